Source: an optimization exercise on an open RTL-to-GDS flow (aim: small area). Production flows keep margins and buffers that such runs may drop. RTL that was checked went through simulation tests only; none was proved equivalent to the original. Order is by start time. A run may have started before the one above it ended, and the first run may already hold edits. Not every run is shown, and edits may drop behaviour that the tests do not exercise. The RTL of run 7 was laid out without a check of its function.

## run.sh

```bash
#!/bin/bash
# synth_recipe.tcl (not shown) runs the flow's synth.tcl, then flattens the netlist and writes it again
# the make line also repeats each setting of config.mk as NAME=value (left out here)
make -C /OpenROAD-flow-scripts/flow DESIGN_CONFIG=/design/flow/config.mk WORK_HOME=/design/flow/orfs CLKGATE_MAP_FILE= SYNTH_SCRIPT=/design/flow/synth_recipe.tcl finish
```

## config.mk

```make
export PLATFORM = sky130hd
export DESIGN_NAME = MazeRunner
export DESIGN_NICKNAME = MazeRunner
export VERILOG_FILES = /design/flow/design.v
export SDC_FILE = /design/flow/constraint.sdc
export NUM_CORES = 4
export LEC_CHECK = 0
export CAP_MARGIN = 20
export CORE_MARGIN = 2
export CORE_UTILIZATION = 40
export PLACE_DENSITY = 0.6
export SLEW_MARGIN = 20
```

## constraint.sdc

```tcl
create_clock -name core_clock -period 10.0 [get_ports {clk}]
set_input_delay 2.0000 -clock core_clock [delete_from_list [all_inputs] [get_ports {clk}]]
set_output_delay 2.0000 -clock core_clock [all_outputs]
set_load 0.01 [all_outputs]
```

## design.v

```verilog
module rst_synch(clk, rst_n, RST_n);
  input RST_n, clk;
  output rst_n;
  reg ff1, ff2;
  always_ff @(negedge clk, negedge RST_n)
    if (!RST_n) begin
      ff1 <= 1'b0;
      ff2 <= 1'b0;
    end else begin
      ff1 <= 1'b1;
      ff2 <= ff1;
    end
  assign rst_n = ff2;
endmodule
module PWM11(clk, rst_n, duty, PWM_sig);
  input clk, rst_n;
  input[10:0] duty;
  output reg PWM_sig;
  reg[10:0] cnt;
  always_ff @(posedge clk, negedge rst_n)
    if (!rst_n) begin
      cnt <= 1'b0;
      PWM_sig <= 1'b0;
    end else begin
      cnt <= cnt + 1;
      PWM_sig <= cnt < duty;
    end
endmodule
module mtr_drv(clk, rst_n, lft_duty, rght_duty, DIRL, DIRR, PWML, PWMR);
  input clk, rst_n;
  input[11:0] lft_duty, rght_duty;
  output PWML, PWMR, DIRL, DIRR;
  wire[10:0] abs_rght_duty, abs_lft_duty;
  assign DIRR = rght_duty[11];
  assign abs_rght_duty = DIRR ? (~rght_duty[10:0]) : rght_duty[10:0];
  assign DIRL = lft_duty[11];
  assign abs_lft_duty = DIRL ? (~lft_duty[10:0]) : lft_duty[10:0];
  PWM11 rght_PWM(.clk(clk), .rst_n(rst_n), .duty(abs_rght_duty), .PWM_sig(PWMR));
  PWM11 lft_PWM(.clk(clk), .rst_n(rst_n), .duty(abs_lft_duty), .PWM_sig(PWML));
endmodule
module err_compute_DP(clk,en_accum,clr_accum,sub,sel,IR_R0,IR_R1,IR_R2,IR_R3,
                    IR_L0,IR_L1,IR_L2,IR_L3,error);
  input clk;							 
  input en_accum,clr_accum;				 
  input sub;							 
  input [2:0] sel;						 
  input [11:0] IR_R0,IR_R1,IR_R2,IR_R3;  
  input [11:0] IR_L0,IR_L1,IR_L2,IR_L3;  
  output reg signed [15:0] error;	 
	wire [15:0] selected_IR; 
	assign selected_IR = (sel==3'b000) ? {4'h0, IR_R0} :
						(sel==3'b001) ? {4'h0, IR_L0} :
						(sel==3'b010) ? {3'h0, IR_R1, 1'b0} :
						(sel==3'b011) ? {3'h0, IR_L1, 1'b0} :
						(sel==3'b100) ? {2'h0, IR_R2, 2'h0} :
						(sel==3'b101) ? {2'h0, IR_L2, 2'h0} :
						(sel==3'b110) ? {1'b0, IR_R3, 3'h0} :
						{1'b0, IR_L3, 3'h0};
	wire [15:0] selected_IR_comp;
	assign selected_IR_comp = sub ? (~selected_IR + 1'b1) : selected_IR;
	wire [15:0] next_error;
	assign next_error = error + selected_IR_comp;
  always_ff @(posedge clk)
    if (clr_accum)
	  error <= 16'h0000;
	else if (en_accum)
	  error <= next_error;  
endmodule
module err_compute_SM(sel, err_vld, IR_vld, clr_accum, en_accum, clk, rst_n);
	typedef enum reg [1:0] {IDLE, ERR, ACCUM} state_t;
		state_t state, nxt_state;
	input IR_vld, clk, rst_n;
	output logic err_vld, clr_accum, en_accum;
	output logic [2:0] sel;
	logic inc_sel, clr_sel;  
	always_ff @(posedge clk, negedge rst_n)
		if(!rst_n)
			state <= IDLE;
		else
			state <= nxt_state;
	always_ff @(posedge clk, negedge rst_n)
		if(!rst_n)
			sel <= 3'h0;
		else if(clr_sel)
			sel <= 3'h0;
		else if(inc_sel)
			sel <= sel + 1;
	always_comb begin
		nxt_state = IDLE;
		err_vld = 0;
		clr_accum = 0;
		en_accum = 0;
		inc_sel = 0;
		clr_sel = 0;
		case(state)
			IDLE: if(IR_vld) begin  
					nxt_state = ERR;
					clr_accum = 1;  
				end
			ERR: begin
					nxt_state = ACCUM;
					en_accum = 1;  
				end
			ACCUM: if(sel == 3'h7) begin  
					nxt_state = IDLE;
					err_vld = 1;  
					clr_sel = 1;
				end else begin  
					nxt_state = ERR;
					inc_sel = 1;  
				end
			default: nxt_state = IDLE;  
		endcase
	end
endmodule
module err_compute(error, err_vld, IR_vld, clk, rst_n, IR_R0,IR_R1,IR_R2,IR_R3,
                    IR_L0,IR_L1,IR_L2,IR_L3);
	input [11:0] IR_R0,IR_R1,IR_R2,IR_R3;
	input [11:0] IR_L0,IR_L1,IR_L2,IR_L3;
	input IR_vld, clk, rst_n;
	output reg signed [15:0] error;
	output logic err_vld;
	logic en_accum, clr_accum;
	wire [2:0] sel;	
	err_compute_SM sm(.sel(sel), .err_vld(err_vld), .IR_vld(IR_vld), .clr_accum(clr_accum), .en_accum(en_accum), .clk(clk), .rst_n(rst_n));			
	err_compute_DP datapath(.clk(clk),.en_accum(en_accum),.clr_accum(clr_accum),.sub(sel[0]),.sel(sel),.IR_R0(IR_R0),.IR_R1(IR_R1),.IR_R2(IR_R2),.IR_R3(IR_R3),
                    .IR_L0(IR_L0),.IR_L1(IR_L1),.IR_L2(IR_L2),.IR_L3(IR_L3),.error(error));
endmodule
module SPI_mstr16(clk,rst_n,SS_n,SCLK,MOSI,MISO,wrt,cmd,done,rd_data);
  input clk,rst_n;
  input wrt;
  input [15:0] cmd;
  input MISO;
  output reg done;		 
  output reg SS_n;		 
  output SCLK, MOSI;
  output [15:0] rd_data;
  typedef enum reg[1:0] {IDLE, FRNT_PRCH, MAIN, BCK_PRCH} state_t;
  state_t state, nxt_state;
  reg [15:0] shft_reg;
  reg [4:0] sclk_div;
  reg MISO_smpl;
  reg [3:0] bit_cnt;
  logic set_done,initialize,rst_sclk_div,shft,smpl;
  wire SCLK_rise_nxt, SCLK_fall_nxt;
  always @(posedge clk)
    if (initialize)
	  shft_reg <= cmd;
	else if (shft)
	  shft_reg <= {shft_reg[14:0],MISO_smpl};
  assign rd_data = shft_reg;
  assign MOSI = shft_reg[15];
  always @(posedge clk)
    if (smpl)
	  MISO_smpl <= MISO;
  always @(posedge clk)
    if (rst_sclk_div)
	  sclk_div <= 5'b10111;
	else
	  sclk_div <= sclk_div + 1;
  assign SCLK = sclk_div[4];
  assign SCLK_fall_nxt = &sclk_div;
  assign SCLK_rise_nxt = ~sclk_div[4] & &sclk_div[3:0];
  always @(posedge clk)
    if (initialize)
	  bit_cnt <= 4'b0000;
	else if (shft)
	  bit_cnt <= bit_cnt + 1;
  always @(posedge clk,negedge rst_n)
    if (!rst_n)
	  done <= 1'b0;			 
	else if (set_done)
	  done <= 1'b1;
	else if (initialize)
	  done <= 1'b0;
  always @(posedge clk,negedge rst_n)
    if (!rst_n)
	  SS_n <= 1'b1;			 
	else if (set_done)
	  SS_n <= 1'b1;
	else if (initialize)
	  SS_n <= 1'b0;
  always @(posedge clk, negedge	rst_n)
    if (!rst_n)
	  state <= IDLE;
	else
	  state <= nxt_state;
  always_comb begin
    nxt_state = IDLE;
	initialize = 0;
	rst_sclk_div = 0;
	set_done = 0;
	shft = 0;
	smpl = 0;
	case (state)
	  IDLE : begin
	    if (wrt) begin
		  initialize = 1;
		  nxt_state = FRNT_PRCH;
		end	 
        rst_sclk_div = 1;			 
	  end
	  FRNT_PRCH : begin
	    if (SCLK_rise_nxt) begin
		  smpl = 1;
		  nxt_state = MAIN;
		end else
		  nxt_state = FRNT_PRCH;
	  end
	  MAIN : begin
	    smpl = SCLK_rise_nxt;
		shft = SCLK_fall_nxt;
		if (&bit_cnt & SCLK_rise_nxt)
		  nxt_state = BCK_PRCH;
		else
		  nxt_state = MAIN;
	  end
	  BCK_PRCH : begin
	    if (SCLK_fall_nxt) begin
		  rst_sclk_div = 1;			 
		  set_done = 1;
		  shft = 1;
		  nxt_state = IDLE;
		end else
		  nxt_state = BCK_PRCH;  
	  end
	endcase
  end
endmodule
module A2D_intf(res, cnv_cmplt, strt_cnv, chnnl, SS_n, SCLK, MOSI, MISO, clk, rst_n);
typedef enum reg [1:0] {IDLE, CMD1, WAIT, CMD2} state_t;
	state_t state, nxt_state;
input strt_cnv, clk, rst_n;
input [2:0] chnnl;
output logic cnv_cmplt;
output [11:0] res;
input MISO;
output SS_n, SCLK, MOSI;
logic wrt, cmplt;
wire done;
wire [15:0] rd_data;
assign res[11:0] = ~rd_data[11:0];  
SPI_mstr16 spi(.cmd({2'b00, chnnl, 11'h000}), .wrt(wrt), .done(done), .rd_data(rd_data),
				.SS_n(SS_n), .SCLK(SCLK), .MOSI(MOSI), .MISO(MISO), .clk(clk), .rst_n(rst_n));
always_ff @(posedge clk, negedge rst_n)
	if(!rst_n)
		state <= IDLE;
	else
		state <= nxt_state;
always_comb begin
	nxt_state = IDLE;
	wrt = 0;
	cmplt = 0;
	case(state)
		IDLE: if(strt_cnv) begin   
				nxt_state = CMD1;
				wrt = 1;           
			end
		CMD1: if(done)             
				nxt_state = WAIT;
			   else
				nxt_state = CMD1;
		WAIT: begin
				nxt_state = CMD2;  
				wrt = 1;           
			end
		CMD2: if(done) begin       
				nxt_state = IDLE;
				cmplt = 1;         
			end else begin
				nxt_state = CMD2;
			end
		default: nxt_state = IDLE;
	endcase
end
always_ff @(posedge clk, negedge rst_n)
	if(!rst_n) begin
		cnv_cmplt <= 0;
	end else if(strt_cnv) begin  
		cnv_cmplt <= 0;
	end else if(cmplt) begin  
		cnv_cmplt <= 1;
	end
endmodule
module IR_intf(clk, rst_n, IR_R0, IR_R1, IR_R2, IR_R3, IR_L0, IR_L1, IR_L2, IR_L3, IR_en, IR_vld, line_present, SS_n, SCLK, MOSI, MISO);
  localparam LINE_THRES = 12'h040;
  parameter FAST_SIM = 0;
  input MISO, clk, rst_n;
  output reg [11:0] IR_R0, IR_R1, IR_R2, IR_R3, IR_L0, IR_L1, IR_L2, IR_L3;
  output logic IR_en, IR_vld, line_present;
  output SS_n, SCLK, MOSI;
  reg [17:0] tmr;
  reg [11:0] IR_max;
  logic rst_tmr, strt_cnv, clr, EN_R0, EN_R1, EN_R2, EN_R3, EN_L0, EN_L1, EN_L2, EN_L3, inc_chnnl, clr_chnnl;
  logic [2:0] chnnl;
  wire nxt_round, settled, cnv_cmplt;
  wire [11:0] res;
  typedef enum reg [2:0] { IDLE, WAIT_TMR, IR_SETTLE, START_CNV, WAIT_CNV } state_t;
  state_t state, next_state;
  A2D_intf a2d(.clk(clk), .rst_n(rst_n), .chnnl(chnnl), .strt_cnv(strt_cnv), .SS_n(SS_n), .SCLK(SCLK), .MOSI(MOSI), .MISO(MISO), .cnv_cmplt(cnv_cmplt), .res(res));
  always_ff @(posedge clk)
    if (EN_R0)
      IR_R0 <= res;
  always_ff @(posedge clk)
    if (EN_R1)
      IR_R1 <= res;
  always_ff @(posedge clk)
    if (EN_R2)
      IR_R2 <= res;
  always_ff @(posedge clk)
    if (EN_R3)
      IR_R3 <= res;
  always_ff @(posedge clk)
    if (EN_L0)
      IR_L0 <= res;
  always_ff @(posedge clk)
    if (EN_L1)
      IR_L1 <= res;
  always_ff @(posedge clk)
    if (EN_L2)
      IR_L2 <= res;
  always_ff @(posedge clk)
    if (EN_L3)
      IR_L3 <= res;
  always_ff @(posedge clk, negedge rst_n)
	if(!rst_n)
	  chnnl <= 3'b000;
    else if (clr_chnnl)
      chnnl <= 3'b000;
    else if (inc_chnnl)
      chnnl <= chnnl + 1;
  always_ff @(posedge clk, negedge rst_n)
  	if(!rst_n)
	  tmr <= 18'h00000;
    else if (rst_tmr)
      tmr <= 18'h00000;
    else
      tmr <= tmr + 1;
  always_ff @(posedge clk, negedge rst_n)
    if (!rst_n)
      state <= IDLE;
    else
      state <= next_state;
  always_ff @(posedge clk, negedge rst_n)
    if (!rst_n)
      line_present <= 1'b0;
    else if (IR_vld) begin
      if (IR_max > LINE_THRES)
        line_present <= 1'b1;
      else
        line_present <= 1'b0;
    end
  always_ff @(posedge clk,negedge rst_n)
    if(!rst_n)
      IR_max <= 12'h000;
    else if (clr)
      IR_max <= 12'h000;
    else if (cnv_cmplt && res > IR_max)
      IR_max <= res;
  always_comb begin
	next_state = IDLE;
    clr = 0;
    IR_en = 0;
    IR_vld = 0;
    rst_tmr = 0;
    strt_cnv = 0;
    inc_chnnl = 0;
    clr_chnnl = 0;
    EN_R0 = 0;
    EN_R1 = 0;
    EN_R2 = 0;
    EN_R3 = 0;
    EN_L0 = 0;
    EN_L1 = 0;
    EN_L2 = 0;
    EN_L3 = 0;
    case(state)
      default : begin
        clr = 1;
        rst_tmr = 1;
        next_state = WAIT_TMR;
      end
      WAIT_TMR : if (nxt_round) begin
        rst_tmr = 1;
        next_state = IR_SETTLE;
        clr = 1;
      end else begin
        clr = 1;
        next_state = WAIT_TMR;
      end
      IR_SETTLE : if (settled) begin
        IR_en = 1;
        clr_chnnl = 1;
        next_state = START_CNV;
      end else begin
        IR_en = 1;
        next_state = IR_SETTLE;
      end
      START_CNV : begin
        IR_en = 1;
        strt_cnv = 1;
        next_state = WAIT_CNV;
      end
      WAIT_CNV : if (cnv_cmplt) begin
        case (chnnl)
          3'b001 : EN_R1 = 1;
          3'b010 : EN_R2 = 1;
          3'b011 : EN_R3 = 1;
          3'b100 : EN_L0 = 1;
          3'b101 : EN_L1 = 1;
          3'b110 : EN_L2 = 1;
          3'b111 : EN_L3 = 1;
          default : EN_R0 = 1;
        endcase
        inc_chnnl = 1;
        if (chnnl == 3'b111) begin
		      rst_tmr = 1;
          IR_vld = 1;
          next_state = IDLE;
        end else begin
          IR_en = 1;
          next_state = START_CNV;
        end
      end else begin
        IR_en = 1;
        next_state = WAIT_CNV;
      end
    endcase
  end
  generate 
    if (FAST_SIM) begin
      assign nxt_round = &tmr[13:0];
      assign settled = &tmr[10:0];
    end else begin
      assign nxt_round = &tmr;
      assign settled = &tmr[11:0];
    end 
  endgenerate
endmodule
module PID(lft_speed, rght_speed, moving, error, err_vld, go, line_present, clk, rst_n);
	parameter FAST_SIM = 0;       
	localparam P_coeff = 7'h06;   
	localparam I_coeff = 7'h01;   
	localparam D_coeff = 7'h38;   
	output [11:0] lft_speed;      
	output [11:0] rght_speed;     
	output wire moving;           
	input [15:0] error;
	input err_vld, go, line_present;
	input clk, rst_n;
	reg [10:0] FRWRD;             
	reg signed [14:0] P_term;
	reg signed [9:0] I_term;
	reg signed [14:0] D_term;
	reg signed [14:0] P_term_flopped;
	reg signed [9:0] I_term_flopped;
	reg signed [14:0] D_term_flopped;
	wire signed [14:0] PID;
	wire [11:0] FRWRD_sum;
	wire [11:0] FRWRD_diff;
	wire incr_en;
	assign PID = go ? (P_term_flopped + {{5{I_term_flopped[9]}},I_term_flopped} + D_term_flopped) : 15'h0000;
	assign moving = (FRWRD > 11'h080) ? 1'b1 : 1'b0;  
	assign lft_speed = moving ? FRWRD_sum : {1'b0, FRWRD};  
	assign rght_speed = moving ? FRWRD_diff : {1'b0, FRWRD};  
	assign FRWRD_sum = {1'b0, FRWRD} + PID[14:3];  
	assign FRWRD_diff = {1'b0, FRWRD} - PID[14:3];
	assign incr_en = err_vld && ~&FRWRD[9:8];  
	always_ff @(posedge clk) begin
		P_term_flopped <= P_term;
		I_term_flopped <= I_term;  
		D_term_flopped <= D_term;
	end
	generate
		if(FAST_SIM) begin
			always_ff @(posedge clk, negedge rst_n)
				if(!rst_n)
					FRWRD <= 11'h000;
				else if(!go)
					FRWRD <= 11'h000;
				else if(incr_en)
					FRWRD <= FRWRD + 6'h20;
		end else begin
			always_ff @(posedge clk, negedge rst_n)
				if(!rst_n)
					FRWRD <= 11'h000;
				else if(!go)
					FRWRD <= 11'h000;
				else if(incr_en)
					FRWRD <= FRWRD + 6'h04;
		end
	endgenerate
	wire signed [10:0] err_sat;
	assign err_sat = (!error[15] && |error[14:10]) ? 11'h3ff :
						(error[15] && ~&error[14:10]) ? 11'h400 :
						error[10:0];
	assign P_term = $signed(P_coeff)*err_sat;  
	logic [10:0] err_sat_flopped, prev_err;
	wire [10:0] D_diff;
	wire signed [7:0] D_diff_sat;
	always_ff @(posedge clk, negedge rst_n)
		if(!rst_n) begin
			err_sat_flopped <= 11'h000;
			prev_err <= 11'h000;
		end else if(err_vld) begin
			err_sat_flopped <= err_sat;
			prev_err <= err_sat_flopped;
		end
	assign D_diff = err_sat - prev_err;
	assign D_diff_sat = (!D_diff[10] && |D_diff[9:7]) ? 8'h7f :
						(D_diff[10] && ~&D_diff[9:7]) ? 8'h80 :
						D_diff[7:0];
	assign D_term = $signed(D_coeff)*D_diff_sat;
	logic signed [15:0] integrator;
    logic [15:0] ext_err_sat;  
    logic [15:0] temp_sum;  
    logic [15:0] res_sum;  
    logic overflow_sel;  
    logic res_sel;  
    assign ext_err_sat = { {5{err_sat[10]}}, err_sat[10:0] };
    assign temp_sum = integrator + ext_err_sat;  
    assign res_sum = (~overflow_sel && err_vld) ? temp_sum : integrator;  
	assign I_term = $signed(I_coeff)*integrator[15:6];
    always_ff @(posedge clk, negedge rst_n)
        if (!rst_n)
            integrator <= 0;
        else if (res_sel)
            integrator <= 0;
        else
            integrator <= res_sum;
    always_comb begin
        overflow_sel = 0;
        if (ext_err_sat[15] == integrator[15] && ext_err_sat[15] != temp_sum[15]) begin
            overflow_sel = 1;
        end
    end
    logic prev_line;  
    always_ff @(posedge clk, negedge rst_n)
        if (!rst_n) 
            prev_line <= 0;
        else
            prev_line <= line_present;
    logic pos_edge;  
    assign pos_edge = (prev_line == 0) && (line_present == 1);
    assign res_sel = pos_edge | (~go) | (~moving);
endmodule
module UART_rcv(rdy, rx_data, clr_rdy, RX, clk, rst_n);
typedef enum reg [1:0] {IDLE, START, RXS} state_t;
	state_t state, nxt_state;
input clk, rst_n;
input clr_rdy;
output [7:0] rx_data;
input RX;
output reg rdy;
reg [12:0] baud_cnt;
reg [3:0] bit_cnt;
reg [8:0] rx_shft_reg;
reg RX_metastable, RX_stable, RX_previous;
reg start, shift, receiving, set_rdy;  
always_ff @(posedge clk)
	if(start)
		bit_cnt <= 4'h0;
	else if(shift)
		bit_cnt <= bit_cnt+1;
always_ff @(posedge clk)
	if(start)
		baud_cnt <= 13'h0000;
	else if(shift)
		baud_cnt <= 13'h0000;
	else if(receiving)
		baud_cnt <= baud_cnt+1;
assign shift = (baud_cnt == 13'h1458);  
always_ff @(posedge clk)
	RX_metastable <= RX;
always_ff @(posedge clk) begin
	RX_stable <= RX_metastable;
	RX_previous <= RX_stable;  
end
always_ff @(posedge clk)
	if(shift)
		rx_shft_reg <= {RX_stable, rx_shft_reg} >> 1;  
assign rx_data = rx_shft_reg;
always_ff @(posedge clk, negedge rst_n)
	if(!rst_n)
		rdy <= 1'b0;
	else if(clr_rdy || start)
		rdy <= 1'b0;
	else if(set_rdy)
		rdy <= 1'b1;
always_ff @(posedge clk, negedge rst_n)
	if(!rst_n)
		state <= IDLE;
	else
		state <= nxt_state;
always_comb begin
	nxt_state = IDLE;
	start = 0;
	receiving = 0;
	set_rdy = 0;
	case(state)
		IDLE: if(!RX_stable && RX_previous) begin  
				nxt_state = START;
				start = 1;
			end
		START: begin
			nxt_state = RXS;
			receiving = 1;
			end
		RXS: if(bit_cnt == 4'h9) begin  
				nxt_state = IDLE;
				set_rdy = 1;
			end else begin
				nxt_state = RXS;
				receiving = 1;
			end
		default: nxt_state = IDLE;  
	endcase
end
endmodule
module UART_wrapper(cmd_rdy, clr_cmd_rdy, cmd, RX, clk, rst_n);
typedef enum reg [1:0] {BYTE1, BYTE2} state_t;
	state_t state, nxt_state;
input clr_cmd_rdy, RX, clk, rst_n;
output logic [15:0] cmd;
output logic cmd_rdy;
wire rx_rdy;
wire [7:0] rx_data;
logic clr_rx_rdy, set_cmd_rdy, shft_byte;
UART_rcv UART_rx(.clk(clk),.rst_n(rst_n),.RX(RX),.rdy(rx_rdy),.rx_data(rx_data),.clr_rdy(clr_rx_rdy));
always_ff @(posedge clk)
	if(shft_byte)
		cmd <= {cmd[7:0],rx_data[7:0]};  
always_ff @(posedge clk, negedge rst_n)
	if(!rst_n)
		state <= BYTE1;
	else
		state <= nxt_state;
always_comb begin
	nxt_state = BYTE1;
	clr_rx_rdy = 0;
	shft_byte = 0;
	set_cmd_rdy = 0;
	case(state)
		BYTE1: if(rx_rdy) begin  
			shft_byte = 1;  
			clr_rx_rdy = 1;  
			nxt_state = BYTE2;
		end
		BYTE2: if(rx_rdy) begin  
			shft_byte = 1;  
			clr_rx_rdy = 1;  
			set_cmd_rdy = 1;  
			nxt_state = BYTE1;
		end else
			nxt_state = BYTE2;
		default: nxt_state = BYTE1;
	endcase
end
always_ff @(posedge clk, negedge rst_n)
	if(!rst_n)
		cmd_rdy <= 0;
	else if(clr_cmd_rdy)
		cmd_rdy <= 0;
	else if(set_cmd_rdy)
		cmd_rdy <= 1;
endmodule
module cmd_proc(clk,rst_n,BMPL_n,BMPR_n,go,err_opn_lp,line_present,buzz,RX);
input clk,rst_n,BMPL_n,BMPR_n,RX,line_present;
output logic go;
output logic buzz;
output reg [15:0] err_opn_lp;
logic last_veer_right, nxt_cmd, cmd_rdy, cap_cmd, rst_tmr;
logic [15:0] cmd;
logic [1:0] cmd_reg;
logic [15:0] cmd_shft_reg;
logic [25:0] tmr;
logic REV_tmr1, REV_tmr2, BMP_DBNC_tmr;
logic shft;
logic en_buzz;
logic [14:0] buzz_cntr;
parameter FAST_SIM = 0;
UART_wrapper UART(.cmd(cmd), .cmd_rdy(cmd_rdy), .clr_cmd_rdy(cap_cmd), .RX(RX), .clk(clk), .rst_n(rst_n));
always_ff @(posedge clk, negedge rst_n)begin 
	if(!rst_n)
		cmd_shft_reg[15:0] <= 16'h0000;
	else if(cap_cmd) begin 
		cmd_shft_reg[15:0] <= cmd[15:0];
	end else if(shft) begin 
		cmd_shft_reg[15:0] <= {2'b0 , cmd_shft_reg[15:2]}; 
	end 
end 
assign cmd_reg[1:0] = cmd_shft_reg[1:0];
always_ff@(posedge clk, negedge rst_n) begin 
	if(!rst_n)
		buzz_cntr <= 15'b000000000000000;
	else if(en_buzz)
		buzz_cntr <= buzz_cntr + 1;
end 
assign buzz = buzz_cntr[14];
always_ff @(posedge clk, negedge rst_n) begin 
	if(!rst_n)
		last_veer_right <= 0;
	else if(nxt_cmd)
		last_veer_right <= cmd_reg[0];
end 
always_ff @(posedge clk, negedge rst_n) begin
	if(!rst_n)
		tmr <= 0;
	else if(rst_tmr)
		tmr <= 0;
	else
		tmr <= tmr + 1;
end 
typedef enum reg [3:0] { IDLE, READY, CLR_GO, ASSERT_ERR_OPN_LP_1,ASSERT_ERR_OPN_LP_2, RST_ERR_OPN_LP, ASSERT_LFT_RGHT_ERR,BUZZ_100MS, BUZZ, REGULAR_VEER} state_t;
state_t state, next_state;
  always_ff @(posedge clk, negedge rst_n)
    if (!rst_n)
      state <= IDLE;
    else
      state <= next_state;
assign shft = nxt_cmd;
always_comb begin 
	next_state = IDLE;
	nxt_cmd = 0;
	cap_cmd = 0;
	err_opn_lp = 0;
	go = 0;
	rst_tmr = 0;
	en_buzz = 0;
	case (state) 
	IDLE : begin 
		if(cmd_rdy && line_present) begin 
			next_state = READY;
			cap_cmd = 1;
			go = 1;
		end else
			next_state = IDLE;
	end 
	READY : begin
		cap_cmd = 0;
		if(line_present) begin 
			if(!BMPL_n || !BMPR_n) begin 
				go = 0;
				rst_tmr = 1;
				en_buzz = 1;
				next_state = BUZZ_100MS;
				if(BMPL_n && BMPR_n)
					next_state = READY;
				else
					next_state = BUZZ;
			end else begin
				go = 1;
				next_state = READY;
			end
		end else if(cmd_shft_reg[1:0] == 2'b11) begin 
			go = 0;
			rst_tmr = 1;
			next_state = ASSERT_ERR_OPN_LP_1;
		end else if(|cmd_shft_reg[1:0]) begin
			go = 1;
			rst_tmr = 1;
			next_state = REGULAR_VEER;
		end else begin 
			go = 0;
			rst_tmr = 1;
			next_state = IDLE;
		end 
	end
	REGULAR_VEER : begin
		go = 1;
		if(cmd_shft_reg[0]) begin
			err_opn_lp = 16'h340;
			next_state = REGULAR_VEER;
		end else begin
			err_opn_lp = -16'h340;
			next_state = REGULAR_VEER;
		end 
		if(line_present) begin 
			nxt_cmd = 1;
			next_state = READY;
		end else
			next_state = REGULAR_VEER;
	end
	ASSERT_ERR_OPN_LP_1 : begin 
		go = 1;
		if(!last_veer_right) begin 
			if(!REV_tmr1) begin 
				err_opn_lp = -16'h1E0;
				next_state = ASSERT_ERR_OPN_LP_1;
			end else begin 
				go = 0;
				rst_tmr = 1;
				next_state = ASSERT_ERR_OPN_LP_2;
			end 
		end else begin 
			if(!REV_tmr1) begin 
				err_opn_lp = 16'h1E0;
				next_state = ASSERT_ERR_OPN_LP_1;
			end else begin 
				go = 0;
				rst_tmr = 1;
				next_state = ASSERT_ERR_OPN_LP_2;
			end 
		end
	end 
	ASSERT_ERR_OPN_LP_2 : begin 
		go = 1;
		if(!last_veer_right) begin 
			if(!REV_tmr2) begin 
				err_opn_lp = 16'h380;
				next_state = ASSERT_ERR_OPN_LP_2;
			end else begin 
				rst_tmr = 1;
				next_state = RST_ERR_OPN_LP;
			end 
		end else begin 
			if(!REV_tmr2) begin 
				err_opn_lp = -16'h380;
				next_state = ASSERT_ERR_OPN_LP_2;
			end else begin 
				rst_tmr = 1;
				next_state = RST_ERR_OPN_LP;
			end 
		end
	end 
	RST_ERR_OPN_LP : begin
		go = 1; 
		err_opn_lp = 0;
		if(line_present) begin
			nxt_cmd = 1;
			next_state = READY;
		end	else
			next_state = RST_ERR_OPN_LP;
	end 
	BUZZ_100MS : begin
		en_buzz = 1;
		if(BMP_DBNC_tmr) begin 
			if(BMPL_n && BMPR_n) begin 
				en_buzz = 0;
				next_state = READY;
			end else begin 
				next_state = BUZZ;
			end
		end else
			next_state = BUZZ_100MS;
	end 
	BUZZ : begin
		en_buzz = 1;
		if(BMPL_n && BMPR_n) begin 
			en_buzz = 0;
			next_state = READY;
		end else begin 
			next_state = BUZZ;
		end
	end 
	endcase
end 
 generate 
    if (FAST_SIM) begin
      assign REV_tmr1 = tmr[20:16] == 5'h0A ? 1'b1 : 1'b0;
      assign REV_tmr2 = tmr[20:16] == 5'h10 ? 1'b1 : 1'b0;
	  assign BMP_DBNC_tmr = &tmr[16:0];
    end else begin
      assign REV_tmr1 = tmr[20:16] == 5'h16 ? 1'b1 : 1'b0;
      assign REV_tmr2 = tmr[25:21] == 5'h1F ? 1'b1 : 1'b0;
	  assign BMP_DBNC_tmr = &tmr[21:0];
    end 
  endgenerate
endmodule 
module MazeRunner(clk,RST_n,SS_n,MOSI,MISO,SCLK,PWMR,PWML,
                  DIRR,DIRL,IR_EN,BMPL_n,BMPR_n,buzz,
				  buzz_n,RX,LED);
  input clk;		 
  input RST_n;		 
  output SS_n;		 
  output MOSI;		 
  output SCLK;		 
  input MISO;		 
  output PWMR;		 
  output PWML;		 
  output DIRR;		 
  output DIRL;		 
  output IR_EN;		 
  input BMPL_n;		 
  input BMPR_n;		 
  output buzz;		 
  output buzz_n;
  input RX;			 
  output [7:0] LED;	 
  wire rst_n;		 
  wire send_resp;	 
  wire cmd_rdy;		 
  wire [15:0] cmd;	 
  wire clr_cmd_rdy;	 
  wire [11:0] IR_R0,IR_R1,IR_R2,IR_R3;
  wire [11:0] IR_L0,IR_L1,IR_L2,IR_L3;
  wire moving;
  wire IR_vld;					 
  wire line_present;		 
  wire err_vld;				 
  wire go;
  wire [15:0] err_raw;		 
  wire [15:0] err_opn_lp;	 
  wire [15:0] error;		 
  wire signed [11:0] lft_spd,rght_spd;
  wire bmp_raw;				 
  localparam FAST_SIM = 1;		 
  rst_synch iRST(.clk(clk),.RST_n(RST_n),.rst_n(rst_n));
  mtr_drv iDRV(.clk(clk), .rst_n(rst_n), .lft_duty(lft_spd), .rght_duty(rght_spd), .DIRL(DIRL), .DIRR(DIRR), .PWML(PWML), .PWMR(PWMR));
  IR_intf #(.FAST_SIM(FAST_SIM)) iINTF(.clk(clk), .rst_n(rst_n), .IR_R0(IR_R0), .IR_R1(IR_R1), .IR_R2(IR_R2), .IR_R3(IR_R3), .IR_L0(IR_L0), .IR_L1(IR_L1), .IR_L2(IR_L2), .IR_L3(IR_L3), .IR_en(IR_EN), .IR_vld(IR_vld), .line_present(line_present), .SS_n(SS_n), .SCLK(SCLK), .MOSI(MOSI), .MISO(MISO));
  err_compute iERR(.error(err_raw), .err_vld(err_vld), .IR_R0(IR_R0), .IR_L0(IR_L0), .IR_R1(IR_R1), .IR_L1(IR_L1), .IR_R2(IR_R2), .IR_L2(IR_L2), .IR_R3(IR_R3), .IR_L3(IR_L3), .IR_vld(IR_vld), .clk(clk), .rst_n(rst_n));
  cmd_proc #(FAST_SIM) iCMDPROC(.clk(clk), .rst_n(rst_n), .BMPL_n(BMPL_n), .BMPR_n(BMPR_n), .go(go), .err_opn_lp(err_opn_lp), .line_present(line_present), .buzz(buzz), .RX(RX));
  assign buzz_n = ~buzz;
  assign error = (line_present) ? err_raw : err_opn_lp;	 
  PID #(.FAST_SIM(FAST_SIM)) iPID(.clk(clk), .rst_n(rst_n), .lft_speed(lft_spd), .rght_speed(rght_spd), .moving(moving), .error(error), .err_vld(err_vld), .go(go), .line_present(line_present));
  assign LED = 0;  
endmodule
```

==> impl_metrics.csv, run 1 <==
group,metric,value,unit
die,placementRows,85,
clock_network,clkSlewWorstSetupHoldPaths,0.04,ns
job,maxCapViolations,0,
finish,diodes,0,
synth,synth_top_area_cell,"dfrtp_1",
die,io_pins,24,
synth,ys_seq_area_frac,0.4584,
clock_network,clk_latency,0.58,ns
synth,synth_cells,2181,
finish,regMostFlops,"iCMDPROC.tmr",
routing,drtPass1Iterations,5,
place,place.gp.congestion,0.8254,
timing,fmax,123.2,MHz
timing,finClkSkew,0.02064,ns
global_routing,grt_max_degree,135,
synth,synth.area.top_cells,"dfrtp_1, edfxtp_1, ha_1",
place,dpl.hpwl,31970,um
global_routing,antenna_found_initial,1,
timing,fin_setup_tns,0,ns
finish,syn_to_final_growth,11.77,%
timing,setup_viol,0,
clock_network,hold_buffers,0,
routing,viasPerCell,5.233,
place,place.port_buffers,15,
die,die-area,56820,um2
timing,drv_slew,0,
hold_path,hp-class,"reg -> reg",
run_status,outcome,"complete, no violations",
finish,largest_reg_flops,21,
hold_path,worstHoldStart,"iRST.ff1$_DFF_NN0_",
finish,layout_common_cells,"nand2_1, nor2_1, dfrtp_1",
finish,final_common_cell,"nand2_1",
timing,final-hold-violation-count,0,
synth,avgSynthCellArea,10.07,um2
global_routing,grt_pass1_vias,15620,
global_routing,grt_usage,0.1637,
global_routing,gr-total-overflow,0,
synth,synth_cell_type_count,95,
clock_network,clock-sinks,396,
synth,synth_area,21970,um2
clock_network,htreeDepth,2,
place,placed_cells,2846,
clock_network,cts_buffer_depth,3,
critical_path,required,8.00,ns
clock_network,ctsResizeCount,0,
routing,ant_nets,0,
routing,drt_wl_total,44940,um
routing,num_vias,15340,
clock_network,clockRootBuffer,"clkbuf_16",
die,die_width,238.4,um
routing,wire_per_inst,15.33,um
finish,fin_area,24560,um2
finish,nets,2398,
critical_path,startpoint,"BMPR_n",
routing,drc,0,
synth,yosys.area.top_type_share,0.1993,
timing,max_slew_margin,0.3666,
die,core,54030,um2
clock_network,cts_tree,"built",
critical_path,critical_path_class,"in -> out",
global_routing,grt_pass1_wl,77020,um
critical_path,worstSetupStartpointType,"input pin",
timing,fin_crit_sh,0.8120,
die,initial_core_util,0.4066,
timing,post-route-min-period,8.120,ns
finish,fin_cells,2931,
finish,layout-drive-gt1-share,0.06174,
critical_path,crit_arrival,6.12,ns
synth,synthArstFlopShare,0.4495,
synth,synth_edf_count,125,
routing,drt_iter0_drc,821,
clock_network,cts_setup_buffers,0,
critical_path,crit_fanout,13,
critical_path,rr_startpoint,"iERR.datapath.error[11]$_SDFFE_PP0N_",
clock_network,numCtsBuffers,46,
die,fp.dieH,238.4,um
synth,ys_ff_latch,396,
timing,rsz0062_at_grt,"no",
synth,yosys_warnings,15,
synth,synth-main-ff-cell,"dfrtp_1",
timing,tightest_slew,0.9500,ns
critical_path,crit_path_end_kind,"primary output",
place,place_area,22870,um2
-- stage by stage --
| step | util | hold slack, ns | setup slack (ns) |
|---|---|---|---|
| after floorplan | - | 0.2917 | -0.4030 |
| after global placement | 0.4233 | 0.3005 | 1.989 |
| after detailed placement | 0.4233 | 0.2984 | 1.890 |
| after CTS | 0.4543 | 0.3002 | 1.863 |
| after global routing | 0.4545 | 0.3250 | 1.499 |
| final | 0.4545 | 0.2985 | 1.880 |
-- synth_stat cells, drive strengths merged, types with 9 or more instances --
master	number
a211oi	11
a21o	41
a21oi	130
a221oi	10
a22oi	15
a31oi	11
and2	14
and3	36
buf	28
clkbuf	51
dfrtp	175
dfxtp	93
edfxtp	125
fa	22
ha	172
inv	138
mux2i	44
nand2	210
nand2b	20
nand3	61
nand4	28
nor2	203
nor2b	32
nor3	26
o21a	14
o21ai	98
o21bai	18
o22ai	13
o31ai	11
or2	9
or3	9
xnor2	114
xor2	74
-- cell families after synthesis --
family,Yosys count,synth area share
AND/OR/NAND/NOR,689,0.1504
AO/OA/AOI/OAI,442,0.1318
flip-flops,396,0.4584
buffers and inverters,218,0.04078
adder cells (fa/ha/maj),194,0.1180
XOR/XNOR,189,0.07666
multiplexers,51,0.02363
other,2,0.0003418
-- layout make-up --
cell class | count | area, um2
clock buffers | 59 | 1251
clock inverters | 26 | 424.2
fillers | 5003 | 29470
inverters | 139 | 521.8
multi-input cells | 1575 | 11070
flip-flops and latches | 396 | 10070
well taps | 696 | 870.8
repair buffers | 40 | 350.3
-- worst paths after layout --
kind	endpoint	slack, ns	cells after the start
min in group asynchronous	iCMDPROC.UART.UART_rx.rdy$_DFFE_PN0P_	5.38	1
min	iRST.ff2$_DFF_NN0_	0.30	0
max	DIRR	1.88	14
min reg2reg	iRST.ff2$_DFF_NN0_	0.30	0
max in group asynchronous	iRST.ff2$_DFF_NN0_	3.37	1
max reg2reg	iPID.D_term_flopped[14]$_DFF_P_	3.01	27
-- routing by layer --
metal	global-route usage	up-vias	share of wire
li1	-	7686	-
met1	0.2018	7372	0.45
met2	0.2909	201	0.49
met3	0.02672	80	0.036
met4	0.05417	0	0.025
met5	0	-	0
-- worst max-delay path, cell delays in order --
cell and delay (ns):
clkdlybuf4s50_1 0.52, nand3_1 0.15, o21ai_0 0.17, a2111o_1 0.49
nand2_1 0.15, ha_1 0.48, a21o_1 0.21, nand2_1 0.07
o21ai_0 0.08, a311oi_1 0.08, o41a_1 0.47, xnor2_2 0.66
nor2_1 0.08, clkdlybuf4s50_1 0.50
Power of run 1 is not shown: the default activity estimate is doubtful for this run.
==> run 2: changes to the inputs <==
==> design.v (replaced) <==
module rst_synch(clk, rst_n, RST_n);
  input RST_n, clk;
  output rst_n;
  reg ff1, ff2;
  always_ff @(negedge clk, negedge RST_n)
    if (!RST_n) begin
      ff1 <= 1'b0;
      ff2 <= 1'b0;
    end else begin
      ff1 <= 1'b1;
      ff2 <= ff1;
    end
  assign rst_n = ff2;
endmodule
module mtr_drv(clk, rst_n, lft_duty, rght_duty, DIRL, DIRR, PWML, PWMR);
  input clk, rst_n;
  input [11:0] lft_duty, rght_duty;
  output PWML, PWMR, DIRL, DIRR;
  reg [10:0] cnt;
  reg PWML, PWMR;
  assign DIRR = rght_duty[11];
  assign DIRL = lft_duty[11];
  wire [10:0] abs_rght = DIRR ? ~rght_duty[10:0] : rght_duty[10:0];
  wire [10:0] abs_lft  = DIRL ? ~lft_duty[10:0]  : lft_duty[10:0];
  always_ff @(posedge clk, negedge rst_n)
    if (!rst_n) begin
      cnt  <= 11'h000;
      PWMR <= 1'b0;
      PWML <= 1'b0;
    end else begin
      cnt  <= cnt + 1'b1;
      PWMR <= cnt < abs_rght;
      PWML <= cnt < abs_lft;
    end
endmodule
module IR_intf(clk, rst_n, MISO, SS_n, SCLK, MOSI, IR_en, line_present, error, err_vld);
  input clk, rst_n, MISO;
  output SS_n, SCLK, MOSI, IR_en;
  output reg line_present;
  output reg [15:0] error;
  output err_vld;
  localparam [2:0] IDLE = 3'd0, WAIT_TMR = 3'd1, SETTLE = 3'd2, START = 3'd3, CONV = 3'd4;
  reg [2:0] state;
  reg [13:0] tmr;		 
  reg [2:0] chnnl;
  reg [11:0] sh;		 
  reg flag;			 
  reg acc;			 
  reg [11:0] r0, r1, r2, r3;	 
  reg [11:0] l0, l1, l2;	 
  wire s_idle   = (state == IDLE);
  wire s_wait   = (state == WAIT_TMR);
  wire s_settle = (state == SETTLE);
  wire s_start  = (state == START);
  wire s_conv   = (state == CONV);
  wire gap   = ~tmr[9] & ~tmr[8];
  wire xfer  = s_conv & ~gap;
  wire w2    = s_conv & gap & tmr[0] & ~tmr[11];	 
  wire cmplt = s_conv & gap & tmr[0] & tmr[11];	 
  wire last  = &chnnl;
  wire ir_vld = cmplt & last;
  wire smpl  = xfer & (tmr[4:0] == 5'b01111);
  assign SS_n = ~xfer;
  assign SCLK = ~xfer | tmr[4];
  assign MOSI = ((tmr[8:5] == 4'd2) & chnnl[2]) | ((tmr[8:5] == 4'd3) & chnnl[1]) | ((tmr[8:5] == 4'd4) & chnnl[0]);
  assign IR_en = s_settle | s_start | (s_conv & ~ir_vld);
  always_ff @(posedge clk, negedge rst_n)
    if (!rst_n)
      state <= IDLE;
    else case (state)
      IDLE:     state <= WAIT_TMR;
      WAIT_TMR: if (&tmr) state <= SETTLE;
      SETTLE:   if (&tmr[10:0]) state <= START;
      START:    state <= CONV;
      CONV:     if (cmplt) state <= last ? IDLE : START;
      default:  state <= IDLE;
    endcase
  always_ff @(posedge clk)
    if (s_idle)
      tmr <= 14'h0000;
    else if (s_start)
      tmr <= 14'h01F7;
    else if (w2)
      tmr <= 14'h05F7;
    else
      tmr <= tmr + 1'b1;
  always_ff @(posedge clk)
    if (s_settle)
      chnnl <= 3'b000;
    else if (cmplt)
      chnnl <= chnnl + 1'b1;
  always_ff @(posedge clk)
    if (smpl)
      sh <= {sh[10:0], ~MISO};
  wire gt = (sh > 12'h040);
  always_ff @(posedge clk, negedge rst_n)
    if (!rst_n)
      flag <= 1'b0;
    else if (cmplt)
      flag <= gt | (flag & ~last);
  always_ff @(posedge clk, negedge rst_n)
    if (!rst_n)
      line_present <= 1'b0;
    else if (ir_vld)
      line_present <= flag;
  wire [3:0] selp = tmr[3:0] + 1'b1;
  wire [2:0] sel = s_idle ? 3'd0 : selp[3:1];
  wire en = acc & (s_idle | (s_wait & tmr[0]));
  assign err_vld = acc & s_wait & (tmr[3:1] == 3'b111);
  wire sub = sel[0];
  always_ff @(posedge clk, negedge rst_n)
    if (!rst_n)
      acc <= 1'b0;
    else if (ir_vld)
      acc <= 1'b1;
    else if (err_vld)
      acc <= 1'b0;
  wire shift_r = (cmplt & ~chnnl[2]) | (en & ~sub);
  wire shift_l = (cmplt & chnnl[2] & ~last) | (en & sub);
  always_ff @(posedge clk)
    if (shift_r) begin
      r0 <= r1; r1 <= r2; r2 <= r3; r3 <= sh;
    end
  always_ff @(posedge clk)
    if (shift_l) begin
      l0 <= l1; l1 <= l2; l2 <= sh;
    end
  wire [11:0] x = sub ? l0 : r0;
  reg [14:0] xs;
  always_comb
    case (sel[2:1])
      2'd0: xs = {3'b000, x};
      2'd1: xs = {2'b00, x, 1'b0};
      2'd2: xs = {1'b0, x, 2'b00};
      default: xs = {x, 3'b000};
    endcase
  wire [15:0] op = {1'b0, xs} ^ {16{sub}};
  always_ff @(posedge clk)
    if (ir_vld)
      error <= 16'h0000;
    else if (en)
      error <= error + op + sub;
endmodule
module PID(lft_speed, rght_speed, moving, error, err_vld, go, line_present, clk, rst_n);
	output [11:0] lft_speed;
	output [11:0] rght_speed;
	output wire moving;
	input [15:0] error;
	input err_vld, go, line_present;
	input clk, rst_n;
	reg [4:0] frwrd;
	always_ff @(posedge clk, negedge rst_n)
		if (!rst_n)
			frwrd <= 5'h00;
		else if (!go)
			frwrd <= 5'h00;
		else if (err_vld && ~&frwrd[4:3])
			frwrd <= frwrd + 1'b1;
	assign moving = frwrd > 5'd4;
	wire [10:0] err_sat = (!error[15] && |error[14:10]) ? 11'h3ff :
	                      (error[15] && ~&error[14:10]) ? 11'h400 :
	                      error[10:0];
	reg [10:0] err_sat_flopped, prev_err;
	always_ff @(posedge clk)
		if (err_vld) begin
			err_sat_flopped <= err_sat;
			prev_err <= err_sat_flopped;
		end
	wire [10:0] D_diff = err_sat - prev_err;
	wire [7:0] D_diff_sat = (!D_diff[10] && |D_diff[9:7]) ? 8'h7f :
	                        (D_diff[10] && ~&D_diff[9:7]) ? 8'h80 :
	                        D_diff[7:0];
	reg [15:0] integrator;
	reg prev_line;
	wire [15:0] ext_err_sat = {{5{err_sat[10]}}, err_sat};
	wire [15:0] temp_sum = integrator + ext_err_sat;
	wire overflow = (ext_err_sat[15] == integrator[15]) && (ext_err_sat[15] != temp_sum[15]);
	wire res_sel = (~prev_line & line_present) | ~go | ~moving;
	always_ff @(posedge clk) begin
		prev_line <= line_present;
		if (res_sel)
			integrator <= 16'h0000;
		else if (err_vld && !overflow)
			integrator <= temp_sum;
	end
	wire [14:0] P_term = {{4{err_sat[10]}}, err_sat} * 15'd6;
	wire [14:0] D_term = {{7{D_diff_sat[7]}}, D_diff_sat} * 15'd56;
	wire [14:0] I_term = {{5{integrator[15]}}, integrator[15:6]};
	wire [14:0] PID_sum = P_term + I_term + D_term;
	reg [11:0] PID_q;
	always_ff @(posedge clk)
		PID_q <= PID_sum[14:3];
	wire [11:0] PID = go ? PID_q : 12'h000;
	wire [11:0] F = {2'b00, frwrd, 5'b00000};
	assign lft_speed  = moving ? F + PID : F;
	assign rght_speed = moving ? F - PID : F;
endmodule
module cmd_proc(clk,rst_n,BMPL_n,BMPR_n,go,err_opn_lp,line_present,buzz,RX);
input clk,rst_n,BMPL_n,BMPR_n,RX,line_present;
output logic go;
output logic buzz;
output logic [10:0] err_opn_lp;
reg [12:0] baud_cnt;
reg [3:0] bit_cnt;
reg [7:0] rx_data;
reg RX_meta, RX_stable, RX_prev;
reg rx_busy;
reg rx_rdy;
wire rx_start = ~rx_busy & ~RX_stable & RX_prev;
wire rx_shift = (baud_cnt == 13'h1458);
wire rx_done = rx_busy & (bit_cnt == 4'h9);
always_ff @(posedge clk) begin
	RX_meta <= RX;
	RX_stable <= RX_meta;
	RX_prev <= RX_stable;
end
always_ff @(posedge clk)
	if (rx_start | rx_shift)
		baud_cnt <= 13'h0000;
	else
		baud_cnt <= baud_cnt + 1'b1;
always_ff @(posedge clk)
	if (rx_start)
		bit_cnt <= 4'h0;
	else if (rx_shift)
		bit_cnt <= bit_cnt + 1'b1;
always_ff @(posedge clk)
	if (rx_shift & ~bit_cnt[3])
		rx_data <= {RX_stable, rx_data[7:1]};
always_ff @(posedge clk, negedge rst_n)
	if (!rst_n)
		rx_busy <= 1'b0;
	else if (rx_start)
		rx_busy <= 1'b1;
	else if (rx_done)
		rx_busy <= 1'b0;
always_ff @(posedge clk, negedge rst_n)
	if (!rst_n)
		rx_rdy <= 1'b0;
	else
		rx_rdy <= rx_done;
reg [15:0] cmd;
reg byte2;
reg cmd_rdy;
logic cap_cmd;
always_ff @(posedge clk)
	if (rx_rdy)
		cmd <= {cmd[7:0], rx_data};
always_ff @(posedge clk, negedge rst_n)
	if (!rst_n)
		byte2 <= 1'b0;
	else if (rx_rdy)
		byte2 <= ~byte2;
always_ff @(posedge clk, negedge rst_n)
	if (!rst_n)
		cmd_rdy <= 1'b0;
	else if (cap_cmd)
		cmd_rdy <= 1'b0;
	else if (rx_rdy & byte2)
		cmd_rdy <= 1'b1;
localparam [2:0] IDLE = 3'd0, READY = 3'd1, VEER = 3'd2, LP1 = 3'd3, LP2 = 3'd4, RST_LP = 3'd5, BUZZ = 3'd6;
reg [2:0] state;
reg [15:0] cmd_shft_reg;
reg last_veer_right;
reg [20:0] tmr;
reg [14:0] buzz_cntr;
logic nxt_cmd, en_buzz, rst_tmr;
logic [2:0] next_state;
wire bump = ~BMPL_n | ~BMPR_n;
wire REV_tmr1 = tmr[19] & tmr[17];	 
wire REV_tmr2 = tmr[20];		 
always_ff @(posedge clk)
	if (cap_cmd)
		cmd_shft_reg <= cmd;
	else if (nxt_cmd)
		cmd_shft_reg <= {2'b00, cmd_shft_reg[15:2]};
always_ff @(posedge clk, negedge rst_n)
	if (!rst_n)
		last_veer_right <= 1'b0;
	else if (nxt_cmd)
		last_veer_right <= cmd_shft_reg[0];
always_ff @(posedge clk)
	if (rst_tmr)
		tmr <= 21'h000000;
	else
		tmr <= tmr + 1'b1;
always_ff @(posedge clk, negedge rst_n)
	if (!rst_n)
		buzz_cntr <= 15'h0000;
	else if (en_buzz)
		buzz_cntr <= buzz_cntr + 1'b1;
assign buzz = buzz_cntr[14];
always_ff @(posedge clk, negedge rst_n)
	if (!rst_n)
		state <= IDLE;
	else
		state <= next_state;
always_comb begin
	next_state = state;
	nxt_cmd = 0;
	cap_cmd = 0;
	err_opn_lp = 11'h000;
	go = 0;
	rst_tmr = 0;
	en_buzz = 0;
	case (state)
	IDLE: if (cmd_rdy && line_present) begin
			next_state = READY;
			cap_cmd = 1;
			go = 1;
		end
	READY: begin
		rst_tmr = 1;
		if (line_present) begin
			if (bump) begin
				en_buzz = 1;
				next_state = BUZZ;
			end else
				go = 1;
		end else if (cmd_shft_reg[1:0] == 2'b11)
			next_state = LP1;
		else if (|cmd_shft_reg[1:0]) begin
			go = 1;
			next_state = VEER;
		end else
			next_state = IDLE;
	end
	VEER: begin
		go = 1;
		err_opn_lp = cmd_shft_reg[0] ? 11'h340 : 11'h4c0;
		if (line_present) begin
			nxt_cmd = 1;
			next_state = READY;
		end
	end
	LP1: if (!REV_tmr1) begin
			go = 1;
			err_opn_lp = last_veer_right ? 11'h1e0 : 11'h620;
		end else begin
			rst_tmr = 1;
			next_state = LP2;
		end
	LP2: begin
		go = 1;
		if (!REV_tmr2)
			err_opn_lp = last_veer_right ? 11'h480 : 11'h380;
		else
			next_state = RST_LP;
	end
	RST_LP: begin
		go = 1;
		if (line_present) begin
			nxt_cmd = 1;
			next_state = READY;
		end
	end
	BUZZ: if (bump)
			en_buzz = 1;
		else
			next_state = READY;
	default: next_state = IDLE;
	endcase
end
endmodule
module MazeRunner(clk,RST_n,SS_n,MOSI,MISO,SCLK,PWMR,PWML,
                  DIRR,DIRL,IR_EN,BMPL_n,BMPR_n,buzz,
				  buzz_n,RX,LED);
  input clk;		 
  input RST_n;		 
  output SS_n;		 
  output MOSI;		 
  output SCLK;		 
  input MISO;		 
  output PWMR;		 
  output PWML;		 
  output DIRR;		 
  output DIRL;		 
  output IR_EN;		 
  input BMPL_n;		 
  input BMPR_n;		 
  output buzz;		 
  output buzz_n;
  input RX;			 
  output [7:0] LED;	 
  wire rst_n;
  wire line_present, err_vld, go, moving;
  wire [15:0] err_raw;
  wire [10:0] err_opn_lp;
  wire [11:0] lft_spd, rght_spd;
  rst_synch iRST(.clk(clk), .RST_n(RST_n), .rst_n(rst_n));
  mtr_drv iDRV(.clk(clk), .rst_n(rst_n), .lft_duty(lft_spd), .rght_duty(rght_spd),
               .DIRL(DIRL), .DIRR(DIRR), .PWML(PWML), .PWMR(PWMR));
  IR_intf iINTF(.clk(clk), .rst_n(rst_n), .MISO(MISO), .SS_n(SS_n), .SCLK(SCLK), .MOSI(MOSI),
                .IR_en(IR_EN), .line_present(line_present), .error(err_raw), .err_vld(err_vld));
  cmd_proc iCMDPROC(.clk(clk), .rst_n(rst_n), .BMPL_n(BMPL_n), .BMPR_n(BMPR_n), .go(go),
                    .err_opn_lp(err_opn_lp), .line_present(line_present), .buzz(buzz), .RX(RX));
  assign buzz_n = ~buzz;
  wire [15:0] error = line_present ? err_raw : {{5{err_opn_lp[10]}}, err_opn_lp};
  PID iPID(.clk(clk), .rst_n(rst_n), .lft_speed(lft_spd), .rght_speed(rght_spd), .moving(moving),
           .error(error), .err_vld(err_vld), .go(go), .line_present(line_present));
  assign LED = 8'h00;
endmodule
==> run 2 against run 1 <==
- still clean
- via count is 25% lower
- area after synthesis shrank 23%
- die area is 23% lower
- critical path type is now reg -> reg
- largest cell class unchanged
==> impl_metrics.csv, run 2 <==
group,metric,value,unit
run_status,outcome,"complete, no violations",
job,maxCapViolations,0,
global_routing,grt_pass1_vias,11510,
global_routing,antenna_found_initial,1,
place,dpl.hpwl,24920,um
global_routing,grt_pass1_wl,57820,um
finish,layout-drive-gt1-share,0.05719,
timing,fmax,113.2,MHz
place,place.gp.congestion,0.8610,
clock_network,hold_buffers,0,
timing,final-hold-violation-count,0,
clock_network,cts_setup_buffers,0,
synth,synthArstFlopShare,0.1581,
place,place.port_buffers,15,
critical_path,slowest_stage,"a311oi_1",
synth,ys_ff_latch,310,
timing,fin_crit_sh,0.8832,
global_routing,gr-total-overflow,0,
clock_network,htreeDepth,2,
synth,synth.area.top_cells,"edfxtp_1, dfxtp_1, ha_1",
die,die-area,43930,um2
routing,ant_nets,0,
critical_path,worstSetupStartpointType,"flop",
clock_network,ctsResizeCount,0,
synth,synth_edf_count,158,
critical_path,crit_path_end_kind,"flop",
critical_path,critical_path_class,"reg -> reg",
routing,num_vias,11500,
clock_network,numCtsBuffers,35,
finish,fin_area,18830,um2
synth,avgSynthCellArea,10.24,um2
routing,drt_iter0_drc,661,
routing,viasPerCell,5.144,
clock_network,clkSlewWorstSetupHoldPaths,0.05,ns
finish,largest_reg_flops,21,
finish,final_common_cell,"nand2_1",
synth,synth_top_area_cell,"edfxtp_1",
clock_network,cts_tree,"built",
synth,synth_area,16910,um2
timing,fin_setup_tns,0,ns
synth,yosys.area.top_type_share,0.2806,
critical_path,crit_fanout,15,
clock_network,clockRootBuffer,"clkbuf_16",
synth,synth_cells,1651,
critical_path,crit_arrival,9.25,ns
routing,drtPass1Iterations,6,
routing,drt_wl_total,34120,um
synth,ys_seq_area_frac,0.4751,
timing,tightest_slew,0.9755,ns
synth,yosys_warnings,5,
clock_network,cts_buffer_depth,3,
finish,syn_to_final_growth,11.40,%
timing,max_slew_margin,0.3428,
die,core,41850,um2
critical_path,max_stage_delay,0.63,ns
timing,drv_slew,0,
timing,rsz0062_at_grt,"no",
timing,finClkSkew,0.02131,ns
routing,drc,0,
timing,post-route-min-period,8.832,ns
timing,setup_viol,0,
finish,regMostFlops,"iCMDPROC.tmr",
die,fp.dieH,209.6,um
die,initial_core_util,0.4039,
finish,nets,1815,
die,die_width,209.6,um
die,io_pins,24,
synth,synth_cell_type_count,73,
clock_network,clock-sinks,310,
critical_path,required,10.42,ns
clock_network,clk_latency,0.56,ns
synth,synth.top_cells.by_count,"nand2_1, edfxtp_1, nor2_1",
place,place_area,17630,um2
finish,layout_common_cells,"nand2_1, edfxtp_1, nor2_1",
synth,yosysMostFrequentCell,"nand2_1",
routing,wire_per_inst,15.26,um
die,placementRows,75,
global_routing,grt_max_degree,49,
hold_path,hp-class,"reg -> reg",
synth,synth-main-ff-cell,"edfxtp_1",
global_routing,grt_usage,0.1616,
-- run 2: path summary, 6_finish.rpt --
path | start | endpoint | slack, ns | depth (start not counted)
max | iINTF.line_present$_DFFE_PN0P_ | iPID.PID_q[11]$_DFF_P_ | 1.17 | 35
min | iRST.ff1$_DFF_NN0_ | iRST.ff2$_DFF_NN0_ | 0.30 | 0
max reg2reg | iINTF.line_present$_DFFE_PN0P_ | iPID.PID_q[11]$_DFF_P_ | 1.17 | 35
min reg2reg | iRST.ff1$_DFF_NN0_ | iRST.ff2$_DFF_NN0_ | 0.30 | 0
max in group asynchronous | RST_n | iRST.ff2$_DFF_NN0_ | 3.36 | 1
min in group asynchronous | iRST.ff2$_DFF_NN0_ | iINTF.state[0]$_DFFE_PN0P_ | 5.43 | 1
-- run 2: cells by family after synthesis --
logic type / count (synthesis) / share of synthesized area
simple gates: 512 / 0.1397
buf+inv: 159 / 0.03848
mux: 34 / 0.02035
other cells: 2 / 0.0004442
fa+ha+maj: 140 / 0.1134
compound gates: 324 / 0.1245
xor+xnor: 170 / 0.08807
flops: 310 / 0.4751
-- run 2: critical path: cells and delay by family (launching register included) --
family,cells,cell delay [ns]
AOI/OAI and AO/OA,13,3.41
adders and majority gates,7,2.54
and+or+nand+nor,7,0.97
buffers and inverters,5,0.69
DFF,1,0.62
xor gates and xnor gates,3,0.47
-- run 2: per-stage QoR --
step	worst slack, ns	hold WS [ns]	util	instances
global route	0.1159	0.3113	0.4499	2235
detailed placement	1.183	0.3009	0.4213	2170
global placement	1.425	0.2956	0.4213	2170
finish	1.168	0.2986	0.4500	2236
CTS	1.160	0.3008	0.4493	2234
floorplan	2.182	0.2917	-	1658
-- run 2: cell type report --
| cell class | count | area, um2 |
|---|---|---|
| Multi-Input combinational cell | 1189 | 8274 |
| Antenna cell | 1 | 2.502 |
| Sequential cell | 310 | 8033 |
| Timing Repair Buffer | 32 | 297.8 |
| Clock buffer | 43 | 945.9 |
| Tap cell | 539 | 674.4 |
| Inverter | 101 | 379.1 |
| Fill cell | 3927 | 23020 |
| Clock inverter | 21 | 226.5 |
-- run 2: layer usage --
metal | GRT usage | up-vias | share of wire
li1 | - | 5858 | -
met1 | 0.2094 | 5414 | 0.47
met2 | 0.2668 | 159 | 0.46
met3 | 0.02708 | 71 | 0.035
met4 | 0.07263 | 0 | 0.039
met5 | 0 | - | 0
Power of run 2 is not shown: the default activity estimate is doubtful for this run.
==> run 3: changes to the inputs <==
--- a/design.v
+++ b/design.v
@@ -46,8 +46,7 @@
   reg [11:0] sh;		 
   reg flag;			 
   reg acc;			 
-  reg [11:0] r0, r1, r2, r3;	 
-  reg [11:0] l0, l1, l2;	 
+  reg [11:0] ring [0:6];
   wire s_idle   = (state == IDLE);
   wire s_wait   = (state == WAIT_TMR);
   wire s_settle = (state == SETTLE);
@@ -115,17 +114,13 @@
       acc <= 1'b1;
     else if (err_vld)
       acc <= 1'b0;
-  wire shift_r = (cmplt & ~chnnl[2]) | (en & ~sub);
-  wire shift_l = (cmplt & chnnl[2] & ~last) | (en & sub);
-  always_ff @(posedge clk)
-    if (shift_r) begin
-      r0 <= r1; r1 <= r2; r2 <= r3; r3 <= sh;
-    end
-  always_ff @(posedge clk)
-    if (shift_l) begin
-      l0 <= l1; l1 <= l2; l2 <= sh;
-    end
-  wire [11:0] x = sub ? l0 : r0;
+  wire wr = s_start & (chnnl != 3'd0);
+  always_ff @(posedge clk) begin
+    ring[0] <= ring[1]; ring[1] <= ring[2]; ring[2] <= ring[3];
+    ring[3] <= ring[4]; ring[4] <= ring[5]; ring[5] <= ring[6];
+    ring[6] <= wr ? sh : ring[0];
+  end
+  wire [11:0] x = (sel == 3'd7) ? sh : ring[0];
   reg [14:0] xs;
   always_comb
     case (sel[2:1])
@@ -207,18 +202,19 @@
 reg rx_busy;
 reg rx_rdy;
 wire rx_start = ~rx_busy & ~RX_stable & RX_prev;
-wire rx_shift = (baud_cnt == 13'h1458);
+wire rx_shift = &baud_cnt;
 wire rx_done = rx_busy & (bit_cnt == 4'h9);
 always_ff @(posedge clk) begin
 	RX_meta <= RX;
 	RX_stable <= RX_meta;
 	RX_prev <= RX_stable;
 end
+localparam [12:0] BAUD_SEED = 13'h1475;
 always_ff @(posedge clk)
 	if (rx_start | rx_shift)
-		baud_cnt <= 13'h0000;
+		baud_cnt <= BAUD_SEED;
 	else
-		baud_cnt <= baud_cnt + 1'b1;
+		baud_cnt <= {baud_cnt[11:0], baud_cnt[12] ^ baud_cnt[11] ^ baud_cnt[10] ^ baud_cnt[7]};
 always_ff @(posedge clk)
 	if (rx_start)
 		bit_cnt <= 4'h0;
@@ -234,11 +230,8 @@
 		rx_busy <= 1'b1;
 	else if (rx_done)
 		rx_busy <= 1'b0;
-always_ff @(posedge clk, negedge rst_n)
-	if (!rst_n)
-		rx_rdy <= 1'b0;
-	else
-		rx_rdy <= rx_done;
+always_ff @(posedge clk)
+	rx_rdy <= rx_done;
 reg [15:0] cmd;
 reg byte2;
 reg cmd_rdy;
@@ -263,12 +256,16 @@
 reg [15:0] cmd_shft_reg;
 reg last_veer_right;
 reg [20:0] tmr;
-reg [14:0] buzz_cntr;
+reg [13:0] buzz_cntr;
+reg buzz_q;
 logic nxt_cmd, en_buzz, rst_tmr;
 logic [2:0] next_state;
 wire bump = ~BMPL_n | ~BMPR_n;
-wire REV_tmr1 = tmr[19] & tmr[17];	 
-wire REV_tmr2 = tmr[20];		 
+localparam [20:0] TMR_SEED1 = 21'h1530aa;
+localparam [20:0] TMR_SEED2 = 21'h155400;
+wire tmr_done = &tmr;
+wire REV_tmr1 = tmr_done;
+wire REV_tmr2 = tmr_done;
 always_ff @(posedge clk)
 	if (cap_cmd)
 		cmd_shft_reg <= cmd;
@@ -281,15 +278,20 @@
 		last_veer_right <= cmd_shft_reg[0];
 always_ff @(posedge clk)
 	if (rst_tmr)
-		tmr <= 21'h000000;
+		tmr <= (state == LP1) ? TMR_SEED2 : TMR_SEED1;
 	else
-		tmr <= tmr + 1'b1;
+		tmr <= {tmr[19:0], tmr[20] ^ tmr[18]};
+wire buzz_z = ~|buzz_cntr[12:0];
 always_ff @(posedge clk, negedge rst_n)
-	if (!rst_n)
-		buzz_cntr <= 15'h0000;
-	else if (en_buzz)
-		buzz_cntr <= buzz_cntr + 1'b1;
-assign buzz = buzz_cntr[14];
+	if (!rst_n) begin
+		buzz_cntr <= 14'h0000;
+		buzz_q <= 1'b0;
+	end else if (en_buzz) begin
+		buzz_cntr <= {buzz_cntr[12:0], buzz_cntr[13] ^ buzz_cntr[12] ^ buzz_cntr[11] ^ buzz_cntr[1] ^ buzz_z};
+		if (buzz_z & buzz_cntr[13])
+			buzz_q <= ~buzz_q;
+	end
+assign buzz = buzz_q;
 always_ff @(posedge clk, negedge rst_n)
 	if (!rst_n)
 		state <= IDLE;
==> run 3 against run 2 <==
- core utilization up 0.51 points
- worst hold slack improved by 0.0028 ns
- count of clock-buffer cells in the layout grew 1
==> impl_metrics.csv, run 3 <==
group,metric,value,unit
routing,drtPass1Iterations,5,
routing,drc,0,
synth,synth_edf_count,74,
timing,hold_slack,0.3015,ns
routing,drt_wl_total,31730,um
synth,yosysMostFrequentCell,"dfxtp_1",
run_status,outcome,"complete, no violations",
finish,layout_common_cells,"dfxtp_1, nand2_1, nor2_1",
hold_path,hp-class,"reg -> reg",
place,place.gp.congestion,0.8701,
die,io_pins,24,
synth,ys_ff_latch,310,
clock_network,clockRootBuffer,"clkbuf_16",
synth,yosys.area.top_type_share,0.2380,
timing,fmax,118.7,MHz
critical_path,crit_arrival,8.86,ns
finish,nets,1796,
timing,fin_setup_tns,0,ns
clock_network,cts_buffer_depth,3,
clock_network,clk_latency,0.53,ns
finish,syn_to_final_growth,11.76,%
critical_path,endpoint,"iPID.PID_q[10]$_DFF_P_",
clock_network,clkSlewWorstSetupHoldPaths,0.06,ns
critical_path,rr_worst_depth,32,
clock_network,cts_setup_buffers,0,
clock_network,cts_tree,"built",
place,place_area,16520,um2
finish,fin_area,17670,um2
timing,finClkSkew,0.02836,ns
global_routing,gr-total-overflow,0,
job,maxCapViolations,0,
finish,regMostFlops,"iINTF.ring",
clock_network,htreeDepth,2,
synth,synth_area,15810,um2
timing,rsz0062_at_grt,"no",
timing,fin_crit_sh,0.8424,
global_routing,top_usage_layer,"met2",
routing,drt_iter0_drc,637,
routing,num_vias,11200,
die,core,38830,um2
die,die_width,202.8,um
timing,setup_viol,0,
critical_path,reg2reg_to,"iPID.PID_q[10]$_DFF_P_",
clock_network,hold_buffers,0,
timing,final-hold-violation-count,0,
synth,avgSynthCellArea,9.682,um2
global_routing,grt_pass1_vias,10760,
die,placementRows,72,
routing,ant_nets,0,
clock_network,ctsResizeCount,0,
timing,drv_slew,0,
critical_path,crit_fanout,19,
timing,max_slew_margin,0.3044,
place,dpl.hpwl,22910,um
die,die-area,41130,um2
finish,fill_cells,3677,
global_routing,antenna_found_initial,0,
global_routing,grt_usage,0.1549,
critical_path,critical_path_class,"reg -> reg",
finish,largest_reg_flops,84,
die,initial_core_util,0.4072,
finish,diodes,0,
finish,final_common_cell,"dfxtp_1",
global_routing,grt_pass1_wl,52980,um
synth,synth_cell_type_count,77,
routing,viasPerCell,5.096,
critical_path,slowest_stage,"dfrtp_1",
critical_path,required,10.44,ns
finish,fin_cells,2197,
timing,post-route-min-period,8.424,ns
clock_network,clock-sinks,310,
synth,yosys_warnings,6,
global_routing,gr-usage-met3,0.02247,
critical_path,crit_path_end_kind,"flop",
timing,tightest_slew,1.042,ns
synth,synthArstFlopShare,0.1548,
finish,reg_top3,"iINTF.ring (84), iCMDPROC.tmr (21)",
synth,synth_top_area_cell,"dfxtp_1",
finish,layout-drive-gt1-share,0.07147,
synth,synth.top_cells.by_count,"dfxtp_1, nand2_1, nor2_1",
synth,synth_cells,1633,
synth,synth.area.top_cells,"dfxtp_1, edfxtp_1, ha_1",
critical_path,rr_startpoint,"iINTF.line_present$_DFFE_PN0P_",
global_routing,use_met1,0.2094,
synth,synth-main-ff-cell,"dfxtp_1",
critical_path,max_stage_delay,0.69,ns
global_routing,grt_max_degree,47,
routing,wire_per_inst,14.44,um
die,fp.dieH,202.8,um
synth,ys_seq_area_frac,0.4545,
place,place.port_buffers,15,
place,placed_cells,2136,
clock_network,numCtsBuffers,34,
critical_path,startpoint,"iINTF.line_present$_DFFE_PN0P_",
critical_path,worstSetupStartpointType,"flop",
critical_path,reg2reg_setup_slack,1.58,ns
global_routing,met2_usage,0.2587,
run 3: cell types whose count changed after synthesis, sizes merged, moves of 10 or more:
cell	before	now
mux2i	31	15
dfxtp	103	188
xor2	63	37
xnor2	107	89
a22o	12	1
mux2	3	24
nor2b	12	24
edfxtp	158	74
o21ai	59	77
nand3	42	32
a21oi	108	127
run 3: how the worst min path moves through the flow:
stage / from / to / slack (ns) / cells past startpoint
2_1_floorplan: iRST.ff1$_DFF_NN0_ / iRST.ff2$_DFF_NN0_ / 0.29 / 0
3_3_place_gp: iRST.ff1$_DFF_NN0_ / iRST.ff2$_DFF_NN0_ / 0.30 / 0
3_5_place_dp: iRST.ff1$_DFF_NN0_ / iRST.ff2$_DFF_NN0_ / 0.30 / 0
4_1_cts: iRST.ff1$_DFF_NN0_ / iRST.ff2$_DFF_NN0_ / 0.30 / 0
5_1_grt: iRST.ff1$_DFF_NN0_ / iRST.ff2$_DFF_NN0_ / 0.32 / 0
6_report: iRST.ff1$_DFF_NN0_ / iRST.ff2$_DFF_NN0_ / 0.30 / 0
run 3: final cells by class:
class | instances | area [um2] | area share
timing repair buffer | 31 | 270.3 | 0.01529
sequential | 310 | 7187 | 0.4067
multi-input combinational | 1179 | 8050 | 0.4556
clock inverter | 17 | 196.4 | 0.01112
clock buffer | 44 | 950.9 | 0.05381
tap | 518 | 648.1 | 0.03668
inverter | 98 | 367.9 | 0.02082
run 3: per-stage QoR:
step | utilization | setup WS, ns
global route | 0.4551 | 0.8578
floorplan | - | 2.588
finish | 0.4551 | 1.576
global placement | 0.4255 | 1.739
detailed placement | 0.4255 | 1.627
CTS | 0.4550 | 1.569
run 3: logic make-up (layout without fill, tap and decap cells):
logic type	count (synthesis)	in the layout	share of synthesized area
simple gates	496	496	0.1424
other cells	2	9	0.0004750
mux	39	39	0.02659
flops	310	310	0.4545
compound gates	373	373	0.1490
xor+xnor	126	126	0.06980
fa+ha+maj	136	136	0.1190
buf+inv	151	190	0.03814
run 3: worst max-delay path, delay by kind of cell, from the launching register on:
family,cells,cell delay (ns)
flops,1,0.69
compound gates,15,3.39
fa+ha+maj,6,2.28
buf+inv,3,0.46
simple gates,5,0.89
xor+xnor,3,0.62
run 3: routing by layer:
layer,up-vias,part of all wire
li1,5735,-
met1,5243,0.48
met2,173,0.47
met3,45,0.034
met4,0,0.020
met5,-,0
Power of run 3 is not shown: the default activity estimate is doubtful for this run.
==> run 4: changes to the inputs <==
--- a/config.mk
+++ b/config.mk
@@ -8,5 +8,8 @@
 export CAP_MARGIN = 20
 export CORE_MARGIN = 2
 export CORE_UTILIZATION = 40
+export CTS_BUF_LIST = sky130_fd_sc_hd__clkbuf_16
+export CTS_CLUSTER_DIAMETER = 100
+export CTS_CLUSTER_SIZE = 30
 export PLACE_DENSITY = 0.6
 export SLEW_MARGIN = 20
==> run 4 against run 3 <==
- area after synthesis unchanged
- wire length down 1.9%
- still clean
- critical path type unchanged
- global-route usage down 0.44 points
==> impl_metrics.csv, run 4 <==
group,metric,value,unit
synth,synth_edf_count,74,
critical_path,startpoint,"iINTF.line_present$_DFFE_PN0P_",
clock_network,cts_setup_buffers,0,
finish,largest_reg_flops,84,
routing,wire_per_inst,14.40,um
synth,yosysMostFrequentCell,"dfxtp_1",
finish,fin_cells,2161,
die,die-area,41130,um2
synth,synth.area.top_cells,"dfxtp_1, edfxtp_1, ha_1",
critical_path,worstSetupStartpointType,"flop",
place,place_area,16520,um2
critical_path,crit_arrival,8.89,ns
timing,fin_setup_tns,0,ns
place,placed_cells,2136,
global_routing,grt_pass1_wl,51920,um
routing,drc,0,
routing,num_vias,11040,
timing,tightest_slew,1.035,ns
synth,synth_area,15810,um2
routing,viasPerCell,5.110,
synth,yosys_warnings,6,
synth,ys_seq_area_frac,0.4545,
finish,regMostFlops,"iINTF.ring",
finish,fin_area,16980,um2
routing,drt_wl_total,31120,um
timing,max_slew_margin,0.3092,
critical_path,critPathTopFamily,"compound AO/OA/AOI/OAI gates",
global_routing,grt_usage,0.1505,
critical_path,max_stage_delay,0.72,ns
finish,seq_area,7187,um2
synth,avgSynthCellArea,9.682,um2
global_routing,gr-total-overflow,0,
routing,drt_iter0_drc,638,
synth,synthArstFlopShare,0.1548,
synth,synth_cells,1633,
critical_path,crit_fanout,19,
critical_path,slowest_stage,"dfrtp_1",
timing,setup_viol,0,
die,die_width,202.8,um
die,io_pins,24,
synth,ys_ff_latch,310,
clock_network,clkSlewWorstSetupHoldPaths,0.12,ns
place,dpl.hpwl,22910,um
finish,syn_to_final_growth,7.383,%
place,place.port_buffers,15,
critical_path,required,10.43,ns
timing,finClkSkew,0.03001,ns
finish,reg_top3,"iINTF.ring (84), iCMDPROC.tmr (21)",
clock_network,clk_latency,0.52,ns
timing,drv_slew,0,
synth,synth-main-ff-cell,"dfxtp_1",
job,maxCapViolations,0,
synth,synth.top_cells.by_count,"dfxtp_1, nand2_1, nor2_1",
critical_path,critical_path_class,"reg -> reg",
clock_network,cts_buffer_depth,3,
finish,diodes,0,
die,initial_core_util,0.4072,
clock_network,ctsResizeCount,0,
finish,multi_input_area,8050,um2
timing,rsz0062_at_grt,"no",
global_routing,grt_pass1_vias,10480,
clock_network,cts_tree,"built",
clock_network,clockRootBuffer,"clkbuf_16",
finish,nets,1777,
critical_path,crit_path_end_kind,"flop",
hold_path,worstHoldStart,"iRST.ff1$_DFF_NN0_",
routing,ant_nets,0,
synth,synth_cell_type_count,77,
timing,final-hold-violation-count,0,
finish,layout-drive-gt1-share,0.05234,
routing,drtPass1Iterations,5,
synth,synth_top_area_cell,"dfxtp_1",
hold_path,hp-class,"reg -> reg",
clock_network,htreeDepth,1,
clock_network,clock-sinks,310,
die,core,38830,um2
global_routing,grt_max_degree,47,
run_status,outcome,"complete, no violations",
clock_network,hold_buffers,0,
die,fp.dieH,202.8,um
timing,fin_crit_sh,0.8462,
critical_path,cp_num_buf_inv,3,
clock_network,numCtsBuffers,15,
place,place.gp.congestion,0.8701,
finish,layout_common_cells,"dfxtp_1, nand2_1, nor2_1",
die,placementRows,72,
synth,yosys.area.top_type_share,0.2380,
global_routing,antenna_found_initial,0,
timing,fmax,118.2,MHz
finish,final_common_cell,"dfxtp_1",
critical_path,rr_startpoint,"iINTF.line_present$_DFFE_PN0P_",
finish,fill_cells,3735,
timing,post-route-min-period,8.462,ns
-- run 4: stage by stage --
stage | worst slack, ns | utilization | hold slack [ns]
finish | 1.538 | 0.4373 | 0.3028
global placement | 1.739 | 0.4255 | 0.2966
global route | 0.8198 | 0.4373 | 0.3255
floorplan | 2.588 | - | 0.2917
CTS | 1.549 | 0.4372 | 0.3062
detailed placement | 1.627 | 0.4255 | 0.3047
-- run 4: final timing paths --
| kind | to | slack [ns] | depth (start not counted) |
|---|---|---|---|
| min in group asynchronous | iCMDPROC.state[2]$_DFFE_PN0P_ | 5.40 | 1 |
| min reg2reg | iRST.ff2$_DFF_NN0_ | 0.30 | 0 |
| max reg2reg | iPID.PID_q[10]$_DFF_P_ | 1.54 | 32 |
| min | iRST.ff2$_DFF_NN0_ | 0.30 | 0 |
| max in group asynchronous | iRST.ff2$_DFF_NN0_ | 3.33 | 1 |
| max | iPID.PID_q[10]$_DFF_P_ | 1.54 | 32 |
-- run 4: cells by family (layout without fill, tap and decap cells) --
family	count (synthesis)	count (layout)	synth area share
other	2	9	0.0004750
AO/OA/AOI/OAI	373	373	0.1490
XOR/XNOR	126	126	0.06980
buffers and inverters	151	154	0.03814
multiplexers	39	39	0.02659
adder cells (fa/ha/maj)	136	136	0.1190
AND/OR/NAND/NOR	496	496	0.1424
flip-flops	310	310	0.4545
-- run 4: per-layer routing --
metal  vias up  global-route usage  wire length, um
li1       5673                   -                -
met1      5181              0.2074            15040
met2       158              0.2583            14760
met3        31             0.01541              906
met4         0             0.02763              421
met5         -                   0                0
-- run 4: final cells by class --
| cell class | count | share of cell area |
|---|---|---|
| multi-input cells | 1179 | 0.4741 |
| inverters | 98 | 0.02167 |
| clock inverters | 10 | 0.004716 |
| repair buffers | 31 | 0.01592 |
| well taps | 518 | 0.03817 |
| clock buffers | 15 | 0.02211 |
| flip-flops and latches | 310 | 0.4233 |
-- run 4: worst register-to-register path: cells and delay by family (launching register included) --
| kind | cells | cell delay (ns) |
|---|---|---|
| compound gates | 15 | 3.40 |
| fa+ha+maj | 6 | 2.28 |
| simple gates | 5 | 0.89 |
| flops | 1 | 0.72 |
| xor+xnor | 3 | 0.62 |
| buf+inv | 3 | 0.47 |
Power of run 4 is not shown: the default activity estimate is doubtful for this run.
==> run 5: changes to the inputs <==
--- a/design.v
+++ b/design.v
@@ -22,17 +22,61 @@
   assign DIRL = lft_duty[11];
   wire [10:0] abs_rght = DIRR ? ~rght_duty[10:0] : rght_duty[10:0];
   wire [10:0] abs_lft  = DIRL ? ~lft_duty[10:0]  : lft_duty[10:0];
+  wire [10:0] cnt_inc;
+  wire lt_r, lt_l;
+  inc #(11) iCNT(.a(cnt), .s(cnt_inc));
+  ltu #(11) iLTR(.a(cnt), .b(abs_rght), .lt(lt_r));
+  ltu #(11) iLTL(.a(cnt), .b(abs_lft), .lt(lt_l));
   always_ff @(posedge clk, negedge rst_n)
     if (!rst_n) begin
       cnt  <= 11'h000;
       PWMR <= 1'b0;
       PWML <= 1'b0;
     end else begin
-      cnt  <= cnt + 1'b1;
-      PWMR <= cnt < abs_rght;
-      PWML <= cnt < abs_lft;
+      cnt  <= cnt_inc;
+      PWMR <= lt_r;
+      PWML <= lt_l;
     end
 endmodule
+module rca #(parameter W = 8) (input [W-1:0] a, input [W-1:0] b, input ci, output [W-1:0] s, output co);
+  wire [W:0] c;
+  assign c[0] = ci;
+  genvar i;
+  generate
+    for (i = 0; i < W; i = i + 1) begin : bit_
+      assign s[i] = a[i] ^ b[i] ^ c[i];
+      assign c[i+1] = (a[i] & b[i]) | (a[i] & c[i]) | (b[i] & c[i]);
+    end
+  endgenerate
+  assign co = c[W];
+endmodule
+module inc #(parameter W = 8) (input [W-1:0] a, output [W-1:0] s);
+  wire [W:0] c;
+  assign c[0] = 1'b1;
+  genvar i;
+  generate
+    for (i = 0; i < W; i = i + 1) begin : bit_
+      assign s[i] = a[i] ^ c[i];
+      assign c[i+1] = a[i] & c[i];
+    end
+  endgenerate
+endmodule
+module ltu #(parameter W = 8) (input [W-1:0] a, input [W-1:0] b, output lt);
+  wire [W:0] c;
+  assign c[0] = 1'b0;
+  genvar i;
+  generate
+    for (i = 0; i < W; i = i + 1) begin : bit_
+      assign c[i+1] = (~a[i] & b[i]) | (~a[i] & c[i]) | (b[i] & c[i]);
+    end
+  endgenerate
+  assign lt = c[W];
+endmodule
+module csa #(parameter W = 8) (input [W-1:0] a, input [W-1:0] b, input [W-1:0] c, output [W-1:0] s, output [W-1:0] cy);
+  assign s = a ^ b ^ c;
+  wire [W-1:0] m = (a & b) | (a & c) | (b & c);
+  assign cy = {m[W-2:0], 1'b0};
+endmodule
 module IR_intf(clk, rst_n, MISO, SS_n, SCLK, MOSI, IR_en, line_present, error, err_vld);
   input clk, rst_n, MISO;
   output SS_n, SCLK, MOSI, IR_en;
@@ -74,6 +118,8 @@
       CONV:     if (cmplt) state <= last ? IDLE : START;
       default:  state <= IDLE;
     endcase
+  wire [13:0] tmr_inc;
+  inc #(14) iTMR(.a(tmr), .s(tmr_inc));
   always_ff @(posedge clk)
     if (s_idle)
       tmr <= 14'h0000;
@@ -82,16 +128,16 @@
     else if (w2)
       tmr <= 14'h05F7;
     else
-      tmr <= tmr + 1'b1;
+      tmr <= tmr_inc;
   always_ff @(posedge clk)
     if (s_settle)
       chnnl <= 3'b000;
     else if (cmplt)
-      chnnl <= chnnl + 1'b1;
+      chnnl <= {chnnl[2] ^ (chnnl[1] & chnnl[0]), chnnl[1] ^ chnnl[0], ~chnnl[0]};
   always_ff @(posedge clk)
     if (smpl)
       sh <= {sh[10:0], ~MISO};
-  wire gt = (sh > 12'h040);
+  wire gt = (|sh[11:7]) | (sh[6] & (|sh[5:0]));
   always_ff @(posedge clk, negedge rst_n)
     if (!rst_n)
       flag <= 1'b0;
@@ -102,8 +148,8 @@
       line_present <= 1'b0;
     else if (ir_vld)
       line_present <= flag;
-  wire [3:0] selp = tmr[3:0] + 1'b1;
-  wire [2:0] sel = s_idle ? 3'd0 : selp[3:1];
+  wire [2:0] selp = {tmr[3] ^ (tmr[2] & tmr[1]), tmr[2] ^ tmr[1], ~tmr[1]};
+  wire [2:0] sel = s_idle ? 3'd0 : selp;
   wire en = acc & (s_idle | (s_wait & tmr[0]));
   assign err_vld = acc & s_wait & (tmr[3:1] == 3'b111);
   wire sub = sel[0];
@@ -130,11 +176,14 @@
       default: xs = {x, 3'b000};
     endcase
   wire [15:0] op = {1'b0, xs} ^ {16{sub}};
+  wire [15:0] err_nxt;
+  wire err_co;
+  rca #(16) iACC(.a(error), .b(op), .ci(sub), .s(err_nxt), .co(err_co));
   always_ff @(posedge clk)
     if (ir_vld)
       error <= 16'h0000;
     else if (en)
-      error <= error + op + sub;
+      error <= err_nxt;
 endmodule
 module PID(lft_speed, rght_speed, moving, error, err_vld, go, line_present, clk, rst_n);
 	output [11:0] lft_speed;
@@ -150,8 +199,10 @@
 		else if (!go)
 			frwrd <= 5'h00;
 		else if (err_vld && ~&frwrd[4:3])
-			frwrd <= frwrd + 1'b1;
-	assign moving = frwrd > 5'd4;
+			frwrd <= frwrd_inc;
+	wire [4:0] frwrd_inc;
+	inc #(5) iFRW(.a(frwrd), .s(frwrd_inc));
+	assign moving = frwrd[4] | frwrd[3] | (frwrd[2] & (frwrd[1] | frwrd[0]));
 	wire [10:0] err_sat = (!error[15] && |error[14:10]) ? 11'h3ff :
 	                      (error[15] && ~&error[14:10]) ? 11'h400 :
 	                      error[10:0];
@@ -161,14 +212,18 @@
 			err_sat_flopped <= err_sat;
 			prev_err <= err_sat_flopped;
 		end
-	wire [10:0] D_diff = err_sat - prev_err;
+	wire [10:0] D_diff;
+	wire d_co;
+	rca #(11) iDD(.a(err_sat), .b(~prev_err), .ci(1'b1), .s(D_diff), .co(d_co));
 	wire [7:0] D_diff_sat = (!D_diff[10] && |D_diff[9:7]) ? 8'h7f :
 	                        (D_diff[10] && ~&D_diff[9:7]) ? 8'h80 :
 	                        D_diff[7:0];
 	reg [15:0] integrator;
 	reg prev_line;
 	wire [15:0] ext_err_sat = {{5{err_sat[10]}}, err_sat};
-	wire [15:0] temp_sum = integrator + ext_err_sat;
+	wire [15:0] temp_sum;
+	wire i_co;
+	rca #(16) iINT(.a(integrator), .b(ext_err_sat), .ci(1'b0), .s(temp_sum), .co(i_co));
 	wire overflow = (ext_err_sat[15] == integrator[15]) && (ext_err_sat[15] != temp_sum[15]);
 	wire res_sel = (~prev_line & line_present) | ~go | ~moving;
 	always_ff @(posedge clk) begin
@@ -178,17 +233,26 @@
 		else if (err_vld && !overflow)
 			integrator <= temp_sum;
 	end
-	wire [14:0] P_term = {{4{err_sat[10]}}, err_sat} * 15'd6;
-	wire [14:0] D_term = {{7{D_diff_sat[7]}}, D_diff_sat} * 15'd56;
+	wire [14:0] e15 = {{4{err_sat[10]}}, err_sat};
 	wire [14:0] I_term = {{5{integrator[15]}}, integrator[15:6]};
-	wire [14:0] PID_sum = P_term + I_term + D_term;
+	wire [14:0] u_s, u_c, u;
+	wire u_co;
+	csa #(15) iU1(.a({e15[12:0], 2'b00}), .b({e15[13:0], 1'b0}), .c(I_term), .s(u_s), .cy(u_c));
+	rca #(15) iU2(.a(u_s), .b(u_c), .ci(1'b0), .s(u), .co(u_co));
+	wire [11:0] d12 = {{4{D_diff_sat[7]}}, D_diff_sat};
+	wire [11:0] v_s, v_c, PID_s;
+	wire v_co;
+	csa #(12) iV1(.a(u[14:3]), .b({d12[8:0], 3'b000}), .c(~d12), .s(v_s), .cy(v_c));
+	rca #(12) iV2(.a(v_s), .b(v_c), .ci(1'b1), .s(PID_s), .co(v_co));
 	reg [11:0] PID_q;
 	always_ff @(posedge clk)
-		PID_q <= PID_sum[14:3];
+		PID_q <= PID_s;
 	wire [11:0] PID = go ? PID_q : 12'h000;
 	wire [11:0] F = {2'b00, frwrd, 5'b00000};
-	assign lft_speed  = moving ? F + PID : F;
-	assign rght_speed = moving ? F - PID : F;
+	wire [11:0] PIDm = moving ? PID : 12'h000;
+	wire l_co, r_co;
+	rca #(12) iL(.a(F), .b(PIDm), .ci(1'b0), .s(lft_speed), .co(l_co));
+	rca #(12) iR(.a(F), .b(~PIDm), .ci(1'b1), .s(rght_speed), .co(r_co));
 endmodule
 module cmd_proc(clk,rst_n,BMPL_n,BMPR_n,go,err_opn_lp,line_present,buzz,RX);
 input clk,rst_n,BMPL_n,BMPR_n,RX,line_present;
@@ -219,7 +283,7 @@
 	if (rx_start)
 		bit_cnt <= 4'h0;
 	else if (rx_shift)
-		bit_cnt <= bit_cnt + 1'b1;
+		bit_cnt <= {bit_cnt[3] ^ (&bit_cnt[2:0]), bit_cnt[2] ^ (&bit_cnt[1:0]), bit_cnt[1] ^ bit_cnt[0], ~bit_cnt[0]};
 always_ff @(posedge clk)
 	if (rx_shift & ~bit_cnt[3])
 		rx_data <= {RX_stable, rx_data[7:1]};
--- a/config.mk
+++ b/config.mk
@@ -10,6 +10,6 @@
 export CORE_UTILIZATION = 40
 export CTS_BUF_LIST = sky130_fd_sc_hd__clkbuf_16
 export CTS_CLUSTER_DIAMETER = 100
-export CTS_CLUSTER_SIZE = 30
+export CTS_CLUSTER_SIZE = 25
 export PLACE_DENSITY = 0.6
 export SLEW_MARGIN = 20
==> run 5 against run 4 <==
- final area is 5.7% lower
- synthesized cell count is 20% lower
- register-to-register slack worse by 1.0 ns
- area after synthesis is 7.2% lower
- clock skew is 0.0090 ns lower
- critical path type is now in -> out
==> impl_metrics.csv, run 5 <==
group,metric,value,unit
run_status,outcome,"complete, no violations",
timing,max_slew_margin,0.3002,
routing,dr_wl_met2,12620,um
finish,final_common_cell,"dfxtp_1",
synth,synth.top_cells.by_count,"dfxtp_1, inv_1, nor2_1",
global_routing,grt_pass1_vias,9158,
finish,syn_to_final_growth,9.195,%
global_routing,grt_max_degree,47,
synth,ys_ff_latch,310,
global_routing,grt_pass1_wl,45210,um
routing,dr.max_layer_used,"met4",
routing,wl_met1,12530,um
place,place.port_buffers,15,
synth,ys_seq_area_frac,0.4899,
clock_network,hold_buffers,0,
synth,avgSynthCellArea,11.16,um2
critical_path,slowest_stage,"clkdlybuf4s50_1",
synth,synth.area.top_cells,"dfxtp_1, edfxtp_1, fa_1",
finish,diodes,0,
synth,yosysMostFrequentCell,"dfxtp_1",
timing,hold_slack,0.3019,ns
synth,synth_area,14670,um2
routing,drt_wl_total,26620,um
die,core,36350,um2
synth,synth-simple-area-share,0.09860,
finish,reg_top3,"iINTF.ring (84), iCMDPROC.tmr (21)",
synth,synth_cells,1314,
die,placementRows,70,
synth,synthArstFlopShare,0.1548,
place,dpl.hpwl,19360,um
finish,layout_common_cells,"dfxtp_1, inv_1, nor2_1",
synth,synth_fa_ha_area_frac,0.1573,
finish,regMostFlops,"iINTF.ring",
critical_path,crit_path_end_kind,"primary output",
routing,drtPass1Iterations,5,
timing,fin_crit_sh,0.9619,
timing,drv_slew,0,
timing,setup_viol,0,
synth,synth_cell_type_count,73,
clock_network,numCtsBuffers,17,
place,place.gp.congestion,0.8347,
synth,yosys.area.top_type_share,0.2566,
synth,synth-compound-area-share,0.1072,
critical_path,crit_path_frequent_cell,"fa_1",
critical_path,cp_num_buf_inv,6,
routing,drt_iter0_drc,487,
critical_path,critPathTopFamily,"adder cells",
routing,viasPerCell,4.950,
job,maxCapViolations,0,
global_routing,grt_usage,0.1435,
synth,synth_top_area_cell,"dfxtp_1",
synth,synthXorXnorAreaFrac,0.04700,
die,io_pins,24,
clock_network,cts_buffer_depth,3,
routing,num_vias,8970,
routing,wire_per_inst,14.69,um
finish,nets,1473,
finish,layout-drive-gt1-share,0.1057,
timing,post-route-min-period,9.619,ns
critical_path,crit_arrival,7.62,ns
timing,finClkSkew,0.02104,ns
hold_path,hp-class,"reg -> reg",
routing,ant_nets,0,
clock_network,clock-sinks,310,
critical_path,required,8.00,ns
timing,fin_setup_tns,0,ns
finish,fin_area,16020,um2
die,die-area,38220,um2
critical_path,critical_path_class,"in -> out",
clock_network,cts_tree,"built",
clock_network,htreeDepth,1,
finish,fill_cells,3386,
critical_path,path_cells,"clkdlybuf4s50_1, nand3_1, a21boi_1, o221a_4, a21oi_1, buf_4, nand2_1, ha_1, ha_1, ha_1, inv_1, fa_1, inv_1, fa_1, fa_1, fa_1, fa_1, ha_1, xnor2_1, clkinv_1, clkdlybuf4s50_1",
critical_path,max_stage_delay,0.54,ns
clock_network,clkSlewWorstSetupHoldPaths,0.06,ns
timing,final-hold-violation-count,0,
routing,wl_met3,945,um
place,place_area,15450,um2
timing,fmax,104.0,MHz
synth,synth_edf_count,74,
routing,drc,0,
clock_network,clk_latency,0.53,ns
synth,synth-main-ff-cell,"dfxtp_1",
finish,largest_reg_flops,84,
timing,tightest_slew,1.049,ns
synth,synthMuxAreaShare,0.04640,
global_routing,gr-total-overflow,0,
timing,rsz0062_at_grt,"no",
synth,yosys_warnings,6,
critical_path,worstSetupStartpointType,"input pin",
clock_network,clockRootBuffer,"clkbuf_16",
die,initial_core_util,0.4036,
die,die_width,195.5,um
die,fp.dieH,195.5,um
finish,fin_util,0.4407,
synth,synth_top_family_by_area,"adder cells",
critical_path,crit_fanout,13,
global_routing,antenna_found_initial,0,
-- run 5: per-layer routing --
layer	vias to the layer above	global-route usage
li1	4471	-
met1	4306	0.1946
met2	144	0.2439
met3	49	0.01969
met4	0	0.03449
met5	-	0
-- run 5: kinds of logic (layout without fill, tap and decap cells) --
group	Yosys count	after routing
buffers and inverters	198	221
XOR/XNOR	59	59
AND/OR/NAND/NOR	314	314
adder cells (fa/ha/maj)	134	134
multiplexers	62	62
other	2	9
AO/OA/AOI/OAI	235	235
flip-flops	310	310
-- run 5: metrics by stage --
stage	setup slack [ns]	cells
after floorplan	0.05437	1321
after global placement	-0.04074	1780
after detailed placement	-0.1910	1780
after CTS	0.0001394	1811
after global routing	0.008746	1812
final	0.3807	1812
-- run 5: final cells by class --
cell class	count	area (um2)	area share
multi-input cells	813	6793	0.4241
clock buffers	17	425.4	0.02656
repair buffers	50	412.9	0.02578
flip-flops and latches	310	7188	0.4488
inverters	141	529.3	0.03304
well taps	468	585.6	0.03656
clock inverters	13	83.83	0.005234
-- run 5: final timing paths --
kind	from	end	slack, ns	depth (start not counted)
min	iRST.ff1$_DFF_NN0_	iRST.ff2$_DFF_NN0_	0.30	0
max	BMPR_n	DIRR	0.38	21
max in group asynchronous	RST_n	iRST.ff2$_DFF_NN0_	3.34	1
min in group asynchronous	iRST.ff2$_DFF_NN0_	iCMDPROC.rx_busy$_DFFE_PN0P_	5.41	1
min reg2reg	iRST.ff1$_DFF_NN0_	iRST.ff2$_DFF_NN0_	0.30	0
max reg2reg	iINTF.error[11]$_SDFFE_PP0P_	iPID.PID_q[11]$_DFF_P_	0.52	34
-- run 5: timing repair --
item                                    in CTS  in global routing
setup buffers                                1                  0
pin swaps                                    1                  3
endpoints found under the setup margin       2                  2
gates resized for setup                      3                 14
Power of run 5 is not shown: the default activity estimate is doubtful for this run.
==> run 6: changes to the inputs <==
--- a/config.mk
+++ b/config.mk
@@ -7,9 +7,9 @@
 export LEC_CHECK = 0
 export CAP_MARGIN = 20
 export CORE_MARGIN = 2
-export CORE_UTILIZATION = 40
+export CORE_UTILIZATION = 70
 export CTS_BUF_LIST = sky130_fd_sc_hd__clkbuf_16
-export CTS_CLUSTER_DIAMETER = 100
-export CTS_CLUSTER_SIZE = 25
-export PLACE_DENSITY = 0.6
+export CTS_CLUSTER_DIAMETER = 60
+export CTS_CLUSTER_SIZE = 30
+export PLACE_DENSITY = 0.8
 export SLEW_MARGIN = 20
==> run 6 against run 5 <==
- critical path type unchanged
- core utilization up 34 points
- register-to-register slack worse by 0.11 ns
- die area down 42%
==> impl_metrics.csv, run 6 <==
group,metric,value,unit
run_status,outcome,"complete, no violations",
timing,rsz0062_at_grt,"no",
global_routing,grt_max_degree,47,
die,initial_core_util,0.7180,
synth,ys_ff_latch,310,
timing,finClkSkew,0.04076,ns
critical_path,crit_path_end_kind,"primary output",
timing,setup_slack,0.3044,ns
clock_network,numCtsBuffers,19,
finish,syn_to_final_growth,8.393,%
finish,nets,1474,
clock_network,clkSlewWorstSetupHoldPaths,0.07,ns
global_routing,grt_pass1_vias,9514,
finish,fill_cells,1341,
hold_path,hp-class,"reg -> reg",
die,placementRows,52,
synth,synth-main-ff-cell,"dfxtp_1",
clock_network,clockRootBuffer,"clkbuf_16",
finish,final_common_cell,"dfxtp_1",
critical_path,reg2reg_setup_slack,0.41,ns
die,core,20430,um2
place,dpl.hpwl,19260,um
synth,yosys_warnings,6,
synth,synth_cell_type_count,73,
finish,regMostFlops,"iINTF.ring",
clock_network,cts_buffer_depth,3,
finish,reg_top3,"iINTF.ring (84), iCMDPROC.tmr (21)",
timing,fmax,103.1,MHz
global_routing,grt_usage,0.2543,
routing,num_vias,9361,
critical_path,critical_path_class,"in -> out",
synth,ys_seq_area_frac,0.4899,
clock_network,clk_latency,0.53,ns
die,die_width,148.8,um
critical_path,crit_fanout,7,
global_routing,grt_pass1_wl,45370,um
synth,yosysMostFrequentCell,"dfxtp_1",
global_routing,gr-total-overflow,0,
synth,yosys.area.top_type_share,0.2566,
clock_network,hold_buffers,0,
synth,synth.top_cells.by_count,"dfxtp_1, inv_1, nor2_1",
critical_path,worstSetupStartpointType,"input pin",
synth,synth_cells,1314,
routing,drt_wl_total,27160,um
routing,drtPass1Iterations,5,
synth,synth_area,14670,um2
die,die-area,22130,um2
place,placed_cells,1579,
place,place.port_buffers,15,
finish,fin_cells,1616,
finish,layout_common_cells,"dfxtp_1, inv_1, nor2_1",
finish,diodes,0,
routing,ant_nets,0,
clock_network,cts_tree,"built",
synth,synth_edf_count,74,
synth,avgSynthCellArea,11.16,um2
synth,synth.area.top_cells,"dfxtp_1, edfxtp_1, fa_1",
timing,setup_viol,0,
routing,viasPerCell,5.793,
routing,drc,0,
synth,synth_top_area_cell,"dfxtp_1",
finish,layout-drive-gt1-share,0.1092,
die,fp.dieH,148.8,um
finish,largest_reg_flops,84,
timing,fin_crit_sh,0.9696,
job,maxCapViolations,0,
synth,synthArstFlopShare,0.1548,
timing,max_slew_margin,0.3079,
timing,drv_slew,0,
timing,tightest_slew,1.034,ns
routing,wire_per_inst,16.81,um
routing,drt_iter0_drc,614,
timing,final-hold-violation-count,0,
place,place.gp.congestion,0.9218,
critical_path,crit_arrival,7.70,ns
critical_path,required,8.00,ns
timing,post-route-min-period,9.696,ns
die,io_pins,24,
clock_network,clock-sinks,310,
clock_network,htreeDepth,1,
place,pre_cts_slack,-0.2895,ns
global_routing,antenna_found_initial,0,
run 6: routing by layer:
layer / global-route usage / routed length, um / share of wire / up-vias
met2: 0.4375 / 13450 / 0.50 / 267
met3: 0.03364 / 1197 / 0.044 / 50
met5: 0 / 0 / 0 / -
met1: 0.3392 / 11800 / 0.43 / 4564
li1: - / - / - / 4480
met4: 0.08286 / 706 / 0.026 / 0
run 6: final timing paths:
check | start | end | cells after the start
max reg2reg | iINTF.error[13]$_SDFFE_PP0P_ | iPID.PID_q[11]$_DFF_P_ | 36
min reg2reg | iRST.ff1$_DFF_NN0_ | iRST.ff2$_DFF_NN0_ | 0
min in group asynchronous | iRST.ff2$_DFF_NN0_ | iCMDPROC.buzz_cntr[3]$_DFFE_PN0P_ | 1
max in group asynchronous | RST_n | iRST.ff1$_DFF_NN0_ | 1
min | iRST.ff1$_DFF_NN0_ | iRST.ff2$_DFF_NN0_ | 0
max | BMPR_n | DIRR | 21
run 6: logic make-up after synthesis:
group / Yosys count / synth area share
xor gates and xnor gates: 59 / 0.04700
other: 2 / 0.0005120
buffers and inverters: 198 / 0.05305
DFF: 310 / 0.4899
and+or+nand+nor: 314 / 0.09860
muxes: 62 / 0.04640
AOI/OAI and AO/OA: 235 / 0.1072
adders and majority gates: 134 / 0.1573
run 6: critical path, stage by stage:
cell and delay (ns):
clkdlybuf4s50_1 0.56, nand3_1 0.12, a21boi_1 0.16, o221a_4 0.31, a21oi_1 0.34, nand2_1 0.15
ha_1 0.20, ha_1 0.18, ha_1 0.18, ha_1 0.17, inv_1 0.07, fa_1 0.17
inv_1 0.05, fa_1 0.41, fa_1 0.42, fa_1 0.42, fa_1 0.40, ha_1 0.22
xnor2_1 0.25, clkinv_1 0.33, clkdlybuf4s50_1 0.57
run 6: metrics by stage:
step / util / area [um2] / setup TNS [ns] / hold slack, ns
6_report: 0.7783 / 15900 / 0 / 0.2977
5_1_grt: 0.7783 / 15900 / 0 / 0.3121
4_1_cts: 0.7773 / 15880 / 0 / 0.3038
3_5_place_dp: 0.7425 / 15170 / -0.4503 / 0.3030
3_3_place_gp: 0.7422 / 15160 / 0 / 0.2952
2_1_floorplan: - / 14700 / 0 / 0.2917
run 6: area by class of cell:
type | instances | area (um2) | area share
Clock buffer | 19 | 475.5 | 0.02990
Inverter | 141 | 529.3 | 0.03329
Tap cell | 270 | 337.8 | 0.02125
Multi-Input combinational cell | 813 | 6782 | 0.4265
Timing Repair Buffer | 49 | 405.4 | 0.02550
Sequential cell | 310 | 7187 | 0.4520
Clock inverter | 14 | 183.9 | 0.01157
run 6: repair_timing:
| item | 4_1_cts | 5_1_grt |
|---|---|---|
| gates resized for setup | 5 | 11 |
| setup buffers | 4 | 0 |
| pin swaps | 1 | 2 |
| endpoints found under the setup margin | 2 | 2 |
Power of run 6 is not shown: the default activity estimate is doubtful for this run.
==> run 7: changes to the inputs <==
--- a/design.v
+++ b/design.v
@@ -161,12 +161,13 @@
     else if (err_vld)
       acc <= 1'b0;
   wire wr = s_start & (chnnl != 3'd0);
+  wire use_sh = wr | (acc & (sel == 3'd7));
+  wire [11:0] x = use_sh ? sh : ring[0];
   always_ff @(posedge clk) begin
     ring[0] <= ring[1]; ring[1] <= ring[2]; ring[2] <= ring[3];
     ring[3] <= ring[4]; ring[4] <= ring[5]; ring[5] <= ring[6];
-    ring[6] <= wr ? sh : ring[0];
+    ring[6] <= x;
   end
-  wire [11:0] x = (sel == 3'd7) ? sh : ring[0];
   reg [14:0] xs;
   always_comb
     case (sel[2:1])
@@ -193,10 +194,8 @@
 	input err_vld, go, line_present;
 	input clk, rst_n;
 	reg [4:0] frwrd;
-	always_ff @(posedge clk, negedge rst_n)
-		if (!rst_n)
-			frwrd <= 5'h00;
-		else if (!go)
+	always_ff @(posedge clk)
+		if (!go)
 			frwrd <= 5'h00;
 		else if (err_vld && ~&frwrd[4:3])
 			frwrd <= frwrd_inc;
--- a/config.mk
+++ b/config.mk
@@ -5,6 +5,7 @@
 export SDC_FILE = /design/flow/constraint.sdc
 export NUM_CORES = 4
 export LEC_CHECK = 0
+export ABC_AREA = 1
 export CAP_MARGIN = 20
 export CORE_MARGIN = 2
 export CORE_UTILIZATION = 70
==> run 7 against run 6 <==
- clock skew decreased by 0.013 ns
- core utilization decreased by 0.35 points
- critical path depth increased by 19
- wire length decreased by 10%
- count of clock-buffer cells in the layout increased by 2
- final area decreased by 2.4%
- global-route usage decreased by 1.5 points
- die area decreased by 3.3%
- via count decreased by 3.8%
- maximum frequency decreased by 0.37%
- register-to-register slack got worse by 0.14 ns
- synthesized cell count increased by 6.3%
- largest cell class unchanged
==> impl_metrics.csv, run 7 <==
group,metric,value,unit
synth,synth_cells,1397,
finish,layout-drive-gt1-share,0.1224,
clock_network,htreeDepth,1,
global_routing,grt_pass1_vias,9051,
timing,fmax,102.8,MHz
finish,layout_common_cells,"inv_1, nand2_1, dfxtp_1",
routing,num_vias,9004,
finish,largest_reg_flops,84,
timing,fin_crit_sh,0.9732,
synth,synth.area.top_cells,"dfxtp_1, edfxtp_1, fa_1",
critical_path,crit_fanout,5,
synth,avgSynthCellArea,10.14,um2
timing,finClkSkew,0.02817,ns
die,initial_core_util,0.7070,
place,dpl.hpwl,17290,um
synth,ys_seq_area_frac,0.5055,
critical_path,reg2reg_setup_slack,0.27,ns
finish,nets,1571,
finish,syn_to_final_growth,9.581,%
critical_path,crit_arrival,10.14,ns
routing,drtPass1Iterations,5,
clock_network,cts_buffer_depth,3,
critical_path,crit_path_frequent_cell,"fa_2",
clock_network,clk_latency,0.54,ns
place,place.port_buffers,15,
critical_path,required,10.41,ns
clock_network,numCtsBuffers,21,
timing,tightest_slew,1.036,ns
synth,yosysMostFrequentCell,"inv_1",
global_routing,gr-total-overflow,0,
timing,max_slew_margin,0.3066,
routing,viasPerCell,5.247,
synth,synthArstFlopShare,0.1387,
synth,synth_area,14170,um2
routing,drc,0,
synth,synth_top_area_cell,"dfxtp_1",
job,maxCapViolations,0,
critical_path,max_stage_delay,0.44,ns
finish,final_common_cell,"inv_1",
finish,multi_input_area,5911,um2
timing,final-hold-violation-count,0,
global_routing,grt_pass1_wl,42050,um
timing,drv_slew,0,
clock_network,clock-sinks,310,
place,placed_cells,1672,
die,die-area,21390,um2
routing,ant_nets,0,
clock_network,cts_tree,"built",
critical_path,critical_path_class,"reg -> reg",
routing,drt_wl_total,24360,um
clock_network,clockRootBuffer,"clkbuf_16",
timing,post-route-min-period,9.732,ns
critical_path,rr_worst_depth,40,
finish,diodes,0,
global_routing,grt_usage,0.2393,
finish,fill_cells,1303,
hold_path,hp-class,"reg -> reg",
finish,regMostFlops,"iINTF.ring",
finish,seq_area,7169,um2
synth,synth-main-ff-cell,"dfxtp_1",
critical_path,rr_startpoint,"iCMDPROC.state[1]$_DFFE_PN0P_",
timing,setup_viol,0,
finish,reg_top3,"iINTF.ring (84), iCMDPROC.tmr (21)",
die,core,20040,um2
die,die_width,146.3,um
routing,wire_per_inst,14.19,um
die,io_pins,24,
critical_path,worstSetupStartpointType,"flop",
synth,synth_edf_count,74,
synth,synth_cell_type_count,56,
hold_path,holdPathEnd,"iRST.ff2$_DFF_NN0_",
critical_path,crit_path_end_kind,"flop",
finish,fin_cells,1716,
critical_path,slowest_stage,"fa_1",
critical_path,reg2reg_to,"iPID.PID_q[11]$_DFF_P_",
synth,yosys.area.top_type_share,0.2727,
run_status,outcome,"complete, no violations",
global_routing,grt_max_degree,42,
place,place.gp.congestion,0.8777,
routing,drt_iter0_drc,530,
clock_network,hold_buffers,0,
hold_path,worstHoldPathCells,0,
clock_network,clkSlewWorstSetupHoldPaths,0.09,ns
global_routing,antenna_found_initial,0,
synth,ys_ff_latch,310,
hold_path,worstHoldStart,"iRST.ff1$_DFF_NN0_",
synth,yosys_warnings,6,
die,placementRows,52,
die,fp.dieH,146.3,um
synth,synth.top_cells.by_count,"inv_1, nand2_1, dfxtp_1",
run 7: cell types whose count changed after synthesis, moves of 14 or more:
cell,previous run,this run
nor2_1,116,81
inv_2,0,22
inv_1,140,259
nor2b_1,19,0
and2_1,16,0
mux2i_1,14,0
nand2_1,77,206
a211oi_1,31,2
o21ai_0,51,84
mux2_2,48,19
clkbuf_1,42,14
run 7: layer usage:
metal	vias up	share of wire	GRT usage
met5	-	0	0
met4	0	0.033	0.08010
met3	61	0.038	0.03031
met2	189	0.50	0.4163
met1	4319	0.43	0.3150
li1	4435	-	-
run 7: logic make-up after synthesis:
family	synth area share
other	0.0005300
adder cells (fa/ha/maj)	0.1628
buffers and inverters	0.08831
multiplexers	0.01510
XOR/XNOR	0.03223
flip-flops	0.5055
AND/OR/NAND/NOR	0.1164
AO/OA/AOI/OAI	0.07912
run 7: worst max-delay path by stage:
stage | start | to | slack [ns] | depth (start not counted)
after floorplan | iCMDPROC.tmr[8]$_SDFF_PP0_ | iPID.PID_q[11]$_DFF_P_ | 0.05 | 45
after global placement | iCMDPROC.state[1]$_DFFE_PN0P_ | iPID.PID_q[11]$_DFF_P_ | 0.12 | 40
after detailed placement | iCMDPROC.state[1]$_DFFE_PN0P_ | iPID.PID_q[11]$_DFF_P_ | -0.23 | 40
after CTS | iCMDPROC.tmr[10]$_DFF_P_ | iPID.PID_q[11]$_DFF_P_ | 0.02 | 45
after global routing | iCMDPROC.tmr[14]$_DFF_P_ | iPID.PID_q[11]$_DFF_P_ | -0.1 | 45
final | iCMDPROC.state[1]$_DFFE_PN0P_ | iPID.PID_q[11]$_DFF_P_ | 0.27 | 40
run 7: through the flow:
step           TNS, ns  hold slack, ns  cell area [um2]  utilization  worst slack [ns]
5_1_grt        -0.1091          0.3132            15530       0.7748          -0.09773
2_1_floorplan        0          0.2917            14220            -           0.04837
6_report             0          0.2965            15530       0.7748            0.2685
3_5_place_dp   -0.3237          0.2992            14650       0.7310           -0.2318
4_1_cts              0          0.2994            15440       0.7705           0.01519
3_3_place_gp         0          0.2929            14650       0.7310            0.1192
run 7: worst max-delay path, delay by kind of cell, from the launching register on:
| family | cells | cell delay [ns] |
|---|---|---|
| AOI/OAI and AO/OA | 5 | 0.72 |
| xor gates and xnor gates | 3 | 0.54 |
| adders and majority gates | 21 | 6.88 |
| buffers and inverters | 5 | 0.41 |
| DFF | 1 | 0.40 |
| and+or+nand+nor | 6 | 0.64 |
run 7: final cells by class:
type,count,area share
timing repair buffer,36,0.02007
tap,270,0.02176
clock inverter,17,0.01322
sequential,310,0.4618
clock buffer,21,0.03385
multi-input combinational,779,0.3807
inverter,283,0.06866
run 7: repair_timing:
item                       in CTS  in global routing
setup endpoints to repair       2                  2
pin swaps                       2                 15
hold endpoints to repair        0                  0
setup buffers                   3                  3
resized for setup              14                 16
cloned                          0                  0
Power of run 7 is not shown: the default activity estimate is doubtful for this run.
==> run 8: changes to the inputs <==
--- a/design.v
+++ b/design.v
@@ -186,11 +186,11 @@
     else if (en)
       error <= err_nxt;
 endmodule
-module PID(lft_speed, rght_speed, moving, error, err_vld, go, line_present, clk, rst_n);
+module PID(lft_speed, rght_speed, moving, err_sat, err_vld, go, line_present, clk, rst_n);
 	output [11:0] lft_speed;
 	output [11:0] rght_speed;
 	output wire moving;
-	input [15:0] error;
+	input [10:0] err_sat;	 
 	input err_vld, go, line_present;
 	input clk, rst_n;
 	reg [4:0] frwrd;
@@ -202,9 +202,6 @@
 	wire [4:0] frwrd_inc;
 	inc #(5) iFRW(.a(frwrd), .s(frwrd_inc));
 	assign moving = frwrd[4] | frwrd[3] | (frwrd[2] & (frwrd[1] | frwrd[0]));
-	wire [10:0] err_sat = (!error[15] && |error[14:10]) ? 11'h3ff :
-	                      (error[15] && ~&error[14:10]) ? 11'h400 :
-	                      error[10:0];
 	reg [10:0] err_sat_flopped, prev_err;
 	always_ff @(posedge clk)
 		if (err_vld) begin
@@ -319,8 +316,7 @@
 reg [15:0] cmd_shft_reg;
 reg last_veer_right;
 reg [20:0] tmr;
-reg [13:0] buzz_cntr;
-reg buzz_q;
+reg [14:0] buzz_cntr;
 logic nxt_cmd, en_buzz, rst_tmr;
 logic [2:0] next_state;
 wire bump = ~BMPL_n | ~BMPR_n;
@@ -344,17 +340,22 @@
 		tmr <= (state == LP1) ? TMR_SEED2 : TMR_SEED1;
 	else
 		tmr <= {tmr[19:0], tmr[20] ^ tmr[18]};
-wire buzz_z = ~|buzz_cntr[12:0];
-always_ff @(posedge clk, negedge rst_n)
-	if (!rst_n) begin
-		buzz_cntr <= 14'h0000;
-		buzz_q <= 1'b0;
-	end else if (en_buzz) begin
-		buzz_cntr <= {buzz_cntr[12:0], buzz_cntr[13] ^ buzz_cntr[12] ^ buzz_cntr[11] ^ buzz_cntr[1] ^ buzz_z};
-		if (buzz_z & buzz_cntr[13])
-			buzz_q <= ~buzz_q;
+wire [14:0] buzz_c, buzz_nxt;
+assign buzz_c[0] = en_buzz;
+assign buzz_nxt[0] = buzz_cntr[0] ^ en_buzz;
+genvar gi;
+generate
+	for (gi = 1; gi < 15; gi = gi + 1) begin : bz
+		assign buzz_c[gi] = buzz_c[gi-1] & buzz_cntr[gi-1];
+		assign buzz_nxt[gi] = buzz_cntr[gi] ^ buzz_c[gi];
 	end
-assign buzz = buzz_q;
+endgenerate
+always_ff @(posedge clk, negedge rst_n)
+	if (!rst_n)
+		buzz_cntr <= 15'h0000;
+	else
+		buzz_cntr <= buzz_nxt;
+assign buzz = buzz_cntr[14];
 always_ff @(posedge clk, negedge rst_n)
 	if (!rst_n)
 		state <= IDLE;
@@ -460,8 +461,11 @@
   cmd_proc iCMDPROC(.clk(clk), .rst_n(rst_n), .BMPL_n(BMPL_n), .BMPR_n(BMPR_n), .go(go),
                     .err_opn_lp(err_opn_lp), .line_present(line_present), .buzz(buzz), .RX(RX));
   assign buzz_n = ~buzz;
-  wire [15:0] error = line_present ? err_raw : {{5{err_opn_lp[10]}}, err_opn_lp};
+  wire [10:0] raw_sat = (!err_raw[15] && |err_raw[14:10]) ? 11'h3ff :
+                        (err_raw[15] && ~&err_raw[14:10]) ? 11'h400 :
+                        err_raw[10:0];
+  wire [10:0] err_sat = line_present ? raw_sat : err_opn_lp;
   PID iPID(.clk(clk), .rst_n(rst_n), .lft_speed(lft_spd), .rght_speed(rght_spd), .moving(moving),
-           .error(error), .err_vld(err_vld), .go(go), .line_present(line_present));
+           .err_sat(err_sat), .err_vld(err_vld), .go(go), .line_present(line_present));
   assign LED = 8'h00;
 endmodule
==> run 8 against run 7 <==
- still clean on timing, DRC and antenna
- final area shrank 2.4%
- global-route usage is 0.82 points lower
- wire length down 3.0%
- via count fell by 2.6%
- synthesized cell count shrank 4.2%
- first-iteration DRC count down 7.4%
- worst hold slack improved by 0.0052 ns
- register-to-register slack improved by 0.45 ns
- flip-flop and latch count did not move
- critical path depth shrank 13
- count of clock-buffer cells in the layout is 1 lower
- final cell count is 4.3% lower
- largest cell class unchanged
- highest routed layer unchanged
==> impl_metrics.csv, run 8 <==
group,metric,value,unit
run_status,outcome,"complete, no violations",
finish,layout-drive-gt1-share,0.09289,
critical_path,worstSetupStartpointType,"input pin",
die,placementRows,51,
routing,ant_nets,0,
routing,dr.max_layer_used,"met4",
clock_network,cts_setup_buffers,0,
clock_network,htreeDepth,1,
synth,synth_edf_count,74,
place,place.port_buffers,15,
routing,drtPass1Iterations,5,
clock_network,numCtsBuffers,20,
clock_network,cts_tree,"built",
synth,avgSynthCellArea,10.44,um2
synth,synth_top_area_cell,"dfxtp_1",
finish,reg_top3,"iINTF.ring (84), iCMDPROC.tmr (21)",
routing,drt_iter0_drc,491,
place,place.gp.congestion,0.8564,
hold_path,hp-class,"reg -> reg",
global_routing,grt_pass1_wl,40470,um
synth,ys_seq_area_frac,0.5124,
place,dpl.hpwl,17120,um
clock_network,ctsResizeCount,0,
timing,max_slew_margin,0.4294,
synth,yosys_warnings,6,
global_routing,grt_usage,0.2311,
job,maxCapViolations,0,
clock_network,clkSlewWorstSetupHoldPaths,0.07,ns
finish,nets,1515,
timing,hold_slack,0.3016,ns
finish,diodes,0,
synth,synth_cell_type_count,56,
timing,post-route-min-period,9.342,ns
finish,syn_to_final_growth,8.451,%
synth,ys_ff_latch,310,
timing,finClkSkew,0.01911,ns
routing,wire_per_inst,14.38,um
critical_path,required,8.00,ns
die,fp.dieH,145.3,um
global_routing,grt_max_degree,42,
synth,synth-main-ff-cell,"dfxtp_1",
clock_network,cts_buffer_depth,3,
timing,fin_crit_sh,0.9342,
synth,yosysMostFrequentCell,"inv_1",
synth,synth_area,13980,um2
finish,fin_util,0.7762,
routing,drc,0,
timing,fin_setup_tns,0,ns
clock_network,clockRootBuffer,"clkbuf_16",
routing,num_vias,8767,
die,die-area,21110,um2
critical_path,crit_path_end_kind,"primary output",
routing,drt_wl_total,23630,um
clock_network,clock-sinks,310,
finish,largest_reg_flops,84,
critical_path,critical_path_class,"in -> out",
global_routing,grt_pass1_vias,8799,
timing,drv_slew,0,
timing,setup_viol,0,
die,initial_core_util,0.7158,
timing,fmax,107.0,MHz
routing,dr_wl_met2,11430,um
finish,final_common_cell,"inv_1",
global_routing,gr-total-overflow,0,
die,core,19530,um2
clock_network,clk_latency,0.54,ns
synth,synth_cells,1339,
routing,viasPerCell,5.336,
timing,rsz0062_at_grt,"no",
synth,synth.top_cells.by_count,"inv_1, dfxtp_1, nand2_1",
finish,regMostFlops,"iINTF.ring",
die,io_pins,24,
die,die_width,145.3,um
timing,tightest_slew,0.8559,ns
critical_path,crit_arrival,7.34,ns
finish,layout_common_cells,"inv_1, dfxtp_1, nand2_1",
finish,fill_cells,1269,
critical_path,crit_fanout,12,
synth,yosys.area.top_type_share,0.2765,
routing,wl_met1,10390,um
clock_network,hold_buffers,0,
timing,final-hold-violation-count,0,
synth,synthArstFlopShare,0.1387,
global_routing,antenna_found_initial,0,
routing,wl_met3,1228,um
synth,synth.area.top_cells,"dfxtp_1, edfxtp_1, fa_1",
run 8: logic make-up after synthesis:
kind of cell | count (synthesis) | share of synthesized area
simple gates | 367 | 0.1179
flops | 310 | 0.5124
buf+inv | 275 | 0.07950
compound gates | 174 | 0.07064
fa+ha+maj | 145 | 0.1728
xor+xnor | 45 | 0.02928
mux | 21 | 0.01692
other cells | 2 | 0.0005374
run 8: through the flow:
| stage | instances | instance area, um2 | worst slack, ns |
|---|---|---|---|
| 3_3_place_gp | 1607 | 14370 | 0.7926 |
| 3_5_place_dp | 1607 | 14370 | 0.6474 |
| 6_report | 1643 | 15160 | 0.6581 |
| 4_1_cts | 1643 | 15140 | 0.5659 |
| 2_1_floorplan | 1346 | 14000 | 1.097 |
| 5_1_grt | 1643 | 15160 | 0.03653 |
run 8: cell type report:
class | instances | area (um2) | area share
multi-input combinational | 761 | 5751 | 0.3794
tap | 265 | 331.6 | 0.02188
timing repair buffer | 25 | 225.2 | 0.01486
clock inverter | 16 | 264.0 | 0.01742
sequential | 310 | 7162 | 0.4725
clock buffer | 20 | 500.5 | 0.03302
inverter | 246 | 923.4 | 0.06092
run 8: worst paths after layout:
kind                                         startpoint                          endpoint  slack (ns)  cells after the start
max                                              BMPR_n                              DIRR        0.66                     27
max in group asynchronous                         RST_n                iRST.ff1$_DFF_NN0_        3.34                      1
min in group asynchronous            iRST.ff2$_DFF_NN0_  iCMDPROC.buzz_cntr[14]$_DFF_PN0_        5.39                      1
max reg2reg                iINTF.error[13]$_SDFFE_PP0P_            iPID.PID_q[11]$_DFF_P_        0.72                     42
min                                  iRST.ff1$_DFF_NN0_                iRST.ff2$_DFF_NN0_        0.30                      0
min reg2reg                          iRST.ff1$_DFF_NN0_                iRST.ff2$_DFF_NN0_        0.30                      0
run 8: critical path, cell delays in order:
cell and delay [ns]:
clkdlybuf4s50_1 0.49, nand2_1 0.08, nand2_1 0.07, o21ai_0 0.10, nor2_2 0.14, nor2_4 0.06, nand2_4 0.10, nand2_4 0.06
inv_2 0.17, nand2_1 0.13, ha_1 0.23, ha_1 0.19, ha_1 0.18, ha_1 0.17, inv_1 0.07, fa_1 0.17
inv_1 0.05, fa_1 0.41, fa_1 0.43, fa_1 0.42, fa_1 0.40, ha_1 0.23, inv_1 0.08, nand3_2 0.13
nand2_4 0.22, inv_1 0.06, clkdlybuf4s50_1 0.47
run 8: metal layers:
metal / global-route usage / vias to the layer above
met5: 0 / -
met3: 0.03553 / 49
met1: 0.3132 / 4199
li1: - / 4299
met4: 0.06716 / 0
met2: 0.3915 / 220
Power of run 8 is not shown: the default activity estimate is doubtful for this run.
==> run 9: changes to the inputs <==
--- a/config.mk
+++ b/config.mk
@@ -8,9 +8,9 @@
 export ABC_AREA = 1
 export CAP_MARGIN = 20
 export CORE_MARGIN = 2
-export CORE_UTILIZATION = 70
+export CORE_UTILIZATION = 40
 export CTS_BUF_LIST = sky130_fd_sc_hd__clkbuf_16
-export CTS_CLUSTER_DIAMETER = 60
-export CTS_CLUSTER_SIZE = 30
-export PLACE_DENSITY = 0.8
+export CTS_CLUSTER_DIAMETER = 100
+export CTS_CLUSTER_SIZE = 25
+export PLACE_DENSITY = 0.6
 export SLEW_MARGIN = 20
==> run 9 against run 8 <==
- still clean
- maximum frequency is 0.58% higher
- final cell count is 11% higher
- via count is 4.4% lower
- wire length is 1.5% lower
- final area is 0.13% lower
- critical path depth stayed put
- core utilization is 34 points lower
==> impl_metrics.csv, run 9 <==
group,metric,value,unit
run_status,outcome,"complete, no violations",
synth,synth_cell_type_count,56,
timing,post-route-min-period,9.288,ns
synth,synth_cells,1339,
synth,synth.area.top_cells,"dfxtp_1, edfxtp_1, fa_1",
finish,fin_cells,1827,
routing,wire_per_inst,12.73,um
timing,setup_viol,0,
clock_network,hold_buffers,0,
routing,drc,0,
job,maxCapViolations,0,
synth,avgSynthCellArea,10.44,um2
place,placed_cells,1797,
die,core,34460,um2
finish,diodes,0,
timing,fin_setup_tns,0,ns
synth,synth_edf_count,74,
timing,hold_slack,0.2975,ns
routing,drt_wl_total,23270,um
synth,synth.top_cells.by_count,"inv_1, dfxtp_1, nand2_1",
finish,reg_top3,"iINTF.ring (84), iCMDPROC.tmr (21)",
synth,yosysMostFrequentCell,"inv_1",
clock_network,clk_latency,0.51,ns
timing,drv_slew,0,
clock_network,clock-sinks,310,
finish,layout_common_cells,"inv_1, dfxtp_1, nand2_1",
critical_path,worstSetupStartpointType,"input pin",
timing,fmax,107.7,MHz
die,fp.dieH,190.9,um
timing,rsz0062_at_grt,"no",
die,initial_core_util,0.4056,
critical_path,crit_fanout,12,
critical_path,max_stage_delay,0.49,ns
routing,num_vias,8380,
critical_path,cp.depth,27,
critical_path,slowest_stage,"clkdlybuf4s50_1",
clock_network,clockRootBuffer,"clkbuf_16",
global_routing,grt_pass1_wl,40350,um
global_routing,grt_max_degree,42,
finish,regMostFlops,"iINTF.ring",
timing,tightest_slew,1.037,ns
clock_network,clkSlewWorstSetupHoldPaths,0.06,ns
synth,yosys.area.top_type_share,0.2765,
routing,ant_nets,0,
critical_path,crit_arrival,7.29,ns
critical_path,reg2reg_to,"iPID.PID_q[11]$_DFF_P_",
hold_path,hp-class,"reg -> reg",
synth,ys_ff_latch,310,
place,place.gp.congestion,0.7990,
synth,synthArstFlopShare,0.1387,
critical_path,endpoint,"DIRR",
synth,yosys_warnings,6,
finish,fill_cells,3238,
critical_path,crit_path_end_kind,"primary output",
global_routing,antenna_found_initial,0,
clock_network,cts_tree,"built",
global_routing,grt_usage,0.1347,
global_routing,gr-total-overflow,0,
timing,max_slew_margin,0.3064,
critical_path,reg2reg_setup_slack,0.75,ns
critical_path,rr_worst_depth,42,
clock_network,numCtsBuffers,17,
die,placementRows,68,
routing,drt_iter0_drc,457,
routing,drtPass1Iterations,5,
finish,nets,1513,
synth,synth_top_area_cell,"dfxtp_1",
global_routing,grt_pass1_vias,8556,
finish,final_common_cell,"inv_1",
clock_network,htreeDepth,1,
hold_path,worstHoldStart,"iRST.ff1$_DFF_NN0_",
die,die_width,190.9,um
critical_path,startpoint,"BMPL_n",
synth,ys_seq_area_frac,0.5124,
clock_network,cts_buffer_depth,3,
finish,syn_to_final_growth,8.308,%
timing,finClkSkew,0.02440,ns
timing,fin_crit_sh,0.9288,
critical_path,rr_startpoint,"iINTF.error[12]$_SDFFE_PP0P_",
finish,largest_reg_flops,84,
synth,synth-main-ff-cell,"dfxtp_1",
synth,synth_area,13980,um2
place,place.port_buffers,15,
critical_path,critical_path_class,"in -> out",
hold_path,worstHoldPathCells,0,
routing,viasPerCell,4.587,
critical_path,cp_num_buf_inv,7,
die,die-area,36450,um2
die,io_pins,24,
finish,layout-drive-gt1-share,0.08163,
timing,final-hold-violation-count,0,
critical_path,required,8.00,ns
place,dpl.hpwl,17200,um
critical_path,critPathTopFamily,"adder cells",
[run 9: timing repair]
action	in CTS	in global routing
gates resized for setup	0	3
hold endpoints to repair	0	0
setup endpoints to repair	0	2
buffers inserted	0	1
[run 9: layout make-up]
type	count	area [um2]	area share
clock buffer	17	425.4	0.02810
clock inverter	12	76.32	0.005042
inverter	246	923.4	0.06100
multi-input combinational	761	5748	0.3797
sequential	310	7162	0.4731
tap	455	569.3	0.03761
timing repair buffer	26	232.7	0.01537
[run 9: worst min-delay path by stage]
stage	end	slack (ns)
4_1_cts	iINTF.ring[1][7]$_DFF_P_	0.30
3_5_place_dp	iRST.ff2$_DFF_NN0_	0.30
2_1_floorplan	iRST.ff2$_DFF_NN0_	0.29
3_3_place_gp	iRST.ff2$_DFF_NN0_	0.29
5_1_grt	iRST.ff2$_DFF_NN0_	0.30
6_report	iRST.ff2$_DFF_NN0_	0.30
[run 9: worst register-to-register path: cells and delay by family, from the launching register on]
kind	cells	cell delay (ns)
fa+ha+maj	20	6.27
xor+xnor	3	0.49
buf+inv	9	0.71
compound gates	4	0.61
flops	1	0.38
simple gates	6	0.75
[run 9: metal layers]
metal	up-vias	GRT usage	wire length, um
met5	-	0	0
met2	118	0.2245	10490
li1	4264	-	-
met1	3967	0.1877	11480
met4	0	0.02773	430
met3	31	0.01818	862
[run 9: cells by family (layout without fill, tap and decap cells)]
kind of cell	Yosys count	in the layout	share of synthesized area
AOI/OAI and AO/OA	174	174	0.07064
xor gates and xnor gates	45	45	0.02928
adders and majority gates	145	145	0.1728
buffers and inverters	275	301	0.07950
DFF	310	310	0.5124
muxes	21	21	0.01692
other	2	9	0.0005374
and+or+nand+nor	367	367	0.1179
[run 9: per-stage QoR]
stage / worst slack, ns / utilization / instance area [um2]
CTS: 0.5090 / 0.4386 / 15110
floorplan: 1.097 / - / 14000
finish: 0.7122 / 0.4393 / 15140
detailed placement: 0.5558 / 0.4240 / 14610
global route: 0.02296 / 0.4393 / 15140
global placement: 0.7421 / 0.4240 / 14610
Power of run 9 is not shown: the default activity estimate is doubtful for this run.
==> run 10: changes to the inputs <==
==> flow/run.sh (new file) <==
#!/bin/bash
# Layout flow: the standard ORFS flow, with three changes:
#  - synthesis maps the logic with an area-oriented ABC script (flow/abc_area.script);
#    everything before and after ABC (and so every register) is as in the standard flow
#  - ports are buffered with sky130_fd_sc_hd__buf_1
#  - clock tree synthesis inserts no dummy loads
set -euo pipefail
W=$(pwd)
rm -rf "$W/scripts_area"
cp -r "$FLOW_HOME/scripts" "$W/scripts_area"
cp "$W/flow/abc_area.script" "$W/scripts_area/abc_area.script"
bash standard.sh \
  SCRIPTS_DIR="$W/scripts_area" \
  "BUFFER_PORTS_ARGS=-buffer_cell sky130_fd_sc_hd__buf_1" \
  "CTS_ARGS=-sink_clustering_enable -repair_clock_nets -sink_clustering_size 25 -sink_clustering_max_diameter 100 -buf_list sky130_fd_sc_hd__clkbuf_16 -dont_use_dummy_load" \
  finish > flow_make.log 2>&1
==> flow/abc_area.script (new file) <==
strash
dch -f
amap
topo
stime -c
==> standard.sh (new file) <==
#!/bin/bash
# synth_recipe.tcl (not shown) runs the flow's synth.tcl, then flattens the netlist and writes it again
# the make line also repeats each setting of config.mk as NAME=value (left out here)
make -C /OpenROAD-flow-scripts/flow DESIGN_CONFIG=/design/flow/config.mk WORK_HOME=/design/flow/orfs CLKGATE_MAP_FILE= SYNTH_SCRIPT=/design/flow/synth_recipe.tcl "${@:-finish}"
removed: run.sh
==> run 10 against run 9 <==
- non-clock buffer count rose by 14
- synthesized cell count shrank 12%
- critical path depth increased by 16
- final cell count shrank 8.3%
- critical endpoint is now iPID.PID_q[11]$_DFF_P_
- critical path type is now reg -> reg
- sequential share of layout area increased by 2.1 points
- worst hold slack worse by 0.0014 ns
- largest cell class unchanged
- register-to-register slack got worse by 0.17 ns
- first-iteration DRC count down 22%
==> impl_metrics.csv, run 10 <==
group,metric,value,unit
finish,seq_area,7162,um2
finish,syn_to_final_growth,9.246,%
synth,yosys.area.top_type_share,0.2910,
timing,fin_crit_sh,0.9423,
die,die_width,186.2,um
clock_network,cts_tree,"built",
critical_path,required,10.42,ns
synth,synth_top_area_cell,"dfxtp_1",
global_routing,grt_usage,0.1395,
routing,ant_nets,0,
hold_path,hp-class,"reg -> reg",
place,placed_cells,1658,
clock_network,htreeDepth,1,
job,maxCapViolations,0,
timing,setup_viol,0,
routing,dr_wl_met2,10500,um
global_routing,grt_pass1_vias,7981,
die,core,32620,um2
clock_network,clkSlewWorstSetupHoldPaths,0.09,ns
routing,drtPass1Iterations,5,
routing,drt_iter0_drc,356,
synth,synthArstFlopShare,0.1387,
clock_network,numCtsBuffers,16,
critical_path,max_stage_delay,0.46,ns
critical_path,worstSetupStartpointType,"flop",
die,placementRows,66,
finish,nets,1386,
global_routing,antenna_found_initial,0,
finish,final_common_cell,"dfxtp_1",
global_routing,grt_pass1_wl,39290,um
synth,synth.area.top_cells,"dfxtp_1, edfxtp_1, fa_1",
synth,synth-main-ff-cell,"dfxtp_1",
die,die-area,34660,um2
clock_network,clockRootBuffer,"clkbuf_16",
place,place.port_buffers,15,
synth,synth_area,13280,um2
die,io_pins,24,
critical_path,critical_path_class,"reg -> reg",
finish,layout_common_cells,"dfxtp_1, clkinv_1, nor2_1",
clock_network,hold_buffers,0,
routing,dr.max_layer_used,"met4",
routing,wire_per_inst,13.76,um
finish,largest_reg_flops,84,
finish,regMostFlops,"iINTF.ring",
routing,viasPerCell,4.910,
finish,reg_top3,"iINTF.ring (84), iCMDPROC.tmr (21)",
synth,synth_cell_type_count,47,
timing,finClkSkew,0.06418,ns
timing,final-hold-violation-count,0,
die,initial_core_util,0.4070,
critical_path,crit_path_frequent_cell,"fa_1",
clock_network,clock-sinks,310,
critical_path,crit_fanout,6,
die,fp.dieH,186.2,um
timing,post-route-min-period,9.423,ns
clock_network,cts_buffer_depth,3,
place,place.gp.congestion,0.8176,
routing,num_vias,8225,
timing,max_slew_margin,0.3529,
place,dpl.hpwl,17110,um
critical_path,crit_arrival,9.84,ns
finish,layout-drive-gt1-share,0.04136,
global_routing,grt_max_degree,42,
run_status,outcome,"complete, no violations",
synth,ys_ff_latch,310,
finish,fill_cells,3046,
finish,fin_cells,1675,
synth,synth_edf_count,74,
synth,ys_seq_area_frac,0.5395,
timing,tightest_slew,0.9676,ns
timing,drv_slew,0,
routing,wl_met1,11280,um
synth,synth.top_cells.by_count,"dfxtp_1, clkinv_1, nor2_1",
synth,yosys_warnings,6,
synth,avgSynthCellArea,11.26,um2
synth,yosysMostFrequentCell,"dfxtp_1",
critical_path,slowest_stage,"fa_1",
routing,drc,0,
finish,multi_input_area,5487,um2
clock_network,clk_latency,0.52,ns
global_routing,gr-total-overflow,0,
routing,drt_wl_total,23050,um
routing,wl_met3,777,um
finish,diodes,0,
timing,fmax,106.1,MHz
critical_path,crit_path_end_kind,"flop",
synth,synth_cells,1179,
run 10: path summary, 6_finish.rpt:
kind | startpoint | end | slack (ns) | cells past startpoint
worst max-delay path | iINTF.error[13]$_SDFFE_PP0P_ | iPID.PID_q[11]$_DFF_P_ | 0.58 | 43
worst min-delay path | iRST.ff1$_DFF_NN0_ | iRST.ff2$_DFF_NN0_ | 0.30 | 0
worst max register to register | iINTF.error[13]$_SDFFE_PP0P_ | iPID.PID_q[11]$_DFF_P_ | 0.58 | 43
worst min register to register | iRST.ff1$_DFF_NN0_ | iRST.ff2$_DFF_NN0_ | 0.30 | 0
max in group asynchronous | RST_n | iRST.ff2$_DFF_NN0_ | 3.71 | 1
min in group asynchronous | iRST.ff2$_DFF_NN0_ | iCMDPROC.rx_busy$_DFFE_PN0P_ | 5.36 | 1
run 10: final cells by class:
| type | count | area share |
|---|---|---|
| repair buffers | 40 | 0.01682 |
| clock buffers | 16 | 0.02761 |
| flip-flops and latches | 310 | 0.4938 |
| multi-input cells | 692 | 0.3783 |
| inverters | 175 | 0.04529 |
| well taps | 442 | 0.03813 |
run 10: kinds of logic (layout without fill, tap and decap cells):
family / after synthesis / after routing / share of synthesized area
adder cells (fa/ha/maj): 145 / 145 / 0.1819
other: 2 / 9 / 0.0005657
buffers and inverters: 184 / 231 / 0.05429
AO/OA/AOI/OAI: 241 / 241 / 0.1213
AND/OR/NAND/NOR: 297 / 297 / 0.1025
flip-flops: 310 / 310 / 0.5395
run 10: worst max-delay path, delay by kind of cell (launching register included):
kind | cells | cell delay [ns]
adders and majority gates | 19 | 5.95
AOI/OAI and AO/OA | 10 | 1.32
buffers and inverters | 8 | 0.89
and+or+nand+nor | 6 | 0.81
DFF | 1 | 0.34
run 10: routing by layer:
metal / track usage / vias up
met2: 0.2275 / 125
met4: 0.03276 / 0
met1: 0.1999 / 3902
li1: - / 4172
met3: 0.01655 / 26
met5: 0 / -
run 10: repair_timing:
| action | in CTS | in global routing |
|---|---|---|
| hold endpoints to repair | 0 | 0 |
| endpoints found under the setup margin | 0 | 3 |
| setup buffers | 0 | 1 |
| resized for setup | 0 | 16 |
run 10: through the flow:
step	cell area, um2	setup slack (ns)	setup TNS, ns	util	hold slack, ns
CTS	14430	0.01289	0	0.4423	0.2984
floorplan	13300	0.1666	0	-	0.2917
global route	14500	-0.007042	-0.007042	0.4446	0.3123
global placement	14030	0.2949	0	0.4300	0.2941
detailed placement	14030	0.08203	0	0.4300	0.2978
finish	14500	0.5767	0	0.4446	0.2961
Power of run 10 is not shown: the default activity estimate is doubtful for this run.
==> run 11: changes to the inputs <==
--- a/flow/run.sh
+++ b/flow/run.sh
@@ -12,5 +12,5 @@
 bash standard.sh \
   SCRIPTS_DIR="$W/scripts_area" \
   "BUFFER_PORTS_ARGS=-buffer_cell sky130_fd_sc_hd__buf_1" \
-  "CTS_ARGS=-sink_clustering_enable -repair_clock_nets -sink_clustering_size 25 -sink_clustering_max_diameter 100 -buf_list sky130_fd_sc_hd__clkbuf_16 -dont_use_dummy_load" \
+  "CTS_ARGS=-sink_clustering_enable -repair_clock_nets -sink_clustering_size 30 -sink_clustering_max_diameter 100 -buf_list sky130_fd_sc_hd__clkbuf_16 -dont_use_dummy_load" \
   finish > flow_make.log 2>&1
==> flow/abc_area.script (replaced) <==
strash
dch -f
amap
strash
dch -f
amap
topo
stime -c
==> config.mk (replaced) <==
export PLATFORM = sky130hd
export DESIGN_NAME = MazeRunner
export DESIGN_NICKNAME = MazeRunner
export VERILOG_FILES = /design/flow/design.v
export SDC_FILE = /design/flow/constraint.sdc
export NUM_CORES = 4
export LEC_CHECK = 0
export ABC_AREA = 1
export CAP_MARGIN = 10
export CORE_MARGIN = 2
export CORE_UTILIZATION = 40
export PLACE_DENSITY = 0.6
export SLEW_MARGIN = 10
==> run 11 against run 10 <==
- still clean on timing, DRC and antenna
- area after synthesis down 0.86%
- clock skew is 0.032 ns lower
- setup slack gained 0.050 ns
- sequential share of layout area grew 0.77 points
- wire length decreased by 1.1%
- first-iteration DRC count increased by 20%
- die area decreased by 0.84%
- synthesized cell count down 0.17%
- critical path depth decreased by 1
- via count fell by 1.5%
- register-to-register slack better by 0.05 ns
==> impl_metrics.csv, run 11 <==
group,metric,value,unit
finish,largest_reg_flops,84,
finish,multi_input_area,5316,um2
timing,setup_viol,0,
critical_path,crit_path_end_kind,"flop",
job,maxCapViolations,0,
finish,layout-drive-gt1-share,0.03752,
clock_network,numCtsBuffers,14,
synth,synth_edf_count,74,
finish,diodes,0,
routing,viasPerCell,4.859,
critical_path,rr_startpoint,"iINTF.error[10]$_SDFFE_PP0P_",
routing,drtPass1Iterations,4,
critical_path,critPathTopFamily,"adder cells",
global_routing,grt_pass1_wl,39030,um
run_status,outcome,"complete, no violations",
critical_path,cp.depth,42,
timing,fin_crit_sh,0.9373,
synth,synth_top_area_cell,"dfxtp_1",
clock_network,clk_latency,0.49,ns
finish,fin_cells,1668,
place,dpl.hpwl,16830,um
clock_network,clkSlewWorstSetupHoldPaths,0.10,ns
die,die-area,34370,um2
routing,drc,0,
synth,avgSynthCellArea,11.18,um2
global_routing,grt_usage,0.1392,
global_routing,grt_pass1_vias,7950,
global_routing,gr-total-overflow,0,
routing,drt_wl_total,22780,um
die,core,32450,um2
timing,post-route-min-period,9.373,ns
critical_path,crit_arrival,9.77,ns
timing,tightest_slew,1.059,ns
synth,synth_cells,1177,
finish,layout_common_cells,"dfxtp_1, clkinv_1, nor2_1",
critical_path,worstSetupStartpointType,"flop",
global_routing,grt_max_degree,42,
die,io_pins,24,
finish,regMostFlops,"iINTF.ring",
synth,synth-main-ff-cell,"dfxtp_1",
finish,nets,1379,
clock_network,clock-sinks,310,
critical_path,slowest_stage,"fa_1",
timing,max_slew_margin,0.2914,
die,fp.dieH,185.4,um
finish,seq_area,7162,um2
critical_path,startpoint,"iINTF.error[10]$_SDFFE_PP0P_",
finish,fin_area,14280,um2
critical_path,crit_fanout,6,
place,placed_cells,1652,
critical_path,critical_path_class,"reg -> reg",
place,pre_cts_slack,0.1434,ns
synth,synth_area,13160,um2
synth,synth.top_cells.by_count,"dfxtp_1, clkinv_1, nor2_1",
critical_path,rr_worst_depth,42,
clock_network,hold_buffers,0,
die,initial_core_util,0.4055,
clock_network,htreeDepth,1,
clock_network,clockRootBuffer,"clkbuf_16",
place,place_area,13880,um2
place,place.gp.congestion,0.8447,
synth,synthArstFlopShare,0.1387,
critical_path,crit_path_frequent_cell,"fa_1",
synth,synth.area.top_cells,"dfxtp_1, edfxtp_1, fa_1",
synth,ys_ff_latch,310,
timing,drv_slew,0,
synth,ys_seq_area_frac,0.5442,
hold_path,hp-class,"reg -> reg",
timing,finClkSkew,0.03264,ns
finish,fill_cells,3033,
timing,final-hold-violation-count,0,
clock_network,cts_tree,"built",
critical_path,required,10.40,ns
timing,hold_slack,0.2977,ns
hold_path,worstHoldPathCells,0,
die,placementRows,66,
place,place.port_buffers,15,
routing,drt_iter0_drc,426,
finish,syn_to_final_growth,8.489,%
clock_network,cts_buffer_depth,3,
finish,final_common_cell,"dfxtp_1",
timing,setup_slack,0.6268,ns
synth,yosys_warnings,6,
finish,reg_top3,"iINTF.ring (84), iCMDPROC.tmr (21)",
routing,wire_per_inst,13.66,um
critical_path,cp_num_buf_inv,8,
timing,fmax,106.7,MHz
synth,synth_cell_type_count,48,
routing,num_vias,8104,
synth,yosysMostFrequentCell,"dfxtp_1",
die,die_width,185.4,um
critical_path,max_stage_delay,0.44,ns
routing,ant_nets,0,
synth,yosys.area.top_type_share,0.2936,
global_routing,antenna_found_initial,0,
hold_path,worstHoldStart,"iRST.ff1$_DFF_NN0_",
==> run 11: cells by family (layout without fill, tap and decap cells) <==
kind of cell               after synthesis  count (layout)  synth area share
adders and majority gates              145             145            0.1835
buffers and inverters                  189             231           0.05618
DFF                                    310             310            0.5442
AOI/OAI and AO/OA                      260             260            0.1260
and+or+nand+nor                        271             271           0.08965
other                                    2               9         0.0005706
==> run 11: routing by layer <==
metal	GRT usage	vias to the layer above	part of all wire
li1	-	4097	-
met1	0.1945	3882	0.49
met2	0.2307	98	0.46
met3	0.01809	27	0.029
met4	0.03238	0	0.020
met5	0	-	0
==> run 11: worst paths after layout <==
path                                          end  slack (ns)
max reg2reg                iPID.PID_q[11]$_DFF_P_        0.63
min in group asynchronous  iDRV.cnt[10]$_DFF_PN0_        5.41
min                            iRST.ff2$_DFF_NN0_        0.30
max                        iPID.PID_q[11]$_DFF_P_        0.63
max in group asynchronous      iRST.ff1$_DFF_NN0_        3.68
min reg2reg                    iRST.ff2$_DFF_NN0_        0.30
==> run 11: metrics by stage <==
step                setup TNS [ns]  utilization
global route              -0.02474       0.4400
global placement                 0       0.4278
floorplan                        0            -
detailed placement               0       0.4278
CTS                              0       0.4386
finish                           0       0.4400
==> run 11: area by class of cell <==
type	instances	area share
Tap cell	442	0.03873
Clock buffer	14	0.02454
Sequential cell	310	0.5016
Multi-Input combinational cell	685	0.3723
Inverter	180	0.04732
Timing Repair Buffer	37	0.01551
==> run 11: worst reg2reg max path: cells and delay by family (launching register included) <==
kind | cells | cell delay, ns
buffers and inverters | 8 | 0.77
and+or+nand+nor | 6 | 0.89
DFF | 1 | 0.34
AOI/OAI and AO/OA | 8 | 1.13
adders and majority gates | 20 | 6.17
==> run 11: what timing repair did <==
action | in CTS | in global routing
buffers inserted | 0 | 2
endpoints found under the setup margin | 0 | 3
resized for setup | 0 | 14
Power of run 11 is not shown: the default activity estimate is doubtful for this run.
==> run 12: changes to the inputs <==
--- a/config.mk
+++ b/config.mk
@@ -9,5 +9,6 @@
 export CAP_MARGIN = 10
 export CORE_MARGIN = 2
 export CORE_UTILIZATION = 40
+export GPL_TIMING_DRIVEN = 0
 export PLACE_DENSITY = 0.6
 export SLEW_MARGIN = 10
==> run 12 against run 11 <==
- area after synthesis did not move
- clock skew rose by 0.015 ns
- final area rose by 0.82%
- die area did not move
- wire length rose by 0.28%
- flip-flop and latch count did not move
- still clean
- non-clock buffer count rose by 1
- global-route usage fell by 0.26 points
- final cell count barely moved
==> impl_metrics.csv, run 12 <==
group,metric,value,unit
synth,ys_ff_latch,310,
timing,drv_slew,0,
global_routing,gr-total-overflow,0,
synth,yosysMostFrequentCell,"dfxtp_1",
global_routing,grt_max_degree,31,
timing,setup_viol,0,
clock_network,cts_buffer_depth,3,
finish,syn_to_final_growth,9.383,%
die,die_width,185.4,um
timing,max_slew_margin,0.1796,
critical_path,critPathTopFamily,"adder cells",
die,io_pins,24,
routing,drt_wl_total,22850,um
job,maxCapViolations,0,
timing,tightest_slew,1.227,ns
routing,wire_per_inst,13.69,um
synth,synth_cells,1177,
synth,synth-main-ff-cell,"dfxtp_1",
routing,num_vias,8067,
finish,layout_common_cells,"dfxtp_1, clkinv_1, nor2_1",
place,place.gp.congestion,0.8266,
clock_network,clkSlewWorstSetupHoldPaths,0.11,ns
finish,fin_util,0.4436,
global_routing,grt_pass1_vias,7885,
synth,synth_top_area_cell,"dfxtp_1",
place,dpl.hpwl,16850,um
synth,avgSynthCellArea,11.18,um2
synth,synth.top_cells.by_count,"dfxtp_1, clkinv_1, nor2_1",
routing,drtPass1Iterations,4,
timing,setup_slack,0.4430,ns
clock_network,cts_tree,"built",
run_status,outcome,"complete, no violations",
clock_network,hold_buffers,0,
synth,yosys_warnings,6,
global_routing,antenna_found_initial,0,
place,place.port_buffers,15,
critical_path,critical_path_class,"reg -> reg",
critical_path,required,10.39,ns
synth,synth_cell_type_count,48,
finish,reg_top3,"iINTF.ring (84), iCMDPROC.tmr (21)",
finish,nets,1380,
die,placementRows,66,
timing,finClkSkew,0.04779,ns
finish,diodes,0,
finish,final_common_cell,"dfxtp_1",
finish,largest_reg_flops,84,
timing,final-hold-violation-count,0,
clock_network,clockRootBuffer,"clkbuf_16",
critical_path,crit_path_frequent_cell,"fa_1",
die,fp.dieH,185.4,um
routing,drc,0,
critical_path,crit_path_end_kind,"flop",
critical_path,cp_num_buf_inv,8,
timing,rsz0062_at_grt,"yes",
synth,synth_edf_count,74,
clock_network,clock-sinks,310,
critical_path,crit_arrival,9.95,ns
synth,ys_seq_area_frac,0.5442,
critical_path,worstSetupStartpointType,"flop",
synth,synthArstFlopShare,0.1387,
clock_network,numCtsBuffers,14,
routing,viasPerCell,4.833,
routing,ant_nets,0,
die,core,32450,um2
hold_path,hp-class,"reg -> reg",
global_routing,grt_pass1_wl,38260,um
timing,post-route-min-period,9.557,ns
place,pre_cts_slack,-0.5828,ns
die,die-area,34370,um2
critical_path,slowest_stage,"dfrtp_1",
finish,layout-drive-gt1-share,0.05216,
clock_network,htreeDepth,1,
critical_path,max_stage_delay,0.56,ns
global_routing,grt_usage,0.1366,
routing,drt_iter0_drc,494,
clock_network,clk_latency,0.51,ns
die,initial_core_util,0.4055,
timing,fin_crit_sh,0.9557,
critical_path,crit_fanout,8,
synth,synth_area,13160,um2
synth,yosys.area.top_type_share,0.2936,
timing,fmax,104.6,MHz
finish,regMostFlops,"iINTF.ring",
synth,synth.area.top_cells,"dfxtp_1, edfxtp_1, fa_1",
-- run 12: cell counts after synthesis --
Identical to the previous run, type by type.
-- run 12: layout make-up --
type                            instances  area, um2
Tap cell                              442      553.0
Fill cell                            3042      18060
Timing Repair Buffer                   29      196.4
Buffer                                  9      63.81
Clock buffer                           14      350.3
Multi-Input combinational cell        685       5388
Inverter                              180      683.2
Sequential cell                       310       7162
-- run 12: metrics by stage --
stage | instance area [um2] | TNS [ns] | hold slack, ns | std cells
floorplan | 13190 | 0 | 0.2917 | 1184
global placement | 13800 | -6.215 | 0.2980 | 1641
detailed placement | 13870 | -1.781 | 0.3008 | 1647
CTS | 14260 | -0.1014 | 0.3016 | 1663
global route | 14400 | -0.1656 | 0.3049 | 1669
finish | 14400 | 0 | 0.2990 | 1669
-- run 12: final timing paths --
kind | startpoint | to | slack (ns) | depth (start not counted)
max | iINTF.line_present$_DFFE_PN0P_ | iPID.PID_q[11]$_DFF_P_ | 0.44 | 41
min | iRST.ff1$_DFF_NN0_ | iRST.ff2$_DFF_NN0_ | 0.30 | 0
max reg2reg | iINTF.line_present$_DFFE_PN0P_ | iPID.PID_q[11]$_DFF_P_ | 0.44 | 41
min reg2reg | iRST.ff1$_DFF_NN0_ | iRST.ff2$_DFF_NN0_ | 0.30 | 0
max in group asynchronous | RST_n | iRST.ff1$_DFF_NN0_ | 3.67 | 1
min in group asynchronous | iRST.ff2$_DFF_NN0_ | iDRV.cnt[2]$_DFF_PN0_ | 5.32 | 0
-- run 12: timing repair --
action	CTS	global route
pin swaps	1	3
gates cloned	0	0
setup endpoints to repair	6	6
buffers inserted	2	6
gates resized for setup	10	23
-- run 12: cell families (layout without fill, tap and decap cells) --
group / after synthesis / count (layout) / share of synthesized area
and+or+nand+nor: 271 / 271 / 0.08965
buffers and inverters: 189 / 232 / 0.05618
AOI/OAI and AO/OA: 260 / 260 / 0.1260
DFF: 310 / 310 / 0.5442
other: 2 / 9 / 0.0005706
adders and majority gates: 145 / 145 / 0.1835
-- run 12: routing by layer --
metal  part of all wire  vias to the layer above  track usage  wire (um)
li1                   -                     4085            -          -
met1               0.48                     3858       0.1869      11010
met2               0.47                       92       0.2282      10660
met3              0.027                       32      0.01789        627
met4              0.024                        0      0.03778        544
met5                  0                        -            0          0
Power of run 12 is not shown: the default activity estimate is doubtful for this run.
==> run 13: changes to the inputs <==
--- a/design.v
+++ b/design.v
@@ -236,10 +236,10 @@
 	csa #(15) iU1(.a({e15[12:0], 2'b00}), .b({e15[13:0], 1'b0}), .c(I_term), .s(u_s), .cy(u_c));
 	rca #(15) iU2(.a(u_s), .b(u_c), .ci(1'b0), .s(u), .co(u_co));
 	wire [11:0] d12 = {{4{D_diff_sat[7]}}, D_diff_sat};
-	wire [11:0] v_s, v_c, PID_s;
-	wire v_co;
-	csa #(12) iV1(.a(u[14:3]), .b({d12[8:0], 3'b000}), .c(~d12), .s(v_s), .cy(v_c));
-	rca #(12) iV2(.a(v_s), .b(v_c), .ci(1'b1), .s(PID_s), .co(v_co));
+	wire [11:0] d7, PID_s;
+	wire c1, c2;
+	rca #(12) iD7(.a({d12[8:0], 3'b000}), .b(~d12), .ci(1'b1), .s(d7), .co(c1));
+	rca #(12) iV2(.a(u[14:3]), .b(d7), .ci(1'b0), .s(PID_s), .co(c2));
 	reg [11:0] PID_q;
 	always_ff @(posedge clk)
 		PID_q <= PID_s;
==> flow/run.sh (replaced) <==
#!/bin/bash
# Layout flow: the standard ORFS flow, with these changes:
#  - synthesis: Yosys's synth skips its early "abc -fast" (-noabc), so the adders
#    written out in the RTL reach extract_fa intact, and the final ABC mapping uses
#    an area-oriented script (flow/abc_area.script). Registers are untouched by both.
#  - ports are buffered with sky130_fd_sc_hd__buf_1
#  - clock tree synthesis uses clusters of up to 30 sinks and inserts no dummy loads
set -euo pipefail
W=$(pwd)
rm -rf "$W/scripts_area"
cp -r "$FLOW_HOME/scripts" "$W/scripts_area"
cp "$W/flow/abc_area.script" "$W/scripts_area/abc_area.script"
sed 's/yosys synth -nofsm -noshare {\*}\$args/yosys synth -nofsm -noshare -noabc {*}$args/' \
  "$W/synth_recipe.tcl" > "$W/synth_recipe_noabc.tcl"
grep -q -- '-nofsm -noshare -noabc' "$W/synth_recipe_noabc.tcl"
bash standard.sh \
  SCRIPTS_DIR="$W/scripts_area" \
  SYNTH_SCRIPT="$W/synth_recipe_noabc.tcl" \
  "BUFFER_PORTS_ARGS=-buffer_cell sky130_fd_sc_hd__buf_1" \
  "CTS_ARGS=-sink_clustering_enable -repair_clock_nets -sink_clustering_size 30 -sink_clustering_max_diameter 100 -buf_list sky130_fd_sc_hd__clkbuf_16 -dont_use_dummy_load" \
  finish > flow_make.log 2>&1
--- a/config.mk
+++ b/config.mk
@@ -9,6 +9,5 @@
 export CAP_MARGIN = 10
 export CORE_MARGIN = 2
 export CORE_UTILIZATION = 40
-export GPL_TIMING_DRIVEN = 0
 export PLACE_DENSITY = 0.6
 export SLEW_MARGIN = 10
==> run 13 against run 12 <==
- count of clock-buffer cells in the layout did not move
- register-to-register slack got worse by 0.12 ns
- global-route usage is essentially flat
- die area down 1.3%
- largest cell class unchanged
- still clean
- maximum frequency is 1.2% lower
- critical endpoint unchanged
==> impl_metrics.csv, run 13 <==
group,metric,value,unit
critical_path,critical_path_class,"reg -> reg",
finish,fin_area,14300,um2
global_routing,grt_pass1_vias,7803,
synth,synth-simple-area-share,0.09475,
global_routing,gr-total-overflow,0,
die,die-area,33910,um2
synth,avgSynthCellArea,11.69,um2
routing,drtPass1Iterations,7,
synth,synthMuxAreaShare,0,
critical_path,critPathTopFamily,"adder cells",
synth,synth-compound-area-share,0.1154,
finish,layout_common_cells,"dfxtp_1, nor2_1, clkinv_1",
finish,fin_util,0.4508,
finish,nets,1340,
critical_path,slowest_stage,"fa_2",
synth,synth-main-ff-cell,"dfxtp_1",
run_status,outcome,"complete, no violations",
place,dpl.hpwl,16220,um
hold_path,hp-class,"reg -> reg",
die,fp.dieH,184.1,um
routing,drt_wl_total,22040,um
timing,fin_setup_tns,0,ns
synth,yosys_warnings,6,
routing,drt_iter0_drc,510,
critical_path,crit_path_frequent_cell,"fa_2",
clock_network,htreeDepth,1,
clock_network,clkSlewWorstSetupHoldPaths,0.11,ns
critical_path,worstSetupStartpointType,"flop",
critical_path,crit_arrival,10.07,ns
synth,synth.top_cells.by_count,"dfxtp_1, nor2_1, clkinv_1",
synth,yosys.area.top_type_share,0.2976,
timing,setup_viol,0,
timing,max_slew_margin,0.2948,
finish,diodes,0,
finish,fin_cells,1580,
timing,post-route-min-period,9.677,ns
synth,synth_cell_type_count,46,
timing,fin_crit_sh,0.9677,
finish,syn_to_final_growth,10.14,%
timing,drv_slew,0,
timing,final-hold-violation-count,0,
routing,drc,0,
finish,regMostFlops,"iINTF.ring",
synth,synth_area,12980,um2
critical_path,crit_fanout,4,
global_routing,grt_usage,0.1363,
global_routing,grt_max_degree,42,
finish,layout-drive-gt1-share,0.08829,
routing,viasPerCell,4.952,
timing,tightest_slew,1.054,ns
global_routing,grt_pass1_wl,38010,um
synth,synth_top_area_cell,"dfxtp_1",
synth,yosysMostFrequentCell,"dfxtp_1",
critical_path,cp_num_buf_inv,4,
die,initial_core_util,0.4093,
synth,synth_edf_count,74,
place,place_area,13870,um2
place,placed_cells,1562,
critical_path,required,10.39,ns
routing,ant_nets,0,
die,placementRows,65,
finish,largest_reg_flops,84,
synth,synthArstFlopShare,0.1387,
job,maxCapViolations,0,
critical_path,crit_path_end_kind,"flop",
timing,fmax,103.3,MHz
synth,synth_cells,1110,
synth,synth.area.top_cells,"dfxtp_1, edfxtp_1, fa_1",
clock_network,clock-sinks,310,
place,place.port_buffers,15,
routing,num_vias,7824,
critical_path,max_stage_delay,0.41,ns
synth,ys_seq_area_frac,0.5517,
clock_network,clk_latency,0.50,ns
die,core,31720,um2
synth,synthXorXnorAreaFrac,0.0006747,
timing,finClkSkew,0.06638,ns
synth,ys_ff_latch,310,
synth,synth_top_family_by_area,"adder cells",
die,io_pins,24,
critical_path,reg2reg_setup_slack,0.32,ns
finish,final_common_cell,"dfxtp_1",
finish,reg_top3,"iINTF.ring (84), iCMDPROC.tmr (21)",
global_routing,antenna_found_initial,0,
die,die_width,184.1,um
place,place.gp.congestion,0.8234,
clock_network,numCtsBuffers,14,
clock_network,cts_buffer_depth,3,
clock_network,cts_tree,"built",
synth,synth_fa_ha_area_frac,0.1976,
routing,wire_per_inst,13.95,um
clock_network,clockRootBuffer,"clkbuf_16",
-- run 13: worst reg2reg max path: cells and delay by family, from the launching register on --
family	cells	cell delay, ns
adder cells (fa/ha/maj)	21	7.67
AO/OA/AOI/OAI	6	0.65
AND/OR/NAND/NOR	5	0.46
buffers and inverters	4	0.45
flip-flops	1	0.35
-- run 13: cells by family (layout without fill, tap and decap cells) --
| logic type | after synthesis | in the layout |
|---|---|---|
| AND/OR/NAND/NOR | 277 | 277 |
| other | 2 | 9 |
| buffers and inverters | 128 | 189 |
| flip-flops | 310 | 310 |
| adder cells (fa/ha/maj) | 154 | 154 |
| AO/OA/AOI/OAI | 238 | 238 |
| XOR/XNOR | 1 | 1 |
-- run 13: stage by stage --
step / setup slack [ns] / hold WS (ns)
detailed placement: -0.06473 / 0.3112
global route: -0.008214 / 0.3275
global placement: 0.08237 / 0.3029
finish: 0.3233 / 0.3184
floorplan: -0.04495 / 0.2917
CTS: 0.02894 / 0.3149
-- run 13: path summary, 6_finish.rpt --
check | endpoint | cells after the start | from
worst max-delay path | iPID.PID_q[11]$_DFF_P_ | 36 | iINTF.error[12]$_SDFFE_PP0P_
worst min-delay path | iRST.ff2$_DFF_NN0_ | 0 | iRST.ff1$_DFF_NN0_
worst max register to register | iPID.PID_q[11]$_DFF_P_ | 36 | iINTF.error[12]$_SDFFE_PP0P_
worst min register to register | iRST.ff2$_DFF_NN0_ | 0 | iRST.ff1$_DFF_NN0_
max in group asynchronous | iRST.ff2$_DFF_NN0_ | 1 | RST_n
min in group asynchronous | iINTF.acc$_DFFE_PN0P_ | 1 | iRST.ff2$_DFF_NN0_
-- run 13: layout make-up --
type                       count  area [um2]
sequential                   310        7168
inverter                     120       455.4
timing repair buffer          55       360.3
multi-input combinational    679        5460
fill                        2965       17420
tap                          402       503.0
clock buffer                  14       350.3
-- run 13: layer usage --
layer  global-route usage  up-vias  wire length [um]
met4              0.03328        0               471
met2               0.2269      101             10320
met5                    0        -                 0
met1               0.1910     3726             10680
li1                     -     3973                 -
met3              0.01561       24               561
-- run 13: repair_timing --
action,CTS,global route
setup buffers,2,2
pin swaps,4,20
resized for setup,3,16
endpoints found under the setup margin,2,2
hold buffers,0,0
Power of run 13 is not shown: the default activity estimate is doubtful for this run.
==> run 14: changes to the inputs <==
==> flow/run.sh (replaced) <==
#!/bin/bash
# Layout flow: the standard ORFS flow, with these changes:
#  - synthesis: Yosys's synth skips its early "abc -fast" (-noabc), so the adders
#    written out in the RTL reach extract_fa intact, and the final ABC mapping uses
#    an area-oriented script (flow/abc_area.script). Registers are untouched by both.
#  - ports are buffered with sky130_fd_sc_hd__buf_1
#  - after synthesis, adder cells with an unused output are swapped for the smaller
#    cell of the same function on the used output (flow/shrink_adders.py)
#  - clock tree synthesis uses clusters of up to 30 sinks and inserts no dummy loads
set -euo pipefail
W=$(pwd)
rm -rf "$W/scripts_area"
cp -r "$FLOW_HOME/scripts" "$W/scripts_area"
cp "$W/flow/abc_area.script" "$W/scripts_area/abc_area.script"
sed 's/yosys synth -nofsm -noshare {\*}\$args/yosys synth -nofsm -noshare -noabc {*}$args/' \
  "$W/synth_recipe.tcl" > "$W/synth_recipe_noabc.tcl"
grep -q -- '-nofsm -noshare -noabc' "$W/synth_recipe_noabc.tcl"
RES="$W/orfs/results/sky130hd/MazeRunner/base"
ARGS=(
  SCRIPTS_DIR="$W/scripts_area"
  SYNTH_SCRIPT="$W/synth_recipe_noabc.tcl"
  "BUFFER_PORTS_ARGS=-buffer_cell sky130_fd_sc_hd__buf_1"
  "CTS_ARGS=-sink_clustering_enable -repair_clock_nets -sink_clustering_size 30 -sink_clustering_max_diameter 100 -buf_list sky130_fd_sc_hd__clkbuf_16 -dont_use_dummy_load"
)
bash standard.sh "${ARGS[@]}" "$RES/1_2_yosys.v" > synth_make.log 2>&1
cp "$RES/1_2_yosys.v" "$W/1_2_yosys_before_shrink.v.txt"
python3 "$W/flow/shrink_adders.py" "$RES/1_2_yosys.v" > shrink_adders.log 2>&1
bash standard.sh "${ARGS[@]}" finish > flow_make.log 2>&1
==> flow/shrink_adders.py (new file) <==
#!/usr/bin/env python3
"""Replace adder cells that have an unused output with a smaller cell of the
same function on the used output:
  fa_1 with SUM unused  -> maj3_1 (X = majority(A, B, CIN))
  ha_1 with COUT unused -> xor2_1 (X = A ^ B)
  ha_1 with SUM unused  -> and2_1 (X = A & B)
Usage: shrink_adders.py netlist.v  (rewrites the file in place)"""
import re, sys, collections

path = sys.argv[1]
text = open(path).read()
inst_re = re.compile(r'(sky130_fd_sc_hd__\w+)\s+(\\\S+\s|\S+)\s*\((.*?)\);', re.S)
pin_re = re.compile(r'\.(\w+)\(\s*(.*?)\s*\)(?=\s*[,)]|\s*$)', re.S)

def pins(body):
    return [(p, n.strip()) for p, n in pin_re.findall(body)]

OUTS = {'X', 'Y', 'Q', 'Q_N', 'SUM', 'COUT', 'HI', 'LO'}
uses = collections.Counter()
insts = list(inst_re.finditer(text))
for m in insts:
    for p, n in pins(m.group(3)):
        if p not in OUTS and n:
            uses[n] += 1
# nets read outside cell instances (assigns, ports)
rest = inst_re.sub('', text)
for stmt in re.findall(r'^\s*(?:assign|output)\b.*?;', rest, re.M | re.S):
    for tok in re.findall(r'(\\\S+|[A-Za-z_][\w$]*(?:\[\d+\])?)', stmt):
        uses[tok.strip()] += 1
    for tok in re.findall(r'output\s+(?:\[(\d+):(\d+)\]\s*)?(\w+)', stmt):
        hi, lo, nm = tok
        if hi:
            for i in range(int(lo), int(hi) + 1):
                uses['%s[%d]' % (nm, i)] += 1

def used(n):
    return bool(n) and uses[n] > 0

out = []
last = 0
counts = collections.Counter()
for m in insts:
    cell, name, body = m.group(1), m.group(2), m.group(3)
    pm = dict(pins(body))
    new = None
    if cell == 'sky130_fd_sc_hd__fa_1' and not used(pm.get('SUM', '')) and used(pm.get('COUT', '')):
        new = 'sky130_fd_sc_hd__maj3_1 %s (.A(%s), .B(%s), .C(%s), .X(%s));' % (name.strip(), pm['A'], pm['B'], pm['CIN'], pm['COUT'])
    elif cell == 'sky130_fd_sc_hd__ha_1' and not used(pm.get('COUT', '')) and used(pm.get('SUM', '')):
        new = 'sky130_fd_sc_hd__xor2_1 %s (.A(%s), .B(%s), .X(%s));' % (name.strip(), pm['A'], pm['B'], pm['SUM'])
    elif cell == 'sky130_fd_sc_hd__ha_1' and not used(pm.get('SUM', '')) and used(pm.get('COUT', '')):
        new = 'sky130_fd_sc_hd__and2_1 %s (.A(%s), .B(%s), .X(%s));' % (name.strip(), pm['A'], pm['B'], pm['COUT'])
    if new:
        # escaped identifiers need their terminating space
        new = re.sub(r'(\\\S+)(?=[),])', r'\1 ', new)
        out.append(text[last:m.start()]); out.append(new); last = m.end()
        counts[cell + ' -> ' + new.split()[0]] += 1
out.append(text[last:])
open(path, 'w').write(''.join(out))
for k, v in sorted(counts.items()):
    print('%4d  %s' % (v, k))
==> run 14 against run 13 <==
- the flow now stops in netlist read-in after synthesis (1_synth)
==> impl_metrics.csv, run 14 <==
group,metric,value,unit
run_status,outcome,"stopped before the end",
run_status,flow.stopped_at,"netlist read-in after synthesis (1_synth)",
run_status,tool.error,"[ERROR STA-0171] /design/flow/orfs/results/sky130hd/MazeRunner/base/1_2_yosys.v line 5407, syntax error",
synth,yosys_warnings,6,
==> run 15: changes to the inputs <==
--- a/flow/shrink_adders.py
+++ b/flow/shrink_adders.py
@@ -33,6 +33,10 @@
             for i in range(int(lo), int(hi) + 1):
                 uses['%s[%d]' % (nm, i)] += 1
 
+def fmt(n):
+    # escaped identifiers need a terminating space
+    return n + ' ' if n.startswith('\\') else n
+
 def used(n):
     return bool(n) and uses[n] > 0
 
@@ -44,14 +48,12 @@
     pm = dict(pins(body))
     new = None
     if cell == 'sky130_fd_sc_hd__fa_1' and not used(pm.get('SUM', '')) and used(pm.get('COUT', '')):
-        new = 'sky130_fd_sc_hd__maj3_1 %s (.A(%s), .B(%s), .C(%s), .X(%s));' % (name.strip(), pm['A'], pm['B'], pm['CIN'], pm['COUT'])
+        new = 'sky130_fd_sc_hd__maj3_1 %s (.A(%s), .B(%s), .C(%s), .X(%s));' % (fmt(name.strip()), fmt(pm['A']), fmt(pm['B']), fmt(pm['CIN']), fmt(pm['COUT']))
     elif cell == 'sky130_fd_sc_hd__ha_1' and not used(pm.get('COUT', '')) and used(pm.get('SUM', '')):
-        new = 'sky130_fd_sc_hd__xor2_1 %s (.A(%s), .B(%s), .X(%s));' % (name.strip(), pm['A'], pm['B'], pm['SUM'])
+        new = 'sky130_fd_sc_hd__xor2_1 %s (.A(%s), .B(%s), .X(%s));' % (fmt(name.strip()), fmt(pm['A']), fmt(pm['B']), fmt(pm['SUM']))
     elif cell == 'sky130_fd_sc_hd__ha_1' and not used(pm.get('SUM', '')) and used(pm.get('COUT', '')):
-        new = 'sky130_fd_sc_hd__and2_1 %s (.A(%s), .B(%s), .X(%s));' % (name.strip(), pm['A'], pm['B'], pm['COUT'])
+        new = 'sky130_fd_sc_hd__and2_1 %s (.A(%s), .B(%s), .X(%s));' % (fmt(name.strip()), fmt(pm['A']), fmt(pm['B']), fmt(pm['COUT']))
     if new:
-        # escaped identifiers need their terminating space
-        new = re.sub(r'(\\\S+)(?=[),])', r'\1 ', new)
         out.append(text[last:m.start()]); out.append(new); last = m.end()
         counts[cell + ' -> ' + new.split()[0]] += 1
 out.append(text[last:])
==> run 15 against run 14 <==
- now clean on timing, DRC and antenna
==> impl_metrics.csv, run 15 <==
group,metric,value,unit
critical_path,crit_path_frequent_cell,"fa_2",
finish,layout-drive-gt1-share,0.09145,
clock_network,htreeDepth,1,
clock_network,cts_buffer_depth,3,
synth,yosys_warnings,6,
die,placementRows,65,
die,core,31640,um2
timing,final-hold-violation-count,0,
die,fp.dieH,183.6,um
routing,viasPerCell,5.028,
timing,fin_crit_sh,0.9538,
place,pre_cts_slack,-0.07332,ns
synth,ys_area,12980,um2
timing,fmax,104.8,MHz
critical_path,crit_path_end_kind,"flop",
global_routing,antenna_found_initial,0,
timing,finClkSkew,0.05976,ns
routing,drt_iter0_drc,455,
routing,drt_wl_total,21980,um
global_routing,grt_max_degree,42,
synth,synth-main-ff-cell,"dfxtp_1",
synth,avgSynthCellArea,11.62,um2
hold_path,hp-class,"reg -> reg",
global_routing,grt_pass1_vias,7894,
critical_path,required,10.41,ns
synth,synth_edf_count,74,
synth,synth_area,12900,um2
routing,num_vias,7960,
finish,regMostFlops,"iINTF.ring",
finish,syn_to_final_growth,10.51,%
clock_network,numCtsBuffers,14,
run_status,outcome,"complete, no violations",
timing,post-route-min-period,9.538,ns
routing,drtPass1Iterations,7,
critical_path,worstSetupStartpointType,"flop",
finish,fill_cells,2961,
timing,rsz0062_at_grt,"no",
critical_path,max_stage_delay,0.57,ns
synth,yosysMostFrequentCell,"dfxtp_1",
global_routing,gr-total-overflow,0,
finish,reg_top3,"iINTF.ring (84), iCMDPROC.tmr (21)",
routing,wire_per_inst,13.89,um
synth,yosys.area.top_type_share,0.2976,
synth,ys_ff_latch,310,
clock_network,clk_latency,0.51,ns
synth,synth.area.top_cells,"dfxtp_1, edfxtp_1, fa_1",
die,die_width,183.6,um
place,dpl.hpwl,16070,um
clock_network,clock-sinks,310,
finish,diodes,0,
synth,synth.top_cells.by_count,"dfxtp_1, nor2_1, clkinv_1",
finish,fin_util,0.4507,
job,maxCapViolations,0,
synth,synth_cells,1110,
critical_path,crit_fanout,6,
timing,setup_slack,0.4617,ns
synth,synthArstFlopShare,0.1387,
timing,hold_slack,0.3092,ns
synth,synth_top_area_cell,"dfxtp_1",
critical_path,slowest_stage,"fa_2",
routing,ant_nets,0,
critical_path,critical_path_class,"reg -> reg",
global_routing,grt_pass1_wl,37910,um
synth,ys_seq_area_frac,0.5517,
timing,tightest_slew,1.035,ns
finish,layout_common_cells,"dfxtp_1, nor2_1, clkinv_1",
finish,final_common_cell,"dfxtp_1",
synth,synth_cell_type_count,46,
place,place.port_buffers,15,
finish,nets,1329,
clock_network,cts_tree,"built",
die,initial_core_util,0.4078,
finish,largest_reg_flops,84,
timing,drv_slew,0,
clock_network,clockRootBuffer,"clkbuf_16",
timing,max_slew_margin,0.3072,
place,place.gp.congestion,0.8265,
timing,setup_viol,0,
critical_path,crit_arrival,9.95,ns
die,io_pins,24,
clock_network,clkSlewWorstSetupHoldPaths,0.11,ns
die,die-area,33710,um2
global_routing,grt_usage,0.1359,
routing,drc,0,
run 15: routing by layer:
metal | vias up | part of all wire | GRT usage
met5 | - | 0 | 0
li1 | 3996 | - | -
met4 | 0 | 0.020 | 0.03392
met1 | 3826 | 0.49 | 0.1863
met3 | 33 | 0.029 | 0.01862
met2 | 105 | 0.46 | 0.2281
run 15: cell families (layout without fill, tap and decap cells):
| kind of cell | after synthesis | after routing | share of synthesized area |
|---|---|---|---|
| compound gates | 238 | 238 | 0.1154 |
| xor+xnor | 1 | 4 | 0.0006748 |
| fa+ha+maj | 154 | 140 | 0.1976 |
| buf+inv | 128 | 192 | 0.03933 |
| flops | 310 | 310 | 0.5517 |
| other cells | 2 | 9 | 0.0005785 |
| simple gates | 277 | 288 | 0.09475 |
run 15: cell type report:
class	count	area, um2	area share
flip-flops and latches	310	7168	0.5028
multi-input cells	679	5401	0.3789
well taps	402	503.0	0.03528
inverters	120	455.4	0.03194
repair buffers	58	379.1	0.02659
clock buffers	14	350.3	0.02457
run 15: what timing repair did:
item / in CTS / in global routing
pin swaps: 3 / 19
buffers inserted: 5 / 0
gates resized for setup: 4 / 14
endpoints found under the setup margin: 2 / 2
hold buffers: 0 / 0
run 15: worst max-delay path: cells and delay by family, from the launching register on:
| family | cells | cell delay (ns) |
|---|---|---|
| fa+ha+maj | 21 | 7.56 |
| compound gates | 5 | 0.64 |
| buf+inv | 6 | 0.55 |
| flops | 1 | 0.36 |
| simple gates | 4 | 0.36 |
run 15: final timing paths:
| path | from | endpoint | slack [ns] | cells after the start |
|---|---|---|---|---|
| worst min-delay path | iRST.ff1$_DFF_NN0_ | iRST.ff2$_DFF_NN0_ | 0.31 | 0 |
| worst min register to register | iRST.ff1$_DFF_NN0_ | iRST.ff2$_DFF_NN0_ | 0.31 | 0 |
| worst max register to register | iINTF.error[13]$_SDFFE_PP0P_ | iPID.PID_q[10]$_DFF_P_ | 0.46 | 36 |
| max in group asynchronous | RST_n | iRST.ff1$_DFF_NN0_ | 3.67 | 1 |
| min in group asynchronous | iRST.ff2$_DFF_NN0_ | iINTF.flag$_DFFE_PN0P_ | 5.36 | 1 |
| worst max-delay path | iINTF.error[13]$_SDFFE_PP0P_ | iPID.PID_q[10]$_DFF_P_ | 0.46 | 36 |
run 15: stage by stage:
stage               instance area (um2)  instances  TNS [ns]
finish                            14260       1583         0
global route                      14260       1583         0
CTS                               14210       1583         0
detailed placement                13810       1564  -0.07332
global placement                  13810       1564         0
floorplan                         13020       1117  -0.04837
Power of run 15 is not shown: the default activity estimate is doubtful for this run.
==> run 16: changes to the inputs <==
--- a/design.v
+++ b/design.v
@@ -236,10 +236,10 @@
 	csa #(15) iU1(.a({e15[12:0], 2'b00}), .b({e15[13:0], 1'b0}), .c(I_term), .s(u_s), .cy(u_c));
 	rca #(15) iU2(.a(u_s), .b(u_c), .ci(1'b0), .s(u), .co(u_co));
 	wire [11:0] d12 = {{4{D_diff_sat[7]}}, D_diff_sat};
-	wire [11:0] d7, PID_s;
-	wire c1, c2;
-	rca #(12) iD7(.a({d12[8:0], 3'b000}), .b(~d12), .ci(1'b1), .s(d7), .co(c1));
-	rca #(12) iV2(.a(u[14:3]), .b(d7), .ci(1'b0), .s(PID_s), .co(c2));
+	wire [11:0] v_s, v_c, PID_s;
+	wire v_co;
+	csa #(12) iV1(.a(u[14:3]), .b({d12[8:0], 3'b000}), .c(~d12), .s(v_s), .cy(v_c));
+	rca #(12) iV2(.a(v_s), .b(v_c), .ci(1'b1), .s(PID_s), .co(v_co));
 	reg [11:0] PID_q;
 	always_ff @(posedge clk)
 		PID_q <= PID_s;
==> run 16 against run 15 <==
- area after synthesis is 1.0% higher
- register-to-register slack worse by 0.15 ns
- critical path type unchanged
- critical path depth is 5 lower
==> impl_metrics.csv, run 16 <==
group,metric,value,unit
critical_path,crit_path_frequent_cell,"fa_2",
finish,layout_common_cells,"dfxtp_1, nor2_1, clkinv_1",
place,dpl.hpwl,16620,um
place,place.port_buffers,15,
critical_path,slowest_stage,"fa_2",
synth,avgSynthCellArea,11.49,um2
routing,ant_nets,0,
synth,synth_cell_type_count,47,
finish,syn_to_final_growth,10.57,%
critical_path,critPathTopFamily,"adder cells",
synth,ys_ff_latch,310,
timing,tightest_slew,1.010,ns
finish,regMostFlops,"iINTF.ring",
routing,num_vias,8051,
die,die_width,184.5,um
clock_network,htreeDepth,1,
critical_path,crit_path_end_kind,"flop",
clock_network,clockRootBuffer,"clkbuf_16",
routing,drc,0,
synth,synth.area.top_cells,"dfxtp_1, edfxtp_1, fa_1",
synth,ys_seq_area_frac,0.5458,
clock_network,clk_latency,0.52,ns
synth,yosys_warnings,6,
die,die-area,34050,um2
synth,synth.top_cells.by_count,"dfxtp_1, clkinv_1, nor2_1",
synth,ys_area,13120,um2
synth,synth_edf_count,74,
timing,setup_viol,0,
routing,wire_per_inst,13.78,um
finish,fin_util,0.4464,
finish,diodes,0,
hold_path,hp-class,"reg -> reg",
place,place.gp.congestion,0.8286,
die,initial_core_util,0.4037,
timing,finClkSkew,0.08147,ns
timing,max_slew_margin,0.3094,
critical_path,worstSetupStartpointType,"flop",
critical_path,max_stage_delay,0.52,ns
die,placementRows,66,
critical_path,crit_fanout,7,
finish,reg_top3,"iINTF.ring (84), iCMDPROC.tmr (21)",
place,pre_cts_slack,-0.04975,ns
die,core,32290,um2
routing,drt_wl_total,22620,um
run_status,outcome,"complete, no violations",
critical_path,required,10.37,ns
global_routing,antenna_found_initial,0,
timing,fin_crit_sh,0.9688,
routing,viasPerCell,4.906,
timing,hold_slack,0.3019,ns
synth,synthArstFlopShare,0.1387,
routing,drtPass1Iterations,6,
critical_path,crit_arrival,10.05,ns
job,maxCapViolations,0,
finish,nets,1348,
global_routing,grt_usage,0.1392,
synth,synth_area,13040,um2
finish,largest_reg_flops,84,
timing,final-hold-violation-count,0,
synth,synth_top_area_cell,"dfxtp_1",
die,fp.dieH,184.5,um
critical_path,critical_path_class,"reg -> reg",
timing,post-route-min-period,9.688,ns
global_routing,grt_pass1_wl,38850,um
routing,drt_iter0_drc,538,
finish,final_common_cell,"dfxtp_1",
clock_network,numCtsBuffers,14,
synth,synth_cells,1135,
clock_network,clock-sinks,310,
global_routing,grt_max_degree,42,
timing,setup_slack,0.3118,ns
clock_network,cts_tree,"built",
synth,synth-main-ff-cell,"dfxtp_1",
finish,fill_cells,3032,
timing,fmax,103.2,MHz
global_routing,gr-total-overflow,0,
timing,drv_slew,0,
die,io_pins,24,
synth,yosysMostFrequentCell,"dfxtp_1",
finish,layout-drive-gt1-share,0.07673,
critical_path,cp_num_buf_inv,1,
synth,yosys.area.top_type_share,0.2944,
clock_network,clkSlewWorstSetupHoldPaths,0.11,ns
clock_network,cts_buffer_depth,3,
global_routing,grt_pass1_vias,8048,
run 16: metal layers:
metal / wire length [um] / global-route usage / vias up
li1: - / - / 4044
met1: 10650 / 0.1843 / 3891
met2: 10890 / 0.2406 / 91
met3: 576 / 0.01778 / 25
met4: 499 / 0.03744 / 0
met5: 0 / 0 / -
run 16: path summary, 6_finish.rpt:
kind	from	to	slack, ns	depth (start not counted)
worst max-delay path	iINTF.error[14]$_SDFFE_PP0P_	iPID.PID_q[11]$_DFF_P_	0.31	31
min in group asynchronous	iRST.ff2$_DFF_NN0_	iINTF.flag$_DFFE_PN0P_	5.36	1
worst max register to register	iINTF.error[14]$_SDFFE_PP0P_	iPID.PID_q[11]$_DFF_P_	0.31	31
max in group asynchronous	RST_n	iRST.ff1$_DFF_NN0_	3.68	1
worst min-delay path	iRST.ff1$_DFF_NN0_	iRST.ff2$_DFF_NN0_	0.30	0
worst min register to register	iRST.ff1$_DFF_NN0_	iRST.ff2$_DFF_NN0_	0.30	0
run 16: area by class of cell:
class,instances,area (um2),share of cell area
Timing Repair Buffer,51,330.3,0.02292
Sequential cell,310,7172,0.4976
Inverter,127,483.0,0.03351
Clock buffer,14,350.3,0.02431
Multi-Input combinational cell,697,5525,0.3833
Tap cell,442,553.0,0.03837
run 16: logic make-up after synthesis:
family | Yosys count | synth area share
flip-flops | 310 | 0.5458
AND/OR/NAND/NOR | 297 | 0.1005
AO/OA/AOI/OAI | 234 | 0.1142
adder cells (fa/ha/maj) | 156 | 0.1974
buffers and inverters | 135 | 0.04090
other | 2 | 0.0005723
XOR/XNOR | 1 | 0.0006676
run 16: per-stage QoR:
stage               std cells   TNS, ns  instance area [um2]
global placement         1621         0                13980
finish                   1641         0                14410
CTS                      1635         0                14340
detailed placement       1621  -0.04975                13980
floorplan                1142  -0.03910                13200
global route             1641  -0.03704                14410
run 16: what timing repair did:
action                                  CTS  global route
gates resized for setup                   3            10
hold buffers                              0             0
buffers inserted                          0             6
pin swaps                                 1            17
endpoints found under the setup margin    1             2
Power of run 16 is not shown: the default activity estimate is doubtful for this run.
==> run 17: changes to the inputs <==
--- a/design.v
+++ b/design.v
@@ -236,10 +236,10 @@
 	csa #(15) iU1(.a({e15[12:0], 2'b00}), .b({e15[13:0], 1'b0}), .c(I_term), .s(u_s), .cy(u_c));
 	rca #(15) iU2(.a(u_s), .b(u_c), .ci(1'b0), .s(u), .co(u_co));
 	wire [11:0] d12 = {{4{D_diff_sat[7]}}, D_diff_sat};
-	wire [11:0] v_s, v_c, PID_s;
-	wire v_co;
-	csa #(12) iV1(.a(u[14:3]), .b({d12[8:0], 3'b000}), .c(~d12), .s(v_s), .cy(v_c));
-	rca #(12) iV2(.a(v_s), .b(v_c), .ci(1'b1), .s(PID_s), .co(v_co));
+	wire [11:0] d7, PID_s;
+	wire c1, c2;
+	rca #(12) iD7(.a({d12[8:0], 3'b000}), .b(~d12), .ci(1'b1), .s(d7), .co(c1));
+	rca #(12) iV2(.a(u[14:3]), .b(d7), .ci(1'b0), .s(PID_s), .co(c2));
 	reg [11:0] PID_q;
 	always_ff @(posedge clk)
 		PID_q <= PID_s;
@@ -325,11 +325,10 @@
 wire tmr_done = &tmr;
 wire REV_tmr1 = tmr_done;
 wire REV_tmr2 = tmr_done;
+wire csr_hold = ~cap_cmd & ~nxt_cmd;
+wire csr_shft = ~cap_cmd & nxt_cmd;
 always_ff @(posedge clk)
-	if (cap_cmd)
-		cmd_shft_reg <= cmd;
-	else if (nxt_cmd)
-		cmd_shft_reg <= {2'b00, cmd_shft_reg[15:2]};
+	cmd_shft_reg <= ({16{cap_cmd}} & cmd) | ({16{csr_shft}} & {2'b00, cmd_shft_reg[15:2]}) | ({16{csr_hold}} & cmd_shft_reg);
 always_ff @(posedge clk, negedge rst_n)
 	if (!rst_n)
 		last_veer_right <= 1'b0;
==> run 17 against run 16 <==
- still clean on timing, DRC and antenna
- worst hold slack lost 0.0061 ns
- clock skew is 0.018 ns lower
- register-to-register slack improved by 0.06 ns
- critical path depth up 3
- maximum frequency up 0.60%
- sequential share of layout area fell by 0.78 points
- count of clock-buffer cells in the layout is the same
- area after synthesis is 0.95% lower
- global-route usage down 0.52 points
- first-iteration DRC count fell by 26%
==> impl_metrics.csv, run 17 <==
group,metric,value,unit
run_status,outcome,"complete, no violations",
finish,final_common_cell,"dfxtp_1",
finish,layout_common_cells,"dfxtp_1, clkinv_1, nor2_1",
timing,tightest_slew,0.9604,ns
global_routing,grt_pass1_vias,7775,
synth,synthXorXnorAreaFrac,0,
clock_network,clk_latency,0.51,ns
synth,synth-main-ff-cell,"dfxtp_1",
critical_path,slowest_stage,"fa_1",
clock_network,cts_tree,"built",
timing,fmax,103.8,MHz
critical_path,crit_arrival,10.07,ns
critical_path,worstSetupStartpointType,"flop",
place,dpl.hpwl,16370,um
timing,finClkSkew,0.06301,ns
place,place_area,13870,um2
die,placementRows,65,
synth,synth_fa_ha_area_frac,0.1974,
clock_network,numCtsBuffers,14,
synth,avgSynthCellArea,11.21,um2
critical_path,crit_path_end_kind,"flop",
timing,max_slew_margin,0.3569,
finish,largest_reg_flops,84,
synth,ys_seq_area_frac,0.5389,
hold_path,worstHoldPathCells,0,
synth,synth_top_area_cell,"dfxtp_1",
synth,synth_cell_type_count,47,
synth,synth_area,12910,um2
timing,fin_crit_sh,0.9630,
global_routing,grt_max_degree,42,
routing,wire_per_inst,13.58,um
routing,num_vias,8055,
routing,viasPerCell,4.939,
place,placed_cells,1611,
clock_network,clockRootBuffer,"clkbuf_16",
place,place.port_buffers,15,
finish,reg_top3,"iINTF.ring (84), iCMDPROC.tmr (21)",
job,maxCapViolations,0,
routing,drtPass1Iterations,6,
synth,synth_edf_count,58,
global_routing,antenna_found_initial,0,
critical_path,required,10.44,ns
timing,final-hold-violation-count,0,
finish,fin_util,0.4523,
finish,fin_cells,1631,
clock_network,cts_buffer_depth,3,
clock_network,htreeDepth,1,
synth,yosys_warnings,6,
synth,yosys.area.top_type_share,0.3220,
die,die-area,33730,um2
finish,diodes,0,
synth,synthMuxAreaShare,0,
die,core,31640,um2
routing,drt_wl_total,22150,um
timing,setup_viol,0,
global_routing,grt_usage,0.1340,
hold_path,hp-class,"reg -> reg",
clock_network,clkSlewWorstSetupHoldPaths,0.12,ns
critical_path,crit_fanout,3,
synth,yosysMostFrequentCell,"dfxtp_1",
clock_network,clock-sinks,310,
critical_path,rr_worst_depth,34,
timing,rsz0062_at_grt,"no",
routing,ant_nets,0,
synth,synth-compound-area-share,0.1183,
synth,synth-simple-area-share,0.1012,
finish,fin_area,14310,um2
hold_path,worstHoldStart,"iRST.ff1$_DFF_NN0_",
finish,syn_to_final_growth,10.81,%
place,pre_cts_slack,-0.2476,ns
timing,post-route-min-period,9.630,ns
global_routing,gr-total-overflow,0,
synth,synth_top_family_by_area,"adder cells",
synth,ys_ff_latch,310,
die,die_width,183.7,um
synth,synth.top_cells.by_count,"dfxtp_1, clkinv_1, nor2_1",
critical_path,reg2reg_setup_slack,0.37,ns
synth,ys_area,12990,um2
synth,synth_cells,1152,
finish,nets,1377,
synth,synth.area.top_cells,"dfxtp_1, edfxtp_1, fa_1",
critical_path,rr_startpoint,"iINTF.error[10]$_SDFFE_PP0P_",
die,fp.dieH,183.7,um
routing,drc,0,
die,io_pins,24,
synth,synthArstFlopShare,0.1387,
critical_path,max_stage_delay,0.55,ns
timing,drv_slew,0,
critical_path,critical_path_class,"reg -> reg",
timing,setup_slack,0.3699,ns
global_routing,grt_pass1_wl,37540,um
finish,regMostFlops,"iINTF.ring",
finish,layout-drive-gt1-share,0.09439,
critical_path,crit_path_frequent_cell,"fa_2",
critical_path,reg2reg_to,"iPID.PID_q[10]$_DFF_P_",
hold_path,holdPathEnd,"iRST.ff2$_DFF_NN0_",
routing,drt_iter0_drc,399,
die,initial_core_util,0.4081,
place,place.gp.congestion,0.8379,
==> run 17: changes by cell type after synthesis, sizes merged, moves of 5 or more <==
cell,delta
o22ai,+7
a222oi,+10
a22o,-12
dfxtp,+16
nand2,+9
edfxtp,-16
or4,+5
nor3,+5
a21oi,+9
clkinv,+8
a22oi,-12
==> run 17: how the worst max path moves through the flow <==
stage / start / to / slack (ns) / depth (start not counted)
2_1_floorplan: iINTF.error[13]$_SDFFE_PP0P_ / iPID.PID_q[11]$_DFF_P_ / -0.07 / 35
3_3_place_gp: iINTF.error[13]$_SDFFE_PP0P_ / iPID.PID_q[11]$_DFF_P_ / -0.07 / 35
3_5_place_dp: iINTF.error[13]$_SDFFE_PP0P_ / iPID.PID_q[11]$_DFF_P_ / -0.25 / 35
4_1_cts: iINTF.error[10]$_SDFFE_PP0P_ / iPID.PID_q[11]$_DFF_P_ / 0.0007 / 37
5_1_grt: iINTF.error[10]$_SDFFE_PP0P_ / iPID.PID_q[11]$_DFF_P_ / 0.002 / 36
6_report: iINTF.error[10]$_SDFFE_PP0P_ / iPID.PID_q[10]$_DFF_P_ / 0.37 / 34
==> run 17: per-layer routing <==
| metal | up-vias | share of wire | global-route usage |
|---|---|---|---|
| met5 | - | 0 | 0 |
| met4 | 0 | 0.017 | 0.02880 |
| met3 | 26 | 0.036 | 0.01882 |
| met2 | 111 | 0.46 | 0.2246 |
| met1 | 3800 | 0.49 | 0.1855 |
| li1 | 4118 | - | - |
==> run 17: cells by family (layout without fill, tap and decap cells) <==
logic type / Yosys count / in the layout
other: 2 / 9
flip-flops: 310 / 310
adder cells (fa/ha/maj): 154 / 140
AO/OA/AOI/OAI: 241 / 241
AND/OR/NAND/NOR: 302 / 313
buffers and inverters: 143 / 213
XOR/XNOR: 0 / 3
==> run 17: cell type report <==
class / instances / area, um2
flip-flops and latches: 310 / 7008
repair buffers: 64 / 424.2
inverters: 135 / 511.7
well taps: 402 / 503.0
clock buffers: 14 / 350.3
multi-input cells: 706 / 5512
fillers: 2899 / 17330
==> run 17: critical path, delay by kind of cell, from the launching register on <==
family	cells	cell delay, ns
adders and majority gates	21	7.66
DFF	1	0.35
and+or+nand+nor	4	0.58
AOI/OAI and AO/OA	5	0.59
buffers and inverters	4	0.38
==> run 17: stage by stage <==
stage / hold WS [ns] / setup TNS [ns]
after global routing: 0.3012 / 0
final: 0.2958 / 0
after CTS: 0.2971 / 0
after floorplan: 0.2917 / -0.07004
after detailed placement: 0.2960 / -0.3937
after global placement: 0.2946 / -0.06938
==> run 17: repair_timing <==
action | in CTS | in global routing
hold endpoints to repair | 0 | 0
resized for setup | 3 | 15
pin swaps | 4 | 27
gates cloned | 0 | 0
setup endpoints to repair | 2 | 2
buffers inserted | 5 | 1
hold buffers | 0 | 0
Power of run 17 is not shown: the default activity estimate is doubtful for this run.
==> run 18: changes to the inputs <==
--- a/flow/run.sh
+++ b/flow/run.sh
@@ -18,7 +18,7 @@
 RES="$W/orfs/results/sky130hd/MazeRunner/base"
 ARGS=(
   SCRIPTS_DIR="$W/scripts_area"
-  SYNTH_SCRIPT="$W/synth_recipe_noabc.tcl"
+  SYNTH_SCRIPT="$W/synth_recipe.tcl"
   "BUFFER_PORTS_ARGS=-buffer_cell sky130_fd_sc_hd__buf_1"
   "CTS_ARGS=-sink_clustering_enable -repair_clock_nets -sink_clustering_size 30 -sink_clustering_max_diameter 100 -buf_list sky130_fd_sc_hd__clkbuf_16 -dont_use_dummy_load"
 )
==> run 18 against run 17 <==
- still clean on timing, DRC and antenna
- first-iteration DRC count is 4.0% lower
- register-to-register slack gained 0.09 ns
- core utilization decreased by 0.91 points
- area after synthesis up 1.0%
- global-route usage shrank 0.052 points
- flip-flop and latch count did not move
- via count unchanged
- count of clock-buffer cells in the layout unchanged
- critical endpoint is now iPID.PID_q[11]$_DFF_P_
- largest cell class unchanged
==> impl_metrics.csv, run 18 <==
group,metric,value,unit
run_status,outcome,"complete, no violations",
die,die-area,34070,um2
die,io_pins,24,
clock_network,cts_buffer_depth,3,
timing,tightest_slew,1.129,ns
routing,wire_per_inst,12.82,um
hold_path,worstHoldPathCells,0,
critical_path,reg2reg_setup_slack,0.46,ns
clock_network,clkSlewWorstSetupHoldPaths,0.11,ns
finish,syn_to_final_growth,9.708,%
timing,finClkSkew,0.06819,ns
synth,synth-main-ff-cell,"dfxtp_1",
timing,max_slew_margin,0.2449,
timing,drv_slew,0,
synth,synth_area,13040,um2
synth,yosys.area.top_type_share,0.3201,
synth,synth.top_cells.by_count,"dfxtp_1, clkinv_1, nor2_1",
timing,final-hold-violation-count,0,
timing,fin_setup_tns,0,ns
die,placementRows,66,
finish,regMostFlops,"iINTF.ring",
clock_network,clock-sinks,310,
critical_path,worstSetupStartpointType,"flop",
routing,drt_wl_total,21830,um
critical_path,crit_path_end_kind,"flop",
synth,ys_seq_area_frac,0.5357,
hold_path,holdPathEnd,"iRST.ff2$_DFF_NN0_",
clock_network,hold_buffers,0,
place,dpl.hpwl,16110,um
synth,synth_edf_count,58,
critical_path,crit_fanout,4,
global_routing,grt_max_degree,42,
hold_path,worstHoldStart,"iRST.ff1$_DFF_NN0_",
timing,post-route-min-period,9.539,ns
routing,ant_nets,0,
routing,drtPass1Iterations,5,
place,place.port_buffers,15,
global_routing,antenna_found_initial,0,
finish,diodes,0,
die,fp.dieH,184.6,um
synth,synth_top_area_cell,"dfxtp_1",
finish,reg_top3,"iINTF.ring (84), iCMDPROC.tmr (21)",
finish,layout_common_cells,"dfxtp_1, clkinv_1, nor2_1",
synth,synthArstFlopShare,0.1387,
timing,setup_viol,0,
clock_network,htreeDepth,1,
global_routing,gr-total-overflow,0,
finish,final_common_cell,"dfxtp_1",
clock_network,clk_latency,0.52,ns
critical_path,slowest_stage,"fa_1",
clock_network,clockRootBuffer,"clkbuf_16",
synth,yosysMostFrequentCell,"dfxtp_1",
synth,synth.area.top_cells,"dfxtp_1, edfxtp_1, fa_1",
critical_path,rr_startpoint,"iINTF.error[11]$_SDFFE_PP0P_",
synth,yosys_warnings,6,
die,core,32290,um2
finish,layout-drive-gt1-share,0.05317,
place,place.gp.congestion,0.8094,
critical_path,rr_worst_depth,38,
clock_network,cts_tree,"built",
synth,avgSynthCellArea,10.88,um2
critical_path,reg2reg_to,"iPID.PID_q[11]$_DFF_P_",
routing,drc,0,
routing,num_vias,8055,
synth,ys_area,13070,um2
job,maxCapViolations,0,
timing,fmax,104.8,MHz
global_routing,grt_usage,0.1335,
timing,fin_crit_sh,0.9539,
critical_path,crit_arrival,9.99,ns
hold_path,hp-class,"reg -> reg",
critical_path,max_stage_delay,0.43,ns
synth,ys_ff_latch,310,
synth,synth_cells,1199,
critical_path,critical_path_class,"reg -> reg",
die,initial_core_util,0.4039,
global_routing,grt_pass1_vias,7893,
finish,nets,1407,
die,die_width,184.6,um
synth,synth_cell_type_count,44,
clock_network,numCtsBuffers,14,
routing,viasPerCell,4.733,
critical_path,startpoint,"iINTF.error[11]$_SDFFE_PP0P_",
critical_path,required,10.45,ns
critical_path,crit_path_frequent_cell,"fa_1",
routing,drt_iter0_drc,383,
global_routing,grt_pass1_wl,37710,um
finish,largest_reg_flops,84,
-- run 18: layer usage --
layer	global-route usage	vias to the layer above	part of all wire
li1	-	4152	-
met4	0.03040	0	0.021
met1	0.1830	3788	0.49
met2	0.2253	87	0.46
met3	0.01759	28	0.026
met5	0	-	0
-- run 18: cell families (layout without fill, tap and decap cells) --
| logic type | after synthesis | in the layout | synth area share |
|---|---|---|---|
| AO/OA/AOI/OAI | 249 | 249 | 0.1225 |
| AND/OR/NAND/NOR | 300 | 304 | 0.09888 |
| adder cells (fa/ha/maj) | 144 | 139 | 0.1844 |
| flip-flops | 310 | 310 | 0.5357 |
| other | 2 | 9 | 0.0005745 |
| buffers and inverters | 194 | 248 | 0.05801 |
| XOR/XNOR | 0 | 1 | 0 |
-- run 18: stage by stage --
stage	hold WS [ns]	worst slack (ns)	utilization	cells	cell area (um2)
finish	0.3048	0.4612	0.4432	1702	14310
global route	0.3088	-0.006368	0.4432	1702	14310
CTS	0.3088	0.01488	0.4412	1700	14250
detailed placement	0.3086	-0.1741	0.4294	1686	13870
global placement	0.3029	0.04943	0.4294	1686	13870
floorplan	0.2917	0.02718	-	1206	13080
-- run 18: worst max path at each step --
stage                             endpoint  slack, ns  depth (start not counted)
CTS                 iPID.PID_q[11]$_DFF_P_       0.01                         38
finish              iPID.PID_q[11]$_DFF_P_       0.46                         38
global placement    iPID.PID_q[11]$_DFF_P_       0.05                         39
global route        iPID.PID_q[11]$_DFF_P_     -0.006                         38
detailed placement  iPID.PID_q[11]$_DFF_P_      -0.17                         39
floorplan           iPID.PID_q[11]$_DFF_P_       0.03                         39
-- run 18: cell type report --
cell class,instances,area [um2]
multi-input cells,702,5396
clock buffers,14,350.3
repair buffers,49,311.5
well taps,442,553.0
fillers,3035,17980
inverters,185,695.7
flip-flops and latches,310,7002
-- run 18: critical path: cells and delay by family, from the launching register on --
kind            cells  cell delay [ns]
buf+inv             4             0.37
fa+ha+maj          20             6.72
flops               1             0.35
compound gates      9             1.38
simple gates        5             0.65
-- run 18: timing repair --
item,4_1_cts,5_1_grt
buffers inserted,0,2
gates resized for setup,7,16
pin swaps,2,5
setup endpoints to repair,2,3
Power of run 18 is not shown: the default activity estimate is doubtful for this run.
==> run 19: changes to the inputs <==
--- a/config.mk
+++ b/config.mk
@@ -6,8 +6,8 @@
 export NUM_CORES = 4
 export LEC_CHECK = 0
 export ABC_AREA = 1
-export CAP_MARGIN = 10
+export CAP_MARGIN = 0
 export CORE_MARGIN = 2
 export CORE_UTILIZATION = 40
 export PLACE_DENSITY = 0.6
-export SLEW_MARGIN = 10
+export SLEW_MARGIN = 0
==> run 19 against run 18 <==
- clock skew did not move
- wire length unchanged
- synthesized cell count is the same
- maximum frequency unchanged
- die area is the same
- sequential share of layout area unchanged
- core utilization unchanged
- area after synthesis unchanged
- final area stayed put
- via count unchanged
- critical path type unchanged
- critical endpoint unchanged
==> impl_metrics.csv, run 19 <==
group,metric,value,unit
timing,finClkSkew,0.06819,ns
clock_network,cts_tree,"built",
finish,final_common_cell,"dfxtp_1",
critical_path,slowest_stage,"fa_1",
hold_path,hp-class,"reg -> reg",
finish,regMostFlops,"iINTF.ring",
critical_path,critPathTopFamily,"adder cells",
synth,synth_top_area_cell,"dfxtp_1",
synth,synth-simple-area-share,0.09888,
critical_path,max_stage_delay,0.43,ns
synth,ys_seq_area_frac,0.5357,
critical_path,reg2reg_setup_slack,0.46,ns
synth,synthMuxAreaShare,0,
critical_path,reg2reg_to,"iPID.PID_q[11]$_DFF_P_",
finish,diodes,0,
critical_path,critical_path_class,"reg -> reg",
synth,synth_top_family_by_area,"adder cells",
finish,fin_cells,1702,
timing,tightest_slew,1.129,ns
critical_path,worstSetupStartpointType,"flop",
die,core,32290,um2
synth,ys_ff_latch,310,
finish,nets,1407,
global_routing,grt_max_degree,42,
synth,synth_fa_ha_area_frac,0.1844,
critical_path,crit_path_frequent_cell,"fa_1",
routing,drt_iter0_drc,383,
routing,viasPerCell,4.733,
finish,syn_to_final_growth,9.708,%
die,placementRows,66,
timing,fin_crit_sh,0.9539,
place,place.gp.congestion,0.8094,
clock_network,clk_latency,0.52,ns
finish,layout_common_cells,"dfxtp_1, clkinv_1, nor2_1",
timing,drv_slew,0,
global_routing,gr-total-overflow,0,
synth,synth.top_cells.by_count,"dfxtp_1, clkinv_1, nor2_1",
critical_path,crit_path_end_kind,"flop",
critical_path,cp_num_buf_inv,4,
routing,drt_wl_total,21830,um
critical_path,cp.depth,38,
critical_path,startpoint,"iINTF.error[11]$_SDFFE_PP0P_",
routing,drtPass1Iterations,5,
global_routing,grt_usage,0.1335,
die,initial_core_util,0.4039,
place,placed_cells,1686,
synth,synth-compound-area-share,0.1225,
routing,num_vias,8055,
global_routing,grt_pass1_wl,37710,um
synth,avgSynthCellArea,10.88,um2
die,fp.dieH,184.6,um
clock_network,numCtsBuffers,14,
clock_network,cts_buffer_depth,3,
place,place.port_buffers,15,
critical_path,endpoint,"iPID.PID_q[11]$_DFF_P_",
critical_path,rr_worst_depth,38,
die,die-area,34070,um2
clock_network,htreeDepth,1,
job,maxCapViolations,0,
critical_path,crit_fanout,4,
timing,max_slew_margin,0.2449,
synth,ys_area,13070,um2
clock_network,clkSlewWorstSetupHoldPaths,0.11,ns
routing,drc,0,
critical_path,crit_arrival,9.99,ns
synth,synth_edf_count,58,
place,place_area,13870,um2
global_routing,antenna_found_initial,0,
finish,layout-drive-gt1-share,0.05317,
die,io_pins,24,
critical_path,required,10.45,ns
synth,synth_cell_type_count,44,
global_routing,grt_pass1_vias,7893,
synth,synth_cells,1199,
place,dpl.hpwl,16110,um
finish,largest_reg_flops,84,
timing,hold_slack,0.3048,ns
synth,synthXorXnorAreaFrac,0,
synth,synth-main-ff-cell,"dfxtp_1",
synth,synth.area.top_cells,"dfxtp_1, edfxtp_1, fa_1",
routing,ant_nets,0,
synth,synthArstFlopShare,0.1387,
clock_network,clock-sinks,310,
synth,yosys.area.top_type_share,0.3201,
die,die_width,184.6,um
finish,fin_area,14310,um2
synth,yosysMostFrequentCell,"dfxtp_1",
timing,post-route-min-period,9.539,ns
clock_network,hold_buffers,0,
synth,synth_area,13040,um2
finish,reg_top3,"iINTF.ring (84), iCMDPROC.tmr (21)",
synth,yosys_warnings,6,
timing,fmax,104.8,MHz
timing,final-hold-violation-count,0,
critical_path,rr_startpoint,"iINTF.error[11]$_SDFFE_PP0P_",
routing,wire_per_inst,12.82,um
clock_network,clockRootBuffer,"clkbuf_16",
timing,setup_viol,0,
run_status,outcome,"complete, no violations",
[run 19: cell counts in the layout (fill, tap and decap cells not counted)]
No cell type changed its count.
[run 19: area by class of cell]
class	count	area [um2]
Clock buffer	14	350.3
Fill cell	3035	17980
Inverter	185	695.7
Multi-Input combinational cell	702	5396
Sequential cell	310	7002
Tap cell	442	553.0
Timing Repair Buffer	49	311.5
[run 19: per-layer routing]
metal  routed length (um)  GRT usage  part of all wire
met2                10080     0.2253              0.46
met3                  560    0.01759             0.026
met5                    0          0                 0
met4                  452    0.03040             0.021
met1                10730     0.1830              0.49
[run 19: stage by stage]
step / worst slack, ns / TNS, ns / utilization
floorplan: 0.02718 / 0 / -
finish: 0.4612 / 0 / 0.4432
global route: -0.006368 / -0.006368 / 0.4432
global placement: 0.04943 / 0 / 0.4294
detailed placement: -0.1741 / -0.2599 / 0.4294
CTS: 0.01488 / 0 / 0.4412
[run 19: cells by family after synthesis]
logic type / Yosys count
adders and majority gates: 144
DFF: 310
AOI/OAI and AO/OA: 249
other: 2
buffers and inverters: 194
and+or+nand+nor: 300
[run 19: worst min path at each step]
stage	from	end	slack, ns	depth (start not counted)
after floorplan	iRST.ff1$_DFF_NN0_	iRST.ff2$_DFF_NN0_	0.29	0
after global placement	iRST.ff1$_DFF_NN0_	iRST.ff2$_DFF_NN0_	0.30	0
after detailed placement	iRST.ff1$_DFF_NN0_	iRST.ff2$_DFF_NN0_	0.31	0
after CTS	iRST.ff1$_DFF_NN0_	iRST.ff2$_DFF_NN0_	0.31	0
after global routing	iRST.ff1$_DFF_NN0_	iRST.ff2$_DFF_NN0_	0.31	0
final	iRST.ff1$_DFF_NN0_	iRST.ff2$_DFF_NN0_	0.30	0
[run 19: what timing repair did]
action	CTS	global route
buffers inserted	0	2
endpoints found under the setup margin	2	3
gates resized for setup	7	16
pin swaps	2	5
gates cloned	0	0
Power of run 19 is not shown: the default activity estimate is doubtful for this run.
==> run 20: changes to the inputs <==
--- a/flow/run.sh
+++ b/flow/run.sh
@@ -20,7 +20,7 @@
   SCRIPTS_DIR="$W/scripts_area"
   SYNTH_SCRIPT="$W/synth_recipe.tcl"
   "BUFFER_PORTS_ARGS=-buffer_cell sky130_fd_sc_hd__buf_1"
-  "CTS_ARGS=-sink_clustering_enable -repair_clock_nets -sink_clustering_size 30 -sink_clustering_max_diameter 100 -buf_list sky130_fd_sc_hd__clkbuf_16 -dont_use_dummy_load"
+  "CTS_ARGS=-sink_clustering_enable -repair_clock_nets -sink_clustering_size 16 -sink_clustering_max_diameter 60 -buf_list sky130_fd_sc_hd__clkbuf_8 -dont_use_dummy_load"
 )
 bash standard.sh "${ARGS[@]}" "$RES/1_2_yosys.v" > synth_make.log 2>&1
 cp "$RES/1_2_yosys.v" "$W/1_2_yosys_before_shrink.v.txt"
--- a/config.mk
+++ b/config.mk
@@ -6,8 +6,8 @@
 export NUM_CORES = 4
 export LEC_CHECK = 0
 export ABC_AREA = 1
-export CAP_MARGIN = 0
+export CAP_MARGIN = 10
 export CORE_MARGIN = 2
 export CORE_UTILIZATION = 40
 export PLACE_DENSITY = 0.6
-export SLEW_MARGIN = 0
+export SLEW_MARGIN = 10
==> run 20 against run 19 <==
- via count rose by 1.1%
- critical path depth did not move
- area after synthesis did not move
- count of clock-buffer cells in the layout rose by 15
- still clean
- first-iteration DRC count fell by 7.0%
- largest cell class unchanged
- worst hold slack barely moved
==> impl_metrics.csv, run 20 <==
group,metric,value,unit
critical_path,endpoint,"iPID.PID_q[11]$_DFF_P_",
timing,setup_slack,0.4437,ns
critical_path,required,10.52,ns
die,die_width,184.6,um
timing,setup_viol,0,
place,pre_cts_slack,-0.1741,ns
timing,tightest_slew,1.140,ns
clock_network,numCtsBuffers,29,
hold_path,hp-class,"reg -> reg",
synth,synth_edf_count,58,
finish,layout_common_cells,"dfxtp_1, clkinv_1, nor2_1",
die,io_pins,24,
routing,drt_wl_total,22020,um
place,place.port_buffers,15,
finish,regMostFlops,"iINTF.ring",
finish,syn_to_final_growth,10.06,%
die,placementRows,66,
synth,yosys_warnings,6,
clock_network,clock-sinks,310,
timing,drv_slew,0,
synth,synth_cell_type_count,44,
synth,synthArstFlopShare,0.1387,
global_routing,grt_max_degree,42,
global_routing,grt_pass1_vias,8022,
clock_network,clkSlewWorstSetupHoldPaths,0.08,ns
global_routing,grt_pass1_wl,38030,um
finish,diodes,0,
global_routing,antenna_found_initial,0,
synth,synth.top_cells.by_count,"dfxtp_1, clkinv_1, nor2_1",
global_routing,gr-total-overflow,0,
timing,fin_crit_sh,0.9556,
critical_path,max_stage_delay,0.43,ns
run_status,outcome,"complete, no violations",
global_routing,grt_usage,0.1348,
routing,viasPerCell,4.744,
synth,ys_area,13070,um2
critical_path,slowest_stage,"fa_1",
timing,max_slew_margin,0.2374,
synth,synth_top_area_cell,"dfxtp_1",
synth,synth_cells,1199,
timing,final-hold-violation-count,0,
critical_path,rr_startpoint,"iINTF.error[11]$_SDFFE_PP0P_",
routing,drtPass1Iterations,5,
routing,wire_per_inst,12.83,um
finish,seq_area,7002,um2
die,core,32290,um2
place,place.gp.congestion,0.8094,
clock_network,htreeDepth,1,
place,dpl.hpwl,16110,um
finish,final_common_cell,"dfxtp_1",
critical_path,crit_fanout,4,
critical_path,startpoint,"iINTF.error[11]$_SDFFE_PP0P_",
finish,nets,1422,
finish,multi_input_area,5394,um2
synth,synth.area.top_cells,"dfxtp_1, edfxtp_1, fa_1",
routing,num_vias,8145,
synth,synth_area,13040,um2
die,fp.dieH,184.6,um
synth,yosys.area.top_type_share,0.3201,
clock_network,clockRootBuffer,"clkbuf_8",
clock_network,cts_tree,"built",
timing,fmax,104.6,MHz
clock_network,hold_buffers,0,
critical_path,crit_path_end_kind,"flop",
finish,reg_top3,"iINTF.ring (84), iCMDPROC.tmr (21)",
clock_network,cts_buffer_depth,3,
die,die-area,34070,um2
hold_path,worstHoldPathCells,0,
job,maxCapViolations,0,
routing,drt_iter0_drc,356,
critical_path,reg2reg_to,"iPID.PID_q[11]$_DFF_P_",
routing,drc,0,
critical_path,reg2reg_setup_slack,0.44,ns
critical_path,worstSetupStartpointType,"flop",
timing,post-route-min-period,9.556,ns
synth,synth-main-ff-cell,"dfxtp_1",
die,initial_core_util,0.4039,
synth,yosysMostFrequentCell,"dfxtp_1",
finish,largest_reg_flops,84,
synth,avgSynthCellArea,10.88,um2
finish,layout-drive-gt1-share,0.06353,
synth,ys_ff_latch,310,
critical_path,critical_path_class,"reg -> reg",
synth,ys_seq_area_frac,0.5357,
timing,finClkSkew,0.08328,ns
critical_path,crit_arrival,10.08,ns
routing,ant_nets,0,
critical_path,crit_path_frequent_cell,"fa_1",
finish,fill_cells,3024,
clock_network,clk_latency,0.59,ns
critical_path,rr_worst_depth,38,
## run 20: timing repair
action | CTS | global route
gates resized for setup | 7 | 15
endpoints found under the setup margin | 2 | 3
pin swaps | 2 | 5
buffers inserted | 0 | 2
## run 20: layout make-up
class / count / area share
clock buffer: 29 / 0.02780
inverter: 185 / 0.04846
multi-input combinational: 702 / 0.3758
sequential: 310 / 0.4878
tap: 442 / 0.03853
timing repair buffer: 49 / 0.02170
## run 20: per-layer routing
| layer | up-vias | track usage | wire length [um] |
|---|---|---|---|
| li1 | 4188 | - | - |
| met1 | 3819 | 0.1834 | 10810 |
| met2 | 102 | 0.2254 | 10010 |
| met3 | 36 | 0.02035 | 694 |
| met4 | 0 | 0.03456 | 505 |
| met5 | - | 0 | 0 |
## run 20: worst min path at each step
| stage | slack, ns | end | start |
|---|---|---|---|
| 2_1_floorplan | 0.29 | iRST.ff2$_DFF_NN0_ | iRST.ff1$_DFF_NN0_ |
| 3_3_place_gp | 0.30 | iRST.ff2$_DFF_NN0_ | iRST.ff1$_DFF_NN0_ |
| 3_5_place_dp | 0.31 | iRST.ff2$_DFF_NN0_ | iRST.ff1$_DFF_NN0_ |
| 4_1_cts | 0.31 | iRST.ff2$_DFF_NN0_ | iRST.ff1$_DFF_NN0_ |
| 5_1_grt | 0.31 | iRST.ff2$_DFF_NN0_ | iRST.ff1$_DFF_NN0_ |
| 6_report | 0.30 | iRST.ff2$_DFF_NN0_ | iRST.ff1$_DFF_NN0_ |
## run 20: logic make-up after synthesis
family                     after synthesis  synth area share
DFF                                    310            0.5357
AOI/OAI and AO/OA                      249            0.1225
and+or+nand+nor                        300           0.09888
buffers and inverters                  194           0.05801
adders and majority gates              144            0.1844
other                                    2         0.0005745
## run 20: stage by stage
step	utilization	cells	instance area (um2)	setup TNS (ns)	hold slack, ns
5_1_grt	0.4446	1717	14360	-0.04772	0.3081
3_3_place_gp	0.4294	1686	13870	0	0.3029
6_report	0.4446	1717	14360	0	0.3044
4_1_cts	0.4427	1715	14300	0	0.3084
2_1_floorplan	-	1206	13080	0	0.2917
3_5_place_dp	0.4294	1686	13870	-0.2599	0.3086
## run 20: worst max-delay path, delay by kind of cell (launching register included)
family / cells / cell delay [ns]
AO/OA/AOI/OAI: 9 / 1.40
adder cells (fa/ha/maj): 20 / 6.74
buffers and inverters: 4 / 0.37
flip-flops: 1 / 0.33
AND/OR/NAND/NOR: 5 / 0.65
Power of run 20 is not shown: the default activity estimate is doubtful for this run.
==> run 21: changes to the inputs <==
--- a/flow/run.sh
+++ b/flow/run.sh
@@ -20,7 +20,7 @@
   SCRIPTS_DIR="$W/scripts_area"
   SYNTH_SCRIPT="$W/synth_recipe.tcl"
   "BUFFER_PORTS_ARGS=-buffer_cell sky130_fd_sc_hd__buf_1"
-  "CTS_ARGS=-sink_clustering_enable -repair_clock_nets -sink_clustering_size 16 -sink_clustering_max_diameter 60 -buf_list sky130_fd_sc_hd__clkbuf_8 -dont_use_dummy_load"
+  "CTS_ARGS=-sink_clustering_enable -repair_clock_nets -sink_clustering_size 18 -sink_clustering_max_diameter 60 -buf_list {sky130_fd_sc_hd__clkbuf_8 sky130_fd_sc_hd__clkbuf_16} -dont_use_dummy_load"
 )
 bash standard.sh "${ARGS[@]}" "$RES/1_2_yosys.v" > synth_make.log 2>&1
 cp "$RES/1_2_yosys.v" "$W/1_2_yosys_before_shrink.v.txt"
==> run 21 against run 20 <==
- wire length increased by 0.32%
- final cell count unchanged
- register-to-register slack better by 0.02 ns
- setup slack improved by 0.016 ns
- area after synthesis unchanged
- clock skew fell by 0.036 ns
- count of clock-buffer cells in the layout unchanged
- critical path depth increased by 1
- via count about the same
- final area up 2.3%
- critical endpoint unchanged
==> impl_metrics.csv, run 21 <==
group,metric,value,unit
run_status,outcome,"complete, no violations",
synth,ys_ff_latch,310,
critical_path,critPathTopFamily,"adder cells",
critical_path,crit_fanout,4,
clock_network,cts_buffer_depth,3,
job,maxCapViolations,0,
clock_network,clkSlewWorstSetupHoldPaths,0.08,ns
routing,viasPerCell,4.743,
clock_network,htreeDepth,1,
critical_path,worstSetupStartpointType,"flop",
critical_path,critical_path_class,"reg -> reg",
synth,ys_area,13070,um2
timing,finClkSkew,0.04750,ns
place,dpl.hpwl,16110,um
finish,fin_area,14690,um2
critical_path,max_stage_delay,0.43,ns
synth,synth.top_cells.by_count,"dfxtp_1, clkinv_1, nor2_1",
synth,synth_cells,1199,
die,placementRows,66,
critical_path,slowest_stage,"fa_1",
critical_path,required,10.47,ns
global_routing,grt_pass1_wl,38250,um
timing,fin_crit_sh,0.9541,
routing,wire_per_inst,12.87,um
synth,yosysMostFrequentCell,"dfxtp_1",
clock_network,numCtsBuffers,29,
global_routing,grt_pass1_vias,8023,
place,place.port_buffers,15,
synth,synth_area,13040,um2
routing,ant_nets,0,
place,placed_cells,1686,
finish,layout-drive-gt1-share,0.06353,
global_routing,gr-total-overflow,0,
finish,seq_area,7002,um2
finish,multi_input_area,5401,um2
die,fp.dieH,184.6,um
place,place_area,13870,um2
global_routing,grt_max_degree,42,
routing,drt_wl_total,22090,um
die,die_width,184.6,um
die,die-area,34070,um2
timing,final-hold-violation-count,0,
die,initial_core_util,0.4039,
finish,diodes,0,
clock_network,clk_latency,0.55,ns
finish,layout_common_cells,"dfxtp_1, clkinv_1, nor2_1",
timing,post-route-min-period,9.541,ns
synth,avgSynthCellArea,10.88,um2
clock_network,clock-sinks,310,
timing,tightest_slew,1.131,ns
hold_path,hp-class,"reg -> reg",
synth,synth_edf_count,58,
finish,syn_to_final_growth,12.62,%
synth,yosys_warnings,6,
routing,drt_iter0_drc,348,
synth,ys_seq_area_frac,0.5357,
finish,fill_cells,3001,
global_routing,antenna_found_initial,0,
synth,synthArstFlopShare,0.1387,
critical_path,crit_path_end_kind,"flop",
finish,reg_top3,"iINTF.ring (84), iCMDPROC.tmr (21)",
die,io_pins,24,
finish,regMostFlops,"iINTF.ring",
critical_path,crit_path_frequent_cell,"fa_1",
finish,final_common_cell,"dfxtp_1",
synth,synth_cell_type_count,44,
synth,synth.area.top_cells,"dfxtp_1, edfxtp_1, fa_1",
finish,fin_util,0.4549,
finish,largest_reg_flops,84,
routing,drtPass1Iterations,5,
timing,fin_setup_tns,0,ns
clock_network,cts_tree,"built",
routing,drc,0,
timing,setup_viol,0,
place,place.gp.congestion,0.8094,
die,core,32290,um2
finish,nets,1422,
synth,synth_top_area_cell,"dfxtp_1",
routing,num_vias,8144,
critical_path,crit_arrival,10.01,ns
synth,yosys.area.top_type_share,0.3201,
critical_path,cp_num_buf_inv,5,
timing,max_slew_margin,0.2436,
timing,drv_slew,0,
finish,fin_cells,1717,
timing,fmax,104.8,MHz
synth,synth-main-ff-cell,"dfxtp_1",
global_routing,grt_usage,0.1359,
clock_network,clockRootBuffer,"clkbuf_16",
[run 21: cell counts after synthesis]
No cell type changed its count.
[run 21: cell families (layout without fill, tap and decap cells)]
logic type | after synthesis | in the layout | synth area share
flip-flops | 310 | 310 | 0.5357
AND/OR/NAND/NOR | 300 | 304 | 0.09888
AO/OA/AOI/OAI | 249 | 249 | 0.1225
buffers and inverters | 194 | 263 | 0.05801
adder cells (fa/ha/maj) | 144 | 139 | 0.1844
other | 2 | 9 | 0.0005745
XOR/XNOR | 0 | 1 | 0
[run 21: what timing repair did]
action,4_1_cts,5_1_grt
hold buffers,0,0
resized for setup,7,16
pin swaps,1,6
setup endpoints to repair,2,3
setup buffers,0,2
[run 21: worst paths after layout]
kind	start	endpoint	slack [ns]	depth (start not counted)
min in group asynchronous	iRST.ff2$_DFF_NN0_	iCMDPROC.rx_busy$_DFFE_PN0P_	5.36	1
worst min register to register	iRST.ff1$_DFF_NN0_	iRST.ff2$_DFF_NN0_	0.30	0
worst max-delay path	iINTF.error[11]$_SDFFE_PP0P_	iPID.PID_q[11]$_DFF_P_	0.46	39
worst max register to register	iINTF.error[11]$_SDFFE_PP0P_	iPID.PID_q[11]$_DFF_P_	0.46	39
max in group asynchronous	RST_n	iRST.ff1$_DFF_NN0_	3.69	1
worst min-delay path	iRST.ff1$_DFF_NN0_	iRST.ff2$_DFF_NN0_	0.30	0
[run 21: final cells by class]
| cell class | count | share of cell area |
|---|---|---|
| Multi-Input combinational cell | 702 | 0.3677 |
| Clock buffer | 29 | 0.04940 |
| Tap cell | 442 | 0.03765 |
| Timing Repair Buffer | 49 | 0.02121 |
| Sequential cell | 310 | 0.4767 |
| Inverter | 185 | 0.04736 |
[run 21: layer usage]
metal,up-vias,part of all wire,global-route usage
li1,4190,-,-
met1,3811,0.49,0.1840
met2,112,0.46,0.2272
met3,31,0.034,0.02253
met4,0,0.022,0.03328
met5,-,0,0
[run 21: through the flow]
| stage | hold slack (ns) | setup slack, ns |
|---|---|---|
| global route | 0.3080 | -0.03897 |
| CTS | 0.3083 | 0.0004698 |
| detailed placement | 0.3086 | -0.1741 |
| finish | 0.3040 | 0.4595 |
| floorplan | 0.2917 | 0.02718 |
| global placement | 0.3029 | 0.04943 |
Power of run 21 is not shown: the default activity estimate is doubtful for this run.
==> run 22: changes to the inputs <==
--- a/flow/run.sh
+++ b/flow/run.sh
@@ -20,7 +20,7 @@
   SCRIPTS_DIR="$W/scripts_area"
   SYNTH_SCRIPT="$W/synth_recipe.tcl"
   "BUFFER_PORTS_ARGS=-buffer_cell sky130_fd_sc_hd__buf_1"
-  "CTS_ARGS=-sink_clustering_enable -repair_clock_nets -sink_clustering_size 18 -sink_clustering_max_diameter 60 -buf_list {sky130_fd_sc_hd__clkbuf_8 sky130_fd_sc_hd__clkbuf_16} -dont_use_dummy_load"
+  "CTS_ARGS=-sink_clustering_enable -repair_clock_nets -sink_clustering_size 30 -sink_clustering_max_diameter 100 -buf_list sky130_fd_sc_hd__clkbuf_16 -dont_use_dummy_load"
 )
 bash standard.sh "${ARGS[@]}" "$RES/1_2_yosys.v" > synth_make.log 2>&1
 cp "$RES/1_2_yosys.v" "$W/1_2_yosys_before_shrink.v.txt"
--- a/config.mk
+++ b/config.mk
@@ -8,6 +8,6 @@
 export ABC_AREA = 1
 export CAP_MARGIN = 10
 export CORE_MARGIN = 2
-export CORE_UTILIZATION = 40
-export PLACE_DENSITY = 0.6
+export CORE_UTILIZATION = 55
+export PLACE_DENSITY = 0.7
 export SLEW_MARGIN = 10
==> run 22 against run 21 <==
- still clean on timing, DRC and antenna
- register-to-register slack improved by 0.05 ns
- sequential share of layout area is 2.0 points higher
- via count fell by 0.47%
- maximum frequency increased by 0.56%
- final area decreased by 3.9%
- first-iteration DRC count increased by 24%
- worst hold slack worse by 0.0072 ns
- synthesized cell count stayed put
- flip-flop and latch count did not move
- area after synthesis did not move
- critical path depth is 1 higher
==> impl_metrics.csv, run 22 <==
group,metric,value,unit
run_status,outcome,"complete, no violations",
routing,num_vias,8106,
die,die-area,24960,um2
timing,setup_slack,0.5127,ns
timing,post-route-min-period,9.487,ns
global_routing,antenna_found_initial,0,
critical_path,crit_arrival,9.92,ns
clock_network,clkSlewWorstSetupHoldPaths,0.11,ns
critical_path,rr_worst_depth,40,
clock_network,cts_tree,"built",
hold_path,hp-class,"reg -> reg",
clock_network,clk_latency,0.50,ns
hold_path,worstHoldStart,"iRST.ff1$_DFF_NN0_",
synth,synth-main-ff-cell,"dfxtp_1",
synth,synth.top_cells.by_count,"dfxtp_1, clkinv_1, nor2_1",
routing,drtPass1Iterations,7,
synth,synth_top_area_cell,"dfxtp_1",
finish,diodes,0,
synth,synth_area,13040,um2
routing,viasPerCell,5.150,
critical_path,reg2reg_setup_slack,0.51,ns
place,place.gp.congestion,0.8435,
synth,synth_edf_count,58,
routing,drt_iter0_drc,433,
timing,drv_slew,0,
die,fp.dieH,158.0,um
place,dpl.hpwl,15940,um
synth,avgSynthCellArea,10.88,um2
die,core,23400,um2
hold_path,worstHoldPathCells,0,
finish,fill_cells,1940,
synth,synth_cell_type_count,44,
critical_path,required,10.43,ns
finish,layout-drive-gt1-share,0.05339,
timing,fin_setup_tns,0,ns
clock_network,clockRootBuffer,"clkbuf_16",
timing,tightest_slew,1.067,ns
timing,setup_viol,0,
place,place_area,13670,um2
global_routing,gr-total-overflow,0,
finish,fin_area,14110,um2
timing,finClkSkew,0.05047,ns
global_routing,grt_max_degree,42,
finish,largest_reg_flops,84,
critical_path,rr_startpoint,"iINTF.error[10]$_SDFFE_PP0P_",
finish,regMostFlops,"iINTF.ring",
finish,final_common_cell,"dfxtp_1",
clock_network,htreeDepth,1,
finish,reg_top3,"iINTF.ring (84), iCMDPROC.tmr (21)",
timing,fin_crit_sh,0.9487,
timing,final-hold-violation-count,0,
critical_path,crit_path_frequent_cell,"fa_1",
routing,wire_per_inst,13.56,um
critical_path,crit_path_end_kind,"flop",
critical_path,worstSetupStartpointType,"flop",
critical_path,slowest_stage,"fa_1",
synth,ys_ff_latch,310,
global_routing,grt_pass1_wl,36950,um
place,pre_cts_slack,-0.05999,ns
place,place.port_buffers,15,
synth,synth.area.top_cells,"dfxtp_1, edfxtp_1, fa_1",
critical_path,max_stage_delay,0.42,ns
finish,layout_common_cells,"dfxtp_1, clkinv_1, nor2_1",
critical_path,critical_path_class,"reg -> reg",
synth,yosysMostFrequentCell,"dfxtp_1",
clock_network,clock-sinks,310,
timing,rsz0062_at_grt,"no",
die,die_width,158.0,um
finish,syn_to_final_growth,8.222,%
job,maxCapViolations,0,
hold_path,holdPathEnd,"iRST.ff2$_DFF_NN0_",
synth,ys_area,13070,um2
routing,ant_nets,0,
global_routing,grt_usage,0.1809,
global_routing,grt_pass1_vias,7891,
timing,max_slew_margin,0.2822,
critical_path,crit_fanout,6,
clock_network,cts_buffer_depth,3,
timing,fmax,105.4,MHz
critical_path,reg2reg_to,"iPID.PID_q[11]$_DFF_P_",
synth,yosys.area.top_type_share,0.3201,
die,io_pins,24,
clock_network,numCtsBuffers,14,
routing,drc,0,
synth,ys_seq_area_frac,0.5357,
synth,yosys_warnings,6,
die,initial_core_util,0.5573,
routing,drt_wl_total,21340,um
finish,nets,1402,
synth,synthArstFlopShare,0.1387,
die,placementRows,56,
synth,synth_cells,1199,
## run 22: worst max path at each step
stage,endpoint,slack [ns],depth (start not counted),from
global placement,iPID.PID_q[11]$_DFF_P_,0.16,36,iINTF.error[10]$_SDFFE_PP0P_
global route,iPID.PID_q[11]$_DFF_P_,0.01,40,iINTF.error[10]$_SDFFE_PP0P_
CTS,iPID.PID_q[11]$_DFF_P_,0.01,41,iINTF.error[10]$_SDFFE_PP0P_
floorplan,iPID.PID_q[11]$_DFF_P_,0.03,39,iINTF.error[10]$_SDFFE_PP0P_
finish,iPID.PID_q[11]$_DFF_P_,0.51,40,iINTF.error[10]$_SDFFE_PP0P_
detailed placement,iPID.PID_q[11]$_DFF_P_,-0.06,38,iINTF.error[10]$_SDFFE_PP0P_
## run 22: kinds of logic after synthesis
kind of cell,Yosys count,synth area share
flops,310,0.5357
simple gates,300,0.09888
compound gates,249,0.1225
buf+inv,194,0.05801
fa+ha+maj,144,0.1844
other cells,2,0.0005745
## run 22: cell type report
class	count	area, um2	share of cell area
Clock buffer	14	350.3	0.02482
Inverter	185	695.7	0.04929
Multi-Input combinational cell	702	5391	0.3820
Sequential cell	310	7004	0.4962
Tap cell	319	399.1	0.02828
Timing Repair Buffer	44	274.0	0.01941
## run 22: per-stage QoR
step             util  hold WS (ns)  instances
6_report       0.6031        0.2968       1574
3_3_place_gp   0.5843        0.2968       1558
5_1_grt        0.6031        0.3031       1574
3_5_place_dp   0.5843        0.2976       1558
2_1_floorplan       -        0.2917       1206
4_1_cts        0.6004        0.2990       1573
## run 22: worst max-delay path: cells and delay by family, from the launching register on
| family | cells | cell delay [ns] |
|---|---|---|
| buf+inv | 6 | 0.58 |
| fa+ha+maj | 20 | 6.59 |
| simple gates | 5 | 0.62 |
| flops | 1 | 0.35 |
| compound gates | 9 | 1.28 |
## run 22: repair_timing
item / 4_1_cts / 5_1_grt
hold buffers: 0 / 0
endpoints found under the setup margin: 2 / 3
gates cloned: 0 / 0
gates resized for setup: 4 / 24
pin swaps: 2 / 4
buffers inserted: 1 / 1
## run 22: routing by layer
| layer | track usage | vias to the layer above | wire length (um) |
|---|---|---|---|
| met1 | 0.2379 | 3836 | 9959 |
| met5 | 0 | - | 0 |
| li1 | - | 4155 | - |
| met3 | 0.02327 | 29 | 605 |
| met4 | 0.04033 | 0 | 378 |
| met2 | 0.3213 | 86 | 10400 |
Power of run 22 is not shown: the default activity estimate is doubtful for this run.
==> run 23: changes to the inputs <==
--- a/design.v
+++ b/design.v
@@ -194,13 +194,13 @@
 	input err_vld, go, line_present;
 	input clk, rst_n;
 	reg [4:0] frwrd;
+	wire [4:0] frwrd_inc;
+	inc #(5) iFRW(.a(frwrd), .s(frwrd_inc));
 	always_ff @(posedge clk)
 		if (!go)
 			frwrd <= 5'h00;
 		else if (err_vld && ~&frwrd[4:3])
 			frwrd <= frwrd_inc;
-	wire [4:0] frwrd_inc;
-	inc #(5) iFRW(.a(frwrd), .s(frwrd_inc));
 	assign moving = frwrd[4] | frwrd[3] | (frwrd[2] & (frwrd[1] | frwrd[0]));
 	reg [10:0] err_sat_flopped, prev_err;
 	always_ff @(posedge clk)
==> flow/run.sh (replaced) <==
#!/bin/bash
# Layout flow: the standard ORFS flow (standard.sh) with these changes:
#  - synthesis is the standard one except for its final ABC mapping, which uses an
#    area-oriented script (flow/abc_area.script); registers are not touched by ABC
#  - after synthesis, adder cells with an unused output are swapped for the smaller
#    cell of the same function on the used output (flow/shrink_adders.py)
#  - ports are buffered with sky130_fd_sc_hd__buf_1
#  - clock tree synthesis uses clusters of up to 30 sinks and inserts no dummy loads
# Every tool's output goes to a log in this folder (ORFS's own logs are under orfs/logs).
set -euo pipefail
W=$(pwd)
rm -rf "$W/scripts_area"
cp -r "$FLOW_HOME/scripts" "$W/scripts_area"
cp "$W/flow/abc_area.script" "$W/scripts_area/abc_area.script"
RES="$W/orfs/results/sky130hd/MazeRunner/base"
ARGS=(
  SCRIPTS_DIR="$W/scripts_area"
  "BUFFER_PORTS_ARGS=-buffer_cell sky130_fd_sc_hd__buf_1"
  "CTS_ARGS=-sink_clustering_enable -repair_clock_nets -sink_clustering_size 30 -sink_clustering_max_diameter 100 -buf_list sky130_fd_sc_hd__clkbuf_16 -dont_use_dummy_load"
)
bash standard.sh "${ARGS[@]}" "$RES/1_2_yosys.v" > synth_make.log 2>&1
cp "$RES/1_2_yosys.v" "$W/1_2_yosys_before_shrink.v.txt"
python3 "$W/flow/shrink_adders.py" "$RES/1_2_yosys.v" > shrink_adders.log 2>&1
bash standard.sh "${ARGS[@]}" finish > flow_make.log 2>&1
==> run 23 against run 22 <==
- still clean on timing, DRC and antenna
- worst hold slack unchanged
- count of clock-buffer cells in the layout unchanged
- synthesized cell count unchanged
- sequential share of layout area unchanged
- non-clock buffer count unchanged
- first-iteration DRC count unchanged
- core utilization unchanged
- critical endpoint unchanged
- largest cell class unchanged
- highest routed layer unchanged
==> impl_metrics.csv, run 23 <==
group,metric,value,unit
die,placementRows,56,
place,placed_cells,1558,
synth,ys_seq_area_frac,0.5357,
finish,largest_reg_flops,84,
clock_network,numCtsBuffers,14,
timing,final-hold-violation-count,0,
clock_network,cts_buffer_depth,3,
timing,tightest_slew,1.067,ns
synth,synth_top_area_cell,"dfxtp_1",
global_routing,grt_pass1_wl,36950,um
synth,avgSynthCellArea,10.88,um2
routing,drt_wl_total,21340,um
die,die_width,158.0,um
timing,post-route-min-period,9.487,ns
synth,synth_area,13040,um2
timing,fin_crit_sh,0.9487,
synth,synth_cell_type_count,44,
critical_path,crit_path_end_kind,"flop",
die,core,23400,um2
global_routing,met2_usage,0.3213,
synth,synth-main-ff-cell,"dfxtp_1",
critical_path,crit_path_frequent_cell,"fa_1",
synth,synth_cells,1199,
global_routing,gr-total-overflow,0,
routing,ant_nets,0,
synth,synthArstFlopShare,0.1387,
clock_network,htreeDepth,1,
critical_path,critical_path_class,"reg -> reg",
clock_network,clockRootBuffer,"clkbuf_16",
finish,fin_cells,1574,
place,place.port_buffers,15,
die,io_pins,24,
critical_path,slowest_stage,"fa_1",
timing,fmax,105.4,MHz
global_routing,grt_usage,0.1809,
routing,viasPerCell,5.150,
global_routing,use_met1,0.2379,
die,initial_core_util,0.5573,
synth,synth.top_cells.by_count,"dfxtp_1, clkinv_1, nor2_1",
global_routing,gr-usage-met3,0.02327,
finish,layout_common_cells,"dfxtp_1, clkinv_1, nor2_1",
hold_path,worstHoldPathCells,0,
critical_path,worstSetupStartpointType,"flop",
timing,setup_viol,0,
timing,rsz0062_at_grt,"no",
clock_network,clkSlewWorstSetupHoldPaths,0.11,ns
finish,final_common_cell,"dfxtp_1",
synth,yosys_warnings,6,
job,maxCapViolations,0,
synth,yosysMostFrequentCell,"dfxtp_1",
hold_path,hp-class,"reg -> reg",
synth,ys_area,13070,um2
critical_path,reg2reg_setup_slack,0.51,ns
critical_path,cp_num_buf_inv,6,
clock_network,cts_tree,"built",
synth,synth.area.top_cells,"dfxtp_1, edfxtp_1, fa_1",
critical_path,rr_worst_depth,40,
die,fp.dieH,158.0,um
die,die-area,24960,um2
finish,diodes,0,
finish,reg_top3,"iINTF.ring (84), iCMDPROC.tmr (21)",
clock_network,clk_latency,0.50,ns
global_routing,grt_max_degree,42,
place,dpl.hpwl,15940,um
critical_path,critPathTopFamily,"adder cells",
critical_path,cp.depth,40,
critical_path,max_stage_delay,0.42,ns
finish,layout-drive-gt1-share,0.05339,
timing,drv_slew,0,
timing,finClkSkew,0.05047,ns
finish,syn_to_final_growth,8.222,%
run_status,outcome,"complete, no violations",
global_routing,grt_pass1_vias,7891,
routing,drt_iter0_drc,433,
finish,regMostFlops,"iINTF.ring",
synth,yosys.area.top_type_share,0.3201,
timing,max_slew_margin,0.2822,
global_routing,top_usage_layer,"met2",
finish,nets,1402,
critical_path,crit_arrival,9.92,ns
global_routing,antenna_found_initial,0,
synth,ys_ff_latch,310,
routing,drc,0,
place,place.gp.congestion,0.8435,
critical_path,required,10.43,ns
synth,synth_edf_count,58,
finish,fill_cells,1940,
routing,drtPass1Iterations,7,
clock_network,clock-sinks,310,
critical_path,crit_fanout,6,
routing,num_vias,8106,
routing,wire_per_inst,13.56,um
==> run 23: cell counts after synthesis <==
No cell type changed its count.
==> run 23: final timing paths <==
path / start / end
worst max-delay path: iINTF.error[10]$_SDFFE_PP0P_ / iPID.PID_q[11]$_DFF_P_
worst min register to register: iRST.ff1$_DFF_NN0_ / iRST.ff2$_DFF_NN0_
worst max register to register: iINTF.error[10]$_SDFFE_PP0P_ / iPID.PID_q[11]$_DFF_P_
worst min-delay path: iRST.ff1$_DFF_NN0_ / iRST.ff2$_DFF_NN0_
min in group asynchronous: iRST.ff2$_DFF_NN0_ / iCMDPROC.buzz_cntr[9]$_DFF_PN0_
max in group asynchronous: RST_n / iRST.ff2$_DFF_NN0_
==> run 23: timing repair <==
| item | in CTS | in global routing |
|---|---|---|
| pin swaps | 2 | 4 |
| hold endpoints to repair | 0 | 0 |
| setup buffers | 1 | 1 |
| resized for setup | 4 | 24 |
| hold buffers | 0 | 0 |
| endpoints found under the setup margin | 2 | 3 |
==> run 23: final cells by class <==
type	instances	area (um2)	share of cell area
multi-input combinational	702	5391	0.3820
clock buffer	14	350.3	0.02482
inverter	185	695.7	0.04929
timing repair buffer	44	274.0	0.01941
sequential	310	7004	0.4962
tap	319	399.1	0.02828
==> run 23: through the flow <==
step | hold WS (ns) | utilization | setup slack, ns | setup TNS, ns | cell area [um2]
floorplan | 0.2917 | - | 0.02718 | 0 | 13080
finish | 0.2968 | 0.6031 | 0.5127 | 0 | 14110
global route | 0.3031 | 0.6031 | 0.01462 | 0 | 14110
global placement | 0.2968 | 0.5843 | 0.1613 | 0 | 13670
CTS | 0.2990 | 0.6004 | 0.01184 | 0 | 14050
detailed placement | 0.2976 | 0.5843 | -0.05999 | -0.05999 | 13670
==> run 23: cells by family (layout without fill, tap and decap cells) <==
logic type,after synthesis,in the layout,share of synthesized area
xor gates and xnor gates,0,1,0
other,2,9,0.0005745
DFF,310,310,0.5357
buffers and inverters,194,243,0.05801
adders and majority gates,144,139,0.1844
and+or+nand+nor,300,304,0.09888
AOI/OAI and AO/OA,249,249,0.1225
==> run 23: per-layer routing <==
layer,up-vias,share of wire
met5,-,0
li1,4155,-
met2,86,0.49
met1,3836,0.47
met4,0,0.018
met3,29,0.028
Power of run 23 is not shown: the default activity estimate is doubtful for this run.
==> run 24: changes to the inputs <==
--- a/flow/run.sh
+++ b/flow/run.sh
@@ -15,6 +15,8 @@
 RES="$W/orfs/results/sky130hd/MazeRunner/base"
 ARGS=(
   SCRIPTS_DIR="$W/scripts_area"
+  SKIP_REPAIR_TIE_FANOUT=1
+  RECOVER_POWER=100
   "BUFFER_PORTS_ARGS=-buffer_cell sky130_fd_sc_hd__buf_1"
   "CTS_ARGS=-sink_clustering_enable -repair_clock_nets -sink_clustering_size 30 -sink_clustering_max_diameter 100 -buf_list sky130_fd_sc_hd__clkbuf_16 -dont_use_dummy_load"
 )
==> run 24 against run 23 <==
- the layout now fails its checks (capacitance limit, slew limit)
- final cell count fell by 0.44%
- sequential share of layout area grew 0.22 points
- clock skew rose by 0.023 ns
- area after synthesis unchanged
- worst hold slack worse by 0.022 ns
- first-iteration DRC count grew 1.6%
- critical path depth unchanged
- global-route usage decreased by 0.24 points
- core utilization shrank 0.28 points
- largest cell class unchanged
==> impl_metrics.csv, run 24 <==
group,metric,value,unit
clock_network,cts_tree,"built",
global_routing,antenna_found_initial,0,
timing,finClkSkew,0.07354,ns
routing,ant_nets,0,
die,core,23400,um2
critical_path,crit_path_frequent_cell,"fa_1",
synth,synth_cell_type_count,44,
timing,fin_setup_tns,0,ns
timing,post-route-min-period,9.507,ns
routing,drc,0,
synth,yosysMostFrequentCell,"dfxtp_1",
die,fp.dieH,158.0,um
critical_path,max_stage_delay,0.43,ns
timing,max_slew_margin,-0.4773,
timing,setup_viol,0,
hold_path,hp-class,"reg -> reg",
finish,syn_to_final_growth,7.722,%
synth,synth_top_area_cell,"dfxtp_1",
die,die_width,158.0,um
finish,fin_util,0.6004,
finish,diodes,0,
critical_path,crit_arrival,9.93,ns
finish,final_common_cell,"dfxtp_1",
routing,drt_wl_total,21280,um
global_routing,grt_pass1_vias,7719,
timing,tightest_slew,2.216,ns
global_routing,grt_max_degree,42,
finish,layout_common_cells,"dfxtp_1, clkinv_1, nor2_1",
synth,ys_seq_area_frac,0.5357,
critical_path,crit_fanout,4,
finish,reg_top3,"iINTF.ring (84), iCMDPROC.tmr (21)",
critical_path,required,10.43,ns
clock_network,numCtsBuffers,14,
routing,drt_iter0_drc,440,
global_routing,gr-total-overflow,0,
finish,layout-drive-gt1-share,0.04087,
synth,ys_area,13070,um2
routing,viasPerCell,5.151,
run_status,so_faults,"capacitance limit, slew limit",
timing,final-hold-violation-count,0,
finish,fin_area,14050,um2
clock_network,cts_buffer_depth,3,
clock_network,clkSlewWorstSetupHoldPaths,0.11,ns
timing,drv_slew,42,
synth,yosys.area.top_type_share,0.3201,
critical_path,worstSetupStartpointType,"flop",
critical_path,critical_path_class,"reg -> reg",
finish,nets,1395,
global_routing,grt_pass1_wl,36560,um
routing,num_vias,8071,
place,place_area,13650,um2
clock_network,clock-sinks,310,
die,die-area,24960,um2
synth,synth_cells,1199,
place,place.port_buffers,15,
timing,fin_crit_sh,0.9507,
synth,yosys_warnings,6,
clock_network,clk_latency,0.50,ns
timing,fmax,105.2,MHz
place,dpl.hpwl,15800,um
finish,fill_cells,1953,
synth,synth.top_cells.by_count,"dfxtp_1, clkinv_1, nor2_1",
synth,synth-main-ff-cell,"dfxtp_1",
place,place.gp.congestion,0.8204,
synth,ys_ff_latch,310,
clock_network,clockRootBuffer,"clkbuf_16",
synth,synthArstFlopShare,0.1387,
die,initial_core_util,0.5573,
synth,synth_edf_count,58,
routing,wire_per_inst,13.58,um
synth,avgSynthCellArea,10.88,um2
global_routing,grt_usage,0.1785,
finish,largest_reg_flops,84,
synth,synth.area.top_cells,"dfxtp_1, edfxtp_1, fa_1",
critical_path,crit_path_end_kind,"flop",
die,io_pins,24,
run_status,outcome,"complete, but fails checks",
die,placementRows,56,
routing,drtPass1Iterations,6,
job,maxCapViolations,1,
synth,synth_area,13040,um2
critical_path,slowest_stage,"fa_1",
finish,regMostFlops,"iINTF.ring",
clock_network,htreeDepth,1,
==> run 24: cell counts after synthesis <==
Identical to the previous run, type by type.
==> run 24: logic make-up (layout without fill, tap and decap cells) <==
group,Yosys count,after routing,share of synthesized area
xor gates and xnor gates,0,1,0
buffers and inverters,194,243,0.05801
AOI/OAI and AO/OA,249,249,0.1225
adders and majority gates,144,139,0.1844
and+or+nand+nor,300,304,0.09888
DFF,310,310,0.5357
other,2,2,0.0005745
==> run 24: per-stage QoR <==
| stage | instances | hold slack [ns] | setup slack, ns |
|---|---|---|---|
| floorplan | 1199 | 0.2917 | 0.02718 |
| global placement | 1551 | 0.2979 | 0.1630 |
| detailed placement | 1551 | 0.2952 | -0.05632 |
| CTS | 1565 | 0.2759 | 0.02956 |
| global route | 1567 | 0.2832 | -0.009971 |
| finish | 1567 | 0.2743 | 0.4928 |
==> run 24: final cells by class <==
class	instances	area (um2)	share of cell area
clock buffer	14	350.3	0.02494
multi-input combinational	695	5373	0.3824
inverter	185	695.7	0.04951
tap	319	399.1	0.02841
sequential	310	7003	0.4984
timing repair buffer	44	229.0	0.01630
==> run 24: layer usage <==
layer | part of all wire | track usage | up-vias
met2 | 0.48 | 0.3089 | 99
met3 | 0.030 | 0.02080 | 27
li1 | - | - | 4140
met5 | 0 | 0 | -
met1 | 0.47 | 0.2438 | 3805
met4 | 0.019 | 0.03904 | 0
==> run 24: worst paths after layout <==
check                                              from                      endpoint  slack [ns]  cells past startpoint
setup reg to reg           iINTF.error[14]$_SDFFE_PP0P_        iPID.PID_q[11]$_DFF_P_        0.49                     40
min in group asynchronous            iRST.ff2$_DFF_NN0_         iDRV.cnt[8]$_DFF_PN0_        6.06                      1
setup / recovery           iINTF.error[14]$_SDFFE_PP0P_        iPID.PID_q[11]$_DFF_P_        0.49                     40
hold / removal                 iINTF.ring[5][9]$_DFF_P_      iINTF.ring[4][9]$_DFF_P_        0.27                      0
max in group asynchronous            iRST.ff2$_DFF_NN0_  iCMDPROC.rx_busy$_DFFE_PN0P_        2.66                      1
hold reg to reg                iINTF.ring[5][9]$_DFF_P_      iINTF.ring[4][9]$_DFF_P_        0.27                      0
==> run 24: worst max-delay path, delay by kind of cell, from the launching register on <==
kind	cells	cell delay [ns]
AO/OA/AOI/OAI	9	1.18
AND/OR/NAND/NOR	5	0.62
adder cells (fa/ha/maj)	20	6.71
flip-flops	1	0.36
buffers and inverters	6	0.54
==> run 24: timing repair <==
item | in CTS | in global routing
setup buffers | 0 | 2
setup endpoints to repair | 2 | 3
hold buffers | 0 | 0
resized for setup | 4 | 21
pin swaps | 0 | 8
Power of run 24 is not shown: the default activity estimate is doubtful for this run.
==> run 25: changes to the inputs <==
--- a/flow/run.sh
+++ b/flow/run.sh
@@ -16,11 +16,11 @@
 ARGS=(
   SCRIPTS_DIR="$W/scripts_area"
   SKIP_REPAIR_TIE_FANOUT=1
-  RECOVER_POWER=100
   "BUFFER_PORTS_ARGS=-buffer_cell sky130_fd_sc_hd__buf_1"
   "CTS_ARGS=-sink_clustering_enable -repair_clock_nets -sink_clustering_size 30 -sink_clustering_max_diameter 100 -buf_list sky130_fd_sc_hd__clkbuf_16 -dont_use_dummy_load"
 )
 bash standard.sh "${ARGS[@]}" "$RES/1_2_yosys.v" > synth_make.log 2>&1
 cp "$RES/1_2_yosys.v" "$W/1_2_yosys_before_shrink.v.txt"
 python3 "$W/flow/shrink_adders.py" "$RES/1_2_yosys.v" > shrink_adders.log 2>&1
+python3 "$W/flow/fa_polarity.py" "$RES/1_2_yosys.v" > fa_polarity.log 2>&1
 bash standard.sh "${ARGS[@]}" finish > flow_make.log 2>&1
==> flow/fa_polarity.py (new file) <==
#!/usr/bin/env python3
"""Remove inverters around full adder cells by flipping their polarity.

A full adder is self-dual: fa(~a, ~b, ~c) gives ~sum and ~cout. So a
sky130_fd_sc_hd__fa_1 whose inputs are mostly inverted signals can instead read
the uninverted signals, provided its outputs are inverted for their readers.
This pass flips full adders one at a time, greedily, whenever that lowers the
number of inverter cells, and repeats until no flip helps.
Usage: fa_polarity.py netlist.v   (rewrites the file in place)"""
import re, sys, collections

path = sys.argv[1]
text = open(path).read()
inst_re = re.compile(r'(sky130_fd_sc_hd__\w+)\s+(\\\S+\s|\S+)\s*\((.*?)\);', re.S)
pin_re = re.compile(r'\.(\w+)\(\s*(.*?)\s*\)(?=\s*[,)]|\s*$)', re.S)
INV = ('sky130_fd_sc_hd__inv_1', 'sky130_fd_sc_hd__clkinv_1')
OUTS = {'X', 'Y', 'Q', 'Q_N', 'SUM', 'COUT', 'HI', 'LO'}

head_end = None
cells = []   # dicts: type, name, pins(list of [pin, net])
pieces = []
last = 0
for m in inst_re.finditer(text):
    pieces.append(text[last:m.start()])
    pieces.append(len(cells))
    cells.append({'type': m.group(1), 'name': m.group(2).strip(),
                  'pins': [[p, n.strip()] for p, n in pin_re.findall(m.group(3))]})
    last = m.end()
pieces.append(text[last:])

# nets that are read outside cells (assign / output statements) are fixed
fixed = set()
rest = ''.join(p for p in pieces if isinstance(p, str))
for stmt in re.findall(r'^\s*(?:assign|output)\b.*?;', rest, re.M | re.S):
    for tok in re.findall(r'(\\\S+|[A-Za-z_][\w$]*(?:\[\d+\])?)', stmt):
        fixed.add(tok.strip())
    for hi, lo, nm in re.findall(r'output\s+(?:\[(\d+):(\d+)\]\s*)?(\w+)', stmt):
        if hi:
            for i in range(int(lo), int(hi) + 1):
                fixed.add('%s[%d]' % (nm, i))
        else:
            fixed.add(nm)

def index():
    drv = {}
    rd = collections.defaultdict(list)
    for i, c in enumerate(cells):
        if c is None:
            continue
        for k, (p, n) in enumerate(c['pins']):
            if not n:
                continue
            if p in OUTS:
                drv[n] = (i, k)
            else:
                rd[n].append((i, k))
    return drv, rd

counter = [0]
def new_net():
    counter[0] += 1
    return 'fapol_n%d' % counter[0]

def is_inv(i):
    return cells[i] is not None and cells[i]['type'] in INV

def inv_in(i):
    return cells[i]['pins'][[p for p, _ in cells[i]['pins']].index('A')][1]

def inv_out(i):
    return cells[i]['pins'][[p for p, _ in cells[i]['pins']].index('Y')][1]

def evaluate(i, drv, rd):
    """inverter-count change if fa i is flipped (negative is better)"""
    c = cells[i]
    delta = 0
    for p, n in c['pins']:
        if p in ('A', 'B', 'CIN'):
            d = drv.get(n)
            if d and is_inv(d[0]):
                # reads an inverter output: read the inverter's input instead;
                # the inverter goes if this was its only reader
                if len(rd[n]) == 1 and n not in fixed:
                    delta -= 1
            else:
                # needs the complement: reuse an inverter of n if there is one
                if not any(is_inv(j) for j, _ in rd.get(n, [])):
                    delta += 1
        elif p in ('SUM', 'COUT') and n:
            readers = rd.get(n, [])
            if not readers and n not in fixed:
                continue
            invs = [j for j, _ in readers if is_inv(j)]
            others = len(readers) - len(invs)
            delta -= len(invs)
            if others or n in fixed:
                delta += 1
    return delta

def flip(i, drv, rd):
    c = cells[i]
    for pin in c['pins']:
        p, n = pin
        if p in ('A', 'B', 'CIN'):
            d = drv.get(n)
            if d and is_inv(d[0]):
                j = d[0]
                pin[1] = inv_in(j)
                if len(rd[n]) == 1 and n not in fixed:
                    cells[j] = None
            else:
                for j, _ in rd.get(n, []):
                    if is_inv(j):
                        pin[1] = inv_out(j)
                        break
                else:
                    o = new_net()
                    cells.append({'type': 'sky130_fd_sc_hd__clkinv_1', 'name': 'fapol_i%d' % counter[0],
                                  'pins': [['A', n], ['Y', o]]})
                    pieces.insert(-1, len(cells) - 1)
                    pin[1] = o
        elif p in ('SUM', 'COUT') and n:
            readers = rd.get(n, [])
            if not readers and n not in fixed:
                continue
            invs = [j for j, _ in readers if is_inv(j)]
            others = [(j, k) for j, k in readers if not is_inv(j)]
            if others or n in fixed:
                # the fa now drives the complement on a new net; an inverter
                # restores n for the other readers
                m = new_net()
                pin[1] = m
                cells.append({'type': 'sky130_fd_sc_hd__clkinv_1', 'name': 'fapol_i%d' % counter[0],
                              'pins': [['A', m], ['Y', n]]})
                pieces.insert(-1, len(cells) - 1)
                for j in invs:
                    # their readers take the fa output directly
                    on = inv_out(j)
                    for jj, kk in rd.get(on, []):
                        cells[jj]['pins'][kk][1] = m
                    if on in fixed:
                        # keep the net name alive with an assign-free buffer: not expected
                        raise SystemExit('inverter output is a port: ' + on)
                    cells[j] = None
            else:
                # every reader is an inverter: the fa output takes over their nets
                if len(invs) == 1:
                    j = invs[0]
                    pin[1] = inv_out(j)
                    cells[j] = None
                else:
                    m = n
                    for j in invs:
                        on = inv_out(j)
                        if on in fixed:
                            raise SystemExit('inverter output is a port: ' + on)
                        for jj, kk in rd.get(on, []):
                            cells[jj]['pins'][kk][1] = m
                        cells[j] = None

def n_inv():
    return sum(1 for c in cells if c is not None and c['type'] in INV)

start = n_inv()
flips = 0
while True:
    drv, rd = index()
    best = None
    for i, c in enumerate(cells):
        if c is not None and c['type'] == 'sky130_fd_sc_hd__fa_1':
            d = evaluate(i, drv, rd)
            if d < 0 and (best is None or d < best[0]):
                best = (d, i)
    if best is None:
        break
    before = n_inv()
    flip(best[1], drv, rd)
    flips += 1
    if n_inv() >= before:
        raise SystemExit('flip did not help: internal error')

def fmt(n):
    return n + ' ' if n.startswith('\\') else n

out = []
declared = set()
for p in pieces:
    if isinstance(p, str):
        out.append(p)
    else:
        c = cells[p]
        if c is None:
            continue
        out.append('%s %s (%s);' % (c['type'], fmt(c['name']),
                   ', '.join('.%s(%s)' % (pp, fmt(nn)) for pp, nn in c['pins'])))
res = ''.join(out)
# declare the new nets
newnets = sorted(set(re.findall(r'fapol_n\d+', res)))
if newnets:
    res = re.sub(r'(module\s+\w+\s*\([^;]*\);)', lambda m: m.group(1) + '\n' + ''.join('  wire %s;\n' % n for n in newnets), res, count=1)
open(path, 'w').write(res)
print('inverters: %d -> %d after %d full adder flips' % (start, n_inv(), flips))
==> run 25 against run 24 <==
- largest cell class unchanged
- final cell count shrank 0.32%
- die area shrank 0.64%
- register-to-register slack lost 0.03 ns
- clock skew shrank 0.033 ns
- core utilization grew 0.72 points
- highest routed layer unchanged
- the run now finishes clean
- global-route usage grew 0.48 points
==> impl_metrics.csv, run 25 <==
group,metric,value,unit
timing,finClkSkew,0.04071,ns
finish,final_common_cell,"dfxtp_1",
finish,reg_top3,"iINTF.ring (84), iCMDPROC.tmr (21)",
finish,layout-drive-gt1-share,0.07884,
critical_path,crit_path_end_kind,"flop",
synth,yosys_warnings,6,
die,core,23330,um2
routing,drt_iter0_drc,433,
timing,post-route-min-period,9.536,ns
timing,max_slew_margin,0.3268,
critical_path,rr_worst_depth,38,
global_routing,antenna_found_initial,0,
hold_path,hp-class,"reg -> reg",
clock_network,clockRootBuffer,"clkbuf_16",
critical_path,crit_fanout,3,
run_status,outcome,"complete, no violations",
clock_network,numCtsBuffers,14,
critical_path,endpoint,"iPID.PID_q[11]$_DFF_P_",
timing,tightest_slew,1.006,ns
clock_network,cts_tree,"built",
routing,drc,0,
critical_path,critical_path_class,"reg -> reg",
finish,diodes,0,
timing,drv_slew,0,
global_routing,grt_max_degree,42,
critical_path,required,10.44,ns
finish,seq_area,7005,um2
critical_path,crit_arrival,9.97,ns
finish,fin_cells,1562,
place,place.gp.congestion,0.8231,
routing,drt_wl_total,21420,um
routing,wire_per_inst,13.71,um
global_routing,grt_usage,0.1833,
finish,fill_cells,1926,
routing,ant_nets,0,
synth,synth_cells,1176,
timing,fin_crit_sh,0.9536,
critical_path,worstSetupStartpointType,"flop",
routing,viasPerCell,5.193,
finish,multi_input_area,5403,um2
critical_path,reg2reg_to,"iPID.PID_q[11]$_DFF_P_",
critical_path,startpoint,"iINTF.error[14]$_SDFFE_PP0P_",
finish,syn_to_final_growth,9.416,%
critical_path,max_stage_delay,0.39,ns
synth,avgSynthCellArea,11.02,um2
clock_network,clkSlewWorstSetupHoldPaths,0.11,ns
job,maxCapViolations,0,
timing,fmax,104.9,MHz
global_routing,gr-total-overflow,0,
global_routing,grt_pass1_wl,37240,um
clock_network,cts_buffer_depth,3,
finish,layout_common_cells,"dfxtp_1, clkinv_1, nor2_1",
die,die_width,157.5,um
critical_path,rr_startpoint,"iINTF.error[14]$_SDFFE_PP0P_",
critical_path,critPathTopFamily,"adder cells",
clock_network,htreeDepth,1,
finish,regMostFlops,"iINTF.ring",
die,io_pins,24,
clock_network,clk_latency,0.50,ns
critical_path,reg2reg_setup_slack,0.46,ns
clock_network,clock-sinks,310,
critical_path,crit_path_frequent_cell,"fa_2",
synth,synth_area,12960,um2
place,placed_cells,1545,
finish,nets,1390,
critical_path,cp.depth,38,
critical_path,slowest_stage,"fa_2",
die,die-area,24800,um2
routing,num_vias,8112,
critical_path,cp_num_buf_inv,4,
place,place.port_buffers,15,
finish,largest_reg_flops,84,
global_routing,grt_pass1_vias,8137,
timing,setup_viol,0,
die,placementRows,56,
die,fp.dieH,157.5,um
die,initial_core_util,0.5553,
routing,drtPass1Iterations,5,
timing,final-hold-violation-count,0,
place,dpl.hpwl,15890,um
==> run 25: per-stage QoR <==
stage	setup WS, ns	setup TNS (ns)	utilization	instance area (um2)	hold slack [ns]
after floorplan	0.01270	0	-	13020	0.2917
after global placement	-0.03310	-0.03310	0.5892	13750	0.2976
after detailed placement	-0.1641	-0.1641	0.5892	13750	0.3040
after CTS	0.01553	0	0.6061	14140	0.3051
after global routing	-0.005734	-0.005734	0.6076	14180	0.3064
final	0.4636	0	0.6076	14180	0.3027
==> run 25: routing by layer <==
metal | GRT usage | wire [um]
met5 | 0 | 0
met4 | 0.04459 | 350
met3 | 0.02368 | 597
met2 | 0.3240 | 10460
met1 | 0.2405 | 10010
==> run 25: how the worst min path moves through the flow <==
stage / from / endpoint / slack, ns / cells past startpoint
finish: iRST.ff1$_DFF_NN0_ / iRST.ff2$_DFF_NN0_ / 0.30 / 0
global route: iRST.ff1$_DFF_NN0_ / iRST.ff2$_DFF_NN0_ / 0.31 / 0
CTS: iRST.ff1$_DFF_NN0_ / iRST.ff2$_DFF_NN0_ / 0.31 / 0
detailed placement: iRST.ff1$_DFF_NN0_ / iRST.ff2$_DFF_NN0_ / 0.30 / 0
global placement: iRST.ff1$_DFF_NN0_ / iRST.ff2$_DFF_NN0_ / 0.30 / 0
floorplan: iRST.ff1$_DFF_NN0_ / iRST.ff2$_DFF_NN0_ / 0.29 / 0
==> run 25: layout make-up <==
class                   count  area share
clock buffers              14     0.02471
inverters                 162     0.04298
multi-input cells         695      0.3811
flip-flops and latches    310      0.4942
well taps                 319     0.02816
repair buffers             62     0.02886
==> run 25: what timing repair did <==
action / 4_1_cts / 5_1_grt
pin swaps: 6 / 8
setup buffers: 2 / 1
hold buffers: 0 / 0
resized for setup: 7 / 13
endpoints found under the setup margin: 1 / 2
Power of run 25 is not shown: the default activity estimate is doubtful for this run.
==> run 26: changes to the inputs <==
--- a/config.mk
+++ b/config.mk
@@ -8,6 +8,6 @@
 export ABC_AREA = 1
 export CAP_MARGIN = 10
 export CORE_MARGIN = 2
-export CORE_UTILIZATION = 55
-export PLACE_DENSITY = 0.7
+export CORE_UTILIZATION = 40
+export PLACE_DENSITY = 0.6
 export SLEW_MARGIN = 10
==> run 26 against run 25 <==
- largest cell class unchanged
- first-iteration DRC count decreased by 16%
- still clean
- clock skew grew 0.031 ns
- synthesized cell count unchanged
- count of clock-buffer cells in the layout rose by 1
==> impl_metrics.csv, run 26 <==
group,metric,value,unit
finish,diodes,0,
die,placementRows,65,
timing,fin_setup_tns,0,ns
critical_path,worstSetupStartpointType,"flop",
place,place.gp.congestion,0.7882,
timing,tightest_slew,1.001,ns
global_routing,grt_max_degree,42,
place,pre_cts_slack,-0.2336,ns
clock_network,htreeDepth,1,
finish,layout-drive-gt1-share,0.08521,
timing,hold_slack,0.3076,ns
critical_path,slowest_stage,"fa_2",
finish,syn_to_final_growth,10.63,%
critical_path,crit_path_end_kind,"flop",
clock_network,cts_tree,"built",
place,place_area,13840,um2
timing,post-route-min-period,9.546,ns
critical_path,max_stage_delay,0.41,ns
routing,drc,0,
finish,fin_area,14330,um2
run_status,outcome,"complete, no violations",
place,place.port_buffers,15,
clock_network,cts_buffer_depth,3,
finish,seq_area,7007,um2
critical_path,crit_arrival,9.98,ns
synth,synth_cells,1176,
routing,drtPass1Iterations,5,
routing,ant_nets,0,
timing,fmax,104.8,MHz
job,maxCapViolations,0,
finish,layout_common_cells,"dfxtp_1, clkinv_1, nor2_1",
routing,dr_wl_met2,10140,um
finish,nets,1391,
global_routing,gr-total-overflow,0,
timing,drv_slew,0,
routing,wl_met1,10930,um
clock_network,clkSlewWorstSetupHoldPaths,0.11,ns
die,die-area,33850,um2
routing,viasPerCell,4.867,
global_routing,grt_pass1_vias,7850,
global_routing,antenna_found_initial,0,
routing,drt_iter0_drc,364,
global_routing,grt_usage,0.1356,
clock_network,clockRootBuffer,"clkbuf_16",
finish,reg_top3,"iINTF.ring (84), iCMDPROC.tmr (21)",
finish,final_common_cell,"dfxtp_1",
timing,fin_crit_sh,0.9546,
clock_network,clock-sinks,310,
routing,dr.max_layer_used,"met4",
finish,largest_reg_flops,84,
synth,yosys_warnings,6,
clock_network,hold_buffers,0,
timing,max_slew_margin,0.3304,
finish,fill_cells,2933,
routing,wl_met3,562,um
finish,regMostFlops,"iINTF.ring",
synth,avgSynthCellArea,11.02,um2
routing,drt_wl_total,22000,um
clock_network,numCtsBuffers,15,
timing,final-hold-violation-count,0,
hold_path,hp-class,"reg -> reg",
routing,wire_per_inst,13.36,um
critical_path,required,10.43,ns
finish,multi_input_area,5426,um2
die,io_pins,24,
place,dpl.hpwl,16180,um
timing,setup_viol,0,
synth,synth_area,12960,um2
critical_path,critical_path_class,"reg -> reg",
critical_path,crit_fanout,5,
timing,finClkSkew,0.07179,ns
routing,num_vias,8011,
critical_path,reg2reg_setup_slack,0.45,ns
critical_path,crit_path_frequent_cell,"fa_2",
clock_network,clk_latency,0.52,ns
timing,rsz0062_at_grt,"no",
die,core,31720,um2
global_routing,grt_pass1_wl,37870,um
die,die_width,184.0,um
die,initial_core_util,0.4085,
timing,setup_slack,0.4539,ns
die,fp.dieH,184.0,um
-- run 26: timing repair --
item                       in CTS  in global routing
buffers inserted                1                  3
gates resized for setup        11                 17
setup endpoints to repair       1                  2
pin swaps                       3                  9
-- run 26: metal layers --
metal  vias to the layer above  track usage
met5                         -            0
met4                         0      0.02752
met3                        23      0.01823
met2                        76       0.2314
met1                      3791       0.1852
li1                       4121            -
-- run 26: layout make-up --
class	count	area share
multi-input cells	695	0.3786
clock buffers	15	0.02619
repair buffers	62	0.02854
flip-flops and latches	310	0.4888
inverters	162	0.04277
well taps	402	0.03509
-- run 26: worst paths after layout --
kind                                              startpoint                        endpoint  cells past startpoint
min in group asynchronous                 iRST.ff2$_DFF_NN0_  iINTF.line_present$_DFFE_PN0P_                      1
worst max-delay path            iINTF.error[14]$_SDFFE_PP0P_          iPID.PID_q[11]$_DFF_P_                     40
worst max register to register  iINTF.error[14]$_SDFFE_PP0P_          iPID.PID_q[11]$_DFF_P_                     40
worst min-delay path                      iRST.ff1$_DFF_NN0_              iRST.ff2$_DFF_NN0_                      0
max in group asynchronous                              RST_n              iRST.ff1$_DFF_NN0_                      1
worst min register to register            iRST.ff1$_DFF_NN0_              iRST.ff2$_DFF_NN0_                      0
-- run 26: per-stage QoR --
step / util / instances
CTS: 0.4499 / 1643
finish: 0.4519 / 1646
global placement: 0.4365 / 1627
detailed placement: 0.4365 / 1627
floorplan: - / 1176
global route: 0.4519 / 1646
-- run 26: worst max-delay path: cells and delay by family (launching register included) --
| kind | cells | cell delay (ns) |
|---|---|---|
| fa+ha+maj | 20 | 6.87 |
| buf+inv | 6 | 0.44 |
| simple gates | 5 | 0.61 |
| flops | 1 | 0.35 |
| compound gates | 9 | 1.15 |
Power of run 26 is not shown: the default activity estimate is doubtful for this run.
==> run 27: changes to the inputs <==
--- a/config.mk
+++ b/config.mk
@@ -8,6 +8,7 @@
 export ABC_AREA = 1
 export CAP_MARGIN = 10
 export CORE_MARGIN = 2
-export CORE_UTILIZATION = 40
-export PLACE_DENSITY = 0.6
+export CORE_UTILIZATION = 55
+export GPL_TIMING_DRIVEN = 0
+export PLACE_DENSITY = 0.7
 export SLEW_MARGIN = 10
==> run 27 against run 26 <==
- worst hold slack worse by 0.021 ns
- core utilization rose by 16 points
- synthesized cell count unchanged
- critical path type unchanged
- non-clock buffer count fell by 19
- count of clock-buffer cells in the layout is 1 lower
- flip-flop and latch count stayed put
- register-to-register slack got worse by 0.25 ns
- global-route usage up 4.3 points
- setup slack worse by 0.25 ns
- area after synthesis unchanged
- maximum frequency decreased by 2.5%
==> impl_metrics.csv, run 27 <==
group,metric,value,unit
timing,post-route-min-period,9.794,ns
finish,layout-drive-gt1-share,0.07516,
clock_network,clock-sinks,310,
routing,viasPerCell,5.154,
timing,final-hold-violation-count,0,
global_routing,gr-total-overflow,0,
timing,setup_viol,0,
finish,syn_to_final_growth,9.406,%
routing,ant_nets,0,
critical_path,required,10.40,ns
timing,tightest_slew,1.062,ns
die,initial_core_util,0.5553,
finish,largest_reg_flops,84,
global_routing,grt_max_degree,31,
clock_network,cts_tree,"built",
critical_path,reg2reg_setup_slack,0.21,ns
critical_path,crit_path_end_kind,"flop",
synth,synth_cells,1176,
clock_network,cts_buffer_depth,3,
routing,num_vias,7953,
routing,drt_wl_total,21250,um
die,fp.dieH,157.5,um
timing,setup_slack,0.2062,ns
global_routing,grt_pass1_vias,7855,
routing,drtPass1Iterations,6,
die,placementRows,56,
clock_network,clockRootBuffer,"clkbuf_16",
critical_path,critical_path_class,"reg -> reg",
synth,yosys_warnings,6,
routing,drc,0,
critical_path,slowest_stage,"fa_2",
finish,fill_cells,1924,
timing,max_slew_margin,0.2898,
finish,nets,1371,
global_routing,grt_pass1_wl,36470,um
die,io_pins,24,
critical_path,worstSetupStartpointType,"flop",
clock_network,numCtsBuffers,14,
die,core,23330,um2
clock_network,htreeDepth,1,
finish,layout_common_cells,"dfxtp_1, clkinv_1, nor2_1",
critical_path,crit_arrival,10.20,ns
finish,reg_top3,"iINTF.ring (84), iCMDPROC.tmr (21)",
critical_path,crit_path_frequent_cell,"fa_2",
hold_path,worstHoldStart,"iINTF.ring[3][9]$_DFF_P_",
timing,drv_slew,0,
critical_path,startpoint,"iINTF.error[12]$_SDFFE_PP0P_",
place,place.port_buffers,15,
global_routing,grt_usage,0.1785,
critical_path,crit_fanout,4,
hold_path,hp-class,"reg -> reg",
synth,synth_area,12960,um2
clock_network,clkSlewWorstSetupHoldPaths,0.11,ns
place,dpl.hpwl,15510,um
die,die-area,24800,um2
routing,wire_per_inst,13.77,um
finish,final_common_cell,"dfxtp_1",
critical_path,rr_startpoint,"iINTF.error[12]$_SDFFE_PP0P_",
clock_network,hold_buffers,0,
finish,regMostFlops,"iINTF.ring",
run_status,outcome,"complete, no violations",
routing,drt_iter0_drc,411,
synth,avgSynthCellArea,11.02,um2
critical_path,max_stage_delay,0.38,ns
finish,diodes,0,
timing,rsz0062_at_grt,"yes",
timing,fin_crit_sh,0.9794,
timing,hold_slack,0.2868,ns
place,pre_cts_slack,-0.8244,ns
place,place.gp.congestion,0.7754,
job,maxCapViolations,0,
finish,fin_util,0.6075,
clock_network,clk_latency,0.52,ns
timing,fmax,102.1,MHz
die,die_width,157.5,um
global_routing,antenna_found_initial,0,
timing,finClkSkew,0.05824,ns
run 27: stage by stage:
step / TNS (ns) / area [um2] / instances
floorplan: 0 / 13020 / 1176
global placement: -2.483 / 13480 / 1510
detailed placement: -3.269 / 13570 / 1516
CTS: -0.3195 / 14080 / 1539
global route: -0.1574 / 14170 / 1543
finish: 0 / 14170 / 1543
run 27: worst paths after layout:
kind	end	cells after the start
min in group asynchronous	iCMDPROC.buzz_cntr[7]$_DFF_PN0_	0
max in group asynchronous	iRST.ff1$_DFF_NN0_	1
hold reg to reg	iINTF.ring[2][9]$_DFF_P_	0
hold / removal	iINTF.ring[2][9]$_DFF_P_	0
setup / recovery	iPID.PID_q[11]$_DFF_P_	38
setup reg to reg	iPID.PID_q[11]$_DFF_P_	38
run 27: cell type report:
type                    instances  area [um2]  area share
inverters                     162       616.8     0.04352
well taps                     319       399.1     0.02816
plain buffers                   9       63.81    0.004502
clock buffers                  14       350.3     0.02472
multi-input cells             695        5512      0.3888
repair buffers                 34       227.7     0.01606
flip-flops and latches        310        7005      0.4942
run 27: metal layers:
metal	up-vias	track usage	routed length [um]
li1	4097	-	-
met1	3731	0.2362	9729
met2	95	0.3163	10510
met3	30	0.01872	520
met4	0	0.04372	484
met5	-	0	0
run 27: critical path: cells and delay by family, from the launching register on:
family                     cells  cell delay (ns)
DFF                            1             0.36
and+or+nand+nor                5             0.69
adders and majority gates     20             6.86
AOI/OAI and AO/OA              9             1.40
buffers and inverters          4             0.36
run 27: repair_timing:
item / in CTS / in global routing
setup endpoints to repair: 7 / 4
gates resized for setup: 20 / 19
buffers inserted: 9 / 2
hold endpoints to repair: 0 / 0
cloned: 0 / 0
pin swaps: 5 / 10
Power of run 27 is not shown: the default activity estimate is doubtful for this run.
==> run 28: changes to the inputs <==
--- a/flow/run.sh
+++ b/flow/run.sh
@@ -17,7 +17,7 @@
   SCRIPTS_DIR="$W/scripts_area"
   SKIP_REPAIR_TIE_FANOUT=1
   "BUFFER_PORTS_ARGS=-buffer_cell sky130_fd_sc_hd__buf_1"
-  "CTS_ARGS=-sink_clustering_enable -repair_clock_nets -sink_clustering_size 30 -sink_clustering_max_diameter 100 -buf_list sky130_fd_sc_hd__clkbuf_16 -dont_use_dummy_load"
+  "CTS_ARGS=-sink_clustering_enable -repair_clock_nets -sink_clustering_size 30 -sink_clustering_max_diameter 100 -buf_list {sky130_fd_sc_hd__clkbuf_4 sky130_fd_sc_hd__clkbuf_16} -sink_clustering_buffer sky130_fd_sc_hd__clkbuf_16 -root_buf sky130_fd_sc_hd__clkbuf_4 -tree_buf sky130_fd_sc_hd__clkbuf_4 -dont_use_dummy_load"
 )
 bash standard.sh "${ARGS[@]}" "$RES/1_2_yosys.v" > synth_make.log 2>&1
 cp "$RES/1_2_yosys.v" "$W/1_2_yosys_before_shrink.v.txt"
--- a/config.mk
+++ b/config.mk
@@ -9,6 +9,5 @@
 export CAP_MARGIN = 10
 export CORE_MARGIN = 2
 export CORE_UTILIZATION = 55
-export GPL_TIMING_DRIVEN = 0
 export PLACE_DENSITY = 0.7
 export SLEW_MARGIN = 10
==> run 28 against run 27 <==
- flip-flop and latch count unchanged
- critical path depth unchanged
- via count up 1.9%
- final cell count up 1.2%
- highest routed layer unchanged
- wire length up 0.30%
- setup slack better by 0.29 ns
- worst hold slack better by 0.016 ns
- die area unchanged
- register-to-register slack better by 0.29 ns
- global-route usage up 0.34 points
- clock skew up 0.016 ns
- count of clock-buffer cells in the layout unchanged
==> impl_metrics.csv, run 28 <==
group,metric,value,unit
finish,regMostFlops,"iINTF.ring",
place,placed_cells,1545,
synth,synth_cells,1176,
critical_path,crit_arrival,10.12,ns
place,place.port_buffers,15,
synth,synth_area,12960,um2
timing,setup_slack,0.4942,ns
global_routing,antenna_found_initial,1,
die,fp.dieH,157.5,um
finish,syn_to_final_growth,8.971,%
hold_path,worstHoldStart,"iRST.ff1$_DFF_NN0_",
critical_path,rr_worst_depth,38,
global_routing,grt_pass1_wl,37070,um
finish,reg_top3,"iINTF.ring (84), iCMDPROC.tmr (21)",
clock_network,clockRootBuffer,"clkbuf_4",
hold_path,holdPathEnd,"iRST.ff2$_DFF_NN0_",
critical_path,cp_num_buf_inv,4,
routing,ant_nets,0,
global_routing,grt_pass1_vias,8114,
critical_path,crit_path_frequent_cell,"fa_2",
finish,fin_util,0.6051,
finish,nets,1389,
finish,largest_reg_flops,84,
job,maxCapViolations,0,
global_routing,grt_max_degree,42,
finish,final_common_cell,"dfxtp_1",
routing,num_vias,8102,
run_status,outcome,"complete, no violations",
clock_network,clkSlewWorstSetupHoldPaths,0.11,ns
die,die_width,157.5,um
critical_path,crit_fanout,3,
clock_network,clock-sinks,310,
critical_path,reg2reg_to,"iPID.PID_q[11]$_DFF_P_",
critical_path,critical_path_class,"reg -> reg",
critical_path,required,10.61,ns
clock_network,cts_tree,"built",
timing,post-route-min-period,9.506,ns
timing,hold_slack,0.3027,ns
global_routing,grt_usage,0.1819,
die,initial_core_util,0.5553,
critical_path,slowest_stage,"fa_2",
critical_path,reg2reg_setup_slack,0.49,ns
finish,layout-drive-gt1-share,0.07890,
clock_network,cts_buffer_depth,3,
die,placementRows,56,
routing,wire_per_inst,13.64,um
place,pre_cts_slack,-0.1641,ns
timing,drv_slew,0,
synth,avgSynthCellArea,11.02,um2
synth,yosys_warnings,6,
timing,finClkSkew,0.07375,ns
die,die-area,24800,um2
timing,max_slew_margin,0.3296,
die,io_pins,24,
timing,tightest_slew,1.002,ns
critical_path,max_stage_delay,0.39,ns
hold_path,worstHoldPathCells,0,
clock_network,clk_latency,0.68,ns
routing,viasPerCell,5.187,
routing,drtPass1Iterations,5,
critical_path,critPathTopFamily,"adder cells",
die,core,23330,um2
hold_path,hp-class,"reg -> reg",
place,dpl.hpwl,15890,um
routing,drt_iter0_drc,402,
global_routing,gr-total-overflow,0,
clock_network,htreeDepth,1,
timing,final-hold-violation-count,0,
timing,fin_crit_sh,0.9506,
critical_path,worstSetupStartpointType,"flop",
critical_path,crit_path_end_kind,"flop",
clock_network,numCtsBuffers,14,
place,place.gp.congestion,0.8231,
critical_path,rr_startpoint,"iINTF.error[14]$_SDFFE_PP0P_",
routing,drc,0,
timing,fmax,105.2,MHz
timing,setup_viol,0,
finish,fin_cells,1562,
routing,drt_wl_total,21310,um
finish,layout_common_cells,"dfxtp_1, clkinv_1, nor2_1",
run 28: repair_timing:
item / CTS / global route
resized for setup: 7 / 14
setup endpoints to repair: 1 / 2
buffers inserted: 2 / 0
hold buffers: 0 / 0
pin swaps: 6 / 7
run 28: area by class of cell:
class | count | area, um2
antenna | 1 | 2.502
clock buffer | 14 | 297.8
fill | 1933 | 9214
inverter | 162 | 609.3
multi-input combinational | 695 | 5403
sequential | 310 | 7005
tap | 319 | 399.1
timing repair buffer | 61 | 401.6
run 28: worst max-delay path by stage:
stage | depth (start not counted) | endpoint | start
2_1_floorplan | 38 | iPID.PID_q[11]$_DFF_P_ | iINTF.error[14]$_SDFFE_PP0P_
3_3_place_gp | 35 | iPID.PID_q[11]$_DFF_P_ | iINTF.error[14]$_SDFFE_PP0P_
3_5_place_dp | 35 | iPID.PID_q[11]$_DFF_P_ | iINTF.error[11]$_SDFFE_PP0P_
4_1_cts | 38 | iPID.PID_q[11]$_DFF_P_ | iINTF.error[10]$_SDFFE_PP0P_
5_1_grt | 41 | iPID.PID_q[11]$_DFF_P_ | iINTF.error[14]$_SDFFE_PP0P_
6_report | 38 | iPID.PID_q[11]$_DFF_P_ | iINTF.error[14]$_SDFFE_PP0P_
run 28: metal layers:
| layer | up-vias | part of all wire | global-route usage |
|---|---|---|---|
| met5 | - | 0 | 0 |
| met4 | 0 | 0.015 | 0.04026 |
| met3 | 28 | 0.029 | 0.02258 |
| met2 | 89 | 0.49 | 0.3229 |
| met1 | 3867 | 0.47 | 0.2397 |
| li1 | 4118 | - | - |
run 28: metrics by stage:
step	TNS, ns	area, um2
2_1_floorplan	0	13020
3_3_place_gp	-0.03310	13750
3_5_place_dp	-0.1641	13750
4_1_cts	0	14090
5_1_grt	-0.03480	14120
6_report	0	14120
Power of run 28 is not shown: the default activity estimate is doubtful for this run.
==> run 29: changes to the inputs <==
--- a/design.v
+++ b/design.v
@@ -208,12 +208,21 @@
 			err_sat_flopped <= err_sat;
 			prev_err <= err_sat_flopped;
 		end
-	wire [10:0] D_diff;
-	wire d_co;
-	rca #(11) iDD(.a(err_sat), .b(~prev_err), .ci(1'b1), .s(D_diff), .co(d_co));
-	wire [7:0] D_diff_sat = (!D_diff[10] && |D_diff[9:7]) ? 8'h7f :
-	                        (D_diff[10] && ~&D_diff[9:7]) ? 8'h80 :
-	                        D_diff[7:0];
+	wire [6:0] D_lo;
+	wire c7;
+	rca #(7) iDL(.a(err_sat[6:0]), .b(~prev_err[6:0]), .ci(1'b1), .s(D_lo), .co(c7));
+	wire [3:0] D_hi0, D_hi1;
+	wire h0_co, h1_co;
+	rca #(4) iDH0(.a(err_sat[10:7]), .b(~prev_err[10:7]), .ci(1'b0), .s(D_hi0), .co(h0_co));
+	rca #(4) iDH1(.a(err_sat[10:7]), .b(~prev_err[10:7]), .ci(1'b1), .s(D_hi1), .co(h1_co));
+	wire pos0 = !D_hi0[3] && |D_hi0[2:0];
+	wire neg0 = D_hi0[3] && ~&D_hi0[2:0];
+	wire pos1 = !D_hi1[3] && |D_hi1[2:0];
+	wire neg1 = D_hi1[3] && ~&D_hi1[2:0];
+	wire d_pos = c7 ? pos1 : pos0;
+	wire d_neg = c7 ? neg1 : neg0;
+	wire d_b7 = c7 ? D_hi1[0] : D_hi0[0];
+	wire [7:0] D_diff_sat = d_pos ? 8'h7f : d_neg ? 8'h80 : {d_b7, D_lo};
 	reg [15:0] integrator;
 	reg prev_line;
 	wire [15:0] ext_err_sat = {{5{err_sat[10]}}, err_sat};
@@ -244,11 +253,14 @@
 	always_ff @(posedge clk)
 		PID_q <= PID_s;
 	wire [11:0] PID = go ? PID_q : 12'h000;
-	wire [11:0] F = {2'b00, frwrd, 5'b00000};
 	wire [11:0] PIDm = moving ? PID : 12'h000;
 	wire l_co, r_co;
-	rca #(12) iL(.a(F), .b(PIDm), .ci(1'b0), .s(lft_speed), .co(l_co));
-	rca #(12) iR(.a(F), .b(~PIDm), .ci(1'b1), .s(rght_speed), .co(r_co));
+	assign lft_speed[4:0] = PIDm[4:0];
+	rca #(7) iL(.a({2'b00, frwrd}), .b(PIDm[11:5]), .ci(1'b0), .s(lft_speed[11:5]), .co(l_co));
+	wire [4:0] pl = PIDm[4:0];
+	wire [4:0] pl_nz = {|pl[3:0], |pl[2:0], |pl[1:0], pl[0], 1'b0};
+	assign rght_speed[4:0] = pl ^ pl_nz;
+	rca #(7) iR(.a({2'b00, frwrd}), .b(~PIDm[11:5]), .ci(~|pl), .s(rght_speed[11:5]), .co(r_co));
 endmodule
 module cmd_proc(clk,rst_n,BMPL_n,BMPR_n,go,err_opn_lp,line_present,buzz,RX);
 input clk,rst_n,BMPL_n,BMPR_n,RX,line_present;
==> run 29 against run 28 <==
- still clean on timing, DRC and antenna
- area after synthesis grew 0.42%
- die area grew 0.41%
- non-clock buffer count shrank 20
- worst hold slack lost 0.013 ns
- final area decreased by 1.4%
- global-route usage shrank 0.43 points
- via count decreased by 2.5%
- critical endpoint unchanged
- largest cell class unchanged
==> impl_metrics.csv, run 29 <==
group,metric,value,unit
timing,finClkSkew,0.1464,ns
die,die_width,157.8,um
finish,regMostFlops,"iINTF.ring",
critical_path,crit_path_frequent_cell,"fa_1",
global_routing,grt_usage,0.1776,
timing,fin_setup_tns,0,ns
critical_path,crit_fanout,7,
finish,layout_common_cells,"dfxtp_1, clkinv_1, nor2_1",
routing,drc,0,
timing,hold_slack,0.2895,ns
synth,synth_cells,1145,
critical_path,crit_arrival,10.06,ns
critical_path,startpoint,"iINTF.error[11]$_SDFFE_PP0P_",
die,io_pins,24,
clock_network,clock-sinks,310,
routing,ant_nets,0,
global_routing,antenna_found_initial,1,
critical_path,crit_path_end_kind,"flop",
finish,layout-drive-gt1-share,0.04111,
place,pre_cts_slack,0.02158,ns
critical_path,rr_startpoint,"iINTF.error[11]$_SDFFE_PP0P_",
clock_network,clockRootBuffer,"clkbuf_4",
finish,syn_to_final_growth,7.040,%
critical_path,required,10.53,ns
place,place_area,13590,um2
finish,fill_cells,1903,
place,place.port_buffers,15,
critical_path,critPathTopFamily,"adder cells",
die,fp.dieH,157.8,um
critical_path,critical_path_class,"reg -> reg",
routing,viasPerCell,5.227,
finish,nets,1341,
clock_network,cts_tree,"built",
clock_network,htreeDepth,1,
finish,reg_top3,"iINTF.ring (84), iCMDPROC.tmr (21)",
routing,drt_iter0_drc,522,
critical_path,cp_num_buf_inv,4,
timing,final-hold-violation-count,0,
die,core,23330,um2
finish,final_common_cell,"dfxtp_1",
critical_path,max_stage_delay,0.45,ns
run_status,outcome,"complete, no violations",
global_routing,gr-total-overflow,0,
timing,setup_viol,0,
routing,num_vias,7903,
synth,yosys_warnings,6,
global_routing,grt_pass1_wl,36190,um
clock_network,hold_buffers,0,
synth,avgSynthCellArea,11.36,um2
finish,largest_reg_flops,84,
routing,drtPass1Iterations,5,
global_routing,grt_pass1_vias,7812,
clock_network,cts_buffer_depth,3,
synth,synth_area,13010,um2
timing,fin_crit_sh,0.9535,
global_routing,grt_max_degree,42,
timing,tightest_slew,1.007,ns
critical_path,worstSetupStartpointType,"flop",
timing,post-route-min-period,9.535,ns
timing,fmax,104.9,MHz
die,die-area,24900,um2
place,dpl.hpwl,15940,um
timing,setup_slack,0.4649,ns
clock_network,numCtsBuffers,14,
clock_network,clk_latency,0.71,ns
clock_network,clkSlewWorstSetupHoldPaths,0.11,ns
timing,drv_slew,0,
die,placementRows,56,
routing,drt_wl_total,21220,um
finish,fin_area,13930,um2
routing,wire_per_inst,14.04,um
timing,rsz0062_at_grt,"no",
die,initial_core_util,0.5576,
hold_path,hp-class,"reg -> reg",
critical_path,slowest_stage,"fa_1",
place,place.gp.congestion,0.8141,
timing,max_slew_margin,0.3263,
hold_path,worstHoldStart,"iINTF.ring[4][11]$_DFF_P_",
job,maxCapViolations,0,
==> run 29: path summary, 6_finish.rpt <==
check                                                  to  slack, ns  cells past startpoint
setup / recovery                   iPID.PID_q[11]$_DFF_P_       0.46                     34
hold reg to reg                 iINTF.ring[3][11]$_DFF_P_       0.29                      0
setup reg to reg                   iPID.PID_q[11]$_DFF_P_       0.46                     34
min in group asynchronous  iINTF.line_present$_DFFE_PN0P_       5.24                      1
max in group asynchronous              iRST.ff2$_DFF_NN0_       3.76                      1
hold / removal                  iINTF.ring[3][11]$_DFF_P_       0.29                      0
==> run 29: routing by layer <==
layer	GRT usage	routed length, um	vias to the layer above
met5	0	0	-
met2	0.3153	10290	91
li1	-	-	4028
met4	0.03420	332	0
met1	0.2366	10090	3767
met3	0.02108	513	17
==> run 29: stage by stage <==
stage | instances | utilization
6_report | 1512 | 0.5968
5_1_grt | 1512 | 0.5968
4_1_cts | 1509 | 0.5951
3_5_place_dp | 1495 | 0.5823
3_3_place_gp | 1495 | 0.5823
2_1_floorplan | 1145 | -
==> run 29: worst register-to-register path, delay by kind of cell (launching register included) <==
family,cells,cell delay [ns]
flops,1,0.34
compound gates,8,1.00
fa+ha+maj,18,7.07
simple gates,4,0.54
buf+inv,4,0.41
==> run 29: area by class of cell <==
| cell class | count | area (um2) | share of cell area |
|---|---|---|---|
| Multi-Input combinational cell | 663 | 5358 | 0.3847 |
| Inverter | 164 | 615.6 | 0.04420 |
| Antenna cell | 1 | 2.502 | 0.0001797 |
| Tap cell | 319 | 399.1 | 0.02866 |
| Sequential cell | 310 | 7002 | 0.5028 |
| Clock buffer | 14 | 297.8 | 0.02138 |
| Timing Repair Buffer | 41 | 251.5 | 0.01806 |
==> run 29: timing repair <==
action,in CTS,in global routing
resized for setup,2,11
endpoints found under the hold margin,0,0
pin swaps,1,2
endpoints found under the setup margin,1,2
buffers inserted,0,2
cloned,0,0
Power of run 29 is not shown: the default activity estimate is doubtful for this run.
==> run 30: changes to the inputs <==
--- a/flow/run.sh
+++ b/flow/run.sh
@@ -2,10 +2,14 @@
 # Layout flow: the standard ORFS flow (standard.sh) with these changes:
 #  - synthesis is the standard one except for its final ABC mapping, which uses an
 #    area-oriented script (flow/abc_area.script); registers are not touched by ABC
-#  - after synthesis, adder cells with an unused output are swapped for the smaller
-#    cell of the same function on the used output (flow/shrink_adders.py)
+#  - after synthesis, two netlist passes, both keeping every register as it is:
+#    flow/shrink_adders.py swaps adder cells with an unused output for the smaller
+#    cell of the same function, and flow/fa_polarity.py flips full adders between
+#    inverted and plain inputs where that removes inverters
+#  - the constant-0 LED outputs share one tie cell (SKIP_REPAIR_TIE_FANOUT)
 #  - ports are buffered with sky130_fd_sc_hd__buf_1
-#  - clock tree synthesis uses clusters of up to 30 sinks and inserts no dummy loads
+#  - clock tree synthesis: clusters of up to 30 sinks on clkbuf_16 leaf buffers,
+#    clkbuf_4 for the root and the branch above the leaves, no dummy loads
 # Every tool's output goes to a log in this folder (ORFS's own logs are under orfs/logs).
 set -euo pipefail
 W=$(pwd)
==> run 30 against run 29 <==
- die area is the same
- sequential share of layout area did not move
- wire length unchanged
- count of clock-buffer cells in the layout stayed put
- flip-flop and latch count stayed put
- maximum frequency stayed put
- still clean on timing, DRC and antenna
- final cell count is the same
- area after synthesis did not move
- critical endpoint unchanged
==> impl_metrics.csv, run 30 <==
group,metric,value,unit
global_routing,met2_usage,0.3153,
timing,fin_setup_tns,0,ns
die,io_pins,24,
die,die-area,24900,um2
clock_network,cts_tree,"built",
timing,max_slew_margin,0.3263,
place,place.gp.congestion,0.8141,
routing,wire_per_inst,14.04,um
critical_path,worstSetupStartpointType,"flop",
synth,yosys_warnings,6,
hold_path,hp-class,"reg -> reg",
finish,nets,1341,
global_routing,grt_max_degree,42,
routing,drt_wl_total,21220,um
critical_path,crit_path_frequent_cell,"fa_1",
critical_path,max_stage_delay,0.45,ns
clock_network,htreeDepth,1,
clock_network,cts_buffer_depth,3,
global_routing,gr-usage-met3,0.02108,
routing,drtPass1Iterations,5,
routing,viasPerCell,5.227,
timing,drv_slew,0,
timing,final-hold-violation-count,0,
run_status,outcome,"complete, no violations",
critical_path,crit_path_end_kind,"flop",
timing,fmax,104.9,MHz
routing,drc,0,
place,dpl.hpwl,15940,um
critical_path,slowest_stage,"fa_1",
finish,fill_cells,1903,
finish,layout-drive-gt1-share,0.04111,
timing,hold_slack,0.2895,ns
timing,setup_viol,0,
finish,fin_util,0.5968,
critical_path,critical_path_class,"reg -> reg",
global_routing,grt_pass1_wl,36190,um
die,fp.dieH,157.8,um
clock_network,hold_buffers,0,
clock_network,numCtsBuffers,14,
timing,rsz0062_at_grt,"no",
die,placementRows,56,
critical_path,crit_fanout,7,
timing,tightest_slew,1.007,ns
place,place.port_buffers,15,
finish,syn_to_final_growth,7.040,%
routing,num_vias,7903,
global_routing,antenna_found_initial,1,
global_routing,use_met1,0.2366,
timing,setup_slack,0.4649,ns
synth,avgSynthCellArea,11.36,um2
routing,ant_nets,0,
critical_path,crit_arrival,10.06,ns
finish,largest_reg_flops,84,
critical_path,required,10.53,ns
die,die_width,157.8,um
routing,drt_iter0_drc,522,
global_routing,grt_usage,0.1776,
synth,synth_cells,1145,
global_routing,gr-total-overflow,0,
timing,fin_crit_sh,0.9535,
place,pre_cts_slack,0.02158,ns
timing,post-route-min-period,9.535,ns
synth,synth_area,13010,um2
die,core,23330,um2
global_routing,top_usage_layer,"met2",
clock_network,clock-sinks,310,
finish,regMostFlops,"iINTF.ring",
clock_network,clkSlewWorstSetupHoldPaths,0.11,ns
clock_network,clk_latency,0.71,ns
job,maxCapViolations,0,
finish,final_common_cell,"dfxtp_1",
clock_network,clockRootBuffer,"clkbuf_4",
global_routing,grt_pass1_vias,7812,
finish,reg_top3,"iINTF.ring (84), iCMDPROC.tmr (21)",
die,initial_core_util,0.5576,
timing,finClkSkew,0.1464,ns
finish,layout_common_cells,"dfxtp_1, clkinv_1, nor2_1",
[run 30: path summary, 6_finish.rpt]
check                                             start  cells past startpoint  slack, ns                              to
max                        iINTF.error[11]$_SDFFE_PP0P_                     34       0.46          iPID.PID_q[11]$_DFF_P_
min                           iINTF.ring[4][11]$_DFF_P_                      0       0.29       iINTF.ring[3][11]$_DFF_P_
max reg2reg                iINTF.error[11]$_SDFFE_PP0P_                     34       0.46          iPID.PID_q[11]$_DFF_P_
min reg2reg                   iINTF.ring[4][11]$_DFF_P_                      0       0.29       iINTF.ring[3][11]$_DFF_P_
max in group asynchronous                         RST_n                      1       3.76              iRST.ff2$_DFF_NN0_
min in group asynchronous            iRST.ff2$_DFF_NN0_                      1       5.24  iINTF.line_present$_DFFE_PN0P_
[run 30: final cells by class]
type / count / area (um2) / area share
clock buffer: 14 / 297.8 / 0.02138
timing repair buffer: 41 / 251.5 / 0.01806
sequential: 310 / 7002 / 0.5028
inverter: 164 / 615.6 / 0.04420
tap: 319 / 399.1 / 0.02866
antenna: 1 / 2.502 / 0.0001797
multi-input combinational: 663 / 5358 / 0.3847
[run 30: layer usage]
metal  routed length [um]  up-vias
li1                     -     4028
met1                10090     3767
met2                10290       91
met3                  513       17
met4                  332        0
met5                    0        -
[run 30: stage by stage]
step                      instance area, um2  instances
final                                  13930       1512
after global routing                   13930       1512
after CTS                              13890       1509
after detailed placement               13590       1495
after global placement                 13590       1495
after floorplan                        13010       1145
[run 30: critical path, delay by kind of cell, from the launching register on]
family	cells	cell delay (ns)
simple gates	4	0.54
flops	1	0.34
fa+ha+maj	18	7.07
buf+inv	4	0.41
compound gates	8	1.00
[run 30: timing repair]
item / 4_1_cts / 5_1_grt
setup endpoints to repair: 1 / 2
gates resized for setup: 2 / 11
pin swaps: 1 / 2
buffers inserted: 0 / 2
Power of run 30 is not shown: the default activity estimate is doubtful for this run.
==> run 31: changes to the inputs <==
--- a/flow/run.sh
+++ b/flow/run.sh
@@ -2,14 +2,10 @@
 # Layout flow: the standard ORFS flow (standard.sh) with these changes:
 #  - synthesis is the standard one except for its final ABC mapping, which uses an
 #    area-oriented script (flow/abc_area.script); registers are not touched by ABC
-#  - after synthesis, two netlist passes, both keeping every register as it is:
-#    flow/shrink_adders.py swaps adder cells with an unused output for the smaller
-#    cell of the same function, and flow/fa_polarity.py flips full adders between
-#    inverted and plain inputs where that removes inverters
-#  - the constant-0 LED outputs share one tie cell (SKIP_REPAIR_TIE_FANOUT)
+#  - after synthesis, adder cells with an unused output are swapped for the smaller
+#    cell of the same function on the used output (flow/shrink_adders.py)
 #  - ports are buffered with sky130_fd_sc_hd__buf_1
-#  - clock tree synthesis: clusters of up to 30 sinks on clkbuf_16 leaf buffers,
-#    clkbuf_4 for the root and the branch above the leaves, no dummy loads
+#  - clock tree synthesis uses clusters of up to 30 sinks and inserts no dummy loads
 # Every tool's output goes to a log in this folder (ORFS's own logs are under orfs/logs).
 set -euo pipefail
 W=$(pwd)
--- a/config.mk
+++ b/config.mk
@@ -9,5 +9,6 @@
 export CAP_MARGIN = 10
 export CORE_MARGIN = 2
 export CORE_UTILIZATION = 55
+export GPL_TIMING_DRIVEN = 0
 export PLACE_DENSITY = 0.7
 export SLEW_MARGIN = 10
==> run 31 against run 30 <==
- still clean
- clock skew fell by 0.024 ns
- area after synthesis unchanged
- count of clock-buffer cells in the layout is the same
- setup slack lost 0.032 ns
- worst hold slack got worse by 0.0054 ns
- flip-flop and latch count unchanged
==> impl_metrics.csv, run 31 <==
group,metric,value,unit
run_status,outcome,"complete, no violations",
finish,layout-drive-gt1-share,0.04983,
synth,yosys_warnings,6,
hold_path,worstHoldStart,"iINTF.ring[4][9]$_DFF_P_",
place,place.gp.congestion,0.8273,
clock_network,hold_buffers,0,
timing,finClkSkew,0.1226,ns
clock_network,clkSlewWorstSetupHoldPaths,0.11,ns
critical_path,required,10.55,ns
critical_path,crit_path_frequent_cell,"fa_1",
finish,reg_top3,"iINTF.ring (84), iCMDPROC.tmr (21)",
timing,post-route-min-period,9.567,ns
critical_path,reg2reg_to,"iPID.PID_q[11]$_DFF_P_",
die,fp.dieH,157.8,um
clock_network,htreeDepth,1,
finish,fin_cells,1504,
timing,tightest_slew,1.205,ns
critical_path,critical_path_class,"reg -> reg",
place,place.port_buffers,15,
finish,syn_to_final_growth,7.550,%
finish,fill_cells,1919,
clock_network,clock-sinks,310,
timing,hold_slack,0.2841,ns
timing,fmax,104.5,MHz
critical_path,cp_num_buf_inv,4,
place,placed_cells,1484,
die,core,23330,um2
global_routing,gr-usage-met3,0.02163,
routing,drc,0,
timing,setup_viol,0,
place,dpl.hpwl,15440,um
global_routing,grt_pass1_vias,7862,
critical_path,reg2reg_setup_slack,0.43,ns
routing,num_vias,7937,
clock_network,clk_latency,0.70,ns
finish,regMostFlops,"iINTF.ring",
global_routing,met2_usage,0.3166,
timing,drv_slew,0,
place,place_area,13540,um2
die,placementRows,56,
routing,drt_iter0_drc,446,
clock_network,cts_buffer_depth,3,
clock_network,clockRootBuffer,"clkbuf_4",
hold_path,hp-class,"reg -> reg",
die,die_width,157.8,um
synth,synth_area,13010,um2
die,io_pins,24,
routing,drt_wl_total,21070,um
die,initial_core_util,0.5576,
global_routing,top_usage_layer,"met2",
hold_path,worstHoldPathCells,0,
hold_path,holdPathEnd,"iINTF.ring[3][9]$_DFF_P_",
critical_path,crit_path_end_kind,"flop",
finish,fin_area,13990,um2
clock_network,cts_tree,"built",
timing,final-hold-violation-count,0,
routing,viasPerCell,5.277,
critical_path,worstSetupStartpointType,"flop",
global_routing,grt_pass1_wl,36590,um
global_routing,gr-total-overflow,0,
critical_path,crit_fanout,8,
timing,fin_crit_sh,0.9567,
global_routing,use_met1,0.2374,
global_routing,antenna_found_initial,1,
clock_network,numCtsBuffers,14,
finish,largest_reg_flops,84,
synth,synth_cells,1145,
die,die-area,24900,um2
routing,wire_per_inst,14.01,um
critical_path,crit_arrival,10.12,ns
routing,ant_nets,0,
finish,final_common_cell,"dfxtp_1",
finish,nets,1333,
global_routing,grt_usage,0.1785,
timing,max_slew_margin,0.1940,
job,maxCapViolations,0,
critical_path,max_stage_delay,0.45,ns
critical_path,rr_startpoint,"iINTF.error[10]$_SDFFE_PP0P_",
finish,layout_common_cells,"dfxtp_1, clkinv_1, nor2_1",
critical_path,slowest_stage,"fa_1",
synth,avgSynthCellArea,11.36,um2
critical_path,rr_worst_depth,34,
routing,drtPass1Iterations,7,
global_routing,grt_max_degree,31,
critical_path,critPathTopFamily,"adder cells",
run 31: area by class of cell:
type                    count  area, um2  share of cell area
well taps                 319      399.1             0.02853
clock buffers              14      297.8             0.02128
diodes                      1      2.502           0.0001788
flip-flops and latches    310       7003              0.5005
inverters                 164      636.9             0.04552
repair buffers             25      153.9             0.01100
multi-input cells         663       5439              0.3887
plain buffers               8      60.06            0.004292
run 31: per-layer routing:
layer	up-vias	wire length, um
li1	4016	-
met1	3799	9726
met2	96	10400
met3	26	572
met4	0	370
met5	-	0
run 31: worst max path at each step:
stage / cells past startpoint / end / start / slack, ns
after floorplan: 25 / iINTF.error[15]$_SDFFE_PP0P_ / iINTF.state[0]$_DFFE_PN0P_ / 0.51
after global placement: 25 / iINTF.error[15]$_SDFFE_PP0P_ / iINTF.state[0]$_DFFE_PN0P_ / -1.19
after detailed placement: 34 / iPID.PID_q[11]$_DFF_P_ / iINTF.error[11]$_SDFFE_PP0P_ / -0.49
after CTS: 34 / iPID.PID_q[11]$_DFF_P_ / iINTF.error[14]$_SDFFE_PP0P_ / 0.02
after global routing: 33 / iPID.PID_q[11]$_DFF_P_ / iINTF.error[10]$_SDFFE_PP0P_ / -0.0007
final: 34 / iPID.PID_q[11]$_DFF_P_ / iINTF.error[10]$_SDFFE_PP0P_ / 0.43
run 31: what timing repair did:
item | in CTS | in global routing
endpoints found under the setup margin | 4 | 4
buffers inserted | 2 | 1
gates resized for setup | 17 | 14
pin swaps | 4 | 4
run 31: metrics by stage:
step | setup slack [ns] | setup TNS [ns] | utilization
floorplan | 0.5067 | 0 | -
global placement | -1.191 | -9.711 | 0.5771
detailed placement | -0.4850 | -0.6518 | 0.5803
CTS | 0.01585 | 0 | 0.5959
global route | -0.0007461 | -0.0007461 | 0.5997
finish | 0.4330 | 0 | 0.5997
Power of run 31 is not shown: the default activity estimate is doubtful for this run.
==> run 32: changes to the inputs <==
--- a/flow/run.sh
+++ b/flow/run.sh
@@ -16,6 +16,7 @@
 ARGS=(
   SCRIPTS_DIR="$W/scripts_area"
   SKIP_REPAIR_TIE_FANOUT=1
+  GPL_KEEP_OVERFLOW=0
   "BUFFER_PORTS_ARGS=-buffer_cell sky130_fd_sc_hd__buf_1"
   "CTS_ARGS=-sink_clustering_enable -repair_clock_nets -sink_clustering_size 30 -sink_clustering_max_diameter 100 -buf_list {sky130_fd_sc_hd__clkbuf_4 sky130_fd_sc_hd__clkbuf_16} -sink_clustering_buffer sky130_fd_sc_hd__clkbuf_16 -root_buf sky130_fd_sc_hd__clkbuf_4 -tree_buf sky130_fd_sc_hd__clkbuf_4 -dont_use_dummy_load"
 )
--- a/config.mk
+++ b/config.mk
@@ -9,6 +9,5 @@
 export CAP_MARGIN = 10
 export CORE_MARGIN = 2
 export CORE_UTILIZATION = 55
-export GPL_TIMING_DRIVEN = 0
 export PLACE_DENSITY = 0.7
 export SLEW_MARGIN = 10
==> run 32 against run 31 <==
- still clean on timing, DRC and antenna
- first-iteration DRC count shrank 0.90%
- sequential share of layout area grew 0.47 points
- non-clock buffer count shrank 14
- count of clock-buffer cells in the layout is the same
- die area is the same
- clock skew shrank 0.050 ns
- final area shrank 0.94%
- global-route usage shrank 0.20 points
- synthesized cell count is the same
- critical path type unchanged
==> impl_metrics.csv, run 32 <==
group,metric,value,unit
timing,post-route-min-period,9.748,ns
synth,yosys_warnings,6,
routing,viasPerCell,5.290,
hold_path,hp-class,"reg -> reg",
critical_path,critical_path_class,"reg -> reg",
timing,setup_viol,0,
place,place.gp.congestion,0.8247,
critical_path,reg2reg_to,"iPID.PID_q[11]$_DFF_P_",
clock_network,htreeDepth,1,
timing,fin_setup_tns,0,ns
timing,finClkSkew,0.07297,ns
timing,tightest_slew,1.186,ns
die,io_pins,24,
clock_network,clock-sinks,310,
timing,final-hold-violation-count,0,
critical_path,slowest_stage,"a31oi_1",
hold_path,worstHoldPathCells,0,
routing,drt_iter0_drc,442,
hold_path,holdPathEnd,"iINTF.ring[2][11]$_DFF_P_",
synth,synth_area,13010,um2
clock_network,cts_setup_buffers,0,
run_status,outcome,"complete, no violations",
clock_network,clkSlewWorstSetupHoldPaths,0.11,ns
finish,nets,1319,
finish,layout_common_cells,"dfxtp_1, clkinv_1, nor2_1",
routing,wire_per_inst,14.17,um
global_routing,grt_pass1_vias,7818,
job,maxCapViolations,0,
timing,max_slew_margin,0.2063,
timing,rsz0062_at_grt,"yes",
critical_path,rr_startpoint,"iINTF.error[11]$_SDFFE_PP0P_",
global_routing,antenna_found_initial,1,
routing,drt_wl_total,21130,um
place,dpl.hpwl,16020,um
global_routing,gr-total-overflow,0,
die,initial_core_util,0.5576,
clock_network,cts_tree,"built",
timing,setup_slack,0.2524,ns
finish,layout-drive-gt1-share,0.02906,
place,place.port_buffers,15,
place,placed_cells,1475,
finish,largest_reg_flops,84,
routing,ant_nets,0,
finish,reg_top3,"iINTF.ring (84), iCMDPROC.tmr (21)",
critical_path,crit_path_frequent_cell,"fa_1",
finish,fin_cells,1491,
routing,drc,0,
critical_path,reg2reg_setup_slack,0.25,ns
critical_path,crit_fanout,8,
die,die_width,157.8,um
die,core,23330,um2
clock_network,numCtsBuffers,14,
critical_path,required,10.58,ns
global_routing,grt_pass1_wl,36110,um
timing,fmax,102.6,MHz
timing,fin_crit_sh,0.9748,
critical_path,worstSetupStartpointType,"flop",
finish,fin_area,13860,um2
synth,avgSynthCellArea,11.36,um2
global_routing,grt_max_degree,31,
routing,drtPass1Iterations,5,
finish,final_common_cell,"dfxtp_1",
finish,regMostFlops,"iINTF.ring",
synth,synth_cells,1145,
global_routing,grt_usage,0.1764,
die,die-area,24900,um2
routing,num_vias,7888,
clock_network,hold_buffers,0,
place,place_area,13490,um2
place,pre_cts_slack,-0.1517,ns
finish,syn_to_final_growth,6.540,%
critical_path,rr_worst_depth,32,
clock_network,clockRootBuffer,"clkbuf_4",
critical_path,crit_arrival,10.33,ns
die,fp.dieH,157.8,um
hold_path,worstHoldStart,"iINTF.ring[3][11]$_DFF_P_",
die,placementRows,56,
critical_path,max_stage_delay,0.59,ns
timing,drv_slew,0,
critical_path,crit_path_end_kind,"flop",
clock_network,clk_latency,0.66,ns
clock_network,cts_buffer_depth,3,
-- run 32: changes by cell type in the layout (fill, tap and decap cells not counted), moves of 2 or more --
cell      change
clkinv_1      +6
fa_1          +2
buf_4        -12
inv_2         -4
buf_2         -2
fa_2          -2
-- run 32: per-stage QoR --
stage	hold WS, ns	utilization
2_1_floorplan	0.2917	-
3_3_place_gp	0.2945	0.5745
3_5_place_dp	0.3121	0.5781
4_1_cts	0.2725	0.5913
5_1_grt	0.2722	0.5941
6_report	0.2708	0.5941
-- run 32: repair_timing --
item / CTS / global route
pin swaps: 0 / 1
setup endpoints to repair: 2 / 3
resized for setup: 5 / 11
-- run 32: layer usage --
| metal | global-route usage | vias up | wire (um) |
|---|---|---|---|
| met3 | 0.01944 | 32 | 476 |
| met1 | 0.2343 | 3787 | 9952 |
| met2 | 0.3097 | 75 | 10230 |
| met4 | 0.04589 | 0 | 470 |
| li1 | - | 3994 | - |
| met5 | 0 | - | 0 |
-- run 32: worst max path at each step --
| stage | start | to | slack [ns] | depth (start not counted) |
|---|---|---|---|---|
| after floorplan | iINTF.state[0]$_DFFE_PN0P_ | iINTF.error[15]$_SDFFE_PP0P_ | 0.51 | 25 |
| after global placement | iINTF.state[0]$_DFFE_PN0P_ | iINTF.error[15]$_SDFFE_PP0P_ | -1.22 | 25 |
| final | iINTF.error[11]$_SDFFE_PP0P_ | iPID.PID_q[11]$_DFF_P_ | 0.25 | 32 |
| after global routing | iINTF.error[10]$_SDFFE_PP0P_ | iPID.PID_q[11]$_DFF_P_ | -0.21 | 34 |
| after detailed placement | iINTF.error[11]$_SDFFE_PP0P_ | iPID.PID_q[11]$_DFF_P_ | -0.15 | 34 |
| after CTS | iINTF.error[11]$_SDFFE_PP0P_ | iPID.PID_q[11]$_DFF_P_ | 0.05 | 34 |
-- run 32: final cells by class --
type / count / area, um2
Antenna cell: 2 / 5.005
Clock buffer: 14 / 297.8
Fill cell: 1902 / 9472
Inverter: 164 / 619.3
Multi-Input combinational cell: 663 / 5411
Sequential cell: 310 / 7002
Tap cell: 319 / 399.1
Timing Repair Buffer: 19 / 126.4
-- run 32: critical path: cells and delay by family, from the launching register on --
family | cells | cell delay [ns]
buf+inv | 4 | 0.46
fa+ha+maj | 18 | 7.09
compound gates | 8 | 1.66
flops | 1 | 0.34
simple gates | 2 | 0.10
Power of run 32 is not shown: the default activity estimate is doubtful for this run.
==> run 33: changes to the inputs <==
--- a/flow/run.sh
+++ b/flow/run.sh
@@ -2,10 +2,17 @@
 # Layout flow: the standard ORFS flow (standard.sh) with these changes:
 #  - synthesis is the standard one except for its final ABC mapping, which uses an
 #    area-oriented script (flow/abc_area.script); registers are not touched by ABC
-#  - after synthesis, adder cells with an unused output are swapped for the smaller
-#    cell of the same function on the used output (flow/shrink_adders.py)
+#  - after synthesis, two netlist passes, both keeping every register as it is:
+#    flow/shrink_adders.py swaps adder cells with an unused output for the smaller
+#    cell of the same function, and flow/fa_polarity.py flips full adders between
+#    inverted and plain inputs where that removes inverters
+#  - the constant-0 LED outputs share one tie cell (SKIP_REPAIR_TIE_FANOUT)
+#  - timing-driven global placement uses its resizer estimates only as guidance and
+#    keeps none of its buffers (GPL_KEEP_OVERFLOW=0); repair_design after placement
+#    still fixes every slew, capacitance and fanout violation
 #  - ports are buffered with sky130_fd_sc_hd__buf_1
-#  - clock tree synthesis uses clusters of up to 30 sinks and inserts no dummy loads
+#  - clock tree synthesis: clusters of up to 30 sinks on clkbuf_16 leaf buffers,
+#    clkbuf_4 for the root and the branch above the leaves, no dummy loads
 # Every tool's output goes to a log in this folder (ORFS's own logs are under orfs/logs).
 set -euo pipefail
 W=$(pwd)
==> run 33 against run 32 <==
- non-clock buffer count stayed put
- core utilization unchanged
- critical path depth is the same
- critical endpoint unchanged
- synthesized cell count unchanged
- register-to-register slack about the same
- count of clock-buffer cells in the layout did not move
- maximum frequency did not move
- largest cell class unchanged
- via count unchanged
- clock skew unchanged
- sequential share of layout area is the same
- flip-flop and latch count stayed put
==> impl_metrics.csv, run 33 <==
group,metric,value,unit
critical_path,worstSetupStartpointType,"flop",
finish,fin_area,13860,um2
die,io_pins,24,
clock_network,cts_setup_buffers,0,
routing,drc,0,
routing,drtPass1Iterations,5,
timing,fmax,102.6,MHz
die,die_width,157.8,um
global_routing,antenna_found_initial,1,
die,fp.dieH,157.8,um
run_status,outcome,"complete, no violations",
global_routing,gr-total-overflow,0,
timing,post-route-min-period,9.748,ns
timing,final-hold-violation-count,0,
critical_path,critical_path_class,"reg -> reg",
clock_network,clk_latency,0.66,ns
timing,rsz0062_at_grt,"yes",
timing,tightest_slew,1.186,ns
clock_network,numCtsBuffers,14,
finish,layout_common_cells,"dfxtp_1, clkinv_1, nor2_1",
synth,synth_cells,1145,
finish,layout-drive-gt1-share,0.02906,
critical_path,reg2reg_setup_slack,0.25,ns
routing,drt_iter0_drc,442,
global_routing,grt_usage,0.1764,
global_routing,grt_pass1_vias,7818,
hold_path,hp-class,"reg -> reg",
clock_network,clock-sinks,310,
timing,setup_viol,0,
critical_path,crit_arrival,10.33,ns
job,maxCapViolations,0,
routing,drt_wl_total,21130,um
die,core,23330,um2
finish,nets,1319,
place,dpl.hpwl,16020,um
critical_path,max_stage_delay,0.59,ns
routing,viasPerCell,5.290,
timing,fin_setup_tns,0,ns
place,place.port_buffers,15,
global_routing,grt_max_degree,31,
place,place.gp.congestion,0.8247,
place,place_area,13490,um2
timing,drv_slew,0,
routing,num_vias,7888,
finish,largest_reg_flops,84,
critical_path,crit_fanout,8,
critical_path,crit_path_frequent_cell,"fa_1",
clock_network,cts_buffer_depth,3,
clock_network,clockRootBuffer,"clkbuf_4",
global_routing,grt_pass1_wl,36110,um
timing,max_slew_margin,0.2063,
timing,fin_crit_sh,0.9748,
finish,reg_top3,"iINTF.ring (84), iCMDPROC.tmr (21)",
synth,synth_area,13010,um2
die,placementRows,56,
die,initial_core_util,0.5576,
clock_network,clkSlewWorstSetupHoldPaths,0.11,ns
timing,finClkSkew,0.07297,ns
routing,wire_per_inst,14.17,um
finish,syn_to_final_growth,6.540,%
critical_path,slowest_stage,"a31oi_1",
synth,avgSynthCellArea,11.36,um2
critical_path,crit_path_end_kind,"flop",
routing,ant_nets,0,
finish,final_common_cell,"dfxtp_1",
clock_network,htreeDepth,1,
finish,regMostFlops,"iINTF.ring",
clock_network,cts_tree,"built",
synth,yosys_warnings,6,
die,die-area,24900,um2
critical_path,required,10.58,ns
clock_network,hold_buffers,0,
finish,fin_util,0.5941,
[run 33: per-layer routing]
metal | vias up | global-route usage | wire (um)
met2 | 75 | 0.3097 | 10230
met4 | 0 | 0.04589 | 470
li1 | 3994 | - | -
met1 | 3787 | 0.2343 | 9952
met3 | 32 | 0.01944 | 476
met5 | - | 0 | 0
[run 33: timing repair]
action	4_1_cts	5_1_grt
resized for setup	5	11
endpoints found under the setup margin	2	3
pin swaps	0	1
[run 33: critical path, delay by kind of cell, from the launching register on]
kind / cells / cell delay, ns
compound gates: 8 / 1.66
fa+ha+maj: 18 / 7.09
buf+inv: 4 / 0.46
flops: 1 / 0.34
simple gates: 2 / 0.10
[run 33: final timing paths]
check / startpoint / end / cells past startpoint
max reg2reg: iINTF.error[11]$_SDFFE_PP0P_ / iPID.PID_q[11]$_DFF_P_ / 32
max in group asynchronous: RST_n / iRST.ff1$_DFF_NN0_ / 1
min: iINTF.ring[3][11]$_DFF_P_ / iINTF.ring[2][11]$_DFF_P_ / 0
min reg2reg: iINTF.ring[3][11]$_DFF_P_ / iINTF.ring[2][11]$_DFF_P_ / 0
min in group asynchronous: iRST.ff2$_DFF_NN0_ / iCMDPROC.buzz_cntr[11]$_DFF_PN0_ / 0
max: iINTF.error[11]$_SDFFE_PP0P_ / iPID.PID_q[11]$_DFF_P_ / 32
[run 33: cell type report]
class                   instances  area (um2)
clock buffers                  14       297.8
multi-input cells             663        5411
flip-flops and latches        310        7002
inverters                     164       619.3
well taps                     319       399.1
diodes                          2       5.005
fillers                      1902        9472
repair buffers                 19       126.4
[run 33: stage by stage]
step | std cells | setup WS, ns | hold slack [ns]
6_report | 1491 | 0.2524 | 0.2708
5_1_grt | 1491 | -0.2115 | 0.2722
4_1_cts | 1489 | 0.05096 | 0.2725
3_5_place_dp | 1475 | -0.1517 | 0.3121
3_3_place_gp | 1471 | -1.224 | 0.2945
2_1_floorplan | 1145 | 0.5067 | 0.2917
Power of run 33 is not shown: the default activity estimate is doubtful for this run.
==> run 34: changes to the inputs <==
--- a/config.mk
+++ b/config.mk
@@ -8,6 +8,6 @@
 export ABC_AREA = 1
 export CAP_MARGIN = 10
 export CORE_MARGIN = 2
-export CORE_UTILIZATION = 55
-export PLACE_DENSITY = 0.7
+export CORE_UTILIZATION = 65
+export PLACE_DENSITY = 0.75
 export SLEW_MARGIN = 10
==> run 34 against run 33 <==
- final cell count shrank 3.6%
- global-route usage up 2.9 points
- area after synthesis stayed put
- non-clock buffer count up 2
- sequential share of layout area is 0.28 points higher
- wire length down 0.49%
- critical path type unchanged
- highest routed layer unchanged
==> impl_metrics.csv, run 34 <==
group,metric,value,unit
die,die_width,145.5,um
critical_path,crit_path_frequent_cell,"fa_1",
timing,tightest_slew,1.216,ns
place,place.port_buffers,15,
critical_path,max_stage_delay,0.43,ns
synth,synth_cells,1145,
global_routing,gr-total-overflow,0,
timing,setup_viol,0,
timing,rsz0062_at_grt,"no",
die,core,19530,um2
global_routing,grt_pass1_vias,7817,
critical_path,crit_arrival,10.07,ns
global_routing,grt_pass1_wl,36530,um
clock_network,cts_buffer_depth,3,
critical_path,worstSetupStartpointType,"flop",
finish,layout-drive-gt1-share,0.03157,
critical_path,crit_path_end_kind,"flop",
global_routing,met2_usage,0.3545,
routing,viasPerCell,5.510,
routing,drt_wl_total,21030,um
die,die-area,21160,um2
clock_network,clock-sinks,310,
critical_path,critical_path_class,"reg -> reg",
finish,fin_util,0.7061,
finish,largest_reg_flops,84,
place,place.gp.congestion,0.8214,
die,placementRows,51,
finish,nets,1321,
place,place_area,13410,um2
die,initial_core_util,0.6663,
global_routing,use_met1,0.2848,
critical_path,slowest_stage,"fa_1",
synth,yosys_warnings,6,
routing,drt_iter0_drc,445,
routing,drtPass1Iterations,5,
timing,fmax,105.7,MHz
critical_path,required,10.61,ns
clock_network,cts_setup_buffers,0,
timing,fin_crit_sh,0.9462,
clock_network,hold_buffers,0,
critical_path,crit_fanout,8,
synth,synth_area,13010,um2
routing,ant_nets,0,
finish,syn_to_final_growth,5.982,%
finish,reg_top3,"iINTF.ring (84), iCMDPROC.tmr (21)",
clock_network,numCtsBuffers,14,
clock_network,cts_tree,"built",
routing,wire_per_inst,14.62,um
finish,layout_common_cells,"dfxtp_1, clkinv_1, nor2_1",
run_status,outcome,"complete, no violations",
timing,post-route-min-period,9.462,ns
finish,fill_cells,1490,
global_routing,top_usage_layer,"met2",
global_routing,gr-usage-met3,0.02288,
die,io_pins,24,
finish,final_common_cell,"dfxtp_1",
timing,fin_setup_tns,0,ns
clock_network,clockRootBuffer,"clkbuf_4",
clock_network,clk_latency,0.66,ns
finish,regMostFlops,"iINTF.ring",
synth,avgSynthCellArea,11.36,um2
routing,num_vias,7923,
global_routing,grt_max_degree,31,
clock_network,htreeDepth,1,
job,maxCapViolations,0,
finish,fin_area,13790,um2
hold_path,hp-class,"reg -> reg",
place,dpl.hpwl,16010,um
global_routing,antenna_found_initial,1,
timing,max_slew_margin,0.1863,
global_routing,grt_usage,0.2052,
timing,drv_slew,0,
timing,final-hold-violation-count,0,
clock_network,clkSlewWorstSetupHoldPaths,0.11,ns
timing,finClkSkew,0.06250,ns
die,fp.dieH,145.5,um
routing,drc,0,
run 34: layer usage:
metal  up-vias  wire length [um]
met5         -                 0
met4         0               297
met3        23               633
met2       113             10350
met1      3802              9744
li1       3985                 -
run 34: through the flow:
stage               hold WS, ns  worst slack [ns]  std cells
CTS                      0.2999           0.03253       1436
finish                   0.3039            0.5377       1438
detailed placement       0.3060           -0.1732       1422
global route             0.3075          0.009560       1438
floorplan                0.2917            0.5067       1145
global placement         0.2980            -1.128       1417
run 34: repair_timing:
action                     in CTS  in global routing
pin swaps                       0                  1
resized for setup               3                 19
setup endpoints to repair       2                  4
run 34: final timing paths:
path	start	end	slack (ns)	depth (start not counted)
max	iINTF.error[10]$_SDFFE_PP0P_	iPID.PID_q[11]$_DFF_P_	0.54	33
min reg2reg	iRST.ff1$_DFF_NN0_	iRST.ff2$_DFF_NN0_	0.30	0
max reg2reg	iINTF.error[10]$_SDFFE_PP0P_	iPID.PID_q[11]$_DFF_P_	0.54	33
min	iRST.ff1$_DFF_NN0_	iRST.ff2$_DFF_NN0_	0.30	0
max in group asynchronous	RST_n	iRST.ff2$_DFF_NN0_	3.79	1
min in group asynchronous	iRST.ff2$_DFF_NN0_	iCMDPROC.buzz_cntr[10]$_DFF_PN0_	5.12	0
run 34: critical path, delay by kind of cell (launching register included):
family,cells,cell delay (ns)
fa+ha+maj,18,6.96
compound gates,7,1.20
simple gates,4,0.58
flops,1,0.34
buf+inv,4,0.34
run 34: cell type report:
class                      count  area [um2]  area share
antenna                        1       2.502   0.0001815
clock buffer                  14       297.8     0.02160
inverter                     164       619.3     0.04492
multi-input combinational    663        5404      0.3919
sequential                   310        7003      0.5079
tap                          265       331.6     0.02405
timing repair buffer          21       130.1    0.009437
Power of run 34 is not shown: the default activity estimate is doubtful for this run.
==> run 35: changes to the inputs <==
--- a/flow/run.sh
+++ b/flow/run.sh
@@ -25,7 +25,7 @@
   SKIP_REPAIR_TIE_FANOUT=1
   GPL_KEEP_OVERFLOW=0
   "BUFFER_PORTS_ARGS=-buffer_cell sky130_fd_sc_hd__buf_1"
-  "CTS_ARGS=-sink_clustering_enable -repair_clock_nets -sink_clustering_size 30 -sink_clustering_max_diameter 100 -buf_list {sky130_fd_sc_hd__clkbuf_4 sky130_fd_sc_hd__clkbuf_16} -sink_clustering_buffer sky130_fd_sc_hd__clkbuf_16 -root_buf sky130_fd_sc_hd__clkbuf_4 -tree_buf sky130_fd_sc_hd__clkbuf_4 -dont_use_dummy_load"
+  "CTS_ARGS=-sink_clustering_enable -repair_clock_nets -sink_clustering_size 32 -sink_clustering_max_diameter 60 -buf_list {sky130_fd_sc_hd__clkbuf_4 sky130_fd_sc_hd__clkbuf_16} -sink_clustering_buffer sky130_fd_sc_hd__clkbuf_16 -root_buf sky130_fd_sc_hd__clkbuf_4 -tree_buf sky130_fd_sc_hd__clkbuf_4 -dont_use_dummy_load"
 )
 bash standard.sh "${ARGS[@]}" "$RES/1_2_yosys.v" > synth_make.log 2>&1
 cp "$RES/1_2_yosys.v" "$W/1_2_yosys_before_shrink.v.txt"
--- a/config.mk
+++ b/config.mk
@@ -8,6 +8,6 @@
 export ABC_AREA = 1
 export CAP_MARGIN = 10
 export CORE_MARGIN = 2
-export CORE_UTILIZATION = 65
-export PLACE_DENSITY = 0.75
+export CORE_UTILIZATION = 55
+export PLACE_DENSITY = 0.7
 export SLEW_MARGIN = 10
==> run 35 against run 34 <==
- via count up 0.20%
- clock skew up 0.065 ns
- wire length up 2.1%
- critical path depth down 1
- flip-flop and latch count unchanged
- non-clock buffer count down 2
- worst hold slack worse by 0.031 ns
==> impl_metrics.csv, run 35 <==
group,metric,value,unit
timing,finClkSkew,0.1272,ns
routing,ant_nets,0,
finish,reg_top3,"iINTF.ring (84), iCMDPROC.tmr (21)",
routing,drt_iter0_drc,419,
finish,syn_to_final_growth,7.829,%
critical_path,rr_worst_depth,32,
critical_path,slowest_stage,"a31oi_1",
die,core,23330,um2
routing,drtPass1Iterations,5,
timing,setup_viol,0,
die,placementRows,56,
timing,fin_setup_tns,0,ns
place,place.gp.congestion,0.8247,
global_routing,gr-total-overflow,0,
die,die-area,24900,um2
job,maxCapViolations,0,
clock_network,clock-sinks,310,
critical_path,cp_num_buf_inv,4,
synth,yosys_warnings,6,
clock_network,numCtsBuffers,21,
critical_path,crit_arrival,10.40,ns
critical_path,required,10.62,ns
die,fp.dieH,157.8,um
finish,final_common_cell,"dfxtp_1",
clock_network,clkSlewWorstSetupHoldPaths,0.06,ns
timing,final-hold-violation-count,0,
critical_path,worstSetupStartpointType,"flop",
critical_path,crit_path_end_kind,"flop",
place,dpl.hpwl,16020,um
clock_network,clockRootBuffer,"clkbuf_4",
clock_network,cts_tree,"built",
timing,hold_slack,0.2728,ns
routing,drc,0,
timing,drv_slew,0,
die,die_width,157.8,um
global_routing,antenna_found_initial,1,
critical_path,crit_path_frequent_cell,"fa_1",
timing,max_slew_margin,0.1920,
place,place.port_buffers,15,
clock_network,hold_buffers,0,
hold_path,worstHoldPathCells,0,
global_routing,grt_pass1_vias,7866,
place,placed_cells,1475,
finish,fin_cells,1497,
routing,num_vias,7939,
critical_path,critical_path_class,"reg -> reg",
routing,drt_wl_total,21470,um
die,initial_core_util,0.5576,
timing,tightest_slew,1.208,ns
finish,nets,1326,
clock_network,cts_setup_buffers,0,
clock_network,htreeDepth,1,
timing,fin_crit_sh,0.9774,
critical_path,max_stage_delay,0.58,ns
clock_network,clk_latency,0.78,ns
routing,wire_per_inst,14.34,um
synth,avgSynthCellArea,11.36,um2
global_routing,grt_pass1_wl,36340,um
run_status,outcome,"complete, no violations",
place,place_area,13490,um2
global_routing,grt_max_degree,33,
timing,rsz0062_at_grt,"yes",
timing,fmax,102.3,MHz
clock_network,cts_buffer_depth,3,
critical_path,crit_fanout,8,
critical_path,critPathTopFamily,"adder cells",
finish,layout-drive-gt1-share,0.03568,
synth,synth_cells,1145,
global_routing,grt_usage,0.1782,
finish,layout_common_cells,"dfxtp_1, clkinv_1, nor2_1",
die,io_pins,24,
timing,post-route-min-period,9.774,ns
finish,regMostFlops,"iINTF.ring",
finish,fin_area,14030,um2
hold_path,hp-class,"reg -> reg",
critical_path,cp.depth,32,
finish,largest_reg_flops,84,
synth,synth_area,13010,um2
routing,viasPerCell,5.303,
-- run 35: cell count changes in the layout (fill, tap and decap cells not counted), sizes merged --
cell,change
clkinv,+4
clkbuf,+7
inv,-5
buf,-2
clkinvlp,+1
-- run 35: what timing repair did --
action	in CTS	in global routing
pin swaps	1	1
gates resized for setup	6	10
endpoints found under the setup margin	3	4
hold endpoints to repair	0	0
-- run 35: worst paths after layout --
path | from | to | slack, ns
worst max-delay path | iINTF.error[11]$_SDFFE_PP0P_ | iPID.PID_q[11]$_DFF_P_ | 0.23
worst min register to register | iRST.ff1$_DFF_NN0_ | iRST.ff2$_DFF_NN0_ | 0.27
worst min-delay path | iRST.ff1$_DFF_NN0_ | iRST.ff2$_DFF_NN0_ | 0.27
worst max register to register | iINTF.error[11]$_SDFFE_PP0P_ | iPID.PID_q[11]$_DFF_P_ | 0.23
max in group asynchronous | RST_n | iRST.ff1$_DFF_NN0_ | 3.79
min in group asynchronous | iRST.ff2$_DFF_NN0_ | iCMDPROC.buzz_cntr[6]$_DFF_PN0_ | 5.17
-- run 35: worst reg2reg max path: cells and delay by family (launching register included) --
kind                       cells  cell delay, ns
adders and majority gates     18            7.10
and+or+nand+nor                2            0.10
buffers and inverters          4            0.47
DFF                            1            0.32
AOI/OAI and AO/OA              8            1.67
-- run 35: layer usage --
layer  up-vias  GRT usage  share of wire  routed length [um]
li1       4002          -              -                   -
met1      3800     0.2343           0.46                9973
met2        96     0.3087           0.48               10350
met3        41    0.02491          0.029                 620
met4         0    0.05238          0.024                 526
met5         -          0              0                   0
-- run 35: layout make-up --
class	count	area, um2
clock buffers	21	473.0
diodes	1	2.502
fillers	1883	9304
well taps	319	399.1
inverters	164	623.1
multi-input cells	663	5403
repair buffers	19	126.4
flip-flops and latches	310	7002
-- run 35: stage by stage --
stage	util	setup slack [ns]
2_1_floorplan	-	0.5067
3_3_place_gp	0.5745	-1.224
3_5_place_dp	0.5781	-0.1517
4_1_cts	0.5988	0.002689
5_1_grt	0.6012	-0.2085
6_report	0.6012	0.2260
Power of run 35 is not shown: the default activity estimate is doubtful for this run.
==> run 36: changes to the inputs <==
--- a/flow/run.sh
+++ b/flow/run.sh
@@ -19,13 +19,17 @@
 rm -rf "$W/scripts_area"
 cp -r "$FLOW_HOME/scripts" "$W/scripts_area"
 cp "$W/flow/abc_area.script" "$W/scripts_area/abc_area.script"
+sed 's/yosys synth -nofsm -noshare {\*}\$args/yosys synth -nofsm -noshare -noabc {*}$args/' \
+  "$W/synth_recipe.tcl" > "$W/synth_recipe_noabc.tcl"
+grep -q -- '-nofsm -noshare -noabc' "$W/synth_recipe_noabc.tcl"
 RES="$W/orfs/results/sky130hd/MazeRunner/base"
 ARGS=(
   SCRIPTS_DIR="$W/scripts_area"
   SKIP_REPAIR_TIE_FANOUT=1
+  SYNTH_SCRIPT="$W/synth_recipe_noabc.tcl"
   GPL_KEEP_OVERFLOW=0
   "BUFFER_PORTS_ARGS=-buffer_cell sky130_fd_sc_hd__buf_1"
-  "CTS_ARGS=-sink_clustering_enable -repair_clock_nets -sink_clustering_size 32 -sink_clustering_max_diameter 60 -buf_list {sky130_fd_sc_hd__clkbuf_4 sky130_fd_sc_hd__clkbuf_16} -sink_clustering_buffer sky130_fd_sc_hd__clkbuf_16 -root_buf sky130_fd_sc_hd__clkbuf_4 -tree_buf sky130_fd_sc_hd__clkbuf_4 -dont_use_dummy_load"
+  "CTS_ARGS=-sink_clustering_enable -repair_clock_nets -sink_clustering_size 30 -sink_clustering_max_diameter 100 -buf_list {sky130_fd_sc_hd__clkbuf_4 sky130_fd_sc_hd__clkbuf_16} -sink_clustering_buffer sky130_fd_sc_hd__clkbuf_16 -root_buf sky130_fd_sc_hd__clkbuf_4 -tree_buf sky130_fd_sc_hd__clkbuf_4 -dont_use_dummy_load"
 )
 bash standard.sh "${ARGS[@]}" "$RES/1_2_yosys.v" > synth_make.log 2>&1
 cp "$RES/1_2_yosys.v" "$W/1_2_yosys_before_shrink.v.txt"
==> run 36 against run 35 <==
- still clean
- setup slack better by 0.28 ns
- maximum frequency grew 2.9%
- wire length is 1.3% higher
- core utilization down 0.17 points
- die area fell by 0.20%
- critical path depth fell by 5
- synthesized cell count is 1.0% higher
- global-route usage is 0.39 points higher
- flip-flop and latch count is the same
- worst hold slack gained 0.024 ns
- final cell count increased by 1.1%
==> impl_metrics.csv, run 36 <==
group,metric,value,unit
place,placed_cells,1494,
timing,drv_slew,0,
timing,max_slew_margin,0.1885,
global_routing,grt_usage,0.1821,
critical_path,reg2reg_setup_slack,0.50,ns
critical_path,cp.depth,27,
routing,drt_iter0_drc,458,
critical_path,reg2reg_to,"iPID.PID_q[11]$_DFF_P_",
critical_path,startpoint,"iINTF.error[13]$_SDFFE_PP0P_",
finish,syn_to_final_growth,7.738,%
clock_network,cts_buffer_depth,3,
place,place.port_buffers,15,
clock_network,clk_latency,0.68,ns
routing,drt_wl_total,21750,um
die,io_pins,24,
routing,viasPerCell,5.311,
timing,fin_crit_sh,0.9497,
die,core,23330,um2
finish,regMostFlops,"iINTF.ring",
critical_path,rr_worst_depth,27,
critical_path,crit_path_frequent_cell,"fa_1",
timing,final-hold-violation-count,0,
critical_path,slowest_stage,"fa_1",
hold_path,worstHoldPathCells,0,
timing,tightest_slew,1.204,ns
critical_path,endpoint,"iPID.PID_q[11]$_DFF_P_",
run_status,outcome,"complete, no violations",
timing,post-route-min-period,9.497,ns
routing,ant_nets,0,
finish,largest_reg_flops,84,
synth,avgSynthCellArea,11.22,um2
synth,synth_area,12980,um2
critical_path,crit_fanout,8,
critical_path,worstSetupStartpointType,"flop",
global_routing,grt_pass1_vias,7874,
timing,setup_viol,0,
clock_network,numCtsBuffers,14,
clock_network,clkSlewWorstSetupHoldPaths,0.11,ns
finish,final_common_cell,"dfxtp_1",
synth,yosys_warnings,6,
clock_network,clock-sinks,310,
critical_path,critPathTopFamily,"adder cells",
timing,fin_setup_tns,0,ns
finish,nets,1342,
critical_path,max_stage_delay,0.46,ns
die,initial_core_util,0.5565,
finish,reg_top3,"iINTF.ring (84), iCMDPROC.tmr (21)",
global_routing,antenna_found_initial,1,
global_routing,gr-total-overflow,0,
timing,fmax,105.3,MHz
die,die_width,157.6,um
global_routing,grt_pass1_wl,37200,um
die,die-area,24850,um2
critical_path,required,10.57,ns
critical_path,crit_path_end_kind,"flop",
job,maxCapViolations,0,
timing,rsz0062_at_grt,"no",
routing,num_vias,8036,
routing,drtPass1Iterations,5,
finish,layout-drive-gt1-share,0.04946,
critical_path,crit_arrival,10.06,ns
synth,synth_cells,1157,
die,fp.dieH,157.6,um
place,place.gp.congestion,0.8377,
critical_path,cp_num_buf_inv,2,
clock_network,cts_tree,"built",
finish,layout_common_cells,"dfxtp_1, nor2_1, clkinv_1",
global_routing,grt_max_degree,31,
clock_network,htreeDepth,1,
routing,drc,0,
hold_path,hp-class,"reg -> reg",
finish,fin_cells,1513,
routing,wire_per_inst,14.37,um
critical_path,critical_path_class,"reg -> reg",
timing,finClkSkew,0.07029,ns
die,placementRows,56,
critical_path,rr_startpoint,"iINTF.error[13]$_SDFFE_PP0P_",
place,dpl.hpwl,16050,um
clock_network,clockRootBuffer,"clkbuf_4",
==> run 36: worst register-to-register path, delay by kind of cell, from the launching register on <==
family	cells	cell delay (ns)
buf+inv	2	0.23
simple gates	3	0.49
compound gates	5	0.85
flops	1	0.38
fa+ha+maj	17	7.45
==> run 36: layer usage <==
layer	share of wire	up-vias	track usage
li1	-	4060	-
met1	0.47	3843	0.2437
met2	0.49	107	0.3207
met3	0.029	26	0.02163
met4	0.016	0	0.03896
met5	0	-	0
==> run 36: repair_timing <==
action	4_1_cts	5_1_grt
gates resized for setup	8	21
setup endpoints to repair	7	20
cloned	0	0
hold buffers	0	0
pin swaps	1	2
setup buffers	1	2
==> run 36: worst min-delay path by stage <==
stage | start | to
after floorplan | iRST.ff1$_DFF_NN0_ | iRST.ff2$_DFF_NN0_
after global placement | iRST.ff1$_DFF_NN0_ | iRST.ff2$_DFF_NN0_
after detailed placement | iRST.ff1$_DFF_NN0_ | iRST.ff2$_DFF_NN0_
after CTS | iINTF.ring[1][11]$_DFF_P_ | iINTF.ring[0][11]$_DFF_P_
after global routing | iINTF.ring[1][11]$_DFF_P_ | iINTF.ring[0][11]$_DFF_P_
final | iINTF.ring[1][11]$_DFF_P_ | iINTF.ring[0][11]$_DFF_P_
==> run 36: layout make-up <==
type	count	area [um2]
fill	1918	9344
sequential	310	7007
multi-input combinational	709	5547
inverter	130	514.2
tap	319	399.1
clock buffer	14	297.8
timing repair buffer	30	221.5
antenna	1	2.502
==> run 36: metrics by stage <==
step | setup slack, ns | cell area [um2] | hold slack (ns) | util
final | 0.5030 | 13990 | 0.2967 | 0.5995
after global placement | -1.205 | 13390 | 0.3022 | 0.5737
after global routing | 0.04387 | 13990 | 0.2901 | 0.5995
after CTS | 0.01682 | 13880 | 0.2792 | 0.5950
after floorplan | 0.1323 | 12990 | 0.2917 | -
after detailed placement | -1.145 | 13560 | 0.2967 | 0.5810
Power of run 36 is not shown: the default activity estimate is doubtful for this run.
